What follows belongs to an exercise in optimizing a design on an open flow for small area and a short achievable clock period; a production flow would make more cautious choices.
RTL that was checked went through simulation tests only; none was proved equivalent to the original.
Order is by start time. A run may have started before the one above it ended, and the first run may already hold edits.
Not every run is shown, and edits may drop behaviour that the tests do not exercise.
For runs 2 to 4, 6 to 10, 12, 15, 16, 19 and 22 to 24, only the layout was checked, not whether the RTL still works.

--- config.mk ---
export PLATFORM = sky130hd
export DESIGN_NAME = gte_mac123
export DESIGN_NICKNAME = gte_mac123
export VERILOG_FILES = /design/flow/design.v
export SDC_FILE = /design/flow/constraint.sdc
export NUM_CORES = 4
export LEC_CHECK = 0
export CAP_MARGIN = 20
export CORE_MARGIN = 2
export CORE_UTILIZATION = 40
export SLEW_MARGIN = 20
--- constraint.sdc ---
create_clock -name core_clock -period 14.0 [get_ports {clk}]
set_input_delay 2.8000 -clock core_clock [delete_from_list [all_inputs] [get_ports {clk}]]
set_output_delay 2.8000 -clock core_clock [all_outputs]
set_load 0.01 [all_outputs]
--- design.v ---
module gte_mac123 (
   input  wire               clk,
   input  wire               reset,
   input  wire               trigger,
   input  wire signed [31:0] mul1,
   input  wire signed [31:0] mul2,
   input  wire signed [44:0] add,
   input  wire               sub,
   input  wire               swap,
   input  wire               save_shifted,
   input  wire               use_ir,
   input  wire               ir_shift,
   input  wire               ir_shift_flag,
   input  wire               sat_ir,
   input  wire               sat_ir_flag,
   input  wire               use_result,
   output reg  signed [31:0] mac_result,
   output reg                mac_writeback,
   output reg  signed [15:0] ir_result,
   output reg                ir_writeback,
   output reg  signed [44:0] mac_last,
   output reg  signed [31:0] mac_shifted,
   output wire               flag_mac_uf,
   output wire               flag_mac_of,
   output reg                flag_ir
);
   localparam signed [44:0] MINVAL = {1'b1, 44'h80000000000};
   localparam signed [44:0] MAXVAL = {1'b0, 44'h7FFFFFFFFFF};
   reg signed [44:0] macResult_1;
   reg               checkOvf;
   reg               IRshift_1;
   reg               IRshiftFlag_1;
   reg               satIR_1;
   reg               satIRFlag_1;
   assign flag_mac_uf = checkOvf && (macResult_1 < MINVAL);
   assign flag_mac_of = checkOvf && (macResult_1 > MAXVAL);
   wire signed [63:0] prod      = mul1 * mul2;
   wire signed [44:0] prod45    = {prod[63], prod[43:0]};
   wire signed [44:0] addVal    = use_result ? {macResult_1[43], macResult_1[43:0]} : add;
   reg  signed [44:0] macResult;
   always @(*) begin
      if (swap && sub)
         macResult = prod45 - addVal;
      else if (sub)
         macResult = addVal - prod45;
      else
         macResult = addVal + prod45;
   end
   always @(posedge clk) begin
      if (trigger) begin
         mac_last    <= macResult_1;
         macResult_1 <= macResult;
         if (save_shifted)
            mac_result <= macResult[43:12];
         else
            mac_result <= macResult[31:0];
         mac_shifted   <= macResult[43:12];
         IRshift_1     <= ir_shift;
         IRshiftFlag_1 <= ir_shift_flag;
         satIR_1       <= sat_ir;
         satIRFlag_1   <= sat_ir_flag;
      end
      if (reset) begin
         mac_writeback <= 1'b0;
         ir_writeback  <= 1'b0;
         checkOvf      <= 1'b0;
      end else begin
         mac_writeback <= trigger;
         ir_writeback  <= trigger & use_ir;
         checkOvf      <= trigger;
      end
   end
   reg signed [31:0] IRresult;
   reg signed [31:0] IRflagval;
   always @(*) begin
      flag_ir   = 1'b0;
      ir_result = 16'd0;
      IRresult  = IRshift_1     ? macResult_1[43:12] : macResult_1[31:0];
      IRflagval = IRshiftFlag_1 ? macResult_1[43:12] : macResult_1[31:0];
      if (ir_writeback) begin
         ir_result = IRresult[15:0];
         if (satIR_1 && IRresult < 0)
            ir_result = 16'h0000;
         else if (!satIR_1 && IRresult < -32'sd32768)
            ir_result = 16'h8000;
         else if (IRresult > 32'sd32767)
            ir_result = 16'h7FFF;
         if (satIRFlag_1 && IRflagval < 0)
            flag_ir = 1'b1;
         else if (!satIRFlag_1 && IRflagval < -32'sd32768)
            flag_ir = 1'b1;
         else if (IRflagval > 32'sd32767)
            flag_ir = 1'b1;
      end
   end
endmodule
--- run.sh ---
#!/bin/bash
# synth_recipe.tcl (not shown) runs the flow's synth.tcl, then flattens the netlist and writes it again
# the make line also repeats each setting of config.mk as NAME=value (left out here)
make -C /OpenROAD-flow-scripts/flow DESIGN_CONFIG=/design/flow/config.mk WORK_HOME=/design/flow/orfs CLKGATE_MAP_FILE= SYNTH_SCRIPT=/design/flow/synth_recipe.tcl finish
==> results of run 1 <==
[synth_stat cells (6+ instances only)]
library cell and count:
and2_1 543, or3_1 11, mux2i_1 75, o21ai_0 90, o31a_1 6, xnor2_1 103, nand4_1 28, buf_1 6
a31oi_1 17, and3_1 10, a21oi_1 174, mux2_2 17, o21bai_1 18, nand3_1 30, fa_1 1084, a211oi_1 22
o211ai_1 20, a21o_1 62, nor3_1 31, a21boi_0 8, inv_1 1148, clkbuf_1 221, a221o_1 9, nor2b_1 24
or2_2 12, nor3b_1 8, xor2_1 45, nor4_1 17, o31ai_1 8, o21a_1 24, nor2_1 139, nand2b_1 45
buf_4 32, nand2_1 585, edfxtp_1 126, nand3b_1 6, ha_1 273, buf_2 6
[registers in the layout (all words and copies together), names as in the netlist]
signal / flops
checkOvf: 1
IRshiftFlag_1: 1
mac_result: 32
satIR_1: 1
mac_last: 45
ir_writeback: 1
satIRFlag_1: 1
mac_shifted: 31
IRshift_1: 1
macResult_1: 14
[metal layers]
metal / up-vias / track usage / share of wire
met5: - / 0 / 0.00020
met4: 4 / 0.05876 / 0.026
met3: 185 / 0.01605 / 0.037
met2: 845 / 0.4408 / 0.53
met1: 18450 / 0.2893 / 0.41
li1: 16050 / - / -
[per-stage QoR]
stage | setup WS [ns] | hold WS (ns) | utilization
detailed placement | -0.01828 | 0.4968 | 0.4454
finish | 0.5738 | 0.5080 | 0.4507
global placement | 0.03185 | 0.4826 | 0.4453
floorplan | 1.421 | 0.4429 | -
CTS | 0.4529 | 0.5086 | 0.4506
global route | 0.06729 | 0.5183 | 0.4507
[area by class of cell]
| class | instances | area (sq um) |
|---|---|---|
| sequential | 128 | 3824 |
| timing repair buffer | 437 | 4024 |
| clock inverter | 9 | 157.7 |
| multi-input combinational | 3644 | 38580 |
| antenna | 1 | 2.502 |
| fill | 11510 | 65030 |
| tap | 1600 | 2002 |
| clock buffer | 23 | 467.9 |
| inverter | 1149 | 4313 |
[kinds of logic (layout without fill, tap and decap cells)]
family,after synthesis,in the layout,share of synthesized area
AO/OA/AOI/OAI,528,528,0.07208
XOR/XNOR,148,148,0.02710
adder cells (fa/ha/maj),1357,1357,0.5252
buffers and inverters,1414,1618,0.1136
flip-flops,128,128,0.07995
multiplexers,92,92,0.01970
other,0,1,0
AND/OR/NAND/NOR,1519,1519,0.1623
[worst max path at each step]
| stage | to | slack [ns] | cells past startpoint |
|---|---|---|---|
| floorplan | mac_result[30] | 1.42 | 36 |
| global placement | macResult_1[44] | 0.03 | 40 |
| detailed placement | macResult_1[44] | -0.02 | 39 |
| CTS | macResult_1[44] | 0.45 | 39 |
| global route | macResult_1[44] | 0.07 | 38 |
| finish | macResult_1[44] | 0.57 | 35 |
[what timing repair did]
| item | CTS | global route |
|---|---|---|
| setup endpoints to repair | 0 | 1 |
| buffers inserted | 0 | 0 |
| hold endpoints to repair | 0 | 0 |
| hold buffers | 0 | 0 |
| gates resized for setup | 0 | 1 |
[critical path: cells and delay by family]
kind	cells	cell delay (ns)
xor+xnor	2	0.34
compound gates	10	1.96
buf+inv	3	1.37
fa+ha+maj	10	4.90
simple gates	10	2.16
==> impl_metrics.json, run 1 <==
{
  "setup_tns_ns": 0,
  "synth_flop_cell": "edfxtp_1",
  "critical_path_peak_fanout": 24,
  "holdPathStages": 0,
  "start_util": 0.4039,
  "placed_cell_area_sq_um": 52730,
  "routedWlPerCell_um": 19.62,
  "start_kind": "primary input",
  "worstPathRequired_ns": 14.16,
  "antenna_found_initial": 5,
  "hold_viol": 0,
  "slew_headroom": 0.2531,
  "design.core.area_sq_um": 118400,
  "critPathLaunch": "mul1[21]",
  "clockBufferDepth": 2,
  "critical_path_class": "in -> reg",
  "layout_min_cycle_time_ns": 13.43,
  "rr_endpoint": "mac_result[25]",
  "synthesis.area_sq_um": 47820,
  "final-max-slew-violation-count": 0,
  "reg2reg_depth": 15,
  "yosysSeqAreaShare": 0.07995,
  "grt_use_total": 0.2342,
  "layout_common_cells": "inv_1, fa_1, nand2_1",
  "hold_end": "mac_last[1]",
  "endpoint_kind": "register",
  "yosysTopAreaCell": "fa_1",
  "cts-root-buf": "clkbuf_16",
  "outcome": "timing/DRC/antenna clean",
  "critPathArrivalTime_ns": 13.58,
  "syn_avg_cell_area_sq_um": 9.222,
  "yosysTopAreaCellShare": 0.4538,
  "fin_nets": 6855,
  "ant_nets": 0,
  "yosys-top-cells-area": "fa_1, inv_1, edfxtp_1",
  "instances_no_fill": 6991,
  "cts.sinks": 128,
  "drive_gt1_frac": 0.05139,
  "ys_seq_elements": 128,
  "die_x_um": 349.8,
  "finalSetupViolations": 0,
  "clk_latency_ns": 0.43,
  "skew_ns": 0.01640,
  "async_flop_share": 0,
  "grt_pass1_wl_um": 222000,
  "synth_edf_count": 126,
  "hp-class": "reg -> reg",
  "cts_made_buffers": 17,
  "firstDrtPassIters": 5,
  "num_rows": 126,
  "die_y_um": 349.8,
  "grt_pass1_vias": 39190,
  "rsz0062_at_grt": "false",
  "grt_max_degree": 68,
  "ys_warn_count": 1,
  "gp_congestion": 0.8973,
  "path_common_cell": "fa_1",
  "max_stage_delay_ns": 0.87,
  "dieArea_sq_um": 122300,
  "fmax_ghz": 0.07448,
  "hpwl_um": 117700,
  "io_pins": 251,
  "final_common_cell": "inv_1",
  "cts_tree": "built",
  "fin_area_sq_um": 53370,
  "timing.rr.start": "macResult_1[1]",
  "r2r_slack_ns": 9.11,
  "syn_to_final_growth_pct": 11.59,
  "drt_iter0_markers": 1939,
  "netlist_instances": 5186,
  "cap_violations": 0,
  "vias": 35530,
  "dp_cells": 6958,
  "via_per_inst": 5.083,
  "min_from": "macResult_1[1]",
  "finalCritPeriodShare": 0.9590,
  "numPortBuffers": 250,
  "ys_types": 98,
  "tightest_slew_ns": 1.120,
  "cts.htree.levels": 4,
  "drc_errors": 0,
  "crit_slowest_cell": "clkdlybuf4s50_1",
  "wl_um": 137100,
  "grt-ovfl-total": 0,
  "path_clk_slew_ns": 0.06
}
Power of run 1 is left out: the tool's default activity adds up to more than one toggle a clock period on the data nets, which glitch-free logic cannot reach.
==> run 2: changes to the inputs <==
==> design.v (replaced) <==
module gte_mac123 (
   input  wire               clk,
   input  wire               reset,
   input  wire               trigger,
   input  wire signed [31:0] mul1,
   input  wire signed [31:0] mul2,
   input  wire signed [44:0] add,
   input  wire               sub,
   input  wire               swap,
   input  wire               save_shifted,
   input  wire               use_ir,
   input  wire               ir_shift,
   input  wire               ir_shift_flag,
   input  wire               sat_ir,
   input  wire               sat_ir_flag,
   input  wire               use_result,
   output wire signed [31:0] mac_result,
   output reg                mac_writeback,
   output reg  signed [15:0] ir_result,
   output reg                ir_writeback,
   output reg  signed [44:0] mac_last,
   output wire signed [31:0] mac_shifted,
   output wire               flag_mac_uf,
   output wire               flag_mac_of,
   output reg                flag_ir
);
   wire [33:0] ybits = {mul2, 1'b0};
   wire [32:0] x = {mul1[31], mul1};
   wire [15:0] bone, btwo, bneg;
   genvar gj;
   generate for (gj = 0; gj < 16; gj = gj + 1) begin : benc
      wire y0 = ybits[2*gj], y1 = ybits[2*gj+1], y2 = ybits[2*gj+2];
      assign bone[gj] = y0 ^ y1;
      assign btwo[gj] = (y2 & ~y1 & ~y0) | (~y2 & y1 & y0);
      assign bneg[gj] = y2;
   end endgenerate
   wire [32:0] pp0 = (({33{bone[0]}} & x) | ({33{btwo[0]}} & {x[31:0], 1'b0})) ^ {33{bneg[0]}};
   wire [32:0] pp1 = (({33{bone[1]}} & x) | ({33{btwo[1]}} & {x[31:0], 1'b0})) ^ {33{bneg[1]}};
   wire [32:0] pp2 = (({33{bone[2]}} & x) | ({33{btwo[2]}} & {x[31:0], 1'b0})) ^ {33{bneg[2]}};
   wire [32:0] pp3 = (({33{bone[3]}} & x) | ({33{btwo[3]}} & {x[31:0], 1'b0})) ^ {33{bneg[3]}};
   wire [32:0] pp4 = (({33{bone[4]}} & x) | ({33{btwo[4]}} & {x[31:0], 1'b0})) ^ {33{bneg[4]}};
   wire [32:0] pp5 = (({33{bone[5]}} & x) | ({33{btwo[5]}} & {x[31:0], 1'b0})) ^ {33{bneg[5]}};
   wire [32:0] pp6 = (({33{bone[6]}} & x) | ({33{btwo[6]}} & {x[31:0], 1'b0})) ^ {33{bneg[6]}};
   wire [32:0] pp7 = (({33{bone[7]}} & x) | ({33{btwo[7]}} & {x[31:0], 1'b0})) ^ {33{bneg[7]}};
   wire [32:0] pp8 = (({33{bone[8]}} & x) | ({33{btwo[8]}} & {x[31:0], 1'b0})) ^ {33{bneg[8]}};
   wire [32:0] pp9 = (({33{bone[9]}} & x) | ({33{btwo[9]}} & {x[31:0], 1'b0})) ^ {33{bneg[9]}};
   wire [32:0] pp10 = (({33{bone[10]}} & x) | ({33{btwo[10]}} & {x[31:0], 1'b0})) ^ {33{bneg[10]}};
   wire [32:0] pp11 = (({33{bone[11]}} & x) | ({33{btwo[11]}} & {x[31:0], 1'b0})) ^ {33{bneg[11]}};
   wire [32:0] pp12 = (({33{bone[12]}} & x) | ({33{btwo[12]}} & {x[31:0], 1'b0})) ^ {33{bneg[12]}};
   wire [32:0] pp13 = (({33{bone[13]}} & x) | ({33{btwo[13]}} & {x[31:0], 1'b0})) ^ {33{bneg[13]}};
   wire [32:0] pp14 = (({33{bone[14]}} & x) | ({33{btwo[14]}} & {x[31:0], 1'b0})) ^ {33{bneg[14]}};
   wire [32:0] pp15 = (({33{bone[15]}} & x) | ({33{btwo[15]}} & {x[31:0], 1'b0})) ^ {33{bneg[15]}};
   wire hs0, hc0;
   mac_ha u_ha0 (.a(bneg[12]), .b(pp0[24]), .s(hs0), .co(hc0));
   wire hs1, hc1;
   mac_ha u_ha1 (.a(pp0[25]), .b(pp1[23]), .s(hs1), .co(hc1));
   wire fs2, fc2;
   mac_fa u_fa2 (.a(bneg[13]), .b(pp0[26]), .c(pp1[24]), .s(fs2), .co(fc2));
   wire hs3, hc3;
   mac_ha u_ha3 (.a(pp2[22]), .b(pp3[20]), .s(hs3), .co(hc3));
   wire fs4, fc4;
   mac_fa u_fa4 (.a(pp0[27]), .b(pp1[25]), .c(pp2[23]), .s(fs4), .co(fc4));
   wire hs5, hc5;
   mac_ha u_ha5 (.a(pp3[21]), .b(pp4[19]), .s(hs5), .co(hc5));
   wire fs6, fc6;
   mac_fa u_fa6 (.a(bneg[14]), .b(pp0[28]), .c(pp1[26]), .s(fs6), .co(fc6));
   wire fs7, fc7;
   mac_fa u_fa7 (.a(pp2[24]), .b(pp3[22]), .c(pp4[20]), .s(fs7), .co(fc7));
   wire hs8, hc8;
   mac_ha u_ha8 (.a(pp5[18]), .b(pp6[16]), .s(hs8), .co(hc8));
   wire fs9, fc9;
   mac_fa u_fa9 (.a(pp0[29]), .b(pp1[27]), .c(pp2[25]), .s(fs9), .co(fc9));
   wire fs10, fc10;
   mac_fa u_fa10 (.a(pp3[23]), .b(pp4[21]), .c(pp5[19]), .s(fs10), .co(fc10));
   wire hs11, hc11;
   mac_ha u_ha11 (.a(pp6[17]), .b(pp7[15]), .s(hs11), .co(hc11));
   wire fs12, fc12;
   mac_fa u_fa12 (.a(bneg[15]), .b(pp0[30]), .c(pp1[28]), .s(fs12), .co(fc12));
   wire fs13, fc13;
   mac_fa u_fa13 (.a(pp2[26]), .b(pp3[24]), .c(pp4[22]), .s(fs13), .co(fc13));
   wire fs14, fc14;
   mac_fa u_fa14 (.a(pp5[20]), .b(pp6[18]), .c(pp7[16]), .s(fs14), .co(fc14));
   wire hs15, hc15;
   mac_ha u_ha15 (.a(pp8[14]), .b(pp9[12]), .s(hs15), .co(hc15));
   wire fs16, fc16;
   mac_fa u_fa16 (.a(pp0[31]), .b(pp1[29]), .c(pp2[27]), .s(fs16), .co(fc16));
   wire fs17, fc17;
   mac_fa u_fa17 (.a(pp3[25]), .b(pp4[23]), .c(pp5[21]), .s(fs17), .co(fc17));
   wire fs18, fc18;
   mac_fa u_fa18 (.a(pp6[19]), .b(pp7[17]), .c(pp8[15]), .s(fs18), .co(fc18));
   wire hs19, hc19;
   mac_ha u_ha19 (.a(pp9[13]), .b(pp10[11]), .s(hs19), .co(hc19));
   wire fs20, fc20;
   mac_fa u_fa20 (.a(1'b1), .b(~pp0[32]), .c(pp1[30]), .s(fs20), .co(fc20));
   wire fs21, fc21;
   mac_fa u_fa21 (.a(pp2[28]), .b(pp3[26]), .c(pp4[24]), .s(fs21), .co(fc21));
   wire fs22, fc22;
   mac_fa u_fa22 (.a(pp5[22]), .b(pp6[20]), .c(pp7[18]), .s(fs22), .co(fc22));
   wire fs23, fc23;
   mac_fa u_fa23 (.a(pp8[16]), .b(pp9[14]), .c(pp10[12]), .s(fs23), .co(fc23));
   wire fs24, fc24;
   mac_fa u_fa24 (.a(1'b1), .b(pp1[31]), .c(pp2[29]), .s(fs24), .co(fc24));
   wire fs25, fc25;
   mac_fa u_fa25 (.a(pp3[27]), .b(pp4[25]), .c(pp5[23]), .s(fs25), .co(fc25));
   wire fs26, fc26;
   mac_fa u_fa26 (.a(pp6[21]), .b(pp7[19]), .c(pp8[17]), .s(fs26), .co(fc26));
   wire hs27, hc27;
   mac_ha u_ha27 (.a(pp9[15]), .b(pp10[13]), .s(hs27), .co(hc27));
   wire fs28, fc28;
   mac_fa u_fa28 (.a(~pp1[32]), .b(pp2[30]), .c(pp3[28]), .s(fs28), .co(fc28));
   wire fs29, fc29;
   mac_fa u_fa29 (.a(pp4[26]), .b(pp5[24]), .c(pp6[22]), .s(fs29), .co(fc29));
   wire fs30, fc30;
   mac_fa u_fa30 (.a(pp7[20]), .b(pp8[18]), .c(pp9[16]), .s(fs30), .co(fc30));
   wire fs31, fc31;
   mac_fa u_fa31 (.a(1'b1), .b(pp2[31]), .c(pp3[29]), .s(fs31), .co(fc31));
   wire fs32, fc32;
   mac_fa u_fa32 (.a(pp4[27]), .b(pp5[25]), .c(pp6[23]), .s(fs32), .co(fc32));
   wire hs33, hc33;
   mac_ha u_ha33 (.a(pp7[21]), .b(pp8[19]), .s(hs33), .co(hc33));
   wire fs34, fc34;
   mac_fa u_fa34 (.a(~pp2[32]), .b(pp3[30]), .c(pp4[28]), .s(fs34), .co(fc34));
   wire fs35, fc35;
   mac_fa u_fa35 (.a(pp5[26]), .b(pp6[24]), .c(pp7[22]), .s(fs35), .co(fc35));
   wire fs36, fc36;
   mac_fa u_fa36 (.a(1'b1), .b(pp3[31]), .c(pp4[29]), .s(fs36), .co(fc36));
   wire hs37, hc37;
   mac_ha u_ha37 (.a(pp5[27]), .b(pp6[25]), .s(hs37), .co(hc37));
   wire fs38, fc38;
   mac_fa u_fa38 (.a(~pp3[32]), .b(pp4[30]), .c(pp5[28]), .s(fs38), .co(fc38));
   wire hs39, hc39;
   mac_ha u_ha39 (.a(1'b1), .b(pp4[31]), .s(hs39), .co(hc39));
   wire hs40, hc40;
   mac_ha u_ha40 (.a(bneg[8]), .b(pp0[16]), .s(hs40), .co(hc40));
   wire hs41, hc41;
   mac_ha u_ha41 (.a(pp0[17]), .b(pp1[15]), .s(hs41), .co(hc41));
   wire fs42, fc42;
   mac_fa u_fa42 (.a(bneg[9]), .b(pp0[18]), .c(pp1[16]), .s(fs42), .co(fc42));
   wire hs43, hc43;
   mac_ha u_ha43 (.a(pp2[14]), .b(pp3[12]), .s(hs43), .co(hc43));
   wire fs44, fc44;
   mac_fa u_fa44 (.a(pp0[19]), .b(pp1[17]), .c(pp2[15]), .s(fs44), .co(fc44));
   wire hs45, hc45;
   mac_ha u_ha45 (.a(pp3[13]), .b(pp4[11]), .s(hs45), .co(hc45));
   wire fs46, fc46;
   mac_fa u_fa46 (.a(bneg[10]), .b(pp0[20]), .c(pp1[18]), .s(fs46), .co(fc46));
   wire fs47, fc47;
   mac_fa u_fa47 (.a(pp2[16]), .b(pp3[14]), .c(pp4[12]), .s(fs47), .co(fc47));
   wire hs48, hc48;
   mac_ha u_ha48 (.a(pp5[10]), .b(pp6[8]), .s(hs48), .co(hc48));
   wire fs49, fc49;
   mac_fa u_fa49 (.a(pp0[21]), .b(pp1[19]), .c(pp2[17]), .s(fs49), .co(fc49));
   wire fs50, fc50;
   mac_fa u_fa50 (.a(pp3[15]), .b(pp4[13]), .c(pp5[11]), .s(fs50), .co(fc50));
   wire hs51, hc51;
   mac_ha u_ha51 (.a(pp6[9]), .b(pp7[7]), .s(hs51), .co(hc51));
   wire fs52, fc52;
   mac_fa u_fa52 (.a(bneg[11]), .b(pp0[22]), .c(pp1[20]), .s(fs52), .co(fc52));
   wire fs53, fc53;
   mac_fa u_fa53 (.a(pp2[18]), .b(pp3[16]), .c(pp4[14]), .s(fs53), .co(fc53));
   wire fs54, fc54;
   mac_fa u_fa54 (.a(pp5[12]), .b(pp6[10]), .c(pp7[8]), .s(fs54), .co(fc54));
   wire hs55, hc55;
   mac_ha u_ha55 (.a(pp8[6]), .b(pp9[4]), .s(hs55), .co(hc55));
   wire fs56, fc56;
   mac_fa u_fa56 (.a(pp0[23]), .b(pp1[21]), .c(pp2[19]), .s(fs56), .co(fc56));
   wire fs57, fc57;
   mac_fa u_fa57 (.a(pp3[17]), .b(pp4[15]), .c(pp5[13]), .s(fs57), .co(fc57));
   wire fs58, fc58;
   mac_fa u_fa58 (.a(pp6[11]), .b(pp7[9]), .c(pp8[7]), .s(fs58), .co(fc58));
   wire hs59, hc59;
   mac_ha u_ha59 (.a(pp9[5]), .b(pp10[3]), .s(hs59), .co(hc59));
   wire fs60, fc60;
   mac_fa u_fa60 (.a(pp1[22]), .b(pp2[20]), .c(pp3[18]), .s(fs60), .co(fc60));
   wire fs61, fc61;
   mac_fa u_fa61 (.a(pp4[16]), .b(pp5[14]), .c(pp6[12]), .s(fs61), .co(fc61));
   wire fs62, fc62;
   mac_fa u_fa62 (.a(pp7[10]), .b(pp8[8]), .c(pp9[6]), .s(fs62), .co(fc62));
   wire fs63, fc63;
   mac_fa u_fa63 (.a(pp10[4]), .b(pp11[2]), .c(pp12[0]), .s(fs63), .co(fc63));
   wire fs64, fc64;
   mac_fa u_fa64 (.a(pp2[21]), .b(pp3[19]), .c(pp4[17]), .s(fs64), .co(fc64));
   wire fs65, fc65;
   mac_fa u_fa65 (.a(pp5[15]), .b(pp6[13]), .c(pp7[11]), .s(fs65), .co(fc65));
   wire fs66, fc66;
   mac_fa u_fa66 (.a(pp8[9]), .b(pp9[7]), .c(pp10[5]), .s(fs66), .co(fc66));
   wire fs67, fc67;
   mac_fa u_fa67 (.a(pp11[3]), .b(pp12[1]), .c(hc0), .s(fs67), .co(fc67));
   wire fs68, fc68;
   mac_fa u_fa68 (.a(pp4[18]), .b(pp5[16]), .c(pp6[14]), .s(fs68), .co(fc68));
   wire fs69, fc69;
   mac_fa u_fa69 (.a(pp7[12]), .b(pp8[10]), .c(pp9[8]), .s(fs69), .co(fc69));
   wire fs70, fc70;
   mac_fa u_fa70 (.a(pp10[6]), .b(pp11[4]), .c(pp12[2]), .s(fs70), .co(fc70));
   wire fs71, fc71;
   mac_fa u_fa71 (.a(pp13[0]), .b(hc1), .c(hs3), .s(fs71), .co(fc71));
   wire fs72, fc72;
   mac_fa u_fa72 (.a(pp5[17]), .b(pp6[15]), .c(pp7[13]), .s(fs72), .co(fc72));
   wire fs73, fc73;
   mac_fa u_fa73 (.a(pp8[11]), .b(pp9[9]), .c(pp10[7]), .s(fs73), .co(fc73));
   wire fs74, fc74;
   mac_fa u_fa74 (.a(pp11[5]), .b(pp12[3]), .c(pp13[1]), .s(fs74), .co(fc74));
   wire fs75, fc75;
   mac_fa u_fa75 (.a(hc3), .b(hs5), .c(fc2), .s(fs75), .co(fc75));
   wire fs76, fc76;
   mac_fa u_fa76 (.a(pp7[14]), .b(pp8[12]), .c(pp9[10]), .s(fs76), .co(fc76));
   wire fs77, fc77;
   mac_fa u_fa77 (.a(pp10[8]), .b(pp11[6]), .c(pp12[4]), .s(fs77), .co(fc77));
   wire fs78, fc78;
   mac_fa u_fa78 (.a(pp13[2]), .b(pp14[0]), .c(hc5), .s(fs78), .co(fc78));
   wire fs79, fc79;
   mac_fa u_fa79 (.a(hs8), .b(fc4), .c(fs6), .s(fs79), .co(fc79));
   wire fs80, fc80;
   mac_fa u_fa80 (.a(pp8[13]), .b(pp9[11]), .c(pp10[9]), .s(fs80), .co(fc80));
   wire fs81, fc81;
   mac_fa u_fa81 (.a(pp11[7]), .b(pp12[5]), .c(pp13[3]), .s(fs81), .co(fc81));
   wire fs82, fc82;
   mac_fa u_fa82 (.a(pp14[1]), .b(hc8), .c(hs11), .s(fs82), .co(fc82));
   wire fs83, fc83;
   mac_fa u_fa83 (.a(fc6), .b(fc7), .c(fs9), .s(fs83), .co(fc83));
   wire fs84, fc84;
   mac_fa u_fa84 (.a(pp10[10]), .b(pp11[8]), .c(pp12[6]), .s(fs84), .co(fc84));
   wire fs85, fc85;
   mac_fa u_fa85 (.a(pp13[4]), .b(pp14[2]), .c(pp15[0]), .s(fs85), .co(fc85));
   wire fs86, fc86;
   mac_fa u_fa86 (.a(hc11), .b(hs15), .c(fc9), .s(fs86), .co(fc86));
   wire fs87, fc87;
   mac_fa u_fa87 (.a(fc10), .b(fs12), .c(fs13), .s(fs87), .co(fc87));
   wire fs88, fc88;
   mac_fa u_fa88 (.a(pp11[9]), .b(pp12[7]), .c(pp13[5]), .s(fs88), .co(fc88));
   wire fs89, fc89;
   mac_fa u_fa89 (.a(pp14[3]), .b(pp15[1]), .c(hc15), .s(fs89), .co(fc89));
   wire fs90, fc90;
   mac_fa u_fa90 (.a(hs19), .b(fc12), .c(fc13), .s(fs90), .co(fc90));
   wire fs91, fc91;
   mac_fa u_fa91 (.a(fc14), .b(fs16), .c(fs17), .s(fs91), .co(fc91));
   wire fs92, fc92;
   mac_fa u_fa92 (.a(pp11[10]), .b(pp12[8]), .c(pp13[6]), .s(fs92), .co(fc92));
   wire fs93, fc93;
   mac_fa u_fa93 (.a(pp14[4]), .b(pp15[2]), .c(hc19), .s(fs93), .co(fc93));
   wire fs94, fc94;
   mac_fa u_fa94 (.a(fc16), .b(fc17), .c(fc18), .s(fs94), .co(fc94));
   wire fs95, fc95;
   mac_fa u_fa95 (.a(fs20), .b(fs21), .c(fs22), .s(fs95), .co(fc95));
   wire fs96, fc96;
   mac_fa u_fa96 (.a(pp11[11]), .b(pp12[9]), .c(pp13[7]), .s(fs96), .co(fc96));
   wire fs97, fc97;
   mac_fa u_fa97 (.a(pp14[5]), .b(pp15[3]), .c(hs27), .s(fs97), .co(fc97));
   wire fs98, fc98;
   mac_fa u_fa98 (.a(fc20), .b(fc21), .c(fc22), .s(fs98), .co(fc98));
   wire fs99, fc99;
   mac_fa u_fa99 (.a(fc23), .b(fs24), .c(fs25), .s(fs99), .co(fc99));
   wire fs100, fc100;
   mac_fa u_fa100 (.a(pp10[14]), .b(pp11[12]), .c(pp12[10]), .s(fs100), .co(fc100));
   wire fs101, fc101;
   mac_fa u_fa101 (.a(pp13[8]), .b(pp14[6]), .c(pp15[4]), .s(fs101), .co(fc101));
   wire fs102, fc102;
   mac_fa u_fa102 (.a(hc27), .b(fc24), .c(fc25), .s(fs102), .co(fc102));
   wire fs103, fc103;
   mac_fa u_fa103 (.a(fc26), .b(fs28), .c(fs29), .s(fs103), .co(fc103));
   wire fs104, fc104;
   mac_fa u_fa104 (.a(pp9[17]), .b(pp10[15]), .c(pp11[13]), .s(fs104), .co(fc104));
   wire fs105, fc105;
   mac_fa u_fa105 (.a(pp12[11]), .b(pp13[9]), .c(pp14[7]), .s(fs105), .co(fc105));
   wire fs106, fc106;
   mac_fa u_fa106 (.a(pp15[5]), .b(hs33), .c(fc28), .s(fs106), .co(fc106));
   wire fs107, fc107;
   mac_fa u_fa107 (.a(fc29), .b(fc30), .c(fs31), .s(fs107), .co(fc107));
   wire fs108, fc108;
   mac_fa u_fa108 (.a(pp8[20]), .b(pp9[18]), .c(pp10[16]), .s(fs108), .co(fc108));
   wire fs109, fc109;
   mac_fa u_fa109 (.a(pp11[14]), .b(pp12[12]), .c(pp13[10]), .s(fs109), .co(fc109));
   wire fs110, fc110;
   mac_fa u_fa110 (.a(pp14[8]), .b(pp15[6]), .c(hc33), .s(fs110), .co(fc110));
   wire fs111, fc111;
   mac_fa u_fa111 (.a(fc31), .b(fc32), .c(fs34), .s(fs111), .co(fc111));
   wire fs112, fc112;
   mac_fa u_fa112 (.a(pp7[23]), .b(pp8[21]), .c(pp9[19]), .s(fs112), .co(fc112));
   wire fs113, fc113;
   mac_fa u_fa113 (.a(pp10[17]), .b(pp11[15]), .c(pp12[13]), .s(fs113), .co(fc113));
   wire fs114, fc114;
   mac_fa u_fa114 (.a(pp13[11]), .b(pp14[9]), .c(pp15[7]), .s(fs114), .co(fc114));
   wire fs115, fc115;
   mac_fa u_fa115 (.a(hs37), .b(fc34), .c(fc35), .s(fs115), .co(fc115));
   wire fs116, fc116;
   mac_fa u_fa116 (.a(pp6[26]), .b(pp7[24]), .c(pp8[22]), .s(fs116), .co(fc116));
   wire fs117, fc117;
   mac_fa u_fa117 (.a(pp9[20]), .b(pp10[18]), .c(pp11[16]), .s(fs117), .co(fc117));
   wire fs118, fc118;
   mac_fa u_fa118 (.a(pp12[14]), .b(pp13[12]), .c(pp14[10]), .s(fs118), .co(fc118));
   wire fs119, fc119;
   mac_fa u_fa119 (.a(pp15[8]), .b(hc37), .c(fc36), .s(fs119), .co(fc119));
   wire fs120, fc120;
   mac_fa u_fa120 (.a(pp5[29]), .b(pp6[27]), .c(pp7[25]), .s(fs120), .co(fc120));
   wire fs121, fc121;
   mac_fa u_fa121 (.a(pp8[23]), .b(pp9[21]), .c(pp10[19]), .s(fs121), .co(fc121));
   wire fs122, fc122;
   mac_fa u_fa122 (.a(pp11[17]), .b(pp12[15]), .c(pp13[13]), .s(fs122), .co(fc122));
   wire fs123, fc123;
   mac_fa u_fa123 (.a(pp14[11]), .b(pp15[9]), .c(hs39), .s(fs123), .co(fc123));
   wire fs124, fc124;
   mac_fa u_fa124 (.a(~pp4[32]), .b(pp5[30]), .c(pp6[28]), .s(fs124), .co(fc124));
   wire fs125, fc125;
   mac_fa u_fa125 (.a(pp7[26]), .b(pp8[24]), .c(pp9[22]), .s(fs125), .co(fc125));
   wire fs126, fc126;
   mac_fa u_fa126 (.a(pp10[20]), .b(pp11[18]), .c(pp12[16]), .s(fs126), .co(fc126));
   wire fs127, fc127;
   mac_fa u_fa127 (.a(pp13[14]), .b(pp14[12]), .c(pp15[10]), .s(fs127), .co(fc127));
   wire fs128, fc128;
   mac_fa u_fa128 (.a(1'b1), .b(pp5[31]), .c(pp6[29]), .s(fs128), .co(fc128));
   wire fs129, fc129;
   mac_fa u_fa129 (.a(pp7[27]), .b(pp8[25]), .c(pp9[23]), .s(fs129), .co(fc129));
   wire fs130, fc130;
   mac_fa u_fa130 (.a(pp10[21]), .b(pp11[19]), .c(pp12[17]), .s(fs130), .co(fc130));
   wire hs131, hc131;
   mac_ha u_ha131 (.a(pp13[15]), .b(pp14[13]), .s(hs131), .co(hc131));
   wire fs132, fc132;
   mac_fa u_fa132 (.a(~pp5[32]), .b(pp6[30]), .c(pp7[28]), .s(fs132), .co(fc132));
   wire fs133, fc133;
   mac_fa u_fa133 (.a(pp8[26]), .b(pp9[24]), .c(pp10[22]), .s(fs133), .co(fc133));
   wire fs134, fc134;
   mac_fa u_fa134 (.a(pp11[20]), .b(pp12[18]), .c(pp13[16]), .s(fs134), .co(fc134));
   wire fs135, fc135;
   mac_fa u_fa135 (.a(1'b1), .b(pp6[31]), .c(pp7[29]), .s(fs135), .co(fc135));
   wire fs136, fc136;
   mac_fa u_fa136 (.a(pp8[27]), .b(pp9[25]), .c(pp10[23]), .s(fs136), .co(fc136));
   wire hs137, hc137;
   mac_ha u_ha137 (.a(pp11[21]), .b(pp12[19]), .s(hs137), .co(hc137));
   wire hs138, hc138;
   mac_ha u_ha138 (.a(bneg[5]), .b(pp0[10]), .s(hs138), .co(hc138));
   wire hs139, hc139;
   mac_ha u_ha139 (.a(pp0[11]), .b(pp1[9]), .s(hs139), .co(hc139));
   wire fs140, fc140;
   mac_fa u_fa140 (.a(bneg[6]), .b(pp0[12]), .c(pp1[10]), .s(fs140), .co(fc140));
   wire hs141, hc141;
   mac_ha u_ha141 (.a(pp2[8]), .b(pp3[6]), .s(hs141), .co(hc141));
   wire fs142, fc142;
   mac_fa u_fa142 (.a(pp0[13]), .b(pp1[11]), .c(pp2[9]), .s(fs142), .co(fc142));
   wire hs143, hc143;
   mac_ha u_ha143 (.a(pp3[7]), .b(pp4[5]), .s(hs143), .co(hc143));
   wire fs144, fc144;
   mac_fa u_fa144 (.a(bneg[7]), .b(pp0[14]), .c(pp1[12]), .s(fs144), .co(fc144));
   wire fs145, fc145;
   mac_fa u_fa145 (.a(pp2[10]), .b(pp3[8]), .c(pp4[6]), .s(fs145), .co(fc145));
   wire hs146, hc146;
   mac_ha u_ha146 (.a(pp5[4]), .b(pp6[2]), .s(hs146), .co(hc146));
   wire fs147, fc147;
   mac_fa u_fa147 (.a(pp0[15]), .b(pp1[13]), .c(pp2[11]), .s(fs147), .co(fc147));
   wire fs148, fc148;
   mac_fa u_fa148 (.a(pp3[9]), .b(pp4[7]), .c(pp5[5]), .s(fs148), .co(fc148));
   wire hs149, hc149;
   mac_ha u_ha149 (.a(pp6[3]), .b(pp7[1]), .s(hs149), .co(hc149));
   wire fs150, fc150;
   mac_fa u_fa150 (.a(pp1[14]), .b(pp2[12]), .c(pp3[10]), .s(fs150), .co(fc150));
   wire fs151, fc151;
   mac_fa u_fa151 (.a(pp4[8]), .b(pp5[6]), .c(pp6[4]), .s(fs151), .co(fc151));
   wire fs152, fc152;
   mac_fa u_fa152 (.a(pp7[2]), .b(pp8[0]), .c(hs40), .s(fs152), .co(fc152));
   wire fs153, fc153;
   mac_fa u_fa153 (.a(pp2[13]), .b(pp3[11]), .c(pp4[9]), .s(fs153), .co(fc153));
   wire fs154, fc154;
   mac_fa u_fa154 (.a(pp5[7]), .b(pp6[5]), .c(pp7[3]), .s(fs154), .co(fc154));
   wire fs155, fc155;
   mac_fa u_fa155 (.a(pp8[1]), .b(hc40), .c(hs41), .s(fs155), .co(fc155));
   wire fs156, fc156;
   mac_fa u_fa156 (.a(pp4[10]), .b(pp5[8]), .c(pp6[6]), .s(fs156), .co(fc156));
   wire fs157, fc157;
   mac_fa u_fa157 (.a(pp7[4]), .b(pp8[2]), .c(pp9[0]), .s(fs157), .co(fc157));
   wire fs158, fc158;
   mac_fa u_fa158 (.a(hc41), .b(hs43), .c(fs42), .s(fs158), .co(fc158));
   wire fs159, fc159;
   mac_fa u_fa159 (.a(pp5[9]), .b(pp6[7]), .c(pp7[5]), .s(fs159), .co(fc159));
   wire fs160, fc160;
   mac_fa u_fa160 (.a(pp8[3]), .b(pp9[1]), .c(hc43), .s(fs160), .co(fc160));
   wire fs161, fc161;
   mac_fa u_fa161 (.a(hs45), .b(fc42), .c(fs44), .s(fs161), .co(fc161));
   wire fs162, fc162;
   mac_fa u_fa162 (.a(pp7[6]), .b(pp8[4]), .c(pp9[2]), .s(fs162), .co(fc162));
   wire fs163, fc163;
   mac_fa u_fa163 (.a(pp10[0]), .b(hc45), .c(hs48), .s(fs163), .co(fc163));
   wire fs164, fc164;
   mac_fa u_fa164 (.a(fc44), .b(fs46), .c(fs47), .s(fs164), .co(fc164));
   wire fs165, fc165;
   mac_fa u_fa165 (.a(pp8[5]), .b(pp9[3]), .c(pp10[1]), .s(fs165), .co(fc165));
   wire fs166, fc166;
   mac_fa u_fa166 (.a(hc48), .b(hs51), .c(fc46), .s(fs166), .co(fc166));
   wire fs167, fc167;
   mac_fa u_fa167 (.a(fc47), .b(fs49), .c(fs50), .s(fs167), .co(fc167));
   wire fs168, fc168;
   mac_fa u_fa168 (.a(pp10[2]), .b(pp11[0]), .c(hc51), .s(fs168), .co(fc168));
   wire fs169, fc169;
   mac_fa u_fa169 (.a(hs55), .b(fc49), .c(fc50), .s(fs169), .co(fc169));
   wire fs170, fc170;
   mac_fa u_fa170 (.a(fs52), .b(fs53), .c(fs54), .s(fs170), .co(fc170));
   wire fs171, fc171;
   mac_fa u_fa171 (.a(pp11[1]), .b(hc55), .c(hs59), .s(fs171), .co(fc171));
   wire fs172, fc172;
   mac_fa u_fa172 (.a(fc52), .b(fc53), .c(fc54), .s(fs172), .co(fc172));
   wire fs173, fc173;
   mac_fa u_fa173 (.a(fs56), .b(fs57), .c(fs58), .s(fs173), .co(fc173));
   wire fs174, fc174;
   mac_fa u_fa174 (.a(hc59), .b(hs0), .c(fc56), .s(fs174), .co(fc174));
   wire fs175, fc175;
   mac_fa u_fa175 (.a(fc57), .b(fc58), .c(fs60), .s(fs175), .co(fc175));
   wire fs176, fc176;
   mac_fa u_fa176 (.a(fs61), .b(fs62), .c(fs63), .s(fs176), .co(fc176));
   wire fs177, fc177;
   mac_fa u_fa177 (.a(hs1), .b(fc60), .c(fc61), .s(fs177), .co(fc177));
   wire fs178, fc178;
   mac_fa u_fa178 (.a(fc62), .b(fc63), .c(fs64), .s(fs178), .co(fc178));
   wire fs179, fc179;
   mac_fa u_fa179 (.a(fs65), .b(fs66), .c(fs67), .s(fs179), .co(fc179));
   wire fs180, fc180;
   mac_fa u_fa180 (.a(fc64), .b(fc65), .c(fc66), .s(fs180), .co(fc180));
   wire fs181, fc181;
   mac_fa u_fa181 (.a(fs68), .b(fs69), .c(fs70), .s(fs181), .co(fc181));
   wire fs182, fc182;
   mac_fa u_fa182 (.a(fs2), .b(fc67), .c(fs71), .s(fs182), .co(fc182));
   wire fs183, fc183;
   mac_fa u_fa183 (.a(fc68), .b(fc69), .c(fc70), .s(fs183), .co(fc183));
   wire fs184, fc184;
   mac_fa u_fa184 (.a(fs72), .b(fs73), .c(fs74), .s(fs184), .co(fc184));
   wire fs185, fc185;
   mac_fa u_fa185 (.a(fs4), .b(fc71), .c(fs75), .s(fs185), .co(fc185));
   wire fs186, fc186;
   mac_fa u_fa186 (.a(fc72), .b(fc73), .c(fc74), .s(fs186), .co(fc186));
   wire fs187, fc187;
   mac_fa u_fa187 (.a(fs76), .b(fs77), .c(fs7), .s(fs187), .co(fc187));
   wire fs188, fc188;
   mac_fa u_fa188 (.a(fs78), .b(fc75), .c(fs79), .s(fs188), .co(fc188));
   wire fs189, fc189;
   mac_fa u_fa189 (.a(fc76), .b(fc77), .c(fs80), .s(fs189), .co(fc189));
   wire fs190, fc190;
   mac_fa u_fa190 (.a(fs81), .b(fs10), .c(fc78), .s(fs190), .co(fc190));
   wire fs191, fc191;
   mac_fa u_fa191 (.a(fs82), .b(fc79), .c(fs83), .s(fs191), .co(fc191));
   wire fs192, fc192;
   mac_fa u_fa192 (.a(fc80), .b(fc81), .c(fs84), .s(fs192), .co(fc192));
   wire fs193, fc193;
   mac_fa u_fa193 (.a(fs85), .b(fs14), .c(fc82), .s(fs193), .co(fc193));
   wire fs194, fc194;
   mac_fa u_fa194 (.a(fc83), .b(fs86), .c(fs87), .s(fs194), .co(fc194));
   wire fs195, fc195;
   mac_fa u_fa195 (.a(fc84), .b(fc85), .c(fs88), .s(fs195), .co(fc195));
   wire fs196, fc196;
   mac_fa u_fa196 (.a(fs18), .b(fs89), .c(fc86), .s(fs196), .co(fc196));
   wire fs197, fc197;
   mac_fa u_fa197 (.a(fc87), .b(fs90), .c(fs91), .s(fs197), .co(fc197));
   wire fs198, fc198;
   mac_fa u_fa198 (.a(fc88), .b(fs92), .c(fs23), .s(fs198), .co(fc198));
   wire fs199, fc199;
   mac_fa u_fa199 (.a(fc89), .b(fs93), .c(fc90), .s(fs199), .co(fc199));
   wire fs200, fc200;
   mac_fa u_fa200 (.a(fc91), .b(fs94), .c(fs95), .s(fs200), .co(fc200));
   wire fs201, fc201;
   mac_fa u_fa201 (.a(fc92), .b(fs96), .c(fs26), .s(fs201), .co(fc201));
   wire fs202, fc202;
   mac_fa u_fa202 (.a(fc93), .b(fc94), .c(fs97), .s(fs202), .co(fc202));
   wire fs203, fc203;
   mac_fa u_fa203 (.a(fc95), .b(fs98), .c(fs99), .s(fs203), .co(fc203));
   wire fs204, fc204;
   mac_fa u_fa204 (.a(fc96), .b(fs100), .c(fs101), .s(fs204), .co(fc204));
   wire fs205, fc205;
   mac_fa u_fa205 (.a(fs30), .b(fc97), .c(fc98), .s(fs205), .co(fc205));
   wire fs206, fc206;
   mac_fa u_fa206 (.a(fc99), .b(fs102), .c(fs103), .s(fs206), .co(fc206));
   wire fs207, fc207;
   mac_fa u_fa207 (.a(fc100), .b(fc101), .c(fs104), .s(fs207), .co(fc207));
   wire fs208, fc208;
   mac_fa u_fa208 (.a(fs105), .b(fs32), .c(fc102), .s(fs208), .co(fc208));
   wire fs209, fc209;
   mac_fa u_fa209 (.a(fc103), .b(fs106), .c(fs107), .s(fs209), .co(fc209));
   wire fs210, fc210;
   mac_fa u_fa210 (.a(fc104), .b(fc105), .c(fs108), .s(fs210), .co(fc210));
   wire fs211, fc211;
   mac_fa u_fa211 (.a(fs109), .b(fs35), .c(fs110), .s(fs211), .co(fc211));
   wire fs212, fc212;
   mac_fa u_fa212 (.a(fc106), .b(fc107), .c(fs111), .s(fs212), .co(fc212));
   wire fs213, fc213;
   mac_fa u_fa213 (.a(fc108), .b(fc109), .c(fs112), .s(fs213), .co(fc213));
   wire fs214, fc214;
   mac_fa u_fa214 (.a(fs113), .b(fs114), .c(fs36), .s(fs214), .co(fc214));
   wire fs215, fc215;
   mac_fa u_fa215 (.a(fc110), .b(fc111), .c(fs115), .s(fs215), .co(fc215));
   wire fs216, fc216;
   mac_fa u_fa216 (.a(fc112), .b(fc113), .c(fc114), .s(fs216), .co(fc216));
   wire fs217, fc217;
   mac_fa u_fa217 (.a(fs116), .b(fs117), .c(fs118), .s(fs217), .co(fc217));
   wire fs218, fc218;
   mac_fa u_fa218 (.a(fs38), .b(fc115), .c(fs119), .s(fs218), .co(fc218));
   wire fs219, fc219;
   mac_fa u_fa219 (.a(fc116), .b(fc117), .c(fc118), .s(fs219), .co(fc219));
   wire fs220, fc220;
   mac_fa u_fa220 (.a(fc38), .b(fs120), .c(fs121), .s(fs220), .co(fc220));
   wire fs221, fc221;
   mac_fa u_fa221 (.a(fs122), .b(fc119), .c(fs123), .s(fs221), .co(fc221));
   wire fs222, fc222;
   mac_fa u_fa222 (.a(hc39), .b(fc120), .c(fc121), .s(fs222), .co(fc222));
   wire fs223, fc223;
   mac_fa u_fa223 (.a(fc122), .b(fs124), .c(fs125), .s(fs223), .co(fc223));
   wire fs224, fc224;
   mac_fa u_fa224 (.a(fs126), .b(fs127), .c(fc123), .s(fs224), .co(fc224));
   wire fs225, fc225;
   mac_fa u_fa225 (.a(pp15[11]), .b(hs131), .c(fc124), .s(fs225), .co(fc225));
   wire fs226, fc226;
   mac_fa u_fa226 (.a(fc125), .b(fc126), .c(fc127), .s(fs226), .co(fc226));
   wire fs227, fc227;
   mac_fa u_fa227 (.a(fs128), .b(fs129), .c(fs130), .s(fs227), .co(fc227));
   wire fs228, fc228;
   mac_fa u_fa228 (.a(pp14[14]), .b(pp15[12]), .c(hc131), .s(fs228), .co(fc228));
   wire fs229, fc229;
   mac_fa u_fa229 (.a(fc128), .b(fc129), .c(fc130), .s(fs229), .co(fc229));
   wire fs230, fc230;
   mac_fa u_fa230 (.a(fs132), .b(fs133), .c(fs134), .s(fs230), .co(fc230));
   wire fs231, fc231;
   mac_fa u_fa231 (.a(pp13[17]), .b(pp14[15]), .c(pp15[13]), .s(fs231), .co(fc231));
   wire fs232, fc232;
   mac_fa u_fa232 (.a(hs137), .b(fc132), .c(fc133), .s(fs232), .co(fc232));
   wire fs233, fc233;
   mac_fa u_fa233 (.a(fc134), .b(fs135), .c(fs136), .s(fs233), .co(fc233));
   wire hs234, hc234;
   mac_ha u_ha234 (.a(bneg[3]), .b(pp0[6]), .s(hs234), .co(hc234));
   wire hs235, hc235;
   mac_ha u_ha235 (.a(pp0[7]), .b(pp1[5]), .s(hs235), .co(hc235));
   wire fs236, fc236;
   mac_fa u_fa236 (.a(bneg[4]), .b(pp0[8]), .c(pp1[6]), .s(fs236), .co(fc236));
   wire hs237, hc237;
   mac_ha u_ha237 (.a(pp2[4]), .b(pp3[2]), .s(hs237), .co(hc237));
   wire fs238, fc238;
   mac_fa u_fa238 (.a(pp0[9]), .b(pp1[7]), .c(pp2[5]), .s(fs238), .co(fc238));
   wire hs239, hc239;
   mac_ha u_ha239 (.a(pp3[3]), .b(pp4[1]), .s(hs239), .co(hc239));
   wire fs240, fc240;
   mac_fa u_fa240 (.a(pp1[8]), .b(pp2[6]), .c(pp3[4]), .s(fs240), .co(fc240));
   wire fs241, fc241;
   mac_fa u_fa241 (.a(pp4[2]), .b(pp5[0]), .c(hs138), .s(fs241), .co(fc241));
   wire fs242, fc242;
   mac_fa u_fa242 (.a(pp2[7]), .b(pp3[5]), .c(pp4[3]), .s(fs242), .co(fc242));
   wire fs243, fc243;
   mac_fa u_fa243 (.a(pp5[1]), .b(hc138), .c(hs139), .s(fs243), .co(fc243));
   wire fs244, fc244;
   mac_fa u_fa244 (.a(pp4[4]), .b(pp5[2]), .c(pp6[0]), .s(fs244), .co(fc244));
   wire fs245, fc245;
   mac_fa u_fa245 (.a(hc139), .b(hs141), .c(fs140), .s(fs245), .co(fc245));
   wire fs246, fc246;
   mac_fa u_fa246 (.a(pp5[3]), .b(pp6[1]), .c(hc141), .s(fs246), .co(fc246));
   wire fs247, fc247;
   mac_fa u_fa247 (.a(hs143), .b(fc140), .c(fs142), .s(fs247), .co(fc247));
   wire fs248, fc248;
   mac_fa u_fa248 (.a(pp7[0]), .b(hc143), .c(hs146), .s(fs248), .co(fc248));
   wire fs249, fc249;
   mac_fa u_fa249 (.a(fc142), .b(fs144), .c(fs145), .s(fs249), .co(fc249));
   wire fs250, fc250;
   mac_fa u_fa250 (.a(hc146), .b(hs149), .c(fc144), .s(fs250), .co(fc250));
   wire fs251, fc251;
   mac_fa u_fa251 (.a(fc145), .b(fs147), .c(fs148), .s(fs251), .co(fc251));
   wire fs252, fc252;
   mac_fa u_fa252 (.a(hc149), .b(fc147), .c(fc148), .s(fs252), .co(fc252));
   wire fs253, fc253;
   mac_fa u_fa253 (.a(fs150), .b(fs151), .c(fs152), .s(fs253), .co(fc253));
   wire fs254, fc254;
   mac_fa u_fa254 (.a(fc150), .b(fc151), .c(fs153), .s(fs254), .co(fc254));
   wire fs255, fc255;
   mac_fa u_fa255 (.a(fs154), .b(fc152), .c(fs155), .s(fs255), .co(fc255));
   wire fs256, fc256;
   mac_fa u_fa256 (.a(fc153), .b(fc154), .c(fs156), .s(fs256), .co(fc256));
   wire fs257, fc257;
   mac_fa u_fa257 (.a(fs157), .b(fc155), .c(fs158), .s(fs257), .co(fc257));
   wire fs258, fc258;
   mac_fa u_fa258 (.a(fc156), .b(fc157), .c(fs159), .s(fs258), .co(fc258));
   wire fs259, fc259;
   mac_fa u_fa259 (.a(fs160), .b(fc158), .c(fs161), .s(fs259), .co(fc259));
   wire fs260, fc260;
   mac_fa u_fa260 (.a(fc159), .b(fs162), .c(fc160), .s(fs260), .co(fc260));
   wire fs261, fc261;
   mac_fa u_fa261 (.a(fs163), .b(fc161), .c(fs164), .s(fs261), .co(fc261));
   wire fs262, fc262;
   mac_fa u_fa262 (.a(fc162), .b(fs165), .c(fc163), .s(fs262), .co(fc262));
   wire fs263, fc263;
   mac_fa u_fa263 (.a(fc164), .b(fs166), .c(fs167), .s(fs263), .co(fc263));
   wire fs264, fc264;
   mac_fa u_fa264 (.a(fc165), .b(fs168), .c(fc166), .s(fs264), .co(fc264));
   wire fs265, fc265;
   mac_fa u_fa265 (.a(fc167), .b(fs169), .c(fs170), .s(fs265), .co(fc265));
   wire fs266, fc266;
   mac_fa u_fa266 (.a(fc168), .b(fc169), .c(fs171), .s(fs266), .co(fc266));
   wire fs267, fc267;
   mac_fa u_fa267 (.a(fc170), .b(fs172), .c(fs173), .s(fs267), .co(fc267));
   wire fs268, fc268;
   mac_fa u_fa268 (.a(fc171), .b(fc172), .c(fc173), .s(fs268), .co(fc268));
   wire fs269, fc269;
   mac_fa u_fa269 (.a(fs174), .b(fs175), .c(fs176), .s(fs269), .co(fc269));
   wire fs270, fc270;
   mac_fa u_fa270 (.a(fc174), .b(fc175), .c(fc176), .s(fs270), .co(fc270));
   wire fs271, fc271;
   mac_fa u_fa271 (.a(fs177), .b(fs178), .c(fs179), .s(fs271), .co(fc271));
   wire fs272, fc272;
   mac_fa u_fa272 (.a(fc177), .b(fc178), .c(fs180), .s(fs272), .co(fc272));
   wire fs273, fc273;
   mac_fa u_fa273 (.a(fs181), .b(fc179), .c(fs182), .s(fs273), .co(fc273));
   wire fs274, fc274;
   mac_fa u_fa274 (.a(fc180), .b(fc181), .c(fs183), .s(fs274), .co(fc274));
   wire fs275, fc275;
   mac_fa u_fa275 (.a(fs184), .b(fc182), .c(fs185), .s(fs275), .co(fc275));
   wire fs276, fc276;
   mac_fa u_fa276 (.a(fc183), .b(fc184), .c(fs186), .s(fs276), .co(fc276));
   wire fs277, fc277;
   mac_fa u_fa277 (.a(fs187), .b(fc185), .c(fs188), .s(fs277), .co(fc277));
   wire fs278, fc278;
   mac_fa u_fa278 (.a(fc186), .b(fc187), .c(fs189), .s(fs278), .co(fc278));
   wire fs279, fc279;
   mac_fa u_fa279 (.a(fs190), .b(fc188), .c(fs191), .s(fs279), .co(fc279));
   wire fs280, fc280;
   mac_fa u_fa280 (.a(fc189), .b(fs192), .c(fc190), .s(fs280), .co(fc280));
   wire fs281, fc281;
   mac_fa u_fa281 (.a(fs193), .b(fc191), .c(fs194), .s(fs281), .co(fc281));
   wire fs282, fc282;
   mac_fa u_fa282 (.a(fc192), .b(fs195), .c(fc193), .s(fs282), .co(fc282));
   wire fs283, fc283;
   mac_fa u_fa283 (.a(fs196), .b(fc194), .c(fs197), .s(fs283), .co(fc283));
   wire fs284, fc284;
   mac_fa u_fa284 (.a(fc195), .b(fs198), .c(fc196), .s(fs284), .co(fc284));
   wire fs285, fc285;
   mac_fa u_fa285 (.a(fs199), .b(fc197), .c(fs200), .s(fs285), .co(fc285));
   wire fs286, fc286;
   mac_fa u_fa286 (.a(fc198), .b(fs201), .c(fc199), .s(fs286), .co(fc286));
   wire fs287, fc287;
   mac_fa u_fa287 (.a(fs202), .b(fc200), .c(fs203), .s(fs287), .co(fc287));
   wire fs288, fc288;
   mac_fa u_fa288 (.a(fc201), .b(fs204), .c(fc202), .s(fs288), .co(fc288));
   wire fs289, fc289;
   mac_fa u_fa289 (.a(fs205), .b(fc203), .c(fs206), .s(fs289), .co(fc289));
   wire fs290, fc290;
   mac_fa u_fa290 (.a(fc204), .b(fs207), .c(fc205), .s(fs290), .co(fc290));
   wire fs291, fc291;
   mac_fa u_fa291 (.a(fs208), .b(fc206), .c(fs209), .s(fs291), .co(fc291));
   wire fs292, fc292;
   mac_fa u_fa292 (.a(fc207), .b(fs210), .c(fc208), .s(fs292), .co(fc292));
   wire fs293, fc293;
   mac_fa u_fa293 (.a(fs211), .b(fc209), .c(fs212), .s(fs293), .co(fc293));
   wire fs294, fc294;
   mac_fa u_fa294 (.a(fc210), .b(fs213), .c(fs214), .s(fs294), .co(fc294));
   wire fs295, fc295;
   mac_fa u_fa295 (.a(fc211), .b(fc212), .c(fs215), .s(fs295), .co(fc295));
   wire fs296, fc296;
   mac_fa u_fa296 (.a(fc213), .b(fc214), .c(fs216), .s(fs296), .co(fc296));
   wire fs297, fc297;
   mac_fa u_fa297 (.a(fs217), .b(fc215), .c(fs218), .s(fs297), .co(fc297));
   wire fs298, fc298;
   mac_fa u_fa298 (.a(fc216), .b(fc217), .c(fs219), .s(fs298), .co(fc298));
   wire fs299, fc299;
   mac_fa u_fa299 (.a(fs220), .b(fc218), .c(fs221), .s(fs299), .co(fc299));
   wire fs300, fc300;
   mac_fa u_fa300 (.a(fc219), .b(fc220), .c(fs222), .s(fs300), .co(fc300));
   wire fs301, fc301;
   mac_fa u_fa301 (.a(fs223), .b(fc221), .c(fs224), .s(fs301), .co(fc301));
   wire fs302, fc302;
   mac_fa u_fa302 (.a(fc222), .b(fc223), .c(fs225), .s(fs302), .co(fc302));
   wire fs303, fc303;
   mac_fa u_fa303 (.a(fs226), .b(fs227), .c(fc224), .s(fs303), .co(fc303));
   wire fs304, fc304;
   mac_fa u_fa304 (.a(fs228), .b(fc225), .c(fc226), .s(fs304), .co(fc304));
   wire fs305, fc305;
   mac_fa u_fa305 (.a(fc227), .b(fs229), .c(fs230), .s(fs305), .co(fc305));
   wire fs306, fc306;
   mac_fa u_fa306 (.a(fs231), .b(fc228), .c(fc229), .s(fs306), .co(fc306));
   wire fs307, fc307;
   mac_fa u_fa307 (.a(fc230), .b(fs232), .c(fs233), .s(fs307), .co(fc307));
   wire hs308, hc308;
   mac_ha u_ha308 (.a(bneg[2]), .b(pp0[4]), .s(hs308), .co(hc308));
   wire hs309, hc309;
   mac_ha u_ha309 (.a(pp0[5]), .b(pp1[3]), .s(hs309), .co(hc309));
   wire fs310, fc310;
   mac_fa u_fa310 (.a(pp1[4]), .b(pp2[2]), .c(pp3[0]), .s(fs310), .co(fc310));
   wire fs311, fc311;
   mac_fa u_fa311 (.a(pp2[3]), .b(pp3[1]), .c(hc234), .s(fs311), .co(fc311));
   wire fs312, fc312;
   mac_fa u_fa312 (.a(pp4[0]), .b(hc235), .c(hs237), .s(fs312), .co(fc312));
   wire fs313, fc313;
   mac_fa u_fa313 (.a(hc237), .b(hs239), .c(fc236), .s(fs313), .co(fc313));
   wire fs314, fc314;
   mac_fa u_fa314 (.a(hc239), .b(fc238), .c(fs240), .s(fs314), .co(fc314));
   wire fs315, fc315;
   mac_fa u_fa315 (.a(fc240), .b(fs242), .c(fc241), .s(fs315), .co(fc315));
   wire fs316, fc316;
   mac_fa u_fa316 (.a(fc242), .b(fs244), .c(fc243), .s(fs316), .co(fc316));
   wire fs317, fc317;
   mac_fa u_fa317 (.a(fc244), .b(fs246), .c(fc245), .s(fs317), .co(fc317));
   wire fs318, fc318;
   mac_fa u_fa318 (.a(fc246), .b(fs248), .c(fc247), .s(fs318), .co(fc318));
   wire fs319, fc319;
   mac_fa u_fa319 (.a(fc248), .b(fc249), .c(fs250), .s(fs319), .co(fc319));
   wire fs320, fc320;
   mac_fa u_fa320 (.a(fc250), .b(fc251), .c(fs252), .s(fs320), .co(fc320));
   wire fs321, fc321;
   mac_fa u_fa321 (.a(fc252), .b(fs254), .c(fc253), .s(fs321), .co(fc321));
   wire fs322, fc322;
   mac_fa u_fa322 (.a(fc254), .b(fs256), .c(fc255), .s(fs322), .co(fc322));
   wire fs323, fc323;
   mac_fa u_fa323 (.a(fc256), .b(fs258), .c(fc257), .s(fs323), .co(fc323));
   wire fs324, fc324;
   mac_fa u_fa324 (.a(fc258), .b(fs260), .c(fc259), .s(fs324), .co(fc324));
   wire fs325, fc325;
   mac_fa u_fa325 (.a(fc260), .b(fs262), .c(fc261), .s(fs325), .co(fc325));
   wire fs326, fc326;
   mac_fa u_fa326 (.a(fc262), .b(fs264), .c(fc263), .s(fs326), .co(fc326));
   wire fs327, fc327;
   mac_fa u_fa327 (.a(fc264), .b(fs266), .c(fc265), .s(fs327), .co(fc327));
   wire fs328, fc328;
   mac_fa u_fa328 (.a(fc266), .b(fc267), .c(fs268), .s(fs328), .co(fc328));
   wire fs329, fc329;
   mac_fa u_fa329 (.a(fc268), .b(fc269), .c(fs270), .s(fs329), .co(fc329));
   wire fs330, fc330;
   mac_fa u_fa330 (.a(fc270), .b(fs272), .c(fc271), .s(fs330), .co(fc330));
   wire fs331, fc331;
   mac_fa u_fa331 (.a(fc272), .b(fs274), .c(fc273), .s(fs331), .co(fc331));
   wire fs332, fc332;
   mac_fa u_fa332 (.a(fc274), .b(fs276), .c(fc275), .s(fs332), .co(fc332));
   wire fs333, fc333;
   mac_fa u_fa333 (.a(fc276), .b(fs278), .c(fc277), .s(fs333), .co(fc333));
   wire fs334, fc334;
   mac_fa u_fa334 (.a(fc278), .b(fs280), .c(fc279), .s(fs334), .co(fc334));
   wire fs335, fc335;
   mac_fa u_fa335 (.a(fc280), .b(fs282), .c(fc281), .s(fs335), .co(fc335));
   wire fs336, fc336;
   mac_fa u_fa336 (.a(fc282), .b(fs284), .c(fc283), .s(fs336), .co(fc336));
   wire fs337, fc337;
   mac_fa u_fa337 (.a(fc284), .b(fs286), .c(fc285), .s(fs337), .co(fc337));
   wire fs338, fc338;
   mac_fa u_fa338 (.a(fc286), .b(fs288), .c(fc287), .s(fs338), .co(fc338));
   wire fs339, fc339;
   mac_fa u_fa339 (.a(fc288), .b(fs290), .c(fc289), .s(fs339), .co(fc339));
   wire fs340, fc340;
   mac_fa u_fa340 (.a(fc290), .b(fs292), .c(fc291), .s(fs340), .co(fc340));
   wire fs341, fc341;
   mac_fa u_fa341 (.a(fs294), .b(fc292), .c(fc293), .s(fs341), .co(fc341));
   wire fs342, fc342;
   mac_fa u_fa342 (.a(fc294), .b(fs296), .c(fc295), .s(fs342), .co(fc342));
   wire fs343, fc343;
   mac_fa u_fa343 (.a(fc296), .b(fs298), .c(fc297), .s(fs343), .co(fc343));
   wire fs344, fc344;
   mac_fa u_fa344 (.a(fc298), .b(fs300), .c(fc299), .s(fs344), .co(fc344));
   wire fs345, fc345;
   mac_fa u_fa345 (.a(fc300), .b(fs302), .c(fc301), .s(fs345), .co(fc345));
   wire fs346, fc346;
   mac_fa u_fa346 (.a(fc302), .b(fs304), .c(fs305), .s(fs346), .co(fc346));
   wire fs347, fc347;
   mac_fa u_fa347 (.a(fc304), .b(fs306), .c(fc305), .s(fs347), .co(fc347));
   wire hs348, hc348;
   mac_ha u_ha348 (.a(bneg[1]), .b(pp0[2]), .s(hs348), .co(hc348));
   wire hs349, hc349;
   mac_ha u_ha349 (.a(pp0[3]), .b(pp1[1]), .s(hs349), .co(hc349));
   wire fs350, fc350;
   mac_fa u_fa350 (.a(pp1[2]), .b(pp2[0]), .c(hs308), .s(fs350), .co(fc350));
   wire fs351, fc351;
   mac_fa u_fa351 (.a(pp2[1]), .b(hc308), .c(hs309), .s(fs351), .co(fc351));
   wire fs352, fc352;
   mac_fa u_fa352 (.a(hc309), .b(hs234), .c(fs310), .s(fs352), .co(fc352));
   wire fs353, fc353;
   mac_fa u_fa353 (.a(hs235), .b(fc310), .c(fs311), .s(fs353), .co(fc353));
   wire fs354, fc354;
   mac_fa u_fa354 (.a(fs236), .b(fc311), .c(fs312), .s(fs354), .co(fc354));
   wire fs355, fc355;
   mac_fa u_fa355 (.a(fs238), .b(fc312), .c(fs313), .s(fs355), .co(fc355));
   wire fs356, fc356;
   mac_fa u_fa356 (.a(fc313), .b(fs241), .c(fs314), .s(fs356), .co(fc356));
   wire fs357, fc357;
   mac_fa u_fa357 (.a(fs243), .b(fc314), .c(fs315), .s(fs357), .co(fc357));
   wire fs358, fc358;
   mac_fa u_fa358 (.a(fs245), .b(fc315), .c(fs316), .s(fs358), .co(fc358));
   wire fs359, fc359;
   mac_fa u_fa359 (.a(fs247), .b(fc316), .c(fs317), .s(fs359), .co(fc359));
   wire fs360, fc360;
   mac_fa u_fa360 (.a(fs249), .b(fc317), .c(fs318), .s(fs360), .co(fc360));
   wire fs361, fc361;
   mac_fa u_fa361 (.a(fs251), .b(fc318), .c(fs319), .s(fs361), .co(fc361));
   wire fs362, fc362;
   mac_fa u_fa362 (.a(fc319), .b(fs253), .c(fs320), .s(fs362), .co(fc362));
   wire fs363, fc363;
   mac_fa u_fa363 (.a(fc320), .b(fs255), .c(fs321), .s(fs363), .co(fc363));
   wire fs364, fc364;
   mac_fa u_fa364 (.a(fs257), .b(fc321), .c(fs322), .s(fs364), .co(fc364));
   wire fs365, fc365;
   mac_fa u_fa365 (.a(fs259), .b(fc322), .c(fs323), .s(fs365), .co(fc365));
   wire fs366, fc366;
   mac_fa u_fa366 (.a(fs261), .b(fc323), .c(fs324), .s(fs366), .co(fc366));
   wire fs367, fc367;
   mac_fa u_fa367 (.a(fs263), .b(fc324), .c(fs325), .s(fs367), .co(fc367));
   wire fs368, fc368;
   mac_fa u_fa368 (.a(fs265), .b(fc325), .c(fs326), .s(fs368), .co(fc368));
   wire fs369, fc369;
   mac_fa u_fa369 (.a(fs267), .b(fc326), .c(fs327), .s(fs369), .co(fc369));
   wire fs370, fc370;
   mac_fa u_fa370 (.a(fs269), .b(fc327), .c(fs328), .s(fs370), .co(fc370));
   wire fs371, fc371;
   mac_fa u_fa371 (.a(fs271), .b(fc328), .c(fs329), .s(fs371), .co(fc371));
   wire fs372, fc372;
   mac_fa u_fa372 (.a(fc329), .b(fs273), .c(fs330), .s(fs372), .co(fc372));
   wire fs373, fc373;
   mac_fa u_fa373 (.a(fs275), .b(fc330), .c(fs331), .s(fs373), .co(fc373));
   wire fs374, fc374;
   mac_fa u_fa374 (.a(fs277), .b(fc331), .c(fs332), .s(fs374), .co(fc374));
   wire fs375, fc375;
   mac_fa u_fa375 (.a(fs279), .b(fc332), .c(fs333), .s(fs375), .co(fc375));
   wire fs376, fc376;
   mac_fa u_fa376 (.a(fs281), .b(fc333), .c(fs334), .s(fs376), .co(fc376));
   wire fs377, fc377;
   mac_fa u_fa377 (.a(fs283), .b(fc334), .c(fs335), .s(fs377), .co(fc377));
   wire fs378, fc378;
   mac_fa u_fa378 (.a(fs285), .b(fc335), .c(fs336), .s(fs378), .co(fc378));
   wire fs379, fc379;
   mac_fa u_fa379 (.a(fs287), .b(fc336), .c(fs337), .s(fs379), .co(fc379));
   wire fs380, fc380;
   mac_fa u_fa380 (.a(fs289), .b(fc337), .c(fs338), .s(fs380), .co(fc380));
   wire fs381, fc381;
   mac_fa u_fa381 (.a(fs291), .b(fc338), .c(fs339), .s(fs381), .co(fc381));
   wire fs382, fc382;
   mac_fa u_fa382 (.a(fs293), .b(fc339), .c(fs340), .s(fs382), .co(fc382));
   wire fs383, fc383;
   mac_fa u_fa383 (.a(fs295), .b(fc340), .c(fs341), .s(fs383), .co(fc383));
   wire fs384, fc384;
   mac_fa u_fa384 (.a(fs297), .b(fc341), .c(fs342), .s(fs384), .co(fc384));
   wire fs385, fc385;
   mac_fa u_fa385 (.a(fs299), .b(fc342), .c(fs343), .s(fs385), .co(fc385));
   wire fs386, fc386;
   mac_fa u_fa386 (.a(fs301), .b(fc343), .c(fs344), .s(fs386), .co(fc386));
   wire fs387, fc387;
   mac_fa u_fa387 (.a(fs303), .b(fc344), .c(fs345), .s(fs387), .co(fc387));
   wire fs388, fc388;
   mac_fa u_fa388 (.a(fc303), .b(fs346), .c(fc345), .s(fs388), .co(fc388));
   wire fs389, fc389;
   mac_fa u_fa389 (.a(fs307), .b(fc346), .c(fs347), .s(fs389), .co(fc389));
   wire [43:0] ps = {fs389, fc387, fc386, fc385, fc384, fc383, fc382, fc381, fc380, fc379, fc378, fc377, fc376, fc375, fc374, fc373, fc372, fc371, fc370, fc369, fc368, fc367, fc366, fc365, fc364, fc363, fc362, fc361, fc360, fc359, fc358, fc357, fc356, fc355, fc354, fc353, fc352, fc351, fc350, hc349, hc348, pp1[0], pp0[1], bneg[0]};
   wire [43:0] pc = {fc388, fs388, fs387, fs386, fs385, fs384, fs383, fs382, fs381, fs380, fs379, fs378, fs377, fs376, fs375, fs374, fs373, fs372, fs371, fs370, fs369, fs368, fs367, fs366, fs365, fs364, fs363, fs362, fs361, fs360, fs359, fs358, fs357, fs356, fs355, fs354, fs353, fs352, fs351, fs350, hs349, hs348, 1'b0, pp0[0]};
   wire psign = (mul1[31] ^ mul2[31]) & (|mul1) & (|mul2);
   reg  [43:0] ps_r, pc_r;      
   reg  [43:0] a_r;             
   reg         z44_r;           
   reg         cin_r;           
   reg         inv_r;           
   reg         save_shifted_r, IRshift_1, IRshiftFlag_1, satIR_1, satIRFlag_1;
   wire [44:0] R;
   wire [44:0] last_next = mac_writeback ? R : mac_last;
   wire [44:0] addVal = use_result ? {last_next[43], last_next[43:0]} : add;
   always @(posedge clk) begin
      ps_r           <= ps;
      pc_r           <= pc;
      a_r            <= addVal[43:0] ^ {44{sub}};
      z44_r          <= addVal[44] ^ sub ^ psign ^ (sub & ~swap);
      cin_r          <= sub & swap;
      inv_r          <= sub & ~swap;
      save_shifted_r <= save_shifted;
      IRshift_1      <= ir_shift;
      IRshiftFlag_1  <= ir_shift_flag;
      satIR_1        <= sat_ir;
      satIRFlag_1    <= sat_ir_flag;
      mac_last       <= last_next;
      if (reset) begin
         mac_writeback <= 1'b0;
         ir_writeback  <= 1'b0;
      end else begin
         mac_writeback <= trigger;
         ir_writeback  <= trigger & use_ir;
      end
   end
   wire [43:0] s3 = a_r ^ ps_r ^ pc_r;
   wire [43:0] c3 = (a_r & ps_r) | (a_r & pc_r) | (ps_r & pc_r);
   wire [44:0] V  = {1'b0, s3} + {c3, cin_r};
   wire [44:0] pfull = {1'b0, ps_r} + {1'b0, pc_r};
   wire        T44 = V[44] ^ z44_r ^ pfull[44];
   assign R = {T44, V[43:0] ^ {44{inv_r}}};
   assign mac_shifted = R[43:12];
   assign mac_result  = save_shifted_r ? R[43:12] : R[31:0];
   assign flag_mac_uf = mac_writeback & R[44] & ~R[43];
   assign flag_mac_of = mac_writeback & ~R[44] & R[43];
   reg signed [31:0] IRresult;
   reg signed [31:0] IRflagval;
   always @(*) begin
      flag_ir   = 1'b0;
      ir_result = 16'd0;
      IRresult  = IRshift_1     ? R[43:12] : R[31:0];
      IRflagval = IRshiftFlag_1 ? R[43:12] : R[31:0];
      if (ir_writeback) begin
         ir_result = IRresult[15:0];
         if (satIR_1 && IRresult < 0)
            ir_result = 16'h0000;
         else if (!satIR_1 && IRresult < -32'sd32768)
            ir_result = 16'h8000;
         else if (IRresult > 32'sd32767)
            ir_result = 16'h7FFF;
         if (satIRFlag_1 && IRflagval < 0)
            flag_ir = 1'b1;
         else if (!satIRFlag_1 && IRflagval < -32'sd32768)
            flag_ir = 1'b1;
         else if (IRflagval > 32'sd32767)
            flag_ir = 1'b1;
      end
   end
endmodule
module mac_fa (input wire a, input wire b, input wire c, output wire s, output wire co);
   assign s  = a ^ b ^ c;
   assign co = (a & b) | (a & c) | (b & c);
endmodule
module mac_ha (input wire a, input wire b, output wire s, output wire co);
   assign s  = a ^ b;
   assign co = a & b;
endmodule
--- a/config.mk
+++ b/config.mk
@@ -5,7 +5,9 @@
 export SDC_FILE = /design/flow/constraint.sdc
 export NUM_CORES = 4
 export LEC_CHECK = 0
+export ABC_AREA = 1
 export CAP_MARGIN = 20
 export CORE_MARGIN = 2
 export CORE_UTILIZATION = 40
 export SLEW_MARGIN = 20
+export SYNTH_HIERARCHICAL = 1
==> run 2 against run 1 <==
Cell area is 40% lower; fmax up 74%; register-to-register slack better by 0.94 ns; core utilization is 0.71 points higher; critical endpoint is now ir_result[3].
==> impl_metrics.json, run 2 <==
{
  "outcome": "timing/DRC/antenna clean",
  "clockBufferDepth": 2,
  "start_util": 0.4022,
  "largest_reg_flops": 45,
  "drive_gt1_frac": 0.06933,
  "min_from": "mac_last[0]",
  "r2r_slack_ns": 10.05,
  "hp-class": "reg -> reg",
  "yosysSeqAreaShare": 0.1330,
  "ys_seq_elements": 186,
  "fin_area_sq_um": 31950,
  "syn_avg_cell_area_sq_um": 8.350,
  "final-seq-area_sq_um": 3735,
  "critical_path_class": "reg -> out",
  "finalCritPeriodShare": 0.5518,
  "layout_min_cycle_time_ns": 7.725,
  "rr_endpoint": "a_r[12]",
  "timing.rr.start": "ps_r[0]",
  "multi_input_area_sq_um": 22340,
  "grt-ovfl-total": 0,
  "io_pins": 251,
  "top_register": "mac_last",
  "num_rows": 97,
  "async_flop_share": 0,
  "routedWlPerCell_um": 23.24,
  "cts_resized": 0,
  "largestRegisters": "mac_last x45, a_r x44, ps_r x44",
  "setup_tns_ns": 0,
  "finish.utilization": 0.4579,
  "reg2reg_depth": 16,
  "fin_nets": 4105,
  "fmax_ghz": 0.1295,
  "critPathLaunch": "ps_r[0]",
  "design.core.area_sq_um": 69790,
  "worstPathRequired_ns": 11.20,
  "die_x_um": 268.9,
  "synth_edf_count": 1,
  "drt_iter0_markers": 2416,
  "clk_latency_ns": 0.49,
  "cts.sinks": 186,
  "path_clk_slew_ns": 0.08,
  "hold_viol": 0,
  "die_y_um": 268.9,
  "hpwl_um": 75450,
  "rsz0062_at_grt": "false",
  "cts_made_buffers": 17,
  "grt_max_degree": 80,
  "pre_cts_slack_ns": 6.109,
  "grt_pass1_vias": 24810,
  "endpoint_kind": "output port",
  "layout_common_cells": "nand2_1, xor2_1, o22ai_1",
  "yosysTopAreaCell": "fa_1",
  "cts.htree.levels": 4,
  "synth_flop_cell": "dfxtp_1",
  "skew_ns": 0.01520,
  "post-cts-setup-buffers": 0,
  "yosysTopAreaCellShare": 0.2839,
  "numPortBuffers": 250,
  "via_per_inst": 5.693,
  "antenna_found_initial": 3,
  "netlist_instances": 3361,
  "final-max-slew-violation-count": 0,
  "start_kind": "register",
  "ys_top_cells_by_count": "nand2_1, xor2_1, o22ai_1",
  "fill_cells": 6886,
  "ys_types": 50,
  "synthesis.area_sq_um": 28060,
  "yosys-top-cells-area": "fa_1, xor2_1, dfxtp_1",
  "critical_path_peak_fanout": 15,
  "cts_hold_buf": 0,
  "finalSetupViolations": 0,
  "grt_use_total": 0.2853,
  "cap_violations": 0,
  "yosysMostFrequentCell": "nand2_1",
  "holdPathStages": 2,
  "vias": 25150,
  "wl_um": 102700,
  "slew_headroom": 0.2291,
  "syn_to_final_growth_pct": 13.86,
  "cts_tree": "built",
  "placed_cell_area_sq_um": 31330,
  "firstDrtPassIters": 6,
  "grt_pass1_wl_um": 154400,
  "hold_end": "mac_last[0]",
  "dieArea_sq_um": 72300,
  "final_common_cell": "nand2_1",
  "gp_congestion": 0.9353,
  "cts-root-buf": "clkbuf_16",
  "drc_errors": 0,
  "ys_warn_count": 7,
  "ant_nets": 0,
  "critPathArrivalTime_ns": 4.92,
  "tightest_slew_ns": 1.154,
  "worst_slack_ns": 6.275
}
run 2: changes by cell type in the layout (fill, tap and decap cells not counted), sizes merged, moves of 108 or more:
cell / delta
fa: -686
ha: -150
xor2: +459
edfxtp: -125
inv: -867
o22ai: +403
and2: -543
dfxtp: +183
buf: -108
run 2: final cells by class:
type	instances	area share
sequential	186	0.1169
inverter	290	0.03415
clock buffer	19	0.01386
tap	940	0.03681
antenna	2	0.0001566
clock inverter	13	0.005443
timing repair buffer	321	0.09343
multi-input combinational	2647	0.6993
run 2: logic make-up after synthesis:
group,after synthesis,share of synthesized area
XOR/XNOR,527,0.1645
flip-flops,186,0.1330
AND/OR/NAND/NOR,915,0.1413
other,1,0.0001336
adder cells (fa/ha/maj),521,0.3387
buffers and inverters,534,0.07321
AO/OA/AOI/OAI,640,0.1359
multiplexers,37,0.01320
run 2: per-stage QoR:
| step | std cells | hold WS, ns |
|---|---|---|
| floorplan | 3367 | 0.4942 |
| global placement | 4384 | 0.4641 |
| detailed placement | 4384 | 0.4704 |
| CTS | 4416 | 0.4900 |
| global route | 4416 | 0.5094 |
| finish | 4418 | 0.4862 |
run 2: per-module statistics from Yosys, one instance, submodules excluded:
| module | copies in the design | flops+latches | cells | area (sq um) |
|---|---|---|---|---|
| mac_fa | 354 | 0 | 1 | 20.02 |
| gte_mac123 | 1 | 186 | 2971 | 20530 |
| mac_ha | 36 | 0 | 1 | 12.51 |
run 2: worst max-delay path, cell delays in order (launching register included):
cell             delay (ns)
dfxtp_1                0.38
fa_1                   0.57
ha_1                   0.21
inv_1                  0.08
fa_1                   0.46
inv_1                  0.13
nand2_1                0.08
nand3_2                0.09
nand3_1                0.12
nand3_1                0.18
nand2_1                0.09
nand2_1                0.07
nand2_1                0.07
nand2_1                0.30
nand2_1                0.09
nand2_1                0.07
nand3_1                0.07
nor2_1                 0.14
nand3_2                0.39
a21oi_1                0.29
nor2_1                 0.07
clkdlybuf4s50_1        0.49
run 2: worst max-delay path by stage:
stage | end | cells past startpoint
after floorplan | pc_r[35] | 13
after global placement | pc_r[33] | 15
after detailed placement | pc_r[34] | 15
after CTS | ir_result[3] | 23
after global routing | ir_result[1] | 23
final | ir_result[3] | 21
run 2: layer usage:
metal | part of all wire | vias up | GRT usage
met2 | 0.45 | 1492 | 0.4538
met4 | 0.046 | 4 | 0.1257
met3 | 0.099 | 299 | 0.05826
met1 | 0.40 | 12120 | 0.3752
li1 | - | 11230 | -
met5 | 0.00022 | - | 0
Power of run 2 is left out for the same reason.
==> run 3: changes to the inputs <==
==> design.v (replaced) <==
module gte_mac123 (
   input  wire               clk,
   input  wire               reset,
   input  wire               trigger,
   input  wire signed [31:0] mul1,
   input  wire signed [31:0] mul2,
   input  wire signed [44:0] add,
   input  wire               sub,
   input  wire               swap,
   input  wire               save_shifted,
   input  wire               use_ir,
   input  wire               ir_shift,
   input  wire               ir_shift_flag,
   input  wire               sat_ir,
   input  wire               sat_ir_flag,
   input  wire               use_result,
   output wire signed [31:0] mac_result,
   output reg                mac_writeback,
   output reg  signed [15:0] ir_result,
   output reg                ir_writeback,
   output reg  signed [44:0] mac_last,
   output wire signed [31:0] mac_shifted,
   output wire               flag_mac_uf,
   output wire               flag_mac_of,
   output reg                flag_ir
);
   wire [33:0] ybits = {mul2, 1'b0};
   wire [32:0] x = {mul1[31], mul1};
   wire [15:0] bone, btwo, bneg;
   genvar gj;
   generate for (gj = 0; gj < 16; gj = gj + 1) begin : benc
      wire y0 = ybits[2*gj], y1 = ybits[2*gj+1], y2 = ybits[2*gj+2];
      assign bone[gj] = y0 ^ y1;
      assign btwo[gj] = (y2 & ~y1 & ~y0) | (~y2 & y1 & y0);
      assign bneg[gj] = y2;
   end endgenerate
   wire [32:0] pp0 = (({33{bone[0]}} & x) | ({33{btwo[0]}} & {x[31:0], 1'b0})) ^ {33{bneg[0]}};
   wire [32:0] pp1 = (({33{bone[1]}} & x) | ({33{btwo[1]}} & {x[31:0], 1'b0})) ^ {33{bneg[1]}};
   wire [32:0] pp2 = (({33{bone[2]}} & x) | ({33{btwo[2]}} & {x[31:0], 1'b0})) ^ {33{bneg[2]}};
   wire [32:0] pp3 = (({33{bone[3]}} & x) | ({33{btwo[3]}} & {x[31:0], 1'b0})) ^ {33{bneg[3]}};
   wire [32:0] pp4 = (({33{bone[4]}} & x) | ({33{btwo[4]}} & {x[31:0], 1'b0})) ^ {33{bneg[4]}};
   wire [32:0] pp5 = (({33{bone[5]}} & x) | ({33{btwo[5]}} & {x[31:0], 1'b0})) ^ {33{bneg[5]}};
   wire [32:0] pp6 = (({33{bone[6]}} & x) | ({33{btwo[6]}} & {x[31:0], 1'b0})) ^ {33{bneg[6]}};
   wire [32:0] pp7 = (({33{bone[7]}} & x) | ({33{btwo[7]}} & {x[31:0], 1'b0})) ^ {33{bneg[7]}};
   wire [32:0] pp8 = (({33{bone[8]}} & x) | ({33{btwo[8]}} & {x[31:0], 1'b0})) ^ {33{bneg[8]}};
   wire [32:0] pp9 = (({33{bone[9]}} & x) | ({33{btwo[9]}} & {x[31:0], 1'b0})) ^ {33{bneg[9]}};
   wire [32:0] pp10 = (({33{bone[10]}} & x) | ({33{btwo[10]}} & {x[31:0], 1'b0})) ^ {33{bneg[10]}};
   wire [32:0] pp11 = (({33{bone[11]}} & x) | ({33{btwo[11]}} & {x[31:0], 1'b0})) ^ {33{bneg[11]}};
   wire [32:0] pp12 = (({33{bone[12]}} & x) | ({33{btwo[12]}} & {x[31:0], 1'b0})) ^ {33{bneg[12]}};
   wire [32:0] pp13 = (({33{bone[13]}} & x) | ({33{btwo[13]}} & {x[31:0], 1'b0})) ^ {33{bneg[13]}};
   wire [32:0] pp14 = (({33{bone[14]}} & x) | ({33{btwo[14]}} & {x[31:0], 1'b0})) ^ {33{bneg[14]}};
   wire [32:0] pp15 = (({33{bone[15]}} & x) | ({33{btwo[15]}} & {x[31:0], 1'b0})) ^ {33{bneg[15]}};
   wire hs0 = bneg[12] ^ pp0[24];
   wire hc0 = bneg[12] & pp0[24];
   wire hs1 = pp0[25] ^ pp1[23];
   wire hc1 = pp0[25] & pp1[23];
   wire fs2 = bneg[13] ^ pp0[26] ^ pp1[24];
   wire fc2 = (bneg[13] & pp0[26]) | (bneg[13] & pp1[24]) | (pp0[26] & pp1[24]);
   wire hs3 = pp2[22] ^ pp3[20];
   wire hc3 = pp2[22] & pp3[20];
   wire fs4 = pp0[27] ^ pp1[25] ^ pp2[23];
   wire fc4 = (pp0[27] & pp1[25]) | (pp0[27] & pp2[23]) | (pp1[25] & pp2[23]);
   wire hs5 = pp3[21] ^ pp4[19];
   wire hc5 = pp3[21] & pp4[19];
   wire fs6 = bneg[14] ^ pp0[28] ^ pp1[26];
   wire fc6 = (bneg[14] & pp0[28]) | (bneg[14] & pp1[26]) | (pp0[28] & pp1[26]);
   wire fs7 = pp2[24] ^ pp3[22] ^ pp4[20];
   wire fc7 = (pp2[24] & pp3[22]) | (pp2[24] & pp4[20]) | (pp3[22] & pp4[20]);
   wire hs8 = pp5[18] ^ pp6[16];
   wire hc8 = pp5[18] & pp6[16];
   wire fs9 = pp0[29] ^ pp1[27] ^ pp2[25];
   wire fc9 = (pp0[29] & pp1[27]) | (pp0[29] & pp2[25]) | (pp1[27] & pp2[25]);
   wire fs10 = pp3[23] ^ pp4[21] ^ pp5[19];
   wire fc10 = (pp3[23] & pp4[21]) | (pp3[23] & pp5[19]) | (pp4[21] & pp5[19]);
   wire hs11 = pp6[17] ^ pp7[15];
   wire hc11 = pp6[17] & pp7[15];
   wire fs12 = bneg[15] ^ pp0[30] ^ pp1[28];
   wire fc12 = (bneg[15] & pp0[30]) | (bneg[15] & pp1[28]) | (pp0[30] & pp1[28]);
   wire fs13 = pp2[26] ^ pp3[24] ^ pp4[22];
   wire fc13 = (pp2[26] & pp3[24]) | (pp2[26] & pp4[22]) | (pp3[24] & pp4[22]);
   wire fs14 = pp5[20] ^ pp6[18] ^ pp7[16];
   wire fc14 = (pp5[20] & pp6[18]) | (pp5[20] & pp7[16]) | (pp6[18] & pp7[16]);
   wire hs15 = pp8[14] ^ pp9[12];
   wire hc15 = pp8[14] & pp9[12];
   wire fs16 = pp0[31] ^ pp1[29] ^ pp2[27];
   wire fc16 = (pp0[31] & pp1[29]) | (pp0[31] & pp2[27]) | (pp1[29] & pp2[27]);
   wire fs17 = pp3[25] ^ pp4[23] ^ pp5[21];
   wire fc17 = (pp3[25] & pp4[23]) | (pp3[25] & pp5[21]) | (pp4[23] & pp5[21]);
   wire fs18 = pp6[19] ^ pp7[17] ^ pp8[15];
   wire fc18 = (pp6[19] & pp7[17]) | (pp6[19] & pp8[15]) | (pp7[17] & pp8[15]);
   wire hs19 = pp9[13] ^ pp10[11];
   wire hc19 = pp9[13] & pp10[11];
   wire fs20 = 1'b1 ^ ~pp0[32] ^ pp1[30];
   wire fc20 = (1'b1 & ~pp0[32]) | (1'b1 & pp1[30]) | (~pp0[32] & pp1[30]);
   wire fs21 = pp2[28] ^ pp3[26] ^ pp4[24];
   wire fc21 = (pp2[28] & pp3[26]) | (pp2[28] & pp4[24]) | (pp3[26] & pp4[24]);
   wire fs22 = pp5[22] ^ pp6[20] ^ pp7[18];
   wire fc22 = (pp5[22] & pp6[20]) | (pp5[22] & pp7[18]) | (pp6[20] & pp7[18]);
   wire fs23 = pp8[16] ^ pp9[14] ^ pp10[12];
   wire fc23 = (pp8[16] & pp9[14]) | (pp8[16] & pp10[12]) | (pp9[14] & pp10[12]);
   wire fs24 = 1'b1 ^ pp1[31] ^ pp2[29];
   wire fc24 = (1'b1 & pp1[31]) | (1'b1 & pp2[29]) | (pp1[31] & pp2[29]);
   wire fs25 = pp3[27] ^ pp4[25] ^ pp5[23];
   wire fc25 = (pp3[27] & pp4[25]) | (pp3[27] & pp5[23]) | (pp4[25] & pp5[23]);
   wire fs26 = pp6[21] ^ pp7[19] ^ pp8[17];
   wire fc26 = (pp6[21] & pp7[19]) | (pp6[21] & pp8[17]) | (pp7[19] & pp8[17]);
   wire hs27 = pp9[15] ^ pp10[13];
   wire hc27 = pp9[15] & pp10[13];
   wire fs28 = ~pp1[32] ^ pp2[30] ^ pp3[28];
   wire fc28 = (~pp1[32] & pp2[30]) | (~pp1[32] & pp3[28]) | (pp2[30] & pp3[28]);
   wire fs29 = pp4[26] ^ pp5[24] ^ pp6[22];
   wire fc29 = (pp4[26] & pp5[24]) | (pp4[26] & pp6[22]) | (pp5[24] & pp6[22]);
   wire fs30 = pp7[20] ^ pp8[18] ^ pp9[16];
   wire fc30 = (pp7[20] & pp8[18]) | (pp7[20] & pp9[16]) | (pp8[18] & pp9[16]);
   wire fs31 = 1'b1 ^ pp2[31] ^ pp3[29];
   wire fc31 = (1'b1 & pp2[31]) | (1'b1 & pp3[29]) | (pp2[31] & pp3[29]);
   wire fs32 = pp4[27] ^ pp5[25] ^ pp6[23];
   wire fc32 = (pp4[27] & pp5[25]) | (pp4[27] & pp6[23]) | (pp5[25] & pp6[23]);
   wire hs33 = pp7[21] ^ pp8[19];
   wire hc33 = pp7[21] & pp8[19];
   wire fs34 = ~pp2[32] ^ pp3[30] ^ pp4[28];
   wire fc34 = (~pp2[32] & pp3[30]) | (~pp2[32] & pp4[28]) | (pp3[30] & pp4[28]);
   wire fs35 = pp5[26] ^ pp6[24] ^ pp7[22];
   wire fc35 = (pp5[26] & pp6[24]) | (pp5[26] & pp7[22]) | (pp6[24] & pp7[22]);
   wire fs36 = 1'b1 ^ pp3[31] ^ pp4[29];
   wire fc36 = (1'b1 & pp3[31]) | (1'b1 & pp4[29]) | (pp3[31] & pp4[29]);
   wire hs37 = pp5[27] ^ pp6[25];
   wire hc37 = pp5[27] & pp6[25];
   wire fs38 = ~pp3[32] ^ pp4[30] ^ pp5[28];
   wire fc38 = (~pp3[32] & pp4[30]) | (~pp3[32] & pp5[28]) | (pp4[30] & pp5[28]);
   wire hs39 = 1'b1 ^ pp4[31];
   wire hc39 = 1'b1 & pp4[31];
   wire hs40 = bneg[8] ^ pp0[16];
   wire hc40 = bneg[8] & pp0[16];
   wire hs41 = pp0[17] ^ pp1[15];
   wire hc41 = pp0[17] & pp1[15];
   wire fs42 = bneg[9] ^ pp0[18] ^ pp1[16];
   wire fc42 = (bneg[9] & pp0[18]) | (bneg[9] & pp1[16]) | (pp0[18] & pp1[16]);
   wire hs43 = pp2[14] ^ pp3[12];
   wire hc43 = pp2[14] & pp3[12];
   wire fs44 = pp0[19] ^ pp1[17] ^ pp2[15];
   wire fc44 = (pp0[19] & pp1[17]) | (pp0[19] & pp2[15]) | (pp1[17] & pp2[15]);
   wire hs45 = pp3[13] ^ pp4[11];
   wire hc45 = pp3[13] & pp4[11];
   wire fs46 = bneg[10] ^ pp0[20] ^ pp1[18];
   wire fc46 = (bneg[10] & pp0[20]) | (bneg[10] & pp1[18]) | (pp0[20] & pp1[18]);
   wire fs47 = pp2[16] ^ pp3[14] ^ pp4[12];
   wire fc47 = (pp2[16] & pp3[14]) | (pp2[16] & pp4[12]) | (pp3[14] & pp4[12]);
   wire hs48 = pp5[10] ^ pp6[8];
   wire hc48 = pp5[10] & pp6[8];
   wire fs49 = pp0[21] ^ pp1[19] ^ pp2[17];
   wire fc49 = (pp0[21] & pp1[19]) | (pp0[21] & pp2[17]) | (pp1[19] & pp2[17]);
   wire fs50 = pp3[15] ^ pp4[13] ^ pp5[11];
   wire fc50 = (pp3[15] & pp4[13]) | (pp3[15] & pp5[11]) | (pp4[13] & pp5[11]);
   wire hs51 = pp6[9] ^ pp7[7];
   wire hc51 = pp6[9] & pp7[7];
   wire fs52 = bneg[11] ^ pp0[22] ^ pp1[20];
   wire fc52 = (bneg[11] & pp0[22]) | (bneg[11] & pp1[20]) | (pp0[22] & pp1[20]);
   wire fs53 = pp2[18] ^ pp3[16] ^ pp4[14];
   wire fc53 = (pp2[18] & pp3[16]) | (pp2[18] & pp4[14]) | (pp3[16] & pp4[14]);
   wire fs54 = pp5[12] ^ pp6[10] ^ pp7[8];
   wire fc54 = (pp5[12] & pp6[10]) | (pp5[12] & pp7[8]) | (pp6[10] & pp7[8]);
   wire hs55 = pp8[6] ^ pp9[4];
   wire hc55 = pp8[6] & pp9[4];
   wire fs56 = pp0[23] ^ pp1[21] ^ pp2[19];
   wire fc56 = (pp0[23] & pp1[21]) | (pp0[23] & pp2[19]) | (pp1[21] & pp2[19]);
   wire fs57 = pp3[17] ^ pp4[15] ^ pp5[13];
   wire fc57 = (pp3[17] & pp4[15]) | (pp3[17] & pp5[13]) | (pp4[15] & pp5[13]);
   wire fs58 = pp6[11] ^ pp7[9] ^ pp8[7];
   wire fc58 = (pp6[11] & pp7[9]) | (pp6[11] & pp8[7]) | (pp7[9] & pp8[7]);
   wire hs59 = pp9[5] ^ pp10[3];
   wire hc59 = pp9[5] & pp10[3];
   wire fs60 = pp1[22] ^ pp2[20] ^ pp3[18];
   wire fc60 = (pp1[22] & pp2[20]) | (pp1[22] & pp3[18]) | (pp2[20] & pp3[18]);
   wire fs61 = pp4[16] ^ pp5[14] ^ pp6[12];
   wire fc61 = (pp4[16] & pp5[14]) | (pp4[16] & pp6[12]) | (pp5[14] & pp6[12]);
   wire fs62 = pp7[10] ^ pp8[8] ^ pp9[6];
   wire fc62 = (pp7[10] & pp8[8]) | (pp7[10] & pp9[6]) | (pp8[8] & pp9[6]);
   wire fs63 = pp10[4] ^ pp11[2] ^ pp12[0];
   wire fc63 = (pp10[4] & pp11[2]) | (pp10[4] & pp12[0]) | (pp11[2] & pp12[0]);
   wire fs64 = pp2[21] ^ pp3[19] ^ pp4[17];
   wire fc64 = (pp2[21] & pp3[19]) | (pp2[21] & pp4[17]) | (pp3[19] & pp4[17]);
   wire fs65 = pp5[15] ^ pp6[13] ^ pp7[11];
   wire fc65 = (pp5[15] & pp6[13]) | (pp5[15] & pp7[11]) | (pp6[13] & pp7[11]);
   wire fs66 = pp8[9] ^ pp9[7] ^ pp10[5];
   wire fc66 = (pp8[9] & pp9[7]) | (pp8[9] & pp10[5]) | (pp9[7] & pp10[5]);
   wire fs67 = pp11[3] ^ pp12[1] ^ hc0;
   wire fc67 = (pp11[3] & pp12[1]) | (pp11[3] & hc0) | (pp12[1] & hc0);
   wire fs68 = pp4[18] ^ pp5[16] ^ pp6[14];
   wire fc68 = (pp4[18] & pp5[16]) | (pp4[18] & pp6[14]) | (pp5[16] & pp6[14]);
   wire fs69 = pp7[12] ^ pp8[10] ^ pp9[8];
   wire fc69 = (pp7[12] & pp8[10]) | (pp7[12] & pp9[8]) | (pp8[10] & pp9[8]);
   wire fs70 = pp10[6] ^ pp11[4] ^ pp12[2];
   wire fc70 = (pp10[6] & pp11[4]) | (pp10[6] & pp12[2]) | (pp11[4] & pp12[2]);
   wire fs71 = pp13[0] ^ hc1 ^ hs3;
   wire fc71 = (pp13[0] & hc1) | (pp13[0] & hs3) | (hc1 & hs3);
   wire fs72 = pp5[17] ^ pp6[15] ^ pp7[13];
   wire fc72 = (pp5[17] & pp6[15]) | (pp5[17] & pp7[13]) | (pp6[15] & pp7[13]);
   wire fs73 = pp8[11] ^ pp9[9] ^ pp10[7];
   wire fc73 = (pp8[11] & pp9[9]) | (pp8[11] & pp10[7]) | (pp9[9] & pp10[7]);
   wire fs74 = pp11[5] ^ pp12[3] ^ pp13[1];
   wire fc74 = (pp11[5] & pp12[3]) | (pp11[5] & pp13[1]) | (pp12[3] & pp13[1]);
   wire fs75 = hc3 ^ hs5 ^ fc2;
   wire fc75 = (hc3 & hs5) | (hc3 & fc2) | (hs5 & fc2);
   wire fs76 = pp7[14] ^ pp8[12] ^ pp9[10];
   wire fc76 = (pp7[14] & pp8[12]) | (pp7[14] & pp9[10]) | (pp8[12] & pp9[10]);
   wire fs77 = pp10[8] ^ pp11[6] ^ pp12[4];
   wire fc77 = (pp10[8] & pp11[6]) | (pp10[8] & pp12[4]) | (pp11[6] & pp12[4]);
   wire fs78 = pp13[2] ^ pp14[0] ^ hc5;
   wire fc78 = (pp13[2] & pp14[0]) | (pp13[2] & hc5) | (pp14[0] & hc5);
   wire fs79 = hs8 ^ fc4 ^ fs6;
   wire fc79 = (hs8 & fc4) | (hs8 & fs6) | (fc4 & fs6);
   wire fs80 = pp8[13] ^ pp9[11] ^ pp10[9];
   wire fc80 = (pp8[13] & pp9[11]) | (pp8[13] & pp10[9]) | (pp9[11] & pp10[9]);
   wire fs81 = pp11[7] ^ pp12[5] ^ pp13[3];
   wire fc81 = (pp11[7] & pp12[5]) | (pp11[7] & pp13[3]) | (pp12[5] & pp13[3]);
   wire fs82 = pp14[1] ^ hc8 ^ hs11;
   wire fc82 = (pp14[1] & hc8) | (pp14[1] & hs11) | (hc8 & hs11);
   wire fs83 = fc6 ^ fc7 ^ fs9;
   wire fc83 = (fc6 & fc7) | (fc6 & fs9) | (fc7 & fs9);
   wire fs84 = pp10[10] ^ pp11[8] ^ pp12[6];
   wire fc84 = (pp10[10] & pp11[8]) | (pp10[10] & pp12[6]) | (pp11[8] & pp12[6]);
   wire fs85 = pp13[4] ^ pp14[2] ^ pp15[0];
   wire fc85 = (pp13[4] & pp14[2]) | (pp13[4] & pp15[0]) | (pp14[2] & pp15[0]);
   wire fs86 = hc11 ^ hs15 ^ fc9;
   wire fc86 = (hc11 & hs15) | (hc11 & fc9) | (hs15 & fc9);
   wire fs87 = fc10 ^ fs12 ^ fs13;
   wire fc87 = (fc10 & fs12) | (fc10 & fs13) | (fs12 & fs13);
   wire fs88 = pp11[9] ^ pp12[7] ^ pp13[5];
   wire fc88 = (pp11[9] & pp12[7]) | (pp11[9] & pp13[5]) | (pp12[7] & pp13[5]);
   wire fs89 = pp14[3] ^ pp15[1] ^ hc15;
   wire fc89 = (pp14[3] & pp15[1]) | (pp14[3] & hc15) | (pp15[1] & hc15);
   wire fs90 = hs19 ^ fc12 ^ fc13;
   wire fc90 = (hs19 & fc12) | (hs19 & fc13) | (fc12 & fc13);
   wire fs91 = fc14 ^ fs16 ^ fs17;
   wire fc91 = (fc14 & fs16) | (fc14 & fs17) | (fs16 & fs17);
   wire fs92 = pp11[10] ^ pp12[8] ^ pp13[6];
   wire fc92 = (pp11[10] & pp12[8]) | (pp11[10] & pp13[6]) | (pp12[8] & pp13[6]);
   wire fs93 = pp14[4] ^ pp15[2] ^ hc19;
   wire fc93 = (pp14[4] & pp15[2]) | (pp14[4] & hc19) | (pp15[2] & hc19);
   wire fs94 = fc16 ^ fc17 ^ fc18;
   wire fc94 = (fc16 & fc17) | (fc16 & fc18) | (fc17 & fc18);
   wire fs95 = fs20 ^ fs21 ^ fs22;
   wire fc95 = (fs20 & fs21) | (fs20 & fs22) | (fs21 & fs22);
   wire fs96 = pp11[11] ^ pp12[9] ^ pp13[7];
   wire fc96 = (pp11[11] & pp12[9]) | (pp11[11] & pp13[7]) | (pp12[9] & pp13[7]);
   wire fs97 = pp14[5] ^ pp15[3] ^ hs27;
   wire fc97 = (pp14[5] & pp15[3]) | (pp14[5] & hs27) | (pp15[3] & hs27);
   wire fs98 = fc20 ^ fc21 ^ fc22;
   wire fc98 = (fc20 & fc21) | (fc20 & fc22) | (fc21 & fc22);
   wire fs99 = fc23 ^ fs24 ^ fs25;
   wire fc99 = (fc23 & fs24) | (fc23 & fs25) | (fs24 & fs25);
   wire fs100 = pp10[14] ^ pp11[12] ^ pp12[10];
   wire fc100 = (pp10[14] & pp11[12]) | (pp10[14] & pp12[10]) | (pp11[12] & pp12[10]);
   wire fs101 = pp13[8] ^ pp14[6] ^ pp15[4];
   wire fc101 = (pp13[8] & pp14[6]) | (pp13[8] & pp15[4]) | (pp14[6] & pp15[4]);
   wire fs102 = hc27 ^ fc24 ^ fc25;
   wire fc102 = (hc27 & fc24) | (hc27 & fc25) | (fc24 & fc25);
   wire fs103 = fc26 ^ fs28 ^ fs29;
   wire fc103 = (fc26 & fs28) | (fc26 & fs29) | (fs28 & fs29);
   wire fs104 = pp9[17] ^ pp10[15] ^ pp11[13];
   wire fc104 = (pp9[17] & pp10[15]) | (pp9[17] & pp11[13]) | (pp10[15] & pp11[13]);
   wire fs105 = pp12[11] ^ pp13[9] ^ pp14[7];
   wire fc105 = (pp12[11] & pp13[9]) | (pp12[11] & pp14[7]) | (pp13[9] & pp14[7]);
   wire fs106 = pp15[5] ^ hs33 ^ fc28;
   wire fc106 = (pp15[5] & hs33) | (pp15[5] & fc28) | (hs33 & fc28);
   wire fs107 = fc29 ^ fc30 ^ fs31;
   wire fc107 = (fc29 & fc30) | (fc29 & fs31) | (fc30 & fs31);
   wire fs108 = pp8[20] ^ pp9[18] ^ pp10[16];
   wire fc108 = (pp8[20] & pp9[18]) | (pp8[20] & pp10[16]) | (pp9[18] & pp10[16]);
   wire fs109 = pp11[14] ^ pp12[12] ^ pp13[10];
   wire fc109 = (pp11[14] & pp12[12]) | (pp11[14] & pp13[10]) | (pp12[12] & pp13[10]);
   wire fs110 = pp14[8] ^ pp15[6] ^ hc33;
   wire fc110 = (pp14[8] & pp15[6]) | (pp14[8] & hc33) | (pp15[6] & hc33);
   wire fs111 = fc31 ^ fc32 ^ fs34;
   wire fc111 = (fc31 & fc32) | (fc31 & fs34) | (fc32 & fs34);
   wire fs112 = pp7[23] ^ pp8[21] ^ pp9[19];
   wire fc112 = (pp7[23] & pp8[21]) | (pp7[23] & pp9[19]) | (pp8[21] & pp9[19]);
   wire fs113 = pp10[17] ^ pp11[15] ^ pp12[13];
   wire fc113 = (pp10[17] & pp11[15]) | (pp10[17] & pp12[13]) | (pp11[15] & pp12[13]);
   wire fs114 = pp13[11] ^ pp14[9] ^ pp15[7];
   wire fc114 = (pp13[11] & pp14[9]) | (pp13[11] & pp15[7]) | (pp14[9] & pp15[7]);
   wire fs115 = hs37 ^ fc34 ^ fc35;
   wire fc115 = (hs37 & fc34) | (hs37 & fc35) | (fc34 & fc35);
   wire fs116 = pp6[26] ^ pp7[24] ^ pp8[22];
   wire fc116 = (pp6[26] & pp7[24]) | (pp6[26] & pp8[22]) | (pp7[24] & pp8[22]);
   wire fs117 = pp9[20] ^ pp10[18] ^ pp11[16];
   wire fc117 = (pp9[20] & pp10[18]) | (pp9[20] & pp11[16]) | (pp10[18] & pp11[16]);
   wire fs118 = pp12[14] ^ pp13[12] ^ pp14[10];
   wire fc118 = (pp12[14] & pp13[12]) | (pp12[14] & pp14[10]) | (pp13[12] & pp14[10]);
   wire fs119 = pp15[8] ^ hc37 ^ fc36;
   wire fc119 = (pp15[8] & hc37) | (pp15[8] & fc36) | (hc37 & fc36);
   wire fs120 = pp5[29] ^ pp6[27] ^ pp7[25];
   wire fc120 = (pp5[29] & pp6[27]) | (pp5[29] & pp7[25]) | (pp6[27] & pp7[25]);
   wire fs121 = pp8[23] ^ pp9[21] ^ pp10[19];
   wire fc121 = (pp8[23] & pp9[21]) | (pp8[23] & pp10[19]) | (pp9[21] & pp10[19]);
   wire fs122 = pp11[17] ^ pp12[15] ^ pp13[13];
   wire fc122 = (pp11[17] & pp12[15]) | (pp11[17] & pp13[13]) | (pp12[15] & pp13[13]);
   wire fs123 = pp14[11] ^ pp15[9] ^ hs39;
   wire fc123 = (pp14[11] & pp15[9]) | (pp14[11] & hs39) | (pp15[9] & hs39);
   wire fs124 = ~pp4[32] ^ pp5[30] ^ pp6[28];
   wire fc124 = (~pp4[32] & pp5[30]) | (~pp4[32] & pp6[28]) | (pp5[30] & pp6[28]);
   wire fs125 = pp7[26] ^ pp8[24] ^ pp9[22];
   wire fc125 = (pp7[26] & pp8[24]) | (pp7[26] & pp9[22]) | (pp8[24] & pp9[22]);
   wire fs126 = pp10[20] ^ pp11[18] ^ pp12[16];
   wire fc126 = (pp10[20] & pp11[18]) | (pp10[20] & pp12[16]) | (pp11[18] & pp12[16]);
   wire fs127 = pp13[14] ^ pp14[12] ^ pp15[10];
   wire fc127 = (pp13[14] & pp14[12]) | (pp13[14] & pp15[10]) | (pp14[12] & pp15[10]);
   wire fs128 = 1'b1 ^ pp5[31] ^ pp6[29];
   wire fc128 = (1'b1 & pp5[31]) | (1'b1 & pp6[29]) | (pp5[31] & pp6[29]);
   wire fs129 = pp7[27] ^ pp8[25] ^ pp9[23];
   wire fc129 = (pp7[27] & pp8[25]) | (pp7[27] & pp9[23]) | (pp8[25] & pp9[23]);
   wire fs130 = pp10[21] ^ pp11[19] ^ pp12[17];
   wire fc130 = (pp10[21] & pp11[19]) | (pp10[21] & pp12[17]) | (pp11[19] & pp12[17]);
   wire hs131 = pp13[15] ^ pp14[13];
   wire hc131 = pp13[15] & pp14[13];
   wire fs132 = ~pp5[32] ^ pp6[30] ^ pp7[28];
   wire fc132 = (~pp5[32] & pp6[30]) | (~pp5[32] & pp7[28]) | (pp6[30] & pp7[28]);
   wire fs133 = pp8[26] ^ pp9[24] ^ pp10[22];
   wire fc133 = (pp8[26] & pp9[24]) | (pp8[26] & pp10[22]) | (pp9[24] & pp10[22]);
   wire fs134 = pp11[20] ^ pp12[18] ^ pp13[16];
   wire fc134 = (pp11[20] & pp12[18]) | (pp11[20] & pp13[16]) | (pp12[18] & pp13[16]);
   wire fs135 = 1'b1 ^ pp6[31] ^ pp7[29];
   wire fc135 = (1'b1 & pp6[31]) | (1'b1 & pp7[29]) | (pp6[31] & pp7[29]);
   wire fs136 = pp8[27] ^ pp9[25] ^ pp10[23];
   wire fc136 = (pp8[27] & pp9[25]) | (pp8[27] & pp10[23]) | (pp9[25] & pp10[23]);
   wire hs137 = pp11[21] ^ pp12[19];
   wire hc137 = pp11[21] & pp12[19];
   wire hs138 = bneg[5] ^ pp0[10];
   wire hc138 = bneg[5] & pp0[10];
   wire hs139 = pp0[11] ^ pp1[9];
   wire hc139 = pp0[11] & pp1[9];
   wire fs140 = bneg[6] ^ pp0[12] ^ pp1[10];
   wire fc140 = (bneg[6] & pp0[12]) | (bneg[6] & pp1[10]) | (pp0[12] & pp1[10]);
   wire hs141 = pp2[8] ^ pp3[6];
   wire hc141 = pp2[8] & pp3[6];
   wire fs142 = pp0[13] ^ pp1[11] ^ pp2[9];
   wire fc142 = (pp0[13] & pp1[11]) | (pp0[13] & pp2[9]) | (pp1[11] & pp2[9]);
   wire hs143 = pp3[7] ^ pp4[5];
   wire hc143 = pp3[7] & pp4[5];
   wire fs144 = bneg[7] ^ pp0[14] ^ pp1[12];
   wire fc144 = (bneg[7] & pp0[14]) | (bneg[7] & pp1[12]) | (pp0[14] & pp1[12]);
   wire fs145 = pp2[10] ^ pp3[8] ^ pp4[6];
   wire fc145 = (pp2[10] & pp3[8]) | (pp2[10] & pp4[6]) | (pp3[8] & pp4[6]);
   wire hs146 = pp5[4] ^ pp6[2];
   wire hc146 = pp5[4] & pp6[2];
   wire fs147 = pp0[15] ^ pp1[13] ^ pp2[11];
   wire fc147 = (pp0[15] & pp1[13]) | (pp0[15] & pp2[11]) | (pp1[13] & pp2[11]);
   wire fs148 = pp3[9] ^ pp4[7] ^ pp5[5];
   wire fc148 = (pp3[9] & pp4[7]) | (pp3[9] & pp5[5]) | (pp4[7] & pp5[5]);
   wire hs149 = pp6[3] ^ pp7[1];
   wire hc149 = pp6[3] & pp7[1];
   wire fs150 = pp1[14] ^ pp2[12] ^ pp3[10];
   wire fc150 = (pp1[14] & pp2[12]) | (pp1[14] & pp3[10]) | (pp2[12] & pp3[10]);
   wire fs151 = pp4[8] ^ pp5[6] ^ pp6[4];
   wire fc151 = (pp4[8] & pp5[6]) | (pp4[8] & pp6[4]) | (pp5[6] & pp6[4]);
   wire fs152 = pp7[2] ^ pp8[0] ^ hs40;
   wire fc152 = (pp7[2] & pp8[0]) | (pp7[2] & hs40) | (pp8[0] & hs40);
   wire fs153 = pp2[13] ^ pp3[11] ^ pp4[9];
   wire fc153 = (pp2[13] & pp3[11]) | (pp2[13] & pp4[9]) | (pp3[11] & pp4[9]);
   wire fs154 = pp5[7] ^ pp6[5] ^ pp7[3];
   wire fc154 = (pp5[7] & pp6[5]) | (pp5[7] & pp7[3]) | (pp6[5] & pp7[3]);
   wire fs155 = pp8[1] ^ hc40 ^ hs41;
   wire fc155 = (pp8[1] & hc40) | (pp8[1] & hs41) | (hc40 & hs41);
   wire fs156 = pp4[10] ^ pp5[8] ^ pp6[6];
   wire fc156 = (pp4[10] & pp5[8]) | (pp4[10] & pp6[6]) | (pp5[8] & pp6[6]);
   wire fs157 = pp7[4] ^ pp8[2] ^ pp9[0];
   wire fc157 = (pp7[4] & pp8[2]) | (pp7[4] & pp9[0]) | (pp8[2] & pp9[0]);
   wire fs158 = hc41 ^ hs43 ^ fs42;
   wire fc158 = (hc41 & hs43) | (hc41 & fs42) | (hs43 & fs42);
   wire fs159 = pp5[9] ^ pp6[7] ^ pp7[5];
   wire fc159 = (pp5[9] & pp6[7]) | (pp5[9] & pp7[5]) | (pp6[7] & pp7[5]);
   wire fs160 = pp8[3] ^ pp9[1] ^ hc43;
   wire fc160 = (pp8[3] & pp9[1]) | (pp8[3] & hc43) | (pp9[1] & hc43);
   wire fs161 = hs45 ^ fc42 ^ fs44;
   wire fc161 = (hs45 & fc42) | (hs45 & fs44) | (fc42 & fs44);
   wire fs162 = pp7[6] ^ pp8[4] ^ pp9[2];
   wire fc162 = (pp7[6] & pp8[4]) | (pp7[6] & pp9[2]) | (pp8[4] & pp9[2]);
   wire fs163 = pp10[0] ^ hc45 ^ hs48;
   wire fc163 = (pp10[0] & hc45) | (pp10[0] & hs48) | (hc45 & hs48);
   wire fs164 = fc44 ^ fs46 ^ fs47;
   wire fc164 = (fc44 & fs46) | (fc44 & fs47) | (fs46 & fs47);
   wire fs165 = pp8[5] ^ pp9[3] ^ pp10[1];
   wire fc165 = (pp8[5] & pp9[3]) | (pp8[5] & pp10[1]) | (pp9[3] & pp10[1]);
   wire fs166 = hc48 ^ hs51 ^ fc46;
   wire fc166 = (hc48 & hs51) | (hc48 & fc46) | (hs51 & fc46);
   wire fs167 = fc47 ^ fs49 ^ fs50;
   wire fc167 = (fc47 & fs49) | (fc47 & fs50) | (fs49 & fs50);
   wire fs168 = pp10[2] ^ pp11[0] ^ hc51;
   wire fc168 = (pp10[2] & pp11[0]) | (pp10[2] & hc51) | (pp11[0] & hc51);
   wire fs169 = hs55 ^ fc49 ^ fc50;
   wire fc169 = (hs55 & fc49) | (hs55 & fc50) | (fc49 & fc50);
   wire fs170 = fs52 ^ fs53 ^ fs54;
   wire fc170 = (fs52 & fs53) | (fs52 & fs54) | (fs53 & fs54);
   wire fs171 = pp11[1] ^ hc55 ^ hs59;
   wire fc171 = (pp11[1] & hc55) | (pp11[1] & hs59) | (hc55 & hs59);
   wire fs172 = fc52 ^ fc53 ^ fc54;
   wire fc172 = (fc52 & fc53) | (fc52 & fc54) | (fc53 & fc54);
   wire fs173 = fs56 ^ fs57 ^ fs58;
   wire fc173 = (fs56 & fs57) | (fs56 & fs58) | (fs57 & fs58);
   wire fs174 = hc59 ^ hs0 ^ fc56;
   wire fc174 = (hc59 & hs0) | (hc59 & fc56) | (hs0 & fc56);
   wire fs175 = fc57 ^ fc58 ^ fs60;
   wire fc175 = (fc57 & fc58) | (fc57 & fs60) | (fc58 & fs60);
   wire fs176 = fs61 ^ fs62 ^ fs63;
   wire fc176 = (fs61 & fs62) | (fs61 & fs63) | (fs62 & fs63);
   wire fs177 = hs1 ^ fc60 ^ fc61;
   wire fc177 = (hs1 & fc60) | (hs1 & fc61) | (fc60 & fc61);
   wire fs178 = fc62 ^ fc63 ^ fs64;
   wire fc178 = (fc62 & fc63) | (fc62 & fs64) | (fc63 & fs64);
   wire fs179 = fs65 ^ fs66 ^ fs67;
   wire fc179 = (fs65 & fs66) | (fs65 & fs67) | (fs66 & fs67);
   wire fs180 = fc64 ^ fc65 ^ fc66;
   wire fc180 = (fc64 & fc65) | (fc64 & fc66) | (fc65 & fc66);
   wire fs181 = fs68 ^ fs69 ^ fs70;
   wire fc181 = (fs68 & fs69) | (fs68 & fs70) | (fs69 & fs70);
   wire fs182 = fs2 ^ fc67 ^ fs71;
   wire fc182 = (fs2 & fc67) | (fs2 & fs71) | (fc67 & fs71);
   wire fs183 = fc68 ^ fc69 ^ fc70;
   wire fc183 = (fc68 & fc69) | (fc68 & fc70) | (fc69 & fc70);
   wire fs184 = fs72 ^ fs73 ^ fs74;
   wire fc184 = (fs72 & fs73) | (fs72 & fs74) | (fs73 & fs74);
   wire fs185 = fs4 ^ fc71 ^ fs75;
   wire fc185 = (fs4 & fc71) | (fs4 & fs75) | (fc71 & fs75);
   wire fs186 = fc72 ^ fc73 ^ fc74;
   wire fc186 = (fc72 & fc73) | (fc72 & fc74) | (fc73 & fc74);
   wire fs187 = fs76 ^ fs77 ^ fs7;
   wire fc187 = (fs76 & fs77) | (fs76 & fs7) | (fs77 & fs7);
   wire fs188 = fs78 ^ fc75 ^ fs79;
   wire fc188 = (fs78 & fc75) | (fs78 & fs79) | (fc75 & fs79);
   wire fs189 = fc76 ^ fc77 ^ fs80;
   wire fc189 = (fc76 & fc77) | (fc76 & fs80) | (fc77 & fs80);
   wire fs190 = fs81 ^ fs10 ^ fc78;
   wire fc190 = (fs81 & fs10) | (fs81 & fc78) | (fs10 & fc78);
   wire fs191 = fs82 ^ fc79 ^ fs83;
   wire fc191 = (fs82 & fc79) | (fs82 & fs83) | (fc79 & fs83);
   wire fs192 = fc80 ^ fc81 ^ fs84;
   wire fc192 = (fc80 & fc81) | (fc80 & fs84) | (fc81 & fs84);
   wire fs193 = fs85 ^ fs14 ^ fc82;
   wire fc193 = (fs85 & fs14) | (fs85 & fc82) | (fs14 & fc82);
   wire fs194 = fc83 ^ fs86 ^ fs87;
   wire fc194 = (fc83 & fs86) | (fc83 & fs87) | (fs86 & fs87);
   wire fs195 = fc84 ^ fc85 ^ fs88;
   wire fc195 = (fc84 & fc85) | (fc84 & fs88) | (fc85 & fs88);
   wire fs196 = fs18 ^ fs89 ^ fc86;
   wire fc196 = (fs18 & fs89) | (fs18 & fc86) | (fs89 & fc86);
   wire fs197 = fc87 ^ fs90 ^ fs91;
   wire fc197 = (fc87 & fs90) | (fc87 & fs91) | (fs90 & fs91);
   wire fs198 = fc88 ^ fs92 ^ fs23;
   wire fc198 = (fc88 & fs92) | (fc88 & fs23) | (fs92 & fs23);
   wire fs199 = fc89 ^ fs93 ^ fc90;
   wire fc199 = (fc89 & fs93) | (fc89 & fc90) | (fs93 & fc90);
   wire fs200 = fc91 ^ fs94 ^ fs95;
   wire fc200 = (fc91 & fs94) | (fc91 & fs95) | (fs94 & fs95);
   wire fs201 = fc92 ^ fs96 ^ fs26;
   wire fc201 = (fc92 & fs96) | (fc92 & fs26) | (fs96 & fs26);
   wire fs202 = fc93 ^ fc94 ^ fs97;
   wire fc202 = (fc93 & fc94) | (fc93 & fs97) | (fc94 & fs97);
   wire fs203 = fc95 ^ fs98 ^ fs99;
   wire fc203 = (fc95 & fs98) | (fc95 & fs99) | (fs98 & fs99);
   wire fs204 = fc96 ^ fs100 ^ fs101;
   wire fc204 = (fc96 & fs100) | (fc96 & fs101) | (fs100 & fs101);
   wire fs205 = fs30 ^ fc97 ^ fc98;
   wire fc205 = (fs30 & fc97) | (fs30 & fc98) | (fc97 & fc98);
   wire fs206 = fc99 ^ fs102 ^ fs103;
   wire fc206 = (fc99 & fs102) | (fc99 & fs103) | (fs102 & fs103);
   wire fs207 = fc100 ^ fc101 ^ fs104;
   wire fc207 = (fc100 & fc101) | (fc100 & fs104) | (fc101 & fs104);
   wire fs208 = fs105 ^ fs32 ^ fc102;
   wire fc208 = (fs105 & fs32) | (fs105 & fc102) | (fs32 & fc102);
   wire fs209 = fc103 ^ fs106 ^ fs107;
   wire fc209 = (fc103 & fs106) | (fc103 & fs107) | (fs106 & fs107);
   wire fs210 = fc104 ^ fc105 ^ fs108;
   wire fc210 = (fc104 & fc105) | (fc104 & fs108) | (fc105 & fs108);
   wire fs211 = fs109 ^ fs35 ^ fs110;
   wire fc211 = (fs109 & fs35) | (fs109 & fs110) | (fs35 & fs110);
   wire fs212 = fc106 ^ fc107 ^ fs111;
   wire fc212 = (fc106 & fc107) | (fc106 & fs111) | (fc107 & fs111);
   wire fs213 = fc108 ^ fc109 ^ fs112;
   wire fc213 = (fc108 & fc109) | (fc108 & fs112) | (fc109 & fs112);
   wire fs214 = fs113 ^ fs114 ^ fs36;
   wire fc214 = (fs113 & fs114) | (fs113 & fs36) | (fs114 & fs36);
   wire fs215 = fc110 ^ fc111 ^ fs115;
   wire fc215 = (fc110 & fc111) | (fc110 & fs115) | (fc111 & fs115);
   wire fs216 = fc112 ^ fc113 ^ fc114;
   wire fc216 = (fc112 & fc113) | (fc112 & fc114) | (fc113 & fc114);
   wire fs217 = fs116 ^ fs117 ^ fs118;
   wire fc217 = (fs116 & fs117) | (fs116 & fs118) | (fs117 & fs118);
   wire fs218 = fs38 ^ fc115 ^ fs119;
   wire fc218 = (fs38 & fc115) | (fs38 & fs119) | (fc115 & fs119);
   wire fs219 = fc116 ^ fc117 ^ fc118;
   wire fc219 = (fc116 & fc117) | (fc116 & fc118) | (fc117 & fc118);
   wire fs220 = fc38 ^ fs120 ^ fs121;
   wire fc220 = (fc38 & fs120) | (fc38 & fs121) | (fs120 & fs121);
   wire fs221 = fs122 ^ fc119 ^ fs123;
   wire fc221 = (fs122 & fc119) | (fs122 & fs123) | (fc119 & fs123);
   wire fs222 = hc39 ^ fc120 ^ fc121;
   wire fc222 = (hc39 & fc120) | (hc39 & fc121) | (fc120 & fc121);
   wire fs223 = fc122 ^ fs124 ^ fs125;
   wire fc223 = (fc122 & fs124) | (fc122 & fs125) | (fs124 & fs125);
   wire fs224 = fs126 ^ fs127 ^ fc123;
   wire fc224 = (fs126 & fs127) | (fs126 & fc123) | (fs127 & fc123);
   wire fs225 = pp15[11] ^ hs131 ^ fc124;
   wire fc225 = (pp15[11] & hs131) | (pp15[11] & fc124) | (hs131 & fc124);
   wire fs226 = fc125 ^ fc126 ^ fc127;
   wire fc226 = (fc125 & fc126) | (fc125 & fc127) | (fc126 & fc127);
   wire fs227 = fs128 ^ fs129 ^ fs130;
   wire fc227 = (fs128 & fs129) | (fs128 & fs130) | (fs129 & fs130);
   wire fs228 = pp14[14] ^ pp15[12] ^ hc131;
   wire fc228 = (pp14[14] & pp15[12]) | (pp14[14] & hc131) | (pp15[12] & hc131);
   wire fs229 = fc128 ^ fc129 ^ fc130;
   wire fc229 = (fc128 & fc129) | (fc128 & fc130) | (fc129 & fc130);
   wire fs230 = fs132 ^ fs133 ^ fs134;
   wire fc230 = (fs132 & fs133) | (fs132 & fs134) | (fs133 & fs134);
   wire fs231 = pp13[17] ^ pp14[15] ^ pp15[13];
   wire fc231 = (pp13[17] & pp14[15]) | (pp13[17] & pp15[13]) | (pp14[15] & pp15[13]);
   wire fs232 = hs137 ^ fc132 ^ fc133;
   wire fc232 = (hs137 & fc132) | (hs137 & fc133) | (fc132 & fc133);
   wire fs233 = fc134 ^ fs135 ^ fs136;
   wire fc233 = (fc134 & fs135) | (fc134 & fs136) | (fs135 & fs136);
   wire hs234 = bneg[3] ^ pp0[6];
   wire hc234 = bneg[3] & pp0[6];
   wire hs235 = pp0[7] ^ pp1[5];
   wire hc235 = pp0[7] & pp1[5];
   wire fs236 = bneg[4] ^ pp0[8] ^ pp1[6];
   wire fc236 = (bneg[4] & pp0[8]) | (bneg[4] & pp1[6]) | (pp0[8] & pp1[6]);
   wire hs237 = pp2[4] ^ pp3[2];
   wire hc237 = pp2[4] & pp3[2];
   wire fs238 = pp0[9] ^ pp1[7] ^ pp2[5];
   wire fc238 = (pp0[9] & pp1[7]) | (pp0[9] & pp2[5]) | (pp1[7] & pp2[5]);
   wire hs239 = pp3[3] ^ pp4[1];
   wire hc239 = pp3[3] & pp4[1];
   wire fs240 = pp1[8] ^ pp2[6] ^ pp3[4];
   wire fc240 = (pp1[8] & pp2[6]) | (pp1[8] & pp3[4]) | (pp2[6] & pp3[4]);
   wire fs241 = pp4[2] ^ pp5[0] ^ hs138;
   wire fc241 = (pp4[2] & pp5[0]) | (pp4[2] & hs138) | (pp5[0] & hs138);
   wire fs242 = pp2[7] ^ pp3[5] ^ pp4[3];
   wire fc242 = (pp2[7] & pp3[5]) | (pp2[7] & pp4[3]) | (pp3[5] & pp4[3]);
   wire fs243 = pp5[1] ^ hc138 ^ hs139;
   wire fc243 = (pp5[1] & hc138) | (pp5[1] & hs139) | (hc138 & hs139);
   wire fs244 = pp4[4] ^ pp5[2] ^ pp6[0];
   wire fc244 = (pp4[4] & pp5[2]) | (pp4[4] & pp6[0]) | (pp5[2] & pp6[0]);
   wire fs245 = hc139 ^ hs141 ^ fs140;
   wire fc245 = (hc139 & hs141) | (hc139 & fs140) | (hs141 & fs140);
   wire fs246 = pp5[3] ^ pp6[1] ^ hc141;
   wire fc246 = (pp5[3] & pp6[1]) | (pp5[3] & hc141) | (pp6[1] & hc141);
   wire fs247 = hs143 ^ fc140 ^ fs142;
   wire fc247 = (hs143 & fc140) | (hs143 & fs142) | (fc140 & fs142);
   wire fs248 = pp7[0] ^ hc143 ^ hs146;
   wire fc248 = (pp7[0] & hc143) | (pp7[0] & hs146) | (hc143 & hs146);
   wire fs249 = fc142 ^ fs144 ^ fs145;
   wire fc249 = (fc142 & fs144) | (fc142 & fs145) | (fs144 & fs145);
   wire fs250 = hc146 ^ hs149 ^ fc144;
   wire fc250 = (hc146 & hs149) | (hc146 & fc144) | (hs149 & fc144);
   wire fs251 = fc145 ^ fs147 ^ fs148;
   wire fc251 = (fc145 & fs147) | (fc145 & fs148) | (fs147 & fs148);
   wire fs252 = hc149 ^ fc147 ^ fc148;
   wire fc252 = (hc149 & fc147) | (hc149 & fc148) | (fc147 & fc148);
   wire fs253 = fs150 ^ fs151 ^ fs152;
   wire fc253 = (fs150 & fs151) | (fs150 & fs152) | (fs151 & fs152);
   wire fs254 = fc150 ^ fc151 ^ fs153;
   wire fc254 = (fc150 & fc151) | (fc150 & fs153) | (fc151 & fs153);
   wire fs255 = fs154 ^ fc152 ^ fs155;
   wire fc255 = (fs154 & fc152) | (fs154 & fs155) | (fc152 & fs155);
   wire fs256 = fc153 ^ fc154 ^ fs156;
   wire fc256 = (fc153 & fc154) | (fc153 & fs156) | (fc154 & fs156);
   wire fs257 = fs157 ^ fc155 ^ fs158;
   wire fc257 = (fs157 & fc155) | (fs157 & fs158) | (fc155 & fs158);
   wire fs258 = fc156 ^ fc157 ^ fs159;
   wire fc258 = (fc156 & fc157) | (fc156 & fs159) | (fc157 & fs159);
   wire fs259 = fs160 ^ fc158 ^ fs161;
   wire fc259 = (fs160 & fc158) | (fs160 & fs161) | (fc158 & fs161);
   wire fs260 = fc159 ^ fs162 ^ fc160;
   wire fc260 = (fc159 & fs162) | (fc159 & fc160) | (fs162 & fc160);
   wire fs261 = fs163 ^ fc161 ^ fs164;
   wire fc261 = (fs163 & fc161) | (fs163 & fs164) | (fc161 & fs164);
   wire fs262 = fc162 ^ fs165 ^ fc163;
   wire fc262 = (fc162 & fs165) | (fc162 & fc163) | (fs165 & fc163);
   wire fs263 = fc164 ^ fs166 ^ fs167;
   wire fc263 = (fc164 & fs166) | (fc164 & fs167) | (fs166 & fs167);
   wire fs264 = fc165 ^ fs168 ^ fc166;
   wire fc264 = (fc165 & fs168) | (fc165 & fc166) | (fs168 & fc166);
   wire fs265 = fc167 ^ fs169 ^ fs170;
   wire fc265 = (fc167 & fs169) | (fc167 & fs170) | (fs169 & fs170);
   wire fs266 = fc168 ^ fc169 ^ fs171;
   wire fc266 = (fc168 & fc169) | (fc168 & fs171) | (fc169 & fs171);
   wire fs267 = fc170 ^ fs172 ^ fs173;
   wire fc267 = (fc170 & fs172) | (fc170 & fs173) | (fs172 & fs173);
   wire fs268 = fc171 ^ fc172 ^ fc173;
   wire fc268 = (fc171 & fc172) | (fc171 & fc173) | (fc172 & fc173);
   wire fs269 = fs174 ^ fs175 ^ fs176;
   wire fc269 = (fs174 & fs175) | (fs174 & fs176) | (fs175 & fs176);
   wire fs270 = fc174 ^ fc175 ^ fc176;
   wire fc270 = (fc174 & fc175) | (fc174 & fc176) | (fc175 & fc176);
   wire fs271 = fs177 ^ fs178 ^ fs179;
   wire fc271 = (fs177 & fs178) | (fs177 & fs179) | (fs178 & fs179);
   wire fs272 = fc177 ^ fc178 ^ fs180;
   wire fc272 = (fc177 & fc178) | (fc177 & fs180) | (fc178 & fs180);
   wire fs273 = fs181 ^ fc179 ^ fs182;
   wire fc273 = (fs181 & fc179) | (fs181 & fs182) | (fc179 & fs182);
   wire fs274 = fc180 ^ fc181 ^ fs183;
   wire fc274 = (fc180 & fc181) | (fc180 & fs183) | (fc181 & fs183);
   wire fs275 = fs184 ^ fc182 ^ fs185;
   wire fc275 = (fs184 & fc182) | (fs184 & fs185) | (fc182 & fs185);
   wire fs276 = fc183 ^ fc184 ^ fs186;
   wire fc276 = (fc183 & fc184) | (fc183 & fs186) | (fc184 & fs186);
   wire fs277 = fs187 ^ fc185 ^ fs188;
   wire fc277 = (fs187 & fc185) | (fs187 & fs188) | (fc185 & fs188);
   wire fs278 = fc186 ^ fc187 ^ fs189;
   wire fc278 = (fc186 & fc187) | (fc186 & fs189) | (fc187 & fs189);
   wire fs279 = fs190 ^ fc188 ^ fs191;
   wire fc279 = (fs190 & fc188) | (fs190 & fs191) | (fc188 & fs191);
   wire fs280 = fc189 ^ fs192 ^ fc190;
   wire fc280 = (fc189 & fs192) | (fc189 & fc190) | (fs192 & fc190);
   wire fs281 = fs193 ^ fc191 ^ fs194;
   wire fc281 = (fs193 & fc191) | (fs193 & fs194) | (fc191 & fs194);
   wire fs282 = fc192 ^ fs195 ^ fc193;
   wire fc282 = (fc192 & fs195) | (fc192 & fc193) | (fs195 & fc193);
   wire fs283 = fs196 ^ fc194 ^ fs197;
   wire fc283 = (fs196 & fc194) | (fs196 & fs197) | (fc194 & fs197);
   wire fs284 = fc195 ^ fs198 ^ fc196;
   wire fc284 = (fc195 & fs198) | (fc195 & fc196) | (fs198 & fc196);
   wire fs285 = fs199 ^ fc197 ^ fs200;
   wire fc285 = (fs199 & fc197) | (fs199 & fs200) | (fc197 & fs200);
   wire fs286 = fc198 ^ fs201 ^ fc199;
   wire fc286 = (fc198 & fs201) | (fc198 & fc199) | (fs201 & fc199);
   wire fs287 = fs202 ^ fc200 ^ fs203;
   wire fc287 = (fs202 & fc200) | (fs202 & fs203) | (fc200 & fs203);
   wire fs288 = fc201 ^ fs204 ^ fc202;
   wire fc288 = (fc201 & fs204) | (fc201 & fc202) | (fs204 & fc202);
   wire fs289 = fs205 ^ fc203 ^ fs206;
   wire fc289 = (fs205 & fc203) | (fs205 & fs206) | (fc203 & fs206);
   wire fs290 = fc204 ^ fs207 ^ fc205;
   wire fc290 = (fc204 & fs207) | (fc204 & fc205) | (fs207 & fc205);
   wire fs291 = fs208 ^ fc206 ^ fs209;
   wire fc291 = (fs208 & fc206) | (fs208 & fs209) | (fc206 & fs209);
   wire fs292 = fc207 ^ fs210 ^ fc208;
   wire fc292 = (fc207 & fs210) | (fc207 & fc208) | (fs210 & fc208);
   wire fs293 = fs211 ^ fc209 ^ fs212;
   wire fc293 = (fs211 & fc209) | (fs211 & fs212) | (fc209 & fs212);
   wire fs294 = fc210 ^ fs213 ^ fs214;
   wire fc294 = (fc210 & fs213) | (fc210 & fs214) | (fs213 & fs214);
   wire fs295 = fc211 ^ fc212 ^ fs215;
   wire fc295 = (fc211 & fc212) | (fc211 & fs215) | (fc212 & fs215);
   wire fs296 = fc213 ^ fc214 ^ fs216;
   wire fc296 = (fc213 & fc214) | (fc213 & fs216) | (fc214 & fs216);
   wire fs297 = fs217 ^ fc215 ^ fs218;
   wire fc297 = (fs217 & fc215) | (fs217 & fs218) | (fc215 & fs218);
   wire fs298 = fc216 ^ fc217 ^ fs219;
   wire fc298 = (fc216 & fc217) | (fc216 & fs219) | (fc217 & fs219);
   wire fs299 = fs220 ^ fc218 ^ fs221;
   wire fc299 = (fs220 & fc218) | (fs220 & fs221) | (fc218 & fs221);
   wire fs300 = fc219 ^ fc220 ^ fs222;
   wire fc300 = (fc219 & fc220) | (fc219 & fs222) | (fc220 & fs222);
   wire fs301 = fs223 ^ fc221 ^ fs224;
   wire fc301 = (fs223 & fc221) | (fs223 & fs224) | (fc221 & fs224);
   wire fs302 = fc222 ^ fc223 ^ fs225;
   wire fc302 = (fc222 & fc223) | (fc222 & fs225) | (fc223 & fs225);
   wire fs303 = fs226 ^ fs227 ^ fc224;
   wire fc303 = (fs226 & fs227) | (fs226 & fc224) | (fs227 & fc224);
   wire fs304 = fs228 ^ fc225 ^ fc226;
   wire fc304 = (fs228 & fc225) | (fs228 & fc226) | (fc225 & fc226);
   wire fs305 = fc227 ^ fs229 ^ fs230;
   wire fc305 = (fc227 & fs229) | (fc227 & fs230) | (fs229 & fs230);
   wire fs306 = fs231 ^ fc228 ^ fc229;
   wire fc306 = (fs231 & fc228) | (fs231 & fc229) | (fc228 & fc229);
   wire fs307 = fc230 ^ fs232 ^ fs233;
   wire fc307 = (fc230 & fs232) | (fc230 & fs233) | (fs232 & fs233);
   wire hs308 = bneg[2] ^ pp0[4];
   wire hc308 = bneg[2] & pp0[4];
   wire hs309 = pp0[5] ^ pp1[3];
   wire hc309 = pp0[5] & pp1[3];
   wire fs310 = pp1[4] ^ pp2[2] ^ pp3[0];
   wire fc310 = (pp1[4] & pp2[2]) | (pp1[4] & pp3[0]) | (pp2[2] & pp3[0]);
   wire fs311 = pp2[3] ^ pp3[1] ^ hc234;
   wire fc311 = (pp2[3] & pp3[1]) | (pp2[3] & hc234) | (pp3[1] & hc234);
   wire fs312 = pp4[0] ^ hc235 ^ hs237;
   wire fc312 = (pp4[0] & hc235) | (pp4[0] & hs237) | (hc235 & hs237);
   wire fs313 = hc237 ^ hs239 ^ fc236;
   wire fc313 = (hc237 & hs239) | (hc237 & fc236) | (hs239 & fc236);
   wire fs314 = hc239 ^ fc238 ^ fs240;
   wire fc314 = (hc239 & fc238) | (hc239 & fs240) | (fc238 & fs240);
   wire fs315 = fc240 ^ fs242 ^ fc241;
   wire fc315 = (fc240 & fs242) | (fc240 & fc241) | (fs242 & fc241);
   wire fs316 = fc242 ^ fs244 ^ fc243;
   wire fc316 = (fc242 & fs244) | (fc242 & fc243) | (fs244 & fc243);
   wire fs317 = fc244 ^ fs246 ^ fc245;
   wire fc317 = (fc244 & fs246) | (fc244 & fc245) | (fs246 & fc245);
   wire fs318 = fc246 ^ fs248 ^ fc247;
   wire fc318 = (fc246 & fs248) | (fc246 & fc247) | (fs248 & fc247);
   wire fs319 = fc248 ^ fc249 ^ fs250;
   wire fc319 = (fc248 & fc249) | (fc248 & fs250) | (fc249 & fs250);
   wire fs320 = fc250 ^ fc251 ^ fs252;
   wire fc320 = (fc250 & fc251) | (fc250 & fs252) | (fc251 & fs252);
   wire fs321 = fc252 ^ fs254 ^ fc253;
   wire fc321 = (fc252 & fs254) | (fc252 & fc253) | (fs254 & fc253);
   wire fs322 = fc254 ^ fs256 ^ fc255;
   wire fc322 = (fc254 & fs256) | (fc254 & fc255) | (fs256 & fc255);
   wire fs323 = fc256 ^ fs258 ^ fc257;
   wire fc323 = (fc256 & fs258) | (fc256 & fc257) | (fs258 & fc257);
   wire fs324 = fc258 ^ fs260 ^ fc259;
   wire fc324 = (fc258 & fs260) | (fc258 & fc259) | (fs260 & fc259);
   wire fs325 = fc260 ^ fs262 ^ fc261;
   wire fc325 = (fc260 & fs262) | (fc260 & fc261) | (fs262 & fc261);
   wire fs326 = fc262 ^ fs264 ^ fc263;
   wire fc326 = (fc262 & fs264) | (fc262 & fc263) | (fs264 & fc263);
   wire fs327 = fc264 ^ fs266 ^ fc265;
   wire fc327 = (fc264 & fs266) | (fc264 & fc265) | (fs266 & fc265);
   wire fs328 = fc266 ^ fc267 ^ fs268;
   wire fc328 = (fc266 & fc267) | (fc266 & fs268) | (fc267 & fs268);
   wire fs329 = fc268 ^ fc269 ^ fs270;
   wire fc329 = (fc268 & fc269) | (fc268 & fs270) | (fc269 & fs270);
   wire fs330 = fc270 ^ fs272 ^ fc271;
   wire fc330 = (fc270 & fs272) | (fc270 & fc271) | (fs272 & fc271);
   wire fs331 = fc272 ^ fs274 ^ fc273;
   wire fc331 = (fc272 & fs274) | (fc272 & fc273) | (fs274 & fc273);
   wire fs332 = fc274 ^ fs276 ^ fc275;
   wire fc332 = (fc274 & fs276) | (fc274 & fc275) | (fs276 & fc275);
   wire fs333 = fc276 ^ fs278 ^ fc277;
   wire fc333 = (fc276 & fs278) | (fc276 & fc277) | (fs278 & fc277);
   wire fs334 = fc278 ^ fs280 ^ fc279;
   wire fc334 = (fc278 & fs280) | (fc278 & fc279) | (fs280 & fc279);
   wire fs335 = fc280 ^ fs282 ^ fc281;
   wire fc335 = (fc280 & fs282) | (fc280 & fc281) | (fs282 & fc281);
   wire fs336 = fc282 ^ fs284 ^ fc283;
   wire fc336 = (fc282 & fs284) | (fc282 & fc283) | (fs284 & fc283);
   wire fs337 = fc284 ^ fs286 ^ fc285;
   wire fc337 = (fc284 & fs286) | (fc284 & fc285) | (fs286 & fc285);
   wire fs338 = fc286 ^ fs288 ^ fc287;
   wire fc338 = (fc286 & fs288) | (fc286 & fc287) | (fs288 & fc287);
   wire fs339 = fc288 ^ fs290 ^ fc289;
   wire fc339 = (fc288 & fs290) | (fc288 & fc289) | (fs290 & fc289);
   wire fs340 = fc290 ^ fs292 ^ fc291;
   wire fc340 = (fc290 & fs292) | (fc290 & fc291) | (fs292 & fc291);
   wire fs341 = fs294 ^ fc292 ^ fc293;
   wire fc341 = (fs294 & fc292) | (fs294 & fc293) | (fc292 & fc293);
   wire fs342 = fc294 ^ fs296 ^ fc295;
   wire fc342 = (fc294 & fs296) | (fc294 & fc295) | (fs296 & fc295);
   wire fs343 = fc296 ^ fs298 ^ fc297;
   wire fc343 = (fc296 & fs298) | (fc296 & fc297) | (fs298 & fc297);
   wire fs344 = fc298 ^ fs300 ^ fc299;
   wire fc344 = (fc298 & fs300) | (fc298 & fc299) | (fs300 & fc299);
   wire fs345 = fc300 ^ fs302 ^ fc301;
   wire fc345 = (fc300 & fs302) | (fc300 & fc301) | (fs302 & fc301);
   wire fs346 = fc302 ^ fs304 ^ fs305;
   wire fc346 = (fc302 & fs304) | (fc302 & fs305) | (fs304 & fs305);
   wire fs347 = fc304 ^ fs306 ^ fc305;
   wire fc347 = (fc304 & fs306) | (fc304 & fc305) | (fs306 & fc305);
   wire hs348 = bneg[1] ^ pp0[2];
   wire hc348 = bneg[1] & pp0[2];
   wire hs349 = pp0[3] ^ pp1[1];
   wire hc349 = pp0[3] & pp1[1];
   wire fs350 = pp1[2] ^ pp2[0] ^ hs308;
   wire fc350 = (pp1[2] & pp2[0]) | (pp1[2] & hs308) | (pp2[0] & hs308);
   wire fs351 = pp2[1] ^ hc308 ^ hs309;
   wire fc351 = (pp2[1] & hc308) | (pp2[1] & hs309) | (hc308 & hs309);
   wire fs352 = hc309 ^ hs234 ^ fs310;
   wire fc352 = (hc309 & hs234) | (hc309 & fs310) | (hs234 & fs310);
   wire fs353 = hs235 ^ fc310 ^ fs311;
   wire fc353 = (hs235 & fc310) | (hs235 & fs311) | (fc310 & fs311);
   wire fs354 = fs236 ^ fc311 ^ fs312;
   wire fc354 = (fs236 & fc311) | (fs236 & fs312) | (fc311 & fs312);
   wire fs355 = fs238 ^ fc312 ^ fs313;
   wire fc355 = (fs238 & fc312) | (fs238 & fs313) | (fc312 & fs313);
   wire fs356 = fc313 ^ fs241 ^ fs314;
   wire fc356 = (fc313 & fs241) | (fc313 & fs314) | (fs241 & fs314);
   wire fs357 = fs243 ^ fc314 ^ fs315;
   wire fc357 = (fs243 & fc314) | (fs243 & fs315) | (fc314 & fs315);
   wire fs358 = fs245 ^ fc315 ^ fs316;
   wire fc358 = (fs245 & fc315) | (fs245 & fs316) | (fc315 & fs316);
   wire fs359 = fs247 ^ fc316 ^ fs317;
   wire fc359 = (fs247 & fc316) | (fs247 & fs317) | (fc316 & fs317);
   wire fs360 = fs249 ^ fc317 ^ fs318;
   wire fc360 = (fs249 & fc317) | (fs249 & fs318) | (fc317 & fs318);
   wire fs361 = fs251 ^ fc318 ^ fs319;
   wire fc361 = (fs251 & fc318) | (fs251 & fs319) | (fc318 & fs319);
   wire fs362 = fc319 ^ fs253 ^ fs320;
   wire fc362 = (fc319 & fs253) | (fc319 & fs320) | (fs253 & fs320);
   wire fs363 = fc320 ^ fs255 ^ fs321;
   wire fc363 = (fc320 & fs255) | (fc320 & fs321) | (fs255 & fs321);
   wire fs364 = fs257 ^ fc321 ^ fs322;
   wire fc364 = (fs257 & fc321) | (fs257 & fs322) | (fc321 & fs322);
   wire fs365 = fs259 ^ fc322 ^ fs323;
   wire fc365 = (fs259 & fc322) | (fs259 & fs323) | (fc322 & fs323);
   wire fs366 = fs261 ^ fc323 ^ fs324;
   wire fc366 = (fs261 & fc323) | (fs261 & fs324) | (fc323 & fs324);
   wire fs367 = fs263 ^ fc324 ^ fs325;
   wire fc367 = (fs263 & fc324) | (fs263 & fs325) | (fc324 & fs325);
   wire fs368 = fs265 ^ fc325 ^ fs326;
   wire fc368 = (fs265 & fc325) | (fs265 & fs326) | (fc325 & fs326);
   wire fs369 = fs267 ^ fc326 ^ fs327;
   wire fc369 = (fs267 & fc326) | (fs267 & fs327) | (fc326 & fs327);
   wire fs370 = fs269 ^ fc327 ^ fs328;
   wire fc370 = (fs269 & fc327) | (fs269 & fs328) | (fc327 & fs328);
   wire fs371 = fs271 ^ fc328 ^ fs329;
   wire fc371 = (fs271 & fc328) | (fs271 & fs329) | (fc328 & fs329);
   wire fs372 = fc329 ^ fs273 ^ fs330;
   wire fc372 = (fc329 & fs273) | (fc329 & fs330) | (fs273 & fs330);
   wire fs373 = fs275 ^ fc330 ^ fs331;
   wire fc373 = (fs275 & fc330) | (fs275 & fs331) | (fc330 & fs331);
   wire fs374 = fs277 ^ fc331 ^ fs332;
   wire fc374 = (fs277 & fc331) | (fs277 & fs332) | (fc331 & fs332);
   wire fs375 = fs279 ^ fc332 ^ fs333;
   wire fc375 = (fs279 & fc332) | (fs279 & fs333) | (fc332 & fs333);
   wire fs376 = fs281 ^ fc333 ^ fs334;
   wire fc376 = (fs281 & fc333) | (fs281 & fs334) | (fc333 & fs334);
   wire fs377 = fs283 ^ fc334 ^ fs335;
   wire fc377 = (fs283 & fc334) | (fs283 & fs335) | (fc334 & fs335);
   wire fs378 = fs285 ^ fc335 ^ fs336;
   wire fc378 = (fs285 & fc335) | (fs285 & fs336) | (fc335 & fs336);
   wire fs379 = fs287 ^ fc336 ^ fs337;
   wire fc379 = (fs287 & fc336) | (fs287 & fs337) | (fc336 & fs337);
   wire fs380 = fs289 ^ fc337 ^ fs338;
   wire fc380 = (fs289 & fc337) | (fs289 & fs338) | (fc337 & fs338);
   wire fs381 = fs291 ^ fc338 ^ fs339;
   wire fc381 = (fs291 & fc338) | (fs291 & fs339) | (fc338 & fs339);
   wire fs382 = fs293 ^ fc339 ^ fs340;
   wire fc382 = (fs293 & fc339) | (fs293 & fs340) | (fc339 & fs340);
   wire fs383 = fs295 ^ fc340 ^ fs341;
   wire fc383 = (fs295 & fc340) | (fs295 & fs341) | (fc340 & fs341);
   wire fs384 = fs297 ^ fc341 ^ fs342;
   wire fc384 = (fs297 & fc341) | (fs297 & fs342) | (fc341 & fs342);
   wire fs385 = fs299 ^ fc342 ^ fs343;
   wire fc385 = (fs299 & fc342) | (fs299 & fs343) | (fc342 & fs343);
   wire fs386 = fs301 ^ fc343 ^ fs344;
   wire fc386 = (fs301 & fc343) | (fs301 & fs344) | (fc343 & fs344);
   wire fs387 = fs303 ^ fc344 ^ fs345;
   wire fc387 = (fs303 & fc344) | (fs303 & fs345) | (fc344 & fs345);
   wire fs388 = fc303 ^ fs346 ^ fc345;
   wire fc388 = (fc303 & fs346) | (fc303 & fc345) | (fs346 & fc345);
   wire fs389 = fs307 ^ fc346 ^ fs347;
   wire fc389 = (fs307 & fc346) | (fs307 & fs347) | (fc346 & fs347);
   wire [43:0] ps = {fs389, fc387, fc386, fc385, fc384, fc383, fc382, fc381, fc380, fc379, fc378, fc377, fc376, fc375, fc374, fc373, fc372, fc371, fc370, fc369, fc368, fc367, fc366, fc365, fc364, fc363, fc362, fc361, fc360, fc359, fc358, fc357, fc356, fc355, fc354, fc353, fc352, fc351, fc350, hc349, hc348, pp1[0], pp0[1], bneg[0]};
   wire [43:0] pc = {fc388, fs388, fs387, fs386, fs385, fs384, fs383, fs382, fs381, fs380, fs379, fs378, fs377, fs376, fs375, fs374, fs373, fs372, fs371, fs370, fs369, fs368, fs367, fs366, fs365, fs364, fs363, fs362, fs361, fs360, fs359, fs358, fs357, fs356, fs355, fs354, fs353, fs352, fs351, fs350, hs349, hs348, 1'b0, pp0[0]};
   wire psign = (mul1[31] ^ mul2[31]) & (|mul1) & (|mul2);
   reg  [43:0] ps_r, pc_r;      
   reg  [43:0] a_r;             
   reg         z44_r;           
   reg         cin_r;           
   reg         inv_r;           
   reg         save_shifted_r, IRshift_1, IRshiftFlag_1, satIR_1, satIRFlag_1;
   wire [44:0] R;
   wire [44:0] last_next = mac_writeback ? R : mac_last;
   wire [44:0] addVal = use_result ? {last_next[43], last_next[43:0]} : add;
   always @(posedge clk) begin
      ps_r           <= ps;
      pc_r           <= pc;
      a_r            <= addVal[43:0] ^ {44{sub}};
      z44_r          <= addVal[44] ^ sub ^ psign ^ (sub & ~swap);
      cin_r          <= sub & swap;
      inv_r          <= sub & ~swap;
      save_shifted_r <= save_shifted;
      IRshift_1      <= ir_shift;
      IRshiftFlag_1  <= ir_shift_flag;
      satIR_1        <= sat_ir;
      satIRFlag_1    <= sat_ir_flag;
      mac_last       <= last_next;
      if (reset) begin
         mac_writeback <= 1'b0;
         ir_writeback  <= 1'b0;
      end else begin
         mac_writeback <= trigger;
         ir_writeback  <= trigger & use_ir;
      end
   end
   wire [43:0] s3 = a_r ^ ps_r ^ pc_r;
   wire [43:0] c3 = (a_r & ps_r) | (a_r & pc_r) | (ps_r & pc_r);
   wire [44:0] V  = {1'b0, s3} + {c3, cin_r};
   wire [44:0] pfull = {1'b0, ps_r} + {1'b0, pc_r};
   wire        T44 = V[44] ^ z44_r ^ pfull[44];
   assign R = {T44, V[43:0] ^ {44{inv_r}}};
   assign mac_shifted = R[43:12];
   assign mac_result  = save_shifted_r ? R[43:12] : R[31:0];
   assign flag_mac_uf = mac_writeback & R[44] & ~R[43];
   assign flag_mac_of = mac_writeback & ~R[44] & R[43];
   reg signed [31:0] IRresult;
   reg signed [31:0] IRflagval;
   always @(*) begin
      flag_ir   = 1'b0;
      ir_result = 16'd0;
      IRresult  = IRshift_1     ? R[43:12] : R[31:0];
      IRflagval = IRshiftFlag_1 ? R[43:12] : R[31:0];
      if (ir_writeback) begin
         ir_result = IRresult[15:0];
         if (satIR_1 && IRresult < 0)
            ir_result = 16'h0000;
         else if (!satIR_1 && IRresult < -32'sd32768)
            ir_result = 16'h8000;
         else if (IRresult > 32'sd32767)
            ir_result = 16'h7FFF;
         if (satIRFlag_1 && IRflagval < 0)
            flag_ir = 1'b1;
         else if (!satIRFlag_1 && IRflagval < -32'sd32768)
            flag_ir = 1'b1;
         else if (IRflagval > 32'sd32767)
            flag_ir = 1'b1;
      end
   end
endmodule
--- a/config.mk
+++ b/config.mk
@@ -10,4 +10,3 @@
 export CORE_MARGIN = 2
 export CORE_UTILIZATION = 40
 export SLEW_MARGIN = 20
-export SYNTH_HIERARCHICAL = 1
==> run 3 against run 2 <==
Cell count increased by 9.7%; via count increased by 5.5%; hold slack got worse by 0.0062 ns; non-clock buffer count decreased by 5; die area increased by 4.2%; first-iteration DRC count increased by 4.0%; sequential cell count unchanged; cell area increased by 3.7%; core utilization decreased by 0.21 points; setup slack got worse by 0.26 ns.
==> impl_metrics.json, run 3 <==
{
  "outcome": "timing/DRC/antenna clean",
  "cts-root-buf": "clkbuf_16",
  "slew_headroom": 0.2414,
  "yosysMostFrequentCell": "nand2_1",
  "placed_cell_area_sq_um": 32560,
  "tightest_slew_ns": 1.135,
  "yosysSeqAreaShare": 0.1276,
  "synth_flop_cell": "dfxtp_1",
  "drc_errors": 0,
  "ant_nets": 0,
  "largestRegisters": "mac_last x45, a_r x44, ps_r x44",
  "hp-class": "reg -> reg",
  "async_flop_share": 0,
  "die_x_um": 274.5,
  "skew_ns": 0.01785,
  "numPortBuffers": 250,
  "hpwl_um": 79050,
  "yosysTopAreaCellShare": 0.2627,
  "grt_pass1_vias": 26300,
  "syn_to_final_growth_pct": 13.27,
  "ys_seq_elements": 186,
  "cts_tree": "built",
  "fin_area_sq_um": 33140,
  "dieArea_sq_um": 75330,
  "ys_warn_count": 1,
  "yosysTopAreaCell": "fa_1",
  "netlist_instances": 3779,
  "critical_path_peak_fanout": 31,
  "drive_gt1_frac": 0.03988,
  "dp_cells": 4814,
  "cts.htree.levels": 4,
  "fill_cells": 7433,
  "setup_tns_ns": 0,
  "start_util": 0.4024,
  "via_per_inst": 5.473,
  "path_clk_slew_ns": 0.08,
  "design.core.area_sq_um": 72710,
  "wl_um": 106400,
  "num_rows": 99,
  "clk_latency_ns": 0.49,
  "cts_hold_buf": 0,
  "fmax_ghz": 0.1252,
  "critPathArrivalTime_ns": 8.34,
  "synth_edf_count": 1,
  "finalSetupViolations": 0,
  "grt_pass1_wl_um": 159800,
  "syn_avg_cell_area_sq_um": 7.743,
  "layout_min_cycle_time_ns": 7.986,
  "cts_resized": 0,
  "vias": 26530,
  "ys_top_cells_by_count": "nand2_1, inv_1, xor2_1",
  "ys_types": 44,
  "instances_no_fill": 4847,
  "grt_use_total": 0.2824,
  "grt-ovfl-total": 0,
  "clockBufferDepth": 2,
  "start_kind": "primary input",
  "yosys-top-cells-area": "fa_1, xor2_1, dfxtp_1",
  "antenna_found_initial": 1,
  "rsz0062_at_grt": "false",
  "final_common_cell": "nand2_1",
  "gp_congestion": 0.9389,
  "layout_common_cells": "nand2_1, inv_1, xor2_1",
  "drt_iter0_markers": 2512,
  "top_register": "mac_last",
  "firstDrtPassIters": 6,
  "synthesis.area_sq_um": 29260,
  "worstPathRequired_ns": 14.36,
  "hold_viol": 0,
  "routedWlPerCell_um": 21.95,
  "critical_path_class": "in -> reg",
  "endpoint_kind": "register",
  "cts_made_buffers": 17,
  "fin_nets": 4505,
  "largest_reg_flops": 45,
  "cts.sinks": 186,
  "finish.utilization": 0.4558,
  "finalCritPeriodShare": 0.5704,
  "die_y_um": 274.5,
  "final-max-slew-violation-count": 0,
  "cap_violations": 0,
  "io_pins": 251,
  "grt_max_degree": 59,
  "post-cts-setup-buffers": 0
}
run 3: cell count changes after synthesis, sizes merged, moves of 4 or more:
| cell | before | now |
|---|---|---|
| buf | 38 | 63 |
| nand2 | 613 | 665 |
| inv | 275 | 656 |
| a21oi | 91 | 74 |
| nand3 | 78 | 92 |
| clkinv | 15 | 11 |
| nor2 | 166 | 158 |
| nand3b | 12 | 6 |
| xnor2 | 23 | 30 |
| xor2 | 504 | 513 |
| fa | 398 | 384 |
| nand4 | 19 | 25 |
| clkbuf | 206 | 177 |
run 3: logic make-up after synthesis:
group / synth area share
buf+inv: 0.1181
flops: 0.1276
compound gates: 0.1267
mux: 0.01197
xor+xnor: 0.1628
fa+ha+maj: 0.3166
simple gates: 0.1362
run 3: final cells by class:
| cell class | count | area (sq um) | area share |
|---|---|---|---|
| antenna | 1 | 2.502 | 0.00007550 |
| clock buffer | 22 | 474.2 | 0.01431 |
| clock inverter | 10 | 105.1 | 0.003171 |
| inverter | 667 | 2505 | 0.07558 |
| multi-input combinational | 2686 | 22120 | 0.6675 |
| sequential | 186 | 3735 | 0.1127 |
| tap | 959 | 1200 | 0.03620 |
| timing repair buffer | 316 | 2998 | 0.09045 |
run 3: critical path, cell delays in order:
cell	delay [ns]
clkdlybuf4s50_1	0.48
buf_4	0.41
clkinv_1	0.19
buf_4	0.27
o21ai_4	0.83
o22ai_1	0.17
xor2_1	0.21
fa_1	0.43
fa_1	0.51
inv_1	0.05
fa_1	0.53
inv_1	0.06
fa_1	0.41
inv_1	0.08
fa_1	0.41
inv_1	0.08
fa_1	0.39
run 3: layer usage:
metal | routed length (um) | vias up | global-route usage
met5 | 0 | - | 0
met4 | 5078 | 0 | 0.1253
met3 | 9961 | 310 | 0.05841
met2 | 47590 | 1418 | 0.4516
met1 | 43760 | 12690 | 0.3675
li1 | - | 12110 | -
run 3: stage by stage:
step,hold WS (ns),setup slack (ns)
2_1_floorplan,0.4942,6.770
3_3_place_gp,0.4584,5.571
3_5_place_dp,0.4665,5.562
4_1_cts,0.4834,6.079
5_1_grt,0.4980,5.749
6_report,0.4800,6.014
run 3: final timing paths:
| path | from | endpoint | cells past startpoint | slack [ns] |
|---|---|---|---|---|
| worst min register to register | mac_last[2] | mac_last[2] | 2 | 0.48 |
| worst max register to register | ps_r[0] | a_r[20] | 17 | 10.18 |
| worst max-delay path | mul2[3] | pc_r[28] | 17 | 6.01 |
| worst min-delay path | mac_last[2] | mac_last[2] | 2 | 0.48 |
Power of run 3 is left out for the same reason.
==> run 4: changes to the inputs <==
==> design.v: back to that of run 2 <==
--- a/config.mk
+++ b/config.mk
@@ -5,8 +5,9 @@
 export SDC_FILE = /design/flow/constraint.sdc
 export NUM_CORES = 4
 export LEC_CHECK = 0
-export ABC_AREA = 1
+export ABC_CLOCK_PERIOD_IN_PS = 3000
 export CAP_MARGIN = 20
 export CORE_MARGIN = 2
 export CORE_UTILIZATION = 40
 export SLEW_MARGIN = 20
+export SYNTH_HIERARCHICAL = 1
==> run 4 against run 3 <==
Core utilization shrank 1.0 points; hold slack better by 0.0031 ns; cell count increased by 4.0%; clock skew shrank 0.0025 ns; setup slack lost 0.92 ns; non-clock buffer count increased by 46; fmax down 10%; register-to-register slack worse by 0.50 ns; critical path depth is 1 lower; critical endpoint is now ir_result[14]; largest cell class unchanged.
==> impl_metrics.json, run 4 <==
{
  "crit_cells": 16,
  "outcome": "timing/DRC/antenna clean",
  "synth_flop_cell": "dfxtp_1",
  "start_kind": "register",
  "cp_num_buf_inv": 2,
  "ant_nets": 0,
  "ys_warn_count": 7,
  "wl_um": 128300,
  "design.core.area_sq_um": 77470,
  "clk_latency_ns": 0.47,
  "holdPathStages": 2,
  "critical_path_class": "reg -> out",
  "placed_cell_area_sq_um": 33910,
  "die_y_um": 283.7,
  "vias": 31540,
  "cap_violations": 0,
  "cts_resized": 0,
  "rsz0062_at_grt": "false",
  "drt_iter0_markers": 4070,
  "io_pins": 251,
  "grt_pass1_wl_um": 192200,
  "ys_top_cells_by_count": "nand2_1, nor2_1, a21oi_1",
  "antenna_found_initial": 5,
  "ys_seq_elements": 186,
  "synth_edf_count": 1,
  "cts.htree.levels": 4,
  "hold_viol": 0,
  "drive_gt1_frac": 0.06134,
  "start_util": 0.4039,
  "cp_cell_sequence": "fa_1, ha_1, inv_1, fa_1, nand2b_1, a21oi_1, o31ai_1, a311oi_2, a31oi_2, o21ai_1, xnor2_1, and2_1, a41oi_1, o41ai_4, a21oi_1, clkdlybuf4s50_1",
  "synthesis.area_sq_um": 31290,
  "grt_pass1_vias": 29440,
  "setup_tns_ns": 0,
  "path_delay_family": "compound AO/OA/AOI/OAI gates",
  "yosysTopAreaCell": "fa_1",
  "largestRegisters": "mac_last x45, a_r x44, ps_r x44",
  "finalCritPeriodShare": 0.6360,
  "numPortBuffers": 250,
  "yosysMostFrequentCell": "nand2_1",
  "num_rows": 102,
  "layout_common_cells": "nand2_1, a21oi_1, nor2_1",
  "netlist_instances": 4107,
  "fill_cells": 7835,
  "firstDrtPassIters": 6,
  "reg2reg_depth": 14,
  "gp_congestion": 0.9496,
  "yosys-top-cells-area": "fa_1, dfxtp_1, a221oi_1",
  "cts-root-buf": "clkbuf_16",
  "critical_path_peak_fanout": 15,
  "cts_hold_buf": 0,
  "crit_slowest_cell": "o41ai_4",
  "top_register": "mac_last",
  "grt-ovfl-total": 0,
  "endpoint_kind": "output port",
  "syn_avg_cell_area_sq_um": 7.619,
  "hp-class": "reg -> reg",
  "syn_to_final_growth_pct": 10.32,
  "cts_made_buffers": 17,
  "drc_errors": 0,
  "critPathArrivalTime_ns": 6.10,
  "layout_min_cycle_time_ns": 8.903,
  "ys_types": 74,
  "slew_headroom": 0.2860,
  "grt_max_degree": 79,
  "fmax_ghz": 0.1123,
  "worstPathRequired_ns": 11.20,
  "die_x_um": 283.7,
  "routedWlPerCell_um": 25.47,
  "grt_use_total": 0.3092,
  "yosysSeqAreaShare": 0.1193,
  "yosysTopAreaCellShare": 0.2546,
  "skew_ns": 0.01534,
  "cts.sinks": 186,
  "path_clk_slew_ns": 0.08,
  "tightest_slew_ns": 1.071,
  "clockBufferDepth": 2,
  "post-cts-setup-buffers": 0,
  "dieArea_sq_um": 80480,
  "finalSetupViolations": 0,
  "fin_area_sq_um": 34520,
  "cts_tree": "built",
  "via_per_inst": 6.258,
  "largest_reg_flops": 45,
  "hpwl_um": 88620,
  "final-max-slew-violation-count": 0,
  "max_stage_delay_ns": 0.85,
  "fin_nets": 4624,
  "async_flop_share": 0,
  "final_common_cell": "nand2_1"
}
## run 4: final cells by class
class / instances / area [sq um] / share of cell area
Sequential cell: 186 / 3737 / 0.1083
Multi-Input combinational cell: 3369 / 25520 / 0.7393
Clock buffer: 17 / 425.4 / 0.01232
Tap cell: 1040 / 1301 / 0.03770
Inverter: 46 / 172.7 / 0.005002
Clock inverter: 14 / 150.1 / 0.004350
Antenna cell: 5 / 12.51 / 0.0003625
Timing Repair Buffer: 362 / 3199 / 0.09268
## run 4: per-module statistics from Yosys, one instance, submodules excluded
module      copies in the design  flip-flops and latches  cells  area (sq um)
mac_ha                        36                       0      1         12.51
mac_fa                       354                       0      1         20.02
gte_mac123                     1                     186   3717         23750
## run 4: final timing paths
| path | to | from | slack [ns] |
|---|---|---|---|
| setup / recovery | ir_result[14] | ps_r[0] | 5.10 |
| hold / removal | mac_last[43] | mac_last[43] | 0.48 |
| setup reg to reg | a_r[40] | ps_r[0] | 9.68 |
| hold reg to reg | mac_last[43] | mac_last[43] | 0.48 |
## run 4: cell families after synthesis
group           share of synthesized area
other cells                     0.0001198
flops                              0.1193
xor+xnor                          0.04687
buf+inv                           0.06882
fa+ha+maj                          0.3038
mux                               0.03351
compound gates                     0.2393
simple gates                       0.1883
## run 4: routing by layer
metal | wire [um] | part of all wire | vias up | track usage
li1 | - | - | 13970 | -
met1 | 52410 | 0.41 | 15200 | 0.4160
met2 | 56790 | 0.44 | 2020 | 0.4836
met3 | 13400 | 0.10 | 340 | 0.06230
met4 | 5720 | 0.045 | 0 | 0.1288
met5 | 0 | 0 | - | 0
## run 4: per-stage QoR
stage | utilization | cells | hold WS, ns | setup WS [ns]
finish | 0.4456 | 5039 | 0.4831 | 5.097
global route | 0.4455 | 5037 | 0.5104 | 4.806
CTS | 0.4452 | 5033 | 0.4866 | 5.176
detailed placement | 0.4378 | 5002 | 0.4713 | 5.692
global placement | 0.4376 | 5001 | 0.4756 | 5.809
floorplan | - | 4113 | 0.4978 | 6.926
## run 4: tightest hold or removal path, delay by kind of cell (launching register included)
kind / cells / cell delay [ns]
AND/OR/NAND/NOR: 2 / 0.13
flip-flops: 1 / 0.32
Power of run 4 is left out for the same reason.
==> run 5: changes to the inputs <==
--- a/design.v
+++ b/design.v
@@ -16,13 +16,13 @@
    input  wire               use_result,
    output wire signed [31:0] mac_result,
    output reg                mac_writeback,
-   output reg  signed [15:0] ir_result,
+   output wire signed [15:0] ir_result,
    output reg                ir_writeback,
    output reg  signed [44:0] mac_last,
    output wire signed [31:0] mac_shifted,
    output wire               flag_mac_uf,
    output wire               flag_mac_of,
-   output reg                flag_ir
+   output wire               flag_ir
 );
    wire [33:0] ybits = {mul2, 1'b0};
    wire [32:0] x = {mul1[31], mul1};
@@ -863,39 +863,347 @@
          ir_writeback  <= trigger & use_ir;
       end
    end
-   wire [43:0] s3 = a_r ^ ps_r ^ pc_r;
-   wire [43:0] c3 = (a_r & ps_r) | (a_r & pc_r) | (ps_r & pc_r);
-   wire [44:0] V  = {1'b0, s3} + {c3, cin_r};
-   wire [44:0] pfull = {1'b0, ps_r} + {1'b0, pc_r};
-   wire        T44 = V[44] ^ z44_r ^ pfull[44];
-   assign R = {T44, V[43:0] ^ {44{inv_r}}};
+   wire [43:0] s3, c3;
+   generate for (gj = 0; gj < 44; gj = gj + 1) begin : csa
+      mac_fa u_fa (.a(a_r[gj]), .b(ps_r[gj]), .c(pc_r[gj]), .s(s3[gj]), .co(c3[gj]));
+   end endgenerate
+   wire [43:0] vb = {c3[42:0], cin_r};
+   wire [43:0] vg = s3 & vb;
+   wire [43:0] vp = s3 | vb;
+   wire [43:0] vh = s3 ^ vb;
+   wire va_g0_1 = vg[1] | (vp[1] & vg[0]);
+   wire va_p0_1 = vp[1] & vp[0];
+   wire va_g0_3 = vg[3] | (vp[3] & vg[2]);
+   wire va_p0_3 = vp[3] & vp[2];
+   wire va_g0_5 = vg[5] | (vp[5] & vg[4]);
+   wire va_p0_5 = vp[5] & vp[4];
+   wire va_g0_7 = vg[7] | (vp[7] & vg[6]);
+   wire va_p0_7 = vp[7] & vp[6];
+   wire va_g0_9 = vg[9] | (vp[9] & vg[8]);
+   wire va_p0_9 = vp[9] & vp[8];
+   wire va_g0_11 = vg[11] | (vp[11] & vg[10]);
+   wire va_p0_11 = vp[11] & vp[10];
+   wire va_g0_13 = vg[13] | (vp[13] & vg[12]);
+   wire va_p0_13 = vp[13] & vp[12];
+   wire va_g0_15 = vg[15] | (vp[15] & vg[14]);
+   wire va_p0_15 = vp[15] & vp[14];
+   wire va_g0_17 = vg[17] | (vp[17] & vg[16]);
+   wire va_p0_17 = vp[17] & vp[16];
+   wire va_g0_19 = vg[19] | (vp[19] & vg[18]);
+   wire va_p0_19 = vp[19] & vp[18];
+   wire va_g0_21 = vg[21] | (vp[21] & vg[20]);
+   wire va_p0_21 = vp[21] & vp[20];
+   wire va_g0_23 = vg[23] | (vp[23] & vg[22]);
+   wire va_p0_23 = vp[23] & vp[22];
+   wire va_g0_25 = vg[25] | (vp[25] & vg[24]);
+   wire va_p0_25 = vp[25] & vp[24];
+   wire va_g0_27 = vg[27] | (vp[27] & vg[26]);
+   wire va_p0_27 = vp[27] & vp[26];
+   wire va_g0_29 = vg[29] | (vp[29] & vg[28]);
+   wire va_p0_29 = vp[29] & vp[28];
+   wire va_g0_31 = vg[31] | (vp[31] & vg[30]);
+   wire va_p0_31 = vp[31] & vp[30];
+   wire va_g0_33 = vg[33] | (vp[33] & vg[32]);
+   wire va_p0_33 = vp[33] & vp[32];
+   wire va_g0_35 = vg[35] | (vp[35] & vg[34]);
+   wire va_p0_35 = vp[35] & vp[34];
+   wire va_g0_37 = vg[37] | (vp[37] & vg[36]);
+   wire va_p0_37 = vp[37] & vp[36];
+   wire va_g0_39 = vg[39] | (vp[39] & vg[38]);
+   wire va_p0_39 = vp[39] & vp[38];
+   wire va_g0_41 = vg[41] | (vp[41] & vg[40]);
+   wire va_p0_41 = vp[41] & vp[40];
+   wire va_g0_43 = vg[43] | (vp[43] & vg[42]);
+   wire va_p0_43 = vp[43] & vp[42];
+   wire va_g1_2 = vg[2] | (vp[2] & va_g0_1);
+   wire va_p1_2 = vp[2] & va_p0_1;
+   wire va_g1_3 = va_g0_3 | (va_p0_3 & va_g0_1);
+   wire va_p1_3 = va_p0_3 & va_p0_1;
+   wire va_g1_6 = vg[6] | (vp[6] & va_g0_5);
+   wire va_p1_6 = vp[6] & va_p0_5;
+   wire va_g1_7 = va_g0_7 | (va_p0_7 & va_g0_5);
+   wire va_p1_7 = va_p0_7 & va_p0_5;
+   wire va_g1_10 = vg[10] | (vp[10] & va_g0_9);
+   wire va_p1_10 = vp[10] & va_p0_9;
+   wire va_g1_11 = va_g0_11 | (va_p0_11 & va_g0_9);
+   wire va_p1_11 = va_p0_11 & va_p0_9;
+   wire va_g1_14 = vg[14] | (vp[14] & va_g0_13);
+   wire va_p1_14 = vp[14] & va_p0_13;
+   wire va_g1_15 = va_g0_15 | (va_p0_15 & va_g0_13);
+   wire va_p1_15 = va_p0_15 & va_p0_13;
+   wire va_g1_18 = vg[18] | (vp[18] & va_g0_17);
+   wire va_p1_18 = vp[18] & va_p0_17;
+   wire va_g1_19 = va_g0_19 | (va_p0_19 & va_g0_17);
+   wire va_p1_19 = va_p0_19 & va_p0_17;
+   wire va_g1_22 = vg[22] | (vp[22] & va_g0_21);
+   wire va_p1_22 = vp[22] & va_p0_21;
+   wire va_g1_23 = va_g0_23 | (va_p0_23 & va_g0_21);
+   wire va_p1_23 = va_p0_23 & va_p0_21;
+   wire va_g1_26 = vg[26] | (vp[26] & va_g0_25);
+   wire va_p1_26 = vp[26] & va_p0_25;
+   wire va_g1_27 = va_g0_27 | (va_p0_27 & va_g0_25);
+   wire va_p1_27 = va_p0_27 & va_p0_25;
+   wire va_g1_30 = vg[30] | (vp[30] & va_g0_29);
+   wire va_p1_30 = vp[30] & va_p0_29;
+   wire va_g1_31 = va_g0_31 | (va_p0_31 & va_g0_29);
+   wire va_p1_31 = va_p0_31 & va_p0_29;
+   wire va_g1_34 = vg[34] | (vp[34] & va_g0_33);
+   wire va_p1_34 = vp[34] & va_p0_33;
+   wire va_g1_35 = va_g0_35 | (va_p0_35 & va_g0_33);
+   wire va_p1_35 = va_p0_35 & va_p0_33;
+   wire va_g1_38 = vg[38] | (vp[38] & va_g0_37);
+   wire va_p1_38 = vp[38] & va_p0_37;
+   wire va_g1_39 = va_g0_39 | (va_p0_39 & va_g0_37);
+   wire va_p1_39 = va_p0_39 & va_p0_37;
+   wire va_g1_42 = vg[42] | (vp[42] & va_g0_41);
+   wire va_p1_42 = vp[42] & va_p0_41;
+   wire va_g1_43 = va_g0_43 | (va_p0_43 & va_g0_41);
+   wire va_p1_43 = va_p0_43 & va_p0_41;
+   wire va_g2_4 = vg[4] | (vp[4] & va_g1_3);
+   wire va_p2_4 = vp[4] & va_p1_3;
+   wire va_g2_5 = va_g0_5 | (va_p0_5 & va_g1_3);
+   wire va_p2_5 = va_p0_5 & va_p1_3;
+   wire va_g2_6 = va_g1_6 | (va_p1_6 & va_g1_3);
+   wire va_p2_6 = va_p1_6 & va_p1_3;
+   wire va_g2_7 = va_g1_7 | (va_p1_7 & va_g1_3);
+   wire va_p2_7 = va_p1_7 & va_p1_3;
+   wire va_g2_12 = vg[12] | (vp[12] & va_g1_11);
+   wire va_p2_12 = vp[12] & va_p1_11;
+   wire va_g2_13 = va_g0_13 | (va_p0_13 & va_g1_11);
+   wire va_p2_13 = va_p0_13 & va_p1_11;
+   wire va_g2_14 = va_g1_14 | (va_p1_14 & va_g1_11);
+   wire va_p2_14 = va_p1_14 & va_p1_11;
+   wire va_g2_15 = va_g1_15 | (va_p1_15 & va_g1_11);
+   wire va_p2_15 = va_p1_15 & va_p1_11;
+   wire va_g2_20 = vg[20] | (vp[20] & va_g1_19);
+   wire va_p2_20 = vp[20] & va_p1_19;
+   wire va_g2_21 = va_g0_21 | (va_p0_21 & va_g1_19);
+   wire va_p2_21 = va_p0_21 & va_p1_19;
+   wire va_g2_22 = va_g1_22 | (va_p1_22 & va_g1_19);
+   wire va_p2_22 = va_p1_22 & va_p1_19;
+   wire va_g2_23 = va_g1_23 | (va_p1_23 & va_g1_19);
+   wire va_p2_23 = va_p1_23 & va_p1_19;
+   wire va_g2_28 = vg[28] | (vp[28] & va_g1_27);
+   wire va_p2_28 = vp[28] & va_p1_27;
+   wire va_g2_29 = va_g0_29 | (va_p0_29 & va_g1_27);
+   wire va_p2_29 = va_p0_29 & va_p1_27;
+   wire va_g2_30 = va_g1_30 | (va_p1_30 & va_g1_27);
+   wire va_p2_30 = va_p1_30 & va_p1_27;
+   wire va_g2_31 = va_g1_31 | (va_p1_31 & va_g1_27);
+   wire va_p2_31 = va_p1_31 & va_p1_27;
+   wire va_g2_36 = vg[36] | (vp[36] & va_g1_35);
+   wire va_p2_36 = vp[36] & va_p1_35;
+   wire va_g2_37 = va_g0_37 | (va_p0_37 & va_g1_35);
+   wire va_p2_37 = va_p0_37 & va_p1_35;
+   wire va_g2_38 = va_g1_38 | (va_p1_38 & va_g1_35);
+   wire va_p2_38 = va_p1_38 & va_p1_35;
+   wire va_g2_39 = va_g1_39 | (va_p1_39 & va_g1_35);
+   wire va_p2_39 = va_p1_39 & va_p1_35;
+   wire va_g3_8 = vg[8] | (vp[8] & va_g2_7);
+   wire va_p3_8 = vp[8] & va_p2_7;
+   wire va_g3_9 = va_g0_9 | (va_p0_9 & va_g2_7);
+   wire va_p3_9 = va_p0_9 & va_p2_7;
+   wire va_g3_10 = va_g1_10 | (va_p1_10 & va_g2_7);
+   wire va_p3_10 = va_p1_10 & va_p2_7;
+   wire va_g3_11 = va_g1_11 | (va_p1_11 & va_g2_7);
+   wire va_p3_11 = va_p1_11 & va_p2_7;
+   wire va_g3_12 = va_g2_12 | (va_p2_12 & va_g2_7);
+   wire va_p3_12 = va_p2_12 & va_p2_7;
+   wire va_g3_13 = va_g2_13 | (va_p2_13 & va_g2_7);
+   wire va_p3_13 = va_p2_13 & va_p2_7;
+   wire va_g3_14 = va_g2_14 | (va_p2_14 & va_g2_7);
+   wire va_p3_14 = va_p2_14 & va_p2_7;
+   wire va_g3_15 = va_g2_15 | (va_p2_15 & va_g2_7);
+   wire va_p3_15 = va_p2_15 & va_p2_7;
+   wire va_g3_24 = vg[24] | (vp[24] & va_g2_23);
+   wire va_p3_24 = vp[24] & va_p2_23;
+   wire va_g3_25 = va_g0_25 | (va_p0_25 & va_g2_23);
+   wire va_p3_25 = va_p0_25 & va_p2_23;
+   wire va_g3_26 = va_g1_26 | (va_p1_26 & va_g2_23);
+   wire va_p3_26 = va_p1_26 & va_p2_23;
+   wire va_g3_27 = va_g1_27 | (va_p1_27 & va_g2_23);
+   wire va_p3_27 = va_p1_27 & va_p2_23;
+   wire va_g3_28 = va_g2_28 | (va_p2_28 & va_g2_23);
+   wire va_p3_28 = va_p2_28 & va_p2_23;
+   wire va_g3_29 = va_g2_29 | (va_p2_29 & va_g2_23);
+   wire va_p3_29 = va_p2_29 & va_p2_23;
+   wire va_g3_30 = va_g2_30 | (va_p2_30 & va_g2_23);
+   wire va_p3_30 = va_p2_30 & va_p2_23;
+   wire va_g3_31 = va_g2_31 | (va_p2_31 & va_g2_23);
+   wire va_p3_31 = va_p2_31 & va_p2_23;
+   wire va_g3_40 = vg[40] | (vp[40] & va_g2_39);
+   wire va_p3_40 = vp[40] & va_p2_39;
+   wire va_g3_41 = va_g0_41 | (va_p0_41 & va_g2_39);
+   wire va_p3_41 = va_p0_41 & va_p2_39;
+   wire va_g3_42 = va_g1_42 | (va_p1_42 & va_g2_39);
+   wire va_p3_42 = va_p1_42 & va_p2_39;
+   wire va_g3_43 = va_g1_43 | (va_p1_43 & va_g2_39);
+   wire va_p3_43 = va_p1_43 & va_p2_39;
+   wire va_g4_16 = vg[16] | (vp[16] & va_g3_15);
+   wire va_p4_16 = vp[16] & va_p3_15;
+   wire va_g4_17 = va_g0_17 | (va_p0_17 & va_g3_15);
+   wire va_p4_17 = va_p0_17 & va_p3_15;
+   wire va_g4_18 = va_g1_18 | (va_p1_18 & va_g3_15);
+   wire va_p4_18 = va_p1_18 & va_p3_15;
+   wire va_g4_19 = va_g1_19 | (va_p1_19 & va_g3_15);
+   wire va_p4_19 = va_p1_19 & va_p3_15;
+   wire va_g4_20 = va_g2_20 | (va_p2_20 & va_g3_15);
+   wire va_p4_20 = va_p2_20 & va_p3_15;
+   wire va_g4_21 = va_g2_21 | (va_p2_21 & va_g3_15);
+   wire va_p4_21 = va_p2_21 & va_p3_15;
+   wire va_g4_22 = va_g2_22 | (va_p2_22 & va_g3_15);
+   wire va_p4_22 = va_p2_22 & va_p3_15;
+   wire va_g4_23 = va_g2_23 | (va_p2_23 & va_g3_15);
+   wire va_p4_23 = va_p2_23 & va_p3_15;
+   wire va_g4_24 = va_g3_24 | (va_p3_24 & va_g3_15);
+   wire va_p4_24 = va_p3_24 & va_p3_15;
+   wire va_g4_25 = va_g3_25 | (va_p3_25 & va_g3_15);
+   wire va_p4_25 = va_p3_25 & va_p3_15;
+   wire va_g4_26 = va_g3_26 | (va_p3_26 & va_g3_15);
+   wire va_p4_26 = va_p3_26 & va_p3_15;
+   wire va_g4_27 = va_g3_27 | (va_p3_27 & va_g3_15);
+   wire va_p4_27 = va_p3_27 & va_p3_15;
+   wire va_g4_28 = va_g3_28 | (va_p3_28 & va_g3_15);
+   wire va_p4_28 = va_p3_28 & va_p3_15;
+   wire va_g4_29 = va_g3_29 | (va_p3_29 & va_g3_15);
+   wire va_p4_29 = va_p3_29 & va_p3_15;
+   wire va_g4_30 = va_g3_30 | (va_p3_30 & va_g3_15);
+   wire va_p4_30 = va_p3_30 & va_p3_15;
+   wire va_g4_31 = va_g3_31 | (va_p3_31 & va_g3_15);
+   wire va_p4_31 = va_p3_31 & va_p3_15;
+   wire va_g5_32 = vg[32] | (vp[32] & va_g4_31);
+   wire va_p5_32 = vp[32] & va_p4_31;
+   wire va_g5_33 = va_g0_33 | (va_p0_33 & va_g4_31);
+   wire va_p5_33 = va_p0_33 & va_p4_31;
+   wire va_g5_34 = va_g1_34 | (va_p1_34 & va_g4_31);
+   wire va_p5_34 = va_p1_34 & va_p4_31;
+   wire va_g5_35 = va_g1_35 | (va_p1_35 & va_g4_31);
+   wire va_p5_35 = va_p1_35 & va_p4_31;
+   wire va_g5_36 = va_g2_36 | (va_p2_36 & va_g4_31);
+   wire va_p5_36 = va_p2_36 & va_p4_31;
+   wire va_g5_37 = va_g2_37 | (va_p2_37 & va_g4_31);
+   wire va_p5_37 = va_p2_37 & va_p4_31;
+   wire va_g5_38 = va_g2_38 | (va_p2_38 & va_g4_31);
+   wire va_p5_38 = va_p2_38 & va_p4_31;
+   wire va_g5_39 = va_g2_39 | (va_p2_39 & va_g4_31);
+   wire va_p5_39 = va_p2_39 & va_p4_31;
+   wire va_g5_40 = va_g3_40 | (va_p3_40 & va_g4_31);
+   wire va_p5_40 = va_p3_40 & va_p4_31;
+   wire va_g5_41 = va_g3_41 | (va_p3_41 & va_g4_31);
+   wire va_p5_41 = va_p3_41 & va_p4_31;
+   wire va_g5_42 = va_g3_42 | (va_p3_42 & va_g4_31);
+   wire va_p5_42 = va_p3_42 & va_p4_31;
+   wire va_g5_43 = va_g3_43 | (va_p3_43 & va_g4_31);
+   wire va_p5_43 = va_p3_43 & va_p4_31;
+   wire pcy_g0_0 = pg[1] | (pp_[1] & pg[0]);
+   wire pcy_p0_0 = pp_[1] & pp_[0];
+   wire pcy_g0_2 = pg[3] | (pp_[3] & pg[2]);
+   wire pcy_p0_2 = pp_[3] & pp_[2];
+   wire pcy_g0_4 = pg[5] | (pp_[5] & pg[4]);
+   wire pcy_p0_4 = pp_[5] & pp_[4];
+   wire pcy_g0_6 = pg[7] | (pp_[7] & pg[6]);
+   wire pcy_p0_6 = pp_[7] & pp_[6];
+   wire pcy_g0_8 = pg[9] | (pp_[9] & pg[8]);
+   wire pcy_p0_8 = pp_[9] & pp_[8];
+   wire pcy_g0_10 = pg[11] | (pp_[11] & pg[10]);
+   wire pcy_p0_10 = pp_[11] & pp_[10];
+   wire pcy_g0_12 = pg[13] | (pp_[13] & pg[12]);
+   wire pcy_p0_12 = pp_[13] & pp_[12];
+   wire pcy_g0_14 = pg[15] | (pp_[15] & pg[14]);
+   wire pcy_p0_14 = pp_[15] & pp_[14];
+   wire pcy_g0_16 = pg[17] | (pp_[17] & pg[16]);
+   wire pcy_p0_16 = pp_[17] & pp_[16];
+   wire pcy_g0_18 = pg[19] | (pp_[19] & pg[18]);
+   wire pcy_p0_18 = pp_[19] & pp_[18];
+   wire pcy_g0_20 = pg[21] | (pp_[21] & pg[20]);
+   wire pcy_p0_20 = pp_[21] & pp_[20];
+   wire pcy_g0_22 = pg[23] | (pp_[23] & pg[22]);
+   wire pcy_p0_22 = pp_[23] & pp_[22];
+   wire pcy_g0_24 = pg[25] | (pp_[25] & pg[24]);
+   wire pcy_p0_24 = pp_[25] & pp_[24];
+   wire pcy_g0_26 = pg[27] | (pp_[27] & pg[26]);
+   wire pcy_p0_26 = pp_[27] & pp_[26];
+   wire pcy_g0_28 = pg[29] | (pp_[29] & pg[28]);
+   wire pcy_p0_28 = pp_[29] & pp_[28];
+   wire pcy_g0_30 = pg[31] | (pp_[31] & pg[30]);
+   wire pcy_p0_30 = pp_[31] & pp_[30];
+   wire pcy_g0_32 = pg[33] | (pp_[33] & pg[32]);
+   wire pcy_p0_32 = pp_[33] & pp_[32];
+   wire pcy_g0_34 = pg[35] | (pp_[35] & pg[34]);
+   wire pcy_p0_34 = pp_[35] & pp_[34];
+   wire pcy_g0_36 = pg[37] | (pp_[37] & pg[36]);
+   wire pcy_p0_36 = pp_[37] & pp_[36];
+   wire pcy_g0_38 = pg[39] | (pp_[39] & pg[38]);
+   wire pcy_p0_38 = pp_[39] & pp_[38];
+   wire pcy_g0_40 = pg[41] | (pp_[41] & pg[40]);
+   wire pcy_p0_40 = pp_[41] & pp_[40];
+   wire pcy_g0_42 = pg[43] | (pp_[43] & pg[42]);
+   wire pcy_p0_42 = pp_[43] & pp_[42];
+   wire pcy_g1_0 = pcy_g0_2 | (pcy_p0_2 & pcy_g0_0);
+   wire pcy_p1_0 = pcy_p0_2 & pcy_p0_0;
+   wire pcy_g1_2 = pcy_g0_6 | (pcy_p0_6 & pcy_g0_4);
+   wire pcy_p1_2 = pcy_p0_6 & pcy_p0_4;
+   wire pcy_g1_4 = pcy_g0_10 | (pcy_p0_10 & pcy_g0_8);
+   wire pcy_p1_4 = pcy_p0_10 & pcy_p0_8;
+   wire pcy_g1_6 = pcy_g0_14 | (pcy_p0_14 & pcy_g0_12);
+   wire pcy_p1_6 = pcy_p0_14 & pcy_p0_12;
+   wire pcy_g1_8 = pcy_g0_18 | (pcy_p0_18 & pcy_g0_16);
+   wire pcy_p1_8 = pcy_p0_18 & pcy_p0_16;
+   wire pcy_g1_10 = pcy_g0_22 | (pcy_p0_22 & pcy_g0_20);
+   wire pcy_p1_10 = pcy_p0_22 & pcy_p0_20;
+   wire pcy_g1_12 = pcy_g0_26 | (pcy_p0_26 & pcy_g0_24);
+   wire pcy_p1_12 = pcy_p0_26 & pcy_p0_24;
+   wire pcy_g1_14 = pcy_g0_30 | (pcy_p0_30 & pcy_g0_28);
+   wire pcy_p1_14 = pcy_p0_30 & pcy_p0_28;
+   wire pcy_g1_16 = pcy_g0_34 | (pcy_p0_34 & pcy_g0_32);
+   wire pcy_p1_16 = pcy_p0_34 & pcy_p0_32;
+   wire pcy_g1_18 = pcy_g0_38 | (pcy_p0_38 & pcy_g0_36);
+   wire pcy_p1_18 = pcy_p0_38 & pcy_p0_36;
+   wire pcy_g1_20 = pcy_g0_42 | (pcy_p0_42 & pcy_g0_40);
+   wire pcy_p1_20 = pcy_p0_42 & pcy_p0_40;
+   wire pcy_g2_0 = pcy_g1_2 | (pcy_p1_2 & pcy_g1_0);
+   wire pcy_p2_0 = pcy_p1_2 & pcy_p1_0;
+   wire pcy_g2_2 = pcy_g1_6 | (pcy_p1_6 & pcy_g1_4);
+   wire pcy_p2_2 = pcy_p1_6 & pcy_p1_4;
+   wire pcy_g2_4 = pcy_g1_10 | (pcy_p1_10 & pcy_g1_8);
+   wire pcy_p2_4 = pcy_p1_10 & pcy_p1_8;
+   wire pcy_g2_6 = pcy_g1_14 | (pcy_p1_14 & pcy_g1_12);
+   wire pcy_p2_6 = pcy_p1_14 & pcy_p1_12;
+   wire pcy_g2_8 = pcy_g1_18 | (pcy_p1_18 & pcy_g1_16);
+   wire pcy_p2_8 = pcy_p1_18 & pcy_p1_16;
+   wire pcy_g3_0 = pcy_g2_2 | (pcy_p2_2 & pcy_g2_0);
+   wire pcy_p3_0 = pcy_p2_2 & pcy_p2_0;
+   wire pcy_g3_2 = pcy_g2_6 | (pcy_p2_6 & pcy_g2_4);
+   wire pcy_p3_2 = pcy_p2_6 & pcy_p2_4;
+   wire pcy_g3_4 = pcy_g1_20 | (pcy_p1_20 & pcy_g2_8);
+   wire pcy_p3_4 = pcy_p1_20 & pcy_p2_8;
+   wire pcy_g4_0 = pcy_g3_2 | (pcy_p3_2 & pcy_g3_0);
+   wire pcy_p4_0 = pcy_p3_2 & pcy_p3_0;
+   wire pcy_g5_0 = pcy_g3_4 | (pcy_p3_4 & pcy_g4_0);
+   wire pcy_p5_0 = pcy_p3_4 & pcy_p4_0;
+   wire [43:0] vcy = {va_g5_43, va_g5_42, va_g5_41, va_g5_40, va_g5_39, va_g5_38, va_g5_37, va_g5_36, va_g5_35, va_g5_34, va_g5_33, va_g5_32, va_g4_31, va_g4_30, va_g4_29, va_g4_28, va_g4_27, va_g4_26, va_g4_25, va_g4_24, va_g4_23, va_g4_22, va_g4_21, va_g4_20, va_g4_19, va_g4_18, va_g4_17, va_g4_16, va_g3_15, va_g3_14, va_g3_13, va_g3_12, va_g3_11, va_g3_10, va_g3_9, va_g3_8, va_g2_7, va_g2_6, va_g2_5, va_g2_4, va_g1_3, va_g1_2, va_g0_1, vg[0]};              
+   wire [43:0] vci = {vcy[42:0], 1'b0};       
+   wire [43:0] pg = ps_r & pc_r;
+   wire [43:0] pp_ = ps_r | pc_r;
+   wire        pcarry = pcy_g5_0;
+   wire        T44 = c3[43] ^ vcy[43] ^ z44_r ^ pcarry;
+   assign R = {T44, (vh ^ {44{inv_r}}) ^ vci};
    assign mac_shifted = R[43:12];
    assign mac_result  = save_shifted_r ? R[43:12] : R[31:0];
    assign flag_mac_uf = mac_writeback & R[44] & ~R[43];
    assign flag_mac_of = mac_writeback & ~R[44] & R[43];
-   reg signed [31:0] IRresult;
-   reg signed [31:0] IRflagval;
-   always @(*) begin
-      flag_ir   = 1'b0;
-      ir_result = 16'd0;
-      IRresult  = IRshift_1     ? R[43:12] : R[31:0];
-      IRflagval = IRshiftFlag_1 ? R[43:12] : R[31:0];
-      if (ir_writeback) begin
-         ir_result = IRresult[15:0];
-         if (satIR_1 && IRresult < 0)
-            ir_result = 16'h0000;
-         else if (!satIR_1 && IRresult < -32'sd32768)
-            ir_result = 16'h8000;
-         else if (IRresult > 32'sd32767)
-            ir_result = 16'h7FFF;
-         if (satIRFlag_1 && IRflagval < 0)
-            flag_ir = 1'b1;
-         else if (!satIRFlag_1 && IRflagval < -32'sd32768)
-            flag_ir = 1'b1;
-         else if (IRflagval > 32'sd32767)
-            flag_ir = 1'b1;
-      end
-   end
+   wire lo_neg = R[31], hi_neg = R[43];
+   wire lo_big = ~(&R[31:15]) & (|R[31:15]);
+   wire hi_big = ~(&R[43:27]) & (|R[43:27]);
+   wire        v_neg  = IRshift_1 ? hi_neg : lo_neg;
+   wire        v_big  = IRshift_1 ? hi_big : lo_big;
+   wire [15:0] v_low  = IRshift_1 ? R[27:12] : R[15:0];
+   assign ir_result = ~ir_writeback ? 16'h0000 :
+                      (satIR_1 & v_neg)  ? 16'h0000 :
+                      v_big ? (v_neg ? 16'h8000 : 16'h7FFF) : v_low;
+   wire        w_neg  = IRshiftFlag_1 ? hi_neg : lo_neg;
+   wire        w_big  = IRshiftFlag_1 ? hi_big : lo_big;
+   assign flag_ir = ir_writeback & ((satIRFlag_1 & w_neg) | w_big);
 endmodule
 module mac_fa (input wire a, input wire b, input wire c, output wire s, output wire co);
    assign s  = a ^ b ^ c;
--- a/config.mk
+++ b/config.mk
@@ -5,7 +5,7 @@
 export SDC_FILE = /design/flow/constraint.sdc
 export NUM_CORES = 4
 export LEC_CHECK = 0
-export ABC_CLOCK_PERIOD_IN_PS = 3000
+export ABC_AREA = 1
 export CAP_MARGIN = 20
 export CORE_MARGIN = 2
 export CORE_UTILIZATION = 40
==> run 5 against run 4 <==
Still clean; register-to-register slack improved by 0.56 ns; sequential share of layout area increased by 1.3 points; fmax increased by 14%; setup slack improved by 1.1 ns; hold slack got worse by 0.0027 ns; sequential cell count unchanged.
==> impl_metrics.json, run 5 <==
{
  "yosysTopAreaCellShare": 0.2944,
  "io_pins": 251,
  "slew_headroom": 0.2660,
  "grt_pass1_vias": 22520,
  "final_common_cell": "xor2_1",
  "rsz0062_at_grt": "false",
  "drt_iter0_markers": 2062,
  "worst_slack_ns": 6.166,
  "via_per_inst": 5.625,
  "path_common_cell": "nand2_1",
  "cts_hold_buf": 0,
  "ys_top_cells_by_count": "xor2_1, o22ai_1, fa_1",
  "cts-root-buf": "clkbuf_16",
  "yosysMostFrequentCell": "xor2_1",
  "ys_seq_elements": 186,
  "post-cts-setup-buffers": 0,
  "ys_warn_count": 7,
  "syn_to_final_growth_pct": 13.89,
  "drive_gt1_frac": 0.07775,
  "pre_cts_slack_ns": 6.073,
  "largest_reg_flops": 45,
  "reg2reg_depth": 21,
  "largestRegisters": "mac_last x45, a_r x44, ps_r x44",
  "antenna_found_initial": 2,
  "layout_min_cycle_time_ns": 7.834,
  "start_util": 0.4037,
  "syn_avg_cell_area_sq_um": 8.874,
  "fin_nets": 3793,
  "cts_tree": "built",
  "finalSetupViolations": 0,
  "grt_use_total": 0.2617,
  "hold_slack_ns": 0.4804,
  "grt_pass1_wl_um": 139900,
  "wl_um": 91680,
  "worstPathRequired_ns": 11.20,
  "ant_nets": 0,
  "yosysTopAreaCell": "fa_1",
  "gp_congestion": 0.8713,
  "max_stage_delay_ns": 0.56,
  "netlist_instances": 3050,
  "cts_resized": 0,
  "grt_max_degree": 63,
  "firstDrtPassIters": 6,
  "outcome": "timing/DRC/antenna clean",
  "tightest_slew_ns": 1.094,
  "cap_violations": 0,
  "cts_made_buffers": 17,
  "yosys-top-cells-area": "fa_1, xor2_1, dfxtp_1",
  "top_register": "mac_last",
  "grt-ovfl-total": 0,
  "vias": 22710,
  "endpoint_kind": "output port",
  "cts.sinks": 186,
  "clk_latency_ns": 0.49,
  "path_clk_slew_ns": 0.08,
  "critPathArrivalTime_ns": 5.03,
  "synth_edf_count": 1,
  "hold_viol": 0,
  "design.core.area_sq_um": 67040,
  "synth_flop_cell": "dfxtp_1",
  "routedWlPerCell_um": 22.70,
  "yosysSeqAreaShare": 0.1380,
  "layout_common_cells": "xor2_1, o22ai_1, fa_1",
  "crit_slowest_cell": "fa_1",
  "critical_path_peak_fanout": 16,
  "async_flop_share": 0,
  "numPortBuffers": 250,
  "fmax_ghz": 0.1277,
  "skew_ns": 0.01779,
  "cts.htree.levels": 4,
  "drc_errors": 0,
  "final-max-slew-violation-count": 0,
  "finish.utilization": 0.4598,
  "holdPathStages": 2,
  "cp_cell_sequence": "fa_1, inv_1, ha_1, nor2_2, nand2_1, nor2_1, nand2_4, nand2_8, nand2_2, nand2_2, nand2_1, nand2_1, nand2_1, nand2_1, inv_1, nand2_1, nand2_2, nand4_1, nand3_1, nand2_2, nor2_1, nor2_1, clkdlybuf4s50_1",
  "dieArea_sq_um": 69760,
  "synthesis.area_sq_um": 27060,
  "ys_types": 63,
  "hp-class": "reg -> reg",
  "finalCritPeriodShare": 0.5596,
  "die_x_um": 264.1,
  "die_y_um": 264.1,
  "setup_tns_ns": 0,
  "start_kind": "register",
  "clockBufferDepth": 2,
  "critical_path_class": "reg -> out",
  "num_rows": 95,
  "hpwl_um": 66270
}
-- run 5: changes by cell type after synthesis, moves of 56 or more --
cell      delta
a21oi_1    -459
a221oi_1   -375
clkbuf_1   -224
inv_1      +203
mux2i_1     -57
nand2_1    -484
nor2_1     -371
o21ai_0     +56
o22ai_1    +376
xnor2_1     -74
xor2_1     +446
-- run 5: Yosys stat by module (local to each module, per instance) --
module      cell area [sq um]  flops+latches
gte_mac123              18650            186
mac_fa                  20.02              0
mac_ha                  12.51              0
-- run 5: area by class of cell --
class	instances	area, sq um
fill	6517	36210
multi-input combinational	2360	21430
sequential	186	3735
timing repair buffer	316	2948
tap	873	1092
inverter	270	1013
clock buffer	18	429.2
clock inverter	14	178.9
antenna	1	2.502
-- run 5: final timing paths --
check / to / slack (ns) / from
worst max-delay path: ir_result[2] / 6.17 / a_r[12]
worst min-delay path: mac_last[22] / 0.48 / mac_last[22]
worst max register to register: a_r[43] / 10.24 / a_r[12]
worst min register to register: mac_last[22] / 0.48 / mac_last[22]
-- run 5: kinds of logic after synthesis --
logic type | share of synthesized area
buffers and inverters | 0.07332
AOI/OAI and AO/OA | 0.1398
xor gates and xnor gates | 0.1752
and+or+nand+nor | 0.1104
other | 0.0002775
adders and majority gates | 0.3513
muxes | 0.01183
DFF | 0.1380
-- run 5: stage by stage --
step | std cells | cell area (sq um)
finish | 4038 | 30820
global route | 4038 | 30820
CTS | 4037 | 30820
detailed placement | 4005 | 30210
global placement | 4005 | 30210
floorplan | 3056 | 27090
-- run 5: critical path: cells and delay by family, from the launching register on --
| kind | cells | cell delay [ns] |
|---|---|---|
| simple gates | 18 | 2.75 |
| fa+ha+maj | 2 | 0.77 |
| flops | 1 | 0.33 |
| buf+inv | 3 | 0.64 |
-- run 5: layer usage --
layer / vias up / GRT usage / routed length (um)
li1: 10200 / - / -
met1: 11020 / 0.3624 / 39110
met2: 1291 / 0.3990 / 40530
met3: 197 / 0.05770 / 8751
met4: 2 / 0.09936 / 3275
met5: - / 0 / 10
Power of run 5 is left out for the same reason.
==> run 6: changes to the inputs <==
--- a/design.v
+++ b/design.v
@@ -1187,14 +1187,21 @@
    wire [43:0] pp_ = ps_r | pc_r;
    wire        pcarry = pcy_g5_0;
    wire        T44 = c3[43] ^ vcy[43] ^ z44_r ^ pcarry;
-   assign R = {T44, (vh ^ {44{inv_r}}) ^ vci};
+   wire [43:0] V = vh ^ vci;
+   assign R = {T44, V ^ {44{inv_r}}};
    assign mac_shifted = R[43:12];
    assign mac_result  = save_shifted_r ? R[43:12] : R[31:0];
    assign flag_mac_uf = mac_writeback & R[44] & ~R[43];
    assign flag_mac_of = mac_writeback & ~R[44] & R[43];
+   wire [43:0] vp1 = {vp[42:0], 1'b0};
+   wire [43:0] vg1 = {vg[42:0], 1'b0};
+   wire lo_z = &(~(vh[31:16] ^ vp1[31:16]));
+   wire lo_o = &(vh[31:16] ^ vg1[31:16]);
+   wire hi_z = &(~(vh[43:28] ^ vp1[43:28]));
+   wire hi_o = &(vh[43:28] ^ vg1[43:28]);
+   wire lo_big = ~(V[15] ? lo_o : lo_z);
+   wire hi_big = ~(V[27] ? hi_o : hi_z);
    wire lo_neg = R[31], hi_neg = R[43];
-   wire lo_big = ~(&R[31:15]) & (|R[31:15]);
-   wire hi_big = ~(&R[43:27]) & (|R[43:27]);
    wire        v_neg  = IRshift_1 ? hi_neg : lo_neg;
    wire        v_big  = IRshift_1 ? hi_big : lo_big;
    wire [15:0] v_low  = IRshift_1 ? R[27:12] : R[15:0];
==> run 6 against run 5 <==
Still clean; core utilization shrank 0.21 points; hold slack gained 0.0029 ns; count of clock-buffer cells in the layout is the same; clock skew grew 0.0059 ns; critical path type unchanged; largest cell class unchanged.
==> impl_metrics.json, run 6 <==
{
  "cts_tree": "built",
  "via_per_inst": 5.595,
  "holdPathStages": 2,
  "ys_seq_elements": 186,
  "hpwl_um": 70700,
  "hp-class": "reg -> reg",
  "rsz0062_at_grt": "false",
  "ys_warn_count": 7,
  "fin_nets": 4065,
  "cts_resized": 0,
  "synth_compound_area_frac": 0.1304,
  "top_register": "mac_last",
  "die_y_um": 268.6,
  "drt_iter0_markers": 2432,
  "hold_end": "mac_last[33]",
  "cts_hold_buf": 0,
  "skew_ns": 0.02369,
  "synth_fa_ha_area_frac": 0.3523,
  "timing.rr.start": "ps_r[0]",
  "drive_gt1_frac": 0.06318,
  "endpoint_kind": "output port",
  "cts_made_buffers": 17,
  "start_kind": "register",
  "cap_violations": 0,
  "synth_top_family_by_area": "adder cells",
  "dieArea_sq_um": 72170,
  "grt-ovfl-total": 0,
  "clk_latency_ns": 0.50,
  "tightest_slew_ns": 1.090,
  "finalSetupViolations": 0,
  "antenna_found_initial": 2,
  "yosysTopAreaCell": "fa_1",
  "drc_errors": 0,
  "final_common_cell": "xor2_1",
  "r2r_slack_ns": 9.69,
  "grt_pass1_wl_um": 149400,
  "grt_use_total": 0.2751,
  "final-max-slew-violation-count": 0,
  "critical_path_peak_fanout": 14,
  "wl_um": 98620,
  "hold_viol": 0,
  "yosys.area_share.simple": 0.1439,
  "synth_flop_cell": "dfxtp_1",
  "num_rows": 97,
  "placed_cell_area_sq_um": 31290,
  "design.core.area_sq_um": 69660,
  "post-cts-setup-buffers": 0,
  "async_flop_share": 0,
  "ant_nets": 0,
  "yosysMostFrequentCell": "xor2_1",
  "layout_common_cells": "xor2_1, nand2_1, fa_1",
  "ys_types": 52,
  "fill_cells": 6875,
  "grt_max_degree": 57,
  "grt_pass1_vias": 24390,
  "slew_headroom": 0.2728,
  "start_util": 0.4021,
  "finalCritPeriodShare": 0.5610,
  "vias": 24400,
  "hold_slack_ns": 0.4833,
  "setup_tns_ns": 0,
  "cts.sinks": 186,
  "critPathLaunch": "ps_r[0]",
  "fmax_ghz": 0.1273,
  "yosysSeqAreaShare": 0.1333,
  "syn_avg_cell_area_sq_um": 8.464,
  "path_clk_slew_ns": 0.08,
  "gp_congestion": 0.9046,
  "cts-root-buf": "clkbuf_16",
  "min_from": "mac_last[33]",
  "synth_mux_area_frac": 0.002144,
  "critical_path_class": "reg -> out",
  "routedWlPerCell_um": 22.61,
  "cts.htree.levels": 4,
  "firstDrtPassIters": 7,
  "fin_area_sq_um": 31880,
  "synthXorXnorAreaFrac": 0.1619,
  "outcome": "timing/DRC/antenna clean",
  "largestRegisters": "mac_last x45, a_r x44, ps_r x44",
  "synth_edf_count": 1,
  "yosysTopAreaCellShare": 0.2987,
  "clockBufferDepth": 2,
  "critPathArrivalTime_ns": 5.05,
  "numPortBuffers": 250,
  "finish.utilization": 0.4576,
  "rr_endpoint": "a_r[33]",
  "synthesis.area_sq_um": 28010,
  "syn_to_final_growth_pct": 13.81,
  "layout_min_cycle_time_ns": 7.854,
  "ys_top_cells_by_count": "xor2_1, nand2_1, fa_1",
  "io_pins": 251,
  "reg2reg_depth": 20,
  "die_x_um": 268.6,
  "largest_reg_flops": 45,
  "netlist_instances": 3310,
  "worstPathRequired_ns": 11.20,
  "yosys-top-cells-area": "fa_1, xor2_1, dfxtp_1"
}
[run 6: cell count changes after synthesis, moves of 20 or more]
cell     before  now
mux2i_1      32    6
nand2_2      37   11
inv_1       247  283
nand2_1     309  490
nand3_1      44  136
fa_1        398  418
xnor2_1      46   24
or2_2         3   42
[run 6: critical path, cell delays in order (launching register included)]
cell             delay [ns]
dfxtp_1                0.37
fa_1                   0.52
ha_1                   0.14
inv_1                  0.05
fa_1                   0.39
nor2_1                 0.11
nand2_1                0.06
nand2_1                0.12
nand2_1                0.08
nand2_2                0.13
nand2_1                0.08
nand2_2                0.21
nand2_1                0.11
nand2_2                0.26
inv_1                  0.09
fa_1                   0.38
xor2_1                 0.50
nand2_1                0.21
o21ai_0                0.17
clkdlybuf4s50_1        0.59
[run 6: worst max path at each step]
stage	end	depth (start not counted)	slack, ns
floorplan	pc_r[35]	14	6.96
global route	mac_result[21]	19	5.82
detailed placement	pc_r[35]	15	6.23
global placement	pc_r[33]	15	6.21
CTS	mac_result[21]	19	6.03
finish	mac_result[21]	19	6.15
[run 6: cells by family (layout without fill, tap and decap cells)]
kind of cell / Yosys count / in the layout
buf+inv: 554 / 657
fa+ha+maj: 538 / 538
other cells: 2 / 10
flops: 186 / 186
xor+xnor: 518 / 518
compound gates: 602 / 602
mux: 6 / 6
simple gates: 904 / 904
[run 6: cell type report]
class	instances	area, sq um	share of cell area
antenna	2	5.005	0.0001570
clock buffer	18	429.2	0.01346
clock inverter	14	153.9	0.004827
inverter	304	1144	0.03587
multi-input combinational	2576	22260	0.6981
sequential	186	3736	0.1172
tap	940	1176	0.03689
timing repair buffer	321	2980	0.09348
[run 6: modules after synthesis (local to each module, per instance)]
module      flip-flops and latches  area, sq um  copies in the design  cells inside
mac_fa                           0        20.02                   398             1
gte_mac123                     186        19600                     1          2876
mac_ha                           0        12.51                    36             1
[run 6: metrics by stage]
step / instances / setup WS [ns]
floorplan: 3316 / 6.960
global placement: 4327 / 6.207
detailed placement: 4327 / 6.234
CTS: 4359 / 6.031
global route: 4359 / 5.816
finish: 4361 / 6.146
[run 6: layer usage]
metal,track usage,part of all wire
met5,0,0.00018
met4,0.1152,0.038
met3,0.07342,0.11
met2,0.4322,0.45
met1,0.3582,0.40
Power of run 6 is left out for the same reason.
==> run 7: changes to the inputs <==
==> flow/run.sh (new file) <==
#!/bin/bash
# The standard layout (standard.sh with its unchanged synthesis) with two
# changes to how the layout is made: the port buffers are plain buffers
# (sky130_fd_sc_hd__buf_1) instead of the delay cells buffer_ports picks by
# default, and ORFS's timing repair is asked for a setup margin past what the
# clock period needs. The clock and constraints are the design's.
# make's full output goes to make_finish.log in the work folder.
set -euo pipefail
here="$(cd "$(dirname "${BASH_SOURCE[0]}")/.." && pwd)"
cd "$here"
bash ./standard.sh "BUFFER_PORTS_ARGS=-buffer_cell sky130_fd_sc_hd__buf_1" \
  SETUP_SLACK_MARGIN=6.5 finish > make_finish.log 2>&1
==> standard.sh (new file) <==
#!/bin/bash
# synth_recipe.tcl (not shown) runs the flow's synth.tcl, then flattens the netlist and writes it again
# the make line also repeats each setting of config.mk as NAME=value (left out here)
make -C /OpenROAD-flow-scripts/flow DESIGN_CONFIG=/design/flow/config.mk WORK_HOME=/design/flow/orfs CLKGATE_MAP_FILE= SYNTH_SCRIPT=/design/flow/synth_recipe.tcl "${@:-finish}"
removed: run.sh
==> run 7 against run 6 <==
Core utilization decreased by 2.0 points; register-to-register slack improved by 0.19 ns; first-iteration DRC count increased by 3.8%; critical path type is now in -> reg; largest cell class unchanged.
==> impl_metrics.json, run 7 <==
{
  "rsz0062_at_grt": "false",
  "hpwl_um": 70520,
  "outcome": "timing/DRC/antenna clean",
  "critPathArrivalTime_ns": 7.73,
  "syn_to_final_growth_pct": 8.723,
  "pre_cts_slack_ns": 6.189,
  "cts_hold_buf": 0,
  "final_common_cell": "xor2_1",
  "grt-ovfl-total": 0,
  "hp-class": "reg -> reg",
  "numPortBuffers": 250,
  "fill_cells": 7021,
  "hold_viol": 0,
  "yosysTopAreaCellShare": 0.2987,
  "crit_slowest_cell": "clkbuf_2",
  "synth_flop_cell": "dfxtp_1",
  "largestRegisters": "mac_last x45, a_r x44, ps_r x44",
  "yosys-top-cells-area": "fa_1, xor2_1, dfxtp_1",
  "die_y_um": 268.6,
  "grt_pass1_vias": 23850,
  "fin_nets": 4061,
  "grt_max_degree": 75,
  "path_clk_slew_ns": 0.07,
  "drive_gt1_frac": 0.06471,
  "fmax_ghz": 0.1357,
  "yosysMostFrequentCell": "xor2_1",
  "final-max-slew-violation-count": 0,
  "ys_top_cells_by_count": "xor2_1, nand2_1, fa_1",
  "hold_slack_ns": 0.4784,
  "endpoint_kind": "register",
  "vias": 24270,
  "clk_latency_ns": 0.50,
  "max_stage_delay_ns": 0.82,
  "design.core.area_sq_um": 69660,
  "start_kind": "primary input",
  "finalSetupViolations": 0,
  "ys_warn_count": 7,
  "gp_congestion": 0.8880,
  "grt_use_total": 0.2690,
  "setup_tns_ns": 0,
  "async_flop_share": 0,
  "cts.sinks": 186,
  "num_rows": 97,
  "critical_path_class": "in -> reg",
  "drt_iter0_markers": 2525,
  "worstPathRequired_ns": 14.36,
  "slew_headroom": 0.2261,
  "top_register": "mac_last",
  "cts_tree": "built",
  "die_x_um": 268.6,
  "largest_reg_flops": 45,
  "path_common_cell": "fa_1",
  "cts-root-buf": "clkbuf_16",
  "grt_pass1_wl_um": 146700,
  "syn_avg_cell_area_sq_um": 8.464,
  "placed_cell_area_sq_um": 29750,
  "num_antenna_cells": 0,
  "start_util": 0.4021,
  "routedWlPerCell_um": 22.18,
  "layout_min_cycle_time_ns": 7.369,
  "cts_made_buffers": 17,
  "synth_edf_count": 1,
  "tightest_slew_ns": 1.158,
  "firstDrtPassIters": 6,
  "ys_types": 52,
  "critical_path_peak_fanout": 27,
  "drc_errors": 0,
  "wl_um": 96590,
  "grtUsageMet3": 0.05361,
  "final-seq-area_sq_um": 3736,
  "yosysSeqAreaShare": 0.1333,
  "skew_ns": 0.02169,
  "via_per_inst": 5.573,
  "ant_nets": 0,
  "netlist_instances": 3310,
  "ys_seq_elements": 186,
  "grtUsageMet1": 0.3664,
  "synthesis.area_sq_um": 28010,
  "antenna_found_initial": 2,
  "cts.htree.levels": 4,
  "cap_violations": 0,
  "cp_cell_sequence": "clkbuf_2, or2_2, nand2_1, o22ai_1, xor2_1, fa_1, fa_1, fa_1, fa_1, fa_1",
  "yosysTopAreaCell": "fa_1",
  "worst_slack_ns": 6.631,
  "clockBufferDepth": 2,
  "dieArea_sq_um": 72170,
  "finalCritPeriodShare": 0.5263,
  "top_usage_layer": "met2",
  "fin_area_sq_um": 30460,
  "io_pins": 251,
  "multi_input_area_sq_um": 22300,
  "layout_common_cells": "xor2_1, nand2_1, fa_1",
  "met2_usage": 0.4200
}
run 7: changes by cell type in the layout (fill, tap and decap cells not counted), moves of 3 or more:
cell             delta
clkdlybuf4s50_1   -239
buf_1             +236
clkbuf_2           +14
inv_1               +3
buf_4               -8
o21ai_4             -3
a21oi_1             -3
buf_2              -11
o21ai_2             +3
run 7: metrics by stage:
stage | cells | util
after CTS | 4353 | 0.4360
after floorplan | 3316 | -
after detailed placement | 4321 | 0.4270
final | 4355 | 0.4372
after global routing | 4355 | 0.4372
after global placement | 4321 | 0.4270
run 7: kinds of logic after synthesis:
| logic type | after synthesis | synth area share |
|---|---|---|
| other cells | 2 | 0.0002681 |
| xor+xnor | 518 | 0.1619 |
| mux | 6 | 0.002144 |
| fa+ha+maj | 538 | 0.3523 |
| simple gates | 904 | 0.1439 |
| flops | 186 | 0.1333 |
| buf+inv | 554 | 0.07584 |
| compound gates | 602 | 0.1304 |
run 7: layout make-up:
| type | instances | share of cell area |
|---|---|---|
| clock inverter | 13 | 0.005258 |
| tap | 940 | 0.03861 |
| multi-input combinational | 2576 | 0.7320 |
| inverter | 304 | 0.03755 |
| clock buffer | 19 | 0.01487 |
| sequential | 186 | 0.1227 |
| timing repair buffer | 317 | 0.04905 |
run 7: path summary, 6_finish.rpt:
kind | slack (ns) | from | depth (start not counted) | to
min | 0.48 | mac_last[31] | 2 | mac_last[31]
min reg2reg | 0.48 | mac_last[31] | 2 | mac_last[31]
max | 6.63 | mul2[23] | 10 | pc_r[37]
max reg2reg | 9.88 | ps_r[0] | 20 | a_r[32]
run 7: repair_timing:
item	CTS	global route
endpoints found under the setup margin	1	6
resized for setup	1	5
buffers inserted	0	0
run 7: Yosys stat by module (local to each module, per instance):
module,cells inside,flip-flops and latches,area [sq um],times used
mac_ha,1,0,12.51,36
mac_fa,1,0,20.02,398
gte_mac123,2876,186,19600,1
run 7: critical path: cells and delay by family:
kind                       cells  cell delay, ns
and+or+nand+nor                2            0.93
adders and majority gates      5            2.47
xor gates and xnor gates       1            0.21
AOI/OAI and AO/OA              1            0.47
buffers and inverters          1            0.82
run 7: per-layer routing:
metal  part of all wire  vias up  wire length [um]
li1                   -    11010                 -
met1               0.42    11690             40850
met2               0.44     1367             42920
met3              0.096      202              9277
met4              0.037        2              3533
met5            0.00013        -                13
Power of run 7 is left out for the same reason.
==> run 8: changes to the inputs <==
--- a/flow/run.sh
+++ b/flow/run.sh
@@ -9,4 +9,4 @@
 here="$(cd "$(dirname "${BASH_SOURCE[0]}")/.." && pwd)"
 cd "$here"
 bash ./standard.sh "BUFFER_PORTS_ARGS=-buffer_cell sky130_fd_sc_hd__buf_1" \
-  SETUP_SLACK_MARGIN=6.5 finish > make_finish.log 2>&1
+  SETUP_SLACK_MARGIN=7.0 finish > make_finish.log 2>&1
==> run 8 against run 7 <==
Routed wire length increased by 2.4%; setup slack better by 0.46 ns; still clean; critical endpoint is now pc_r[31]; non-clock buffer count grew 9; fmax increased by 6.7%; critical path depth rose by 4; synthesized cell count unchanged; die area stayed put.
==> impl_metrics.json, run 8 <==
{
  "synth_flop_cell": "dfxtp_1",
  "path_clk_slew_ns": 0.08,
  "grt_pass1_wl_um": 148400,
  "cts-root-buf": "clkbuf_16",
  "synthXorXnorAreaFrac": 0.1619,
  "timing.rr.start": "a_r[0]",
  "start_util": 0.4021,
  "grt_use_total": 0.2737,
  "ys_seq_elements": 186,
  "via_per_inst": 5.644,
  "worstPathRequired_ns": 14.36,
  "yosysMostFrequentCell": "xor2_1",
  "grt_max_degree": 78,
  "min_from": "mac_last[31]",
  "hold_viol": 0,
  "fin_nets": 4073,
  "r2r_slack_ns": 10.09,
  "vias": 24650,
  "finalCritPeriodShare": 0.4933,
  "yosys-top-cells-area": "fa_1, xor2_1, dfxtp_1",
  "synth_fa_ha_area_frac": 0.3523,
  "layout_common_cells": "xor2_1, nand2_1, fa_1",
  "grt-ovfl-total": 0,
  "gp_congestion": 0.8948,
  "dieArea_sq_um": 72170,
  "netlist_instances": 3310,
  "final-max-slew-violation-count": 0,
  "setup_tns_ns": 0,
  "critical_path_peak_fanout": 31,
  "drive_gt1_frac": 0.07441,
  "start_kind": "primary input",
  "cts_hold_buf": 0,
  "grt_pass1_vias": 23820,
  "rsz0062_at_grt": "false",
  "yosys.area_share.simple": 0.1439,
  "yosysTopAreaCell": "fa_1",
  "clockBufferDepth": 2,
  "tightest_slew_ns": 1.102,
  "drt_iter0_markers": 2617,
  "critical_path_class": "in -> reg",
  "reg2reg_depth": 21,
  "largest_reg_flops": 45,
  "hold_end": "mac_last[31]",
  "top_register": "mac_last",
  "numPortBuffers": 250,
  "cap_violations": 0,
  "endpoint_kind": "register",
  "yosysTopAreaCellShare": 0.2987,
  "ys_types": 52,
  "holdPathStages": 2,
  "largestRegisters": "mac_last x45, a_r x44, ps_r x44",
  "cts_made_buffers": 17,
  "die_x_um": 268.6,
  "finalSetupViolations": 0,
  "syn_avg_cell_area_sq_um": 8.464,
  "ys_warn_count": 7,
  "design.core.area_sq_um": 69660,
  "yosysSeqAreaShare": 0.1333,
  "num_antenna_cells": 0,
  "die_y_um": 268.6,
  "slew_headroom": 0.2644,
  "fmax_ghz": 0.1448,
  "synthesis.area_sq_um": 28010,
  "drc_errors": 0,
  "antenna_found_initial": 1,
  "routedWlPerCell_um": 22.64,
  "synth_mux_area_frac": 0.002144,
  "ys_top_cells_by_count": "xor2_1, nand2_1, fa_1",
  "final_common_cell": "xor2_1",
  "fill_cells": 6939,
  "num_rows": 97,
  "cts_tree": "built",
  "clk_latency_ns": 0.50,
  "rr_endpoint": "a_r[32]",
  "layout_min_cycle_time_ns": 6.906,
  "critPathArrivalTime_ns": 7.26,
  "ant_nets": 0,
  "syn_to_final_growth_pct": 9.781,
  "synth_compound_area_frac": 0.1304,
  "async_flop_share": 0,
  "skew_ns": 0.01948,
  "cts.sinks": 186,
  "hpwl_um": 70910,
  "outcome": "timing/DRC/antenna clean",
  "io_pins": 251,
  "firstDrtPassIters": 6,
  "hp-class": "reg -> reg",
  "synth_edf_count": 1,
  "synth_top_family_by_area": "adder cells",
  "cts.htree.levels": 4,
  "wl_um": 98870
}
## run 8: cell counts after synthesis
No cell type changed its count.
## run 8: layout make-up
| cell class | instances | area, sq um | area share |
|---|---|---|---|
| inverter | 304 | 1147 | 0.03731 |
| clock buffer | 18 | 439.2 | 0.01428 |
| sequential | 186 | 3739 | 0.1216 |
| clock inverter | 14 | 181.4 | 0.005899 |
| tap | 940 | 1176 | 0.03824 |
| multi-input combinational | 2579 | 22400 | 0.7284 |
| timing repair buffer | 326 | 1669 | 0.05427 |
## run 8: kinds of logic (layout without fill, tap and decap cells)
kind of cell	count (synthesis)	after routing
compound gates	602	604
xor+xnor	518	518
fa+ha+maj	538	538
buf+inv	554	662
flops	186	186
mux	6	6
other cells	2	8
simple gates	904	905
## run 8: through the flow
stage | std cells | instance area, sq um | hold WS (ns) | utilization | setup WS (ns)
floorplan | 3316 | 28040 | 0.4945 | - | 7.043
global route | 4367 | 30750 | 0.4929 | 0.4415 | 6.968
global placement | 4319 | 29740 | 0.4621 | 0.4269 | 6.223
detailed placement | 4320 | 29760 | 0.4686 | 0.4272 | 6.192
CTS | 4360 | 30520 | 0.4833 | 0.4381 | 7.000
finish | 4367 | 30750 | 0.4797 | 0.4415 | 7.094
## run 8: worst max path at each step
stage / from / end / slack, ns / depth (start not counted)
final: mul2[0] / pc_r[31] / 7.09 / 14
after detailed placement: mul2[11] / pc_r[32] / 6.19 / 12
after floorplan: mul2[13] / pc_r[35] / 7.04 / 14
after CTS: ps_r[0] / ir_result[5] / 7.00 / 20
after global routing: mul2[1] / pc_r[32] / 6.97 / 13
after global placement: mul2[11] / pc_r[32] / 6.22 / 12
## run 8: per-layer routing
metal / wire, um / vias to the layer above / global-route usage
met4: 4238 / 0 / 0.1086
met2: 43560 / 1516 / 0.4256
li1: - / 11040 / -
met1: 40440 / 11830 / 0.3635
met3: 10640 / 268 / 0.07114
met5: 0 / - / 0
## run 8: per-module statistics from Yosys (local to each module, per instance)
module / cells / cell area, sq um
gte_mac123: 2876 / 19600
mac_ha: 1 / 12.51
mac_fa: 1 / 20.02
## run 8: timing repair
item / 4_1_cts / 5_1_grt
endpoints found under the setup margin: 48 / 55
gates cloned: 2 / 1
buffers inserted: 6 / 6
gates resized for setup: 13 / 45
endpoints found under the hold margin: 0 / 0
pin swaps: 5 / 5
## run 8: worst max-delay path: stages
cell     delay [ns]
buf_1          0.07
buf_4          0.17
inv_1          0.06
buf_4          0.39
nand2_1        0.09
buf_4          0.28
o22ai_1        0.20
xor2_1         0.31
fa_1           0.51
fa_1           0.56
fa_1           0.44
fa_1           0.40
fa_1           0.51
fa_1           0.43
Power of run 8 is left out for the same reason.
==> run 9: changes to the inputs <==
--- a/flow/run.sh
+++ b/flow/run.sh
@@ -9,4 +9,4 @@
 here="$(cd "$(dirname "${BASH_SOURCE[0]}")/.." && pwd)"
 cd "$here"
 bash ./standard.sh "BUFFER_PORTS_ARGS=-buffer_cell sky130_fd_sc_hd__buf_1" \
-  SETUP_SLACK_MARGIN=7.0 finish > make_finish.log 2>&1
+  SETUP_SLACK_MARGIN=7.5 finish > make_finish.log 2>&1
==> run 9 against run 8 <==
Still clean; critical path depth rose by 10; clock skew shrank 0.0063 ns; synthesized cell count is the same; setup slack better by 0.37 ns; global-route usage grew 0.68 points; sequential share of layout area is 0.74 points lower; sequential cell count unchanged; critical endpoint is now ir_result[3].
==> impl_metrics.json, run 9 <==
{
  "grt_pass1_wl_um": 151900,
  "fill_cells": 6781,
  "hold_viol": 0,
  "worstPathRequired_ns": 11.20,
  "via_per_inst": 5.647,
  "hp-class": "reg -> reg",
  "critical_path_peak_fanout": 7,
  "syn_to_final_growth_pct": 17.84,
  "path_common_cell": "nand2_4",
  "die_y_um": 268.6,
  "crit_slowest_cell": "fa_1",
  "holdPathStages": 2,
  "drt_iter0_markers": 2496,
  "final-seq-area_sq_um": 3767,
  "firstDrtPassIters": 6,
  "tightest_slew_ns": 1.228,
  "rr_endpoint": "a_r[32]",
  "antenna_found_initial": 2,
  "ys_seq_elements": 186,
  "hold_end": "mac_last[8]",
  "ys_warn_count": 7,
  "layout_common_cells": "xor2_1, nand2_1, o22ai_1",
  "critPathArrivalTime_ns": 3.74,
  "drc_errors": 0,
  "critical_path_class": "reg -> out",
  "start_util": 0.4021,
  "yosys-top-cells-area": "fa_1, xor2_1, dfxtp_1",
  "numPortBuffers": 250,
  "outcome": "timing/DRC/antenna clean",
  "skew_ns": 0.01322,
  "fmax_ghz": 0.1529,
  "ys_types": 52,
  "die_x_um": 268.6,
  "highest_layer": "met4",
  "met2_length_um": 45550,
  "clk_latency_ns": 0.49,
  "slew_headroom": 0.1802,
  "top_register": "mac_last",
  "finalCritPeriodShare": 0.4671,
  "num_rows": 97,
  "cts-root-buf": "clkbuf_16",
  "fin_nets": 4165,
  "synth_edf_count": 1,
  "cts_tree": "built",
  "grt-ovfl-total": 0,
  "async_flop_share": 0,
  "clockBufferDepth": 2,
  "cts_hold_buf": 0,
  "dieArea_sq_um": 72170,
  "final-max-slew-violation-count": 0,
  "r2r_slack_ns": 10.35,
  "grt_max_degree": 74,
  "cp_cell_sequence": "fa_1, ha_2, inv_2, fa_2, nor2_1, nand2_1, nand2_2, nand2_2, nand2_4, nand2_4, nand2_8, buf_4, nand2_4, nand2_4, nand2_2, nand3_2, nand2_2, nand2_2, nand2_4, nand2_4, nand3_4, buf_16, nor2_2, buf_2",
  "design.core.area_sq_um": 69660,
  "vias": 25200,
  "ys_top_cells_by_count": "xor2_1, nand2_1, fa_1",
  "layout_min_cycle_time_ns": 6.540,
  "io_pins": 251,
  "cts.sinks": 186,
  "routedWlPerCell_um": 22.94,
  "timing.rr.start": "a_r[0]",
  "wl_met1_um": 40850,
  "met3WireLength_um": 11010,
  "yosysSeqAreaShare": 0.1333,
  "grt_pass1_vias": 24680,
  "hpwl_um": 70530,
  "cap_violations": 0,
  "syn_avg_cell_area_sq_um": 8.464,
  "multi_input_area_sq_um": 23230,
  "endpoint_kind": "output port",
  "synth_flop_cell": "dfxtp_1",
  "max_stage_delay_ns": 0.54,
  "path_clk_slew_ns": 0.08,
  "final_common_cell": "xor2_1",
  "start_kind": "register",
  "finalSetupViolations": 0,
  "wl_um": 102400,
  "largest_reg_flops": 45,
  "grt_use_total": 0.2805,
  "cts_made_buffers": 17,
  "gp_congestion": 0.8860,
  "reg2reg_depth": 21,
  "yosysTopAreaCellShare": 0.2987,
  "netlist_instances": 3310,
  "yosysTopAreaCell": "fa_1",
  "ant_nets": 0,
  "rsz0062_at_grt": "true",
  "largestRegisters": "mac_last x45, a_r x44, ps_r x44",
  "yosysMostFrequentCell": "xor2_1",
  "synthesis.area_sq_um": 28010,
  "setup_tns_ns": 0,
  "drive_gt1_frac": 0.1648,
  "min_from": "mac_last[8]",
  "cts.htree.levels": 4
}
[run 9: metal layers]
layer,GRT usage,up-vias
met4,0.1414,0
met1,0.3621,12190
li1,-,11240
met5,0,-
met3,0.07187,275
met2,0.4355,1492
[run 9: how the worst max path moves through the flow]
stage | startpoint | endpoint | cells past startpoint
after floorplan | mul2[11] | pc_r[35] | 13
after global placement | mul2[5] | pc_r[30] | 13
after detailed placement | mul2[5] | pc_r[30] | 13
after CTS | pc_r[0] | mac_result[20] | 19
after global routing | pc_r[25] | mac_result[20] | 18
final | a_r[0] | ir_result[3] | 24
[run 9: kinds of logic (layout without fill, tap and decap cells)]
group           after synthesis  after routing  synth area share
flops                       186            186            0.1333
fa+ha+maj                   538            538            0.3523
buf+inv                     554            756           0.07584
mux                           6              6          0.002144
other cells                   2             11         0.0002681
xor+xnor                    518            518            0.1619
simple gates                904            904            0.1439
compound gates              602            603            0.1304
[run 9: repair_timing]
action | in CTS | in global routing
endpoints found under the setup margin | 107 | 93
gates resized for setup | 155 | 243
setup buffers | 27 | 57
hold endpoints to repair | 0 | 0
pin swaps | 24 | 44
cloned | 10 | 11
[run 9: layout make-up]
class,count,area share
multi-input combinational,2577,0.7036
timing repair buffer,414,0.09161
antenna,3,0.0002274
timing repair inverter,6,0.001289
inverter,304,0.03658
tap,940,0.03563
clock buffer,21,0.01364
clock inverter,11,0.003297
sequential,186,0.1141
[run 9: modules after synthesis, one instance, submodules excluded]
module | area, sq um | times used
mac_fa | 20.02 | 398
mac_ha | 12.51 | 36
gte_mac123 | 19600 | 1
[run 9: critical path, delay by kind of cell (launching register included)]
kind / cells / cell delay, ns
flip-flops: 1 / 0.33
adder cells (fa/ha/maj): 3 / 1.04
AND/OR/NAND/NOR: 17 / 1.40
buffers and inverters: 4 / 0.48
[run 9: per-stage QoR]
step	utilization	std cells	hold slack (ns)	setup slack [ns]	area, sq um
floorplan	-	3316	0.4945	7.383	28600
global placement	0.4305	4322	0.4599	6.261	29990
detailed placement	0.4305	4322	0.4668	6.198	29990
CTS	0.4532	4391	0.4830	7.324	31570
global route	0.4738	4460	0.5203	7.276	33010
finish	0.4739	4462	0.4795	7.460	33010
Power of run 9 is left out for the same reason.
==> run 10: changes to the inputs <==
--- a/config.mk
+++ b/config.mk
@@ -8,6 +8,6 @@
 export ABC_AREA = 1
 export CAP_MARGIN = 20
 export CORE_MARGIN = 2
-export CORE_UTILIZATION = 40
+export CORE_UTILIZATION = 55
 export SLEW_MARGIN = 20
 export SYNTH_HIERARCHICAL = 1
==> run 10 against run 9 <==
Core utilization grew 19 points; clock skew increased by 0.0039 ns; via count increased by 4.5%.
==> impl_metrics.json, run 10 <==
{
  "outcome": "timing/DRC/antenna clean",
  "yosysTopAreaCellShare": 0.2987,
  "endpoint_kind": "output port",
  "cp_cell_sequence": "fa_1, ha_2, inv_2, fa_2, nor2_2, nand2_1, nand2_2, nand2_2, nand2_4, nand2_4, nand2_8, nand2_2, nand2_2, nand2_1, nand3_1, nand2_2, nand2_2, nand2_4, nand2_4, nand3_4, buf_12, nor2_4, buf_6",
  "reg2reg_depth": 22,
  "gp_congestion": 0.9425,
  "hpwl_um": 71050,
  "largest_reg_flops": 45,
  "placed_cell_area_sq_um": 29670,
  "worst_slack_ns": 7.357,
  "layout_common_cells": "xor2_1, nand2_1, fa_1",
  "largestRegisters": "mac_last x45, a_r x44, ps_r x44",
  "antenna_found_initial": 3,
  "layout_min_cycle_time_ns": 6.643,
  "max_stage_delay_ns": 0.54,
  "numPortBuffers": 250,
  "hp-class": "reg -> reg",
  "holdPathStages": 2,
  "min_from": "mac_last[30]",
  "cts_tree": "built",
  "cts_made_buffers": 17,
  "crit_slowest_cell": "fa_1",
  "fill_cells": 4220,
  "hold_viol": 0,
  "worstPathRequired_ns": 11.20,
  "ys_types": 52,
  "syn_avg_cell_area_sq_um": 8.464,
  "timing.rr.start": "pc_r[0]",
  "critPathArrivalTime_ns": 3.84,
  "grt_pass1_wl_um": 154800,
  "num_antenna_cells": 0,
  "cts.sinks": 186,
  "start_kind": "register",
  "die_y_um": 229.7,
  "fin_area_sq_um": 33200,
  "grt_pass1_vias": 25900,
  "finalCritPeriodShare": 0.4745,
  "r2r_slack_ns": 10.16,
  "dp_cells": 4050,
  "grt_max_degree": 79,
  "hold_end": "mac_last[30]",
  "ys_top_cells_by_count": "xor2_1, nand2_1, fa_1",
  "vias": 26340,
  "yosys-top-cells-area": "fa_1, xor2_1, dfxtp_1",
  "drive_gt1_frac": 0.1737,
  "routedWlPerCell_um": 25.38,
  "ys_warn_count": 7,
  "async_flop_share": 0,
  "final-max-slew-violation-count": 0,
  "skew_ns": 0.01707,
  "firstDrtPassIters": 8,
  "start_util": 0.5584,
  "yosysSeqAreaShare": 0.1333,
  "yosysTopAreaCell": "fa_1",
  "path_common_cell": "nand2_2",
  "final_common_cell": "xor2_1",
  "cts.htree.levels": 4,
  "synthesis.area_sq_um": 28010,
  "critical_path_peak_fanout": 7,
  "grt_use_total": 0.3879,
  "critPathLaunch": "pc_r[0]",
  "path_clk_slew_ns": 0.07,
  "design.core.area_sq_um": 50170,
  "yosysMostFrequentCell": "xor2_1",
  "finalSetupViolations": 0,
  "die_x_um": 229.7,
  "rsz0062_at_grt": "true",
  "wl_um": 106600,
  "clk_latency_ns": 0.49,
  "num_rows": 82,
  "instances_no_fill": 4202,
  "drt_iter0_markers": 3066,
  "fin_nets": 4176,
  "syn_to_final_growth_pct": 18.52,
  "via_per_inst": 6.269,
  "pre_cts_slack_ns": 6.283,
  "critical_path_class": "reg -> out",
  "tightest_slew_ns": 1.021,
  "ant_nets": 0,
  "drc_errors": 0,
  "setup_tns_ns": 0,
  "top_register": "mac_last",
  "clockBufferDepth": 2,
  "grt-ovfl-total": 0,
  "synth_flop_cell": "dfxtp_1",
  "cap_violations": 0,
  "netlist_instances": 3310,
  "fmax_ghz": 0.1505,
  "synth_edf_count": 1,
  "slew_headroom": 0.3193,
  "rr_endpoint": "a_r[32]",
  "io_pins": 251,
  "ys_seq_elements": 186,
  "cts_hold_buf": 0,
  "dieArea_sq_um": 52760,
  "cts-root-buf": "clkbuf_16"
}
-- run 10: cell counts after synthesis --
Identical to the previous run, type by type.
-- run 10: layout make-up --
type / instances / area (sq um) / share of cell area
Multi-Input combinational cell: 2577 / 23430 / 0.7058
Clock inverter: 13 / 143.9 / 0.004334
Inverter: 304 / 1226 / 0.03693
Tap cell: 672 / 840.8 / 0.02532
Timing Repair Buffer: 426 / 3307 / 0.09960
Sequential cell: 186 / 3751 / 0.1130
Clock buffer: 19 / 464.2 / 0.01398
Timing Repair inverter: 5 / 36.28 / 0.001093
-- run 10: worst max-delay path by stage --
stage                endpoint  slack, ns  cells after the start
2_1_floorplan        pc_r[35]       7.38                     13
3_3_place_gp         pc_r[37]       6.30                     10
3_5_place_dp         pc_r[37]       6.28                     10
4_1_cts        mac_result[20]       7.37                     19
5_1_grt          ir_result[5]       7.19                     16
6_report        ir_result[12]       7.36                     23
-- run 10: layer usage --
layer	routed length, um	global-route usage	vias up	part of all wire
met4	6379	0.1877	8	0.060
met3	12780	0.1086	504	0.12
met1	41320	0.5092	12680	0.39
li1	-	-	11250	-
met5	120	0	-	0.0011
met2	46040	0.5923	1901	0.43
-- run 10: what timing repair did --
item / CTS / global route
gates cloned: 10 / 16
setup endpoints to repair: 98 / 84
setup buffers: 34 / 59
resized for setup: 179 / 277
pin swaps: 19 / 74
endpoints found under the hold margin: 0 / 0
-- run 10: kinds of logic after synthesis --
group	after synthesis	share of synthesized area
and+or+nand+nor	904	0.1439
AOI/OAI and AO/OA	602	0.1304
buffers and inverters	554	0.07584
adders and majority gates	538	0.3523
xor gates and xnor gates	518	0.1619
DFF	186	0.1333
muxes	6	0.002144
other	2	0.0002681
-- run 10: modules after synthesis (local to each module, per instance) --
| module | area, sq um | flip-flops and latches | cells inside | copies in the design |
|---|---|---|---|---|
| mac_fa | 20.02 | 0 | 1 | 398 |
| gte_mac123 | 19600 | 186 | 2876 | 1 |
| mac_ha | 12.51 | 0 | 1 | 36 |
-- run 10: per-stage QoR --
step,hold slack (ns),utilization
6_report,0.4768,0.6618
5_1_grt,0.4966,0.6618
4_1_cts,0.4769,0.6275
3_5_place_dp,0.4657,0.5914
3_3_place_gp,0.4583,0.5911
2_1_floorplan,0.4945,-
-- run 10: critical path: cells and delay by family, from the launching register on --
kind          cells  cell delay, ns
buf+inv           3            0.34
simple gates     17            1.55
flops             1            0.37
fa+ha+maj         3            1.07
Power of run 10 is left out for the same reason.
==> run 11: changes to the inputs <==
--- a/design.v
+++ b/design.v
@@ -1187,21 +1187,14 @@
    wire [43:0] pp_ = ps_r | pc_r;
    wire        pcarry = pcy_g5_0;
    wire        T44 = c3[43] ^ vcy[43] ^ z44_r ^ pcarry;
-   wire [43:0] V = vh ^ vci;
-   assign R = {T44, V ^ {44{inv_r}}};
+   assign R = {T44, (vh ^ {44{inv_r}}) ^ vci};
    assign mac_shifted = R[43:12];
    assign mac_result  = save_shifted_r ? R[43:12] : R[31:0];
    assign flag_mac_uf = mac_writeback & R[44] & ~R[43];
    assign flag_mac_of = mac_writeback & ~R[44] & R[43];
-   wire [43:0] vp1 = {vp[42:0], 1'b0};
-   wire [43:0] vg1 = {vg[42:0], 1'b0};
-   wire lo_z = &(~(vh[31:16] ^ vp1[31:16]));
-   wire lo_o = &(vh[31:16] ^ vg1[31:16]);
-   wire hi_z = &(~(vh[43:28] ^ vp1[43:28]));
-   wire hi_o = &(vh[43:28] ^ vg1[43:28]);
-   wire lo_big = ~(V[15] ? lo_o : lo_z);
-   wire hi_big = ~(V[27] ? hi_o : hi_z);
    wire lo_neg = R[31], hi_neg = R[43];
+   wire lo_big = ~(&R[31:15]) & (|R[31:15]);
+   wire hi_big = ~(&R[43:27]) & (|R[43:27]);
    wire        v_neg  = IRshift_1 ? hi_neg : lo_neg;
    wire        v_big  = IRshift_1 ? hi_big : lo_big;
    wire [15:0] v_low  = IRshift_1 ? R[27:12] : R[15:0];
--- a/flow/run.sh
+++ b/flow/run.sh
@@ -9,4 +9,4 @@
 here="$(cd "$(dirname "${BASH_SOURCE[0]}")/.." && pwd)"
 cd "$here"
 bash ./standard.sh "BUFFER_PORTS_ARGS=-buffer_cell sky130_fd_sc_hd__buf_1" \
-  SETUP_SLACK_MARGIN=7.5 finish > make_finish.log 2>&1
+  SETUP_SLACK_MARGIN=7.0 finish > make_finish.log 2>&1
--- a/config.mk
+++ b/config.mk
@@ -8,6 +8,6 @@
 export ABC_AREA = 1
 export CAP_MARGIN = 20
 export CORE_MARGIN = 2
-export CORE_UTILIZATION = 55
+export CORE_UTILIZATION = 40
 export SLEW_MARGIN = 20
 export SYNTH_HIERARCHICAL = 1
==> run 11 against run 10 <==
Still clean; global-route usage down 12 points; cell count down 3.1%; highest routed layer is now met4; critical path depth down 10; critical endpoint is now pc_r[32]; cell area down 9.0%.
==> impl_metrics.json, run 11 <==
{
  "gp_congestion": 0.8783,
  "path_delay_family": "adder cells",
  "setup_tns_ns": 0,
  "clk_latency_ns": 0.50,
  "layout_common_cells": "xor2_1, o22ai_1, fa_1",
  "num_rows": 95,
  "outcome": "timing/DRC/antenna clean",
  "grt-ovfl-total": 0,
  "hpwl_um": 65790,
  "drt_iter0_markers": 2433,
  "die_y_um": 264.1,
  "yosysMostFrequentCell": "xor2_1",
  "cp_num_buf_inv": 3,
  "final_common_cell": "xor2_1",
  "largestRegisters": "mac_last x45, a_r x44, ps_r x44",
  "r2r_slack_ns": 10.61,
  "vias": 23010,
  "critPathArrivalTime_ns": 7.33,
  "slew_headroom": 0.2198,
  "finalCritPeriodShare": 0.4970,
  "critical_path_class": "in -> reg",
  "largest_reg_flops": 45,
  "tightest_slew_ns": 1.170,
  "synth_edf_count": 1,
  "start_kind": "primary input",
  "ys_top_cells_by_count": "xor2_1, o22ai_1, fa_1",
  "cp_cell_sequence": "clkbuf_2, clkbuf_8, nor2_1, a21oi_4, buf_4, o22ai_1, xor2_1, fa_1, fa_1, fa_1, fa_1, fa_1, fa_1",
  "crit_cells": 13,
  "crit_slowest_cell": "fa_1",
  "dieArea_sq_um": 69760,
  "path_clk_slew_ns": 0.08,
  "hold_viol": 0,
  "cts_made_buffers": 17,
  "ys_seq_elements": 186,
  "fmax_ghz": 0.1437,
  "reg2reg_depth": 14,
  "via_per_inst": 5.653,
  "firstDrtPassIters": 6,
  "drc_errors": 0,
  "wl_um": 93860,
  "finalSetupViolations": 0,
  "grt_max_degree": 64,
  "routedWlPerCell_um": 23.06,
  "yosysTopAreaCellShare": 0.2944,
  "design.core.area_sq_um": 67040,
  "synth_flop_cell": "dfxtp_1",
  "grt_use_total": 0.2629,
  "multi_input_area_sq_um": 21940,
  "ys_types": 63,
  "netlist_instances": 3050,
  "die_x_um": 264.1,
  "critical_path_peak_fanout": 37,
  "cap_violations": 0,
  "layout_min_cycle_time_ns": 6.959,
  "top_register": "mac_last",
  "drive_gt1_frac": 0.1176,
  "yosys-top-cells-area": "fa_1, xor2_1, dfxtp_1",
  "synthesis.area_sq_um": 27060,
  "ys_warn_count": 7,
  "start_util": 0.4037,
  "cts_tree": "built",
  "cts-root-buf": "clkbuf_16",
  "worstPathRequired_ns": 14.37,
  "critPathLaunch": "mul2[13]",
  "hp-class": "reg -> reg",
  "yosysSeqAreaShare": 0.1380,
  "clockBufferDepth": 2,
  "syn_avg_cell_area_sq_um": 8.874,
  "yosysTopAreaCell": "fa_1",
  "ant_nets": 0,
  "grt_pass1_wl_um": 139500,
  "endpoint_kind": "register",
  "endpoint": "pc_r[32]",
  "final-max-slew-violation-count": 0,
  "cts_hold_buf": 0,
  "io_pins": 251,
  "skew_ns": 0.01748,
  "antenna_found_initial": 1,
  "syn_to_final_growth_pct": 11.65,
  "rsz0062_at_grt": "true",
  "max_stage_delay_ns": 0.57,
  "final-seq-area_sq_um": 3767,
  "async_flop_share": 0,
  "cts.htree.levels": 4,
  "fin_nets": 3825,
  "numPortBuffers": 250,
  "timing.rr.start": "ps_r[2]",
  "grt_pass1_vias": 22260,
  "fill_cells": 6559,
  "path_common_cell": "fa_1",
  "rr_endpoint": "a_r[14]",
  "cts.sinks": 186
}
## run 11: cell types whose count changed after synthesis, moves of 15 or more
| cell | change |
|---|---|
| nand2_1 | -181 |
| nand3_1 | -92 |
| or2_2 | -39 |
| inv_1 | -36 |
| mux2i_1 | +26 |
| nand2_2 | +26 |
| xnor2_1 | +22 |
| fa_1 | -20 |
| nor2_2 | +16 |
| o21ai_0 | +15 |
## run 11: repair_timing
action / in CTS / in global routing
setup buffers: 0 / 29
setup endpoints to repair: 40 / 46
pin swaps: 5 / 34
resized for setup: 23 / 141
gates cloned: 2 / 2
hold endpoints to repair: 0 / 0
## run 11: cell families after synthesis
| kind of cell | count (synthesis) | synth area share |
|---|---|---|
| AO/OA/AOI/OAI | 620 | 0.1398 |
| XOR/XNOR | 537 | 0.1752 |
| adder cells (fa/ha/maj) | 521 | 0.3513 |
| buffers and inverters | 510 | 0.07332 |
| flip-flops | 186 | 0.1380 |
| multiplexers | 32 | 0.01183 |
| other | 2 | 0.0002775 |
| AND/OR/NAND/NOR | 642 | 0.1104 |
## run 11: per-module statistics from Yosys (local to each module, per instance)
module | flops+latches | cells inside | times used | area [sq um]
mac_fa | 0 | 1 | 398 | 20.02
mac_ha | 0 | 1 | 36 | 12.51
gte_mac123 | 186 | 2616 | 1 | 18650
## run 11: through the flow
stage,instances,util,hold WS (ns),setup slack [ns],instance area (sq um)
after global routing,4070,0.4507,0.4995,6.867,30220
final,4070,0.4507,0.4799,7.042,30220
after CTS,4037,0.4393,0.4820,7.003,29450
after floorplan,3056,-,0.4942,7.043,27090
after global placement,4003,0.4281,0.4634,6.300,28700
after detailed placement,4003,0.4281,0.4643,6.244,28700
## run 11: final cells by class
class / count / area share
antenna: 1 / 0.00008282
clock buffer: 20 / 0.01478
multi-input combinational: 2364 / 0.7260
inverter: 270 / 0.03366
clock inverter: 12 / 0.005217
sequential: 186 / 0.1247
timing repair buffer: 344 / 0.05938
tap: 873 / 0.03615
## run 11: worst min-delay path, cell delays in order (launching register included)
cell	delay (ns)
dfxtp_1	0.32
nand2_1	0.08
nand2_1	0.05
## run 11: worst min path at each step
stage | start | end | slack, ns | depth (start not counted)
2_1_floorplan | mac_last[43] | mac_last[43] | 0.49 | 2
3_3_place_gp | mac_last[5] | mac_last[5] | 0.46 | 2
3_5_place_dp | mac_last[8] | mac_last[8] | 0.46 | 2
4_1_cts | mac_last[5] | mac_last[5] | 0.48 | 2
5_1_grt | mac_last[5] | mac_last[5] | 0.50 | 2
6_report | mac_last[5] | mac_last[5] | 0.48 | 2
## run 11: layer usage
layer,track usage,part of all wire
met3,0.06628,0.11
met2,0.4037,0.45
met5,0,0
met4,0.08646,0.031
met1,0.3616,0.42
Power of run 11 is left out for the same reason.
==> run 12: changes to the inputs <==
--- a/design.v
+++ b/design.v
@@ -29,10 +29,8 @@
    wire [15:0] bone, btwo, bneg;
    genvar gj;
    generate for (gj = 0; gj < 16; gj = gj + 1) begin : benc
-      wire y0 = ybits[2*gj], y1 = ybits[2*gj+1], y2 = ybits[2*gj+2];
-      assign bone[gj] = y0 ^ y1;
-      assign btwo[gj] = (y2 & ~y1 & ~y0) | (~y2 & y1 & y0);
-      assign bneg[gj] = y2;
+      mac_benc u_enc (.y0(ybits[2*gj]), .y1(ybits[2*gj+1]), .y2(ybits[2*gj+2]),
+                      .one(bone[gj]), .two(btwo[gj]), .neg(bneg[gj]));
    end endgenerate
    wire [32:0] pp0 = (({33{bone[0]}} & x) | ({33{btwo[0]}} & {x[31:0], 1'b0})) ^ {33{bneg[0]}};
    wire [32:0] pp1 = (({33{bone[1]}} & x) | ({33{btwo[1]}} & {x[31:0], 1'b0})) ^ {33{bneg[1]}};
@@ -1187,14 +1185,21 @@
    wire [43:0] pp_ = ps_r | pc_r;
    wire        pcarry = pcy_g5_0;
    wire        T44 = c3[43] ^ vcy[43] ^ z44_r ^ pcarry;
-   assign R = {T44, (vh ^ {44{inv_r}}) ^ vci};
+   wire [43:0] V = vh ^ vci;
+   assign R = {T44, V ^ {44{inv_r}}};
    assign mac_shifted = R[43:12];
    assign mac_result  = save_shifted_r ? R[43:12] : R[31:0];
    assign flag_mac_uf = mac_writeback & R[44] & ~R[43];
    assign flag_mac_of = mac_writeback & ~R[44] & R[43];
+   wire [43:0] vp1 = {vp[42:0], 1'b0};
+   wire [43:0] vg1 = {vg[42:0], 1'b0};
+   wire lo_z = &(~(vh[31:16] ^ vp1[31:16]));
+   wire lo_o = &(vh[31:16] ^ vg1[31:16]);
+   wire hi_z = &(~(vh[43:28] ^ vp1[43:28]));
+   wire hi_o = &(vh[43:28] ^ vg1[43:28]);
+   wire lo_big = ~(V[15] ? lo_o : lo_z);
+   wire hi_big = ~(V[27] ? hi_o : hi_z);
    wire lo_neg = R[31], hi_neg = R[43];
-   wire lo_big = ~(&R[31:15]) & (|R[31:15]);
-   wire hi_big = ~(&R[43:27]) & (|R[43:27]);
    wire        v_neg  = IRshift_1 ? hi_neg : lo_neg;
    wire        v_big  = IRshift_1 ? hi_big : lo_big;
    wire [15:0] v_low  = IRshift_1 ? R[27:12] : R[15:0];
@@ -1205,6 +1210,12 @@
    wire        w_big  = IRshiftFlag_1 ? hi_big : lo_big;
    assign flag_ir = ir_writeback & ((satIRFlag_1 & w_neg) | w_big);
 endmodule
+module mac_benc (input wire y0, input wire y1, input wire y2,
+                 output wire one, output wire two, output wire neg);
+   assign one = y0 ^ y1;
+   assign two = (y2 & ~y1 & ~y0) | (~y2 & y1 & y0);
+   assign neg = y2;
+endmodule
 module mac_fa (input wire a, input wire b, input wire c, output wire s, output wire co);
    assign s  = a ^ b ^ c;
    assign co = (a & b) | (a & c) | (b & c);
--- a/flow/run.sh
+++ b/flow/run.sh
@@ -9,4 +9,4 @@
 here="$(cd "$(dirname "${BASH_SOURCE[0]}")/.." && pwd)"
 cd "$here"
 bash ./standard.sh "BUFFER_PORTS_ARGS=-buffer_cell sky130_fd_sc_hd__buf_1" \
-  SETUP_SLACK_MARGIN=7.0 finish > make_finish.log 2>&1
+  SETUP_SLACK_MARGIN=7.5 finish > make_finish.log 2>&1
==> run 12 against run 11 <==
Still clean on timing, DRC and antenna; first-iteration DRC count up 4.3%; count of clock-buffer cells in the layout down 1; sequential share of layout area down 1.1 points; hold slack better by 0.0028 ns; non-clock buffer count up 53; via count up 9.4%; core utilization up 2.1 points.
==> impl_metrics.json, run 12 <==
{
  "outcome": "timing/DRC/antenna clean",
  "critPathArrivalTime_ns": 3.80,
  "yosys-top-cells-area": "fa_1, xor2_1, dfxtp_1",
  "yosysTopAreaCellShare": 0.2948,
  "ys_top_cells_by_count": "xor2_1, nand2_1, fa_1",
  "ys_seq_elements": 186,
  "syn_avg_cell_area_sq_um": 8.456,
  "worst_slack_ns": 7.396,
  "final_common_cell": "xor2_1",
  "hp-class": "reg -> reg",
  "yosysSeqAreaShare": 0.1315,
  "grt_max_degree": 69,
  "grt-ovfl-total": 0,
  "slew_headroom": 0.3265,
  "hpwl_um": 70090,
  "tightest_slew_ns": 1.010,
  "vias": 25170,
  "io_pins": 251,
  "dieArea_sq_um": 73120,
  "clockBufferDepth": 2,
  "setup_tns_ns": 0,
  "layout_common_cells": "xor2_1, nand2_1, fa_1",
  "critical_path_class": "reg -> out",
  "yosysMostFrequentCell": "xor2_1",
  "netlist_instances": 3357,
  "cts-root-buf": "clkbuf_16",
  "final-max-slew-violation-count": 0,
  "ys_warn_count": 7,
  "endpoint_kind": "output port",
  "num_rows": 97,
  "syn_to_final_growth_pct": 16.62,
  "pre_cts_slack_ns": 5.979,
  "die_x_um": 270.4,
  "wl_um": 101100,
  "synth_edf_count": 1,
  "cts.htree.levels": 4,
  "r2r_slack_ns": 10.27,
  "worstPathRequired_ns": 11.20,
  "routedWlPerCell_um": 22.58,
  "via_per_inst": 5.620,
  "cap_violations": 0,
  "cts_tree": "built",
  "design.core.area_sq_um": 70150,
  "clk_latency_ns": 0.49,
  "ys_types": 53,
  "ant_nets": 0,
  "synthesis.area_sq_um": 28390,
  "hold_viol": 0,
  "finalCritPeriodShare": 0.4717,
  "skew_ns": 0.01608,
  "top_register": "mac_last",
  "fin_nets": 4183,
  "antenna_found_initial": 2,
  "finalSetupViolations": 0,
  "start_util": 0.4047,
  "synth_flop_cell": "dfxtp_1",
  "drc_errors": 0,
  "async_flop_share": 0,
  "grt_pass1_vias": 24300,
  "fill_cells": 6739,
  "largestRegisters": "mac_last x45, a_r x44, ps_r x44",
  "fmax_ghz": 0.1514,
  "gp_congestion": 0.8799,
  "firstDrtPassIters": 5,
  "rsz0062_at_grt": "true",
  "die_y_um": 270.4,
  "grt_use_total": 0.2650,
  "yosysTopAreaCell": "fa_1",
  "layout_min_cycle_time_ns": 6.604,
  "path_clk_slew_ns": 0.08,
  "cts.sinks": 186,
  "largest_reg_flops": 45,
  "drt_iter0_markers": 2538,
  "cts_made_buffers": 17,
  "drive_gt1_frac": 0.1481,
  "grt_pass1_wl_um": 148900,
  "numPortBuffers": 250,
  "start_kind": "register",
  "critical_path_peak_fanout": 7
}
run 12: cell types whose count changed after synthesis, sizes merged, moves of 21 or more:
cell / delta
nor2: -66
nand3: +119
clkbuf: -28
nand2: +123
buf: +51
inv: +84
or2: +33
o21ai: -21
mux2i: -26
run 12: per-layer routing:
metal	vias up	routed length, um	part of all wire	GRT usage
li1	11270	-	-	-
met1	12210	41440	0.41	0.3551
met2	1462	45120	0.45	0.4123
met3	235	10650	0.11	0.06881
met4	0	3905	0.039	0.09538
met5	-	0	0	0
run 12: path summary, 6_finish.rpt:
kind	from	to	cells past startpoint
max reg2reg	a_r[0]	a_r[16]	20
min reg2reg	mac_last[33]	mac_last[33]	2
min	mac_last[33]	mac_last[33]	2
max	a_r[19]	ir_result[2]	19
run 12: final cells by class:
type / count / area, sq um / area share
Clock buffer: 19 / 452.9 / 0.01368
Timing Repair Buffer: 397 / 3009 / 0.09090
Multi-Input combinational cell: 2556 / 23070 / 0.6970
Sequential cell: 186 / 3760 / 0.1136
Clock inverter: 13 / 153.9 / 0.004649
Tap cell: 940 / 1176 / 0.03553
Antenna cell: 2 / 5.005 / 0.0001512
Timing Repair inverter: 5 / 37.54 / 0.001134
Inverter: 361 / 1436 / 0.04339
run 12: cells by family after synthesis:
group                      count (synthesis)  synth area share
other                                      2         0.0002646
muxes                                      6          0.002116
and+or+nand+nor                          879            0.1406
xor gates and xnor gates                 541            0.1669
DFF                                      186            0.1315
buffers and inverters                    624           0.08608
AOI/OAI and AO/OA                        581            0.1248
adders and majority gates                538            0.3477
run 12: timing repair:
item                                    CTS  global route
resized for setup                       159           263
cloned                                   13            14
pin swaps                                20            67
endpoints found under the setup margin  107            88
hold buffers                              0             0
buffers inserted                         37            31
run 12: critical path, cell delays in order (launching register included):
cell     delay (ns)
dfxtp_1        0.35
fa_1           0.57
inv_1          0.08
ha_1           0.27
nor4_4         0.37
nand2_1        0.19
nor2_2         0.18
nand2_4        0.07
nand2_4        0.08
buf_12         0.12
nand2_8        0.05
nand2_4        0.07
nand2_4        0.07
nand3_4        0.12
nand2_4        0.08
nand2_4        0.08
nand3_4        0.12
buf_12         0.18
nor2_1         0.08
buf_2          0.14
run 12: per-module statistics from Yosys, one instance, submodules excluded:
module	area, sq um	cells inside	flip-flops and latches	times used
gte_mac123	19310	2795	186	1
mac_benc	41.29	8	0	16
mac_ha	12.51	1	0	36
mac_fa	20.02	1	0	398
run 12: metrics by stage:
stage	hold WS [ns]	area (sq um)	std cells	utilization
floorplan	0.4945	28450	3366	-
CTS	0.4829	31650	4432	0.4511
global route	0.5027	33110	4479	0.4719
global placement	0.4606	29900	4350	0.4262
detailed placement	0.4649	29900	4350	0.4262
finish	0.4827	33110	4479	0.4719
Power of run 12 is left out for the same reason.
==> run 13: changes to the inputs <==
--- a/design.v
+++ b/design.v
@@ -29,8 +29,10 @@
    wire [15:0] bone, btwo, bneg;
    genvar gj;
    generate for (gj = 0; gj < 16; gj = gj + 1) begin : benc
-      mac_benc u_enc (.y0(ybits[2*gj]), .y1(ybits[2*gj+1]), .y2(ybits[2*gj+2]),
-                      .one(bone[gj]), .two(btwo[gj]), .neg(bneg[gj]));
+      wire y0 = ybits[2*gj], y1 = ybits[2*gj+1], y2 = ybits[2*gj+2];
+      assign bone[gj] = y0 ^ y1;
+      assign btwo[gj] = (y2 & ~y1 & ~y0) | (~y2 & y1 & y0);
+      assign bneg[gj] = y2;
    end endgenerate
    wire [32:0] pp0 = (({33{bone[0]}} & x) | ({33{btwo[0]}} & {x[31:0], 1'b0})) ^ {33{bneg[0]}};
    wire [32:0] pp1 = (({33{bone[1]}} & x) | ({33{btwo[1]}} & {x[31:0], 1'b0})) ^ {33{bneg[1]}};
@@ -1185,21 +1187,14 @@
    wire [43:0] pp_ = ps_r | pc_r;
    wire        pcarry = pcy_g5_0;
    wire        T44 = c3[43] ^ vcy[43] ^ z44_r ^ pcarry;
-   wire [43:0] V = vh ^ vci;
-   assign R = {T44, V ^ {44{inv_r}}};
+   assign R = {T44, (vh ^ {44{inv_r}}) ^ vci};
    assign mac_shifted = R[43:12];
    assign mac_result  = save_shifted_r ? R[43:12] : R[31:0];
    assign flag_mac_uf = mac_writeback & R[44] & ~R[43];
    assign flag_mac_of = mac_writeback & ~R[44] & R[43];
-   wire [43:0] vp1 = {vp[42:0], 1'b0};
-   wire [43:0] vg1 = {vg[42:0], 1'b0};
-   wire lo_z = &(~(vh[31:16] ^ vp1[31:16]));
-   wire lo_o = &(vh[31:16] ^ vg1[31:16]);
-   wire hi_z = &(~(vh[43:28] ^ vp1[43:28]));
-   wire hi_o = &(vh[43:28] ^ vg1[43:28]);
-   wire lo_big = ~(V[15] ? lo_o : lo_z);
-   wire hi_big = ~(V[27] ? hi_o : hi_z);
    wire lo_neg = R[31], hi_neg = R[43];
+   wire lo_big = ~(&R[31:15]) & (|R[31:15]);
+   wire hi_big = ~(&R[43:27]) & (|R[43:27]);
    wire        v_neg  = IRshift_1 ? hi_neg : lo_neg;
    wire        v_big  = IRshift_1 ? hi_big : lo_big;
    wire [15:0] v_low  = IRshift_1 ? R[27:12] : R[15:0];
@@ -1210,12 +1205,6 @@
    wire        w_big  = IRshiftFlag_1 ? hi_big : lo_big;
    assign flag_ir = ir_writeback & ((satIRFlag_1 & w_neg) | w_big);
 endmodule
-module mac_benc (input wire y0, input wire y1, input wire y2,
-                 output wire one, output wire two, output wire neg);
-   assign one = y0 ^ y1;
-   assign two = (y2 & ~y1 & ~y0) | (~y2 & y1 & y0);
-   assign neg = y2;
-endmodule
 module mac_fa (input wire a, input wire b, input wire c, output wire s, output wire co);
    assign s  = a ^ b ^ c;
    assign co = (a & b) | (a & c) | (b & c);
--- a/flow/run.sh
+++ b/flow/run.sh
@@ -9,4 +9,4 @@
 here="$(cd "$(dirname "${BASH_SOURCE[0]}")/.." && pwd)"
 cd "$here"
 bash ./standard.sh "BUFFER_PORTS_ARGS=-buffer_cell sky130_fd_sc_hd__buf_1" \
-  SETUP_SLACK_MARGIN=7.5 finish > make_finish.log 2>&1
+  SETUP_SLACK_MARGIN=7.25 finish > make_finish.log 2>&1
==> run 13 against run 12 <==
Setup slack got worse by 0.18 ns; hold slack got worse by 0.0028 ns; via count fell by 5.6%; routed wire length fell by 3.1%; highest routed layer is now met5.
==> impl_metrics.json, run 13 <==
{
  "die_y_um": 264.1,
  "largest_reg_flops": 45,
  "ys_warn_count": 7,
  "setup_tns_ns": 0,
  "hold_viol": 0,
  "via_per_inst": 5.756,
  "crit_slowest_cell": "fa_1",
  "fill_cells": 6441,
  "clk_latency_ns": 0.50,
  "start_util": 0.4037,
  "yosysTopAreaCell": "fa_1",
  "outcome": "timing/DRC/antenna clean",
  "routedWlPerCell_um": 23.73,
  "firstDrtPassIters": 6,
  "tightest_slew_ns": 1.187,
  "die_x_um": 264.1,
  "start_kind": "register",
  "drc_errors": 0,
  "yosys-top-cells-area": "fa_1, xor2_1, dfxtp_1",
  "dieArea_sq_um": 69760,
  "syn_avg_cell_area_sq_um": 8.874,
  "grt_max_degree": 64,
  "ys_top_cells_by_count": "xor2_1, o22ai_1, fa_1",
  "drt_iter0_markers": 2539,
  "holdPathStages": 2,
  "synth_flop_cell": "dfxtp_1",
  "wl_um": 97970,
  "cts.sinks": 186,
  "finalCritPeriodShare": 0.4849,
  "critical_path_class": "reg -> out",
  "hp-class": "reg -> reg",
  "synthesis.area_sq_um": 27060,
  "critPathArrivalTime_ns": 3.99,
  "yosysTopAreaCellShare": 0.2944,
  "ys_types": 63,
  "top_register": "mac_last",
  "critical_path_peak_fanout": 8,
  "grt_pass1_wl_um": 146100,
  "antenna_found_initial": 4,
  "cts-root-buf": "clkbuf_16",
  "r2r_slack_ns": 10.48,
  "hold_slack_ns": 0.4800,
  "num_rows": 95,
  "numPortBuffers": 250,
  "grt-ovfl-total": 0,
  "gp_congestion": 0.8840,
  "fin_nets": 3882,
  "cts_tree": "built",
  "endpoint_kind": "output port",
  "slew_headroom": 0.2081,
  "yosysSeqAreaShare": 0.1380,
  "path_delay_family": "simple AND/OR/NAND/NOR gates",
  "async_flop_share": 0,
  "critPathLaunch": "pc_r[7]",
  "path_clk_slew_ns": 0.07,
  "skew_ns": 0.02149,
  "reg2reg_depth": 16,
  "ys_seq_elements": 186,
  "cts_hold_buf": 0,
  "fmax_ghz": 0.1473,
  "crit_cells": 24,
  "drive_gt1_frac": 0.1611,
  "syn_to_final_growth_pct": 15.94,
  "grt_pass1_vias": 23530,
  "grt_use_total": 0.2763,
  "max_stage_delay_ns": 0.57,
  "netlist_instances": 3050,
  "design.core.area_sq_um": 67040,
  "layout_min_cycle_time_ns": 6.789,
  "timing.rr.start": "pc_r[5]",
  "yosysMostFrequentCell": "xor2_1",
  "cts_made_buffers": 17,
  "finalSetupViolations": 0,
  "worstPathRequired_ns": 11.20,
  "cts.htree.levels": 4,
  "min_from": "mac_last[43]",
  "synth_edf_count": 1,
  "cap_violations": 0,
  "hpwl_um": 66660,
  "io_pins": 251,
  "path_common_cell": "nand2_8",
  "rsz0062_at_grt": "true",
  "cp_cell_sequence": "fa_1, inv_2, ha_4, nor2_4, and3_4, nand2_4, nand2_8, nand2_8, nand2_8, nand2_8, nand2_8, nand2_4, nand2_2, nand2_2, nand2_4, nand2_2, nor2_2, nand4_1, buf_4, nand3_4, nand2_8, nor2_4, nor2_2, buf_2",
  "finish.utilization": 0.4680,
  "vias": 23770,
  "final-max-slew-violation-count": 0,
  "final_common_cell": "xor2_1",
  "clockBufferDepth": 2,
  "largestRegisters": "mac_last x45, a_r x44, ps_r x44",
  "ant_nets": 0,
  "cp_num_buf_inv": 3,
  "layout_common_cells": "xor2_1, o22ai_1, fa_1"
}
## run 13: per-layer routing
metal,vias to the layer above,share of wire,track usage
met2,1487,0.45,0.4293
met3,289,0.11,0.07690
met4,2,0.048,0.1156
met5,-,0.00011,0
met1,11580,0.39,0.3616
li1,10410,-,-
## run 13: per-module statistics from Yosys (local to each module, per instance)
module	times used	cells
mac_fa	398	1
mac_ha	36	1
gte_mac123	1	2616
## run 13: final timing paths
path	to
worst min-delay path	mac_last[43]
worst max register to register	a_r[14]
worst max-delay path	ir_result[4]
worst min register to register	mac_last[43]
## run 13: final cells by class
| class | count | area [sq um] | area share |
|---|---|---|---|
| Clock inverter | 15 | 180.2 | 0.005742 |
| Clock buffer | 17 | 425.4 | 0.01356 |
| Multi-Input combinational cell | 2369 | 22410 | 0.7143 |
| Antenna cell | 3 | 7.507 | 0.0002393 |
| Inverter | 270 | 1044 | 0.03326 |
| Timing Repair Buffer | 394 | 2420 | 0.07712 |
| Tap cell | 873 | 1092 | 0.03481 |
| Sequential cell | 186 | 3785 | 0.1206 |
| Timing Repair inverter | 2 | 12.51 | 0.0003988 |
## run 13: logic make-up (layout without fill, tap and decap cells)
kind of cell,Yosys count,in the layout,synth area share
AO/OA/AOI/OAI,620,625,0.1398
XOR/XNOR,537,537,0.1752
adder cells (fa/ha/maj),521,521,0.3513
buffers and inverters,510,698,0.07332
flip-flops,186,186,0.1380
multiplexers,32,32,0.01183
other,2,11,0.0002775
AND/OR/NAND/NOR,642,646,0.1104
## run 13: repair_timing
action | 4_1_cts | 5_1_grt
setup buffers | 33 | 46
pin swaps | 46 | 61
setup endpoints to repair | 68 | 51
gates resized for setup | 169 | 146
gates cloned | 11 | 5
## run 13: stage by stage
| stage | setup slack (ns) | cells | area (sq um) |
|---|---|---|---|
| after floorplan | 7.250 | 3056 | 27120 |
| after global placement | 6.115 | 3998 | 28700 |
| after detailed placement | 6.049 | 3999 | 28730 |
| after CTS | 7.243 | 4075 | 30390 |
| after global routing | 6.999 | 4127 | 31370 |
| final | 7.211 | 4129 | 31380 |
## run 13: worst min-delay path: cells and delay by family (launching register included)
kind             cells  cell delay (ns)
and+or+nand+nor      2             0.12
DFF                  1             0.31
Power of run 13 is left out for the same reason.
==> run 14: changes to the inputs <==
--- a/flow/run.sh
+++ b/flow/run.sh
@@ -9,4 +9,4 @@
 here="$(cd "$(dirname "${BASH_SOURCE[0]}")/.." && pwd)"
 cd "$here"
 bash ./standard.sh "BUFFER_PORTS_ARGS=-buffer_cell sky130_fd_sc_hd__buf_1" \
-  SETUP_SLACK_MARGIN=7.25 finish > make_finish.log 2>&1
+  SETUP_SLACK_MARGIN=7.0 finish > make_finish.log 2>&1
--- a/config.mk
+++ b/config.mk
@@ -6,6 +6,7 @@
 export NUM_CORES = 4
 export LEC_CHECK = 0
 export ABC_AREA = 1
+export ABC_CLOCK_PERIOD_IN_PS = 2500
 export CAP_MARGIN = 20
 export CORE_MARGIN = 2
 export CORE_UTILIZATION = 40
==> run 14 against run 13 <==
Still clean; cell area shrank 3.7%; clock skew shrank 0.0040 ns; global-route usage shrank 1.3 points; die area is the same; hold slack is essentially flat; register-to-register slack gained 0.13 ns; highest routed layer is now met4.
==> impl_metrics.json, run 14 <==
{
  "outcome": "timing/DRC/antenna clean",
  "rsz0062_at_grt": "true",
  "drive_gt1_frac": 0.1176,
  "gp_congestion": 0.8783,
  "via_per_inst": 5.653,
  "worstPathRequired_ns": 14.37,
  "grt_max_degree": 64,
  "io_pins": 251,
  "cts_made_buffers": 17,
  "layout_common_cells": "xor2_1, o22ai_1, fa_1",
  "fin_nets": 3825,
  "yosysTopAreaCellShare": 0.2944,
  "wl_met1_um": 38980,
  "cts_tree": "built",
  "synth_top_family_by_area": "adder cells",
  "pre_cts_slack_ns": 6.244,
  "met3WireLength_um": 9904,
  "ys_types": 63,
  "synthXorXnorAreaFrac": 0.1752,
  "vias": 23010,
  "finalSetupViolations": 0,
  "drt_iter0_markers": 2433,
  "synthesis.area_sq_um": 27060,
  "critPathArrivalTime_ns": 7.33,
  "layout_min_cycle_time_ns": 6.959,
  "finalCritPeriodShare": 0.4970,
  "critical_path_peak_fanout": 37,
  "synth_edf_count": 1,
  "clk_latency_ns": 0.50,
  "clockBufferDepth": 2,
  "yosys.area_share.simple": 0.1104,
  "final_common_cell": "xor2_1",
  "instances_no_fill": 4070,
  "start_util": 0.4037,
  "synth_flop_cell": "dfxtp_1",
  "dieArea_sq_um": 69760,
  "die_y_um": 264.1,
  "placed_cell_area_sq_um": 28700,
  "cts_hold_buf": 0,
  "async_flop_share": 0,
  "grt-ovfl-total": 0,
  "cts.htree.levels": 4,
  "syn_to_final_growth_pct": 11.65,
  "start_kind": "primary input",
  "synth_compound_area_frac": 0.1398,
  "setup_tns_ns": 0,
  "grt_pass1_wl_um": 139500,
  "ys_warn_count": 7,
  "syn_avg_cell_area_sq_um": 8.874,
  "hold_viol": 0,
  "yosysSeqAreaShare": 0.1380,
  "largest_reg_flops": 45,
  "hp-class": "reg -> reg",
  "numPortBuffers": 250,
  "largestRegisters": "mac_last x45, a_r x44, ps_r x44",
  "yosysTopAreaCell": "fa_1",
  "netlist_instances": 3050,
  "wl_um": 93860,
  "cap_violations": 0,
  "final-max-slew-violation-count": 0,
  "die_x_um": 264.1,
  "yosys-top-cells-area": "fa_1, xor2_1, dfxtp_1",
  "synth_fa_ha_area_frac": 0.3513,
  "endpoint_kind": "register",
  "grt_pass1_vias": 22260,
  "skew_ns": 0.01748,
  "synth_mux_area_frac": 0.01183,
  "critical_path_class": "in -> reg",
  "worst_slack_ns": 7.042,
  "tightest_slew_ns": 1.170,
  "cts.sinks": 186,
  "firstDrtPassIters": 6,
  "grt_use_total": 0.2629,
  "routedWlPerCell_um": 23.06,
  "slew_headroom": 0.2198,
  "highest_layer": "met4",
  "met2_length_um": 42080,
  "antenna_found_initial": 1,
  "design.core.area_sq_um": 67040,
  "hpwl_um": 65790,
  "num_rows": 95,
  "drc_errors": 0,
  "cts-root-buf": "clkbuf_16",
  "path_clk_slew_ns": 0.08,
  "dp_cells": 4003,
  "yosysMostFrequentCell": "xor2_1",
  "top_register": "mac_last",
  "ant_nets": 0,
  "fin_area_sq_um": 30220,
  "fmax_ghz": 0.1437,
  "ys_seq_elements": 186,
  "ys_top_cells_by_count": "xor2_1, o22ai_1, fa_1"
}
## run 14: per-stage QoR
| stage | hold WS [ns] | util |
|---|---|---|
| finish | 0.4799 | 0.4507 |
| global placement | 0.4634 | 0.4281 |
| detailed placement | 0.4643 | 0.4281 |
| floorplan | 0.4942 | - |
| global route | 0.4995 | 0.4507 |
| CTS | 0.4820 | 0.4393 |
## run 14: kinds of logic after synthesis
family	after synthesis
xor gates and xnor gates	537
AOI/OAI and AO/OA	620
muxes	32
other	2
buffers and inverters	510
DFF	186
and+or+nand+nor	642
adders and majority gates	521
## run 14: worst max-delay path, stage by stage
cell      delay, ns
clkbuf_2       0.08
clkbuf_8       0.37
nor2_1         0.19
a21oi_4        0.43
buf_4          0.33
o22ai_1        0.11
xor2_1         0.20
fa_1           0.42
fa_1           0.57
fa_1           0.44
fa_1           0.40
fa_1           0.51
fa_1           0.41
## run 14: per-module statistics from Yosys (local to each module, per instance)
| module | area [sq um] | times used | cells inside | flip-flops and latches |
|---|---|---|---|---|
| mac_fa | 20.02 | 398 | 1 | 0 |
| mac_ha | 12.51 | 36 | 1 | 0 |
| gte_mac123 | 18650 | 1 | 2616 | 186 |
## run 14: path summary, 6_finish.rpt
path	endpoint	cells after the start	slack (ns)	from
setup / recovery	pc_r[32]	13	7.04	mul2[13]
setup reg to reg	a_r[14]	14	10.61	ps_r[2]
hold reg to reg	mac_last[5]	2	0.48	mac_last[5]
hold / removal	mac_last[5]	2	0.48	mac_last[5]
## run 14: routing by layer
layer | vias to the layer above | global-route usage
met1 | 11160 | 0.3616
met4 | 0 | 0.08646
li1 | 10280 | -
met2 | 1377 | 0.4037
met3 | 183 | 0.06628
met5 | - | 0
## run 14: what timing repair did
| item | 4_1_cts | 5_1_grt |
|---|---|---|
| pin swaps | 5 | 34 |
| cloned | 2 | 2 |
| endpoints found under the setup margin | 40 | 46 |
| gates resized for setup | 23 | 141 |
| setup buffers | 0 | 29 |
## run 14: layout make-up
class,count,area (sq um)
diodes,1,2.502
multi-input cells,2364,21940
fillers,6559,36820
well taps,873,1092
repair buffers,344,1794
clock inverters,12,157.7
flip-flops and latches,186,3767
clock buffers,20,446.7
inverters,270,1017
Power of run 14 is left out for the same reason.
==> run 15: changes to the inputs <==
--- a/design.v
+++ b/design.v
@@ -32,24 +32,24 @@
       wire y0 = ybits[2*gj], y1 = ybits[2*gj+1], y2 = ybits[2*gj+2];
       assign bone[gj] = y0 ^ y1;
       assign btwo[gj] = (y2 & ~y1 & ~y0) | (~y2 & y1 & y0);
-      assign bneg[gj] = y2;
+      assign bneg[gj] = y2 & ~(y1 & y0);    
    end endgenerate
-   wire [32:0] pp0 = (({33{bone[0]}} & x) | ({33{btwo[0]}} & {x[31:0], 1'b0})) ^ {33{bneg[0]}};
-   wire [32:0] pp1 = (({33{bone[1]}} & x) | ({33{btwo[1]}} & {x[31:0], 1'b0})) ^ {33{bneg[1]}};
-   wire [32:0] pp2 = (({33{bone[2]}} & x) | ({33{btwo[2]}} & {x[31:0], 1'b0})) ^ {33{bneg[2]}};
-   wire [32:0] pp3 = (({33{bone[3]}} & x) | ({33{btwo[3]}} & {x[31:0], 1'b0})) ^ {33{bneg[3]}};
-   wire [32:0] pp4 = (({33{bone[4]}} & x) | ({33{btwo[4]}} & {x[31:0], 1'b0})) ^ {33{bneg[4]}};
-   wire [32:0] pp5 = (({33{bone[5]}} & x) | ({33{btwo[5]}} & {x[31:0], 1'b0})) ^ {33{bneg[5]}};
-   wire [32:0] pp6 = (({33{bone[6]}} & x) | ({33{btwo[6]}} & {x[31:0], 1'b0})) ^ {33{bneg[6]}};
-   wire [32:0] pp7 = (({33{bone[7]}} & x) | ({33{btwo[7]}} & {x[31:0], 1'b0})) ^ {33{bneg[7]}};
-   wire [32:0] pp8 = (({33{bone[8]}} & x) | ({33{btwo[8]}} & {x[31:0], 1'b0})) ^ {33{bneg[8]}};
-   wire [32:0] pp9 = (({33{bone[9]}} & x) | ({33{btwo[9]}} & {x[31:0], 1'b0})) ^ {33{bneg[9]}};
-   wire [32:0] pp10 = (({33{bone[10]}} & x) | ({33{btwo[10]}} & {x[31:0], 1'b0})) ^ {33{bneg[10]}};
-   wire [32:0] pp11 = (({33{bone[11]}} & x) | ({33{btwo[11]}} & {x[31:0], 1'b0})) ^ {33{bneg[11]}};
-   wire [32:0] pp12 = (({33{bone[12]}} & x) | ({33{btwo[12]}} & {x[31:0], 1'b0})) ^ {33{bneg[12]}};
-   wire [32:0] pp13 = (({33{bone[13]}} & x) | ({33{btwo[13]}} & {x[31:0], 1'b0})) ^ {33{bneg[13]}};
-   wire [32:0] pp14 = (({33{bone[14]}} & x) | ({33{btwo[14]}} & {x[31:0], 1'b0})) ^ {33{bneg[14]}};
-   wire [32:0] pp15 = (({33{bone[15]}} & x) | ({33{btwo[15]}} & {x[31:0], 1'b0})) ^ {33{bneg[15]}};
+   wire [32:0] pp0 = ({33{bone[0]}} & (x ^ {33{bneg[0]}})) | ({33{btwo[0]}} & ({x[31:0], 1'b0} ^ {33{bneg[0]}}));
+   wire [32:0] pp1 = ({33{bone[1]}} & (x ^ {33{bneg[1]}})) | ({33{btwo[1]}} & ({x[31:0], 1'b0} ^ {33{bneg[1]}}));
+   wire [32:0] pp2 = ({33{bone[2]}} & (x ^ {33{bneg[2]}})) | ({33{btwo[2]}} & ({x[31:0], 1'b0} ^ {33{bneg[2]}}));
+   wire [32:0] pp3 = ({33{bone[3]}} & (x ^ {33{bneg[3]}})) | ({33{btwo[3]}} & ({x[31:0], 1'b0} ^ {33{bneg[3]}}));
+   wire [32:0] pp4 = ({33{bone[4]}} & (x ^ {33{bneg[4]}})) | ({33{btwo[4]}} & ({x[31:0], 1'b0} ^ {33{bneg[4]}}));
+   wire [32:0] pp5 = ({33{bone[5]}} & (x ^ {33{bneg[5]}})) | ({33{btwo[5]}} & ({x[31:0], 1'b0} ^ {33{bneg[5]}}));
+   wire [32:0] pp6 = ({33{bone[6]}} & (x ^ {33{bneg[6]}})) | ({33{btwo[6]}} & ({x[31:0], 1'b0} ^ {33{bneg[6]}}));
+   wire [32:0] pp7 = ({33{bone[7]}} & (x ^ {33{bneg[7]}})) | ({33{btwo[7]}} & ({x[31:0], 1'b0} ^ {33{bneg[7]}}));
+   wire [32:0] pp8 = ({33{bone[8]}} & (x ^ {33{bneg[8]}})) | ({33{btwo[8]}} & ({x[31:0], 1'b0} ^ {33{bneg[8]}}));
+   wire [32:0] pp9 = ({33{bone[9]}} & (x ^ {33{bneg[9]}})) | ({33{btwo[9]}} & ({x[31:0], 1'b0} ^ {33{bneg[9]}}));
+   wire [32:0] pp10 = ({33{bone[10]}} & (x ^ {33{bneg[10]}})) | ({33{btwo[10]}} & ({x[31:0], 1'b0} ^ {33{bneg[10]}}));
+   wire [32:0] pp11 = ({33{bone[11]}} & (x ^ {33{bneg[11]}})) | ({33{btwo[11]}} & ({x[31:0], 1'b0} ^ {33{bneg[11]}}));
+   wire [32:0] pp12 = ({33{bone[12]}} & (x ^ {33{bneg[12]}})) | ({33{btwo[12]}} & ({x[31:0], 1'b0} ^ {33{bneg[12]}}));
+   wire [32:0] pp13 = ({33{bone[13]}} & (x ^ {33{bneg[13]}})) | ({33{btwo[13]}} & ({x[31:0], 1'b0} ^ {33{bneg[13]}}));
+   wire [32:0] pp14 = ({33{bone[14]}} & (x ^ {33{bneg[14]}})) | ({33{btwo[14]}} & ({x[31:0], 1'b0} ^ {33{bneg[14]}}));
+   wire [32:0] pp15 = ({33{bone[15]}} & (x ^ {33{bneg[15]}})) | ({33{btwo[15]}} & ({x[31:0], 1'b0} ^ {33{bneg[15]}}));
    wire hs0, hc0;
    mac_ha u_ha0 (.a(bneg[12]), .b(pp0[24]), .s(hs0), .co(hc0));
    wire hs1, hc1;
--- a/config.mk
+++ b/config.mk
@@ -6,7 +6,6 @@
 export NUM_CORES = 4
 export LEC_CHECK = 0
 export ABC_AREA = 1
-export ABC_CLOCK_PERIOD_IN_PS = 2500
 export CAP_MARGIN = 20
 export CORE_MARGIN = 2
 export CORE_UTILIZATION = 40
==> run 15 against run 14 <==
Synthesized cell count rose by 1.8%; critical path type unchanged; cell area rose by 0.82%; core utilization rose by 0.37 points; sequential share of layout area fell by 0.064 points; critical path depth fell by 3; sequential cell count did not move; non-clock buffer count fell by 24; count of clock-buffer cells in the layout fell by 1; via count rose by 2.3%.
==> impl_metrics.json, run 15 <==
{
  "netlist_instances": 3104,
  "synth_fa_ha_area_frac": 0.3582,
  "crit_slowest_cell": "clkinv_1",
  "numPortBuffers": 250,
  "ys_top_cells_by_count": "xor2_1, o22ai_1, fa_1",
  "max_stage_delay_ns": 0.77,
  "yosys-top-cells-area": "fa_1, dfxtp_1, xor2_1",
  "final_common_cell": "xor2_1",
  "setup_tns_ns": 0,
  "synthesis.area_sq_um": 27060,
  "num_rows": 95,
  "synth_flop_cell": "dfxtp_1",
  "die_x_um": 264.1,
  "clockBufferDepth": 2,
  "start_kind": "primary input",
  "via_per_inst": 5.656,
  "clk_latency_ns": 0.49,
  "outcome": "timing/DRC/antenna clean",
  "gp_congestion": 0.9409,
  "final-seq-area_sq_um": 3779,
  "grt-ovfl-total": 0,
  "drt_iter0_markers": 2326,
  "drc_errors": 0,
  "yosys.area_share.simple": 0.1072,
  "hold_slack_ns": 0.4716,
  "synth_compound_area_frac": 0.1470,
  "cts_tree": "built",
  "cts-root-buf": "clkbuf_16",
  "critPathArrivalTime_ns": 7.29,
  "grt_pass1_vias": 23240,
  "die_y_um": 264.1,
  "ys_seq_elements": 186,
  "cts_made_buffers": 17,
  "largestRegisters": "mac_last x45, a_r x44, ps_r x44",
  "cts.htree.levels": 4,
  "cts.sinks": 186,
  "pre_cts_slack_ns": 5.766,
  "grt_pass1_wl_um": 142600,
  "design.core.area_sq_um": 67040,
  "fmax_ghz": 0.1443,
  "yosysTopAreaCellShare": 0.2944,
  "drive_gt1_frac": 0.1132,
  "ys_types": 55,
  "path_clk_slew_ns": 0.08,
  "hp-class": "reg -> reg",
  "slew_headroom": 0.2677,
  "yosysSeqAreaShare": 0.1380,
  "hold_viol": 0,
  "fin_nets": 3930,
  "cp_cell_sequence": "buf_1, clkinv_1, xor2_1, o22ai_1, fa_1, fa_1, fa_1, fa_1, fa_1, fa_1",
  "tightest_slew_ns": 1.088,
  "syn_to_final_growth_pct": 12.58,
  "start_util": 0.4037,
  "antenna_found_initial": 2,
  "dieArea_sq_um": 69750,
  "synth_mux_area_frac": 0.01221,
  "yosysTopAreaCell": "fa_1",
  "largest_reg_flops": 45,
  "wl_um": 94950,
  "r2r_slack_ns": 10.42,
  "vias": 23530,
  "top_register": "mac_last",
  "fill_cells": 6601,
  "finalCritPeriodShare": 0.4949,
  "multi_input_area_sq_um": 22280,
  "worst_slack_ns": 7.072,
  "layout_common_cells": "xor2_1, o22ai_1, fa_1",
  "hpwl_um": 74950,
  "worstPathRequired_ns": 14.37,
  "finalSetupViolations": 0,
  "syn_avg_cell_area_sq_um": 8.718,
  "rsz0062_at_grt": "true",
  "path_common_cell": "fa_1",
  "endpoint_kind": "register",
  "async_flop_share": 0,
  "final-max-slew-violation-count": 0,
  "skew_ns": 0.02079,
  "ant_nets": 0,
  "ys_warn_count": 7,
  "cap_violations": 0,
  "firstDrtPassIters": 5,
  "routedWlPerCell_um": 22.82,
  "critical_path_class": "in -> reg",
  "layout_min_cycle_time_ns": 6.928,
  "synthXorXnorAreaFrac": 0.1681,
  "yosysMostFrequentCell": "xor2_1",
  "grt_use_total": 0.2688,
  "synth_top_family_by_area": "adder cells",
  "synth_edf_count": 1,
  "grt_max_degree": 76,
  "critical_path_peak_fanout": 14,
  "io_pins": 251
}
[run 15: changes by cell type in the layout (fill, tap and decap cells not counted), sizes merged, moves of 15 or more]
cell	before	now
clkbuf	52	32
ha	123	138
inv	263	296
nand2	363	390
nand3	49	85
o21ai	110	164
xnor2	48	98
xor2	489	417
[run 15: timing repair]
action	CTS	global route
setup endpoints to repair	45	37
setup buffers	4	29
gates resized for setup	33	193
gates cloned	3	4
pin swaps	3	41
hold buffers	0	0
[run 15: Yosys stat by module (local to each module, per instance)]
module	cells	times used	flops+latches	area [sq um]
gte_mac123	2670	1	186	18640
mac_fa	1	398	0	20.02
mac_ha	1	36	0	12.51
[run 15: final cells by class]
type                    count  share of cell area
clock inverters            13            0.004846
clock buffers              19             0.01487
diodes                      1          0.00008214
flip-flops and latches    186              0.1240
repair buffers            320             0.05023
inverters                 302             0.03844
multi-input cells        2444              0.7313
well taps                 873             0.03586
repair inverters            2           0.0003286
[run 15: metrics by stage]
stage	cell area, sq um	instances	utilization
final	30460	4160	0.4544
after global routing	30460	4160	0.4544
after CTS	29510	4125	0.4401
after detailed placement	28750	4086	0.4288
after global placement	28720	4085	0.4284
after floorplan	27090	3110	-
[run 15: cell families (layout without fill, tap and decap cells)]
kind of cell / Yosys count / in the layout
simple gates: 681 / 686
compound gates: 666 / 666
fa+ha+maj: 536 / 536
xor+xnor: 515 / 515
buf+inv: 485 / 656
flops: 186 / 186
mux: 33 / 33
other cells: 2 / 9
[run 15: path summary, 6_finish.rpt]
check,startpoint,to,cells past startpoint
min reg2reg,mac_last[43],mac_last[43],2
max,mul1[18],pc_r[35],10
min,mac_last[43],mac_last[43],2
max reg2reg,ps_r[3],a_r[14],16
[run 15: worst max-delay path, delay by kind of cell]
kind            cells  cell delay, ns
fa+ha+maj           6            2.80
buf+inv             2            1.02
xor+xnor            1            0.52
compound gates      1            0.16
[run 15: routing by layer]
metal | vias up | global-route usage | part of all wire
met2 | 1260 | 0.4322 | 0.46
met1 | 11470 | 0.3576 | 0.42
li1 | 10630 | - | -
met3 | 172 | 0.06106 | 0.091
met4 | 0 | 0.08814 | 0.035
met5 | - | 0 | 0
Power of run 15 is left out for the same reason.
==> run 16: changes to the inputs <==
--- a/flow/run.sh
+++ b/flow/run.sh
@@ -9,4 +9,4 @@
 here="$(cd "$(dirname "${BASH_SOURCE[0]}")/.." && pwd)"
 cd "$here"
 bash ./standard.sh "BUFFER_PORTS_ARGS=-buffer_cell sky130_fd_sc_hd__buf_1" \
-  SETUP_SLACK_MARGIN=7.0 finish > make_finish.log 2>&1
+  SETUP_SLACK_MARGIN=7.3 finish > make_finish.log 2>&1
==> run 16 against run 15 <==
Still clean on timing, DRC and antenna; setup slack improved by 0.090 ns; cell count up 1.3%; global-route usage is 0.19 points higher; largest cell class unchanged.
==> impl_metrics.json, run 16 <==
{
  "outcome": "timing/DRC/antenna clean",
  "antenna_found_initial": 2,
  "tightest_slew_ns": 1.121,
  "hp-class": "reg -> reg",
  "slew_headroom": 0.2460,
  "gp_congestion": 0.9732,
  "hold_slack_ns": 0.4800,
  "cp_cell_sequence": "fa_1, inv_1, ha_2, nor2_4, and3_4, nand2_4, nand2_8, nand2_8, nand2_8, nand2_8, nand2_8, nand2_4, nand3_2, nand2_2, nor2_1, nand2_1, nor2_4, nand3_4, nand2_2, nand2_2, nand3_4, nand2_8, nor2_1, buf_2",
  "die_y_um": 264.1,
  "yosys-top-cells-area": "fa_1, dfxtp_1, xor2_1",
  "ys_top_cells_by_count": "xor2_1, o22ai_1, fa_1",
  "layout_min_cycle_time_ns": 6.838,
  "ys_seq_elements": 186,
  "max_stage_delay_ns": 0.57,
  "routedWlPerCell_um": 22.72,
  "hpwl_um": 74670,
  "ys_types": 55,
  "cts_made_buffers": 17,
  "drive_gt1_frac": 0.1602,
  "syn_to_final_growth_pct": 16.23,
  "start_util": 0.4037,
  "num_antenna_cells": 0,
  "final_common_cell": "xor2_1",
  "io_pins": 251,
  "yosysMostFrequentCell": "xor2_1",
  "endpoint": "ir_result[10]",
  "reg2reg_depth": 23,
  "top_register": "mac_last",
  "yosysSeqAreaShare": 0.1380,
  "cts-root-buf": "clkbuf_16",
  "cap_violations": 0,
  "grt_use_total": 0.2706,
  "syn_avg_cell_area_sq_um": 8.718,
  "largestRegisters": "mac_last x45, a_r x44, ps_r x44",
  "finalSetupViolations": 0,
  "ant_nets": 0,
  "grt_pass1_vias": 23500,
  "synth_edf_count": 1,
  "num_rows": 95,
  "rr_endpoint": "z44_r",
  "vias": 23900,
  "clockBufferDepth": 2,
  "fill_cells": 6567,
  "largest_reg_flops": 45,
  "drc_errors": 0,
  "drt_iter0_markers": 2395,
  "skew_ns": 0.01933,
  "worst_slack_ns": 7.162,
  "grt_pass1_wl_um": 143800,
  "pre_cts_slack_ns": 5.767,
  "via_per_inst": 5.674,
  "clk_latency_ns": 0.49,
  "cts.htree.levels": 4,
  "cts_hold_buf": 0,
  "worstPathRequired_ns": 11.20,
  "rsz0062_at_grt": "true",
  "netlist_instances": 3104,
  "critical_path_class": "reg -> out",
  "crit_slowest_cell": "fa_1",
  "die_x_um": 264.1,
  "synthesis.area_sq_um": 27060,
  "setup_tns_ns": 0,
  "cp_num_buf_inv": 2,
  "layout_common_cells": "xor2_1, o22ai_1, fa_1",
  "critPathArrivalTime_ns": 4.04,
  "design.core.area_sq_um": 67040,
  "fin_nets": 3984,
  "critical_path_peak_fanout": 8,
  "synth_flop_cell": "dfxtp_1",
  "timing.rr.start": "pc_r[5]",
  "yosysTopAreaCellShare": 0.2944,
  "path_clk_slew_ns": 0.08,
  "final-max-slew-violation-count": 0,
  "fmax_ghz": 0.1462,
  "dieArea_sq_um": 69750,
  "grt-ovfl-total": 0,
  "endpoint_kind": "output port",
  "cts_tree": "built",
  "crit_cells": 24,
  "firstDrtPassIters": 6,
  "grt_max_degree": 76,
  "critPathLaunch": "pc_r[7]",
  "r2r_slack_ns": 10.49,
  "start_kind": "register",
  "path_common_cell": "nand2_8",
  "cts.sinks": 186,
  "finish.utilization": 0.4692,
  "wl_um": 95740,
  "async_flop_share": 0,
  "finalCritPeriodShare": 0.4884,
  "hold_viol": 0,
  "ys_warn_count": 7,
  "path_delay_family": "simple AND/OR/NAND/NOR gates",
  "numPortBuffers": 250,
  "yosysTopAreaCell": "fa_1"
}
==> run 16: changes by cell type in the layout (fill, tap and decap cells not counted), moves of 9 or more <==
cell      previous run  this run
ha_2                 9        19
inv_1              255       245
nor2_4              18        35
ha_1               127       118
buf_12               0         9
buf_4               64       104
nand2_1            311       280
nor2_1             124       103
dfxtp_1            153       134
dfxtp_2             30        46
nand2_2             49        74
clkbuf_2            12         1
==> run 16: layer usage <==
layer	track usage	share of wire
met1	0.3547	0.41
met2	0.4294	0.45
met3	0.07177	0.10
met4	0.09843	0.039
met5	0	0.00014
==> run 16: how the worst min path moves through the flow <==
stage	slack, ns	endpoint	from	depth (start not counted)
final	0.48	mac_last[0]	mac_last[0]	2
after global placement	0.46	mac_last[5]	mac_last[5]	2
after CTS	0.48	mac_last[21]	mac_last[21]	2
after floorplan	0.49	mac_last[43]	mac_last[43]	2
after detailed placement	0.47	mac_last[21]	mac_last[21]	2
after global routing	0.51	mac_last[6]	mac_last[6]	2
==> run 16: area by class of cell <==
cell class              count  area [sq um]  share of cell area
multi-input cells        2444         22680              0.7210
flip-flops and latches    186          3810              0.1211
repair buffers            369          2069             0.06580
inverters                 302          1197             0.03807
well taps                 873          1092             0.03473
clock buffers              20         436.7             0.01388
clock inverters            12         128.9            0.004097
repair inverters            7         40.04            0.001273
==> run 16: Yosys stat by module (local to each module, per instance) <==
module / copies in the design / cells inside
mac_fa: 398 / 1
gte_mac123: 1 / 2670
mac_ha: 36 / 1
==> run 16: through the flow <==
step                      instance area, sq um  std cells
after detailed placement                 28720       4085
after global routing                     31450       4213
after global placement                   28720       4085
after floorplan                          27160       3110
after CTS                                30390       4169
final                                    31450       4213
==> run 16: cells by family after synthesis <==
group           synth area share
other cells            0.0002775
xor+xnor                  0.1681
buf+inv                  0.06908
flops                     0.1380
simple gates              0.1072
fa+ha+maj                 0.3582
mux                      0.01221
compound gates            0.1470
==> run 16: tightest hold or removal path: stages (launching register included) <==
cell	delay, ns
dfxtp_1	0.32
nand2_1	0.08
nand2_1	0.05
==> run 16: repair_timing <==
item	CTS	global route
setup endpoints to repair	72	44
pin swaps	58	76
resized for setup	192	207
buffers inserted	45	38
cloned	7	6
Power of run 16 is left out for the same reason.
==> run 17: changes to the inputs <==
==> design.v: back to that of run 5 <==
--- a/flow/run.sh
+++ b/flow/run.sh
@@ -9,4 +9,4 @@
 here="$(cd "$(dirname "${BASH_SOURCE[0]}")/.." && pwd)"
 cd "$here"
 bash ./standard.sh "BUFFER_PORTS_ARGS=-buffer_cell sky130_fd_sc_hd__buf_1" \
-  SETUP_SLACK_MARGIN=7.3 finish > make_finish.log 2>&1
+  SETUP_SLACK_MARGIN=7.0 finish > make_finish.log 2>&1
--- a/config.mk
+++ b/config.mk
@@ -6,8 +6,8 @@
 export NUM_CORES = 4
 export LEC_CHECK = 0
 export ABC_AREA = 1
-export CAP_MARGIN = 20
+export CAP_MARGIN = 0
 export CORE_MARGIN = 2
 export CORE_UTILIZATION = 40
-export SLEW_MARGIN = 20
+export SLEW_MARGIN = 0
 export SYNTH_HIERARCHICAL = 1
==> run 17 against run 16 <==
Fmax decreased by 1.9%; die area about the same; count of clock-buffer cells in the layout stayed put; global-route usage fell by 0.77 points; via count decreased by 3.7%; critical endpoint is now pc_r[32]; non-clock buffer count is 26 lower; first-iteration DRC count is 4.7% higher; synthesized cell count fell by 1.7%; core utilization decreased by 1.9 points.
==> impl_metrics.json, run 17 <==
{
  "cts-root-buf": "clkbuf_16",
  "clk_latency_ns": 0.50,
  "instances_no_fill": 4069,
  "critical_path_class": "in -> reg",
  "antenna_found_initial": 1,
  "yosysTopAreaCellShare": 0.2944,
  "numPortBuffers": 250,
  "netlist_instances": 3050,
  "final-max-slew-violation-count": 0,
  "drive_gt1_frac": 0.1177,
  "cts_made_buffers": 17,
  "die_y_um": 264.1,
  "r2r_slack_ns": 10.59,
  "synth_flop_cell": "dfxtp_1",
  "cts_tree": "built",
  "worstPathRequired_ns": 14.37,
  "crit_slowest_cell": "fa_1",
  "vias": 23010,
  "largestRegisters": "mac_last x45, a_r x44, ps_r x44",
  "grt_max_degree": 64,
  "yosysTopAreaCell": "fa_1",
  "cts.sinks": 186,
  "start_kind": "primary input",
  "ys_warn_count": 7,
  "fmax_ghz": 0.1434,
  "layout_min_cycle_time_ns": 6.973,
  "clockBufferDepth": 2,
  "via_per_inst": 5.656,
  "drc_errors": 0,
  "ys_top_cells_by_count": "xor2_1, o22ai_1, fa_1",
  "drt_iter0_markers": 2508,
  "reg2reg_depth": 14,
  "cts_hold_buf": 0,
  "dp_cells": 4003,
  "layout_common_cells": "xor2_1, o22ai_1, fa_1",
  "dieArea_sq_um": 69760,
  "grt-ovfl-total": 0,
  "io_pins": 251,
  "gp_congestion": 0.8783,
  "fin_nets": 3824,
  "timing.rr.start": "ps_r[2]",
  "grt_pass1_vias": 22260,
  "final_common_cell": "xor2_1",
  "finalSetupViolations": 0,
  "cap_violations": 0,
  "finalCritPeriodShare": 0.4981,
  "synth_edf_count": 1,
  "hp-class": "reg -> reg",
  "critPathArrivalTime_ns": 7.34,
  "yosysMostFrequentCell": "xor2_1",
  "worst_slack_ns": 7.027,
  "pre_cts_slack_ns": 6.244,
  "grt_pass1_wl_um": 139500,
  "firstDrtPassIters": 6,
  "hold_end": "mac_last[5]",
  "yosys-top-cells-area": "fa_1, xor2_1, dfxtp_1",
  "ant_nets": 0,
  "hold_viol": 0,
  "cts.htree.levels": 4,
  "path_common_cell": "fa_1",
  "rsz0062_at_grt": "true",
  "top_register": "mac_last",
  "cp_cell_sequence": "clkbuf_2, clkbuf_8, nor2_1, a21oi_4, buf_4, o22ai_1, xor2_1, fa_1, fa_1, fa_1, fa_1, fa_1, fa_1",
  "endpoint_kind": "register",
  "largest_reg_flops": 45,
  "die_x_um": 264.1,
  "syn_avg_cell_area_sq_um": 8.874,
  "slew_headroom": 0.2131,
  "design.core.area_sq_um": 67040,
  "skew_ns": 0.01742,
  "setup_tns_ns": 0,
  "routedWlPerCell_um": 23.04,
  "async_flop_share": 0,
  "min_from": "mac_last[5]",
  "start_util": 0.4037,
  "max_stage_delay_ns": 0.57,
  "syn_to_final_growth_pct": 11.56,
  "yosysSeqAreaShare": 0.1380,
  "path_clk_slew_ns": 0.08,
  "hpwl_um": 65790,
  "ys_seq_elements": 186,
  "tightest_slew_ns": 1.180,
  "rr_endpoint": "a_r[14]",
  "grt_use_total": 0.2629,
  "holdPathStages": 2,
  "synthesis.area_sq_um": 27060,
  "ys_types": 63,
  "num_rows": 95,
  "critical_path_peak_fanout": 37,
  "outcome": "timing/DRC/antenna clean",
  "wl_um": 93740
}
[run 17: repair_timing]
action | in CTS | in global routing
setup endpoints to repair | 40 | 46
resized for setup | 23 | 143
setup buffers | 0 | 29
pin swaps | 5 | 34
cloned | 2 | 2
endpoints found under the hold margin | 0 | 0
[run 17: worst max-delay path by stage]
stage,from,to,depth (start not counted)
floorplan,mul2[19],pc_r[34],12
global placement,mul2[13],pc_r[32],13
detailed placement,mul2[13],pc_r[34],13
CTS,mul2[1],pc_r[34],14
global route,ps_r[2],ir_result[3],25
finish,mul2[13],pc_r[32],13
[run 17: layout make-up]
class | instances | area, sq um
inverter | 270 | 1021
antenna | 1 | 2.502
clock buffer | 20 | 446.7
tap | 873 | 1092
multi-input combinational | 2364 | 21940
timing repair buffer | 343 | 1767
fill | 6565 | 36850
sequential | 186 | 3767
clock inverter | 12 | 157.7
[run 17: metrics by stage]
step / instance area, sq um / hold slack, ns / utilization
after global placement: 28700 / 0.4634 / 0.4281
after global routing: 30190 / 0.4995 / 0.4504
after floorplan: 27090 / 0.4942 / -
final: 30190 / 0.4797 / 0.4504
after CTS: 29450 / 0.4820 / 0.4393
after detailed placement: 28700 / 0.4643 / 0.4281
[run 17: modules after synthesis (local to each module, per instance)]
module	area, sq um	copies in the design	flops+latches
mac_ha	12.51	36	0
mac_fa	20.02	398	0
gte_mac123	18650	1	186
[run 17: layer usage]
metal	track usage	wire [um]	vias up
met3	0.06628	9955	208
met4	0.08646	3089	0
met1	0.3616	38980	11130
met5	0	0	-
li1	-	-	10280
met2	0.4037	41710	1401
[run 17: kinds of logic (layout without fill, tap and decap cells)]
family	Yosys count	after routing	synth area share
compound gates	620	620	0.1398
simple gates	642	646	0.1104
fa+ha+maj	521	521	0.3513
mux	32	32	0.01183
buf+inv	510	645	0.07332
flops	186	186	0.1380
xor+xnor	537	537	0.1752
other cells	2	9	0.0002775
[run 17: critical path, delay by kind of cell]
family	cells	cell delay, ns
buf+inv	3	0.78
fa+ha+maj	6	2.75
simple gates	1	0.19
compound gates	2	0.54
xor+xnor	1	0.20
Power of run 17 is left out for the same reason.
==> run 18: changes to the inputs <==
--- a/config.mk
+++ b/config.mk
@@ -6,8 +6,9 @@
 export NUM_CORES = 4
 export LEC_CHECK = 0
 export ABC_AREA = 1
-export CAP_MARGIN = 0
+export CAP_MARGIN = 20
 export CORE_MARGIN = 2
 export CORE_UTILIZATION = 40
-export SLEW_MARGIN = 0
+export PLACE_DENSITY = 0.8
+export SLEW_MARGIN = 20
 export SYNTH_HIERARCHICAL = 1
==> run 18 against run 17 <==
Still clean on timing, DRC and antenna; routed wire length shrank 1.9%; hold slack got worse by 0.00070 ns; non-clock buffer count is 16 higher; sequential cell count unchanged; global-route usage fell by 0.80 points; critical path type unchanged.
==> impl_metrics.json, run 18 <==
{
  "largest_reg_flops": 45,
  "die_x_um": 264.1,
  "firstDrtPassIters": 8,
  "wl_um": 91940,
  "final_common_cell": "xor2_1",
  "synth_edf_count": 1,
  "syn_avg_cell_area_sq_um": 8.874,
  "fmax_ghz": 0.1438,
  "drt_iter0_markers": 3336,
  "ys_types": 63,
  "grt_pass1_wl_um": 137600,
  "hpwl_um": 65290,
  "synth_flop_cell": "dfxtp_1",
  "tightest_slew_ns": 1.124,
  "endpoint_kind": "register",
  "cts_tree": "built",
  "finalSetupViolations": 0,
  "cts_made_buffers": 17,
  "yosysTopAreaCell": "fa_1",
  "syn_to_final_growth_pct": 12.19,
  "rsz0062_at_grt": "true",
  "start_util": 0.4037,
  "antenna_found_initial": 3,
  "drc_errors": 0,
  "grt-ovfl-total": 0,
  "cts-root-buf": "clkbuf_16",
  "yosysTopAreaCellShare": 0.2944,
  "critical_path_class": "in -> reg",
  "cap_violations": 0,
  "netlist_instances": 3050,
  "gp_congestion": 0.9163,
  "path_common_cell": "fa_1",
  "design.core.area_sq_um": 67040,
  "synthesis.area_sq_um": 27060,
  "outcome": "timing/DRC/antenna clean",
  "final-max-slew-violation-count": 0,
  "critPathArrivalTime_ns": 7.33,
  "routedWlPerCell_um": 22.52,
  "hold_viol": 0,
  "async_flop_share": 0,
  "clk_latency_ns": 0.50,
  "ys_warn_count": 7,
  "path_clk_slew_ns": 0.08,
  "top_register": "mac_last",
  "fin_nets": 3839,
  "worstPathRequired_ns": 14.38,
  "dieArea_sq_um": 69760,
  "max_stage_delay_ns": 0.53,
  "num_antenna_cells": 0,
  "cp_cell_sequence": "buf_1, inv_1, buf_4, nand2_1, buf_4, o22ai_1, xor2_1, fa_1, fa_1, fa_1, fa_1, fa_1, fa_1",
  "ys_seq_elements": 186,
  "start_kind": "primary input",
  "yosys-top-cells-area": "fa_1, xor2_1, dfxtp_1",
  "vias": 24250,
  "hp-class": "reg -> reg",
  "clockBufferDepth": 2,
  "via_per_inst": 5.940,
  "layout_min_cycle_time_ns": 6.952,
  "skew_ns": 0.01796,
  "numPortBuffers": 250,
  "die_y_um": 264.1,
  "setup_tns_ns": 0,
  "yosysMostFrequentCell": "xor2_1",
  "crit_slowest_cell": "fa_1",
  "largestRegisters": "mac_last x45, a_r x44, ps_r x44",
  "ys_top_cells_by_count": "xor2_1, o22ai_1, fa_1",
  "yosysSeqAreaShare": 0.1380,
  "layout_common_cells": "xor2_1, o22ai_1, fa_1",
  "slew_headroom": 0.2459,
  "io_pins": 251,
  "drive_gt1_frac": 0.1318,
  "cts.sinks": 186,
  "cts.htree.levels": 4,
  "finalCritPeriodShare": 0.4966,
  "num_rows": 95,
  "critical_path_peak_fanout": 31,
  "grt_max_degree": 64,
  "ant_nets": 0,
  "grt_pass1_vias": 23410,
  "grt_use_total": 0.2549
}
## run 18: per-module statistics from Yosys, one instance, submodules excluded
module | cell area (sq um) | flops+latches | times used | cells inside
gte_mac123 | 18650 | 186 | 1 | 2616
mac_ha | 12.51 | 0 | 36 | 1
mac_fa | 20.02 | 0 | 398 | 1
## run 18: final cells by class
type,count,area (sq um)
Clock inverter,15,150.1
Clock buffer,17,425.4
Multi-Input combinational cell,2363,22050
Fill cell,6235,36680
Inverter,270,1013
Tap cell,873,1092
Sequential cell,186,3779
Timing Repair Buffer,359,1857
## run 18: repair_timing
action,in CTS,in global routing
hold endpoints to repair,0,0
gates cloned,2,1
gates resized for setup,26,185
setup endpoints to repair,45,44
hold buffers,0,0
pin swaps,4,68
buffers inserted,0,43
## run 18: worst paths after layout
kind / slack, ns / end / cells after the start / start
setup / recovery: 7.05 / pc_r[31] / 13 / mul2[0]
hold reg to reg: 0.48 / mac_last[0] / 2 / mac_last[0]
setup reg to reg: 10.41 / a_r[14] / 16 / pc_r[7]
hold / removal: 0.48 / mac_last[0] / 2 / mac_last[0]
## run 18: metrics by stage
stage	util	instance area (sq um)	setup WS, ns	hold WS, ns	std cells
2_1_floorplan	-	27090	7.043	0.4942	3056
3_3_place_gp	0.4282	28700	6.257	0.4568	4005
3_5_place_dp	0.4282	28700	6.169	0.4630	4005
4_1_cts	0.4391	29440	7.001	0.4812	4039
5_1_grt	0.4529	30360	6.941	0.5090	4083
6_report	0.4529	30360	7.048	0.4791	4083
## run 18: layer usage
layer | global-route usage | vias up | share of wire
met5 | 0 | - | 0.00037
met4 | 0.1132 | 6 | 0.053
met3 | 0.08389 | 444 | 0.13
met2 | 0.4064 | 1937 | 0.45
met1 | 0.3142 | 11540 | 0.36
li1 | - | 10330 | -
## run 18: critical path, delay by kind of cell
kind                     cells  cell delay, ns
XOR/XNOR                     1            0.26
buffers and inverters        4            1.16
AND/OR/NAND/NOR              1            0.11
AO/OA/AOI/OAI                1            0.16
adder cells (fa/ha/maj)      6            2.77
## run 18: logic make-up after synthesis
family,count (synthesis),synth area share
and+or+nand+nor,642,0.1104
AOI/OAI and AO/OA,620,0.1398
xor gates and xnor gates,537,0.1752
adders and majority gates,521,0.3513
buffers and inverters,510,0.07332
DFF,186,0.1380
muxes,32,0.01183
other,2,0.0002775
Power of run 18 is left out for the same reason.
==> run 19: changes to the inputs <==
--- a/design.v
+++ b/design.v
@@ -833,8 +833,85 @@
    wire [43:0] ps = {fs389, fc387, fc386, fc385, fc384, fc383, fc382, fc381, fc380, fc379, fc378, fc377, fc376, fc375, fc374, fc373, fc372, fc371, fc370, fc369, fc368, fc367, fc366, fc365, fc364, fc363, fc362, fc361, fc360, fc359, fc358, fc357, fc356, fc355, fc354, fc353, fc352, fc351, fc350, hc349, hc348, pp1[0], pp0[1], bneg[0]};
    wire [43:0] pc = {fc388, fs388, fs387, fs386, fs385, fs384, fs383, fs382, fs381, fs380, fs379, fs378, fs377, fs376, fs375, fs374, fs373, fs372, fs371, fs370, fs369, fs368, fs367, fs366, fs365, fs364, fs363, fs362, fs361, fs360, fs359, fs358, fs357, fs356, fs355, fs354, fs353, fs352, fs351, fs350, hs349, hs348, 1'b0, pp0[0]};
    wire psign = (mul1[31] ^ mul2[31]) & (|mul1) & (|mul2);
-   reg  [43:0] ps_r, pc_r;      
-   reg  [43:0] a_r;             
+   wire [43:0] pg = ps & pc;
+   wire [43:0] pp_ = ps | pc;
+   wire pb0_g0_0 = pg[1] | (pp_[1] & pg[0]);
+   wire pb0_p0_0 = pp_[1] & pp_[0];
+   wire pb0_g0_2 = pg[3] | (pp_[3] & pg[2]);
+   wire pb0_p0_2 = pp_[3] & pp_[2];
+   wire pb0_g0_4 = pg[5] | (pp_[5] & pg[4]);
+   wire pb0_p0_4 = pp_[5] & pp_[4];
+   wire pb0_g1_0 = pb0_g0_2 | (pb0_p0_2 & pb0_g0_0);
+   wire pb0_p1_0 = pb0_p0_2 & pb0_p0_0;
+   wire pb0_g2_0 = pb0_g0_4 | (pb0_p0_4 & pb0_g1_0);
+   wire pb0_p2_0 = pb0_p0_4 & pb0_p1_0;
+   wire pb1_g0_0 = pg[7] | (pp_[7] & pg[6]);
+   wire pb1_p0_0 = pp_[7] & pp_[6];
+   wire pb1_g0_2 = pg[9] | (pp_[9] & pg[8]);
+   wire pb1_p0_2 = pp_[9] & pp_[8];
+   wire pb1_g0_4 = pg[11] | (pp_[11] & pg[10]);
+   wire pb1_p0_4 = pp_[11] & pp_[10];
+   wire pb1_g1_0 = pb1_g0_2 | (pb1_p0_2 & pb1_g0_0);
+   wire pb1_p1_0 = pb1_p0_2 & pb1_p0_0;
+   wire pb1_g2_0 = pb1_g0_4 | (pb1_p0_4 & pb1_g1_0);
+   wire pb1_p2_0 = pb1_p0_4 & pb1_p1_0;
+   wire pb2_g0_0 = pg[13] | (pp_[13] & pg[12]);
+   wire pb2_p0_0 = pp_[13] & pp_[12];
+   wire pb2_g0_2 = pg[15] | (pp_[15] & pg[14]);
+   wire pb2_p0_2 = pp_[15] & pp_[14];
+   wire pb2_g0_4 = pg[17] | (pp_[17] & pg[16]);
+   wire pb2_p0_4 = pp_[17] & pp_[16];
+   wire pb2_g1_0 = pb2_g0_2 | (pb2_p0_2 & pb2_g0_0);
+   wire pb2_p1_0 = pb2_p0_2 & pb2_p0_0;
+   wire pb2_g2_0 = pb2_g0_4 | (pb2_p0_4 & pb2_g1_0);
+   wire pb2_p2_0 = pb2_p0_4 & pb2_p1_0;
+   wire pb3_g0_0 = pg[19] | (pp_[19] & pg[18]);
+   wire pb3_p0_0 = pp_[19] & pp_[18];
+   wire pb3_g0_2 = pg[21] | (pp_[21] & pg[20]);
+   wire pb3_p0_2 = pp_[21] & pp_[20];
+   wire pb3_g0_4 = pg[23] | (pp_[23] & pg[22]);
+   wire pb3_p0_4 = pp_[23] & pp_[22];
+   wire pb3_g1_0 = pb3_g0_2 | (pb3_p0_2 & pb3_g0_0);
+   wire pb3_p1_0 = pb3_p0_2 & pb3_p0_0;
+   wire pb3_g2_0 = pb3_g0_4 | (pb3_p0_4 & pb3_g1_0);
+   wire pb3_p2_0 = pb3_p0_4 & pb3_p1_0;
+   wire pb4_g0_0 = pg[25] | (pp_[25] & pg[24]);
+   wire pb4_p0_0 = pp_[25] & pp_[24];
+   wire pb4_g0_2 = pg[27] | (pp_[27] & pg[26]);
+   wire pb4_p0_2 = pp_[27] & pp_[26];
+   wire pb4_g0_4 = pg[29] | (pp_[29] & pg[28]);
+   wire pb4_p0_4 = pp_[29] & pp_[28];
+   wire pb4_g1_0 = pb4_g0_2 | (pb4_p0_2 & pb4_g0_0);
+   wire pb4_p1_0 = pb4_p0_2 & pb4_p0_0;
+   wire pb4_g2_0 = pb4_g0_4 | (pb4_p0_4 & pb4_g1_0);
+   wire pb4_p2_0 = pb4_p0_4 & pb4_p1_0;
+   wire pb5_g0_0 = pg[31] | (pp_[31] & pg[30]);
+   wire pb5_p0_0 = pp_[31] & pp_[30];
+   wire pb5_g0_2 = pg[33] | (pp_[33] & pg[32]);
+   wire pb5_p0_2 = pp_[33] & pp_[32];
+   wire pb5_g0_4 = pg[35] | (pp_[35] & pg[34]);
+   wire pb5_p0_4 = pp_[35] & pp_[34];
+   wire pb5_g1_0 = pb5_g0_2 | (pb5_p0_2 & pb5_g0_0);
+   wire pb5_p1_0 = pb5_p0_2 & pb5_p0_0;
+   wire pb5_g2_0 = pb5_g0_4 | (pb5_p0_4 & pb5_g1_0);
+   wire pb5_p2_0 = pb5_p0_4 & pb5_p1_0;
+   wire pb6_g0_0 = pg[37] | (pp_[37] & pg[36]);
+   wire pb6_p0_0 = pp_[37] & pp_[36];
+   wire pb6_g0_2 = pg[39] | (pp_[39] & pg[38]);
+   wire pb6_p0_2 = pp_[39] & pp_[38];
+   wire pb6_g0_4 = pg[41] | (pp_[41] & pg[40]);
+   wire pb6_p0_4 = pp_[41] & pp_[40];
+   wire pb6_g1_0 = pb6_g0_2 | (pb6_p0_2 & pb6_g0_0);
+   wire pb6_p1_0 = pb6_p0_2 & pb6_p0_0;
+   wire pb6_g2_0 = pb6_g0_4 | (pb6_p0_4 & pb6_g1_0);
+   wire pb6_p2_0 = pb6_p0_4 & pb6_p1_0;
+   wire pb7_g0_0 = pg[43] | (pp_[43] & pg[42]);
+   wire pb7_p0_0 = pp_[43] & pp_[42];
+   wire [7:0] bg = {pb7_g0_0, pb6_g2_0, pb5_g2_0, pb4_g2_0, pb3_g2_0, pb2_g2_0, pb1_g2_0, pb0_g2_0};
+   wire [7:0] bp = {pb7_p0_0, pb6_p2_0, pb5_p2_0, pb4_p2_0, pb3_p2_0, pb2_p2_0, pb1_p2_0, pb0_p2_0};
+   reg  [43:0] s3_r;            
+   reg  [43:0] c3_r;            
+   reg  [7:0] bg_r, bp_r;      
    reg         z44_r;           
    reg         cin_r;           
    reg         inv_r;           
@@ -842,10 +919,16 @@
    wire [44:0] R;
    wire [44:0] last_next = mac_writeback ? R : mac_last;
    wire [44:0] addVal = use_result ? {last_next[43], last_next[43:0]} : add;
+   wire [43:0] a_in = addVal[43:0] ^ {44{sub}};
+   wire [43:0] s3, c3;
+   generate for (gj = 0; gj < 44; gj = gj + 1) begin : csa
+      mac_fa u_fa (.a(a_in[gj]), .b(ps[gj]), .c(pc[gj]), .s(s3[gj]), .co(c3[gj]));
+   end endgenerate
    always @(posedge clk) begin
-      ps_r           <= ps;
-      pc_r           <= pc;
-      a_r            <= addVal[43:0] ^ {44{sub}};
+      s3_r           <= s3;
+      c3_r           <= c3;
+      bg_r           <= bg;
+      bp_r           <= bp;
       z44_r          <= addVal[44] ^ sub ^ psign ^ (sub & ~swap);
       cin_r          <= sub & swap;
       inv_r          <= sub & ~swap;
@@ -863,14 +946,11 @@
          ir_writeback  <= trigger & use_ir;
       end
    end
-   wire [43:0] s3, c3;
-   generate for (gj = 0; gj < 44; gj = gj + 1) begin : csa
-      mac_fa u_fa (.a(a_r[gj]), .b(ps_r[gj]), .c(pc_r[gj]), .s(s3[gj]), .co(c3[gj]));
-   end endgenerate
-   wire [43:0] vb = {c3[42:0], cin_r};
-   wire [43:0] vg = s3 & vb;
-   wire [43:0] vp = s3 | vb;
-   wire [43:0] vh = s3 ^ vb;
+   wire [43:0] s3o = s3_r;
+   wire [43:0] vb = {c3_r[42:0], cin_r};
+   wire [43:0] vg = s3o & vb;
+   wire [43:0] vp = s3o | vb;
+   wire [43:0] vh = s3o ^ vb;
    wire va_g0_1 = vg[1] | (vp[1] & vg[0]);
    wire va_p0_1 = vp[1] & vp[0];
    wire va_g0_3 = vg[3] | (vp[3] & vg[2]);
@@ -1095,98 +1175,10 @@
    wire va_p5_42 = va_p3_42 & va_p4_31;
    wire va_g5_43 = va_g3_43 | (va_p3_43 & va_g4_31);
    wire va_p5_43 = va_p3_43 & va_p4_31;
-   wire pcy_g0_0 = pg[1] | (pp_[1] & pg[0]);
-   wire pcy_p0_0 = pp_[1] & pp_[0];
-   wire pcy_g0_2 = pg[3] | (pp_[3] & pg[2]);
-   wire pcy_p0_2 = pp_[3] & pp_[2];
-   wire pcy_g0_4 = pg[5] | (pp_[5] & pg[4]);
-   wire pcy_p0_4 = pp_[5] & pp_[4];
-   wire pcy_g0_6 = pg[7] | (pp_[7] & pg[6]);
-   wire pcy_p0_6 = pp_[7] & pp_[6];
-   wire pcy_g0_8 = pg[9] | (pp_[9] & pg[8]);
-   wire pcy_p0_8 = pp_[9] & pp_[8];
-   wire pcy_g0_10 = pg[11] | (pp_[11] & pg[10]);
-   wire pcy_p0_10 = pp_[11] & pp_[10];
-   wire pcy_g0_12 = pg[13] | (pp_[13] & pg[12]);
-   wire pcy_p0_12 = pp_[13] & pp_[12];
-   wire pcy_g0_14 = pg[15] | (pp_[15] & pg[14]);
-   wire pcy_p0_14 = pp_[15] & pp_[14];
-   wire pcy_g0_16 = pg[17] | (pp_[17] & pg[16]);
-   wire pcy_p0_16 = pp_[17] & pp_[16];
-   wire pcy_g0_18 = pg[19] | (pp_[19] & pg[18]);
-   wire pcy_p0_18 = pp_[19] & pp_[18];
-   wire pcy_g0_20 = pg[21] | (pp_[21] & pg[20]);
-   wire pcy_p0_20 = pp_[21] & pp_[20];
-   wire pcy_g0_22 = pg[23] | (pp_[23] & pg[22]);
-   wire pcy_p0_22 = pp_[23] & pp_[22];
-   wire pcy_g0_24 = pg[25] | (pp_[25] & pg[24]);
-   wire pcy_p0_24 = pp_[25] & pp_[24];
-   wire pcy_g0_26 = pg[27] | (pp_[27] & pg[26]);
-   wire pcy_p0_26 = pp_[27] & pp_[26];
-   wire pcy_g0_28 = pg[29] | (pp_[29] & pg[28]);
-   wire pcy_p0_28 = pp_[29] & pp_[28];
-   wire pcy_g0_30 = pg[31] | (pp_[31] & pg[30]);
-   wire pcy_p0_30 = pp_[31] & pp_[30];
-   wire pcy_g0_32 = pg[33] | (pp_[33] & pg[32]);
-   wire pcy_p0_32 = pp_[33] & pp_[32];
-   wire pcy_g0_34 = pg[35] | (pp_[35] & pg[34]);
-   wire pcy_p0_34 = pp_[35] & pp_[34];
-   wire pcy_g0_36 = pg[37] | (pp_[37] & pg[36]);
-   wire pcy_p0_36 = pp_[37] & pp_[36];
-   wire pcy_g0_38 = pg[39] | (pp_[39] & pg[38]);
-   wire pcy_p0_38 = pp_[39] & pp_[38];
-   wire pcy_g0_40 = pg[41] | (pp_[41] & pg[40]);
-   wire pcy_p0_40 = pp_[41] & pp_[40];
-   wire pcy_g0_42 = pg[43] | (pp_[43] & pg[42]);
-   wire pcy_p0_42 = pp_[43] & pp_[42];
-   wire pcy_g1_0 = pcy_g0_2 | (pcy_p0_2 & pcy_g0_0);
-   wire pcy_p1_0 = pcy_p0_2 & pcy_p0_0;
-   wire pcy_g1_2 = pcy_g0_6 | (pcy_p0_6 & pcy_g0_4);
-   wire pcy_p1_2 = pcy_p0_6 & pcy_p0_4;
-   wire pcy_g1_4 = pcy_g0_10 | (pcy_p0_10 & pcy_g0_8);
-   wire pcy_p1_4 = pcy_p0_10 & pcy_p0_8;
-   wire pcy_g1_6 = pcy_g0_14 | (pcy_p0_14 & pcy_g0_12);
-   wire pcy_p1_6 = pcy_p0_14 & pcy_p0_12;
-   wire pcy_g1_8 = pcy_g0_18 | (pcy_p0_18 & pcy_g0_16);
-   wire pcy_p1_8 = pcy_p0_18 & pcy_p0_16;
-   wire pcy_g1_10 = pcy_g0_22 | (pcy_p0_22 & pcy_g0_20);
-   wire pcy_p1_10 = pcy_p0_22 & pcy_p0_20;
-   wire pcy_g1_12 = pcy_g0_26 | (pcy_p0_26 & pcy_g0_24);
-   wire pcy_p1_12 = pcy_p0_26 & pcy_p0_24;
-   wire pcy_g1_14 = pcy_g0_30 | (pcy_p0_30 & pcy_g0_28);
-   wire pcy_p1_14 = pcy_p0_30 & pcy_p0_28;
-   wire pcy_g1_16 = pcy_g0_34 | (pcy_p0_34 & pcy_g0_32);
-   wire pcy_p1_16 = pcy_p0_34 & pcy_p0_32;
-   wire pcy_g1_18 = pcy_g0_38 | (pcy_p0_38 & pcy_g0_36);
-   wire pcy_p1_18 = pcy_p0_38 & pcy_p0_36;
-   wire pcy_g1_20 = pcy_g0_42 | (pcy_p0_42 & pcy_g0_40);
-   wire pcy_p1_20 = pcy_p0_42 & pcy_p0_40;
-   wire pcy_g2_0 = pcy_g1_2 | (pcy_p1_2 & pcy_g1_0);
-   wire pcy_p2_0 = pcy_p1_2 & pcy_p1_0;
-   wire pcy_g2_2 = pcy_g1_6 | (pcy_p1_6 & pcy_g1_4);
-   wire pcy_p2_2 = pcy_p1_6 & pcy_p1_4;
-   wire pcy_g2_4 = pcy_g1_10 | (pcy_p1_10 & pcy_g1_8);
-   wire pcy_p2_4 = pcy_p1_10 & pcy_p1_8;
-   wire pcy_g2_6 = pcy_g1_14 | (pcy_p1_14 & pcy_g1_12);
-   wire pcy_p2_6 = pcy_p1_14 & pcy_p1_12;
-   wire pcy_g2_8 = pcy_g1_18 | (pcy_p1_18 & pcy_g1_16);
-   wire pcy_p2_8 = pcy_p1_18 & pcy_p1_16;
-   wire pcy_g3_0 = pcy_g2_2 | (pcy_p2_2 & pcy_g2_0);
-   wire pcy_p3_0 = pcy_p2_2 & pcy_p2_0;
-   wire pcy_g3_2 = pcy_g2_6 | (pcy_p2_6 & pcy_g2_4);
-   wire pcy_p3_2 = pcy_p2_6 & pcy_p2_4;
-   wire pcy_g3_4 = pcy_g1_20 | (pcy_p1_20 & pcy_g2_8);
-   wire pcy_p3_4 = pcy_p1_20 & pcy_p2_8;
-   wire pcy_g4_0 = pcy_g3_2 | (pcy_p3_2 & pcy_g3_0);
-   wire pcy_p4_0 = pcy_p3_2 & pcy_p3_0;
-   wire pcy_g5_0 = pcy_g3_4 | (pcy_p3_4 & pcy_g4_0);
-   wire pcy_p5_0 = pcy_p3_4 & pcy_p4_0;
    wire [43:0] vcy = {va_g5_43, va_g5_42, va_g5_41, va_g5_40, va_g5_39, va_g5_38, va_g5_37, va_g5_36, va_g5_35, va_g5_34, va_g5_33, va_g5_32, va_g4_31, va_g4_30, va_g4_29, va_g4_28, va_g4_27, va_g4_26, va_g4_25, va_g4_24, va_g4_23, va_g4_22, va_g4_21, va_g4_20, va_g4_19, va_g4_18, va_g4_17, va_g4_16, va_g3_15, va_g3_14, va_g3_13, va_g3_12, va_g3_11, va_g3_10, va_g3_9, va_g3_8, va_g2_7, va_g2_6, va_g2_5, va_g2_4, va_g1_3, va_g1_2, va_g0_1, vg[0]};              
    wire [43:0] vci = {vcy[42:0], 1'b0};       
-   wire [43:0] pg = ps_r & pc_r;
-   wire [43:0] pp_ = ps_r | pc_r;
-   wire        pcarry = pcy_g5_0;
-   wire        T44 = c3[43] ^ vcy[43] ^ z44_r ^ pcarry;
+   wire        pcarry = (bg_r[7] | (bp_r[7] & (bg_r[6] | (bp_r[6] & (bg_r[5] | (bp_r[5] & (bg_r[4] | (bp_r[4] & (bg_r[3] | (bp_r[3] & (bg_r[2] | (bp_r[2] & (bg_r[1] | (bp_r[1] & bg_r[0]))))))))))))));
+   wire        T44 = c3_r[43] ^ vcy[43] ^ z44_r ^ pcarry;
    assign R = {T44, (vh ^ {44{inv_r}}) ^ vci};
    assign mac_shifted = R[43:12];
    assign mac_result  = save_shifted_r ? R[43:12] : R[31:0];
--- a/config.mk
+++ b/config.mk
@@ -9,6 +9,5 @@
 export CAP_MARGIN = 20
 export CORE_MARGIN = 2
 export CORE_UTILIZATION = 40
-export PLACE_DENSITY = 0.8
 export SLEW_MARGIN = 20
 export SYNTH_HIERARCHICAL = 1
==> run 19 against run 18 <==
Fmax fell by 3.1%; synthesized cell count down 0.85%; routed wire length up 14%; cell count is 2.0% higher; setup slack got worse by 0.23 ns; non-clock buffer count grew 109; clock skew about the same; sequential cell count is 28 lower; synthesized area decreased by 2.6%; largest cell class unchanged; critical path depth grew 4; hold slack gained 0.0045 ns; cell area grew 5.7%.
==> impl_metrics.json, run 19 <==
{
  "firstDrtPassIters": 9,
  "synth_flop_cell": "dfxtp_1",
  "num_rows": 94,
  "antenna_found_initial": 3,
  "ys_warn_count": 7,
  "drc_errors": 0,
  "finalCritPeriodShare": 0.5127,
  "layout_common_cells": "xor2_1, o22ai_1, fa_1",
  "design.core.area_sq_um": 65510,
  "hp-class": "reg -> reg",
  "start_util": 0.4023,
  "dieArea_sq_um": 67960,
  "yosysSeqAreaShare": 0.1204,
  "start_kind": "primary input",
  "worstPathRequired_ns": 14.38,
  "fmax_ghz": 0.1393,
  "synth_edf_count": 1,
  "yosys-top-cells-area": "fa_1, xor2_1, dfxtp_1",
  "ys_seq_elements": 158,
  "slew_headroom": 0.3753,
  "cap_violations": 0,
  "finalSetupViolations": 0,
  "synthesis.area_sq_um": 26360,
  "via_per_inst": 5.843,
  "synth_top_family_by_area": "adder cells",
  "final-max-slew-violation-count": 0,
  "ys_types": 57,
  "final_common_cell": "xor2_1",
  "multi_input_area_sq_um": 22110,
  "cts-root-buf": "clkbuf_16",
  "clockBufferDepth": 2,
  "syn_to_final_growth_pct": 21.80,
  "gp_congestion": 0.9099,
  "layout_min_cycle_time_ns": 7.178,
  "critical_path_peak_fanout": 7,
  "grt_pass1_wl_um": 148800,
  "cts_made_buffers": 17,
  "die_x_um": 260.7,
  "wl_um": 105000,
  "synth_fa_ha_area_frac": 0.3612,
  "fin_nets": 3928,
  "async_flop_share": 0,
  "grt-ovfl-total": 0,
  "syn_avg_cell_area_sq_um": 8.715,
  "io_pins": 251,
  "numPortBuffers": 250,
  "die_y_um": 260.7,
  "top_register": "mac_last",
  "critical_path_class": "in -> reg",
  "setup_tns_ns": 0,
  "final-seq-area_sq_um": 3174,
  "yosysMostFrequentCell": "xor2_1",
  "synth_compound_area_frac": 0.1488,
  "tightest_slew_ns": 0.9370,
  "ant_nets": 0,
  "synth_mux_area_frac": 0.01177,
  "yosys.area_share.simple": 0.09808,
  "grt_max_degree": 76,
  "endpoint_kind": "register",
  "clk_latency_ns": 0.45,
  "netlist_instances": 3024,
  "vias": 24320,
  "routedWlPerCell_um": 25.23,
  "path_clk_slew_ns": 0.07,
  "fill_cells": 6151,
  "drt_iter0_markers": 3415,
  "cts.sinks": 158,
  "hold_viol": 0,
  "critPathArrivalTime_ns": 7.56,
  "rsz0062_at_grt": "true",
  "synthXorXnorAreaFrac": 0.1806,
  "drive_gt1_frac": 0.1728,
  "cts_hold_buf": 0,
  "skew_ns": 0.01798,
  "cts.htree.levels": 4,
  "yosysTopAreaCell": "fa_1",
  "outcome": "timing/DRC/antenna clean",
  "largestRegisters": "mac_last x45, c3_r x44, s3_r x44",
  "yosysTopAreaCellShare": 0.3023,
  "grt_use_total": 0.2935,
  "largest_reg_flops": 45,
  "ys_top_cells_by_count": "xor2_1, o22ai_1, fa_1",
  "cts_tree": "built",
  "hpwl_um": 66420,
  "grt_pass1_vias": 23320
}
## run 19: Yosys stat by module (local to each module, per instance)
module	area, sq um	flops+latches
gte_mac123	17940	158
mac_fa	20.02	0
mac_ha	12.51	0
## run 19: per-layer routing
metal  GRT usage  vias up  part of all wire
li1            -    10440                 -
met5           0        -            0.0018
met2      0.4491     1816              0.43
met1      0.3884    11620              0.39
met3     0.07207      435              0.12
met4      0.1408        8             0.060
## run 19: kinds of logic (layout without fill, tap and decap cells)
logic type / Yosys count / count (layout)
other: 2 / 9
AND/OR/NAND/NOR: 590 / 592
buffers and inverters: 541 / 805
multiplexers: 31 / 31
AO/OA/AOI/OAI: 643 / 645
XOR/XNOR: 537 / 537
flip-flops: 158 / 158
adder cells (fa/ha/maj): 522 / 522
## run 19: final cells by class
type / instances / share of cell area
Multi-Input combinational cell: 2335 / 0.6887
Timing Repair Buffer: 468 / 0.1213
Sequential cell: 158 / 0.09888
Inverter: 301 / 0.03691
Tap cell: 864 / 0.03368
Clock buffer: 19 / 0.01446
Clock inverter: 13 / 0.005067
Timing Repair inverter: 4 / 0.0009354
Antenna cell: 1 / 0.00007795
## run 19: worst max-delay path, cell delays in order
cell     delay, ns
buf_6         0.11
buf_12        0.13
nand2_4       0.06
inv_1         0.05
nor2_2        0.10
inv_2         0.12
buf_12        0.17
o22ai_2       0.17
xor2_1        0.25
fa_1          0.49
fa_1          0.49
fa_1          0.52
fa_2          0.39
fa_1          0.54
fa_2          0.46
buf_6         0.13
fa_2          0.54
## run 19: path summary, 6_finish.rpt
kind	startpoint	endpoint	slack, ns	depth (start not counted)
setup / recovery	mul2[7]	s3_r[32]	6.82	17
hold reg to reg	mac_last[25]	mac_last[25]	0.48	2
setup reg to reg	s3_r[10]	s3_r[38]	10.26	17
hold / removal	mac_last[25]	mac_last[25]	0.48	2
## run 19: per-stage QoR
stage | setup slack [ns] | cells | hold slack (ns) | util | area [sq um]
final | 6.822 | 4163 | 0.4835 | 0.4900 | 32100
after global routing | 6.741 | 4163 | 0.4925 | 0.4900 | 32100
after CTS | 6.938 | 4074 | 0.4827 | 0.4685 | 30690
after detailed placement | 5.510 | 3964 | 0.4651 | 0.4310 | 28230
after global placement | 5.539 | 3964 | 0.4629 | 0.4310 | 28230
after floorplan | 6.825 | 3030 | 0.4978 | - | 26930
## run 19: repair_timing
item                                   CTS  global route
pin swaps                               26            60
setup buffers                           53            75
cloned                                  25            13
endpoints found under the hold margin    0             0
gates resized for setup                163           145
setup endpoints to repair               60            52
Power of run 19 is left out for the same reason.
==> run 20: changes to the inputs <==
==> design.v: back to that of run 5 <==
--- a/config.mk
+++ b/config.mk
@@ -11,3 +11,4 @@
 export CORE_UTILIZATION = 40
 export SLEW_MARGIN = 20
 export SYNTH_HIERARCHICAL = 1
+export TNS_END_PERCENT = 30
==> run 20 against run 19 <==
Sequential share of layout area is 2.6 points higher; via count is 5.5% lower; critical endpoint is now pc_r[34]; critical path type unchanged; register-to-register slack better by 0.32 ns.
==> impl_metrics.json, run 20 <==
{
  "largest_reg_flops": 45,
  "yosysTopAreaCell": "fa_1",
  "path_clk_slew_ns": 0.08,
  "endpoint_kind": "register",
  "cap_violations": 0,
  "rsz0062_at_grt": "true",
  "worstPathRequired_ns": 14.37,
  "hold_viol": 0,
  "num_rows": 95,
  "antenna_found_initial": 1,
  "drt_iter0_markers": 2509,
  "cts_tree": "built",
  "wl_um": 93800,
  "final_common_cell": "xor2_1",
  "critPathArrivalTime_ns": 7.45,
  "timing.rr.start": "ps_r[3]",
  "yosys-top-cells-area": "fa_1, xor2_1, dfxtp_1",
  "finalCritPeriodShare": 0.5053,
  "ys_seq_elements": 186,
  "tightest_slew_ns": 1.155,
  "die_y_um": 264.1,
  "slew_headroom": 0.2300,
  "critPathLaunch": "mul2[17]",
  "layout_common_cells": "xor2_1, o22ai_1, fa_1",
  "reg2reg_depth": 16,
  "r2r_slack_ns": 10.58,
  "clockBufferDepth": 2,
  "drive_gt1_frac": 0.1158,
  "cts.sinks": 186,
  "start_kind": "primary input",
  "min_from": "mac_last[5]",
  "ys_types": 63,
  "top_register": "mac_last",
  "synth_flop_cell": "dfxtp_1",
  "cts_hold_buf": 0,
  "cts-root-buf": "clkbuf_16",
  "grt_pass1_wl_um": 139500,
  "drc_errors": 0,
  "via_per_inst": 5.648,
  "final-max-slew-violation-count": 0,
  "critical_path_class": "in -> reg",
  "grt_use_total": 0.2629,
  "async_flop_share": 0,
  "yosysTopAreaCellShare": 0.2944,
  "syn_to_final_growth_pct": 11.46,
  "grt_max_degree": 64,
  "ys_top_cells_by_count": "xor2_1, o22ai_1, fa_1",
  "fin_nets": 3825,
  "io_pins": 251,
  "vias": 22990,
  "dieArea_sq_um": 69760,
  "layout_min_cycle_time_ns": 7.074,
  "hp-class": "reg -> reg",
  "design.core.area_sq_um": 67040,
  "hpwl_um": 65790,
  "grt_pass1_vias": 22260,
  "gp_congestion": 0.8783,
  "grt-ovfl-total": 0,
  "routedWlPerCell_um": 23.05,
  "synthesis.area_sq_um": 27060,
  "numPortBuffers": 250,
  "critical_path_peak_fanout": 33,
  "largestRegisters": "mac_last x45, a_r x44, ps_r x44",
  "fmax_ghz": 0.1414,
  "yosysMostFrequentCell": "xor2_1",
  "cts_made_buffers": 17,
  "cts.htree.levels": 4,
  "outcome": "timing/DRC/antenna clean",
  "ys_warn_count": 7,
  "clk_latency_ns": 0.50,
  "firstDrtPassIters": 6,
  "setup_tns_ns": 0,
  "syn_avg_cell_area_sq_um": 8.874,
  "netlist_instances": 3050,
  "synth_edf_count": 1,
  "skew_ns": 0.01717,
  "start_util": 0.4037,
  "ant_nets": 0,
  "endpoint": "pc_r[34]",
  "die_x_um": 264.1,
  "yosysSeqAreaShare": 0.1380,
  "rr_endpoint": "a_r[14]",
  "finalSetupViolations": 0
}
-- run 20: cell count changes in the layout (fill, tap and decap cells not counted), sizes merged, moves of 10 or more --
cell      delta
buf        -109
bufbuf      -21
clkinvlp    -10
dfxtp       +28
inv         -30
nand2       +15
nand3b      +10
nor2        +25
o21ai       -20
-- run 20: cells by family (layout without fill, tap and decap cells) --
family	count (synthesis)	count (layout)	share of synthesized area
DFF	186	186	0.1380
xor gates and xnor gates	537	537	0.1752
and+or+nand+nor	642	646	0.1104
buffers and inverters	510	646	0.07332
muxes	32	32	0.01183
AOI/OAI and AO/OA	620	620	0.1398
other	2	9	0.0002775
adders and majority gates	521	521	0.3513
-- run 20: per-module statistics from Yosys, one instance, submodules excluded --
module / area (sq um) / copies in the design / cells
gte_mac123: 18650 / 1 / 2616
mac_fa: 20.02 / 398 / 1
mac_ha: 12.51 / 36 / 1
-- run 20: timing repair --
item | CTS | global route
setup buffers | 0 | 29
gates resized for setup | 23 | 123
pin swaps | 5 | 33
setup endpoints to repair | 40 | 46
cloned | 2 | 2
-- run 20: how the worst min path moves through the flow --
stage | end | cells after the start
finish | mac_last[5] | 2
global route | mac_last[5] | 2
global placement | mac_last[5] | 2
CTS | mac_last[5] | 2
detailed placement | mac_last[8] | 2
floorplan | mac_last[43] | 2
-- run 20: layout make-up --
class	count	area (sq um)
multi-input cells	2364	21930
flip-flops and latches	186	3767
clock inverters	12	157.7
fillers	6553	36870
well taps	873	1092
clock buffers	20	446.7
inverters	270	1017
diodes	1	2.502
repair buffers	344	1754
-- run 20: critical path: stages --
cell and delay [ns]:
clkbuf_2 0.07, buf_4 0.56, nor2_1 0.20, a21oi_4 0.18, buf_4 0.45, o22ai_1 0.15
xor2_1 0.19, fa_1 0.46, fa_1 0.57, fa_1 0.45, fa_1 0.42, fa_1 0.52
fa_1 0.40
-- run 20: per-stage QoR --
step / worst slack, ns / area (sq um) / std cells / hold slack, ns / util
global route: 6.867 / 30170 / 4070 / 0.4995 / 0.4500
finish: 6.926 / 30170 / 4070 / 0.4806 / 0.4500
floorplan: 7.043 / 27090 / 3056 / 0.4942 / -
CTS: 7.003 / 29450 / 4037 / 0.4820 / 0.4393
detailed placement: 6.244 / 28700 / 4003 / 0.4643 / 0.4281
global placement: 6.300 / 28700 / 4003 / 0.4634 / 0.4281
-- run 20: routing by layer --
| layer | global-route usage | part of all wire | routed length [um] | up-vias |
|---|---|---|---|---|
| li1 | - | - | - | 10270 |
| met4 | 0.08646 | 0.032 | 3023 | 0 |
| met5 | 0 | 0 | 0 | - |
| met3 | 0.06628 | 0.10 | 9781 | 202 |
| met2 | 0.4037 | 0.45 | 41770 | 1354 |
| met1 | 0.3616 | 0.42 | 39220 | 11160 |
Power of run 20 is left out for the same reason.
==> run 21: changes to the inputs <==
--- a/flow/run.sh
+++ b/flow/run.sh
@@ -9,4 +9,4 @@
 here="$(cd "$(dirname "${BASH_SOURCE[0]}")/.." && pwd)"
 cd "$here"
 bash ./standard.sh "BUFFER_PORTS_ARGS=-buffer_cell sky130_fd_sc_hd__buf_1" \
-  SETUP_SLACK_MARGIN=7.0 finish > make_finish.log 2>&1
+  SETUP_SLACK_MARGIN=6.8 finish > make_finish.log 2>&1
--- a/config.mk
+++ b/config.mk
@@ -11,4 +11,3 @@
 export CORE_UTILIZATION = 40
 export SLEW_MARGIN = 20
 export SYNTH_HIERARCHICAL = 1
-export TNS_END_PERCENT = 30
==> run 21 against run 20 <==
Still clean on timing, DRC and antenna; count of clock-buffer cells in the layout decreased by 3; core utilization decreased by 0.81 points; cell area decreased by 1.8%; via count decreased by 0.16%; sequential share of layout area increased by 0.21 points; sequential cell count unchanged; global-route usage increased by 0.13 points; die area unchanged; register-to-register slack got worse by 0.09 ns; routed wire length decreased by 0.37%; highest routed layer unchanged.
==> impl_metrics.json, run 21 <==
{
  "outcome": "timing/DRC/antenna clean",
  "top_register": "mac_last",
  "io_pins": 251,
  "path_common_cell": "fa_1",
  "routedWlPerCell_um": 23.11,
  "critical_path_peak_fanout": 35,
  "layout_common_cells": "xor2_1, o22ai_1, fa_1",
  "firstDrtPassIters": 6,
  "crit_slowest_cell": "fa_1",
  "ys_warn_count": 7,
  "cts.sinks": 186,
  "critical_path_class": "in -> reg",
  "synthesis.area_sq_um": 27060,
  "gp_congestion": 0.8756,
  "die_y_um": 264.1,
  "path_clk_slew_ns": 0.08,
  "die_x_um": 264.1,
  "clockBufferDepth": 2,
  "cts.htree.levels": 4,
  "ys_types": 63,
  "design.core.area_sq_um": 67040,
  "netlist_instances": 3050,
  "synth_flop_cell": "dfxtp_1",
  "yosysTopAreaCellShare": 0.2944,
  "vias": 22950,
  "num_rows": 95,
  "ys_seq_elements": 186,
  "grt_pass1_vias": 22660,
  "skew_ns": 0.02322,
  "final_common_cell": "xor2_1",
  "drc_errors": 0,
  "start_kind": "primary input",
  "hpwl_um": 66090,
  "num_antenna_cells": 0,
  "cts_made_buffers": 17,
  "worstPathRequired_ns": 14.37,
  "slew_headroom": 0.2183,
  "fill_cells": 6672,
  "syn_to_final_growth_pct": 9.454,
  "numPortBuffers": 250,
  "hold_viol": 0,
  "layout_min_cycle_time_ns": 7.095,
  "synth_edf_count": 1,
  "ant_nets": 0,
  "finalSetupViolations": 0,
  "fmax_ghz": 0.1409,
  "wl_um": 93450,
  "yosys-top-cells-area": "fa_1, xor2_1, dfxtp_1",
  "fin_nets": 3800,
  "syn_avg_cell_area_sq_um": 8.874,
  "start_util": 0.4037,
  "antenna_found_initial": 0,
  "setup_tns_ns": 0,
  "grt_pass1_wl_um": 140500,
  "critPathArrivalTime_ns": 7.46,
  "yosysSeqAreaShare": 0.1380,
  "cts_tree": "built",
  "yosysTopAreaCell": "fa_1",
  "grt-ovfl-total": 0,
  "dieArea_sq_um": 69760,
  "via_per_inst": 5.676,
  "grt_max_degree": 64,
  "largestRegisters": "mac_last x45, a_r x44, ps_r x44",
  "max_stage_delay_ns": 0.56,
  "final-max-slew-violation-count": 0,
  "drt_iter0_markers": 2180,
  "cts-root-buf": "clkbuf_16",
  "cap_violations": 0,
  "rsz0062_at_grt": "true",
  "clk_latency_ns": 0.50,
  "endpoint_kind": "register",
  "hp-class": "reg -> reg",
  "drive_gt1_frac": 0.09748,
  "cp_cell_sequence": "clkbuf_2, buf_4, nor2_2, a21oi_4, buf_4, o22ai_1, xor2_1, fa_1, fa_1, fa_1, fa_1, fa_1, fa_1",
  "grt_use_total": 0.2642,
  "yosysMostFrequentCell": "xor2_1",
  "ys_top_cells_by_count": "xor2_1, o22ai_1, fa_1",
  "finalCritPeriodShare": 0.5068,
  "tightest_slew_ns": 1.173,
  "largest_reg_flops": 45,
  "async_flop_share": 0
}
==> run 21: cell counts after synthesis <==
No cell type changed its count.
==> run 21: kinds of logic after synthesis <==
family,share of synthesized area
AND/OR/NAND/NOR,0.1104
flip-flops,0.1380
buffers and inverters,0.07332
AO/OA/AOI/OAI,0.1398
adder cells (fa/ha/maj),0.3513
multiplexers,0.01183
XOR/XNOR,0.1752
other,0.0002775
==> run 21: path summary, 6_finish.rpt <==
check                            startpoint     endpoint  slack (ns)  cells after the start
worst min register to register  mac_last[8]  mac_last[8]        0.48                      2
worst max-delay path               mul2[15]     pc_r[34]        6.90                     13
worst min-delay path            mac_last[8]  mac_last[8]        0.48                      2
worst max register to register      a_r[15]      a_r[43]       10.49                     23
==> run 21: worst max-delay path: cells and delay by family <==
family	cells	cell delay, ns
AND/OR/NAND/NOR	1	0.16
AO/OA/AOI/OAI	2	0.50
buffers and inverters	3	0.95
adder cells (fa/ha/maj)	6	2.81
XOR/XNOR	1	0.19
==> run 21: routing by layer <==
layer / share of wire / vias up / track usage
li1: - / 10220 / -
met1: 0.41 / 11160 / 0.3522
met2: 0.45 / 1360 / 0.4159
met3: 0.10 / 205 / 0.06683
met4: 0.033 / 0 / 0.09321
met5: 0 / - / 0
==> run 21: metrics by stage <==
step / instances / area (sq um) / hold WS, ns / utilization / setup slack, ns
5_1_grt: 4043 / 29620 / 0.5107 / 0.4419 / 6.773
6_report: 4043 / 29620 / 0.4788 / 0.4419 / 6.905
3_5_place_dp: 3999 / 28690 / 0.4596 / 0.4279 / 6.241
2_1_floorplan: 3056 / 27090 / 0.4942 / - / 6.975
3_3_place_gp: 3999 / 28680 / 0.4587 / 0.4278 / 6.310
4_1_cts: 4030 / 29320 / 0.4801 / 0.4374 / 6.852
==> run 21: modules after synthesis (local to each module, per instance) <==
module / flip-flops and latches / cells inside / area, sq um
gte_mac123: 186 / 2616 / 18650
mac_fa: 0 / 1 / 20.02
mac_ha: 0 / 1 / 12.51
==> run 21: cell type report <==
cell class	instances	area (sq um)	area share
clock inverters	14	180.2	0.006082
clock buffers	17	425.4	0.01436
repair buffers	319	1505	0.05081
inverters	270	1013	0.03421
multi-input cells	2364	21640	0.7307
well taps	873	1092	0.03687
flip-flops and latches	186	3762	0.1270
==> run 21: timing repair <==
action                     4_1_cts  5_1_grt
setup buffers                    0        9
pin swaps                        0       14
gates cloned                     0        4
resized for setup                5       66
setup endpoints to repair       18       38
hold buffers                     0        0
hold endpoints to repair         0        0
Power of run 21 is left out for the same reason.
==> run 22: changes to the inputs <==
--- a/design.v
+++ b/design.v
@@ -1187,14 +1187,21 @@
    wire [43:0] pp_ = ps_r | pc_r;
    wire        pcarry = pcy_g5_0;
    wire        T44 = c3[43] ^ vcy[43] ^ z44_r ^ pcarry;
-   assign R = {T44, (vh ^ {44{inv_r}}) ^ vci};
+   wire [43:0] V = vh ^ vci;
+   assign R = {T44, V ^ {44{inv_r}}};
    assign mac_shifted = R[43:12];
    assign mac_result  = save_shifted_r ? R[43:12] : R[31:0];
    assign flag_mac_uf = mac_writeback & R[44] & ~R[43];
    assign flag_mac_of = mac_writeback & ~R[44] & R[43];
+   wire [43:0] vp1 = {vp[42:0], 1'b0};
+   wire [43:0] vg1 = {vg[42:0], 1'b0};
+   wire lo_z = &(~(vh[31:16] ^ vp1[31:16]));
+   wire lo_o = &(vh[31:16] ^ vg1[31:16]);
+   wire hi_z = &(~(vh[43:28] ^ vp1[43:28]));
+   wire hi_o = &(vh[43:28] ^ vg1[43:28]);
+   wire lo_big = ~(V[15] ? lo_o : lo_z);
+   wire hi_big = ~(V[27] ? hi_o : hi_z);
    wire lo_neg = R[31], hi_neg = R[43];
-   wire lo_big = ~(&R[31:15]) & (|R[31:15]);
-   wire hi_big = ~(&R[43:27]) & (|R[43:27]);
    wire        v_neg  = IRshift_1 ? hi_neg : lo_neg;
    wire        v_big  = IRshift_1 ? hi_big : lo_big;
    wire [15:0] v_low  = IRshift_1 ? R[27:12] : R[15:0];
==> run 22 against run 21 <==
Sequential cell count unchanged; fmax rose by 0.40%; register-to-register slack got worse by 0.43 ns; synthesized cell count is 8.5% higher; cell area rose by 3.5%; setup slack improved by 0.029 ns; via count increased by 5.8%; critical path type unchanged; critical endpoint is now pc_r[37]; largest cell class unchanged.
==> impl_metrics.json, run 22 <==
{
  "final-max-slew-violation-count": 0,
  "fill_cells": 6997,
  "finalCritPeriodShare": 0.5048,
  "top_register": "mac_last",
  "yosys-top-cells-area": "fa_1, xor2_1, dfxtp_1",
  "drc_errors": 0,
  "grt_pass1_vias": 23850,
  "grt_use_total": 0.2690,
  "fmax_ghz": 0.1415,
  "finalSetupViolations": 0,
  "num_antenna_cells": 0,
  "start_kind": "primary input",
  "num_rows": 97,
  "cts.htree.levels": 4,
  "max_stage_delay_ns": 0.68,
  "die_y_um": 268.6,
  "crit_slowest_cell": "nand2_1",
  "syn_avg_cell_area_sq_um": 8.464,
  "synthesis.area_sq_um": 28010,
  "cts_made_buffers": 17,
  "routedWlPerCell_um": 22.11,
  "yosysTopAreaCell": "fa_1",
  "synth_edf_count": 1,
  "cap_violations": 0,
  "largestRegisters": "mac_last x45, a_r x44, ps_r x44",
  "yosysMostFrequentCell": "xor2_1",
  "hp-class": "reg -> reg",
  "via_per_inst": 5.559,
  "io_pins": 251,
  "yosysTopAreaCellShare": 0.2987,
  "path_delay_family": "adder cells",
  "cp_cell_sequence": "clkbuf_4, or2_2, nand2_1, o22ai_1, xor2_1, fa_1, fa_1, fa_1, fa_1, fa_1",
  "drt_iter0_markers": 2603,
  "layout_common_cells": "xor2_1, nand2_1, fa_1",
  "firstDrtPassIters": 7,
  "outcome": "timing/DRC/antenna clean",
  "worstPathRequired_ns": 14.36,
  "critical_path_class": "in -> reg",
  "clockBufferDepth": 2,
  "rsz0062_at_grt": "true",
  "numPortBuffers": 250,
  "ant_nets": 0,
  "grt_max_degree": 75,
  "cts_tree": "built",
  "skew_ns": 0.02250,
  "dieArea_sq_um": 72170,
  "cp_num_buf_inv": 1,
  "vias": 24280,
  "die_x_um": 268.6,
  "ys_top_cells_by_count": "xor2_1, nand2_1, fa_1",
  "largest_reg_flops": 45,
  "syn_to_final_growth_pct": 9.401,
  "critical_path_peak_fanout": 27,
  "drive_gt1_frac": 0.07003,
  "slew_headroom": 0.2014,
  "grt_pass1_wl_um": 146600,
  "endpoint_kind": "register",
  "tightest_slew_ns": 1.195,
  "ys_warn_count": 7,
  "async_flop_share": 0,
  "clk_latency_ns": 0.49,
  "path_common_cell": "fa_1",
  "netlist_instances": 3310,
  "synth_flop_cell": "dfxtp_1",
  "layout_min_cycle_time_ns": 7.067,
  "start_util": 0.4021,
  "wl_um": 96570,
  "grt-ovfl-total": 0,
  "cts-root-buf": "clkbuf_16",
  "path_clk_slew_ns": 0.09,
  "final_common_cell": "xor2_1",
  "cts.sinks": 186,
  "antenna_found_initial": 2,
  "gp_congestion": 0.8880,
  "hpwl_um": 70520,
  "hold_viol": 0,
  "ys_seq_elements": 186,
  "yosysSeqAreaShare": 0.1333,
  "cts_hold_buf": 0,
  "fin_nets": 4073,
  "design.core.area_sq_um": 69660,
  "ys_types": 52,
  "setup_tns_ns": 0,
  "critPathArrivalTime_ns": 7.42
}
run 22: area by class of cell:
class / count / area [sq um] / share of cell area
clock buffers: 19 / 452.9 / 0.01478
clock inverters: 13 / 160.2 / 0.005226
inverters: 304 / 1147 / 0.03744
multi-input cells: 2576 / 22320 / 0.7283
flip-flops and latches: 186 / 3736 / 0.1219
well taps: 940 / 1176 / 0.03838
repair buffers: 329 / 1655 / 0.05401
run 22: final timing paths:
| check | from | to | slack, ns | depth (start not counted) |
|---|---|---|---|---|
| setup / recovery | mul2[23] | pc_r[37] | 6.93 | 10 |
| hold / removal | mac_last[4] | mac_last[4] | 0.48 | 2 |
| setup reg to reg | ps_r[0] | a_r[32] | 10.06 | 21 |
| hold reg to reg | mac_last[4] | mac_last[4] | 0.48 | 2 |
run 22: through the flow:
stage / utilization / instances / cell area (sq um) / hold WS [ns] / worst slack [ns]
CTS: 0.4364 / 4353 / 30400 / 0.4804 / 6.728
global route: 0.4399 / 4367 / 30650 / 0.5014 / 6.787
global placement: 0.4270 / 4321 / 29750 / 0.4612 / 6.203
floorplan: - / 3316 / 28040 / 0.4945 / 6.960
finish: 0.4399 / 4367 / 30650 / 0.4820 / 6.933
detailed placement: 0.4270 / 4321 / 29750 / 0.4690 / 6.189
run 22: timing repair:
item | in CTS | in global routing
setup endpoints to repair | 7 | 43
cloned | 0 | 0
buffers inserted | 0 | 12
resized for setup | 7 | 19
pin swaps | 0 | 4
run 22: worst register-to-register path: cells and delay by family (launching register included):
| family | cells | cell delay, ns |
|---|---|---|
| fa+ha+maj | 4 | 1.55 |
| simple gates | 11 | 1.02 |
| xor+xnor | 2 | 0.48 |
| flops | 1 | 0.38 |
| buf+inv | 3 | 0.22 |
| compound gates | 1 | 0.12 |
run 22: kinds of logic (layout without fill, tap and decap cells):
group | count (synthesis) | after routing | share of synthesized area
other cells | 2 | 8 | 0.0002681
buf+inv | 554 | 665 | 0.07584
mux | 6 | 6 | 0.002144
fa+ha+maj | 538 | 538 | 0.3523
flops | 186 | 186 | 0.1333
xor+xnor | 518 | 518 | 0.1619
simple gates | 904 | 904 | 0.1439
compound gates | 602 | 602 | 0.1304
run 22: metal layers:
layer | global-route usage | vias to the layer above | part of all wire
met5 | 0 | - | 0.00011
met4 | 0.1068 | 2 | 0.036
met3 | 0.05388 | 194 | 0.096
met2 | 0.4204 | 1380 | 0.44
met1 | 0.3658 | 11670 | 0.42
li1 | - | 11040 | -
run 22: modules after synthesis, one instance, submodules excluded:
module | cells inside | flops+latches | cell area [sq um] | times used
gte_mac123 | 2876 | 186 | 19600 | 1
mac_fa | 1 | 0 | 20.02 | 398
mac_ha | 1 | 0 | 12.51 | 36
Power of run 22 is left out for the same reason.
==> run 23: changes to the inputs <==
==> design.v: back to that of run 15 <==
==> run 23 against run 22 <==
Via count shrank 4.4%; clock skew shrank 0.0034 ns; synthesized area decreased by 3.4%; still clean on timing, DRC and antenna; cell area is 3.4% lower; global-route usage decreased by 0.26 points; register-to-register slack better by 0.27 ns; critical path type unchanged; critical path depth rose by 2; setup slack worse by 0.032 ns; synthesized cell count down 6.2%; fmax fell by 0.46%.
==> impl_metrics.json, run 23 <==
{
  "multi_input_area_sq_um": 21780,
  "num_rows": 95,
  "syn_to_final_growth_pct": 9.441,
  "grt_max_degree": 76,
  "skew_ns": 0.01909,
  "reg2reg_depth": 16,
  "synth_fa_ha_area_frac": 0.3582,
  "drt_iter0_markers": 2282,
  "cts.htree.levels": 4,
  "clockBufferDepth": 2,
  "ant_nets": 0,
  "synth_flop_cell": "dfxtp_1",
  "drc_errors": 0,
  "yosys-top-cells-area": "fa_1, dfxtp_1, xor2_1",
  "synth_top_family_by_area": "adder cells",
  "layout_common_cells": "xor2_1, o22ai_1, fa_1",
  "start_kind": "primary input",
  "fin_nets": 3899,
  "endpoint_kind": "register",
  "ys_seq_elements": 186,
  "fmax_ghz": 0.1409,
  "path_clk_slew_ns": 0.09,
  "hpwl_um": 74990,
  "wl_um": 93410,
  "path_delay_family": "adder cells",
  "largest_reg_flops": 45,
  "antenna_found_initial": 1,
  "grt_use_total": 0.2664,
  "yosysSeqAreaShare": 0.1380,
  "setup_tns_ns": 0,
  "rsz0062_at_grt": "true",
  "final_common_cell": "xor2_1",
  "critical_path_peak_fanout": 18,
  "largestRegisters": "mac_last x45, a_r x44, ps_r x44",
  "numPortBuffers": 250,
  "cap_violations": 0,
  "cts_hold_buf": 0,
  "r2r_slack_ns": 10.33,
  "yosys.area_share.simple": 0.1072,
  "fill_cells": 6737,
  "grt_pass1_wl_um": 141200,
  "cts_made_buffers": 17,
  "yosysTopAreaCell": "fa_1",
  "top_usage_layer": "met2",
  "grtUsageMet1": 0.3658,
  "min_from": "mac_last[5]",
  "critPathArrivalTime_ns": 7.46,
  "grt_pass1_vias": 22590,
  "drive_gt1_frac": 0.06636,
  "synth_edf_count": 1,
  "hold_viol": 0,
  "cts.sinks": 186,
  "crit_slowest_cell": "nor2_2",
  "timing.rr.start": "pc_r[0]",
  "ys_types": 55,
  "vias": 23200,
  "holdPathStages": 2,
  "ys_warn_count": 7,
  "yosysMostFrequentCell": "xor2_1",
  "final-max-slew-violation-count": 0,
  "syn_avg_cell_area_sq_um": 8.718,
  "io_pins": 251,
  "finalSetupViolations": 0,
  "path_common_cell": "fa_1",
  "die_x_um": 264.1,
  "via_per_inst": 5.620,
  "ys_top_cells_by_count": "xor2_1, o22ai_1, fa_1",
  "cts_tree": "built",
  "cts-root-buf": "clkbuf_16",
  "routedWlPerCell_um": 22.63,
  "top_register": "mac_last",
  "critical_path_class": "in -> reg",
  "synthesis.area_sq_um": 27060,
  "layout_min_cycle_time_ns": 7.099,
  "netlist_instances": 3104,
  "start_util": 0.4037,
  "gp_congestion": 0.9652,
  "met2_usage": 0.4183,
  "hold_end": "mac_last[5]",
  "grt-ovfl-total": 0,
  "clk_latency_ns": 0.50,
  "num_antenna_cells": 0,
  "yosysTopAreaCellShare": 0.2944,
  "firstDrtPassIters": 6,
  "final-seq-area_sq_um": 3740,
  "tightest_slew_ns": 1.158,
  "die_y_um": 264.1,
  "max_stage_delay_ns": 0.59,
  "design.core.area_sq_um": 67040,
  "synthXorXnorAreaFrac": 0.1681,
  "synth_mux_area_frac": 0.01221,
  "synth_compound_area_frac": 0.1470,
  "dieArea_sq_um": 69750,
  "hp-class": "reg -> reg",
  "cp_num_buf_inv": 2,
  "finalCritPeriodShare": 0.5071,
  "outcome": "timing/DRC/antenna clean",
  "slew_headroom": 0.2197,
  "cp_cell_sequence": "buf_1, ha_1, nor2_2, buf_4, xor2_1, o22ai_1, fa_1, fa_1, fa_1, fa_1, fa_1, fa_1",
  "worstPathRequired_ns": 14.36,
  "async_flop_share": 0,
  "grtUsageMet3": 0.05845,
  "rr_endpoint": "a_r[14]"
}
-- run 23: changes by cell type in the layout (fill, tap and decap cells not counted), sizes merged, moves of 17 or more --
cell / delta
or2: -39
nor2: +17
mux2i: +27
ha: +18
xor2: -77
nand3: -53
fa: -20
nand2: -115
xnor2: +74
buf: -28
o21ai: +66
-- run 23: how the worst max path moves through the flow --
stage | from | endpoint | slack [ns] | depth (start not counted)
finish | mul2[19] | pc_r[34] | 6.90 | 12
global route | a_r[1] | ir_result[2] | 6.76 | 27
CTS | ps_r[1] | ir_result[2] | 6.81 | 27
detailed placement | mul2[1] | pc_r[34] | 6.18 | 13
global placement | mul2[1] | pc_r[34] | 6.27 | 13
floorplan | mul2[17] | pc_r[34] | 6.85 | 11
-- run 23: worst min-delay path, cell delays in order, from the launching register on --
cell     delay (ns)
dfxtp_1        0.32
nand2_1        0.08
nand2_1        0.05
-- run 23: cells by family after synthesis --
kind of cell / Yosys count
flip-flops: 186
AND/OR/NAND/NOR: 681
AO/OA/AOI/OAI: 666
adder cells (fa/ha/maj): 536
multiplexers: 33
other: 2
XOR/XNOR: 515
buffers and inverters: 485
-- run 23: final cells by class --
| type | count | share of cell area |
|---|---|---|
| repair inverters | 1 | 0.0001690 |
| inverters | 302 | 0.03878 |
| repair buffers | 292 | 0.04292 |
| clock inverters | 11 | 0.003464 |
| flip-flops and latches | 186 | 0.1263 |
| multi-input cells | 2442 | 0.7356 |
| clock buffers | 21 | 0.01593 |
| well taps | 873 | 0.03688 |
-- run 23: metrics by stage --
step,instance area [sq um],utilization,hold WS (ns),std cells,setup slack [ns]
floorplan,27080,-,0.4942,3110,6.847
global placement,28730,0.4285,0.4613,4086,6.271
detailed placement,28740,0.4287,0.4645,4087,6.176
CTS,29360,0.4379,0.4859,4120,6.806
global route,29620,0.4418,0.5063,4128,6.763
finish,29620,0.4418,0.4854,4128,6.901
-- run 23: layer usage --
metal | up-vias | part of all wire
met5 | - | 0
met1 | 11280 | 0.43
met3 | 156 | 0.090
met4 | 0 | 0.031
li1 | 10570 | -
met2 | 1192 | 0.45
-- run 23: per-module statistics from Yosys, one instance, submodules excluded --
module | flops+latches | copies in the design | area, sq um | cells inside
gte_mac123 | 186 | 1 | 18640 | 2670
mac_fa | 0 | 398 | 20.02 | 1
mac_ha | 0 | 36 | 12.51 | 1
-- run 23: what timing repair did --
action,4_1_cts,5_1_grt
pin swaps,1,3
gates cloned,1,3
gates resized for setup,9,45
setup endpoints to repair,20,26
setup buffers,0,5
Power of run 23 is left out for the same reason.
==> run 24: changes to the inputs <==
--- a/design.v
+++ b/design.v
@@ -868,9 +868,11 @@
       mac_fa u_fa (.a(a_r[gj]), .b(ps_r[gj]), .c(pc_r[gj]), .s(s3[gj]), .co(c3[gj]));
    end endgenerate
    wire [43:0] vb = {c3[42:0], cin_r};
-   wire [43:0] vg = s3 & vb;
+   wire [43:0] vg, vh;
+   generate for (gj = 0; gj < 44; gj = gj + 1) begin : cpa_in
+      mac_ha u_ha (.a(s3[gj]), .b(vb[gj]), .s(vh[gj]), .co(vg[gj]));
+   end endgenerate
    wire [43:0] vp = s3 | vb;
-   wire [43:0] vh = s3 ^ vb;
    wire va_g0_1 = vg[1] | (vp[1] & vg[0]);
    wire va_p0_1 = vp[1] & vp[0];
    wire va_g0_3 = vg[3] | (vp[3] & vg[2]);
==> run 24 against run 23 <==
Sequential share of layout area rose by 0.20 points; count of clock-buffer cells in the layout fell by 4; hold slack hardly changed; global-route usage increased by 0.53 points; highest routed layer is now met5; non-clock buffer count up 5; largest cell class unchanged; synthesized area decreased by 1.5%; first-iteration DRC count is 11% higher; sequential cell count unchanged; routed wire length about the same; clock skew about the same.
==> impl_metrics.json, run 24 <==
{
  "start_util": 0.4045,
  "fill_cells": 6572,
  "final-max-slew-violation-count": 0,
  "max_stage_delay_ns": 0.56,
  "yosys-top-cells-area": "fa_1, dfxtp_1, xor2_1",
  "async_flop_share": 0,
  "outcome": "timing/DRC/antenna clean",
  "ys_types": 54,
  "cts.sinks": 186,
  "design.core.area_sq_um": 65860,
  "grt_max_degree": 77,
  "die_y_um": 262.1,
  "ys_warn_count": 7,
  "yosysSeqAreaShare": 0.1401,
  "grt_pass1_vias": 22550,
  "yosysTopAreaCell": "fa_1",
  "drc_errors": 0,
  "layout_min_cycle_time_ns": 7.018,
  "hold_viol": 0,
  "critPathArrivalTime_ns": 7.38,
  "synth_edf_count": 1,
  "grt-ovfl-total": 0,
  "io_pins": 251,
  "synth_flop_cell": "dfxtp_1",
  "finalSetupViolations": 0,
  "slew_headroom": 0.2750,
  "fmax_ghz": 0.1425,
  "ant_nets": 0,
  "dieArea_sq_um": 68690,
  "critical_path_peak_fanout": 38,
  "start_kind": "primary input",
  "yosysMostFrequentCell": "xor2_1",
  "syn_avg_cell_area_sq_um": 8.869,
  "highest_layer": "met5",
  "cts_hold_buf": 0,
  "hpwl_um": 74120,
  "tightest_slew_ns": 1.086,
  "clockBufferDepth": 2,
  "top_register": "mac_last",
  "path_clk_slew_ns": 0.08,
  "grt_use_total": 0.2718,
  "critical_path_class": "in -> reg",
  "vias": 22950,
  "routedWlPerCell_um": 23.20,
  "grt_pass1_wl_um": 139900,
  "hp-class": "reg -> reg",
  "rsz0062_at_grt": "true",
  "antenna_found_initial": 2,
  "skew_ns": 0.01877,
  "layout_common_cells": "xor2_1, o22ai_1, fa_1",
  "ys_seq_elements": 186,
  "drive_gt1_frac": 0.08478,
  "ys_top_cells_by_count": "xor2_1, fa_1, o22ai_1",
  "numPortBuffers": 250,
  "worstPathRequired_ns": 14.36,
  "cts_made_buffers": 17,
  "netlist_instances": 3004,
  "finalCritPeriodShare": 0.5013,
  "cp_cell_sequence": "clkbuf_2, buf_4, inv_1, nand2_1, nand2_1, clkinvlp_4, o22ai_1, fa_1, fa_1, fa_1, fa_1, fa_1, fa_1",
  "path_common_cell": "fa_1",
  "hold_end": "mac_last[8]",
  "cts-root-buf": "clkbuf_16",
  "via_per_inst": 5.700,
  "synthesis.area_sq_um": 26640,
  "met2_length_um": 41640,
  "r2r_slack_ns": 10.40,
  "multi_input_area_sq_um": 21620,
  "crit_slowest_cell": "fa_1",
  "cts.htree.levels": 4,
  "wl_um": 93400,
  "reg2reg_depth": 16,
  "holdPathStages": 2,
  "die_x_um": 262.1,
  "yosysTopAreaCellShare": 0.2991,
  "final-seq-area_sq_um": 3746,
  "min_from": "mac_last[8]",
  "clk_latency_ns": 0.49,
  "cap_violations": 0,
  "fin_nets": 3762,
  "wl_met1_um": 38800,
  "setup_tns_ns": 0,
  "met3WireLength_um": 9561,
  "firstDrtPassIters": 7,
  "cts_tree": "built",
  "syn_to_final_growth_pct": 9.580,
  "drt_iter0_markers": 2529,
  "timing.rr.start": "ps_r[0]",
  "largestRegisters": "mac_last x45, a_r x44, ps_r x44",
  "final_common_cell": "xor2_1",
  "num_rows": 94,
  "endpoint_kind": "register",
  "rr_endpoint": "a_r[13]",
  "largest_reg_flops": 45,
  "gp_congestion": 0.9609
}
-- run 24: cell count changes after synthesis, moves of 4 or more --
cell	previous run	this run
inv_1	263	179
o21ai_0	162	166
nand3_1	84	74
nor2_1	163	169
nand3_2	1	5
nand2_1	352	324
nor2_2	6	28
ha_1	138	95
nand2_4	6	16
-- run 24: per-stage QoR --
stage                     instance area (sq um)  worst slack (ns)  hold WS, ns  cells  utilization
after floorplan                           26670             6.847       0.4978   3010            -
after global placement                    28290             6.212       0.4587   3978       0.4295
after detailed placement                  28290             6.144       0.4647   3978       0.4296
after CTS                                 28960             6.797       0.4831   4011       0.4397
after global routing                      29200             6.796       0.5005   4026       0.4433
final                                     29200             6.982       0.4855   4026       0.4433
-- run 24: timing repair --
item	in CTS	in global routing
endpoints found under the setup margin	27	30
endpoints found under the hold margin	0	0
gates resized for setup	10	32
cloned	1	4
pin swaps	1	4
setup buffers	0	10
-- run 24: layout make-up --
class / instances / share of cell area
Inverter: 216 / 0.02833
Clock inverter: 15 / 0.006471
Multi-Input combinational cell: 2429 / 0.7406
Sequential cell: 186 / 0.1283
Timing Repair Buffer: 297 / 0.04440
Antenna cell: 1 / 0.00008571
Timing Repair inverter: 1 / 0.0001714
Clock buffer: 17 / 0.01457
Tap cell: 864 / 0.03703
-- run 24: how the worst max path moves through the flow --
| stage | startpoint | to | slack (ns) | depth (start not counted) |
|---|---|---|---|---|
| finish | mul2[1] | pc_r[33] | 6.98 | 13 |
| global placement | mul2[1] | pc_r[34] | 6.21 | 13 |
| global route | a_r[8] | ir_result[0] | 6.80 | 22 |
| floorplan | mul2[17] | pc_r[34] | 6.85 | 11 |
| CTS | ps_r[0] | ir_result[4] | 6.80 | 25 |
| detailed placement | mul2[1] | pc_r[35] | 6.14 | 13 |
-- run 24: per-layer routing --
layer / GRT usage / vias to the layer above
li1: - / 10370
met1: 0.3636 / 11150
met2: 0.4273 / 1238
met3: 0.06964 / 186
met4: 0.09275 / 2
met5: 0 / -
-- run 24: cells by family after synthesis --
group,share of synthesized area
xor gates and xnor gates,0.1745
and+or+nand+nor,0.1174
buffers and inverters,0.05889
adders and majority gates,0.3437
AOI/OAI and AO/OA,0.1520
muxes,0.01315
other,0.0002819
DFF,0.1401
-- run 24: modules after synthesis, one instance, submodules excluded --
module / cells / cell area [sq um]
mac_ha: 1 / 12.51
gte_mac123: 2526 / 17670
mac_fa: 1 / 20.02
-- run 24: critical path, delay by kind of cell --
kind	cells	cell delay, ns
adders and majority gates	6	2.79
AOI/OAI and AO/OA	1	0.31
and+or+nand+nor	2	0.36
buffers and inverters	4	1.08
Power of run 24 is left out for the same reason.
==> run 25: changes to the inputs <==
--- a/design.v
+++ b/design.v
@@ -32,24 +32,24 @@
       wire y0 = ybits[2*gj], y1 = ybits[2*gj+1], y2 = ybits[2*gj+2];
       assign bone[gj] = y0 ^ y1;
       assign btwo[gj] = (y2 & ~y1 & ~y0) | (~y2 & y1 & y0);
-      assign bneg[gj] = y2 & ~(y1 & y0);    
+      assign bneg[gj] = y2;
    end endgenerate
-   wire [32:0] pp0 = ({33{bone[0]}} & (x ^ {33{bneg[0]}})) | ({33{btwo[0]}} & ({x[31:0], 1'b0} ^ {33{bneg[0]}}));
-   wire [32:0] pp1 = ({33{bone[1]}} & (x ^ {33{bneg[1]}})) | ({33{btwo[1]}} & ({x[31:0], 1'b0} ^ {33{bneg[1]}}));
-   wire [32:0] pp2 = ({33{bone[2]}} & (x ^ {33{bneg[2]}})) | ({33{btwo[2]}} & ({x[31:0], 1'b0} ^ {33{bneg[2]}}));
-   wire [32:0] pp3 = ({33{bone[3]}} & (x ^ {33{bneg[3]}})) | ({33{btwo[3]}} & ({x[31:0], 1'b0} ^ {33{bneg[3]}}));
-   wire [32:0] pp4 = ({33{bone[4]}} & (x ^ {33{bneg[4]}})) | ({33{btwo[4]}} & ({x[31:0], 1'b0} ^ {33{bneg[4]}}));
-   wire [32:0] pp5 = ({33{bone[5]}} & (x ^ {33{bneg[5]}})) | ({33{btwo[5]}} & ({x[31:0], 1'b0} ^ {33{bneg[5]}}));
-   wire [32:0] pp6 = ({33{bone[6]}} & (x ^ {33{bneg[6]}})) | ({33{btwo[6]}} & ({x[31:0], 1'b0} ^ {33{bneg[6]}}));
-   wire [32:0] pp7 = ({33{bone[7]}} & (x ^ {33{bneg[7]}})) | ({33{btwo[7]}} & ({x[31:0], 1'b0} ^ {33{bneg[7]}}));
-   wire [32:0] pp8 = ({33{bone[8]}} & (x ^ {33{bneg[8]}})) | ({33{btwo[8]}} & ({x[31:0], 1'b0} ^ {33{bneg[8]}}));
-   wire [32:0] pp9 = ({33{bone[9]}} & (x ^ {33{bneg[9]}})) | ({33{btwo[9]}} & ({x[31:0], 1'b0} ^ {33{bneg[9]}}));
-   wire [32:0] pp10 = ({33{bone[10]}} & (x ^ {33{bneg[10]}})) | ({33{btwo[10]}} & ({x[31:0], 1'b0} ^ {33{bneg[10]}}));
-   wire [32:0] pp11 = ({33{bone[11]}} & (x ^ {33{bneg[11]}})) | ({33{btwo[11]}} & ({x[31:0], 1'b0} ^ {33{bneg[11]}}));
-   wire [32:0] pp12 = ({33{bone[12]}} & (x ^ {33{bneg[12]}})) | ({33{btwo[12]}} & ({x[31:0], 1'b0} ^ {33{bneg[12]}}));
-   wire [32:0] pp13 = ({33{bone[13]}} & (x ^ {33{bneg[13]}})) | ({33{btwo[13]}} & ({x[31:0], 1'b0} ^ {33{bneg[13]}}));
-   wire [32:0] pp14 = ({33{bone[14]}} & (x ^ {33{bneg[14]}})) | ({33{btwo[14]}} & ({x[31:0], 1'b0} ^ {33{bneg[14]}}));
-   wire [32:0] pp15 = ({33{bone[15]}} & (x ^ {33{bneg[15]}})) | ({33{btwo[15]}} & ({x[31:0], 1'b0} ^ {33{bneg[15]}}));
+   wire [32:0] pp0 = (({33{bone[0]}} & x) | ({33{btwo[0]}} & {x[31:0], 1'b0})) ^ {33{bneg[0]}};
+   wire [32:0] pp1 = (({33{bone[1]}} & x) | ({33{btwo[1]}} & {x[31:0], 1'b0})) ^ {33{bneg[1]}};
+   wire [32:0] pp2 = (({33{bone[2]}} & x) | ({33{btwo[2]}} & {x[31:0], 1'b0})) ^ {33{bneg[2]}};
+   wire [32:0] pp3 = (({33{bone[3]}} & x) | ({33{btwo[3]}} & {x[31:0], 1'b0})) ^ {33{bneg[3]}};
+   wire [32:0] pp4 = (({33{bone[4]}} & x) | ({33{btwo[4]}} & {x[31:0], 1'b0})) ^ {33{bneg[4]}};
+   wire [32:0] pp5 = (({33{bone[5]}} & x) | ({33{btwo[5]}} & {x[31:0], 1'b0})) ^ {33{bneg[5]}};
+   wire [32:0] pp6 = (({33{bone[6]}} & x) | ({33{btwo[6]}} & {x[31:0], 1'b0})) ^ {33{bneg[6]}};
+   wire [32:0] pp7 = (({33{bone[7]}} & x) | ({33{btwo[7]}} & {x[31:0], 1'b0})) ^ {33{bneg[7]}};
+   wire [32:0] pp8 = (({33{bone[8]}} & x) | ({33{btwo[8]}} & {x[31:0], 1'b0})) ^ {33{bneg[8]}};
+   wire [32:0] pp9 = (({33{bone[9]}} & x) | ({33{btwo[9]}} & {x[31:0], 1'b0})) ^ {33{bneg[9]}};
+   wire [32:0] pp10 = (({33{bone[10]}} & x) | ({33{btwo[10]}} & {x[31:0], 1'b0})) ^ {33{bneg[10]}};
+   wire [32:0] pp11 = (({33{bone[11]}} & x) | ({33{btwo[11]}} & {x[31:0], 1'b0})) ^ {33{bneg[11]}};
+   wire [32:0] pp12 = (({33{bone[12]}} & x) | ({33{btwo[12]}} & {x[31:0], 1'b0})) ^ {33{bneg[12]}};
+   wire [32:0] pp13 = (({33{bone[13]}} & x) | ({33{btwo[13]}} & {x[31:0], 1'b0})) ^ {33{bneg[13]}};
+   wire [32:0] pp14 = (({33{bone[14]}} & x) | ({33{btwo[14]}} & {x[31:0], 1'b0})) ^ {33{bneg[14]}};
+   wire [32:0] pp15 = (({33{bone[15]}} & x) | ({33{btwo[15]}} & {x[31:0], 1'b0})) ^ {33{bneg[15]}};
    wire hs0, hc0;
    mac_ha u_ha0 (.a(bneg[12]), .b(pp0[24]), .s(hs0), .co(hc0));
    wire hs1, hc1;
==> run 25 against run 24 <==
Register-to-register slack improved by 0.02 ns; cell area fell by 1.5%; critical path depth unchanged; synthesized cell count decreased by 0.87%; global-route usage shrank 0.13 points; highest routed layer unchanged; still clean on timing, DRC and antenna; routed wire length down 1.9%; setup slack got worse by 0.075 ns; critical endpoint is now pc_r[35]; synthesized area down 1.3%.
==> impl_metrics.json, run 25 <==
{
  "slew_headroom": 0.1994,
  "via_per_inst": 5.718,
  "antenna_found_initial": 4,
  "worst_slack_ns": 6.907,
  "pre_cts_slack_ns": 6.107,
  "netlist_instances": 2978,
  "endpoint_kind": "register",
  "cp_cell_sequence": "clkbuf_2, clkbuf_8, nor2_1, o21ai_4, buf_4, o22ai_1, xor2_1, fa_1, fa_1, fa_1, fa_1, fa_1, fa_1",
  "crit_slowest_cell": "fa_1",
  "yosys-top-cells-area": "fa_1, xor2_1, dfxtp_1",
  "firstDrtPassIters": 5,
  "holdPathStages": 2,
  "dieArea_sq_um": 67790,
  "numPortBuffers": 250,
  "finalCritPeriodShare": 0.5066,
  "crit_cells": 13,
  "fin_area_sq_um": 28750,
  "skew_ns": 0.03030,
  "die_x_um": 260.4,
  "final_common_cell": "xor2_1",
  "tightest_slew_ns": 1.201,
  "ys_top_cells_by_count": "xor2_1, o22ai_1, fa_1",
  "rsz0062_at_grt": "false",
  "gp_congestion": 0.9212,
  "ant_nets": 0,
  "synth_flop_cell": "dfxtp_1",
  "syn_to_final_growth_pct": 9.357,
  "grt-ovfl-total": 0,
  "async_flop_share": 0,
  "cts_made_buffers": 17,
  "hp-class": "reg -> reg",
  "design.core.area_sq_um": 64700,
  "fill_cells": 6357,
  "clk_latency_ns": 0.51,
  "yosysTopAreaCellShare": 0.3031,
  "layout_min_cycle_time_ns": 7.093,
  "ys_warn_count": 7,
  "ys_seq_elements": 186,
  "routedWlPerCell_um": 23.19,
  "die_y_um": 260.4,
  "final-seq-area_sq_um": 3740,
  "hold_viol": 0,
  "placed_cell_area_sq_um": 27890,
  "num_rows": 93,
  "critPathArrivalTime_ns": 7.46,
  "timing.rr.start": "pc_r[0]",
  "top_register": "mac_last",
  "worstPathRequired_ns": 14.37,
  "cap_violations": 0,
  "wl_um": 91660,
  "grt_use_total": 0.2704,
  "cts_hold_buf": 0,
  "yosysMostFrequentCell": "xor2_1",
  "largest_reg_flops": 45,
  "ys_types": 56,
  "r2r_slack_ns": 10.42,
  "outcome": "timing/DRC/antenna clean",
  "drt_iter0_markers": 2324,
  "synthesis.area_sq_um": 26290,
  "hpwl_um": 66650,
  "grt_pass1_wl_um": 138600,
  "rr_endpoint": "a_r[13]",
  "largestRegisters": "mac_last x45, a_r x44, ps_r x44",
  "drc_errors": 0,
  "start_util": 0.4063,
  "fin_nets": 3681,
  "drive_gt1_frac": 0.08045,
  "syn_avg_cell_area_sq_um": 8.828,
  "vias": 22600,
  "reg2reg_depth": 16,
  "yosysSeqAreaShare": 0.1420,
  "grt_pass1_vias": 22520,
  "path_common_cell": "fa_1",
  "multi_input_area_sq_um": 21080,
  "critical_path_class": "in -> reg",
  "cts_tree": "built",
  "io_pins": 251,
  "path_clk_slew_ns": 0.08,
  "final-max-slew-violation-count": 0,
  "clockBufferDepth": 2,
  "critical_path_peak_fanout": 37,
  "fmax_ghz": 0.1410,
  "cts.sinks": 186,
  "synth_edf_count": 1,
  "max_stage_delay_ns": 0.55,
  "cp_num_buf_inv": 3,
  "yosysTopAreaCell": "fa_1",
  "cts.htree.levels": 4,
  "min_from": "mac_last[6]",
  "finalSetupViolations": 0,
  "grt_max_degree": 47,
  "path_delay_family": "adder cells",
  "hold_end": "mac_last[6]",
  "start_kind": "primary input",
  "layout_common_cells": "xor2_1, o22ai_1, fa_1",
  "cts-root-buf": "clkbuf_16",
  "setup_tns_ns": 0
}
## run 25: how the worst max path moves through the flow
stage | endpoint | slack (ns) | startpoint
2_1_floorplan | pc_r[35] | 6.98 | mul2[13]
3_3_place_gp | pc_r[33] | 6.16 | mul2[3]
3_5_place_dp | pc_r[33] | 6.11 | mul2[1]
4_1_cts | pc_r[37] | 6.81 | mul2[7]
5_1_grt | pc_r[35] | 6.79 | mul2[5]
6_report | pc_r[35] | 6.91 | mul2[5]
## run 25: kinds of logic after synthesis
kind of cell,synth area share
compound gates,0.1467
xor+xnor,0.1814
fa+ha+maj,0.3412
buf+inv,0.06340
flops,0.1420
mux,0.01256
other cells,0.0002857
simple gates,0.1124
## run 25: cell type report
| class | instances | area share |
|---|---|---|
| flip-flops and latches | 186 | 0.1301 |
| inverters | 191 | 0.02520 |
| diodes | 2 | 0.0001741 |
| clock inverters | 15 | 0.006789 |
| well taps | 855 | 0.03721 |
| multi-input cells | 2370 | 0.7333 |
| clock buffers | 17 | 0.01480 |
| repair buffers | 316 | 0.05249 |
## run 25: per-module statistics from Yosys (local to each module, per instance)
module      copies in the design  cells inside
mac_ha                        80             1
gte_mac123                     1          2500
mac_fa                       398             1
## run 25: metrics by stage
step / hold WS (ns) / util / instances
after global routing: 0.5093 / 0.4443 / 3950
after CTS: 0.4833 / 0.4413 / 3944
after detailed placement: 0.4661 / 0.4311 / 3911
after floorplan: 0.4942 / - / 2984
after global placement: 0.4612 / 0.4311 / 3911
final: 0.4827 / 0.4444 / 3952
## run 25: what timing repair did
action / in CTS / in global routing
pin swaps: 1 / 4
resized for setup: 6 / 37
endpoints found under the setup margin: 13 / 50
gates cloned: 1 / 0
buffers inserted: 0 / 6
## run 25: tightest hold or removal path: cells and delay by family, from the launching register on
kind	cells	cell delay, ns
flops	1	0.32
simple gates	2	0.13
## run 25: layer usage
metal	GRT usage	routed length, um	vias to the layer above
met5	0	23	-
met4	0.1313	4233	4
met3	0.07119	9647	269
met2	0.4222	40720	1289
met1	0.3479	37040	10940
li1	-	-	10100
Power of run 25 is left out for the same reason.
==> run 26: changes to the inputs <==
--- a/flow/run.sh
+++ b/flow/run.sh
@@ -9,4 +9,4 @@
 here="$(cd "$(dirname "${BASH_SOURCE[0]}")/.." && pwd)"
 cd "$here"
 bash ./standard.sh "BUFFER_PORTS_ARGS=-buffer_cell sky130_fd_sc_hd__buf_1" \
-  SETUP_SLACK_MARGIN=6.8 finish > make_finish.log 2>&1
+  SETUP_SLACK_MARGIN=7.1 finish > make_finish.log 2>&1
==> run 26 against run 25 <==
Cell area up 4.0%; clock skew down 0.0051 ns; still clean; first-iteration DRC count up 6.3%; critical endpoint is now pc_r[33].
==> impl_metrics.json, run 26 <==
{
  "design.core.area_sq_um": 64700,
  "critical_path_peak_fanout": 37,
  "syn_avg_cell_area_sq_um": 8.828,
  "yosysSeqAreaShare": 0.1420,
  "async_flop_share": 0,
  "syn_to_final_growth_pct": 13.76,
  "met2_length_um": 42570,
  "clockBufferDepth": 2,
  "wl_um": 94110,
  "cts_hold_buf": 0,
  "multi_input_area_sq_um": 21640,
  "finalSetupViolations": 0,
  "via_per_inst": 5.793,
  "tightest_slew_ns": 1.118,
  "yosysTopAreaCell": "fa_1",
  "grt_pass1_vias": 22820,
  "grt_max_degree": 72,
  "cap_violations": 0,
  "routedWlPerCell_um": 23.48,
  "io_pins": 251,
  "critical_path_class": "in -> reg",
  "cts_tree": "built",
  "netlist_instances": 2978,
  "ant_nets": 0,
  "critPathLaunch": "mul2[11]",
  "met3WireLength_um": 10050,
  "critPathArrivalTime_ns": 7.20,
  "start_kind": "primary input",
  "cts.htree.levels": 4,
  "outcome": "timing/DRC/antenna clean",
  "hpwl_um": 67080,
  "finish.utilization": 0.4623,
  "path_clk_slew_ns": 0.09,
  "timing.rr.start": "ps_r[4]",
  "hp-class": "reg -> reg",
  "fin_nets": 3739,
  "endpoint_kind": "register",
  "hold_viol": 0,
  "numPortBuffers": 250,
  "ys_top_cells_by_count": "xor2_1, o22ai_1, fa_1",
  "num_antenna_cells": 0,
  "yosys-top-cells-area": "fa_1, xor2_1, dfxtp_1",
  "num_rows": 93,
  "firstDrtPassIters": 8,
  "top_register": "mac_last",
  "die_x_um": 260.4,
  "drc_errors": 0,
  "start_util": 0.4063,
  "ys_types": 56,
  "drt_iter0_markers": 2470,
  "final_common_cell": "xor2_1",
  "dieArea_sq_um": 67790,
  "grt-ovfl-total": 0,
  "synth_edf_count": 1,
  "layout_common_cells": "xor2_1, o22ai_1, fa_1",
  "clk_latency_ns": 0.51,
  "highest_layer": "met5",
  "synthesis.area_sq_um": 26290,
  "slew_headroom": 0.2537,
  "setup_tns_ns": 0,
  "yosysMostFrequentCell": "xor2_1",
  "final-seq-area_sq_um": 3759,
  "grt_use_total": 0.2771,
  "skew_ns": 0.02515,
  "ys_seq_elements": 186,
  "largestRegisters": "mac_last x45, a_r x44, ps_r x44",
  "layout_min_cycle_time_ns": 6.824,
  "finalCritPeriodShare": 0.4874,
  "drive_gt1_frac": 0.1338,
  "die_y_um": 260.4,
  "worstPathRequired_ns": 14.37,
  "vias": 23220,
  "fill_cells": 6287,
  "antenna_found_initial": 2,
  "rsz0062_at_grt": "true",
  "cts_made_buffers": 17,
  "fmax_ghz": 0.1465,
  "largest_reg_flops": 45,
  "cts-root-buf": "clkbuf_16",
  "ys_warn_count": 7,
  "min_from": "mac_last[13]",
  "wl_met1_um": 37310,
  "yosysTopAreaCellShare": 0.3031,
  "grt_pass1_wl_um": 141700,
  "gp_congestion": 0.9317,
  "final-max-slew-violation-count": 0,
  "cts.sinks": 186,
  "synth_flop_cell": "dfxtp_1"
}
## run 26: through the flow
step | instance area [sq um] | setup WS [ns] | hold WS [ns] | instances
global route | 29910 | 7.013 | 0.5076 | 4008
detailed placement | 27910 | 6.179 | 0.4676 | 3914
finish | 29910 | 7.176 | 0.4854 | 4008
floorplan | 26330 | 7.125 | 0.4942 | 2984
CTS | 28920 | 7.097 | 0.4862 | 3959
global placement | 27910 | 6.204 | 0.4656 | 3914
## run 26: metal layers
layer	track usage	vias up
li1	-	10220
met1	0.3555	11270
met2	0.4396	1439
met3	0.07479	288
met4	0.1190	2
met5	0	-
## run 26: cell families (layout without fill, tap and decap cells)
kind of cell               count (synthesis)  count (layout)  share of synthesized area
other                                      2               8                  0.0002857
xor gates and xnor gates                 542             542                     0.1814
buffers and inverters                    429             595                    0.06340
DFF                                      186             186                     0.1420
adders and majority gates                478             478                     0.3412
muxes                                     33              33                    0.01256
and+or+nand+nor                          675             678                     0.1124
AOI/OAI and AO/OA                        633             633                     0.1467
## run 26: final cells by class
type / instances / share of cell area
Sequential cell: 186 / 0.1257
Multi-Input combinational cell: 2372 / 0.7235
Inverter: 191 / 0.02426
Clock buffer: 17 / 0.01422
Clock inverter: 15 / 0.006568
Timing Repair Buffer: 372 / 0.07003
Tap cell: 855 / 0.03577
## run 26: path summary, 6_finish.rpt
path | end | slack, ns | depth (start not counted)
worst max-delay path | pc_r[33] | 7.18 | 12
worst min-delay path | mac_last[13] | 0.49 | 2
worst max register to register | a_r[13] | 10.38 | 15
worst min register to register | mac_last[13] | 0.49 | 2
## run 26: timing repair
action | 4_1_cts | 5_1_grt
pin swaps | 13 | 76
endpoints found under the setup margin | 61 | 52
cloned | 3 | 0
gates resized for setup | 59 | 182
buffers inserted | 10 | 48
## run 26: critical path, cell delays in order
cell	delay, ns
clkbuf_2	0.08
clkbuf_8	0.38
inv_1	0.20
o21ai_4	0.48
o22ai_1	0.16
xor2_1	0.22
fa_1	0.60
fa_1	0.45
fa_1	0.46
fa_1	0.39
fa_1	0.52
fa_1	0.42
## run 26: per-module statistics from Yosys, one instance, submodules excluded
module      flops+latches  cell area [sq um]  copies in the design  cells
mac_fa                  0              20.02                   398      1
mac_ha                  0              12.51                    80      1
gte_mac123            186              17320                     1   2500
Power of run 26 is left out for the same reason.
==> run 27: changes to the inputs <==
--- a/flow/run.sh
+++ b/flow/run.sh
@@ -9,4 +9,4 @@
 here="$(cd "$(dirname "${BASH_SOURCE[0]}")/.." && pwd)"
 cd "$here"
 bash ./standard.sh "BUFFER_PORTS_ARGS=-buffer_cell sky130_fd_sc_hd__buf_1" \
-  SETUP_SLACK_MARGIN=7.1 finish > make_finish.log 2>&1
+  SETUP_SLACK_MARGIN=6.5 finish > make_finish.log 2>&1
==> run 27 against run 26 <==
Critical endpoint is now pc_r[34]; routed wire length shrank 3.0%; critical path depth grew 1; core utilization shrank 2.1 points; still clean; sequential share of layout area grew 0.52 points; clock skew grew 0.0031 ns.
==> impl_metrics.json, run 27 <==
{
  "outcome": "timing/DRC/antenna clean",
  "yosys.area_share.simple": 0.1124,
  "finalCritPeriodShare": 0.5268,
  "clockBufferDepth": 2,
  "path_clk_slew_ns": 0.08,
  "grt-ovfl-total": 0,
  "synth_fa_ha_area_frac": 0.3412,
  "synth_compound_area_frac": 0.1467,
  "io_pins": 251,
  "yosysMostFrequentCell": "xor2_1",
  "numPortBuffers": 250,
  "synthXorXnorAreaFrac": 0.1814,
  "critPathArrivalTime_ns": 7.74,
  "path_common_cell": "fa_1",
  "design.core.area_sq_um": 64700,
  "cts_tree": "built",
  "dieArea_sq_um": 67790,
  "syn_avg_cell_area_sq_um": 8.828,
  "largestRegisters": "mac_last x45, a_r x44, ps_r x44",
  "grt_use_total": 0.2698,
  "fin_nets": 3674,
  "rsz0062_at_grt": "false",
  "syn_to_final_growth_pct": 8.562,
  "fin_area_sq_um": 28540,
  "grt_pass1_wl_um": 138400,
  "fmax_ghz": 0.1356,
  "drive_gt1_frac": 0.07319,
  "clk_latency_ns": 0.51,
  "die_x_um": 260.4,
  "final_common_cell": "xor2_1",
  "antenna_found_initial": 3,
  "cts.sinks": 186,
  "setup_tns_ns": 0,
  "hold_viol": 0,
  "endpoint_kind": "register",
  "routedWlPerCell_um": 23.14,
  "gp_congestion": 0.9212,
  "cts-root-buf": "clkbuf_16",
  "cap_violations": 0,
  "hold_slack_ns": 0.4828,
  "async_flop_share": 0,
  "start_util": 0.4063,
  "crit_slowest_cell": "nand2_1",
  "ys_warn_count": 7,
  "yosys-top-cells-area": "fa_1, xor2_1, dfxtp_1",
  "start_kind": "primary input",
  "drt_iter0_markers": 2405,
  "cts_made_buffers": 17,
  "synthesis.area_sq_um": 26290,
  "largest_reg_flops": 45,
  "slew_headroom": 0.2010,
  "ys_types": 56,
  "ant_nets": 0,
  "yosysTopAreaCellShare": 0.3031,
  "die_y_um": 260.4,
  "firstDrtPassIters": 6,
  "grt_pass1_vias": 22420,
  "critical_path_class": "in -> reg",
  "grt_max_degree": 47,
  "critical_path_peak_fanout": 33,
  "drc_errors": 0,
  "post-cts-setup-buffers": 0,
  "yosysSeqAreaShare": 0.1420,
  "via_per_inst": 5.702,
  "finalSetupViolations": 0,
  "worstPathRequired_ns": 14.37,
  "synth_flop_cell": "dfxtp_1",
  "worst_slack_ns": 6.625,
  "final-max-slew-violation-count": 0,
  "synth_top_family_by_area": "adder cells",
  "hpwl_um": 66650,
  "max_stage_delay_ns": 0.68,
  "top_register": "mac_last",
  "layout_common_cells": "xor2_1, o22ai_1, fa_1",
  "yosysTopAreaCell": "fa_1",
  "ys_top_cells_by_count": "xor2_1, o22ai_1, fa_1",
  "placed_cell_area_sq_um": 27890,
  "skew_ns": 0.02824,
  "hp-class": "reg -> reg",
  "cts.htree.levels": 4,
  "tightest_slew_ns": 1.196,
  "netlist_instances": 2978,
  "pre_cts_slack_ns": 6.107,
  "wl_um": 91250,
  "vias": 22490,
  "ys_seq_elements": 186,
  "layout_min_cycle_time_ns": 7.375,
  "synth_mux_area_frac": 0.01256,
  "cp_cell_sequence": "clkbuf_2, buf_4, nor2_1, inv_1, nand2_1, o22ai_1, xor2_1, fa_1, fa_1, fa_1, fa_1, fa_1, fa_1",
  "synth_edf_count": 1,
  "num_rows": 93
}
-- run 27: cell counts after synthesis --
No cell type changed its count.
-- run 27: final cells by class --
| class | count | area [sq um] |
|---|---|---|
| Sequential cell | 186 | 3735 |
| Clock inverter | 15 | 195.2 |
| Inverter | 191 | 720.7 |
| Tap cell | 855 | 1070 |
| Fill cell | 6385 | 36160 |
| Multi-Input combinational cell | 2369 | 20980 |
| Clock buffer | 17 | 425.4 |
| Timing Repair Buffer | 310 | 1413 |
| Antenna cell | 1 | 2.502 |
-- run 27: per-module statistics from Yosys, one instance, submodules excluded --
module | cells | copies in the design | cell area (sq um) | flops+latches
gte_mac123 | 2500 | 1 | 17320 | 186
mac_ha | 1 | 80 | 12.51 | 0
mac_fa | 1 | 398 | 20.02 | 0
-- run 27: critical path, delay by kind of cell --
| kind | cells | cell delay [ns] |
|---|---|---|
| compound gates | 1 | 0.48 |
| xor+xnor | 1 | 0.14 |
| fa+ha+maj | 6 | 2.80 |
| buf+inv | 3 | 0.67 |
| simple gates | 2 | 0.84 |
-- run 27: final timing paths --
check,startpoint,end,slack (ns),depth (start not counted)
worst min-delay path,mac_last[6],mac_last[6],0.48,2
worst max register to register,ps_r[0],a_r[13],10.42,16
worst max-delay path,mul2[17],pc_r[34],6.62,13
worst min register to register,mac_last[6],mac_last[6],0.48,2
-- run 27: repair_timing --
action | CTS | global route
gates resized for setup | 0 | 6
hold buffers | 0 | 0
endpoints found under the setup margin | 0 | 11
-- run 27: logic make-up (layout without fill, tap and decap cells) --
logic type / count (synthesis) / count (layout)
AND/OR/NAND/NOR: 675 / 675
AO/OA/AOI/OAI: 633 / 633
XOR/XNOR: 542 / 542
adder cells (fa/ha/maj): 478 / 478
buffers and inverters: 429 / 533
flip-flops: 186 / 186
multiplexers: 33 / 33
other: 2 / 9
-- run 27: metal layers --
layer  global-route usage  part of all wire  vias up  wire, um
met3              0.07090              0.10      248      9129
met1               0.3479              0.41    10930     37150
met4               0.1246             0.044        4      4046
met2               0.4232              0.45     1225     40900
li1                     -                 -    10090         -
met5                    0           0.00031        -        28
-- run 27: through the flow --
stage,utilization,cells
after floorplan,-,2984
after global placement,0.4311,3911
after detailed placement,0.4311,3911
after CTS,0.4407,3943
after global routing,0.4411,3943
final,0.4411,3944
Power of run 27 is left out for the same reason.
==> run 28: changes to the inputs <==
--- a/design.v
+++ b/design.v
@@ -872,7 +872,7 @@
    generate for (gj = 0; gj < 44; gj = gj + 1) begin : cpa_in
       mac_ha u_ha (.a(s3[gj]), .b(vb[gj]), .s(vh[gj]), .co(vg[gj]));
    end endgenerate
-   wire [43:0] vp = s3 | vb;
+   wire [43:0] vp = vh;          
    wire va_g0_1 = vg[1] | (vp[1] & vg[0]);
    wire va_p0_1 = vp[1] & vp[0];
    wire va_g0_3 = vg[3] | (vp[3] & vg[2]);
--- a/flow/run.sh
+++ b/flow/run.sh
@@ -9,4 +9,4 @@
 here="$(cd "$(dirname "${BASH_SOURCE[0]}")/.." && pwd)"
 cd "$here"
 bash ./standard.sh "BUFFER_PORTS_ARGS=-buffer_cell sky130_fd_sc_hd__buf_1" \
-  SETUP_SLACK_MARGIN=6.5 finish > make_finish.log 2>&1
+  SETUP_SLACK_MARGIN=7.0 finish > make_finish.log 2>&1
==> run 28 against run 27 <==
Hold slack lost 0.0025 ns; still clean on timing, DRC and antenna; clock skew fell by 0.0082 ns; largest cell class unchanged; register-to-register slack improved by 0.16 ns.
==> impl_metrics.json, run 28 <==
{
  "outcome": "timing/DRC/antenna clean",
  "crit_cells": 23,
  "timing.rr.start": "a_r[10]",
  "wl_um": 94050,
  "path_delay_family": "simple AND/OR/NAND/NOR gates",
  "largest_reg_flops": 45,
  "synth_edf_count": 1,
  "cp_num_buf_inv": 4,
  "cts.htree.levels": 4,
  "reg2reg_depth": 19,
  "start_kind": "register",
  "netlist_instances": 2958,
  "design.core.area_sq_um": 64350,
  "grt-ovfl-total": 0,
  "drt_iter0_markers": 2468,
  "endpoint_kind": "output port",
  "firstDrtPassIters": 6,
  "die_x_um": 258.7,
  "cts_tree": "built",
  "holdPathStages": 2,
  "hold_viol": 0,
  "async_flop_share": 0,
  "antenna_found_initial": 3,
  "synth_flop_cell": "dfxtp_1",
  "top_usage_layer": "met2",
  "syn_to_final_growth_pct": 13.76,
  "num_rows": 93,
  "clockBufferDepth": 2,
  "hold_slack_ns": 0.4804,
  "via_per_inst": 5.797,
  "layout_common_cells": "xor2_1, o22ai_1, fa_1",
  "ys_types": 54,
  "numPortBuffers": 250,
  "tightest_slew_ns": 1.037,
  "cts_hold_buf": 0,
  "hpwl_um": 65830,
  "grt_pass1_wl_um": 140500,
  "io_pins": 251,
  "synthesis.area_sq_um": 25950,
  "yosysTopAreaCellShare": 0.3070,
  "ant_nets": 0,
  "yosys-top-cells-area": "fa_1, xor2_1, dfxtp_1",
  "finalSetupViolations": 0,
  "cts.sinks": 186,
  "setup_tns_ns": 0,
  "cp_cell_sequence": "fa_1, ha_1, nand2_2, inv_2, nand2_2, nand2_4, a21oi_4, nand2_8, nand2_8, nand2_8, buf_8, xor2_4, buf_4, nor2_1, nand2_1, nor2_2, nand3_2, nand2_2, nand2_2, nand3_4, nand2_8, nor2_1, clkbuf_2",
  "rsz0062_at_grt": "true",
  "grtUsageMet3": 0.06641,
  "grt_use_total": 0.2764,
  "critPathArrivalTime_ns": 4.10,
  "layout_min_cycle_time_ns": 6.902,
  "top_register": "mac_last",
  "final-max-slew-violation-count": 0,
  "slew_headroom": 0.3081,
  "critPathLaunch": "a_r[10]",
  "met2_usage": 0.4456,
  "min_from": "mac_last[5]",
  "skew_ns": 0.02003,
  "fin_nets": 3698,
  "worstPathRequired_ns": 11.20,
  "placed_cell_area_sq_um": 27620,
  "final_common_cell": "xor2_1",
  "path_clk_slew_ns": 0.08,
  "gp_congestion": 0.9137,
  "largestRegisters": "mac_last x45, a_r x44, ps_r x44",
  "start_util": 0.4034,
  "max_stage_delay_ns": 0.48,
  "critical_path_class": "reg -> out",
  "die_y_um": 258.7,
  "num_antenna_cells": 0,
  "clk_latency_ns": 0.49,
  "routedWlPerCell_um": 23.71,
  "fin_area_sq_um": 29530,
  "grt_max_degree": 61,
  "cap_violations": 0,
  "ys_warn_count": 7,
  "ys_seq_elements": 186,
  "finalCritPeriodShare": 0.4930,
  "yosysMostFrequentCell": "xor2_1",
  "yosysTopAreaCell": "fa_1",
  "drc_errors": 0,
  "hp-class": "reg -> reg",
  "fmax_ghz": 0.1449,
  "yosysSeqAreaShare": 0.1438,
  "critical_path_peak_fanout": 8,
  "crit_slowest_cell": "fa_1",
  "drive_gt1_frac": 0.1218,
  "grt_pass1_vias": 22600,
  "cts_made_buffers": 17,
  "grtUsageMet1": 0.3551,
  "cts-root-buf": "clkbuf_16",
  "ys_top_cells_by_count": "xor2_1, o22ai_1, fa_1",
  "syn_avg_cell_area_sq_um": 8.774,
  "dieArea_sq_um": 66940,
  "vias": 23000
}
run 28: cell type report:
cell class,instances,area (sq um)
fill,6216,34820
inverter,192,737.0
clock inverter,12,147.6
multi-input combinational,2350,21490
timing repair buffer,351,1858
tap,855,1070
clock buffer,20,456.7
sequential,186,3766
timing repair inverter,1,5.005
run 28: kinds of logic after synthesis:
family / count (synthesis) / share of synthesized area
flops: 186 / 0.1438
buf+inv: 431 / 0.06383
simple gates: 675 / 0.1077
mux: 39 / 0.01504
xor+xnor: 534 / 0.1815
compound gates: 613 / 0.1422
other cells: 2 / 0.0002893
fa+ha+maj: 478 / 0.3455
run 28: path summary, 6_finish.rpt:
check / to / slack, ns
max reg2reg: a_r[19] / 10.58
min: mac_last[5] / 0.48
max: ir_result[6] / 7.10
min reg2reg: mac_last[5] / 0.48
run 28: what timing repair did:
action | 4_1_cts | 5_1_grt
cloned | 1 | 3
setup endpoints to repair | 52 | 53
hold endpoints to repair | 0 | 0
pin swaps | 4 | 45
gates resized for setup | 45 | 216
setup buffers | 7 | 27
run 28: per-stage QoR:
step,std cells,utilization,setup slack (ns)
2_1_floorplan,2964,-,7.043
3_3_place_gp,3897,0.4292,6.171
3_5_place_dp,3897,0.4292,6.126
4_1_cts,3937,0.4422,7.001
5_1_grt,3967,0.4588,6.940
6_report,3967,0.4588,7.098
run 28: metal layers:
layer  vias to the layer above  wire length, um
li1                      10100                -
met1                     11240            36850
met2                      1409            43100
met3                       253             9858
met4                         0             4235
met5                         -                0
run 28: modules after synthesis, one instance, submodules excluded:
module	flops+latches	cells inside	cell area, sq um	times used
mac_fa	0	1	20.02	398
mac_ha	0	1	12.51	80
gte_mac123	186	2480	16990	1
run 28: worst reg2reg max path: stages, from the launching register on:
cell,delay [ns]
dfxtp_1,0.33
fa_1,0.48
ha_1,0.35
nand2_2,0.09
inv_2,0.05
nand2_2,0.08
nand2_4,0.06
a21oi_4,0.26
nand2_8,0.14
buf_4,0.17
nand3_2,0.06
nand2_2,0.07
a21oi_2,0.15
inv_1,0.06
nand2_2,0.07
nand2_4,0.11
buf_4,0.17
o21ai_0,0.20
mux2i_1,0.15
xor2_1,0.20
Power of run 28 is left out for the same reason.
==> run 29: changes to the inputs <==
--- a/flow/run.sh
+++ b/flow/run.sh
@@ -9,4 +9,4 @@
 here="$(cd "$(dirname "${BASH_SOURCE[0]}")/.." && pwd)"
 cd "$here"
 bash ./standard.sh "BUFFER_PORTS_ARGS=-buffer_cell sky130_fd_sc_hd__buf_1" \
-  SETUP_SLACK_MARGIN=7.0 finish > make_finish.log 2>&1
+  SETUP_SLACK_MARGIN=6.8 finish > make_finish.log 2>&1
==> run 29 against run 28 <==
Cell count down 0.63%; sequential share of layout area up 0.29 points; critical path depth down 9; die area unchanged; count of clock-buffer cells in the layout down 3; core utilization down 1.3 points; clock skew about the same; fmax down 2.5%; critical path type is now in -> reg; critical endpoint is now pc_r[31]; highest routed layer unchanged.
==> impl_metrics.json, run 29 <==
{
  "grt_pass1_wl_um": 139500,
  "hp-class": "reg -> reg",
  "synth_mux_area_frac": 0.01504,
  "crit_cells": 14,
  "firstDrtPassIters": 5,
  "yosys-top-cells-area": "fa_1, xor2_1, dfxtp_1",
  "die_x_um": 258.7,
  "fin_nets": 3672,
  "dieArea_sq_um": 66940,
  "start_util": 0.4034,
  "vias": 22750,
  "setup_tns_ns": 0,
  "ys_seq_elements": 186,
  "hold_end": "mac_last[43]",
  "cts.htree.levels": 4,
  "fin_area_sq_um": 28680,
  "synth_flop_cell": "dfxtp_1",
  "num_rows": 93,
  "min_from": "mac_last[43]",
  "syn_avg_cell_area_sq_um": 8.774,
  "top_register": "mac_last",
  "outcome": "timing/DRC/antenna clean",
  "worstPathRequired_ns": 14.36,
  "final-max-slew-violation-count": 0,
  "cp_num_buf_inv": 4,
  "finalCritPeriodShare": 0.5057,
  "ys_types": 54,
  "synth_top_family_by_area": "adder cells",
  "hold_viol": 0,
  "synthesis.area_sq_um": 25950,
  "synth_compound_area_frac": 0.1422,
  "numPortBuffers": 250,
  "cp_cell_sequence": "clkbuf_2, buf_6, nor2_1, nor2_1, clkinvlp_4, buf_4, o22ai_1, xor2_1, fa_1, fa_1, fa_1, fa_1, fa_1, fa_1",
  "pre_cts_slack_ns": 6.242,
  "worst_slack_ns": 6.920,
  "slew_headroom": 0.2143,
  "start_kind": "primary input",
  "layout_common_cells": "xor2_1, o22ai_1, fa_1",
  "synth_edf_count": 1,
  "timing.rr.start": "ps_r[3]",
  "grt-ovfl-total": 0,
  "finalSetupViolations": 0,
  "fmax_ghz": 0.1412,
  "largestRegisters": "mac_last x45, a_r x44, ps_r x44",
  "crit_slowest_cell": "fa_1",
  "yosysSeqAreaShare": 0.1438,
  "cap_violations": 0,
  "rsz0062_at_grt": "true",
  "synth_fa_ha_area_frac": 0.3455,
  "drc_errors": 0,
  "via_per_inst": 5.771,
  "cts_tree": "built",
  "antenna_found_initial": 4,
  "cts.sinks": 186,
  "cts-root-buf": "clkbuf_16",
  "largest_reg_flops": 45,
  "syn_to_final_growth_pct": 10.49,
  "skew_ns": 0.02020,
  "path_clk_slew_ns": 0.07,
  "reg2reg_depth": 19,
  "design.core.area_sq_um": 64350,
  "critical_path_class": "in -> reg",
  "grt_use_total": 0.2759,
  "ant_nets": 0,
  "drive_gt1_frac": 0.08004,
  "tightest_slew_ns": 1.178,
  "path_delay_family": "adder cells",
  "holdPathStages": 2,
  "critical_path_peak_fanout": 37,
  "path_common_cell": "fa_1",
  "r2r_slack_ns": 10.53,
  "clockBufferDepth": 2,
  "gp_congestion": 0.9358,
  "hpwl_um": 67010,
  "wl_um": 93410,
  "io_pins": 251,
  "async_flop_share": 0,
  "final_common_cell": "xor2_1",
  "drt_iter0_markers": 2575,
  "yosysMostFrequentCell": "xor2_1",
  "cts_made_buffers": 17,
  "yosys.area_share.simple": 0.1077,
  "grt_max_degree": 61,
  "synthXorXnorAreaFrac": 0.1815,
  "die_y_um": 258.7,
  "layout_min_cycle_time_ns": 7.080,
  "max_stage_delay_ns": 0.51,
  "cts_hold_buf": 0,
  "rr_endpoint": "a_r[43]",
  "yosysTopAreaCellShare": 0.3070,
  "grt_pass1_vias": 22580,
  "clk_latency_ns": 0.50,
  "critPathArrivalTime_ns": 7.44,
  "endpoint_kind": "register",
  "routedWlPerCell_um": 23.69,
  "netlist_instances": 2958,
  "ys_top_cells_by_count": "xor2_1, o22ai_1, fa_1",
  "placed_cell_area_sq_um": 27650,
  "yosysTopAreaCell": "fa_1",
  "ys_warn_count": 7
}
[run 29: cell type report]
cell class | count | area (sq um)
Fill cell | 6364 | 35670
Multi-Input combinational cell | 2348 | 20940
Sequential cell | 186 | 3741
Timing Repair Buffer | 328 | 1602
Tap cell | 855 | 1070
Inverter | 192 | 725.7
Clock buffer | 17 | 425.4
Clock inverter | 15 | 171.4
Antenna cell | 1 | 2.502
[run 29: metal layers]
metal	wire [um]	GRT usage	vias up
li1	-	-	10050
met1	37240	0.3524	10980
met2	42360	0.4467	1443
met3	9745	0.06514	272
met4	4057	0.1187	0
met5	0	0	-
[run 29: worst reg2reg max path, delay by kind of cell (launching register included)]
| family | cells | cell delay (ns) |
|---|---|---|
| AOI/OAI and AO/OA | 2 | 0.48 |
| xor gates and xnor gates | 2 | 0.38 |
| adders and majority gates | 2 | 0.81 |
| DFF | 1 | 0.40 |
| and+or+nand+nor | 13 | 1.32 |
[run 29: metrics by stage]
step                      std cells  hold slack, ns    util
after detailed placement       3899          0.4749  0.4296
after global placement         3899          0.4670  0.4296
after global routing           3942          0.5072  0.4457
final                          3942          0.4862  0.4457
after CTS                      3931          0.4878  0.4396
after floorplan                2964          0.4942       -
[run 29: logic make-up after synthesis]
kind of cell,count (synthesis)
AOI/OAI and AO/OA,613
xor gates and xnor gates,534
buffers and inverters,431
muxes,39
DFF,186
adders and majority gates,478
and+or+nand+nor,675
other,2
[run 29: Yosys stat by module, one instance, submodules excluded]
module	cell area, sq um	cells inside	copies in the design
mac_fa	20.02	1	398
gte_mac123	16990	2480	1
mac_ha	12.51	1	80
[run 29: worst max-delay path by stage]
| stage | to | slack (ns) | start |
|---|---|---|---|
| after floorplan | pc_r[35] | 6.98 | mul2[13] |
| after global placement | pc_r[33] | 6.27 | mul2[5] |
| after detailed placement | pc_r[33] | 6.24 | mul2[5] |
| after CTS | ir_result[2] | 6.80 | ps_r[11] |
| after global routing | ir_result[13] | 6.79 | a_r[1] |
| final | pc_r[31] | 6.92 | mul2[3] |
[run 29: what timing repair did]
action / in CTS / in global routing
setup endpoints to repair: 19 / 51
setup buffers: 0 / 9
pin swaps: 0 / 4
cloned: 0 / 1
resized for setup: 7 / 77
hold endpoints to repair: 0 / 0
Power of run 29 is left out for the same reason.
==> run 30: changes to the inputs <==
--- a/design.v
+++ b/design.v
@@ -917,186 +917,120 @@
    wire va_p0_41 = vp[41] & vp[40];
    wire va_g0_43 = vg[43] | (vp[43] & vg[42]);
    wire va_p0_43 = vp[43] & vp[42];
-   wire va_g1_2 = vg[2] | (vp[2] & va_g0_1);
-   wire va_p1_2 = vp[2] & va_p0_1;
    wire va_g1_3 = va_g0_3 | (va_p0_3 & va_g0_1);
    wire va_p1_3 = va_p0_3 & va_p0_1;
-   wire va_g1_6 = vg[6] | (vp[6] & va_g0_5);
-   wire va_p1_6 = vp[6] & va_p0_5;
    wire va_g1_7 = va_g0_7 | (va_p0_7 & va_g0_5);
    wire va_p1_7 = va_p0_7 & va_p0_5;
-   wire va_g1_10 = vg[10] | (vp[10] & va_g0_9);
-   wire va_p1_10 = vp[10] & va_p0_9;
    wire va_g1_11 = va_g0_11 | (va_p0_11 & va_g0_9);
    wire va_p1_11 = va_p0_11 & va_p0_9;
-   wire va_g1_14 = vg[14] | (vp[14] & va_g0_13);
-   wire va_p1_14 = vp[14] & va_p0_13;
    wire va_g1_15 = va_g0_15 | (va_p0_15 & va_g0_13);
    wire va_p1_15 = va_p0_15 & va_p0_13;
-   wire va_g1_18 = vg[18] | (vp[18] & va_g0_17);
-   wire va_p1_18 = vp[18] & va_p0_17;
    wire va_g1_19 = va_g0_19 | (va_p0_19 & va_g0_17);
    wire va_p1_19 = va_p0_19 & va_p0_17;
-   wire va_g1_22 = vg[22] | (vp[22] & va_g0_21);
-   wire va_p1_22 = vp[22] & va_p0_21;
    wire va_g1_23 = va_g0_23 | (va_p0_23 & va_g0_21);
    wire va_p1_23 = va_p0_23 & va_p0_21;
-   wire va_g1_26 = vg[26] | (vp[26] & va_g0_25);
-   wire va_p1_26 = vp[26] & va_p0_25;
    wire va_g1_27 = va_g0_27 | (va_p0_27 & va_g0_25);
    wire va_p1_27 = va_p0_27 & va_p0_25;
-   wire va_g1_30 = vg[30] | (vp[30] & va_g0_29);
-   wire va_p1_30 = vp[30] & va_p0_29;
    wire va_g1_31 = va_g0_31 | (va_p0_31 & va_g0_29);
    wire va_p1_31 = va_p0_31 & va_p0_29;
-   wire va_g1_34 = vg[34] | (vp[34] & va_g0_33);
-   wire va_p1_34 = vp[34] & va_p0_33;
    wire va_g1_35 = va_g0_35 | (va_p0_35 & va_g0_33);
    wire va_p1_35 = va_p0_35 & va_p0_33;
-   wire va_g1_38 = vg[38] | (vp[38] & va_g0_37);
-   wire va_p1_38 = vp[38] & va_p0_37;
    wire va_g1_39 = va_g0_39 | (va_p0_39 & va_g0_37);
    wire va_p1_39 = va_p0_39 & va_p0_37;
-   wire va_g1_42 = vg[42] | (vp[42] & va_g0_41);
-   wire va_p1_42 = vp[42] & va_p0_41;
    wire va_g1_43 = va_g0_43 | (va_p0_43 & va_g0_41);
    wire va_p1_43 = va_p0_43 & va_p0_41;
-   wire va_g2_4 = vg[4] | (vp[4] & va_g1_3);
-   wire va_p2_4 = vp[4] & va_p1_3;
-   wire va_g2_5 = va_g0_5 | (va_p0_5 & va_g1_3);
-   wire va_p2_5 = va_p0_5 & va_p1_3;
-   wire va_g2_6 = va_g1_6 | (va_p1_6 & va_g1_3);
-   wire va_p2_6 = va_p1_6 & va_p1_3;
    wire va_g2_7 = va_g1_7 | (va_p1_7 & va_g1_3);
    wire va_p2_7 = va_p1_7 & va_p1_3;
-   wire va_g2_12 = vg[12] | (vp[12] & va_g1_11);
-   wire va_p2_12 = vp[12] & va_p1_11;
-   wire va_g2_13 = va_g0_13 | (va_p0_13 & va_g1_11);
-   wire va_p2_13 = va_p0_13 & va_p1_11;
-   wire va_g2_14 = va_g1_14 | (va_p1_14 & va_g1_11);
-   wire va_p2_14 = va_p1_14 & va_p1_11;
    wire va_g2_15 = va_g1_15 | (va_p1_15 & va_g1_11);
    wire va_p2_15 = va_p1_15 & va_p1_11;
-   wire va_g2_20 = vg[20] | (vp[20] & va_g1_19);
-   wire va_p2_20 = vp[20] & va_p1_19;
-   wire va_g2_21 = va_g0_21 | (va_p0_21 & va_g1_19);
-   wire va_p2_21 = va_p0_21 & va_p1_19;
-   wire va_g2_22 = va_g1_22 | (va_p1_22 & va_g1_19);
-   wire va_p2_22 = va_p1_22 & va_p1_19;
    wire va_g2_23 = va_g1_23 | (va_p1_23 & va_g1_19);
    wire va_p2_23 = va_p1_23 & va_p1_19;
-   wire va_g2_28 = vg[28] | (vp[28] & va_g1_27);
-   wire va_p2_28 = vp[28] & va_p1_27;
-   wire va_g2_29 = va_g0_29 | (va_p0_29 & va_g1_27);
-   wire va_p2_29 = va_p0_29 & va_p1_27;
-   wire va_g2_30 = va_g1_30 | (va_p1_30 & va_g1_27);
-   wire va_p2_30 = va_p1_30 & va_p1_27;
    wire va_g2_31 = va_g1_31 | (va_p1_31 & va_g1_27);
    wire va_p2_31 = va_p1_31 & va_p1_27;
-   wire va_g2_36 = vg[36] | (vp[36] & va_g1_35);
-   wire va_p2_36 = vp[36] & va_p1_35;
-   wire va_g2_37 = va_g0_37 | (va_p0_37 & va_g1_35);
-   wire va_p2_37 = va_p0_37 & va_p1_35;
-   wire va_g2_38 = va_g1_38 | (va_p1_38 & va_g1_35);
-   wire va_p2_38 = va_p1_38 & va_p1_35;
    wire va_g2_39 = va_g1_39 | (va_p1_39 & va_g1_35);
    wire va_p2_39 = va_p1_39 & va_p1_35;
-   wire va_g3_8 = vg[8] | (vp[8] & va_g2_7);
-   wire va_p3_8 = vp[8] & va_p2_7;
-   wire va_g3_9 = va_g0_9 | (va_p0_9 & va_g2_7);
-   wire va_p3_9 = va_p0_9 & va_p2_7;
-   wire va_g3_10 = va_g1_10 | (va_p1_10 & va_g2_7);
-   wire va_p3_10 = va_p1_10 & va_p2_7;
-   wire va_g3_11 = va_g1_11 | (va_p1_11 & va_g2_7);
-   wire va_p3_11 = va_p1_11 & va_p2_7;
-   wire va_g3_12 = va_g2_12 | (va_p2_12 & va_g2_7);
-   wire va_p3_12 = va_p2_12 & va_p2_7;
-   wire va_g3_13 = va_g2_13 | (va_p2_13 & va_g2_7);
-   wire va_p3_13 = va_p2_13 & va_p2_7;
-   wire va_g3_14 = va_g2_14 | (va_p2_14 & va_g2_7);
-   wire va_p3_14 = va_p2_14 & va_p2_7;
    wire va_g3_15 = va_g2_15 | (va_p2_15 & va_g2_7);
    wire va_p3_15 = va_p2_15 & va_p2_7;
-   wire va_g3_24 = vg[24] | (vp[24] & va_g2_23);
-   wire va_p3_24 = vp[24] & va_p2_23;
-   wire va_g3_25 = va_g0_25 | (va_p0_25 & va_g2_23);
-   wire va_p3_25 = va_p0_25 & va_p2_23;
-   wire va_g3_26 = va_g1_26 | (va_p1_26 & va_g2_23);
-   wire va_p3_26 = va_p1_26 & va_p2_23;
-   wire va_g3_27 = va_g1_27 | (va_p1_27 & va_g2_23);
-   wire va_p3_27 = va_p1_27 & va_p2_23;
-   wire va_g3_28 = va_g2_28 | (va_p2_28 & va_g2_23);
-   wire va_p3_28 = va_p2_28 & va_p2_23;
-   wire va_g3_29 = va_g2_29 | (va_p2_29 & va_g2_23);
-   wire va_p3_29 = va_p2_29 & va_p2_23;
-   wire va_g3_30 = va_g2_30 | (va_p2_30 & va_g2_23);
-   wire va_p3_30 = va_p2_30 & va_p2_23;
    wire va_g3_31 = va_g2_31 | (va_p2_31 & va_g2_23);
    wire va_p3_31 = va_p2_31 & va_p2_23;
-   wire va_g3_40 = vg[40] | (vp[40] & va_g2_39);
-   wire va_p3_40 = vp[40] & va_p2_39;
-   wire va_g3_41 = va_g0_41 | (va_p0_41 & va_g2_39);
-   wire va_p3_41 = va_p0_41 & va_p2_39;
-   wire va_g3_42 = va_g1_42 | (va_p1_42 & va_g2_39);
-   wire va_p3_42 = va_p1_42 & va_p2_39;
-   wire va_g3_43 = va_g1_43 | (va_p1_43 & va_g2_39);
-   wire va_p3_43 = va_p1_43 & va_p2_39;
-   wire va_g4_16 = vg[16] | (vp[16] & va_g3_15);
-   wire va_p4_16 = vp[16] & va_p3_15;
-   wire va_g4_17 = va_g0_17 | (va_p0_17 & va_g3_15);
-   wire va_p4_17 = va_p0_17 & va_p3_15;
-   wire va_g4_18 = va_g1_18 | (va_p1_18 & va_g3_15);
-   wire va_p4_18 = va_p1_18 & va_p3_15;
-   wire va_g4_19 = va_g1_19 | (va_p1_19 & va_g3_15);
-   wire va_p4_19 = va_p1_19 & va_p3_15;
-   wire va_g4_20 = va_g2_20 | (va_p2_20 & va_g3_15);
-   wire va_p4_20 = va_p2_20 & va_p3_15;
-   wire va_g4_21 = va_g2_21 | (va_p2_21 & va_g3_15);
-   wire va_p4_21 = va_p2_21 & va_p3_15;
-   wire va_g4_22 = va_g2_22 | (va_p2_22 & va_g3_15);
-   wire va_p4_22 = va_p2_22 & va_p3_15;
-   wire va_g4_23 = va_g2_23 | (va_p2_23 & va_g3_15);
-   wire va_p4_23 = va_p2_23 & va_p3_15;
-   wire va_g4_24 = va_g3_24 | (va_p3_24 & va_g3_15);
-   wire va_p4_24 = va_p3_24 & va_p3_15;
-   wire va_g4_25 = va_g3_25 | (va_p3_25 & va_g3_15);
-   wire va_p4_25 = va_p3_25 & va_p3_15;
-   wire va_g4_26 = va_g3_26 | (va_p3_26 & va_g3_15);
-   wire va_p4_26 = va_p3_26 & va_p3_15;
-   wire va_g4_27 = va_g3_27 | (va_p3_27 & va_g3_15);
-   wire va_p4_27 = va_p3_27 & va_p3_15;
-   wire va_g4_28 = va_g3_28 | (va_p3_28 & va_g3_15);
-   wire va_p4_28 = va_p3_28 & va_p3_15;
-   wire va_g4_29 = va_g3_29 | (va_p3_29 & va_g3_15);
-   wire va_p4_29 = va_p3_29 & va_p3_15;
-   wire va_g4_30 = va_g3_30 | (va_p3_30 & va_g3_15);
-   wire va_p4_30 = va_p3_30 & va_p3_15;
    wire va_g4_31 = va_g3_31 | (va_p3_31 & va_g3_15);
    wire va_p4_31 = va_p3_31 & va_p3_15;
-   wire va_g5_32 = vg[32] | (vp[32] & va_g4_31);
-   wire va_p5_32 = vp[32] & va_p4_31;
-   wire va_g5_33 = va_g0_33 | (va_p0_33 & va_g4_31);
-   wire va_p5_33 = va_p0_33 & va_p4_31;
-   wire va_g5_34 = va_g1_34 | (va_p1_34 & va_g4_31);
-   wire va_p5_34 = va_p1_34 & va_p4_31;
-   wire va_g5_35 = va_g1_35 | (va_p1_35 & va_g4_31);
-   wire va_p5_35 = va_p1_35 & va_p4_31;
-   wire va_g5_36 = va_g2_36 | (va_p2_36 & va_g4_31);
-   wire va_p5_36 = va_p2_36 & va_p4_31;
-   wire va_g5_37 = va_g2_37 | (va_p2_37 & va_g4_31);
-   wire va_p5_37 = va_p2_37 & va_p4_31;
-   wire va_g5_38 = va_g2_38 | (va_p2_38 & va_g4_31);
-   wire va_p5_38 = va_p2_38 & va_p4_31;
-   wire va_g5_39 = va_g2_39 | (va_p2_39 & va_g4_31);
-   wire va_p5_39 = va_p2_39 & va_p4_31;
-   wire va_g5_40 = va_g3_40 | (va_p3_40 & va_g4_31);
-   wire va_p5_40 = va_p3_40 & va_p4_31;
-   wire va_g5_41 = va_g3_41 | (va_p3_41 & va_g4_31);
-   wire va_p5_41 = va_p3_41 & va_p4_31;
-   wire va_g5_42 = va_g3_42 | (va_p3_42 & va_g4_31);
-   wire va_p5_42 = va_p3_42 & va_p4_31;
-   wire va_g5_43 = va_g3_43 | (va_p3_43 & va_g4_31);
-   wire va_p5_43 = va_p3_43 & va_p4_31;
+   wire va_g8_23 = va_g2_23 | (va_p2_23 & va_g3_15);
+   wire va_p8_23 = va_p2_23 & va_p3_15;
+   wire va_g8_39 = va_g2_39 | (va_p2_39 & va_g4_31);
+   wire va_p8_39 = va_p2_39 & va_p4_31;
+   wire va_g9_11 = va_g1_11 | (va_p1_11 & va_g2_7);
+   wire va_p9_11 = va_p1_11 & va_p2_7;
+   wire va_g9_19 = va_g1_19 | (va_p1_19 & va_g3_15);
+   wire va_p9_19 = va_p1_19 & va_p3_15;
+   wire va_g9_27 = va_g1_27 | (va_p1_27 & va_g8_23);
+   wire va_p9_27 = va_p1_27 & va_p8_23;
+   wire va_g9_35 = va_g1_35 | (va_p1_35 & va_g4_31);
+   wire va_p9_35 = va_p1_35 & va_p4_31;
+   wire va_g9_43 = va_g1_43 | (va_p1_43 & va_g8_39);
+   wire va_p9_43 = va_p1_43 & va_p8_39;
+   wire va_g10_5 = va_g0_5 | (va_p0_5 & va_g1_3);
+   wire va_p10_5 = va_p0_5 & va_p1_3;
+   wire va_g10_9 = va_g0_9 | (va_p0_9 & va_g2_7);
+   wire va_p10_9 = va_p0_9 & va_p2_7;
+   wire va_g10_13 = va_g0_13 | (va_p0_13 & va_g9_11);
+   wire va_p10_13 = va_p0_13 & va_p9_11;
+   wire va_g10_17 = va_g0_17 | (va_p0_17 & va_g3_15);
+   wire va_p10_17 = va_p0_17 & va_p3_15;
+   wire va_g10_21 = va_g0_21 | (va_p0_21 & va_g9_19);
+   wire va_p10_21 = va_p0_21 & va_p9_19;
+   wire va_g10_25 = va_g0_25 | (va_p0_25 & va_g8_23);
+   wire va_p10_25 = va_p0_25 & va_p8_23;
+   wire va_g10_29 = va_g0_29 | (va_p0_29 & va_g9_27);
+   wire va_p10_29 = va_p0_29 & va_p9_27;
+   wire va_g10_33 = va_g0_33 | (va_p0_33 & va_g4_31);
+   wire va_p10_33 = va_p0_33 & va_p4_31;
+   wire va_g10_37 = va_g0_37 | (va_p0_37 & va_g9_35);
+   wire va_p10_37 = va_p0_37 & va_p9_35;
+   wire va_g10_41 = va_g0_41 | (va_p0_41 & va_g8_39);
+   wire va_p10_41 = va_p0_41 & va_p8_39;
+   wire va_g11_2 = vg[2] | (vp[2] & va_g0_1);
+   wire va_p11_2 = vp[2] & va_p0_1;
+   wire va_g11_4 = vg[4] | (vp[4] & va_g1_3);
+   wire va_p11_4 = vp[4] & va_p1_3;
+   wire va_g11_6 = vg[6] | (vp[6] & va_g10_5);
+   wire va_p11_6 = vp[6] & va_p10_5;
+   wire va_g11_8 = vg[8] | (vp[8] & va_g2_7);
+   wire va_p11_8 = vp[8] & va_p2_7;
+   wire va_g11_10 = vg[10] | (vp[10] & va_g10_9);
+   wire va_p11_10 = vp[10] & va_p10_9;
+   wire va_g11_12 = vg[12] | (vp[12] & va_g9_11);
+   wire va_p11_12 = vp[12] & va_p9_11;
+   wire va_g11_14 = vg[14] | (vp[14] & va_g10_13);
+   wire va_p11_14 = vp[14] & va_p10_13;
+   wire va_g11_16 = vg[16] | (vp[16] & va_g3_15);
+   wire va_p11_16 = vp[16] & va_p3_15;
+   wire va_g11_18 = vg[18] | (vp[18] & va_g10_17);
+   wire va_p11_18 = vp[18] & va_p10_17;
+   wire va_g11_20 = vg[20] | (vp[20] & va_g9_19);
+   wire va_p11_20 = vp[20] & va_p9_19;
+   wire va_g11_22 = vg[22] | (vp[22] & va_g10_21);
+   wire va_p11_22 = vp[22] & va_p10_21;
+   wire va_g11_24 = vg[24] | (vp[24] & va_g8_23);
+   wire va_p11_24 = vp[24] & va_p8_23;
+   wire va_g11_26 = vg[26] | (vp[26] & va_g10_25);
+   wire va_p11_26 = vp[26] & va_p10_25;
+   wire va_g11_28 = vg[28] | (vp[28] & va_g9_27);
+   wire va_p11_28 = vp[28] & va_p9_27;
+   wire va_g11_30 = vg[30] | (vp[30] & va_g10_29);
+   wire va_p11_30 = vp[30] & va_p10_29;
+   wire va_g11_32 = vg[32] | (vp[32] & va_g4_31);
+   wire va_p11_32 = vp[32] & va_p4_31;
+   wire va_g11_34 = vg[34] | (vp[34] & va_g10_33);
+   wire va_p11_34 = vp[34] & va_p10_33;
+   wire va_g11_36 = vg[36] | (vp[36] & va_g9_35);
+   wire va_p11_36 = vp[36] & va_p9_35;
+   wire va_g11_38 = vg[38] | (vp[38] & va_g10_37);
+   wire va_p11_38 = vp[38] & va_p10_37;
+   wire va_g11_40 = vg[40] | (vp[40] & va_g8_39);
+   wire va_p11_40 = vp[40] & va_p8_39;
+   wire va_g11_42 = vg[42] | (vp[42] & va_g10_41);
+   wire va_p11_42 = vp[42] & va_p10_41;
    wire pcy_g0_0 = pg[1] | (pp_[1] & pg[0]);
    wire pcy_p0_0 = pp_[1] & pp_[0];
    wire pcy_g0_2 = pg[3] | (pp_[3] & pg[2]);
@@ -1183,7 +1117,7 @@
    wire pcy_p4_0 = pcy_p3_2 & pcy_p3_0;
    wire pcy_g5_0 = pcy_g3_4 | (pcy_p3_4 & pcy_g4_0);
    wire pcy_p5_0 = pcy_p3_4 & pcy_p4_0;
-   wire [43:0] vcy = {va_g5_43, va_g5_42, va_g5_41, va_g5_40, va_g5_39, va_g5_38, va_g5_37, va_g5_36, va_g5_35, va_g5_34, va_g5_33, va_g5_32, va_g4_31, va_g4_30, va_g4_29, va_g4_28, va_g4_27, va_g4_26, va_g4_25, va_g4_24, va_g4_23, va_g4_22, va_g4_21, va_g4_20, va_g4_19, va_g4_18, va_g4_17, va_g4_16, va_g3_15, va_g3_14, va_g3_13, va_g3_12, va_g3_11, va_g3_10, va_g3_9, va_g3_8, va_g2_7, va_g2_6, va_g2_5, va_g2_4, va_g1_3, va_g1_2, va_g0_1, vg[0]};              
+   wire [43:0] vcy = {va_g9_43, va_g11_42, va_g10_41, va_g11_40, va_g8_39, va_g11_38, va_g10_37, va_g11_36, va_g9_35, va_g11_34, va_g10_33, va_g11_32, va_g4_31, va_g11_30, va_g10_29, va_g11_28, va_g9_27, va_g11_26, va_g10_25, va_g11_24, va_g8_23, va_g11_22, va_g10_21, va_g11_20, va_g9_19, va_g11_18, va_g10_17, va_g11_16, va_g3_15, va_g11_14, va_g10_13, va_g11_12, va_g9_11, va_g11_10, va_g10_9, va_g11_8, va_g2_7, va_g11_6, va_g10_5, va_g11_4, va_g1_3, va_g11_2, va_g0_1, vg[0]};              
    wire [43:0] vci = {vcy[42:0], 1'b0};       
    wire [43:0] pg = ps_r & pc_r;
    wire [43:0] pp_ = ps_r | pc_r;
--- a/flow/run.sh
+++ b/flow/run.sh
@@ -9,4 +9,4 @@
 here="$(cd "$(dirname "${BASH_SOURCE[0]}")/.." && pwd)"
 cd "$here"
 bash ./standard.sh "BUFFER_PORTS_ARGS=-buffer_cell sky130_fd_sc_hd__buf_1" \
-  SETUP_SLACK_MARGIN=6.8 finish > make_finish.log 2>&1
+  SETUP_SLACK_MARGIN=7.0 finish > make_finish.log 2>&1
==> run 30 against run 29 <==
Cell count shrank 1.6%; global-route usage shrank 0.39 points; still clean; critical endpoint unchanged; register-to-register slack got worse by 0.03 ns; non-clock buffer count grew 34; cell area rose by 2.4%.
==> impl_metrics.json, run 30 <==
{
  "outcome": "timing/DRC/antenna clean",
  "cp_num_buf_inv": 4,
  "largest_reg_flops": 45,
  "crit_slowest_cell": "fa_1",
  "min_from": "mac_last[11]",
  "timing.rr.start": "a_r[13]",
  "critical_path_peak_fanout": 31,
  "critical_path_class": "in -> reg",
  "grt_pass1_wl_um": 137400,
  "setup_tns_ns": 0,
  "top_register": "mac_last",
  "slew_headroom": 0.2386,
  "grt-ovfl-total": 0,
  "tightest_slew_ns": 1.141,
  "wl_um": 92610,
  "cp_cell_sequence": "buf_1, inv_1, buf_4, nand2_1, buf_4, o22ai_1, xor2_1, fa_1, fa_1, fa_1, fa_1, fa_1, fa_1",
  "via_per_inst": 5.804,
  "yosysSeqAreaShare": 0.1454,
  "ys_warn_count": 7,
  "drive_gt1_frac": 0.1391,
  "syn_to_final_growth_pct": 14.43,
  "yosys-top-cells-area": "fa_1, xor2_1, dfxtp_1",
  "io_pins": 251,
  "firstDrtPassIters": 6,
  "final-seq-area_sq_um": 3785,
  "numPortBuffers": 250,
  "layout_common_cells": "xor2_1, o22ai_1, fa_1",
  "hold_viol": 0,
  "cts.sinks": 186,
  "worstPathRequired_ns": 14.36,
  "grt_max_degree": 76,
  "cts-root-buf": "clkbuf_16",
  "ys_seq_elements": 186,
  "finalSetupViolations": 0,
  "cts.htree.levels": 4,
  "num_antenna_cells": 0,
  "ys_types": 59,
  "worst_slack_ns": 7.040,
  "path_delay_family": "adder cells",
  "yosysTopAreaCellShare": 0.3104,
  "rr_endpoint": "z44_r",
  "gp_congestion": 0.9101,
  "fill_cells": 6134,
  "num_rows": 92,
  "vias": 22520,
  "clockBufferDepth": 2,
  "instances_no_fill": 3879,
  "ant_nets": 0,
  "hold_slack_ns": 0.4809,
  "antenna_found_initial": 0,
  "cts_hold_buf": 0,
  "final-max-slew-violation-count": 0,
  "clk_latency_ns": 0.50,
  "rsz0062_at_grt": "true",
  "skew_ns": 0.01429,
  "holdPathStages": 2,
  "netlist_instances": 2869,
  "multi_input_area_sq_um": 21320,
  "endpoint_kind": "register",
  "hp-class": "reg -> reg",
  "pre_cts_slack_ns": 6.258,
  "syn_avg_cell_area_sq_um": 8.947,
  "dp_cells": 3801,
  "synth_edf_count": 1,
  "critPathArrivalTime_ns": 7.32,
  "start_kind": "primary input",
  "dieArea_sq_um": 66220,
  "grt_use_total": 0.2720,
  "routedWlPerCell_um": 23.87,
  "drt_iter0_markers": 2480,
  "fin_nets": 3619,
  "path_clk_slew_ns": 0.08,
  "finalCritPeriodShare": 0.4971,
  "hold_end": "mac_last[11]",
  "r2r_slack_ns": 10.50,
  "cts_made_buffers": 17,
  "die_y_um": 257.3,
  "fmax_ghz": 0.1437,
  "yosysMostFrequentCell": "xor2_1",
  "cts_tree": "built",
  "start_util": 0.4055,
  "synthesis.area_sq_um": 25670,
  "final_common_cell": "xor2_1",
  "max_stage_delay_ns": 0.54,
  "synth_flop_cell": "dfxtp_1",
  "path_common_cell": "fa_1",
  "hpwl_um": 64960,
  "yosysTopAreaCell": "fa_1",
  "layout_min_cycle_time_ns": 6.960,
  "grt_pass1_vias": 21870,
  "cap_violations": 0,
  "async_flop_share": 0,
  "die_x_um": 257.3,
  "largestRegisters": "mac_last x45, a_r x44, ps_r x44",
  "drc_errors": 0,
  "ys_top_cells_by_count": "xor2_1, o22ai_1, fa_1",
  "reg2reg_depth": 21,
  "design.core.area_sq_um": 63310
}
[run 30: cell types whose count changed after synthesis, sizes merged, moves of 6 or more]
cell   before  now
nand4      16   10
nor2      159  146
nand2     405  373
inv       183  173
nor4        3   10
nand3      74   55
mux2i      39   32
[run 30: what timing repair did]
action,4_1_cts,5_1_grt
endpoints found under the setup margin,39,46
gates resized for setup,34,241
cloned,0,2
pin swaps,7,56
buffers inserted,3,41
[run 30: cell families (layout without fill, tap and decap cells)]
group / count (synthesis) / count (layout) / share of synthesized area
fa+ha+maj: 478 / 478 / 0.3494
mux: 32 / 32 / 0.01248
simple gates: 621 / 623 / 0.1049
xor+xnor: 531 / 531 / 0.1831
compound gates: 600 / 600 / 0.1419
flops: 186 / 186 / 0.1454
other cells: 2 / 8 / 0.0002926
buf+inv: 419 / 575 / 0.06249
[run 30: worst max path at each step]
stage	startpoint	to	slack, ns	cells past startpoint
finish	mul2[0]	pc_r[31]	7.04	13
global route	ps_r[1]	ir_result[0]	6.86	29
CTS	pc_r[3]	ir_result[0]	7.00	22
detailed placement	mul2[7]	pc_r[31]	6.26	15
global placement	mul2[9]	pc_r[32]	6.34	13
floorplan	mul2[19]	pc_r[34]	7.04	12
[run 30: metal layers]
metal | vias to the layer above | GRT usage | part of all wire
met2 | 1478 | 0.4283 | 0.46
met4 | 0 | 0.1063 | 0.039
met5 | - | 0 | 0
met1 | 10950 | 0.3576 | 0.40
met3 | 251 | 0.07033 | 0.10
li1 | 9834 | - | -
[run 30: final cells by class]
type	instances	share of cell area
multi-input cells	2272	0.7258
repair buffers	362	0.06551
inverters	181	0.02356
clock inverters	15	0.005708
flip-flops and latches	186	0.1289
well taps	846	0.03604
clock buffers	17	0.01448
[run 30: per-module statistics from Yosys, one instance, submodules excluded]
| module | cell area (sq um) | cells inside | flops+latches | copies in the design |
|---|---|---|---|---|
| gte_mac123 | 16700 | 2391 | 186 | 1 |
| mac_fa | 20.02 | 1 | 0 | 398 |
| mac_ha | 12.51 | 1 | 0 | 80 |
[run 30: stage by stage]
stage / area, sq um / utilization
after floorplan: 25690 / -
after global placement: 27370 / 0.4323
after detailed placement: 27370 / 0.4323
after CTS: 28120 / 0.4441
after global routing: 29370 / 0.4640
final: 29370 / 0.4640
[run 30: worst register-to-register path, delay by kind of cell (launching register included)]
| family | cells | cell delay [ns] |
|---|---|---|
| fa+ha+maj | 2 | 0.85 |
| flops | 1 | 0.32 |
| xor+xnor | 2 | 0.44 |
| compound gates | 3 | 0.61 |
| simple gates | 14 | 1.16 |
Power of run 30 is left out for the same reason.
==> run 31: changes to the inputs <==
--- a/flow/run.sh
+++ b/flow/run.sh
@@ -9,4 +9,4 @@
 here="$(cd "$(dirname "${BASH_SOURCE[0]}")/.." && pwd)"
 cd "$here"
 bash ./standard.sh "BUFFER_PORTS_ARGS=-buffer_cell sky130_fd_sc_hd__buf_1" \
-  SETUP_SLACK_MARGIN=7.0 finish > make_finish.log 2>&1
+  SETUP_SLACK_MARGIN=6.8 finish > make_finish.log 2>&1
==> run 31 against run 30 <==
Still clean on timing, DRC and antenna; count of clock-buffer cells in the layout grew 1; sequential cell count is the same; first-iteration DRC count grew 1.3%.
==> impl_metrics.json, run 31 <==
{
  "io_pins": 251,
  "layout_min_cycle_time_ns": 7.069,
  "start_kind": "primary input",
  "num_rows": 92,
  "ys_seq_elements": 186,
  "die_x_um": 257.3,
  "antenna_found_initial": 5,
  "critical_path_class": "in -> reg",
  "via_per_inst": 5.809,
  "fmax_ghz": 0.1415,
  "wl_um": 91880,
  "top_register": "mac_last",
  "yosys-top-cells-area": "fa_1, xor2_1, dfxtp_1",
  "hpwl_um": 65310,
  "firstDrtPassIters": 6,
  "worstPathRequired_ns": 14.35,
  "hold_slack_ns": 0.4822,
  "cts_tree": "built",
  "cts-root-buf": "clkbuf_16",
  "grt-ovfl-total": 0,
  "hp-class": "reg -> reg",
  "ys_top_cells_by_count": "xor2_1, o22ai_1, fa_1",
  "drc_errors": 0,
  "finalSetupViolations": 0,
  "netlist_instances": 2869,
  "num_antenna_cells": 0,
  "yosysTopAreaCellShare": 0.3104,
  "dp_cells": 3801,
  "dieArea_sq_um": 66220,
  "critPathArrivalTime_ns": 7.42,
  "gp_congestion": 0.9105,
  "finalCritPeriodShare": 0.5049,
  "grt_use_total": 0.2747,
  "clk_latency_ns": 0.49,
  "drive_gt1_frac": 0.09233,
  "cap_violations": 0,
  "cts.htree.levels": 4,
  "syn_avg_cell_area_sq_um": 8.947,
  "synth_edf_count": 1,
  "hold_viol": 0,
  "syn_to_final_growth_pct": 10.76,
  "fin_area_sq_um": 28430,
  "numPortBuffers": 250,
  "slew_headroom": 0.2423,
  "instances_no_fill": 3846,
  "endpoint_kind": "register",
  "largestRegisters": "mac_last x45, a_r x44, ps_r x44",
  "ant_nets": 0,
  "design.core.area_sq_um": 63310,
  "ys_types": 59,
  "largest_reg_flops": 45,
  "outcome": "timing/DRC/antenna clean",
  "path_clk_slew_ns": 0.08,
  "rsz0062_at_grt": "false",
  "tightest_slew_ns": 1.135,
  "fill_cells": 6254,
  "cts.sinks": 186,
  "grt_pass1_wl_um": 138300,
  "final_common_cell": "xor2_1",
  "clockBufferDepth": 2,
  "final-max-slew-violation-count": 0,
  "critical_path_peak_fanout": 37,
  "skew_ns": 0.01389,
  "synthesis.area_sq_um": 25670,
  "layout_common_cells": "xor2_1, o22ai_1, fa_1",
  "ys_warn_count": 7,
  "fin_nets": 3586,
  "vias": 22340,
  "routedWlPerCell_um": 23.89,
  "synth_flop_cell": "dfxtp_1",
  "grt_max_degree": 75,
  "yosysTopAreaCell": "fa_1",
  "start_util": 0.4055,
  "setup_tns_ns": 0,
  "yosysMostFrequentCell": "xor2_1",
  "yosysSeqAreaShare": 0.1454,
  "die_y_um": 257.3,
  "grt_pass1_vias": 21880,
  "async_flop_share": 0,
  "cts_made_buffers": 17,
  "placed_cell_area_sq_um": 27370,
  "drt_iter0_markers": 2512
}
==> run 31: cell counts after synthesis <==
No cell type changed its count.
==> run 31: layout make-up <==
type | instances | area (sq um) | area share
Multi-Input combinational cell | 2271 | 20720 | 0.7288
Tap cell | 846 | 1059 | 0.03723
Timing Repair Buffer | 330 | 1588 | 0.05585
Clock buffer | 18 | 439.2 | 0.01545
Clock inverter | 14 | 180.2 | 0.006337
Inverter | 181 | 689.4 | 0.02425
Sequential cell | 186 | 3755 | 0.1321
==> run 31: what timing repair did <==
action / in CTS / in global routing
pin swaps: 0 / 14
hold buffers: 0 / 0
gates cloned: 0 / 1
setup endpoints to repair: 21 / 49
gates resized for setup: 5 / 70
buffers inserted: 0 / 12
==> run 31: cell families (layout without fill, tap and decap cells) <==
group,count (synthesis),after routing,share of synthesized area
AND/OR/NAND/NOR,621,622,0.1049
buffers and inverters,419,543,0.06249
AO/OA/AOI/OAI,600,600,0.1419
XOR/XNOR,531,531,0.1831
multiplexers,32,32,0.01248
adder cells (fa/ha/maj),478,478,0.3494
other,2,8,0.0002926
flip-flops,186,186,0.1454
==> run 31: per-module statistics from Yosys, one instance, submodules excluded <==
module | times used | flops+latches | area (sq um) | cells inside
mac_fa | 398 | 0 | 20.02 | 1
mac_ha | 80 | 0 | 12.51 | 1
gte_mac123 | 1 | 186 | 16700 | 2391
==> run 31: final timing paths <==
kind                                  start  slack [ns]          end  cells after the start
worst max-delay path                mul2[7]        6.93     pc_r[34]                     14
worst min-delay path            mac_last[3]        0.48  mac_last[3]                      2
worst min register to register  mac_last[3]        0.48  mac_last[3]                      2
worst max register to register      a_r[11]       10.48        z44_r                     21
==> run 31: stage by stage <==
stage / utilization / worst slack (ns)
floorplan: - / 6.975
detailed placement: 0.4323 / 6.222
CTS: 0.4423 / 6.792
global placement: 0.4323 / 6.301
finish: 0.4491 / 6.931
global route: 0.4491 / 6.793
==> run 31: critical path, cell delays in order <==
cell and delay, ns:
clkbuf_2 0.10, buf_12 0.25, nor2_1 0.17, nor2_1 0.26, clkinvlp_4 0.31, buf_4 0.30
o22ai_1 0.21, xor2_1 0.22, fa_1 0.45, fa_1 0.52, fa_1 0.43, fa_1 0.39
fa_1 0.52, fa_1 0.43
==> run 31: per-layer routing <==
metal,track usage,vias to the layer above,part of all wire
li1,-,9762,-
met1,0.3617,10930,0.40
met2,0.4295,1386,0.45
met3,0.07053,257,0.11
met4,0.1135,6,0.040
met5,0,-,0.00044
Power of run 31 is left out for the same reason.

[port drivers added, routing unchanged]
In the flow no input, the clock included, has a driving cell. The finished layouts below were timed again as built, in two steps. Step 1 assumes that a clkbuf_16 drives the clock port and a buf_2 every other input. Step 2 times the ports against the registers' clock, not the clock port: input delays grow and output delays shrink by t, the midpoint of the rising clock arrivals with the driver on. Three values: ideal ports, drivers, drivers and shift; two values: the first two.
| run | shift t [ns] | setup slack, ns | worst setup path at the end | worst data-port slew with drivers (ns) |
|---|---|---|---|---|
| run 1 | 0.467 | 0.574 / 0.602 / 0.135 | input to register | 0.19 |
| run 2 | 0.540 | 6.275 / 6.217 / 6.029 | input to register | 0.08 |
| run 3 | 0.543 | 6.014 / 6.029 / 5.505 | input to register | 0.05 |
| run 4 | 0.521 | 5.097 / 5.040 / 5.561 | register to output | 0.21 |
| run 5 | 0.543 | 6.166 / 6.104 / 5.983 | input to register | 0.10 |
| run 6 | 0.530 | 6.146 / 6.100 / 6.119 | input to register | 0.09 |
| run 7 | 0.539 | 6.631 / 6.664 / 6.125 | input to register | 0.10 |
| run 8 | 0.541 | 7.094 / 7.123 / 6.582 | input to register | 0.07 |
| run 9 | 0.544 | 7.460 / 7.398 / 6.996 | input to register | 0.13 |
| run 10 | 0.542 | 7.357 / 7.296 / 6.976 | input to register | 0.09 |
| run 11 | 0.552 | 7.041 / 7.007 / 6.527 | input to register | 0.09 |
| run 12 | 0.548 | 7.396 / 7.333 / 6.936 | input to register | 0.10 |
| run 13 | 0.544 | 7.211 / 7.153 / 6.763 | input to register | 0.18 |
| run 14 | 0.552 | 7.041 / 7.007 / 6.527 | input to register | 0.09 |
| run 15 | 0.532 | 7.072 / 7.041 / 6.561 | input to register | 0.09 |
| run 16 | 0.532 | 7.162 / 7.113 / 6.835 | input to register | 0.08 |
| run 17 | 0.550 | 7.027 / 7.009 / 6.514 | input to register | 0.08 |
| run 18 | 0.551 | 7.048 / 7.078 / 6.529 | input to register | 0.08 |
| run 19 | 0.491 | 6.822 / 6.829 / 6.337 | input to register | 0.16 |
| run 20 | 0.552 | 6.926 / 6.959 / 6.407 | input to register | 0.08 |
| run 21 | 0.552 | 6.905 / 6.928 / 6.375 | input to register | 0.08 |
| run 22 | 0.536 | 6.933 / 6.963 / 6.427 | input to register | 0.10 |
| run 23 | 0.542 | 6.901 / 6.937 / 6.394 | input to register | 0.08 |
| run 24 | 0.532 | 6.982 / 6.960 / 6.473 | input to register | 0.10 |
| run 25 | 0.543 | 6.907 / 6.934 / 6.391 | input to register | 0.10 |
| run 26 | 0.547 | 7.176 / 7.155 / 6.655 | input to register | 0.07 |
| run 27 | 0.545 | 6.625 / 6.656 / 6.111 | input to register | 0.10 |
| run 28 | 0.534 | 7.098 / 7.047 / 6.603 | input to register | 0.10 |
| run 29 | 0.542 | 6.920 / 6.909 / 6.366 | input to register | 0.14 |
| run 30 | 0.538 | 7.040 / 7.003 / 6.524 | input to register | 0.08 |
| run 31 | 0.541 | 6.931 / 6.954 / 6.423 | input to register | 0.07 |
After both steps every run listed still meets setup and hold. For run 29, which loses most, drivers alone change the setup slack by -0.011 ns; drivers and shift together by -0.554 ns.
